Background: an optimization exercise with open tools, aiming at small area, a short achievable clock period and few clock cycles. Do not read the settings as production practice.
At most, simulation tests tie the RTL to the original design; equivalence was not proved.
The runs stand in the order in which they began. Some may have run side by side, so a run need not build on the results above it, and the first need not be the original design.
Some runs may be left out. An edit can pass the tests and still lose a function that they never use.
Function not checked in runs 2 to 11, 15, 21, 24, 29 and 30: the RTL went through the layout flow alone.
Power and IR drop assume default switching activity.

File: run.sh
#!/bin/bash
# synth_recipe.tcl (not shown) runs the flow's synth.tcl, then flattens the netlist and writes it again
# the make line also repeats each setting of config.mk as NAME=value (left out here)
make -C /OpenROAD-flow-scripts/flow DESIGN_CONFIG=/design/flow/config.mk WORK_HOME=/design/flow/orfs CLKGATE_MAP_FILE= SYNTH_SCRIPT=/design/flow/synth_recipe.tcl finish
File: config.mk
export PLATFORM = sky130hd
export DESIGN_NAME = SAD
export DESIGN_NICKNAME = SAD
export VERILOG_FILES = /design/flow/design.v
export SDC_FILE = /design/flow/constraint.sdc
export NUM_CORES = 4
export LEC_CHECK = 0
export CAP_MARGIN = 20
export CORE_MARGIN = 2
export CORE_UTILIZATION = 40
export SLEW_MARGIN = 20
File: constraint.sdc
create_clock -name core_clock -period 8.0 [get_ports {Clk}]
set_input_delay 1.6000 -clock core_clock [delete_from_list [all_inputs] [get_ports {Clk}]]
set_output_delay 1.6000 -clock core_clock [all_outputs]
set_load 0.01 [all_outputs]
File: design.v
`timescale 1 ns/1 ns
module SAD(Go, A_Addr, A_Data, B_Addr, B_Data, C_Addr, I_RW, I_En, O_RW, O_En, Done, SAD_Out, Clk, Rst);
   input Go;
   input [7:0] A_Data, B_Data;
   output [14:0] A_Addr, B_Addr;
   output reg [6:0] C_Addr;
   output I_RW, I_En, O_RW;
   output reg O_En, Done;
   output [31:0] SAD_Out;
   input Clk, Rst;
   reg [14:0] n;           
   reg [15:0] Sum;
   reg [7:0]  x1;          
   reg        c1;
   reg        f1, f2;      
   reg        l1, l2;      
   reg        e1, e2;      
   wire       run = Go | (|n);
   wire       lastpix = &n[7:0];
   wire [8:0] s = {1'b0, A_Data} + {1'b0, ~B_Data};
   wire       c = s[8];
   assign A_Addr = n;
   assign B_Addr = n;
   assign I_En = 1'b1;
   assign I_RW = 1'b0;
   assign O_RW = 1'b1;
   assign SAD_Out = {16'b0, Sum};
   always @(posedge Clk) begin
      if (Rst) n <= 15'd0;
      else n <= n + {14'd0, run};
      if (lastpix) C_Addr <= n[14:8];
      f1 <= (n[7:0] == 8'd0);
      l1 <= ~Rst & lastpix;
      e1 <= ~Rst & lastpix & (&n[14:8]);
      x1 <= s[7:0] ^ {8{~c}};
      c1 <= c;
      f2 <= f1;
      l2 <= ~Rst & l1;
      e2 <= ~Rst & e1;
      Sum <= (f2 ? 16'd0 : Sum) + {8'd0, x1} + {15'd0, c1};
      O_En <= ~Rst & l2;
      Done <= ~Rst & e2;
   end
endmodule
==> impl_metrics.prom, run 1 <==
# TYPE chip_impl_metric gauge
chip_impl_metric{name="clock_tree.buffer_depth",unit=""} 2
chip_impl_metric{name="grt_first_pass_wirelength",unit="um"} 9777
chip_impl_metric{name="critical_path_required",unit="ns"} 8.18
chip_impl_metric{name="critical_path.n_buffers_inverters",unit=""} 2
chip_impl_metric{name="std_cell_rows",unit=""} 31
chip_impl_metric{name="ioPinCount",unit=""} 93
chip_impl_metric{name="final_standard_cell_utilization_of_the_core",unit="%"} 51.77
chip_impl_info{name="post_synth_most_frequent_cells",value="48 x sky130_fd_sc_hd__dfxtp_1, 34 x sky130_fd_sc_hd__buf_4, 26 x sky130_fd_sc_hd__nor2_1, 24 x sky130_fd_sc_hd__nor2b_1, 18 x sky130_fd_sc_hd__inv_1"} 1
chip_impl_metric{name="powerDensity",unit="nW/um^2"} 246.9
chip_impl_info{name="timing.hold.worst.class",value="flip-flop to flip-flop"} 1
chip_impl_metric{name="drtIter0Drc",unit=""} 50
chip_impl_metric{name="drt-pass1-iter-count",unit=""} 4
chip_impl_metric{name="synth-edff-count",unit=""} 7
chip_impl_metric{name="path_max_fanout",unit=""} 8
chip_impl_metric{name="globalRouteTotalUtil",unit="%"} 14.39
chip_impl_metric{name="worst_slew_pin_slew",unit="ns"} 0.7073
chip_impl_info{name="cts-root-buf",value="sky130_fd_sc_hd__clkbuf_8"} 1
chip_impl_metric{name="multi_input_area",unit="um^2"} 1530
chip_impl_metric{name="worst_skew_pair.late_latency",unit="ns"} 0.31
chip_impl_info{name="grt_setup_unrepaired",value="no"} 1
chip_impl_metric{name="synth_largest_type_area_fraction",unit="%"} 32.27
chip_impl_info{name="postSynth.topFlopCell",value="sky130_fd_sc_hd__dfxtp_1"} 1
chip_impl_info{name="cts_tree",value="built"} 1
chip_impl_metric{name="ys_async_sr_fraction",unit="%"} 0
chip_impl_metric{name="post_cts_buffers",unit=""} 0
chip_impl_info{name="timing.critical_path.from",value="B_Data[0]"} 1
chip_impl_metric{name="cts_num_sinks",unit=""} 55
chip_impl_metric{name="slew_violations",unit=""} 0
chip_impl_metric{name="syn_avg_cell_area",unit="um^2"} 9.364
chip_impl_metric{name="fin_hold_ws",unit="ns"} 0.3394
chip_impl_metric{name="drt-vias-per-instance",unit=""} 4.667
chip_impl_metric{name="cts-buffers-inserted",unit=""} 5
chip_impl_metric{name="mappedNetlistArea",unit="um^2"} 2978
chip_impl_metric{name="grt_start_max_net_pins",unit=""} 24
chip_impl_metric{name="place.port_buffers",unit=""} 73
chip_impl_metric{name="number_of_global_route_vias_before_repair",unit=""} 2167
chip_impl_metric{name="post_drt_wl_per_cell",unit="um"} 11.91
chip_impl_metric{name="antenna_cells_inserted",unit=""} 0
chip_impl_metric{name="ff_latch_area",unit="um^2"} 1171
chip_impl_metric{name="timing.critical_path.slowest_cell_delay",unit="ns"} 0.46
chip_impl_metric{name="overflow",unit=""} 0
chip_impl_info{name="slowest_stage",value="sky130_fd_sc_hd__clkdlybuf4s50_1"} 1
chip_impl_metric{name="cts-hold-fix-buffers",unit=""} 0
chip_impl_metric{name="timing.setup.tns",unit="ns"} 0
chip_impl_info{name="synth_top_area_cell",value="sky130_fd_sc_hd__dfxtp_1"} 1
chip_impl_metric{name="cts_resized",unit=""} 0
chip_impl_metric{name="route.antenna.remaining_nets",unit=""} 0
chip_impl_metric{name="vdd_drop_max",unit="mV"} 0.1144
chip_impl_metric{name="synthCells",unit=""} 318
chip_impl_info{name="startpoint_type",value="primary input"} 1
chip_impl_info{name="critical_path.most_common_cell",value="sky130_fd_sc_hd__nor2_1"} 1
chip_impl_metric{name="final_hold_violating_endpoints",unit=""} 0
chip_impl_metric{name="nFillCells",unit=""} 698
chip_impl_info{name="largest_cells_by_area_after_synthesis",value="sky130_fd_sc_hd__dfxtp_1 32%, sky130_fd_sc_hd__buf_4 8.6%, sky130_fd_sc_hd__ha_1 7.1%, sky130_fd_sc_hd__edfxtp_1 7.1%, sky130_fd_sc_hd__nor2b_1 5.0%"} 1
chip_impl_metric{name="fp.dieW",unit="um"} 90.28
chip_impl_metric{name="slew_headroom",unit="%"} 52.70
chip_impl_metric{name="post-route-period-util",unit="%"} 45.55
chip_impl_metric{name="drt_drc_violations_left",unit=""} 0
chip_impl_metric{name="post_route_cells_drive_above_1_share",unit="%"} 5.585
chip_impl_info{name="crit_chain",value="clkdlybuf4s50_1, inv_1, ha_1, fa_1, a21oi_1, nor2_1, nor2_1, o21ai_4, xnor3_1"} 1
chip_impl_metric{name="place_hpwl",unit="um"} 4338
chip_impl_metric{name="path_clk_slew",unit="ns"} 0.10
chip_impl_metric{name="timing.final.setup_violations",unit=""} 0
chip_impl_info{name="r2r_start",value="f2"} 1
chip_impl_metric{name="postRouteWirelength",unit="um"} 5655
chip_impl_info{name="run_status",value="timing/DRC/antenna clean"} 1
chip_impl_metric{name="flow.area_growth_from_synthesis",unit="%"} 25.42
chip_impl_metric{name="synthesis.yosys.warnings",unit=""} 1
chip_impl_metric{name="design.die.area",unit="um^2"} 8150
chip_impl_metric{name="maxCapViolCount",unit=""} 0
chip_impl_info{name="worst_setup_path_end_kind",value="flip-flop"} 1
chip_impl_metric{name="leakagePower",unit="nW"} 1.447
chip_impl_info{name="critPathKind",value="primary input to flip-flop"} 1
chip_impl_metric{name="start_util",unit="%"} 41.28
chip_impl_metric{name="grt_antenna_before_repair",unit=""} 0
chip_impl_metric{name="ys_seq_elements",unit=""} 55
chip_impl_metric{name="fin_worst_skew",unit="ns"} 0.01357
chip_impl_metric{name="place_congestion",unit=""} 0.7917
chip_impl_metric{name="ys_seq_area_share",unit="%"} 39.33
chip_impl_info{name="yosys.cell_count.top_type",value="sky130_fd_sc_hd__dfxtp_1"} 1
chip_impl_metric{name="number_of_unique_standard_cell_types_used_by_synthesis",unit=""} 49
chip_impl_metric{name="timing.critical_path.arrival",unit="ns"} 3.82
chip_impl_metric{name="max_freq",unit="MHz"} 274.5
chip_impl_metric{name="period_needed",unit="ns"} 3.644
chip_impl_metric{name="detailroute.via_count",unit=""} 2217
chip_impl_info{name="hp-start",value="f1"} 1
chip_impl_metric{name="die_h",unit="um"} 90.28
chip_impl_info{name="critical-path-top-delay-family",value="adder cells"} 1
chip_impl_metric{name="core-area",unit="um^2"} 7214
chip_impl_metric{name="htree_levels",unit=""} 2
chip_impl_metric{name="nNetsFinal",unit=""} 414
[flip-flops by register name, indices dropped and copies added (netlist names), 7 cells and up]
register	cells
C_Addr	7
Sum	16
n	15
x1	8
[layout make-up]
class | instances | area share (%)
clock buffer | 6 | 2.513
clock inverter | 2 | 0.4690
inverter | 18 | 1.809
multi-input combinational | 222 | 40.97
sequential | 55 | 31.36
tap | 99 | 3.317
timing repair buffer | 73 | 19.56
[report_power, final]
| part | switching [mW] | internal (mW) | total (mW) |
|---|---|---|---|
| sequential | 0.0450 | 0.330 | 0.375 |
| clock | 0.0926 | 0.0824 | 0.175 |
| combinational | 0.178 | 0.194 | 0.372 |
| total | 0.315 | 0.607 | 0.922 |
[metrics by stage]
step                      cells  instance area (um^2)  worst slack, ns  total power, mW
after floorplan             335                  3042            4.670           0.6383
after global placement      467                  3618            4.109           0.7506
after detailed placement    467                  3618            4.024           0.7558
after CTS                   475                  3730            4.339           0.9346
after global routing        475                  3735            4.233           0.9905
final                       475                  3735            4.356           0.9223
[logic make-up (layout without fill, tap and decap cells)]
kind of cell	after synthesis	in the layout	share of synthesized area [%]
xor gates and xnor gates	27	27	8.403
adders and majority gates	20	20	9.160
and+or+nand+nor	106	106	19.33
buffers and inverters	58	99	11.60
DFF	55	55	39.33
other	2	19	0.2522
muxes	7	7	2.563
AOI/OAI and AO/OA	43	43	9.370
[path summary, 6_finish.rpt]
kind | to | slack, ns | cells after the start
worst max-delay path | x1[3] | 4.36 | 9
worst min-delay path | f2 | 0.34 | 0
worst max register to register | Sum[14] | 5.07 | 9
worst min register to register | f2 | 0.34 | 0
[layout by cell type (no fill, tap or decap), types with 3 or more instances in the layout]
cell and n:
sky130_fd_sc_hd__a21oi_1 16, sky130_fd_sc_hd__and3_1 3, sky130_fd_sc_hd__clkbuf_8 5, sky130_fd_sc_hd__clkdlybuf4s50_1 73
sky130_fd_sc_hd__conb_1 19, sky130_fd_sc_hd__dfxtp_1 48, sky130_fd_sc_hd__edfxtp_1 7, sky130_fd_sc_hd__fa_1 3
sky130_fd_sc_hd__ha_1 17, sky130_fd_sc_hd__inv_1 18, sky130_fd_sc_hd__mux2_2 5, sky130_fd_sc_hd__nand2_1 9
sky130_fd_sc_hd__nand2b_1 4, sky130_fd_sc_hd__nand3_1 13, sky130_fd_sc_hd__nand4_1 3, sky130_fd_sc_hd__nor2_1 26
sky130_fd_sc_hd__nor2b_1 24, sky130_fd_sc_hd__nor3_1 5, sky130_fd_sc_hd__nor4_1 3, sky130_fd_sc_hd__o21ai_0 9
sky130_fd_sc_hd__o21bai_1 3, sky130_fd_sc_hd__or3_1 3, sky130_fd_sc_hd__or4_1 3, sky130_fd_sc_hd__xnor2_1 16
sky130_fd_sc_hd__xor2_1 10
[metal layers]
metal / GRT usage [%] / share of wire (%) / up-vias
met5: 0 / 0 / -
met4: 5.000 / 1.3 / 0
met2: 23.50 / 46 / 52
li1: - / - / 1143
met1: 18.84 / 49 / 1016
met3: 3.172 / 3.6 / 6
Testbench counts, summed over its fixed seeds: cycles 393,246.
==> run 2: changes to the inputs <==
==> design.v (replaced) <==
`timescale 1 ns/1 ns
module SAD(Go, A_Addr, A_Data, B_Addr, B_Data, C_Addr, I_RW, I_En, O_RW, O_En, Done, SAD_Out, Clk, Rst);
   input Go;
   input [7:0] A_Data, B_Data;
   output [14:0] A_Addr, B_Addr;
   output reg [6:0] C_Addr;
   output I_RW, I_En, O_RW;
   output reg O_En, Done;
   output [31:0] SAD_Out;
   input Clk, Rst;
   reg [14:0] n;           
   reg [15:0] Sum;
   reg [7:0]  x1;
   reg        c1;
   reg        f2;          
   reg        l1, l2;      
   wire       busy = |n;
   wire       run = Go | busy;
   wire       lastpix = &n[7:0];
   wire [14:0] t;
   genvar gi;
   generate
      for (gi = 0; gi < 15; gi = gi + 1) begin : inc
         if (gi == 0) assign t[gi] = run;
         else assign t[gi] = run & (&n[gi-1:0]);
      end
   endgenerate
   wire [7:0] g0 = A_Data & ~B_Data;
   wire [7:0] p0 = ~(A_Data ^ B_Data);
   wire [7:0] g1, p1, g2, p2, g3, p3;
   generate
      for (gi = 0; gi < 8; gi = gi + 1) begin : ks
         if (gi >= 1) begin
            assign g1[gi] = g0[gi] | (p0[gi] & g0[gi-1]);
            assign p1[gi] = p0[gi] & p0[gi-1];
         end else begin
            assign g1[gi] = g0[gi];
            assign p1[gi] = p0[gi];
         end
         if (gi >= 2) begin
            assign g2[gi] = g1[gi] | (p1[gi] & g1[gi-2]);
            assign p2[gi] = p1[gi] & p1[gi-2];
         end else begin
            assign g2[gi] = g1[gi];
            assign p2[gi] = p1[gi];
         end
         if (gi >= 4) begin
            assign g3[gi] = g2[gi] | (p2[gi] & g2[gi-4]);
            assign p3[gi] = p2[gi] & p2[gi-4];
         end else begin
            assign g3[gi] = g2[gi];
            assign p3[gi] = p2[gi];
         end
      end
   endgenerate
   wire [7:0] s = p0 ^ {g3[6:0], 1'b0};
   wire       c = g3[7];
   wire [15:0] base = f2 ? 16'd0 : Sum;
   wire [15:0] acc = base + {8'd0, x1} + {15'd0, c1};
   assign A_Addr = n;
   assign B_Addr = n;
   assign I_En = 1'b1;
   assign I_RW = 1'b0;
   assign O_RW = 1'b1;
   assign SAD_Out = {16'b0, Sum};
   always @(posedge Clk) begin
      n <= Rst ? 15'd0 : (n ^ t);
      if (lastpix) C_Addr <= n[14:8];
      l1 <= ~Rst & lastpix;
      x1 <= s ^ {8{~c}};
      c1 <= c;
      l2 <= ~Rst & l1;
      f2 <= (n[7:0] == 8'd1);
      Sum <= acc;
      O_En <= ~Rst & l2;
      Done <= ~Rst & l2 & ~busy;
   end
endmodule
==> impl_metrics.prom, run 2 <==
# TYPE chip_impl_metric gauge
chip_impl_info{name="rr_endpoint",value="Sum[14]"} 1
chip_impl_metric{name="drt-pass1-iter-count",unit=""} 4
chip_impl_info{name="post_synth_most_frequent_cells",value="45 x sky130_fd_sc_hd__dfxtp_1, 36 x sky130_fd_sc_hd__nor2_1, 34 x sky130_fd_sc_hd__buf_4, 17 x sky130_fd_sc_hd__inv_1, 16 x sky130_fd_sc_hd__ha_1"} 1
chip_impl_metric{name="globalRouteTotalUtil",unit="%"} 13.36
chip_impl_metric{name="flow.area_growth_from_synthesis",unit="%"} 25.05
chip_impl_metric{name="cts_num_sinks",unit=""} 52
chip_impl_metric{name="reg2regPathDepth",unit=""} 8
chip_impl_metric{name="number_of_global_route_vias_before_repair",unit=""} 1924
chip_impl_metric{name="numPlacedInstances",unit=""} 464
chip_impl_metric{name="period_needed",unit="ns"} 3.804
chip_impl_info{name="postSynth.topFlopCell",value="sky130_fd_sc_hd__dfxtp_1"} 1
chip_impl_info{name="timing.hold.worst.class",value="flip-flop to flip-flop"} 1
chip_impl_metric{name="worst_skew_pair.late_latency",unit="ns"} 0.30
chip_impl_metric{name="grt_start_max_net_pins",unit=""} 21
chip_impl_metric{name="ys_async_sr_fraction",unit="%"} 0
chip_impl_metric{name="maxCapViolCount",unit=""} 0
chip_impl_info{name="regMostFlops",value="Sum"} 1
chip_impl_metric{name="drtIter0Drc",unit=""} 54
chip_impl_metric{name="slew_violations",unit=""} 0
chip_impl_metric{name="grt_first_pass_wirelength",unit="um"} 8431
chip_impl_metric{name="core-area",unit="um^2"} 7137
chip_impl_metric{name="place.port_buffers",unit=""} 73
chip_impl_metric{name="die_h",unit="um"} 89.39
chip_impl_metric{name="post_route_cells_drive_above_1_share",unit="%"} 4.826
chip_impl_info{name="critPathKind",value="primary input to flip-flop"} 1
chip_impl_metric{name="path_clk_slew",unit="ns"} 0.09
chip_impl_metric{name="ioPinCount",unit=""} 93
chip_impl_metric{name="syn_avg_cell_area",unit="um^2"} 9.288
chip_impl_metric{name="path_max_fanout",unit=""} 7
chip_impl_metric{name="post_drt_wl_per_cell",unit="um"} 11.06
chip_impl_metric{name="fp.dieW",unit="um"} 89.39
chip_impl_metric{name="number_of_unique_standard_cell_types_used_by_synthesis",unit=""} 46
chip_impl_metric{name="worst_slew_pin_slew",unit="ns"} 0.6762
chip_impl_metric{name="timing.setup.tns",unit="ns"} 0
chip_impl_metric{name="power_frac_clock",unit="%"} 15.7
chip_impl_info{name="worst_setup_path_end_kind",value="flip-flop"} 1
chip_impl_metric{name="number_of_flip_flops_under_the_largest_register_name",unit=""} 16
chip_impl_metric{name="place_congestion",unit=""} 0.8489
chip_impl_metric{name="cts-buffers-inserted",unit=""} 5
chip_impl_info{name="grt_setup_unrepaired",value="no"} 1
chip_impl_metric{name="combinationalPowerShare",unit="%"} 46.0
chip_impl_metric{name="timing.critical_path.arrival",unit="ns"} 3.98
chip_impl_metric{name="postRouteWirelength",unit="um"} 5221
chip_impl_metric{name="route.antenna.remaining_nets",unit=""} 0
chip_impl_info{name="r2r_start",value="f2"} 1
chip_impl_metric{name="detailroute.via_count",unit=""} 2143
chip_impl_metric{name="cell_internal_power",unit="mW"} 0.6156
chip_impl_metric{name="cts-hold-fix-buffers",unit=""} 0
chip_impl_info{name="startpoint_type",value="primary input"} 1
chip_impl_metric{name="nFillCells",unit=""} 703
chip_impl_metric{name="start_util",unit="%"} 40.87
chip_impl_metric{name="nNetsFinal",unit=""} 410
chip_impl_metric{name="fin_area",unit="um^2"} 3647
chip_impl_metric{name="design.die.area",unit="um^2"} 7991
chip_impl_metric{name="post-route-period-util",unit="%"} 47.55
chip_impl_info{name="layout.cells.most_common_list",value="73 x sky130_fd_sc_hd__clkdlybuf4s50_1, 45 x sky130_fd_sc_hd__dfxtp_1, 36 x sky130_fd_sc_hd__nor2_1"} 1
chip_impl_info{name="hold-path-endpoint",value="l2"} 1
chip_impl_metric{name="layoutNonFillerInstCount",unit=""} 472
chip_impl_info{name="cts-root-buf",value="sky130_fd_sc_hd__clkbuf_8"} 1
chip_impl_metric{name="preCtsSetupSlack",unit="ns"} 3.870
chip_impl_metric{name="slew_headroom",unit="%"} 54.86
chip_impl_metric{name="timing.final.setup_violations",unit=""} 0
chip_impl_metric{name="ff_latch_area",unit="um^2"} 1111
chip_impl_info{name="layout.cells.most_common",value="sky130_fd_sc_hd__clkdlybuf4s50_1"} 1
chip_impl_metric{name="synth-edff-count",unit=""} 7
chip_impl_metric{name="powerDensity",unit="nW/um^2"} 265.8
chip_impl_metric{name="cts_resized",unit=""} 0
chip_impl_metric{name="pwr-share-seq",unit="%"} 38.3
chip_impl_metric{name="max_freq",unit="MHz"} 262.9
chip_impl_metric{name="place_hpwl",unit="um"} 4055
chip_impl_metric{name="ys_seq_area_share",unit="%"} 38.10
chip_impl_metric{name="final_standard_cell_utilization_of_the_core",unit="%"} 51.10
chip_impl_metric{name="report.power.total",unit="mW"} 0.9693
chip_impl_info{name="yosys.cell_count.top_type",value="sky130_fd_sc_hd__dfxtp_1"} 1
chip_impl_metric{name="clock_tree.buffer_depth",unit=""} 2
chip_impl_metric{name="synth_largest_type_area_fraction",unit="%"} 30.89
chip_impl_metric{name="ys_seq_elements",unit=""} 52
chip_impl_info{name="synth_top_area_cell",value="sky130_fd_sc_hd__dfxtp_1"} 1
chip_impl_metric{name="hold-path-cell-count",unit=""} 1
chip_impl_metric{name="grt_antenna_before_repair",unit=""} 0
chip_impl_info{name="layout_top_registers",value="Sum x16, n x15, x1 x8"} 1
chip_impl_metric{name="synthCells",unit=""} 314
chip_impl_info{name="largest_cells_by_area_after_synthesis",value="sky130_fd_sc_hd__dfxtp_1 31%, sky130_fd_sc_hd__buf_4 8.8%, sky130_fd_sc_hd__edfxtp_1 7.2%, sky130_fd_sc_hd__ha_1 6.9%, sky130_fd_sc_hd__nor2_1 4.6%"} 1
chip_impl_info{name="hp-start",value="l1"} 1
chip_impl_metric{name="synthesis.yosys.warnings",unit=""} 1
chip_impl_metric{name="dpl_cell_area",unit="um^2"} 3553
chip_impl_metric{name="regToRegSetupSlack",unit="ns"} 5.14
chip_impl_info{name="run_status",value="timing/DRC/antenna clean"} 1
chip_impl_metric{name="antenna_cells_inserted",unit=""} 0
chip_impl_metric{name="drt_drc_violations_left",unit=""} 0
chip_impl_metric{name="fin_hold_ws",unit="ns"} 0.4447
chip_impl_metric{name="overflow",unit=""} 0
chip_impl_metric{name="fin_worst_skew",unit="ns"} 0.008786
chip_impl_metric{name="htree_levels",unit=""} 2
chip_impl_metric{name="critical_path_required",unit="ns"} 8.17
chip_impl_metric{name="power_switching",unit="mW"} 0.3537
chip_impl_metric{name="mappedNetlistArea",unit="um^2"} 2917
chip_impl_metric{name="post_cts_buffers",unit=""} 0
chip_impl_info{name="cts_tree",value="built"} 1
chip_impl_metric{name="post-route-worst-setup-slack",unit="ns"} 4.196
chip_impl_metric{name="final_hold_violating_endpoints",unit=""} 0
chip_impl_metric{name="drt-vias-per-instance",unit=""} 4.540
chip_impl_metric{name="swShare",unit="%"} 36.49
chip_impl_metric{name="vdd_drop_max",unit="mV"} 0.1197
chip_impl_metric{name="std_cell_rows",unit=""} 31
chip_impl_metric{name="leakagePower",unit="nW"} 1.491
chip_impl_metric{name="multi_input_area",unit="um^2"} 1524
run 2: power groups by stage:
stage | clock network [mW] | logic [mW] | registers, mW
4_1_cts | 0.159 | 0.453 | 0.372
2_1_floorplan | 0 | 0.322 | 0.368
5_1_grt | 0.171 | 0.498 | 0.379
6_report | 0.152 | 0.446 | 0.371
3_5_place_dp | 0 | 0.448 | 0.378
3_3_place_gp | 0 | 0.443 | 0.377
run 2: cells by family (layout without fill, tap and decap cells):
logic type      Yosys count  in the layout  synth area share [%]
compound gates           41             41                 9.696
xor+xnor                 30             30                 10.55
fa+ha+maj                19             19                 8.923
buf+inv                  56             98                 11.84
flops                    52             52                 38.10
mux                       4              4                 1.544
other cells               2             19                0.2575
simple gates            110            110                 19.09
run 2: area by class of cell:
class,instances,share of cell area [%]
multi-input combinational,223,41.78
tap,99,3.396
inverter,17,1.750
sequential,52,30.46
clock inverter,1,0.2058
clock buffer,7,2.367
timing repair buffer,73,20.03
run 2: critical path, cell delays in order:
cell and delay (ns):
sky130_fd_sc_hd__clkdlybuf4s50_1 0.45, sky130_fd_sc_hd__inv_1 0.04, sky130_fd_sc_hd__ha_1 0.20, sky130_fd_sc_hd__fa_1 0.40, sky130_fd_sc_hd__a21o_1 0.22, sky130_fd_sc_hd__a221oi_2 0.38, sky130_fd_sc_hd__o21bai_1 0.10, sky130_fd_sc_hd__a21o_1 0.37
sky130_fd_sc_hd__xnor2_2 0.21
run 2: worst max-delay path by stage:
stage               startpoint    end  slack (ns)  cells past startpoint
floorplan            B_Data[0]  x1[4]        4.58                      9
global placement     B_Data[0]  x1[2]        3.90                      9
detailed placement   B_Data[0]  x1[5]        3.87                      9
CTS                  B_Data[0]  x1[5]        4.19                      9
global route         B_Data[0]  x1[2]        4.08                      9
finish               B_Data[0]  x1[5]        4.20                      9
run 2: routing by layer:
| metal | routed length, um | share of wire, % | global-route usage (%) | vias to the layer above |
|---|---|---|---|---|
| met3 | 213 | 4.1 | 2.770 | 2 |
| met4 | 40 | 0.77 | 4.071 | 0 |
| met1 | 2562 | 49 | 17.67 | 957 |
| li1 | - | - | - | 1131 |
| met2 | 2405 | 46 | 21.95 | 53 |
| met5 | 0 | 0 | 0 | - |
==> run 3: changes to the inputs <==
==> flow/run.sh (new file) <==
#!/bin/bash
# Standard layout, with the port buffers made of buf_1 cells instead of the
# delay buffers buffer_ports picks by default.
set -euo pipefail
bash standard.sh "BUFFER_PORTS_ARGS=-buffer_cell sky130_fd_sc_hd__buf_1" finish > make_finish.log 2>&1
==> standard.sh (new file) <==
#!/bin/bash
# synth_recipe.tcl (not shown) runs the flow's synth.tcl, then flattens the netlist and writes it again
# the make line also repeats each setting of config.mk as NAME=value (left out here)
make -C /OpenROAD-flow-scripts/flow DESIGN_CONFIG=/design/flow/config.mk WORK_HOME=/design/flow/orfs CLKGATE_MAP_FILE= SYNTH_SCRIPT=/design/flow/synth_recipe.tcl "${@:-finish}"
removed: run.sh
==> impl_metrics.prom, run 3 <==
# TYPE chip_impl_metric gauge
chip_impl_metric{name="synth_compound_gate_area_share",unit="%"} 9.695
chip_impl_metric{name="post_synth_fa_ha_maj_area_fraction",unit="%"} 8.923
chip_impl_metric{name="design.die.area",unit="um^2"} 7991
chip_impl_metric{name="vdd_drop_max",unit="mV"} 0.08776
chip_impl_metric{name="synthCells",unit=""} 314
chip_impl_metric{name="leakagePower",unit="nW"} 1.308
chip_impl_metric{name="route.antenna.remaining_nets",unit=""} 0
chip_impl_metric{name="cts_resized",unit=""} 0
chip_impl_metric{name="ys_seq_elements",unit=""} 52
chip_impl_metric{name="drtIter0Drc",unit=""} 59
chip_impl_metric{name="cts-buffers-inserted",unit=""} 5
chip_impl_info{name="yosys.cell_count.top_type",value="sky130_fd_sc_hd__dfxtp_1"} 1
chip_impl_info{name="synth_top_area_cell",value="sky130_fd_sc_hd__dfxtp_1"} 1
chip_impl_metric{name="fp.dieW",unit="um"} 89.39
chip_impl_metric{name="grt_first_pass_wirelength",unit="um"} 7893
chip_impl_info{name="synth_top_family_by_area",value="simple AND/OR/NAND/NOR gates"} 1
chip_impl_info{name="timing.hold.worst.class",value="flip-flop to flip-flop"} 1
chip_impl_metric{name="path_max_fanout",unit=""} 7
chip_impl_metric{name="postRouteWirelength",unit="um"} 5035
chip_impl_metric{name="numPlacedInstances",unit=""} 464
chip_impl_metric{name="drt_drc_violations_left",unit=""} 0
chip_impl_metric{name="reg2regPathDepth",unit=""} 8
chip_impl_metric{name="slew_violations",unit=""} 0
chip_impl_info{name="critPathKind",value="primary input to flip-flop"} 1
chip_impl_info{name="cts-root-buf",value="sky130_fd_sc_hd__clkbuf_8"} 1
chip_impl_info{name="grt_setup_unrepaired",value="no"} 1
chip_impl_metric{name="flow.area_growth_from_synthesis",unit="%"} 9.224
chip_impl_metric{name="start_util",unit="%"} 40.87
chip_impl_metric{name="yosys.area_share.simple",unit="%"} 19.09
chip_impl_metric{name="drt-vias-per-instance",unit=""} 4.544
chip_impl_metric{name="grt_antenna_before_repair",unit=""} 0
chip_impl_metric{name="number_of_flip_flops_under_the_largest_register_name",unit=""} 16
chip_impl_info{name="regMostFlops",value="Sum"} 1
chip_impl_metric{name="core-area",unit="um^2"} 7137
chip_impl_metric{name="hold-path-cell-count",unit=""} 1
chip_impl_info{name="layout.cells.most_common",value="sky130_fd_sc_hd__buf_1"} 1
chip_impl_info{name="post_synth_most_frequent_cells",value="45 x sky130_fd_sc_hd__dfxtp_1, 36 x sky130_fd_sc_hd__nor2_1, 34 x sky130_fd_sc_hd__buf_4, 17 x sky130_fd_sc_hd__inv_1, 16 x sky130_fd_sc_hd__ha_1"} 1
chip_impl_metric{name="post-route-period-util",unit="%"} 42.76
chip_impl_metric{name="layoutNonFillerInstCount",unit=""} 472
chip_impl_metric{name="number_of_global_route_vias_before_repair",unit=""} 1796
chip_impl_metric{name="final_standard_cell_utilization_of_the_core",unit="%"} 44.64
chip_impl_metric{name="post_cts_buffers",unit=""} 0
chip_impl_info{name="largest_cells_by_area_after_synthesis",value="sky130_fd_sc_hd__dfxtp_1 31%, sky130_fd_sc_hd__buf_4 8.8%, sky130_fd_sc_hd__edfxtp_1 7.2%, sky130_fd_sc_hd__ha_1 6.9%, sky130_fd_sc_hd__nor2_1 4.6%"} 1
chip_impl_metric{name="syn_avg_cell_area",unit="um^2"} 9.288
chip_impl_metric{name="synth-edff-count",unit=""} 7
chip_impl_info{name="worst_setup_path_end_kind",value="flip-flop"} 1
chip_impl_metric{name="synthesis.yosys.warnings",unit=""} 1
chip_impl_metric{name="cts-hold-fix-buffers",unit=""} 0
chip_impl_metric{name="ioPinCount",unit=""} 93
chip_impl_metric{name="dpl_cell_area",unit="um^2"} 3097
chip_impl_metric{name="path_clk_slew",unit="ns"} 0.09
chip_impl_metric{name="report.power.total",unit="mW"} 0.9129
chip_impl_metric{name="fin_area",unit="um^2"} 3186
chip_impl_metric{name="nNetsFinal",unit=""} 410
chip_impl_metric{name="timing.final.setup_violations",unit=""} 0
chip_impl_metric{name="clock_tree.buffer_depth",unit=""} 2
chip_impl_metric{name="globalRouteTotalUtil",unit="%"} 12.50
chip_impl_info{name="startpoint_type",value="primary input"} 1
chip_impl_metric{name="critical_path_required",unit="ns"} 8.17
chip_impl_metric{name="powerDensity",unit="nW/um^2"} 286.6
chip_impl_metric{name="std_cell_rows",unit=""} 31
chip_impl_info{name="layout.cells.most_common_list",value="73 x sky130_fd_sc_hd__buf_1, 45 x sky130_fd_sc_hd__dfxtp_1, 36 x sky130_fd_sc_hd__nor2_1"} 1
chip_impl_metric{name="ys_seq_area_share",unit="%"} 38.10
chip_impl_metric{name="mappedNetlistArea",unit="um^2"} 2917
chip_impl_metric{name="overflow",unit=""} 0
chip_impl_metric{name="period_needed",unit="ns"} 3.421
chip_impl_metric{name="place.port_buffers",unit=""} 73
chip_impl_metric{name="die_h",unit="um"} 89.39
chip_impl_info{name="run_status",value="timing/DRC/antenna clean"} 1
chip_impl_metric{name="grt_start_max_net_pins",unit=""} 21
chip_impl_metric{name="synth_xor_area_share",unit="%"} 10.55
chip_impl_metric{name="synth_mux_area_share",unit="%"} 1.544
chip_impl_metric{name="synth_largest_type_area_fraction",unit="%"} 30.89
chip_impl_metric{name="fin_worst_skew",unit="ns"} 0.005773
chip_impl_metric{name="place_hpwl",unit="um"} 3880
chip_impl_metric{name="ys_async_sr_fraction",unit="%"} 0
chip_impl_info{name="cts_tree",value="built"} 1
chip_impl_metric{name="slew_headroom",unit="%"} 48.12
chip_impl_metric{name="detailroute.via_count",unit=""} 2145
chip_impl_metric{name="drt-pass1-iter-count",unit=""} 4
chip_impl_metric{name="htree_levels",unit=""} 2
chip_impl_info{name="postSynth.topFlopCell",value="sky130_fd_sc_hd__dfxtp_1"} 1
chip_impl_info{name="layout_top_registers",value="Sum x16, n x15, x1 x8"} 1
chip_impl_metric{name="cts_num_sinks",unit=""} 52
chip_impl_metric{name="maxCapViolCount",unit=""} 0
chip_impl_metric{name="worst_slew_pin_slew",unit="ns"} 0.7782
chip_impl_metric{name="number_of_unique_standard_cell_types_used_by_synthesis",unit=""} 46
chip_impl_metric{name="final_hold_violating_endpoints",unit=""} 0
chip_impl_metric{name="place_congestion",unit=""} 0.8583
chip_impl_metric{name="timing.critical_path.arrival",unit="ns"} 3.59
chip_impl_metric{name="antenna_cells_inserted",unit=""} 0
chip_impl_metric{name="timing.setup.tns",unit="ns"} 0
chip_impl_metric{name="post_route_cells_drive_above_1_share",unit="%"} 4.826
chip_impl_metric{name="worst_skew_pair.late_latency",unit="ns"} 0.30
chip_impl_metric{name="max_freq",unit="MHz"} 292.3
chip_impl_metric{name="post_drt_wl_per_cell",unit="um"} 10.67
run 3: layout make-up:
class | count | area (um^2)
Clock inverter | 2 | 16.27
Sequential cell | 52 | 1111
Clock buffer | 6 | 72.57
Tap cell | 99 | 123.9
Timing Repair Buffer | 73 | 274.0
Multi-Input combinational cell | 223 | 1524
Inverter | 17 | 63.81
Fill cell | 712 | 3951
run 3: routing by layer:
metal	GRT usage, %	vias up	wire length, um
li1	-	1129	-
met5	0	-	0
met4	4.613	0	47
met1	17.32	953	2518
met3	2.678	2	214
met2	19.12	61	2255
run 3: logic make-up (layout without fill, tap and decap cells):
logic type,count (synthesis),count (layout)
mux,4,4
buf+inv,56,98
other cells,2,19
simple gates,110,110
flops,52,52
compound gates,41,41
xor+xnor,30,30
fa+ha+maj,19,19
run 3: worst paths after layout:
kind         slack (ns)       to      start
max                4.58    x1[2]  B_Data[0]
min reg2reg        0.44       l2         l1
max reg2reg        5.14  Sum[14]         f2
min                0.44       l2         l1
run 3: critical path: stages:
cell and delay (ns):
sky130_fd_sc_hd__buf_1 0.07, sky130_fd_sc_hd__inv_1 0.04, sky130_fd_sc_hd__ha_1 0.20, sky130_fd_sc_hd__fa_1 0.40, sky130_fd_sc_hd__a21o_1 0.21, sky130_fd_sc_hd__a221oi_2 0.39, sky130_fd_sc_hd__o21bai_1 0.11, sky130_fd_sc_hd__a21o_1 0.37
sky130_fd_sc_hd__xnor2_2 0.21
run 3: where the power goes:
part | switching [mW] | internal [mW]
clock | 0.0845 | 0.0630
sequential | 0.0519 | 0.318
combinational | 0.221 | 0.174
total | 0.358 | 0.555
run 3: metrics by stage:
step	setup WS [ns]	hold WS (ns)
floorplan	4.575	0.4138
global placement	4.294	0.4216
detailed placement	4.267	0.4292
CTS	4.579	0.4473
global route	4.507	0.4820
finish	4.579	0.4428
==> run 4: changes to the inputs <==
==> design.v (replaced) <==
`timescale 1 ns/1 ns
module SAD(Go, A_Addr, A_Data, B_Addr, B_Data, C_Addr, I_RW, I_En, O_RW, O_En, Done, SAD_Out, Clk, Rst);
   input Go;
   input [7:0] A_Data, B_Data;
   output [14:0] A_Addr, B_Addr;
   output [6:0] C_Addr;
   output I_RW, I_En, O_RW;
   output reg O_En, Done;
   output [31:0] SAD_Out;
   input Clk, Rst;
   reg [7:0]  L;           
   reg [6:0]  H;           
   reg        H7;
   reg [7:0]  Ar, Br;
   reg [15:0] Sum;
   reg        f2;          
   reg        l1, l2;      
   wire       busy = (|L) | (|H);
   wire       run = Go | busy;
   wire       lastpix = &L;
   wire       adv = run & lastpix;
   wire       fb = H[6] ^ H[5] ^ (H[5:0] == 6'd0);
   wire [7:0] d = Ar - Br;
   wire [7:0] ad = (Ar > Br) ? d : -d;
   wire [15:0] base = f2 ? 16'd0 : Sum;
   assign A_Addr = {H, L};
   assign B_Addr = {H, L};
   assign C_Addr = {H7, H[6:1]};
   assign I_En = 1'b1;
   assign I_RW = 1'b0;
   assign O_RW = 1'b1;
   assign SAD_Out = {16'b0, Sum};
   always @(posedge Clk) begin
      if (Rst) begin
         L <= 8'd0;
         H <= 7'd0;
      end else begin
         L <= L + {7'd0, run};
         if (adv) H <= {H[5:0], fb};
      end
      if (adv) H7 <= H[6];
      l1 <= ~Rst & lastpix;
      Ar <= A_Data;
      Br <= B_Data;
      l2 <= ~Rst & l1;
      f2 <= (L == 8'd1);
      Sum <= base + {8'd0, ad};
      O_En <= ~Rst & l2;
      Done <= ~Rst & l2 & ~busy;
   end
endmodule
==> impl_metrics.prom, run 4 <==
# TYPE chip_impl_metric gauge
chip_impl_metric{name="post-route-period-util",unit="%"} 45.50
chip_impl_info{name="grt_setup_unrepaired",value="no"} 1
chip_impl_metric{name="number_of_unique_standard_cell_types_used_by_synthesis",unit=""} 46
chip_impl_metric{name="cts-hold-fix-buffers",unit=""} 0
chip_impl_metric{name="powerDensity",unit="nW/um^2"} 303.8
chip_impl_metric{name="postRouteWirelength",unit="um"} 4945
chip_impl_metric{name="timing.final.setup_violations",unit=""} 0
chip_impl_info{name="critPathKind",value="flip-flop to flip-flop"} 1
chip_impl_metric{name="cts-buffers-inserted",unit=""} 5
chip_impl_info{name="critical_path.most_common_cell",value="sky130_fd_sc_hd__fa_1"} 1
chip_impl_metric{name="grt_antenna_before_repair",unit=""} 0
chip_impl_metric{name="nNetsFinal",unit=""} 397
chip_impl_metric{name="path_max_fanout",unit=""} 7
chip_impl_metric{name="swShare",unit="%"} 37.32
chip_impl_metric{name="leakagePower",unit="nW"} 1.255
chip_impl_info{name="yosys.cell_count.top_type",value="sky130_fd_sc_hd__dfxtp_1"} 1
chip_impl_metric{name="timing.critical_path.slowest_cell_delay",unit="ns"} 0.48
chip_impl_metric{name="route.antenna.remaining_nets",unit=""} 0
chip_impl_metric{name="nFillCells",unit=""} 712
chip_impl_metric{name="place.port_buffers",unit=""} 73
chip_impl_metric{name="drt-pass1-iter-count",unit=""} 4
chip_impl_metric{name="ioPinCount",unit=""} 93
chip_impl_metric{name="grt_start_max_net_pins",unit=""} 19
chip_impl_info{name="postSynth.topFlopCell",value="sky130_fd_sc_hd__dfxtp_1"} 1
chip_impl_metric{name="pwr-share-seq",unit="%"} 36.9
chip_impl_info{name="largest_cells_by_area_after_synthesis",value="sky130_fd_sc_hd__dfxtp_1 37%, sky130_fd_sc_hd__buf_4 11%, sky130_fd_sc_hd__ha_1 8.4%, sky130_fd_sc_hd__xnor2_1 5.3%, sky130_fd_sc_hd__nor2_1 3.8%"} 1
chip_impl_metric{name="number_of_flip_flops_under_the_largest_register_name",unit=""} 16
chip_impl_metric{name="overflow",unit=""} 0
chip_impl_info{name="cts_tree",value="built"} 1
chip_impl_metric{name="ys_async_sr_fraction",unit="%"} 0
chip_impl_metric{name="clock_tree.buffer_depth",unit=""} 2
chip_impl_metric{name="cell_internal_power",unit="mW"} 0.5890
chip_impl_metric{name="path_clk_slew",unit="ns"} 0.09
chip_impl_metric{name="max_freq",unit="MHz"} 274.7
chip_impl_metric{name="vdd_drop_max",unit="mV"} 0.1171
chip_impl_metric{name="routed-wl-met2",unit="um"} 2262
chip_impl_metric{name="preCtsSetupSlack",unit="ns"} 4.364
chip_impl_info{name="synth_top_area_cell",value="sky130_fd_sc_hd__dfxtp_1"} 1
chip_impl_metric{name="globalRouteTotalUtil",unit="%"} 13.21
chip_impl_metric{name="flow.area_growth_from_synthesis",unit="%"} 9.139
chip_impl_metric{name="final_hold_violating_endpoints",unit=""} 0
chip_impl_metric{name="fp.dieW",unit="um"} 88.17
chip_impl_metric{name="slew_headroom",unit="%"} 48.74
chip_impl_metric{name="power_frac_clock",unit="%"} 19.8
chip_impl_metric{name="fin_area",unit="um^2"} 3093
chip_impl_metric{name="post_synth_fa_ha_maj_area_fraction",unit="%"} 9.801
chip_impl_metric{name="met1_length",unit="um"} 2322
chip_impl_metric{name="drtIter0Drc",unit=""} 43
chip_impl_metric{name="post-route-worst-setup-slack",unit="ns"} 4.360
chip_impl_metric{name="synth-edff-count",unit=""} 1
chip_impl_metric{name="combinationalPowerShare",unit="%"} 43.2
chip_impl_metric{name="timing.setup.tns",unit="ns"} 0
chip_impl_metric{name="synth_mux_area_share",unit="%"} 2.826
chip_impl_metric{name="post_route_cells_drive_above_1_share",unit="%"} 5.866
chip_impl_metric{name="cts_num_sinks",unit=""} 53
chip_impl_metric{name="ys_seq_area_share",unit="%"} 37.79
chip_impl_metric{name="cts_resized",unit=""} 0
chip_impl_metric{name="design.die.area",unit="um^2"} 7774
chip_impl_info{name="layout.cells.most_common",value="sky130_fd_sc_hd__buf_1"} 1
chip_impl_info{name="synth_top_family_by_area",value="simple AND/OR/NAND/NOR gates"} 1
chip_impl_info{name="post_synth_most_frequent_cells",value="52 x sky130_fd_sc_hd__dfxtp_1, 41 x sky130_fd_sc_hd__buf_4, 29 x sky130_fd_sc_hd__nor2_1, 19 x sky130_fd_sc_hd__ha_1, 17 x sky130_fd_sc_hd__xnor2_1"} 1
chip_impl_info{name="startpoint_type",value="flip-flop"} 1
chip_impl_metric{name="std_cell_rows",unit=""} 30
chip_impl_metric{name="maxCapViolCount",unit=""} 0
chip_impl_metric{name="slew_violations",unit=""} 0
chip_impl_metric{name="ys_seq_elements",unit=""} 53
chip_impl_metric{name="final_standard_cell_utilization_of_the_core",unit="%"} 45.27
chip_impl_metric{name="critical_path_required",unit="ns"} 8.18
chip_impl_metric{name="syn_avg_cell_area",unit="um^2"} 9.322
chip_impl_metric{name="die_h",unit="um"} 88.17
chip_impl_metric{name="synthCells",unit=""} 304
chip_impl_metric{name="dpl_cell_area",unit="um^2"} 2973
chip_impl_metric{name="drt-vias-per-instance",unit=""} 4.581
chip_impl_metric{name="antenna_cells_inserted",unit=""} 0
chip_impl_metric{name="critical_path.n_buffers_inverters",unit=""} 1
chip_impl_info{name="crit_chain",value="inv_1, ha_1, fa_1, nand2b_1, a21oi_2, a221oi_2, nor2_2, mux2i_1, fa_1, a21oi_1, o21ai_1, a2111oi_4, nor3_1, xnor2_1, nor2_1"} 1
chip_impl_metric{name="core-area",unit="um^2"} 6832
chip_impl_info{name="top_layer",value="met4"} 1
chip_impl_metric{name="fin_worst_skew",unit="ns"} 0.005386
chip_impl_metric{name="route.met3.wl",unit="um"} 310
chip_impl_metric{name="synth_largest_type_area_fraction",unit="%"} 36.73
chip_impl_metric{name="report.power.total",unit="mW"} 0.9397
chip_impl_metric{name="htree_levels",unit=""} 2
chip_impl_info{name="cts-root-buf",value="sky130_fd_sc_hd__clkbuf_8"} 1
chip_impl_info{name="timing.hold.worst.class",value="flip-flop to flip-flop"} 1
chip_impl_info{name="run_status",value="timing/DRC/antenna clean"} 1
chip_impl_metric{name="post_cts_buffers",unit=""} 0
chip_impl_metric{name="synth_xor_area_share",unit="%"} 7.417
chip_impl_info{name="layout.cells.most_common_list",value="73 x sky130_fd_sc_hd__buf_1, 52 x sky130_fd_sc_hd__dfxtp_1, 29 x sky130_fd_sc_hd__nor2_1"} 1
chip_impl_metric{name="ff_latch_area",unit="um^2"} 1071
chip_impl_info{name="worst_setup_path_end_kind",value="flip-flop"} 1
chip_impl_metric{name="post_drt_wl_per_cell",unit="um"} 10.89
chip_impl_metric{name="grt_first_pass_wirelength",unit="um"} 8252
chip_impl_metric{name="synth_compound_gate_area_share",unit="%"} 11.21
chip_impl_metric{name="mappedNetlistArea",unit="um^2"} 2834
chip_impl_metric{name="place_congestion",unit=""} 0.7988
chip_impl_metric{name="timing.critical_path.arrival",unit="ns"} 3.82
chip_impl_metric{name="detailroute.via_count",unit=""} 2080
chip_impl_metric{name="place_hpwl",unit="um"} 3883
chip_impl_metric{name="number_of_global_route_vias_before_repair",unit=""} 1866
chip_impl_info{name="regMostFlops",value="Sum"} 1
chip_impl_info{name="critical-path-top-delay-family",value="compound AO/OA/AOI/OAI gates"} 1
chip_impl_metric{name="worst_skew_pair.late_latency",unit="ns"} 0.30
chip_impl_metric{name="power_switching",unit="mW"} 0.3507
chip_impl_metric{name="period_needed",unit="ns"} 3.640
chip_impl_metric{name="synthesis.yosys.warnings",unit=""} 1
chip_impl_metric{name="start_util",unit="%"} 41.48
chip_impl_metric{name="drt_drc_violations_left",unit=""} 0
chip_impl_metric{name="worst_slew_pin_slew",unit="ns"} 0.7690
chip_impl_info{name="slowest_stage",value="sky130_fd_sc_hd__fa_1"} 1
chip_impl_metric{name="yosys.area_share.simple",unit="%"} 17.31
chip_impl_metric{name="multi_input_area",unit="um^2"} 1448
[run 4: changes by cell type in the layout (fill, tap and decap cells not counted), moves of 4 or more]
cell	before	now
sky130_fd_sc_hd__nand3_1	10	5
sky130_fd_sc_hd__nor2_1	36	29
sky130_fd_sc_hd__edfxtp_1	7	1
sky130_fd_sc_hd__mux2i_1	0	8
sky130_fd_sc_hd__xor2_1	12	7
sky130_fd_sc_hd__xnor2_2	6	0
sky130_fd_sc_hd__nand2_1	13	8
sky130_fd_sc_hd__dfxtp_1	45	52
sky130_fd_sc_hd__xnor2_1	12	17
sky130_fd_sc_hd__or3_1	2	7
sky130_fd_sc_hd__mux2_1	4	0
[run 4: path summary, 6_finish.rpt]
kind / depth (start not counted) / to / slack, ns / start
max: 15 / Sum[10] / 4.36 / Ar[0]
min: 1 / l2 / 0.44 / l1
max reg2reg: 15 / Sum[10] / 4.36 / Ar[0]
min reg2reg: 1 / l2 / 0.44 / l1
[run 4: area by class of cell]
cell class	instances	share of cell area, %
Multi-Input combinational cell	208	46.80
Timing Repair Buffer	73	8.859
Clock buffer	6	2.670
Tap cell	96	3.883
Clock inverter	2	1.214
Inverter	16	1.942
Sequential cell	53	34.63
[run 4: cell families after synthesis]
family,after synthesis
and+or+nand+nor,93
buffers and inverters,60
DFF,53
AOI/OAI and AO/OA,43
xor gates and xnor gates,24
adders and majority gates,21
muxes,8
other,2
[run 4: layer usage]
| metal | vias up | GRT usage, % |
|---|---|---|
| met5 | - | 0 |
| li1 | 1075 | - |
| met1 | 946 | 17.69 |
| met2 | 54 | 20.71 |
| met4 | 0 | 4.545 |
| met3 | 5 | 3.393 |
[run 4: per-stage QoR]
step / std cells / hold slack [ns]
after floorplan: 321 / 0.4138
after global placement: 446 / 0.4179
after detailed placement: 446 / 0.4242
after CTS: 454 / 0.4480
after global routing: 454 / 0.4580
final: 454 / 0.4440
[run 4: power by group through the flow]
stage          Combinational [mW]  Clock, mW  Sequential, mW
3_3_place_gp                0.405          0           0.353
5_1_grt                     0.458      0.207           0.355
2_1_floorplan               0.327          0           0.356
3_5_place_dp                0.407          0           0.355
6_report                    0.406      0.186           0.347
4_1_cts                     0.412      0.196           0.349
==> run 5: changes to the inputs <==
==> flow/run.sh (replaced) <==
#!/bin/bash
# Standard layout, with the port buffers made of buf_1 cells instead of the
# delay buffers buffer_ports picks by default, and adders left to ABC.
set -euo pipefail
bash standard.sh "BUFFER_PORTS_ARGS=-buffer_cell sky130_fd_sc_hd__buf_1" ADDER_MAP_FILE= ABC_CLOCK_PERIOD_IN_PS=2500 finish > make_finish.log 2>&1
==> impl_metrics.prom, run 5 <==
# TYPE chip_impl_metric gauge
chip_impl_metric{name="flow.area_growth_from_synthesis",unit="%"} 8.333
chip_impl_info{name="synth_top_area_cell",value="sky130_fd_sc_hd__dfxtp_1"} 1
chip_impl_metric{name="path_max_fanout",unit=""} 11
chip_impl_info{name="cts-root-buf",value="sky130_fd_sc_hd__clkbuf_8"} 1
chip_impl_metric{name="drtIter0Drc",unit=""} 103
chip_impl_metric{name="overflow",unit=""} 0
chip_impl_metric{name="ys_seq_elements",unit=""} 53
chip_impl_metric{name="cts_resized",unit=""} 0
chip_impl_metric{name="multi_input_area",unit="um^2"} 1723
chip_impl_metric{name="leakagePower",unit="nW"} 1.256
chip_impl_metric{name="htree_levels",unit=""} 2
chip_impl_metric{name="worst_slew_pin_slew",unit="ns"} 0.8250
chip_impl_metric{name="ys_async_sr_fraction",unit="%"} 0
chip_impl_metric{name="grt_antenna_before_repair",unit=""} 0
chip_impl_info{name="post_synth_most_frequent_cells",value="52 x sky130_fd_sc_hd__dfxtp_1, 43 x sky130_fd_sc_hd__nor2_1, 41 x sky130_fd_sc_hd__buf_4, 27 x sky130_fd_sc_hd__nand2_1, 22 x sky130_fd_sc_hd__xnor2_1"} 1
chip_impl_metric{name="syn_avg_cell_area",unit="um^2"} 8.355
chip_impl_metric{name="std_cell_rows",unit=""} 32
chip_impl_metric{name="number_of_unique_standard_cell_types_used_by_synthesis",unit=""} 53
chip_impl_info{name="grt_setup_unrepaired",value="no"} 1
chip_impl_metric{name="timing.setup.tns",unit="ns"} 0
chip_impl_metric{name="postRouteWirelength",unit="um"} 5854
chip_impl_metric{name="post-route-period-util",unit="%"} 50.72
chip_impl_metric{name="place.port_buffers",unit=""} 73
chip_impl_info{name="worst_setup_path_end_kind",value="flip-flop"} 1
chip_impl_metric{name="slew_violations",unit=""} 0
chip_impl_metric{name="drt_drc_violations_left",unit=""} 0
chip_impl_info{name="layout.cells.most_common_list",value="73 x sky130_fd_sc_hd__buf_1, 52 x sky130_fd_sc_hd__dfxtp_1, 43 x sky130_fd_sc_hd__nor2_1"} 1
chip_impl_metric{name="synth_largest_type_area_fraction",unit="%"} 33.49
chip_impl_metric{name="core-area",unit="um^2"} 7607
chip_impl_metric{name="max_freq",unit="MHz"} 246.4
chip_impl_metric{name="drt-pass1-iter-count",unit=""} 4
chip_impl_metric{name="fin_hold_ws",unit="ns"} 0.4495
chip_impl_metric{name="fin_worst_skew",unit="ns"} 0.009989
chip_impl_metric{name="synthesis.yosys.warnings",unit=""} 1
chip_impl_metric{name="cts-hold-fix-buffers",unit=""} 0
chip_impl_metric{name="clock_tree.buffer_depth",unit=""} 2
chip_impl_metric{name="post_cts_buffers",unit=""} 0
chip_impl_metric{name="worst_skew_pair.late_latency",unit="ns"} 0.30
chip_impl_metric{name="drt-vias-per-instance",unit=""} 4.816
chip_impl_metric{name="ioPinCount",unit=""} 93
chip_impl_metric{name="nNetsFinal",unit=""} 442
chip_impl_metric{name="cts_num_sinks",unit=""} 53
chip_impl_info{name="critPathKind",value="flip-flop to flip-flop"} 1
chip_impl_info{name="cts_tree",value="built"} 1
chip_impl_metric{name="number_of_global_route_vias_before_repair",unit=""} 2183
chip_impl_metric{name="vdd_drop_max",unit="mV"} 0.08660
chip_impl_metric{name="grt_start_max_net_pins",unit=""} 23
chip_impl_metric{name="powerDensity",unit="nW/um^2"} 276.2
chip_impl_metric{name="number_of_flip_flops_under_the_largest_register_name",unit=""} 16
chip_impl_metric{name="timing.final.setup_violations",unit=""} 0
chip_impl_info{name="startpoint_type",value="flip-flop"} 1
chip_impl_metric{name="fp.dieW",unit="um"} 92.15
chip_impl_info{name="layout.cells.most_common",value="sky130_fd_sc_hd__buf_1"} 1
chip_impl_metric{name="design.die.area",unit="um^2"} 8491
chip_impl_metric{name="synthCells",unit=""} 372
chip_impl_info{name="largest_cells_by_area_after_synthesis",value="sky130_fd_sc_hd__dfxtp_1 33%, sky130_fd_sc_hd__buf_4 9.9%, sky130_fd_sc_hd__xnor2_1 6.2%, sky130_fd_sc_hd__nor2_1 5.2%, sky130_fd_sc_hd__xor2_1 4.2%"} 1
chip_impl_info{name="postSynth.topFlopCell",value="sky130_fd_sc_hd__dfxtp_1"} 1
chip_impl_metric{name="maxCapViolCount",unit=""} 0
chip_impl_metric{name="post_route_cells_drive_above_1_share",unit="%"} 5.425
chip_impl_metric{name="detailroute.via_count",unit=""} 2533
chip_impl_metric{name="nFillCells",unit=""} 817
chip_impl_metric{name="period_needed",unit="ns"} 4.058
chip_impl_info{name="yosys.cell_count.top_type",value="sky130_fd_sc_hd__dfxtp_1"} 1
chip_impl_metric{name="place_hpwl",unit="um"} 4475
chip_impl_metric{name="route.antenna.remaining_nets",unit=""} 0
chip_impl_metric{name="ys_seq_area_share",unit="%"} 34.46
chip_impl_metric{name="synth-edff-count",unit=""} 1
chip_impl_metric{name="globalRouteTotalUtil",unit="%"} 14.32
chip_impl_metric{name="mappedNetlistArea",unit="um^2"} 3108
chip_impl_metric{name="fin_area",unit="um^2"} 3367
chip_impl_metric{name="antenna_cells_inserted",unit=""} 0
chip_impl_info{name="regMostFlops",value="Sum"} 1
chip_impl_metric{name="post_drt_wl_per_cell",unit="um"} 11.13
chip_impl_metric{name="critical_path_required",unit="ns"} 8.24
chip_impl_metric{name="ff_latch_area",unit="um^2"} 1071
chip_impl_metric{name="dpl_cell_area",unit="um^2"} 3249
chip_impl_metric{name="post-route-worst-setup-slack",unit="ns"} 3.942
chip_impl_metric{name="grt_first_pass_wirelength",unit="um"} 10010
chip_impl_info{name="run_status",value="timing/DRC/antenna clean"} 1
chip_impl_metric{name="final_hold_violating_endpoints",unit=""} 0
chip_impl_metric{name="start_util",unit="%"} 40.86
chip_impl_metric{name="preCtsSetupSlack",unit="ns"} 3.778
chip_impl_metric{name="cts-buffers-inserted",unit=""} 5
chip_impl_metric{name="die_h",unit="um"} 92.15
chip_impl_metric{name="place_congestion",unit=""} 0.8356
chip_impl_metric{name="path_clk_slew",unit="ns"} 0.10
chip_impl_metric{name="timing.critical_path.arrival",unit="ns"} 4.30
chip_impl_info{name="timing.hold.worst.class",value="flip-flop to flip-flop"} 1
chip_impl_metric{name="slew_headroom",unit="%"} 44.80
[run 5: changes by cell type after synthesis, sizes merged, moves of 5 or more]
cell and change:
o21ai -5, nand2 +19, nand3 +5, xnor2 +5, maj3 +6, ha -19
o31ai +6, xor2 +8, o211ai +6, nor2 +12
[run 5: power by group]
part | switching [mW] | internal (mW)
Clock | 0.0887 | 0.0941
Combinational | 0.228 | 0.164
Sequential | 0.0489 | 0.306
[run 5: area by class of cell]
class / count / share of cell area (%)
Multi-Input combinational cell: 275 / 51.17
Sequential cell: 53 / 31.81
Timing Repair Buffer: 74 / 8.361
Tap cell: 102 / 3.790
Clock buffer: 6 / 2.155
Inverter: 14 / 1.561
Clock inverter: 2 / 1.152
[run 5: layer usage]
layer,GRT usage [%],wire length [um]
met1,19.55,2787
met2,22.30,2691
met3,3.287,300
met4,4.726,76
met5,0,0
[run 5: cells by family after synthesis]
logic type	count (synthesis)	share of synthesized area, %
compound gates	61	14.01
xor+xnor	37	10.43
fa+ha+maj	6	2.093
buf+inv	61	12.36
flops	53	34.46
mux	11	3.784
other cells	2	0.2416
simple gates	141	22.62
[run 5: path summary, 6_finish.rpt]
check	start	end	slack, ns	cells after the start
min reg2reg	l1	l2	0.45	1
max	Br[4]	Sum[13]	3.94	12
min	l1	l2	0.45	1
max reg2reg	Br[4]	Sum[13]	3.94	12
[run 5: stage by stage]
step	cells	power, mW	util [%]
5_1_grt	526	1.013	44.26
4_1_cts	526	0.9366	44.18
6_report	526	0.9301	44.26
3_5_place_dp	518	0.7494	42.71
2_1_floorplan	389	0.6705	-
3_3_place_gp	518	0.7440	42.71
[run 5: critical path, stage by stage, from the launching register on]
cell	delay [ns]
sky130_fd_sc_hd__dfxtp_1	0.36
sky130_fd_sc_hd__nand2b_2	0.21
sky130_fd_sc_hd__maj3_2	0.31
sky130_fd_sc_hd__maj3_2	0.31
sky130_fd_sc_hd__maj3_2	0.36
sky130_fd_sc_hd__a21o_4	0.26
sky130_fd_sc_hd__mux2_4	0.32
sky130_fd_sc_hd__maj3_2	0.38
sky130_fd_sc_hd__a221o_1	0.38
sky130_fd_sc_hd__o211ai_2	0.19
sky130_fd_sc_hd__a311oi_2	0.23
sky130_fd_sc_hd__or4_1	0.55
sky130_fd_sc_hd__a21oi_1	0.15
==> run 6: changes to the inputs <==
--- a/design.v
+++ b/design.v
@@ -12,17 +12,47 @@
    reg [6:0]  H;           
    reg        H7;
    reg [7:0]  Ar, Br;
+   reg [7:0]  x1;
+   reg        c1;
    reg [15:0] Sum;
-   reg        f2;          
-   reg        l1, l2;      
+   reg        f3;          
+   reg        l1, l2, l3;  
    wire       busy = (|L) | (|H);
    wire       run = Go | busy;
    wire       lastpix = &L;
    wire       adv = run & lastpix;
    wire       fb = H[6] ^ H[5] ^ (H[5:0] == 6'd0);
-   wire [7:0] d = Ar - Br;
-   wire [7:0] ad = (Ar > Br) ? d : -d;
-   wire [15:0] base = f2 ? 16'd0 : Sum;
+   function [7:0] ks8;
+      input [7:0] a, b;
+      input cin;
+      reg [7:0] g, p, g1, p1, g2, p2, g3;
+      integer i;
+      begin
+         g = a & b;
+         p = a | b;
+         g[0] = g[0] | (p[0] & cin);
+         for (i = 0; i < 8; i = i + 1) begin
+            g1[i] = (i >= 1) ? g[i] | (p[i] & g[i-1]) : g[i];
+            p1[i] = (i >= 1) ? p[i] & p[i-1] : p[i];
+         end
+         for (i = 0; i < 8; i = i + 1) begin
+            g2[i] = (i >= 2) ? g1[i] | (p1[i] & g1[i-2]) : g1[i];
+            p2[i] = (i >= 2) ? p1[i] & p1[i-2] : p1[i];
+         end
+         for (i = 0; i < 8; i = i + 1)
+            g3[i] = (i >= 4) ? g2[i] | (p2[i] & g2[i-4]) : g2[i];
+         ks8 = g3;
+      end
+   endfunction
+   wire [7:0] nb = ~Br;
+   wire [7:0] dc = ks8(Ar, nb, 1'b0);
+   wire [7:0] s = Ar ^ nb ^ {dc[6:0], 1'b0};
+   wire       c = dc[7];
+   wire [15:0] base = f3 ? 16'd0 : Sum;
+   wire [7:0]  lc = ks8(base[7:0], x1, c1);
+   wire [7:0]  lo = base[7:0] ^ x1 ^ {lc[6:0], c1};
+   wire [7:0]  hi1 = base[15:8] + 8'd1;
+   wire [7:0]  hi = lc[7] ? hi1 : base[15:8];
    assign A_Addr = {H, L};
    assign B_Addr = {H, L};
    assign C_Addr = {H7, H[6:1]};
@@ -43,9 +73,12 @@
       Ar <= A_Data;
       Br <= B_Data;
       l2 <= ~Rst & l1;
-      f2 <= (L == 8'd1);
-      Sum <= base + {8'd0, ad};
-      O_En <= ~Rst & l2;
-      Done <= ~Rst & l2 & ~busy;
+      x1 <= s ^ {8{~c}};
+      c1 <= c;
+      l3 <= ~Rst & l2;
+      f3 <= (L == 8'd2);
+      Sum <= {hi, lo};
+      O_En <= ~Rst & l3;
+      Done <= ~Rst & l3 & ~busy;
    end
 endmodule
==> flow/run.sh (replaced) <==
#!/bin/bash
# Standard layout, with the port buffers made of buf_1 cells instead of the
# delay buffers buffer_ports picks by default, and adders left to ABC.
set -euo pipefail
bash standard.sh "BUFFER_PORTS_ARGS=-buffer_cell sky130_fd_sc_hd__buf_1" ADDER_MAP_FILE= finish > make_finish.log 2>&1
==> impl_metrics.prom, run 6 <==
# TYPE chip_impl_metric gauge
chip_impl_info{name="run_status",value="timing/DRC/antenna clean"} 1
chip_impl_metric{name="core-area",unit="um^2"} 8258
chip_impl_metric{name="critical_path_required",unit="ns"} 6.40
chip_impl_metric{name="timing.critical_path.arrival",unit="ns"} 1.06
chip_impl_metric{name="ioPinCount",unit=""} 93
chip_impl_metric{name="number_of_flip_flops_under_the_largest_register_name",unit=""} 16
chip_impl_metric{name="post_route_cells_drive_above_1_share",unit="%"} 8.241
chip_impl_metric{name="place.port_buffers",unit=""} 73
chip_impl_metric{name="vdd_drop_max",unit="mV"} 0.1131
chip_impl_metric{name="drtIter0Drc",unit=""} 71
chip_impl_metric{name="start_util",unit="%"} 41.59
chip_impl_metric{name="slew_violations",unit=""} 0
chip_impl_info{name="regMostFlops",value="Sum"} 1
chip_impl_metric{name="hold-path-cell-count",unit=""} 1
chip_impl_metric{name="cts-buffers-inserted",unit=""} 9
chip_impl_metric{name="cts-hold-fix-buffers",unit=""} 0
chip_impl_metric{name="post_cts_buffers",unit=""} 0
chip_impl_metric{name="mappedNetlistArea",unit="um^2"} 3435
chip_impl_metric{name="worst_slew_pin_slew",unit="ns"} 0.7881
chip_impl_metric{name="synth-edff-count",unit=""} 1
chip_impl_metric{name="drt-pass1-iter-count",unit=""} 4
chip_impl_metric{name="final_standard_cell_utilization_of_the_core",unit="%"} 45.18
chip_impl_metric{name="leakagePower",unit="nW"} 1.420
chip_impl_metric{name="syn_avg_cell_area",unit="um^2"} 8.565
chip_impl_metric{name="ys_seq_area_share",unit="%"} 37.01
chip_impl_metric{name="fp.dieW",unit="um"} 96.66
chip_impl_metric{name="design.die.area",unit="um^2"} 9343
chip_impl_metric{name="final_hold_violating_endpoints",unit=""} 0
chip_impl_metric{name="path_clk_slew",unit="ns"} 0.08
chip_impl_metric{name="number_of_global_route_vias_before_repair",unit=""} 2304
chip_impl_metric{name="place_hpwl",unit="um"} 4391
chip_impl_info{name="timing.hold.worst.class",value="flip-flop to flip-flop"} 1
chip_impl_metric{name="number_of_unique_standard_cell_types_used_by_synthesis",unit=""} 59
chip_impl_metric{name="nNetsFinal",unit=""} 463
chip_impl_metric{name="cts_num_sinks",unit=""} 63
chip_impl_metric{name="clock_tree.buffer_depth",unit=""} 2
chip_impl_metric{name="path_max_fanout",unit=""} 11
chip_impl_metric{name="timing.setup.tns",unit="ns"} 0
chip_impl_metric{name="flow.area_growth_from_synthesis",unit="%"} 8.634
chip_impl_metric{name="fin_worst_skew",unit="ns"} 0.01054
chip_impl_metric{name="detailroute.via_count",unit=""} 2664
chip_impl_info{name="hp-start",value="l2"} 1
chip_impl_info{name="worst_setup_path_end_kind",value="output pin"} 1
chip_impl_info{name="layout.cells.most_common",value="sky130_fd_sc_hd__buf_1"} 1
chip_impl_info{name="cts_tree",value="built"} 1
chip_impl_info{name="largest_cells_by_area_after_synthesis",value="sky130_fd_sc_hd__dfxtp_1 36%, sky130_fd_sc_hd__buf_4 9.0%, sky130_fd_sc_hd__xnor2_1 6.4%, sky130_fd_sc_hd__nor2_1 4.0%, sky130_fd_sc_hd__nand2_1 3.7%"} 1
chip_impl_info{name="post_synth_most_frequent_cells",value="62 x sky130_fd_sc_hd__dfxtp_1, 41 x sky130_fd_sc_hd__buf_4, 37 x sky130_fd_sc_hd__nor2_1, 34 x sky130_fd_sc_hd__nand2_1"} 1
chip_impl_metric{name="reg2regPathDepth",unit=""} 7
chip_impl_info{name="layout.cells.most_common_list",value="73 x sky130_fd_sc_hd__buf_1, 62 x sky130_fd_sc_hd__dfxtp_1, 37 x sky130_fd_sc_hd__nor2_1"} 1
chip_impl_metric{name="synthCells",unit=""} 401
chip_impl_info{name="crit_chain",value="buf_1"} 1
chip_impl_metric{name="htree_levels",unit=""} 3
chip_impl_info{name="r2r_start",value="f3"} 1
chip_impl_metric{name="drt-vias-per-instance",unit=""} 4.809
chip_impl_metric{name="timing.critical_path.slowest_cell_delay",unit="ns"} 0.53
chip_impl_metric{name="max_freq",unit="MHz"} 376.3
chip_impl_info{name="synth_top_area_cell",value="sky130_fd_sc_hd__dfxtp_1"} 1
chip_impl_metric{name="critical_path.n_buffers_inverters",unit=""} 1
chip_impl_metric{name="worst_skew_pair.late_latency",unit="ns"} 0.34
chip_impl_info{name="yosys.cell_count.top_type",value="sky130_fd_sc_hd__dfxtp_1"} 1
chip_impl_info{name="grt_setup_unrepaired",value="no"} 1
chip_impl_info{name="critPathKind",value="flip-flop to output pin"} 1
chip_impl_metric{name="cts_resized",unit=""} 0
chip_impl_info{name="slowest_stage",value="sky130_fd_sc_hd__dfxtp_1"} 1
chip_impl_info{name="cts-root-buf",value="sky130_fd_sc_hd__clkbuf_8"} 1
chip_impl_metric{name="die_h",unit="um"} 96.66
chip_impl_metric{name="globalRouteTotalUtil",unit="%"} 12.99
chip_impl_info{name="hold-path-endpoint",value="l3"} 1
chip_impl_metric{name="synth_largest_type_area_fraction",unit="%"} 36.14
chip_impl_info{name="rr_endpoint",value="Sum[7]"} 1
chip_impl_metric{name="postRouteWirelength",unit="um"} 6071
chip_impl_metric{name="post_drt_wl_per_cell",unit="um"} 10.96
chip_impl_metric{name="antenna_cells_inserted",unit=""} 0
chip_impl_info{name="startpoint_type",value="flip-flop"} 1
chip_impl_metric{name="synthesis.yosys.warnings",unit=""} 1
chip_impl_metric{name="std_cell_rows",unit=""} 33
chip_impl_metric{name="maxCapViolCount",unit=""} 0
chip_impl_metric{name="post-route-period-util",unit="%"} 33.22
chip_impl_metric{name="route.antenna.remaining_nets",unit=""} 0
chip_impl_metric{name="grt_first_pass_wirelength",unit="um"} 10280
chip_impl_metric{name="grt_antenna_before_repair",unit=""} 0
chip_impl_metric{name="drt_drc_violations_left",unit=""} 0
chip_impl_metric{name="ys_async_sr_fraction",unit="%"} 0
chip_impl_metric{name="regToRegSetupSlack",unit="ns"} 5.83
chip_impl_metric{name="ys_seq_elements",unit=""} 63
chip_impl_metric{name="period_needed",unit="ns"} 2.657
chip_impl_metric{name="place_congestion",unit=""} 0.7610
chip_impl_metric{name="timing.final.setup_violations",unit=""} 0
chip_impl_info{name="critical-path-top-delay-family",value="flip-flops"} 1
chip_impl_metric{name="powerDensity",unit="nW/um^2"} 318.8
chip_impl_metric{name="slew_headroom",unit="%"} 47.46
chip_impl_metric{name="overflow",unit=""} 0
chip_impl_metric{name="grt_start_max_net_pins",unit=""} 45
chip_impl_info{name="postSynth.topFlopCell",value="sky130_fd_sc_hd__dfxtp_1"} 1
[run 6: layout make-up]
type	instances	area [um^2]
repair buffers	74	281.5
inverters	14	52.55
clock inverters	6	91.34
clock buffers	10	127.6
multi-input cells	282	1775
flip-flops and latches	63	1271
fillers	830	4527
well taps	105	131.4
[run 6: kinds of logic after synthesis]
| family | after synthesis | share of synthesized area, % |
|---|---|---|
| AOI/OAI and AO/OA | 77 | 15.99 |
| adders and majority gates | 3 | 1.020 |
| xor gates and xnor gates | 35 | 8.925 |
| muxes | 10 | 3.170 |
| other | 2 | 0.2187 |
| buffers and inverters | 73 | 13.15 |
| and+or+nand+nor | 138 | 20.51 |
| DFF | 63 | 37.01 |
[run 6: how the worst max path moves through the flow]
stage | start | end | cells past startpoint
6_report | Sum[3] | SAD_Out[3] | 1
5_1_grt | Sum[3] | SAD_Out[3] | 1
4_1_cts | Sum[3] | SAD_Out[3] | 1
3_5_place_dp | Rst | L[0] | 2
3_3_place_gp | Rst | L[2] | 2
2_1_floorplan | L[0] | B_Addr[0] | 1
[run 6: worst reg2reg max path, cell delays in order (launching register included)]
cell	delay, ns
sky130_fd_sc_hd__dfxtp_1	0.31
sky130_fd_sc_hd__buf_4	0.37
sky130_fd_sc_hd__nand2b_1	0.21
sky130_fd_sc_hd__o31ai_1	0.09
sky130_fd_sc_hd__o21ai_0	0.43
sky130_fd_sc_hd__a21oi_4	0.13
sky130_fd_sc_hd__o41ai_1	0.41
sky130_fd_sc_hd__nor4_2	0.10
[run 6: stage by stage]
step	instances	total power, mW	setup slack (ns)	hold WS [ns]	area [um^2]
2_1_floorplan	418	0.8184	5.771	0.4138	3498
3_3_place_gp	538	0.8838	5.531	0.4178	3512
3_5_place_dp	538	0.8913	5.535	0.4305	3512
4_1_cts	554	1.205	5.303	0.4540	3731
5_1_grt	554	1.284	5.249	0.4604	3731
6_report	554	1.189	5.343	0.4480	3731
[run 6: layer usage]
| metal | up-vias | wire length [um] | track usage [%] |
|---|---|---|---|
| met5 | - | 0 | 0 |
| met4 | 0 | 108 | 5.850 |
| met3 | 12 | 351 | 3.107 |
| met2 | 79 | 2786 | 20.89 |
| met1 | 1189 | 2824 | 16.53 |
| li1 | 1384 | - | - |
[run 6: power by group]
part           leakage, nW  total, mW  switching (mW)  internal (mW)
Clock                0.108      0.306           0.129          0.178
Combinational        0.789      0.422           0.222          0.199
Sequential           0.523      0.461          0.0908          0.370
Total                 1.42       1.19           0.442          0.747
==> run 7: changes to the inputs <==
--- a/config.mk
+++ b/config.mk
@@ -7,5 +7,7 @@
 export LEC_CHECK = 0
 export CAP_MARGIN = 20
 export CORE_MARGIN = 2
-export CORE_UTILIZATION = 40
+export CORE_UTILIZATION = 70
+export CTS_CLUSTER_DIAMETER = 100
+export CTS_CLUSTER_SIZE = 40
 export SLEW_MARGIN = 20
==> impl_metrics.prom, run 7 <==
# TYPE chip_impl_metric gauge
chip_impl_metric{name="ff_latch_area",unit="um^2"} 1271
chip_impl_info{name="post_synth_most_frequent_cells",value="62 x sky130_fd_sc_hd__dfxtp_1, 41 x sky130_fd_sc_hd__buf_4, 37 x sky130_fd_sc_hd__nor2_1, 34 x sky130_fd_sc_hd__nand2_1"} 1
chip_impl_metric{name="place_hpwl",unit="um"} 4190
chip_impl_metric{name="post_drt_wl_per_cell",unit="um"} 11.19
chip_impl_metric{name="drt-vias-per-instance",unit=""} 5.200
chip_impl_metric{name="place.port_buffers",unit=""} 73
chip_impl_metric{name="die_h",unit="um"} 74.05
chip_impl_info{name="postSynth.topFlopCell",value="sky130_fd_sc_hd__dfxtp_1"} 1
chip_impl_metric{name="leakagePower",unit="nW"} 1.425
chip_impl_info{name="top_layer",value="met4"} 1
chip_impl_metric{name="ys_async_sr_fraction",unit="%"} 0
chip_impl_info{name="timing.hold.worst.class",value="flip-flop to flip-flop"} 1
chip_impl_metric{name="worst_skew_pair.late_latency",unit="ns"} 0.33
chip_impl_metric{name="met1_length",unit="um"} 2684
chip_impl_info{name="slowest_stage",value="sky130_fd_sc_hd__dfxtp_1"} 1
chip_impl_info{name="crit_chain",value="buf_1"} 1
chip_impl_metric{name="ys_seq_elements",unit=""} 63
chip_impl_metric{name="std_cell_rows",unit=""} 25
chip_impl_metric{name="post_route_cells_drive_above_1_share",unit="%"} 8.018
chip_impl_info{name="yosys.cell_count.top_type",value="sky130_fd_sc_hd__dfxtp_1"} 1
chip_impl_metric{name="drtIter0Drc",unit=""} 119
chip_impl_metric{name="timing.final.setup_violations",unit=""} 0
chip_impl_metric{name="multi_input_area",unit="um^2"} 1775
chip_impl_metric{name="cts_num_sinks",unit=""} 63
chip_impl_metric{name="design.die.area",unit="um^2"} 5483
chip_impl_metric{name="drt-pass1-iter-count",unit=""} 5
chip_impl_metric{name="drt_drc_violations_left",unit=""} 0
chip_impl_info{name="largest_cells_by_area_after_synthesis",value="sky130_fd_sc_hd__dfxtp_1 36%, sky130_fd_sc_hd__buf_4 9.0%, sky130_fd_sc_hd__xnor2_1 6.4%, sky130_fd_sc_hd__nor2_1 4.0%, sky130_fd_sc_hd__nand2_1 3.7%"} 1
chip_impl_metric{name="postRouteWirelength",unit="um"} 5774
chip_impl_metric{name="slew_violations",unit=""} 0
chip_impl_metric{name="cts-buffers-inserted",unit=""} 9
chip_impl_info{name="cts-root-buf",value="sky130_fd_sc_hd__clkbuf_8"} 1
chip_impl_info{name="critPathKind",value="flip-flop to output pin"} 1
chip_impl_metric{name="flow.area_growth_from_synthesis",unit="%"} 7.395
chip_impl_metric{name="ioPinCount",unit=""} 93
chip_impl_metric{name="report.power.total",unit="mW"} 1.187
chip_impl_metric{name="timing.setup.tns",unit="ns"} 0
chip_impl_metric{name="vdd_drop_max",unit="mV"} 0.1867
chip_impl_metric{name="number_of_global_route_vias_before_repair",unit=""} 2170
chip_impl_metric{name="maxCapViolCount",unit=""} 0
chip_impl_info{name="grt_setup_unrepaired",value="no"} 1
chip_impl_metric{name="globalRouteTotalUtil",unit="%"} 21.90
chip_impl_info{name="synth_top_area_cell",value="sky130_fd_sc_hd__dfxtp_1"} 1
chip_impl_metric{name="timing.critical_path.slowest_cell_delay",unit="ns"} 0.51
chip_impl_metric{name="synth-edff-count",unit=""} 1
chip_impl_metric{name="grt_antenna_before_repair",unit=""} 0
chip_impl_info{name="critical-path-top-delay-family",value="flip-flops"} 1
chip_impl_metric{name="period_needed",unit="ns"} 2.621
chip_impl_metric{name="critical_path.n_buffers_inverters",unit=""} 1
chip_impl_metric{name="place_congestion",unit=""} 0.8662
chip_impl_metric{name="grt_start_max_net_pins",unit=""} 45
chip_impl_metric{name="overflow",unit=""} 0
chip_impl_metric{name="ys_seq_area_share",unit="%"} 37.01
chip_impl_metric{name="synthCells",unit=""} 401
chip_impl_info{name="layout.cells.most_common",value="sky130_fd_sc_hd__buf_1"} 1
chip_impl_info{name="regMostFlops",value="Sum"} 1
chip_impl_metric{name="grt_first_pass_wirelength",unit="um"} 9418
chip_impl_metric{name="syn_avg_cell_area",unit="um^2"} 8.565
chip_impl_metric{name="cts_resized",unit=""} 0
chip_impl_metric{name="number_of_unique_standard_cell_types_used_by_synthesis",unit=""} 59
chip_impl_metric{name="slew_headroom",unit="%"} 44.29
chip_impl_metric{name="core-area",unit="um^2"} 4723
chip_impl_metric{name="clock_tree.buffer_depth",unit=""} 2
chip_impl_info{name="layout.cells.most_common_list",value="73 x sky130_fd_sc_hd__buf_1, 62 x sky130_fd_sc_hd__dfxtp_1, 37 x sky130_fd_sc_hd__nor2_1"} 1
chip_impl_info{name="startpoint_type",value="flip-flop"} 1
chip_impl_metric{name="path_max_fanout",unit=""} 11
chip_impl_metric{name="route.met3.wl",unit="um"} 318
chip_impl_metric{name="path_clk_slew",unit="ns"} 0.07
chip_impl_metric{name="synthesis.yosys.warnings",unit=""} 1
chip_impl_metric{name="detailroute.via_count",unit=""} 2683
chip_impl_metric{name="fin_worst_skew",unit="ns"} 0.009575
chip_impl_metric{name="post-route-period-util",unit="%"} 32.76
chip_impl_metric{name="nFillCells",unit=""} 344
chip_impl_metric{name="cts-hold-fix-buffers",unit=""} 0
chip_impl_info{name="worst_setup_path_end_kind",value="output pin"} 1
chip_impl_info{name="run_status",value="timing/DRC/antenna clean"} 1
chip_impl_metric{name="route.antenna.remaining_nets",unit=""} 0
chip_impl_metric{name="max_freq",unit="MHz"} 381.5
chip_impl_metric{name="final_hold_violating_endpoints",unit=""} 0
chip_impl_metric{name="fp.dieW",unit="um"} 74.05
chip_impl_metric{name="critical_path_required",unit="ns"} 6.40
chip_impl_metric{name="worst_slew_pin_slew",unit="ns"} 0.8357
chip_impl_metric{name="nNetsFinal",unit=""} 463
chip_impl_metric{name="number_of_flip_flops_under_the_largest_register_name",unit=""} 16
chip_impl_metric{name="post_cts_buffers",unit=""} 0
chip_impl_metric{name="start_util",unit="%"} 72.72
chip_impl_metric{name="routed-wl-met2",unit="um"} 2709
chip_impl_metric{name="powerDensity",unit="nW/um^2"} 321.8
chip_impl_metric{name="synth_largest_type_area_fraction",unit="%"} 36.14
chip_impl_metric{name="antenna_cells_inserted",unit=""} 0
chip_impl_metric{name="htree_levels",unit=""} 3
chip_impl_metric{name="mappedNetlistArea",unit="um^2"} 3435
chip_impl_metric{name="timing.critical_path.arrival",unit="ns"} 1.02
chip_impl_info{name="cts_tree",value="built"} 1
run 7: through the flow:
step	utilization, %	hold WS (ns)	instances	worst slack [ns]	instance area [um^2]
after floorplan	-	0.4138	418	5.771	3498
after detailed placement	73.35	0.4317	500	5.517	3465
after global routing	78.09	0.4591	516	5.291	3689
final	78.09	0.4385	516	5.379	3689
after global placement	73.35	0.4184	500	5.553	3465
after CTS	78.09	0.4455	516	5.354	3689
run 7: logic make-up after synthesis:
group	count (synthesis)	synth area share, %
and+or+nand+nor	138	20.51
AOI/OAI and AO/OA	77	15.99
buffers and inverters	73	13.15
DFF	63	37.01
xor gates and xnor gates	35	8.925
muxes	10	3.170
adders and majority gates	3	1.020
other	2	0.2187
run 7: worst paths after layout:
kind,startpoint,endpoint,slack (ns),cells after the start
setup reg to reg,Sum[3],Sum[12],5.82,6
setup / recovery,Sum[3],SAD_Out[3],5.38,1
hold / removal,l2,l3,0.44,1
hold reg to reg,l2,l3,0.44,1
run 7: per-layer routing:
layer,vias to the layer above,GRT usage [%]
li1,1383,-
met1,1210,29.69
met2,84,34.13
met3,6,4.472
met4,0,9.293
met5,-,0
run 7: final cells by class:
| cell class | count | share of cell area, % |
|---|---|---|
| Multi-Input combinational cell | 282 | 48.13 |
| Inverter | 14 | 1.425 |
| Clock buffer | 13 | 4.308 |
| Timing Repair Buffer | 74 | 7.632 |
| Tap cell | 67 | 2.273 |
| Sequential cell | 63 | 34.46 |
| Clock inverter | 3 | 1.764 |
run 7: power breakdown:
part	internal (mW)	switching, mW
Clock	0.192	0.113
Combinational	0.199	0.222
Sequential	0.371	0.0899
Total	0.762	0.425
==> run 8: changes to the inputs <==
--- a/design.v
+++ b/design.v
@@ -11,12 +11,11 @@
    reg [7:0]  L;           
    reg [6:0]  H;           
    reg        H7;
-   reg [7:0]  Ar, Br;
    reg [7:0]  x1;
    reg        c1;
    reg [15:0] Sum;
-   reg        f3;          
-   reg        l1, l2, l3;  
+   reg        f2;          
+   reg        l1, l2;      
    wire       busy = (|L) | (|H);
    wire       run = Go | busy;
    wire       lastpix = &L;
@@ -44,11 +43,11 @@
          ks8 = g3;
       end
    endfunction
-   wire [7:0] nb = ~Br;
-   wire [7:0] dc = ks8(Ar, nb, 1'b0);
-   wire [7:0] s = Ar ^ nb ^ {dc[6:0], 1'b0};
+   wire [7:0] nb = ~B_Data;
+   wire [7:0] dc = ks8(A_Data, nb, 1'b0);
+   wire [7:0] s = A_Data ^ nb ^ {dc[6:0], 1'b0};
    wire       c = dc[7];
-   wire [15:0] base = f3 ? 16'd0 : Sum;
+   wire [15:0] base = f2 ? 16'd0 : Sum;
    wire [7:0]  lc = ks8(base[7:0], x1, c1);
    wire [7:0]  lo = base[7:0] ^ x1 ^ {lc[6:0], c1};
    wire [7:0]  hi1 = base[15:8] + 8'd1;
@@ -70,15 +69,12 @@
       end
       if (adv) H7 <= H[6];
       l1 <= ~Rst & lastpix;
-      Ar <= A_Data;
-      Br <= B_Data;
-      l2 <= ~Rst & l1;
       x1 <= s ^ {8{~c}};
       c1 <= c;
-      l3 <= ~Rst & l2;
-      f3 <= (L == 8'd2);
+      l2 <= ~Rst & l1;
+      f2 <= (L == 8'd1);
       Sum <= {hi, lo};
-      O_En <= ~Rst & l3;
-      Done <= ~Rst & l3 & ~busy;
+      O_En <= ~Rst & l2;
+      Done <= ~Rst & l2 & ~busy;
    end
 endmodule
--- a/config.mk
+++ b/config.mk
@@ -7,7 +7,5 @@
 export LEC_CHECK = 0
 export CAP_MARGIN = 20
 export CORE_MARGIN = 2
-export CORE_UTILIZATION = 70
-export CTS_CLUSTER_DIAMETER = 100
-export CTS_CLUSTER_SIZE = 40
+export CORE_UTILIZATION = 40
 export SLEW_MARGIN = 20
==> impl_metrics.prom, run 8 <==
# TYPE chip_impl_metric gauge
chip_impl_metric{name="number_of_flip_flops_under_the_largest_register_name",unit=""} 16
chip_impl_metric{name="critical_path_required",unit="ns"} 8.17
chip_impl_metric{name="grt_start_max_net_pins",unit=""} 29
chip_impl_metric{name="synthesis.yosys.warnings",unit=""} 1
chip_impl_metric{name="timing.critical_path.arrival",unit="ns"} 3.52
chip_impl_metric{name="ys_async_sr_fraction",unit="%"} 0
chip_impl_metric{name="fp.dieW",unit="um"} 86.98
chip_impl_metric{name="vdd_drop_max",unit="mV"} 0.1014
chip_impl_metric{name="postRouteWirelength",unit="um"} 4996
chip_impl_metric{name="timing.final.setup_violations",unit=""} 0
chip_impl_info{name="worst_setup_path_end_kind",value="flip-flop"} 1
chip_impl_info{name="timing.hold.worst.class",value="flip-flop to flip-flop"} 1
chip_impl_metric{name="detailroute.via_count",unit=""} 2219
chip_impl_info{name="post_synth_most_frequent_cells",value="45 x sky130_fd_sc_hd__dfxtp_1, 43 x sky130_fd_sc_hd__buf_4, 35 x sky130_fd_sc_hd__nor2_1, 32 x sky130_fd_sc_hd__nand2_1, 27 x sky130_fd_sc_hd__xnor2_1"} 1
chip_impl_metric{name="cts_num_sinks",unit=""} 46
chip_impl_info{name="regMostFlops",value="Sum"} 1
chip_impl_metric{name="place_congestion",unit=""} 0.7998
chip_impl_metric{name="preCtsSetupSlack",unit="ns"} 4.332
chip_impl_metric{name="number_of_unique_standard_cell_types_used_by_synthesis",unit=""} 50
chip_impl_metric{name="place_hpwl",unit="um"} 3750
chip_impl_metric{name="nNetsFinal",unit=""} 401
chip_impl_metric{name="core-area",unit="um^2"} 6719
chip_impl_metric{name="ioPinCount",unit=""} 93
chip_impl_metric{name="cts-hold-fix-buffers",unit=""} 0
chip_impl_metric{name="ys_seq_area_share",unit="%"} 33.80
chip_impl_metric{name="synth_largest_type_area_fraction",unit="%"} 32.71
chip_impl_metric{name="post_route_cells_drive_above_1_share",unit="%"} 3.916
chip_impl_metric{name="max_freq",unit="MHz"} 298.5
chip_impl_metric{name="drt_drc_violations_left",unit=""} 0
chip_impl_info{name="layout.cells.most_common_list",value="73 x sky130_fd_sc_hd__buf_1, 45 x sky130_fd_sc_hd__dfxtp_1, 35 x sky130_fd_sc_hd__nor2_1"} 1
chip_impl_metric{name="drtIter0Drc",unit=""} 87
chip_impl_metric{name="post-route-period-util",unit="%"} 41.87
chip_impl_metric{name="leakagePower",unit="nW"} 1.129
chip_impl_metric{name="timing.setup.tns",unit="ns"} 0
chip_impl_metric{name="slew_violations",unit=""} 0
chip_impl_metric{name="maxCapViolCount",unit=""} 0
chip_impl_metric{name="final_standard_cell_utilization_of_the_core",unit="%"} 44.30
chip_impl_metric{name="slew_headroom",unit="%"} 45.30
chip_impl_info{name="cts_tree",value="built"} 1
chip_impl_metric{name="place.port_buffers",unit=""} 73
chip_impl_metric{name="grt_first_pass_wirelength",unit="um"} 8217
chip_impl_metric{name="drt-pass1-iter-count",unit=""} 4
chip_impl_info{name="synth_top_area_cell",value="sky130_fd_sc_hd__dfxtp_1"} 1
chip_impl_metric{name="clock_tree.buffer_depth",unit=""} 2
chip_impl_metric{name="syn_avg_cell_area",unit="um^2"} 8.221
chip_impl_metric{name="post-route-worst-setup-slack",unit="ns"} 4.650
chip_impl_info{name="layout_top_registers",value="Sum x16, L x8, x1 x8"} 1
chip_impl_metric{name="std_cell_rows",unit=""} 30
chip_impl_metric{name="worst_skew_pair.late_latency",unit="ns"} 0.30
chip_impl_metric{name="powerDensity",unit="nW/um^2"} 311.2
chip_impl_metric{name="fin_worst_skew",unit="ns"} 0.004896
chip_impl_metric{name="start_util",unit="%"} 40.99
chip_impl_metric{name="synthCells",unit=""} 335
chip_impl_metric{name="antenna_cells_inserted",unit=""} 0
chip_impl_info{name="run_status",value="timing/DRC/antenna clean"} 1
chip_impl_metric{name="mappedNetlistArea",unit="um^2"} 2754
chip_impl_metric{name="overflow",unit=""} 0
chip_impl_metric{name="grt_antenna_before_repair",unit=""} 0
chip_impl_metric{name="globalRouteTotalUtil",unit="%"} 13.05
chip_impl_metric{name="cts_resized",unit=""} 0
chip_impl_info{name="layout.cells.most_common",value="sky130_fd_sc_hd__buf_1"} 1
chip_impl_metric{name="path_max_fanout",unit=""} 8
chip_impl_info{name="postSynth.topFlopCell",value="sky130_fd_sc_hd__dfxtp_1"} 1
chip_impl_metric{name="numPlacedInstances",unit=""} 455
chip_impl_metric{name="ys_seq_elements",unit=""} 46
chip_impl_metric{name="design.die.area",unit="um^2"} 7565
chip_impl_info{name="yosys.cell_count.top_type",value="sky130_fd_sc_hd__dfxtp_1"} 1
chip_impl_metric{name="htree_levels",unit=""} 2
chip_impl_metric{name="path_clk_slew",unit="ns"} 0.09
chip_impl_info{name="grt_setup_unrepaired",value="no"} 1
chip_impl_metric{name="cts-buffers-inserted",unit=""} 5
chip_impl_metric{name="layoutNonFillerInstCount",unit=""} 463
chip_impl_info{name="startpoint_type",value="primary input"} 1
chip_impl_metric{name="post_cts_buffers",unit=""} 0
chip_impl_info{name="cts-root-buf",value="sky130_fd_sc_hd__clkbuf_8"} 1
chip_impl_metric{name="route.antenna.remaining_nets",unit=""} 0
chip_impl_metric{name="post_drt_wl_per_cell",unit="um"} 10.79
chip_impl_info{name="largest_cells_by_area_after_synthesis",value="sky130_fd_sc_hd__dfxtp_1 33%, sky130_fd_sc_hd__buf_4 12%, sky130_fd_sc_hd__xnor2_1 8.6%, sky130_fd_sc_hd__nor2_1 4.8%, sky130_fd_sc_hd__nand2_1 4.4%"} 1
chip_impl_info{name="critPathKind",value="primary input to flip-flop"} 1
chip_impl_metric{name="die_h",unit="um"} 86.98
chip_impl_metric{name="period_needed",unit="ns"} 3.350
chip_impl_metric{name="synth-edff-count",unit=""} 1
chip_impl_metric{name="final_hold_violating_endpoints",unit=""} 0
chip_impl_metric{name="fin_hold_ws",unit="ns"} 0.4476
chip_impl_metric{name="flow.area_growth_from_synthesis",unit="%"} 8.087
chip_impl_metric{name="drt-vias-per-instance",unit=""} 4.793
chip_impl_metric{name="nFillCells",unit=""} 683
chip_impl_metric{name="number_of_global_route_vias_before_repair",unit=""} 1913
chip_impl_metric{name="worst_slew_pin_slew",unit="ns"} 0.8205
==> run 8: cell types whose count changed in the layout (fill, tap and decap cells not counted), moves of 4 or more <==
| cell | before | now |
|---|---|---|
| sky130_fd_sc_hd__nor2b_1 | 18 | 14 |
| sky130_fd_sc_hd__a21oi_1 | 25 | 19 |
| sky130_fd_sc_hd__nor3b_1 | 6 | 2 |
| sky130_fd_sc_hd__mux2_2 | 7 | 0 |
| sky130_fd_sc_hd__nor3_1 | 7 | 3 |
| sky130_fd_sc_hd__dfxtp_1 | 62 | 45 |
| sky130_fd_sc_hd__and3_1 | 2 | 6 |
| sky130_fd_sc_hd__clkbuf_8 | 11 | 5 |
| sky130_fd_sc_hd__o21ai_0 | 15 | 9 |
==> run 8: power by group <==
group,internal [mW],leakage [nW],switching (mW)
Clock,0.125,0.0683,0.0791
Sequential,0.278,0.380,0.0670
Combinational,0.173,0.681,0.204
==> run 8: stage by stage <==
stage | area (um^2) | power [mW]
2_1_floorplan | 2818 | 0.6630
4_1_cts | 2977 | 0.9358
5_1_grt | 2977 | 0.9989
6_report | 2977 | 0.9263
3_3_place_gp | 2839 | 0.7198
3_5_place_dp | 2839 | 0.7286
==> run 8: area by class of cell <==
cell class / instances / area [um^2] / share of cell area (%)
Sequential cell: 46 / 930.9 / 31.27
Multi-Input combinational cell: 242 / 1478 / 49.64
Tap cell: 80 / 100.1 / 3.363
Timing Repair Buffer: 74 / 281.5 / 9.458
Inverter: 13 / 48.80 / 1.639
Clock buffer: 5 / 68.82 / 2.312
Clock inverter: 3 / 68.82 / 2.312
==> run 8: critical path, cell delays in order <==
cell and delay (ns):
sky130_fd_sc_hd__buf_1 0.09, sky130_fd_sc_hd__nand2b_1 0.18, sky130_fd_sc_hd__maj3_2 0.36, sky130_fd_sc_hd__a311oi_1 0.34
sky130_fd_sc_hd__nor2_1 0.12, sky130_fd_sc_hd__a22oi_1 0.25, sky130_fd_sc_hd__maj3_1 0.46, sky130_fd_sc_hd__xnor2_1 0.13
==> run 8: metal layers <==
| metal | GRT usage [%] | up-vias | part of all wire, % |
|---|---|---|---|
| met4 | 3.835 | 0 | 1.1 |
| met1 | 16.24 | 982 | 49 |
| met2 | 22.76 | 66 | 45 |
| met3 | 2.464 | 4 | 5.3 |
| li1 | - | 1167 | - |
| met5 | 0 | - | 0 |
==> run 8: cell families (layout without fill, tap and decap cells) <==
| family | count (synthesis) | count (layout) | share of synthesized area, % |
|---|---|---|---|
| compound gates | 63 | 63 | 16.22 |
| xor+xnor | 37 | 37 | 11.77 |
| fa+ha+maj | 3 | 3 | 1.136 |
| buf+inv | 64 | 95 | 14.86 |
| flops | 46 | 46 | 33.80 |
| mux | 5 | 5 | 1.954 |
| other cells | 2 | 19 | 0.2727 |
| simple gates | 115 | 115 | 19.99 |
==> run 8: final timing paths <==
check / startpoint / depth (start not counted) / end / slack [ns]
min: l1 / 1 / l2 / 0.45
max reg2reg: f2 / 8 / Sum[15] / 5.40
max: B_Data[0] / 8 / x1[2] / 4.65
min reg2reg: l1 / 1 / l2 / 0.45
==> run 9: changes to the inputs <==
==> flow/run.sh (replaced) <==
#!/bin/bash
# Standard layout with three changes: port buffers made of buf_1 cells
# instead of the delay buffers buffer_ports picks by default, adders left to
# ABC, and no dummy loads added to the clock tree.
set -euo pipefail
bash standard.sh \
  "BUFFER_PORTS_ARGS=-buffer_cell sky130_fd_sc_hd__buf_1" \
  ADDER_MAP_FILE= \
  "CTS_ARGS=-sink_clustering_enable -repair_clock_nets -dont_use_dummy_load" \
  finish > make_finish.log 2>&1
==> impl_metrics.prom, run 9 <==
# TYPE chip_impl_metric gauge
chip_impl_metric{name="synthCells",unit=""} 335
chip_impl_metric{name="number_of_flip_flops_under_the_largest_register_name",unit=""} 16
chip_impl_metric{name="ys_async_sr_fraction",unit="%"} 0
chip_impl_metric{name="dpl_cell_area",unit="um^2"} 2839
chip_impl_metric{name="globalRouteTotalUtil",unit="%"} 13.03
chip_impl_metric{name="overflow",unit=""} 0
chip_impl_info{name="layout.cells.most_common",value="sky130_fd_sc_hd__buf_1"} 1
chip_impl_metric{name="ioPinCount",unit=""} 93
chip_impl_metric{name="post_drt_wl_per_cell",unit="um"} 10.89
chip_impl_metric{name="nFillCells",unit=""} 693
chip_impl_info{name="post_synth_most_frequent_cells",value="45 x sky130_fd_sc_hd__dfxtp_1, 43 x sky130_fd_sc_hd__buf_4, 35 x sky130_fd_sc_hd__nor2_1, 32 x sky130_fd_sc_hd__nand2_1, 27 x sky130_fd_sc_hd__xnor2_1"} 1
chip_impl_metric{name="synth_largest_type_area_fraction",unit="%"} 32.71
chip_impl_metric{name="std_cell_rows",unit=""} 30
chip_impl_metric{name="synthesis.yosys.warnings",unit=""} 1
chip_impl_info{name="postSynth.topFlopCell",value="sky130_fd_sc_hd__dfxtp_1"} 1
chip_impl_info{name="run_status",value="timing/DRC/antenna clean"} 1
chip_impl_metric{name="drt-pass1-iter-count",unit=""} 4
chip_impl_metric{name="reg2regPathDepth",unit=""} 8
chip_impl_metric{name="drt-vias-per-instance",unit=""} 4.828
chip_impl_metric{name="ys_seq_elements",unit=""} 46
chip_impl_metric{name="cts_num_sinks",unit=""} 46
chip_impl_metric{name="cts-hold-fix-buffers",unit=""} 0
chip_impl_metric{name="timing.setup.tns",unit="ns"} 0
chip_impl_metric{name="core-area",unit="um^2"} 6719
chip_impl_info{name="worst_setup_path_end_kind",value="flip-flop"} 1
chip_impl_metric{name="cts_resized",unit=""} 0
chip_impl_metric{name="cp_num_cells",unit=""} 8
chip_impl_metric{name="slew_headroom",unit="%"} 45.29
chip_impl_info{name="slowest_stage",value="sky130_fd_sc_hd__maj3_1"} 1
chip_impl_metric{name="critical_path_required",unit="ns"} 8.16
chip_impl_metric{name="leakagePower",unit="nW"} 1.097
chip_impl_info{name="critical-path-top-delay-family",value="adder cells"} 1
chip_impl_info{name="cts_tree",value="built"} 1
chip_impl_info{name="regMostFlops",value="Sum"} 1
chip_impl_metric{name="synth-edff-count",unit=""} 1
chip_impl_info{name="crit_chain",value="buf_1, nand2b_1, maj3_2, a311oi_1, nor2_1, a22oi_1, maj3_1, xnor2_1"} 1
chip_impl_metric{name="mappedNetlistArea",unit="um^2"} 2754
chip_impl_info{name="layout.cells.most_common_list",value="73 x sky130_fd_sc_hd__buf_1, 45 x sky130_fd_sc_hd__dfxtp_1, 35 x sky130_fd_sc_hd__nor2_1"} 1
chip_impl_metric{name="drt_drc_violations_left",unit=""} 0
chip_impl_metric{name="path_clk_slew",unit="ns"} 0.09
chip_impl_metric{name="grt_start_max_net_pins",unit=""} 29
chip_impl_metric{name="postRouteWirelength",unit="um"} 5011
chip_impl_metric{name="clock_tree.buffer_depth",unit=""} 2
chip_impl_metric{name="path_max_fanout",unit=""} 8
chip_impl_metric{name="powerDensity",unit="nW/um^2"} 291.4
chip_impl_metric{name="detailroute.via_count",unit=""} 2221
chip_impl_metric{name="grt_first_pass_wirelength",unit="um"} 8211
chip_impl_info{name="synth_top_area_cell",value="sky130_fd_sc_hd__dfxtp_1"} 1
chip_impl_metric{name="slew_violations",unit=""} 0
chip_impl_metric{name="design.die.area",unit="um^2"} 7565
chip_impl_metric{name="nNetsFinal",unit=""} 401
chip_impl_metric{name="post_cts_buffers",unit=""} 0
chip_impl_metric{name="fin_hold_ws",unit="ns"} 0.4476
chip_impl_metric{name="post-route-worst-setup-slack",unit="ns"} 4.638
chip_impl_metric{name="timing.final.setup_violations",unit=""} 0
chip_impl_metric{name="preCtsSetupSlack",unit="ns"} 4.332
chip_impl_metric{name="flow.area_growth_from_synthesis",unit="%"} 5.588
chip_impl_metric{name="die_h",unit="um"} 86.98
chip_impl_info{name="largest_cells_by_area_after_synthesis",value="sky130_fd_sc_hd__dfxtp_1 33%, sky130_fd_sc_hd__buf_4 12%, sky130_fd_sc_hd__xnor2_1 8.6%, sky130_fd_sc_hd__nor2_1 4.8%, sky130_fd_sc_hd__nand2_1 4.4%"} 1
chip_impl_metric{name="place_congestion",unit=""} 0.7998
chip_impl_metric{name="antenna_cells_inserted",unit=""} 0
chip_impl_metric{name="vdd_drop_max",unit="mV"} 0.09178
chip_impl_metric{name="critical_path.n_buffers_inverters",unit=""} 1
chip_impl_info{name="critPathKind",value="primary input to flip-flop"} 1
chip_impl_metric{name="report.power.total",unit="mW"} 0.8473
chip_impl_metric{name="worst_slew_pin_slew",unit="ns"} 0.8207
chip_impl_metric{name="htree_levels",unit=""} 2
chip_impl_metric{name="max_freq",unit="MHz"} 297.5
chip_impl_metric{name="number_of_global_route_vias_before_repair",unit=""} 1911
chip_impl_info{name="timing.hold.worst.class",value="flip-flop to flip-flop"} 1
chip_impl_metric{name="number_of_unique_standard_cell_types_used_by_synthesis",unit=""} 50
chip_impl_metric{name="post_route_cells_drive_above_1_share",unit="%"} 3.158
chip_impl_metric{name="route.antenna.remaining_nets",unit=""} 0
chip_impl_metric{name="fp.dieW",unit="um"} 86.98
chip_impl_metric{name="place_hpwl",unit="um"} 3750
chip_impl_metric{name="fin_area",unit="um^2"} 2908
chip_impl_info{name="startpoint_type",value="primary input"} 1
chip_impl_metric{name="fin_worst_skew",unit="ns"} 0.01890
chip_impl_metric{name="grt_antenna_before_repair",unit=""} 0
chip_impl_info{name="grt_setup_unrepaired",value="no"} 1
chip_impl_metric{name="place.port_buffers",unit=""} 73
chip_impl_metric{name="start_util",unit="%"} 40.99
chip_impl_metric{name="maxCapViolCount",unit=""} 0
chip_impl_metric{name="hold-path-cell-count",unit=""} 1
chip_impl_info{name="layout_top_registers",value="Sum x16, L x8, x1 x8"} 1
chip_impl_metric{name="timing.critical_path.slowest_cell_delay",unit="ns"} 0.46
chip_impl_metric{name="period_needed",unit="ns"} 3.362
chip_impl_metric{name="final_standard_cell_utilization_of_the_core",unit="%"} 43.28
chip_impl_info{name="yosys.cell_count.top_type",value="sky130_fd_sc_hd__dfxtp_1"} 1
chip_impl_info{name="cts-root-buf",value="sky130_fd_sc_hd__clkbuf_8"} 1
chip_impl_metric{name="drtIter0Drc",unit=""} 66
chip_impl_metric{name="cts-buffers-inserted",unit=""} 5
chip_impl_metric{name="final_hold_violating_endpoints",unit=""} 0
chip_impl_metric{name="layoutNonFillerInstCount",unit=""} 460
chip_impl_metric{name="worst_skew_pair.late_latency",unit="ns"} 0.30
chip_impl_metric{name="post-route-period-util",unit="%"} 42.02
chip_impl_metric{name="ys_seq_area_share",unit="%"} 33.80
chip_impl_metric{name="syn_avg_cell_area",unit="um^2"} 8.221
chip_impl_metric{name="numPlacedInstances",unit=""} 455
chip_impl_metric{name="timing.critical_path.arrival",unit="ns"} 3.52
## run 9: cell counts after synthesis
Identical to the previous run, type by type.
## run 9: final cells by class
| class | instances | area, um^2 | share of cell area [%] |
|---|---|---|---|
| well taps | 80 | 100.1 | 3.442 |
| repair buffers | 74 | 281.5 | 9.682 |
| multi-input cells | 242 | 1478 | 50.82 |
| clock buffers | 5 | 68.82 | 2.367 |
| inverters | 13 | 48.80 | 1.678 |
| flip-flops and latches | 46 | 930.9 | 32.01 |
## run 9: logic make-up after synthesis
kind of cell / Yosys count / synth area share [%]
AOI/OAI and AO/OA: 63 / 16.22
buffers and inverters: 64 / 14.86
and+or+nand+nor: 115 / 19.99
muxes: 5 / 1.954
other: 2 / 0.2727
DFF: 46 / 33.80
adders and majority gates: 3 / 1.136
xor gates and xnor gates: 37 / 11.77
## run 9: final timing paths
path | startpoint | endpoint | slack [ns]
max | B_Data[0] | x1[2] | 4.64
min | l1 | l2 | 0.45
max reg2reg | f2 | Sum[15] | 5.41
min reg2reg | l1 | l2 | 0.45
## run 9: worst reg2reg max path, delay by kind of cell, from the launching register on
| kind | cells | cell delay [ns] |
|---|---|---|
| and+or+nand+nor | 3 | 0.89 |
| AOI/OAI and AO/OA | 3 | 0.68 |
| DFF | 1 | 0.31 |
| muxes | 1 | 0.30 |
| buffers and inverters | 1 | 0.29 |
## run 9: report_power, final
group / internal (mW) / switching [mW] / total (mW)
Clock: 0.0564 / 0.0685 / 0.125
Combinational: 0.173 / 0.204 / 0.377
Sequential: 0.278 / 0.0674 / 0.346
## run 9: per-layer routing
metal	vias to the layer above	track usage, %	routed length (um)
li1	1165	-	-
met1	980	16.18	2464
met2	72	22.76	2214
met3	4	2.464	275
met4	0	3.835	57
met5	-	0	0
==> run 10: changes to the inputs <==
--- a/design.v
+++ b/design.v
@@ -48,8 +48,9 @@
    wire [7:0] s = A_Data ^ nb ^ {dc[6:0], 1'b0};
    wire       c = dc[7];
    wire [15:0] base = f2 ? 16'd0 : Sum;
-   wire [7:0]  lc = ks8(base[7:0], x1, c1);
-   wire [7:0]  lo = base[7:0] ^ x1 ^ {lc[6:0], c1};
+   wire [7:0]  x = x1 ^ {8{~c1}};
+   wire [7:0]  lc = ks8(base[7:0], x, c1);
+   wire [7:0]  lo = base[7:0] ^ x ^ {lc[6:0], c1};
    wire [7:0]  hi1 = base[15:8] + 8'd1;
    wire [7:0]  hi = lc[7] ? hi1 : base[15:8];
    assign A_Addr = {H, L};
@@ -69,7 +70,7 @@
       end
       if (adv) H7 <= H[6];
       l1 <= ~Rst & lastpix;
-      x1 <= s ^ {8{~c}};
+      x1 <= s;
       c1 <= c;
       l2 <= ~Rst & l1;
       f2 <= (L == 8'd1);
==> impl_metrics.prom, run 10 <==
# TYPE chip_impl_metric gauge
chip_impl_info{name="run_status",value="timing/DRC/antenna clean"} 1
chip_impl_metric{name="reg2regPathDepth",unit=""} 8
chip_impl_metric{name="vdd_drop_max",unit="mV"} 0.1126
chip_impl_metric{name="path_clk_slew",unit="ns"} 0.08
chip_impl_metric{name="multi_input_area",unit="um^2"} 1632
chip_impl_metric{name="post_cts_buffers",unit=""} 0
chip_impl_info{name="critPathKind",value="primary input to flip-flop"} 1
chip_impl_info{name="cts-root-buf",value="sky130_fd_sc_hd__clkbuf_8"} 1
chip_impl_metric{name="synthCells",unit=""} 360
chip_impl_metric{name="leakagePower",unit="nW"} 1.127
chip_impl_metric{name="period_needed",unit="ns"} 3.325
chip_impl_info{name="cts_tree",value="built"} 1
chip_impl_metric{name="ys_async_sr_fraction",unit="%"} 0
chip_impl_metric{name="drt-vias-per-instance",unit=""} 4.869
chip_impl_metric{name="number_of_flip_flops_under_the_largest_register_name",unit=""} 16
chip_impl_metric{name="grt_antenna_before_repair",unit=""} 0
chip_impl_metric{name="number_of_unique_standard_cell_types_used_by_synthesis",unit=""} 50
chip_impl_metric{name="ys_seq_elements",unit=""} 46
chip_impl_metric{name="synthesis.yosys.warnings",unit=""} 1
chip_impl_metric{name="ioPinCount",unit=""} 93
chip_impl_metric{name="worst_skew_pair.late_latency",unit="ns"} 0.30
chip_impl_metric{name="timing.critical_path.slowest_cell_delay",unit="ns"} 0.36
chip_impl_info{name="timing.critical_path.from",value="A_Data[0]"} 1
chip_impl_metric{name="grt_start_max_net_pins",unit=""} 34
chip_impl_metric{name="nNetsFinal",unit=""} 419
chip_impl_metric{name="core-area",unit="um^2"} 7176
chip_impl_info{name="slowest_stage",value="sky130_fd_sc_hd__maj3_2"} 1
chip_impl_info{name="yosys.cell_count.top_type",value="sky130_fd_sc_hd__dfxtp_1"} 1
chip_impl_info{name="synth_top_area_cell",value="sky130_fd_sc_hd__dfxtp_1"} 1
chip_impl_metric{name="clock_tree.buffer_depth",unit=""} 2
chip_impl_metric{name="htree_levels",unit=""} 2
chip_impl_metric{name="fp.dieW",unit="um"} 89.74
chip_impl_metric{name="regToRegSetupSlack",unit="ns"} 5.21
chip_impl_metric{name="start_util",unit="%"} 40.98
chip_impl_metric{name="grt_first_pass_wirelength",unit="um"} 9418
chip_impl_metric{name="worst_slew_pin_slew",unit="ns"} 0.9957
chip_impl_metric{name="detailroute.via_count",unit=""} 2420
chip_impl_metric{name="number_of_global_route_vias_before_repair",unit=""} 2098
chip_impl_metric{name="postRouteWirelength",unit="um"} 5669
chip_impl_metric{name="post_route_cells_drive_above_1_share",unit="%"} 3.769
chip_impl_metric{name="antenna_cells_inserted",unit=""} 0
chip_impl_metric{name="path_max_fanout",unit=""} 5
chip_impl_info{name="setup.worst_path.end",value="c1"} 1
chip_impl_metric{name="place_hpwl",unit="um"} 4107
chip_impl_metric{name="place_congestion",unit=""} 0.7628
chip_impl_info{name="timing.hold.worst.class",value="flip-flop to flip-flop"} 1
chip_impl_metric{name="fin_worst_skew",unit="ns"} 0.01884
chip_impl_info{name="worst_setup_path_end_kind",value="flip-flop"} 1
chip_impl_info{name="critical-path-top-delay-family",value="adder cells"} 1
chip_impl_metric{name="post_drt_wl_per_cell",unit="um"} 11.41
chip_impl_metric{name="globalRouteTotalUtil",unit="%"} 13.75
chip_impl_metric{name="syn_avg_cell_area",unit="um^2"} 8.168
chip_impl_info{name="regMostFlops",value="Sum"} 1
chip_impl_info{name="largest_cells_by_area_after_synthesis",value="sky130_fd_sc_hd__dfxtp_1 31%, sky130_fd_sc_hd__buf_4 10%, sky130_fd_sc_hd__xnor2_1 8.3%, sky130_fd_sc_hd__nor2_1 3.8%, sky130_fd_sc_hd__nor2b_1 3.2%"} 1
chip_impl_metric{name="drtIter0Drc",unit=""} 88
chip_impl_metric{name="drt-pass1-iter-count",unit=""} 4
chip_impl_metric{name="maxCapViolCount",unit=""} 0
chip_impl_metric{name="synth-edff-count",unit=""} 1
chip_impl_metric{name="cts-hold-fix-buffers",unit=""} 0
chip_impl_info{name="rr_endpoint",value="Sum[13]"} 1
chip_impl_metric{name="critical_path_required",unit="ns"} 8.17
chip_impl_metric{name="slew_headroom",unit="%"} 33.33
chip_impl_info{name="layout.cells.most_common_list",value="73 x sky130_fd_sc_hd__buf_1, 45 x sky130_fd_sc_hd__dfxtp_1, 30 x sky130_fd_sc_hd__nor2_1"} 1
chip_impl_info{name="r2r_start",value="c1"} 1
chip_impl_metric{name="cts_resized",unit=""} 0
chip_impl_metric{name="die_h",unit="um"} 89.74
chip_impl_metric{name="drt_drc_violations_left",unit=""} 0
chip_impl_metric{name="route.antenna.remaining_nets",unit=""} 0
chip_impl_info{name="layout_top_registers",value="Sum x16, L x8, x1 x8"} 1
chip_impl_info{name="grt_setup_unrepaired",value="no"} 1
chip_impl_metric{name="design.die.area",unit="um^2"} 8052
chip_impl_metric{name="cp_num_cells",unit=""} 8
chip_impl_metric{name="powerDensity",unit="nW/um^2"} 279.7
chip_impl_info{name="layout.cells.most_common",value="sky130_fd_sc_hd__buf_1"} 1
chip_impl_metric{name="timing.setup.tns",unit="ns"} 0
chip_impl_info{name="critical_path.most_common_cell",value="sky130_fd_sc_hd__maj3_2"} 1
chip_impl_metric{name="flow.area_growth_from_synthesis",unit="%"} 5.575
chip_impl_metric{name="std_cell_rows",unit=""} 31
chip_impl_metric{name="ys_seq_area_share",unit="%"} 31.66
chip_impl_info{name="post_synth_most_frequent_cells",value="45 x sky130_fd_sc_hd__dfxtp_1, 41 x sky130_fd_sc_hd__buf_4, 30 x sky130_fd_sc_hd__nor2_1, 28 x sky130_fd_sc_hd__xnor2_1, 18 x sky130_fd_sc_hd__o21ai_0"} 1
chip_impl_metric{name="timing.critical_path.arrival",unit="ns"} 3.49
chip_impl_metric{name="fin_hold_ws",unit="ns"} 0.4588
chip_impl_metric{name="report.power.total",unit="mW"} 0.8683
chip_impl_info{name="crit_chain",value="buf_1, nor2b_1, maj3_2, maj3_2, maj3_2, a211oi_2, maj3_1, o21ai_0"} 1
chip_impl_metric{name="cts-buffers-inserted",unit=""} 5
chip_impl_metric{name="synth_largest_type_area_fraction",unit="%"} 30.64
chip_impl_metric{name="max_freq",unit="MHz"} 300.7
chip_impl_metric{name="timing.final.setup_violations",unit=""} 0
chip_impl_info{name="startpoint_type",value="primary input"} 1
chip_impl_metric{name="nFillCells",unit=""} 768
chip_impl_metric{name="post-route-period-util",unit="%"} 41.57
chip_impl_metric{name="mappedNetlistArea",unit="um^2"} 2940
chip_impl_metric{name="ff_latch_area",unit="um^2"} 930.9
chip_impl_info{name="postSynth.topFlopCell",value="sky130_fd_sc_hd__dfxtp_1"} 1
chip_impl_metric{name="critical_path.n_buffers_inverters",unit=""} 1
chip_impl_metric{name="slew_violations",unit=""} 0
chip_impl_metric{name="place.port_buffers",unit=""} 73
chip_impl_metric{name="final_hold_violating_endpoints",unit=""} 0
chip_impl_metric{name="cts_num_sinks",unit=""} 46
chip_impl_metric{name="overflow",unit=""} 0
-- run 10: cell count changes after synthesis, moves of 5 or more --
cell,previous run,this run
sky130_fd_sc_hd__a22oi_1,2,7
sky130_fd_sc_hd__or3_1,3,9
sky130_fd_sc_hd__nand2_1,32,14
sky130_fd_sc_hd__mux2i_1,2,9
sky130_fd_sc_hd__o21ai_0,9,18
sky130_fd_sc_hd__nor2_1,35,30
sky130_fd_sc_hd__a211oi_1,1,6
-- run 10: cell families after synthesis --
logic type,count (synthesis),synth area share [%]
AOI/OAI and AO/OA,77,17.23
xor gates and xnor gates,39,12.13
adders and majority gates,6,2.170
buffers and inverters,75,15.02
DFF,46,31.66
muxes,9,3.064
other,2,0.2554
and+or+nand+nor,106,18.47
-- run 10: where the power goes --
| group | internal (mW) | switching, mW |
|---|---|---|
| Combinational | 0.181 | 0.210 |
| Sequential | 0.274 | 0.0757 |
| Clock | 0.0564 | 0.0713 |
| Total | 0.511 | 0.357 |
-- run 10: metal layers --
| layer | track usage [%] | share of wire [%] | vias up |
|---|---|---|---|
| li1 | - | - | 1253 |
| met1 | 16.74 | 47 | 1104 |
| met2 | 23.42 | 46 | 56 |
| met3 | 3.940 | 5.5 | 7 |
| met4 | 4.487 | 1.4 | 0 |
| met5 | 0 | 0 | - |
-- run 10: layout make-up --
| cell class | instances | area share [%] |
|---|---|---|
| clock buffer | 5 | 2.217 |
| inverter | 16 | 1.935 |
| multi-input combinational | 256 | 52.56 |
| sequential | 46 | 29.99 |
| tap | 99 | 3.990 |
| timing repair buffer | 75 | 9.311 |
-- run 10: through the flow --
| stage | instance area [um^2] | setup WS, ns | util, % | instances |
|---|---|---|---|---|
| after floorplan | 3004 | 4.561 | - | 377 |
| after global placement | 3035 | 4.376 | 42.30 | 492 |
| after detailed placement | 3035 | 4.347 | 42.30 | 492 |
| after CTS | 3104 | 4.653 | 43.26 | 497 |
| after global routing | 3104 | 4.576 | 43.26 | 497 |
| final | 3104 | 4.675 | 43.26 | 497 |
-- run 10: how the worst min path moves through the flow --
stage / from / to / slack [ns] / depth (start not counted)
floorplan: l1 / l2 / 0.41 / 1
global placement: l1 / l2 / 0.43 / 1
detailed placement: l1 / l2 / 0.43 / 1
CTS: l1 / l2 / 0.46 / 1
global route: l1 / l2 / 0.47 / 1
finish: l1 / l2 / 0.46 / 1
==> run 11: changes to the inputs <==
==> flow/run.sh (replaced) <==
#!/bin/bash
# Standard layout with three changes: port buffers made of buf_1 cells
# instead of the delay buffers buffer_ports picks by default, adders left to
# ABC, no dummy loads added to the clock tree, and timing repair aimed 5.4 ns below the period.
set -euo pipefail
bash standard.sh \
  "BUFFER_PORTS_ARGS=-buffer_cell sky130_fd_sc_hd__buf_1" \
  ADDER_MAP_FILE= \
  "CTS_ARGS=-sink_clustering_enable -repair_clock_nets -dont_use_dummy_load" \
  SETUP_SLACK_MARGIN=5.4 \
  finish > make_finish.log 2>&1
==> impl_metrics.prom, run 11 <==
# TYPE chip_impl_metric gauge
chip_impl_metric{name="grt_start_max_net_pins",unit=""} 34
chip_impl_metric{name="ys_seq_elements",unit=""} 46
chip_impl_info{name="yosys.cell_count.top_type",value="sky130_fd_sc_hd__dfxtp_1"} 1
chip_impl_metric{name="core-area",unit="um^2"} 7176
chip_impl_metric{name="ys_async_sr_fraction",unit="%"} 0
chip_impl_metric{name="maxCapViolCount",unit=""} 0
chip_impl_metric{name="globalRouteTotalUtil",unit="%"} 13.53
chip_impl_metric{name="cts-buffers-inserted",unit=""} 5
chip_impl_metric{name="place_hpwl",unit="um"} 4028
chip_impl_info{name="critPathKind",value="primary input to flip-flop"} 1
chip_impl_metric{name="post_synth_fa_ha_maj_area_fraction",unit="%"} 2.170
chip_impl_metric{name="synth_xor_area_share",unit="%"} 12.13
chip_impl_metric{name="worst_slew_pin_slew",unit="ns"} 0.7740
chip_impl_metric{name="dpl_cell_area",unit="um^2"} 3044
chip_impl_metric{name="number_of_global_route_vias_before_repair",unit=""} 2119
chip_impl_info{name="grt_setup_unrepaired",value="yes"} 1
chip_impl_metric{name="grt_first_pass_wirelength",unit="um"} 9459
chip_impl_metric{name="fp.dieW",unit="um"} 89.74
chip_impl_info{name="slowest_stage",value="sky130_fd_sc_hd__maj3_2"} 1
chip_impl_info{name="critical_path.most_common_cell",value="sky130_fd_sc_hd__maj3_2"} 1
chip_impl_metric{name="period_needed",unit="ns"} 3.140
chip_impl_metric{name="start_util",unit="%"} 40.98
chip_impl_metric{name="path_clk_slew",unit="ns"} 0.10
chip_impl_metric{name="ioPinCount",unit=""} 93
chip_impl_info{name="crit_chain",value="buf_6, nor2b_4, maj3_2, maj3_2, maj3_2, a211oi_4, maj3_2, o21ai_1"} 1
chip_impl_metric{name="synth_mux_area_share",unit="%"} 3.064
chip_impl_metric{name="fin_area",unit="um^2"} 3253
chip_impl_metric{name="leakagePower",unit="nW"} 1.219
chip_impl_metric{name="synth_compound_gate_area_share",unit="%"} 17.23
chip_impl_info{name="critical-path-top-delay-family",value="adder cells"} 1
chip_impl_info{name="postSynth.topFlopCell",value="sky130_fd_sc_hd__dfxtp_1"} 1
chip_impl_metric{name="path_max_fanout",unit=""} 2
chip_impl_info{name="post_synth_most_frequent_cells",value="45 x sky130_fd_sc_hd__dfxtp_1, 41 x sky130_fd_sc_hd__buf_4, 30 x sky130_fd_sc_hd__nor2_1, 28 x sky130_fd_sc_hd__xnor2_1, 18 x sky130_fd_sc_hd__o21ai_0"} 1
chip_impl_metric{name="flow.area_growth_from_synthesis",unit="%"} 10.64
chip_impl_metric{name="number_of_flip_flops_under_the_largest_register_name",unit=""} 16
chip_impl_metric{name="hold-path-cell-count",unit=""} 1
chip_impl_metric{name="design.die.area",unit="um^2"} 8052
chip_impl_metric{name="syn_avg_cell_area",unit="um^2"} 8.168
chip_impl_metric{name="place_congestion",unit=""} 0.7560
chip_impl_metric{name="cts-hold-fix-buffers",unit=""} 0
chip_impl_metric{name="post_route_cells_drive_above_1_share",unit="%"} 10.27
chip_impl_metric{name="regToRegSetupSlack",unit="ns"} 5.63
chip_impl_info{name="r2r_start",value="x1[0]"} 1
chip_impl_metric{name="slew_violations",unit=""} 0
chip_impl_metric{name="yosys.area_share.simple",unit="%"} 18.47
chip_impl_metric{name="final_hold_violating_endpoints",unit=""} 0
chip_impl_metric{name="timing.setup.tns",unit="ns"} 0
chip_impl_metric{name="slew_headroom",unit="%"} 48.40
chip_impl_info{name="synth_top_family_by_area",value="simple AND/OR/NAND/NOR gates"} 1
chip_impl_metric{name="post_drt_wl_per_cell",unit="um"} 11.02
chip_impl_metric{name="cts_num_sinks",unit=""} 46
chip_impl_info{name="largest_cells_by_area_after_synthesis",value="sky130_fd_sc_hd__dfxtp_1 31%, sky130_fd_sc_hd__buf_4 10%, sky130_fd_sc_hd__xnor2_1 8.3%, sky130_fd_sc_hd__nor2_1 3.8%, sky130_fd_sc_hd__nor2b_1 3.2%"} 1
chip_impl_metric{name="powerDensity",unit="nW/um^2"} 276.0
chip_impl_metric{name="max_freq",unit="MHz"} 318.5
chip_impl_metric{name="vdd_drop_max",unit="mV"} 0.08241
chip_impl_metric{name="grt_antenna_before_repair",unit=""} 0
chip_impl_metric{name="critical_path_required",unit="ns"} 8.17
chip_impl_metric{name="overflow",unit=""} 0
chip_impl_info{name="timing.hold.worst.class",value="flip-flop to flip-flop"} 1
chip_impl_metric{name="synthesis.yosys.warnings",unit=""} 1
chip_impl_metric{name="die_h",unit="um"} 89.74
chip_impl_info{name="layout_top_registers",value="Sum x16, L x8, x1 x8"} 1
chip_impl_info{name="cts_tree",value="built"} 1
chip_impl_info{name="layout.cells.most_common_list",value="70 x sky130_fd_sc_hd__buf_1, 38 x sky130_fd_sc_hd__dfxtp_1, 30 x sky130_fd_sc_hd__nor2_1"} 1
chip_impl_metric{name="number_of_unique_standard_cell_types_used_by_synthesis",unit=""} 50
chip_impl_metric{name="fin_worst_skew",unit="ns"} 0.02897
chip_impl_metric{name="ys_seq_area_share",unit="%"} 31.66
chip_impl_metric{name="route.antenna.remaining_nets",unit=""} 0
chip_impl_metric{name="worst_skew_pair.late_latency",unit="ns"} 0.31
chip_impl_metric{name="timing.critical_path.slowest_cell_delay",unit="ns"} 0.34
chip_impl_metric{name="timing.critical_path.arrival",unit="ns"} 3.31
chip_impl_metric{name="htree_levels",unit=""} 2
chip_impl_metric{name="synth-edff-count",unit=""} 1
chip_impl_metric{name="post-route-period-util",unit="%"} 39.25
chip_impl_metric{name="mappedNetlistArea",unit="um^2"} 2940
chip_impl_metric{name="report.power.total",unit="mW"} 0.8980
chip_impl_info{name="cts-root-buf",value="sky130_fd_sc_hd__clkbuf_8"} 1
chip_impl_metric{name="clock_tree.buffer_depth",unit=""} 2
chip_impl_metric{name="antenna_cells_inserted",unit=""} 0
chip_impl_info{name="worst_setup_path_end_kind",value="flip-flop"} 1
chip_impl_info{name="run_status",value="timing/DRC/antenna clean"} 1
chip_impl_metric{name="std_cell_rows",unit=""} 31
chip_impl_metric{name="drt_drc_violations_left",unit=""} 0
chip_impl_metric{name="reg2regPathDepth",unit=""} 8
chip_impl_metric{name="place.port_buffers",unit=""} 73
chip_impl_metric{name="timing.final.setup_violations",unit=""} 0
chip_impl_info{name="regMostFlops",value="Sum"} 1
chip_impl_info{name="rr_endpoint",value="Sum[14]"} 1
chip_impl_info{name="hp-start",value="l1"} 1
chip_impl_info{name="startpoint_type",value="primary input"} 1
chip_impl_metric{name="drt-vias-per-instance",unit=""} 4.827
chip_impl_metric{name="synthCells",unit=""} 360
chip_impl_metric{name="synth_largest_type_area_fraction",unit="%"} 30.64
chip_impl_info{name="synth_top_area_cell",value="sky130_fd_sc_hd__dfxtp_1"} 1
chip_impl_metric{name="detailroute.via_count",unit=""} 2452
chip_impl_metric{name="drtIter0Drc",unit=""} 160
chip_impl_metric{name="postRouteWirelength",unit="um"} 5597
chip_impl_info{name="layout.cells.most_common",value="sky130_fd_sc_hd__buf_1"} 1
chip_impl_metric{name="drt-pass1-iter-count",unit=""} 4
chip_impl_info{name="hold-path-endpoint",value="l2"} 1
chip_impl_metric{name="nNetsFinal",unit=""} 430
chip_impl_metric{name="critical_path.n_buffers_inverters",unit=""} 1
run 11: worst max path at each step:
stage / start / end / slack, ns / depth (start not counted)
global placement: A_Data[0] / x1[7] / 4.48 / 8
global route: A_Data[0] / x1[7] / 4.81 / 8
floorplan: A_Data[0] / x1[7] / 4.67 / 7
CTS: A_Data[0] / x1[7] / 4.78 / 8
finish: A_Data[0] / c1 / 4.86 / 8
detailed placement: B_Data[0] / x1[7] / 4.42 / 8
run 11: kinds of logic (layout without fill, tap and decap cells):
family	after synthesis	after routing
AO/OA/AOI/OAI	77	77
XOR/XNOR	39	39
adder cells (fa/ha/maj)	6	6
buffers and inverters	75	107
flip-flops	46	46
multiplexers	9	9
other	2	19
AND/OR/NAND/NOR	106	106
run 11: where the power goes:
part / total [mW] / internal (mW) / switching, mW
logic: 0.416 / 0.201 / 0.215
registers: 0.354 / 0.278 / 0.0764
clock network: 0.127 / 0.0564 / 0.0709
run 11: through the flow:
step           worst slack (ns)  std cells  util [%]  hold WS, ns
2_1_floorplan             4.673        377         -       0.4138
3_3_place_gp              4.480        492     42.42       0.4189
3_5_place_dp              4.423        492     42.42       0.4347
4_1_cts                   4.781        505     44.57       0.4595
5_1_grt                   4.809        508     45.34       0.4709
6_report                  4.860        508     45.34       0.4507
run 11: layout make-up:
type	count	area (um^2)
inverter	16	60.06
sequential	46	939.7
timing repair buffer	86	385.4
tap	99	123.9
multi-input combinational	256	1675
clock buffer	5	68.82
fill	745	3923
run 11: worst reg2reg max path, cell delays in order (launching register included):
cell,delay [ns]
sky130_fd_sc_hd__dfxtp_1,0.51
sky130_fd_sc_hd__o21ai_0,0.17
sky130_fd_sc_hd__a21boi_1,0.25
sky130_fd_sc_hd__o21ai_0,0.17
sky130_fd_sc_hd__a21oi_1,0.24
sky130_fd_sc_hd__o211ai_1,0.10
sky130_fd_sc_hd__buf_4,0.18
sky130_fd_sc_hd__or4_1,0.51
sky130_fd_sc_hd__a21oi_1,0.14
run 11: routing by layer:
layer | share of wire, % | vias up | track usage (%)
li1 | - | 1276 | -
met1 | 49 | 1108 | 18.71
met2 | 45 | 63 | 21.72
met3 | 4.7 | 5 | 2.682
met4 | 1.0 | 0 | 3.462
met5 | 0 | - | 0
run 11: timing repair:
item | 4_1_cts | 5_1_grt
setup buffers | 8 | 3
hold endpoints to repair | 0 | 0
endpoints found under the setup margin | 12 | 15
resized for setup | 6 | 13
pin swaps | 8 | 6
==> run 12: changes to the inputs <==
==> design.v (replaced) <==
`timescale 1 ns/1 ns
module SAD(Go, A_Addr, A_Data, B_Addr, B_Data, C_Addr, I_RW, I_En, O_RW, O_En, Done, SAD_Out, Clk, Rst);
   input Go;
   input [7:0] A_Data, B_Data;
   output [14:0] A_Addr, B_Addr;
   output [6:0] C_Addr;
   output I_RW, I_En, O_RW;
   output reg O_En, Done;
   output [31:0] SAD_Out;
   input Clk, Rst;
   reg [7:0]  L;           
   reg [6:0]  H;           
   reg        H7;
   reg [7:0]  x1;
   reg        c1;
   reg [15:0] Sum;
   reg        f2;          
   reg        l1, l2;      
   wire       busy = (|L) | (|H);
   wire       run = Go | busy;
   wire       lastpix = &L;
   wire       adv = run & lastpix;
   wire       fb = H[6] ^ H[5] ^ (H[5:0] == 6'd0);
   wire [7:0] ag = A_Data & ~B_Data;
   wire [7:0] ap = A_Data | ~B_Data;
   wire [7:0] ah = ~(A_Data ^ B_Data);
   wire [7:0] ac;          
   sad_pfx8 u_pa(.g(ag), .p(ap), .c(ac));
   wire [7:0] s = ah ^ {ac[6:0], 1'b0};
   wire [7:0]  x = ~(x1 ^ {8{c1}});
   wire [15:0] base = f2 ? 16'd0 : Sum;
   wire [7:0]  bg = base[7:0] & x;
   wire [7:0]  bp = base[7:0] | x;
   wire [7:0]  bh = base[7:0] ^ x;
   wire        bg0;
   sad_g u_b0(.gh(bg[0]), .ph(bp[0]), .gl(c1), .g(bg0));
   wire [7:0]  bc;         
   sad_pfx8 u_pb(.g({bg[7:1], bg0}), .p(bp), .c(bc));
   wire [7:0]  lo = bh ^ {bc[6:0], c1};
   wire [7:0]  hi1 = base[15:8] + 8'd1;
   wire [7:0]  hi = bc[7] ? hi1 : base[15:8];
   assign A_Addr = {H, L};
   assign B_Addr = {H, L};
   assign C_Addr = {H7, H[6:1]};
   assign I_En = 1'b1;
   assign I_RW = 1'b0;
   assign O_RW = 1'b1;
   assign SAD_Out = {16'b0, Sum};
   always @(posedge Clk) begin
      if (Rst) begin
         L <= 8'd0;
         H <= 7'd0;
      end else begin
         L <= L + {7'd0, run};
         if (adv) H <= {H[5:0], fb};
      end
      if (adv) H7 <= H[6];
      l1 <= ~Rst & lastpix;
      x1 <= s;
      c1 <= ac[7];
      l2 <= ~Rst & l1;
      f2 <= (L == 8'd1);
      Sum <= {hi, lo};
      O_En <= ~Rst & l2;
      Done <= ~Rst & l2 & ~busy;
   end
endmodule
module sad_g(gh, ph, gl, g);
   input gh, ph, gl;
   output g;
   assign g = gh | (ph & gl);
endmodule
module sad_gp(gh, ph, gl, pl, g, p);
   input gh, ph, gl, pl;
   output g, p;
   assign g = gh | (ph & gl);
   assign p = ph & pl;
endmodule
module sad_pfx8(g, p, c);
   input [7:0] g, p;
   output [7:0] c;
   wire g10, g32, p32, g54, p54, g76, p76;
   wire g20, g30, g64, p64, g74, p74;
   sad_g  l1a(.gh(g[1]), .ph(p[1]), .gl(g[0]), .g(g10));
   sad_gp l1b(.gh(g[3]), .ph(p[3]), .gl(g[2]), .pl(p[2]), .g(g32), .p(p32));
   sad_gp l1c(.gh(g[5]), .ph(p[5]), .gl(g[4]), .pl(p[4]), .g(g54), .p(p54));
   sad_gp l1d(.gh(g[7]), .ph(p[7]), .gl(g[6]), .pl(p[6]), .g(g76), .p(p76));
   sad_g  l2a(.gh(g[2]), .ph(p[2]), .gl(g10), .g(g20));
   sad_g  l2b(.gh(g32), .ph(p32), .gl(g10), .g(g30));
   sad_gp l2c(.gh(g[6]), .ph(p[6]), .gl(g54), .pl(p54), .g(g64), .p(p64));
   sad_gp l2d(.gh(g76), .ph(p76), .gl(g54), .pl(p54), .g(g74), .p(p74));
   sad_g  l3a(.gh(g[4]), .ph(p[4]), .gl(g30), .g(c[4]));
   sad_g  l3b(.gh(g54), .ph(p54), .gl(g30), .g(c[5]));
   sad_g  l3c(.gh(g64), .ph(p64), .gl(g30), .g(c[6]));
   sad_g  l3d(.gh(g74), .ph(p74), .gl(g30), .g(c[7]));
   assign c[0] = g[0];
   assign c[1] = g10;
   assign c[2] = g20;
   assign c[3] = g30;
endmodule
==> flow/run.sh (replaced) <==
#!/bin/bash
# Standard layout with three changes: port buffers made of buf_1 cells
# instead of the delay buffers buffer_ports picks by default, adders left to
# ABC, and no dummy loads added to the clock tree.
set -euo pipefail
bash standard.sh \
  "BUFFER_PORTS_ARGS=-buffer_cell sky130_fd_sc_hd__buf_1" \
  ADDER_MAP_FILE= \
  "CTS_ARGS=-sink_clustering_enable -repair_clock_nets -dont_use_dummy_load" \
  finish > make_finish.log 2>&1
--- a/config.mk
+++ b/config.mk
@@ -7,5 +7,7 @@
 export LEC_CHECK = 0
 export CAP_MARGIN = 20
 export CORE_MARGIN = 2
-export CORE_UTILIZATION = 40
+export CORE_UTILIZATION = 45
 export SLEW_MARGIN = 20
+export SYNTH_HIERARCHICAL = 1
+export SYNTH_MINIMUM_KEEP_SIZE = 0
==> impl_metrics.prom, run 12 <==
# TYPE chip_impl_metric gauge
chip_impl_metric{name="mappedNetlistArea",unit="um^2"} 2673
chip_impl_info{name="timing.hold.worst.class",value="flip-flop to flip-flop"} 1
chip_impl_metric{name="design.die.area",unit="um^2"} 6572
chip_impl_metric{name="leakagePower",unit="nW"} 1.217
chip_impl_metric{name="powerDensity",unit="nW/um^2"} 274.5
chip_impl_metric{name="worst_skew_pair.late_latency",unit="ns"} 0.29
chip_impl_metric{name="place_hpwl",unit="um"} 3265
chip_impl_metric{name="drt-vias-per-instance",unit=""} 4.547
chip_impl_metric{name="ioPinCount",unit=""} 93
chip_impl_info{name="layout.cells.most_common_list",value="73 x sky130_fd_sc_hd__buf_1, 45 x sky130_fd_sc_hd__dfxtp_1, 27 x sky130_fd_sc_hd__xnor2_1"} 1
chip_impl_info{name="layout.cells.most_common",value="sky130_fd_sc_hd__buf_1"} 1
chip_impl_metric{name="slew_headroom",unit="%"} 40.64
chip_impl_metric{name="detailroute.via_count",unit=""} 1896
chip_impl_metric{name="cts-hold-fix-buffers",unit=""} 0
chip_impl_metric{name="drt-pass1-iter-count",unit=""} 4
chip_impl_metric{name="post_drt_wl_per_cell",unit="um"} 10.39
chip_impl_metric{name="cp_num_cells",unit=""} 1
chip_impl_info{name="crit_chain",value="buf_1"} 1
chip_impl_metric{name="cts_num_sinks",unit=""} 46
chip_impl_metric{name="slew_violations",unit=""} 0
chip_impl_info{name="cts-root-buf",value="sky130_fd_sc_hd__clkbuf_8"} 1
chip_impl_metric{name="antenna_cells_inserted",unit=""} 0
chip_impl_metric{name="grt_start_max_net_pins",unit=""} 21
chip_impl_metric{name="clock_tree.buffer_depth",unit=""} 2
chip_impl_info{name="critPathKind",value="flip-flop to output pin"} 1
chip_impl_info{name="worst_setup_path_end_kind",value="output pin"} 1
chip_impl_metric{name="flow.area_growth_from_synthesis",unit="%"} 3.745
chip_impl_metric{name="fin_hold_ws",unit="ns"} 0.4428
chip_impl_info{name="cts_tree",value="built"} 1
chip_impl_metric{name="syn_avg_cell_area",unit="um^2"} 8.850
chip_impl_info{name="startpoint_type",value="flip-flop"} 1
chip_impl_metric{name="layoutNonFillerInstCount",unit=""} 417
chip_impl_metric{name="regToRegSetupSlack",unit="ns"} 5.47
chip_impl_metric{name="drtIter0Drc",unit=""} 67
chip_impl_info{name="critical-path-top-delay-family",value="flip-flops"} 1
chip_impl_metric{name="post-route-period-util",unit="%"} 33.30
chip_impl_metric{name="grt_first_pass_wirelength",unit="um"} 6920
chip_impl_metric{name="post_route_cells_drive_above_1_share",unit="%"} 2.924
chip_impl_metric{name="number_of_global_route_vias_before_repair",unit=""} 1548
chip_impl_metric{name="fin_worst_skew",unit="ns"} 0.01558
chip_impl_metric{name="start_util",unit="%"} 45.96
chip_impl_metric{name="globalRouteTotalUtil",unit="%"} 13.34
chip_impl_metric{name="hold-path-cell-count",unit=""} 1
chip_impl_metric{name="numPlacedInstances",unit=""} 412
chip_impl_metric{name="postRouteWirelength",unit="um"} 4331
chip_impl_metric{name="max_freq",unit="MHz"} 375.3
chip_impl_metric{name="fp.dieW",unit="um"} 81.07
chip_impl_info{name="layout_top_registers",value="Sum x16, L x8, x1 x8"} 1
chip_impl_metric{name="place.port_buffers",unit=""} 73
chip_impl_metric{name="overflow",unit=""} 0
chip_impl_metric{name="cts_resized",unit=""} 0
chip_impl_metric{name="period_needed",unit="ns"} 2.664
chip_impl_metric{name="synthesis.yosys.warnings",unit=""} 7
chip_impl_metric{name="timing.setup.tns",unit="ns"} 0
chip_impl_metric{name="path_clk_slew",unit="ns"} 0.09
chip_impl_info{name="grt_setup_unrepaired",value="no"} 1
chip_impl_metric{name="nFillCells",unit=""} 608
chip_impl_metric{name="maxCapViolCount",unit=""} 0
chip_impl_metric{name="worst_slew_pin_slew",unit="ns"} 0.8904
chip_impl_metric{name="nNetsFinal",unit=""} 363
chip_impl_metric{name="final_hold_violating_endpoints",unit=""} 0
chip_impl_metric{name="path_max_fanout",unit=""} 10
chip_impl_info{name="run_status",value="timing/DRC/antenna clean"} 1
chip_impl_metric{name="core-area",unit="um^2"} 5816
chip_impl_metric{name="route.antenna.remaining_nets",unit=""} 0
chip_impl_info{name="slowest_stage",value="sky130_fd_sc_hd__dfxtp_1"} 1
chip_impl_metric{name="reg2regPathDepth",unit=""} 10
chip_impl_metric{name="number_of_flip_flops_under_the_largest_register_name",unit=""} 16
chip_impl_metric{name="timing.final.setup_violations",unit=""} 0
chip_impl_metric{name="vdd_drop_max",unit="mV"} 0.1161
chip_impl_metric{name="htree_levels",unit=""} 2
chip_impl_metric{name="critical_path.n_buffers_inverters",unit=""} 1
chip_impl_metric{name="cts-buffers-inserted",unit=""} 5
chip_impl_metric{name="timing.critical_path.slowest_cell_delay",unit="ns"} 0.57
chip_impl_metric{name="place_congestion",unit=""} 0.7236
chip_impl_metric{name="timing.critical_path.arrival",unit="ns"} 1.06
chip_impl_metric{name="drt_drc_violations_left",unit=""} 0
chip_impl_metric{name="die_h",unit="um"} 81.07
chip_impl_info{name="regMostFlops",value="Sum"} 1
chip_impl_metric{name="report.power.total",unit="mW"} 0.7612
chip_impl_metric{name="grt_antenna_before_repair",unit=""} 0
chip_impl_metric{name="std_cell_rows",unit=""} 28
chip_impl_metric{name="post_cts_buffers",unit=""} 0
chip_impl_metric{name="critical_path_required",unit="ns"} 6.40
chip_impl_metric{name="synthCells",unit=""} 302
==> run 12: path summary, 6_finish.rpt <==
path / from / endpoint
worst min register to register: l1 / l2
worst max register to register: f2 / Sum[15]
worst max-delay path: L[0] / B_Addr[0]
worst min-delay path: l1 / l2
==> run 12: metal layers <==
metal  global-route usage, %  up-vias  share of wire, %
met2                   21.82       52                46
met1                   17.14      852                48
met3                   3.333        4               5.2
met5                       0        -                 0
li1                        -      988                 -
met4                   4.576        0               1.2
==> run 12: area by class of cell <==
cell class / instances / area, um^2 / area share (%)
inverter: 1 / 3.754 / 0.1354
clock buffer: 5 / 68.82 / 2.482
tap: 75 / 93.84 / 3.384
sequential: 46 / 930.9 / 33.57
timing repair buffer: 73 / 274.0 / 9.883
multi-input combinational: 217 / 1401 / 50.54
==> run 12: power breakdown <==
group | internal, mW | switching [mW]
registers | 0.278 | 0.0352
logic | 0.156 | 0.167
clock network | 0.0564 | 0.0694
==> run 12: stage by stage <==
| step | cell area, um^2 | util (%) | setup slack, ns |
|---|---|---|---|
| after floorplan | 2736 | - | 5.366 |
| after global placement | 2704 | 46.49 | 5.166 |
| after detailed placement | 2704 | 46.49 | 5.134 |
| after CTS | 2773 | 47.68 | 5.309 |
| after global routing | 2773 | 47.68 | 5.262 |
| final | 2773 | 47.68 | 5.336 |
Testbench counts for the RTL of run 12, summed over its fixed seeds: cycles 393,246.
==> run 13: changes to the inputs <==
==> flow/run.sh (replaced) <==
#!/bin/bash
# Standard layout with three changes: port buffers made of buf_1 cells
# instead of the delay buffers buffer_ports picks by default, adders left to
# ABC, no dummy loads added to the clock tree, and timing repair aimed 5.4 ns below the period.
set -euo pipefail
bash standard.sh \
  "BUFFER_PORTS_ARGS=-buffer_cell sky130_fd_sc_hd__buf_1" \
  ADDER_MAP_FILE= \
  "CTS_ARGS=-sink_clustering_enable -repair_clock_nets -dont_use_dummy_load" \
  SETUP_SLACK_MARGIN=5.4 \
  finish > make_finish.log 2>&1
==> impl_metrics.prom, run 13 <==
# TYPE chip_impl_metric gauge
chip_impl_metric{name="overflow",unit=""} 0
chip_impl_metric{name="timing.critical_path.arrival",unit="ns"} 2.74
chip_impl_metric{name="drt-vias-per-instance",unit=""} 4.453
chip_impl_metric{name="clock_tree.buffer_depth",unit=""} 2
chip_impl_metric{name="mappedNetlistArea",unit="um^2"} 2673
chip_impl_metric{name="slew_violations",unit=""} 0
chip_impl_metric{name="ioPinCount",unit=""} 93
chip_impl_metric{name="globalRouteTotalUtil",unit="%"} 13.27
chip_impl_metric{name="number_of_global_route_vias_before_repair",unit=""} 1574
chip_impl_metric{name="grt_start_max_net_pins",unit=""} 21
chip_impl_metric{name="regToRegSetupSlack",unit="ns"} 5.69
chip_impl_metric{name="core-area",unit="um^2"} 5816
chip_impl_metric{name="number_of_flip_flops_under_the_largest_register_name",unit=""} 16
chip_impl_metric{name="worst_skew_pair.late_latency",unit="ns"} 0.29
chip_impl_metric{name="htree_levels",unit=""} 2
chip_impl_info{name="critPathKind",value="primary input to flip-flop"} 1
chip_impl_metric{name="post_route_cells_drive_above_1_share",unit="%"} 9.593
chip_impl_metric{name="route.met3.wl",unit="um"} 192
chip_impl_metric{name="critical_path_required",unit="ns"} 8.18
chip_impl_metric{name="cts-buffers-inserted",unit=""} 5
chip_impl_metric{name="cts_num_sinks",unit=""} 46
chip_impl_metric{name="timing.final.setup_violations",unit=""} 0
chip_impl_metric{name="drt-pass1-iter-count",unit=""} 4
chip_impl_metric{name="synthCells",unit=""} 302
chip_impl_metric{name="powerDensity",unit="nW/um^2"} 269.1
chip_impl_info{name="run_status",value="timing/DRC/antenna clean"} 1
chip_impl_metric{name="path_clk_slew",unit="ns"} 0.07
chip_impl_metric{name="cts-hold-fix-buffers",unit=""} 0
chip_impl_metric{name="post-route-period-util",unit="%"} 31.99
chip_impl_metric{name="met1_length",unit="um"} 2050
chip_impl_metric{name="timing.setup.tns",unit="ns"} 0
chip_impl_metric{name="detailroute.via_count",unit=""} 1866
chip_impl_metric{name="final_hold_violating_endpoints",unit=""} 0
chip_impl_metric{name="fin_worst_skew",unit="ns"} 0.009290
chip_impl_metric{name="grt_first_pass_wirelength",unit="um"} 6858
chip_impl_metric{name="place.port_buffers",unit=""} 73
chip_impl_metric{name="drt_drc_violations_left",unit=""} 0
chip_impl_info{name="timing.hold.worst.class",value="flip-flop to flip-flop"} 1
chip_impl_metric{name="antenna_cells_inserted",unit=""} 0
chip_impl_metric{name="die_h",unit="um"} 81.07
chip_impl_metric{name="period_needed",unit="ns"} 2.560
chip_impl_metric{name="hold-path-cell-count",unit=""} 1
chip_impl_info{name="layout_top_registers",value="Sum x16, L x8, x1 x8"} 1
chip_impl_metric{name="syn_avg_cell_area",unit="um^2"} 8.850
chip_impl_metric{name="reg2regPathDepth",unit=""} 10
chip_impl_info{name="setup.worst_path.end",value="x1[7]"} 1
chip_impl_info{name="layout.cells.most_common_list",value="66 x sky130_fd_sc_hd__buf_1, 35 x sky130_fd_sc_hd__dfxtp_1, 27 x sky130_fd_sc_hd__xnor2_1"} 1
chip_impl_info{name="rr_endpoint",value="Sum[15]"} 1
chip_impl_metric{name="fin_hold_ws",unit="ns"} 0.4369
chip_impl_metric{name="flow.area_growth_from_synthesis",unit="%"} 6.507
chip_impl_metric{name="synthesis.yosys.warnings",unit=""} 7
chip_impl_metric{name="start_util",unit="%"} 45.96
chip_impl_info{name="grt_setup_unrepaired",value="no"} 1
chip_impl_metric{name="drtIter0Drc",unit=""} 64
chip_impl_metric{name="routed-wl-met2",unit="um"} 1913
chip_impl_info{name="cts-root-buf",value="sky130_fd_sc_hd__clkbuf_8"} 1
chip_impl_metric{name="std_cell_rows",unit=""} 28
chip_impl_info{name="worst_setup_path_end_kind",value="flip-flop"} 1
chip_impl_info{name="timing.critical_path.from",value="A_Data[0]"} 1
chip_impl_info{name="r2r_start",value="f2"} 1
chip_impl_metric{name="path_max_fanout",unit=""} 5
chip_impl_metric{name="max_freq",unit="MHz"} 390.7
chip_impl_metric{name="vdd_drop_max",unit="mV"} 0.1126
chip_impl_info{name="cts_tree",value="built"} 1
chip_impl_info{name="layout.cells.most_common",value="sky130_fd_sc_hd__buf_1"} 1
chip_impl_metric{name="post_drt_wl_per_cell",unit="um"} 10.09
chip_impl_metric{name="maxCapViolCount",unit=""} 0
chip_impl_info{name="top_layer",value="met4"} 1
chip_impl_metric{name="postRouteWirelength",unit="um"} 4227
chip_impl_metric{name="leakagePower",unit="nW"} 1.273
chip_impl_info{name="regMostFlops",value="Sum"} 1
chip_impl_metric{name="grt_antenna_before_repair",unit=""} 0
chip_impl_metric{name="place_congestion",unit=""} 0.7298
chip_impl_metric{name="place_hpwl",unit="um"} 3230
chip_impl_metric{name="fp.dieW",unit="um"} 81.07
chip_impl_metric{name="design.die.area",unit="um^2"} 6572
chip_impl_metric{name="route.antenna.remaining_nets",unit=""} 0
chip_impl_metric{name="nNetsFinal",unit=""} 365
chip_impl_info{name="startpoint_type",value="primary input"} 1
==> run 13: cell count changes in the layout (fill, tap and decap cells not counted), sizes merged <==
cell,change
buf,-3
clkbuf,+5
==> run 13: area by class of cell <==
class / count / area (um^2)
Clock buffer: 5 / 68.82
Fill cell: 590 / 2969
Inverter: 1 / 3.754
Multi-Input combinational cell: 217 / 1426
Sequential cell: 46 / 943.4
Tap cell: 75 / 93.84
Timing Repair Buffer: 75 / 310.3
==> run 13: what timing repair did <==
action / 4_1_cts / 5_1_grt
endpoints found under the setup margin: 4 / 21
resized for setup: 2 / 23
pin swaps: 0 / 5
hold endpoints to repair: 0 / 0
setup buffers: 0 / 2
==> run 13: worst max-delay path, cell delays in order <==
cell and delay, ns:
sky130_fd_sc_hd__buf_6 0.09, sky130_fd_sc_hd__nor2b_4 0.12, sky130_fd_sc_hd__a21o_1 0.20, sky130_fd_sc_hd__a21o_1 0.24
sky130_fd_sc_hd__a21o_1 0.20, sky130_fd_sc_hd__xor2_1 0.15, sky130_fd_sc_hd__xnor2_1 0.13
==> run 13: how the worst min path moves through the flow <==
stage / start / endpoint
final: l1 / l2
after global routing: l1 / l2
after CTS: l1 / l2
after detailed placement: l1 / l2
after global placement: l1 / l2
after floorplan: l1 / l2
==> run 13: power by group <==
part	switching, mW	total, mW	internal, mW
combinational	0.169	0.328	0.159
clock	0.0677	0.124	0.0563
sequential	0.0358	0.314	0.279
==> run 13: per-layer routing <==
layer  global-route usage, %  up-vias
met5                       0        -
met4                   5.085        0
met3                   3.333        6
met2                   22.23       49
met1                   16.36      813
li1                        -      998
==> run 13: through the flow <==
step                      util (%)  cell area (um^2)  total power [mW]  worst slack (ns)  cells
after floorplan                  -              2744            0.6071             5.374    319
after CTS                    47.85              2783            0.7759             5.404    417
final                        48.95              2846            0.7660             5.440    419
after detailed placement     46.62              2711            0.6462             5.109    412
after global routing         48.95              2846            0.8302             5.401    419
after global placement       46.62              2711            0.6375             5.161    412
==> run 14: changes to the inputs <==
--- a/flow/run.sh
+++ b/flow/run.sh
@@ -6,6 +6,6 @@
 bash standard.sh \
   "BUFFER_PORTS_ARGS=-buffer_cell sky130_fd_sc_hd__buf_1" \
   ADDER_MAP_FILE= \
-  "CTS_ARGS=-sink_clustering_enable -repair_clock_nets -dont_use_dummy_load" \
+  "CTS_ARGS=-sink_clustering_enable -sink_clustering_size 50 -sink_clustering_max_diameter 500 -repair_clock_nets -dont_use_dummy_load" \
   SETUP_SLACK_MARGIN=5.4 \
   finish > make_finish.log 2>&1
==> impl_metrics.prom, run 14 <==
# TYPE chip_impl_metric gauge
chip_impl_info{name="run_status",value="timing/DRC/antenna clean"} 1
chip_impl_metric{name="htree_levels",unit=""} 2
chip_impl_metric{name="place.port_buffers",unit=""} 73
chip_impl_metric{name="design.die.area",unit="um^2"} 6572
chip_impl_metric{name="vdd_drop_max",unit="mV"} 0.1126
chip_impl_info{name="layout.cells.most_common_list",value="66 x sky130_fd_sc_hd__buf_1, 35 x sky130_fd_sc_hd__dfxtp_1, 27 x sky130_fd_sc_hd__xnor2_1"} 1
chip_impl_metric{name="start_util",unit="%"} 45.96
chip_impl_metric{name="maxCapViolCount",unit=""} 0
chip_impl_metric{name="hold-path-cell-count",unit=""} 1
chip_impl_metric{name="post_route_cells_drive_above_1_share",unit="%"} 9.593
chip_impl_metric{name="route.antenna.remaining_nets",unit=""} 0
chip_impl_metric{name="cts_num_sinks",unit=""} 46
chip_impl_metric{name="nNetsFinal",unit=""} 365
chip_impl_metric{name="leakagePower",unit="nW"} 1.273
chip_impl_info{name="cts-root-buf",value="sky130_fd_sc_hd__clkbuf_8"} 1
chip_impl_metric{name="syn_avg_cell_area",unit="um^2"} 8.850
chip_impl_metric{name="mappedNetlistArea",unit="um^2"} 2673
chip_impl_metric{name="core-area",unit="um^2"} 5816
chip_impl_metric{name="final_hold_violating_endpoints",unit=""} 0
chip_impl_metric{name="critical_path_required",unit="ns"} 8.18
chip_impl_metric{name="overflow",unit=""} 0
chip_impl_metric{name="fp.dieW",unit="um"} 81.07
chip_impl_metric{name="globalRouteTotalUtil",unit="%"} 13.27
chip_impl_info{name="startpoint_type",value="primary input"} 1
chip_impl_metric{name="number_of_flip_flops_under_the_largest_register_name",unit=""} 16
chip_impl_metric{name="drtIter0Drc",unit=""} 64
chip_impl_metric{name="reg2regPathDepth",unit=""} 10
chip_impl_metric{name="powerDensity",unit="nW/um^2"} 269.1
chip_impl_metric{name="flow.area_growth_from_synthesis",unit="%"} 6.507
chip_impl_metric{name="place_hpwl",unit="um"} 3230
chip_impl_info{name="worst_setup_path_end_kind",value="flip-flop"} 1
chip_impl_info{name="regMostFlops",value="Sum"} 1
chip_impl_metric{name="cts-buffers-inserted",unit=""} 5
chip_impl_metric{name="slew_violations",unit=""} 0
chip_impl_info{name="grt_setup_unrepaired",value="no"} 1
chip_impl_metric{name="synthesis.yosys.warnings",unit=""} 7
chip_impl_metric{name="drt_drc_violations_left",unit=""} 0
chip_impl_metric{name="max_freq",unit="MHz"} 390.7
chip_impl_metric{name="cts-hold-fix-buffers",unit=""} 0
chip_impl_metric{name="worst_skew_pair.late_latency",unit="ns"} 0.29
chip_impl_metric{name="synthCells",unit=""} 302
chip_impl_metric{name="cp_num_cells",unit=""} 7
chip_impl_metric{name="timing.critical_path.arrival",unit="ns"} 2.74
chip_impl_info{name="timing.hold.worst.class",value="flip-flop to flip-flop"} 1
chip_impl_metric{name="path_clk_slew",unit="ns"} 0.07
chip_impl_metric{name="regToRegSetupSlack",unit="ns"} 5.69
chip_impl_metric{name="preCtsSetupSlack",unit="ns"} 5.109
chip_impl_info{name="hold-path-endpoint",value="l2"} 1
chip_impl_metric{name="period_needed",unit="ns"} 2.560
chip_impl_metric{name="timing.setup.tns",unit="ns"} 0
chip_impl_metric{name="critical_path.n_buffers_inverters",unit=""} 1
chip_impl_info{name="layout_top_registers",value="Sum x16, L x8, x1 x8"} 1
chip_impl_info{name="hp-start",value="l1"} 1
chip_impl_metric{name="number_of_global_route_vias_before_repair",unit=""} 1574
chip_impl_metric{name="fin_area",unit="um^2"} 2846
chip_impl_metric{name="post-route-period-util",unit="%"} 31.99
chip_impl_info{name="layout.cells.most_common",value="sky130_fd_sc_hd__buf_1"} 1
chip_impl_metric{name="dpl_cell_area",unit="um^2"} 2711
chip_impl_metric{name="drt-pass1-iter-count",unit=""} 4
chip_impl_metric{name="fin_worst_skew",unit="ns"} 0.009290
chip_impl_metric{name="timing.critical_path.slowest_cell_delay",unit="ns"} 0.24
chip_impl_metric{name="post-route-worst-setup-slack",unit="ns"} 5.440
chip_impl_info{name="critical-path-top-delay-family",value="compound AO/OA/AOI/OAI gates"} 1
chip_impl_info{name="r2r_start",value="f2"} 1
chip_impl_metric{name="ioPinCount",unit=""} 93
chip_impl_info{name="rr_endpoint",value="Sum[15]"} 1
chip_impl_metric{name="grt_first_pass_wirelength",unit="um"} 6858
chip_impl_metric{name="clock_tree.buffer_depth",unit=""} 2
chip_impl_metric{name="die_h",unit="um"} 81.07
chip_impl_metric{name="postRouteWirelength",unit="um"} 4227
chip_impl_metric{name="timing.final.setup_violations",unit=""} 0
chip_impl_metric{name="detailroute.via_count",unit=""} 1866
chip_impl_metric{name="path_max_fanout",unit=""} 5
chip_impl_metric{name="antenna_cells_inserted",unit=""} 0
chip_impl_info{name="critPathKind",value="primary input to flip-flop"} 1
chip_impl_metric{name="grt_start_max_net_pins",unit=""} 21
chip_impl_info{name="critical_path.most_common_cell",value="sky130_fd_sc_hd__a21o_1"} 1
chip_impl_metric{name="grt_antenna_before_repair",unit=""} 0
chip_impl_metric{name="place_congestion",unit=""} 0.7298
chip_impl_info{name="slowest_stage",value="sky130_fd_sc_hd__a21o_1"} 1
chip_impl_info{name="cts_tree",value="built"} 1
chip_impl_metric{name="drt-vias-per-instance",unit=""} 4.453
chip_impl_metric{name="std_cell_rows",unit=""} 28
chip_impl_info{name="crit_chain",value="buf_6, nor2b_4, a21o_1, a21o_1, a21o_1, xor2_1, xnor2_1"} 1
chip_impl_metric{name="post_drt_wl_per_cell",unit="um"} 10.09
==> run 14: final cells by class <==
type | count | area (um^2)
Inverter | 1 | 3.754
Tap cell | 75 | 93.84
Sequential cell | 46 | 943.4
Fill cell | 590 | 2969
Timing Repair Buffer | 75 | 310.3
Multi-Input combinational cell | 217 | 1426
Clock buffer | 5 | 68.82
==> run 14: through the flow <==
stage | utilization, % | power, mW | hold slack, ns | std cells
after floorplan | - | 0.6071 | 0.4138 | 319
after global placement | 46.62 | 0.6375 | 0.4204 | 412
after detailed placement | 46.62 | 0.6462 | 0.4220 | 412
after CTS | 47.85 | 0.7759 | 0.4416 | 417
after global routing | 48.95 | 0.8302 | 0.4602 | 419
final | 48.95 | 0.7660 | 0.4369 | 419
==> run 14: metal layers <==
layer,GRT usage (%),vias to the layer above,wire length (um)
li1,-,998,-
met1,16.36,813,2050
met2,22.23,49,1913
met3,3.333,6,192
met4,5.085,0,70
met5,0,-,0
==> run 14: how the worst max path moves through the flow <==
stage                   start        end  slack [ns]
finish              A_Data[0]      x1[7]        5.44
global route        A_Data[0]      x1[7]        5.40
detailed placement  A_Data[0]      x1[7]        5.11
floorplan           A_Data[1]      x1[7]        5.37
CTS                      L[1]  A_Addr[1]        5.40
global placement    B_Data[1]      x1[5]        5.16
==> run 14: repair_timing <==
item / 4_1_cts / 5_1_grt
setup buffers: 0 / 2
setup endpoints to repair: 4 / 21
resized for setup: 2 / 23
endpoints found under the hold margin: 0 / 0
pin swaps: 0 / 5
==> run 14: power breakdown <==
| part | leakage, nW | switching (mW) | internal [mW] |
|---|---|---|---|
| clock | 0.0359 | 0.0677 | 0.0563 |
| sequential | 0.384 | 0.0358 | 0.279 |
| combinational | 0.853 | 0.169 | 0.159 |
==> run 15: changes to the inputs <==
--- a/design.v
+++ b/design.v
@@ -12,7 +12,7 @@
    reg [6:0]  H;           
    reg        H7;
    reg [7:0]  x1;
-   reg        c1;
+   reg        c1n;
    reg [15:0] Sum;
    reg        f2;          
    reg        l1, l2;      
@@ -24,10 +24,32 @@
    wire [7:0] ag = A_Data & ~B_Data;
    wire [7:0] ap = A_Data | ~B_Data;
    wire [7:0] ah = ~(A_Data ^ B_Data);
-   wire [7:0] ac;          
-   sad_pfx8 u_pa(.g(ag), .p(ap), .c(ac));
-   wire [7:0] s = ah ^ {ac[6:0], 1'b0};
-   wire [7:0]  x = ~(x1 ^ {8{c1}});
+   wire n10, n32, q32, n54, q54, n76, q76;      
+   wire g20, g30, g64, p64, g74, p74;           
+   wire n40, n50, n60, n70;                     
+   sad_g  #(4'b0001)   l1a(.gh(ag[1]), .ph(ap[1]), .gl(ag[0]), .g(n10));
+   sad_gp #(6'b000011) l1b(.gh(ag[3]), .ph(ap[3]), .gl(ag[2]), .pl(ap[2]), .g(n32), .p(q32));
+   sad_gp #(6'b000011) l1c(.gh(ag[5]), .ph(ap[5]), .gl(ag[4]), .pl(ap[4]), .g(n54), .p(q54));
+   sad_gp #(6'b000011) l1d(.gh(ag[7]), .ph(ap[7]), .gl(ag[6]), .pl(ap[6]), .g(n76), .p(q76));
+   sad_g  #(4'b0010)   l2a(.gh(ag[2]), .ph(ap[2]), .gl(n10), .g(g20));
+   sad_g  #(4'b1110)   l2b(.gh(n32), .ph(q32), .gl(n10), .g(g30));
+   sad_gp #(6'b001100) l2c(.gh(ag[6]), .ph(ap[6]), .gl(n54), .pl(q54), .g(g64), .p(p64));
+   sad_gp #(6'b111100) l2d(.gh(n76), .ph(q76), .gl(n54), .pl(q54), .g(g74), .p(p74));
+   sad_g  #(4'b0001)   l3a(.gh(ag[4]), .ph(ap[4]), .gl(g30), .g(n40));
+   sad_g  #(4'b1101)   l3b(.gh(n54), .ph(q54), .gl(g30), .g(n50));
+   sad_g  #(4'b0001)   l3c(.gh(g64), .ph(p64), .gl(g30), .g(n60));
+   sad_g  #(4'b0001)   l3d(.gh(g74), .ph(p74), .gl(g30), .g(n70));
+   wire [7:0] s;
+   assign s[0] = ah[0];
+   sad_x  u_s1(.a(ah[1]), .b(ag[0]), .y(s[1]));
+   sad_xn u_s2(.a(ah[2]), .b(n10), .y(s[2]));
+   sad_x  u_s3(.a(ah[3]), .b(g20), .y(s[3]));
+   sad_x  u_s4(.a(ah[4]), .b(g30), .y(s[4]));
+   sad_xn u_s5(.a(ah[5]), .b(n40), .y(s[5]));
+   sad_xn u_s6(.a(ah[6]), .b(n50), .y(s[6]));
+   sad_xn u_s7(.a(ah[7]), .b(n60), .y(s[7]));
+   wire        c1 = ~c1n;
+   wire [7:0]  x = x1 ^ {8{c1n}};
    wire [15:0] base = f2 ? 16'd0 : Sum;
    wire [7:0]  bg = base[7:0] & x;
    wire [7:0]  bp = base[7:0] | x;
@@ -57,7 +79,7 @@
       if (adv) H7 <= H[6];
       l1 <= ~Rst & lastpix;
       x1 <= s;
-      c1 <= ac[7];
+      c1n <= n70;
       l2 <= ~Rst & l1;
       f2 <= (L == 8'd1);
       Sum <= {hi, lo};
@@ -66,15 +88,34 @@
    end
 endmodule
 module sad_g(gh, ph, gl, g);
+   parameter INV = 4'b0000;
    input gh, ph, gl;
    output g;
-   assign g = gh | (ph & gl);
+   wire igh = gh ^ INV[3];
+   wire iph = ph ^ INV[2];
+   wire igl = gl ^ INV[1];
+   assign g = (igh | (iph & igl)) ^ INV[0];
 endmodule
 module sad_gp(gh, ph, gl, pl, g, p);
+   parameter INV = 6'b000000;
    input gh, ph, gl, pl;
    output g, p;
-   assign g = gh | (ph & gl);
-   assign p = ph & pl;
+   wire igh = gh ^ INV[5];
+   wire iph = ph ^ INV[4];
+   wire igl = gl ^ INV[3];
+   wire ipl = pl ^ INV[2];
+   assign g = (igh | (iph & igl)) ^ INV[1];
+   assign p = (iph & ipl) ^ INV[0];
+endmodule
+module sad_x(a, b, y);
+   input a, b;
+   output y;
+   assign y = a ^ b;
+endmodule
+module sad_xn(a, b, y);
+   input a, b;
+   output y;
+   assign y = ~(a ^ b);
 endmodule
 module sad_pfx8(g, p, c);
    input [7:0] g, p;
--- a/flow/run.sh
+++ b/flow/run.sh
@@ -6,6 +6,6 @@
 bash standard.sh \
   "BUFFER_PORTS_ARGS=-buffer_cell sky130_fd_sc_hd__buf_1" \
   ADDER_MAP_FILE= \
-  "CTS_ARGS=-sink_clustering_enable -sink_clustering_size 50 -sink_clustering_max_diameter 500 -repair_clock_nets -dont_use_dummy_load" \
+  "CTS_ARGS=-sink_clustering_enable -repair_clock_nets -dont_use_dummy_load" \
   SETUP_SLACK_MARGIN=5.4 \
   finish > make_finish.log 2>&1
==> impl_metrics.prom, run 15 <==
# TYPE chip_impl_metric gauge
chip_impl_info{name="largest_cells_by_area_after_synthesis",value="sky130_fd_sc_hd__dfxtp_1 34%, sky130_fd_sc_hd__buf_4 13%, sky130_fd_sc_hd__xnor2_1 10%, sky130_fd_sc_hd__nand2b_1 5.5%, sky130_fd_sc_hd__xor2_1 4.7%"} 1
chip_impl_info{name="postSynth.topFlopCell",value="sky130_fd_sc_hd__dfxtp_1"} 1
chip_impl_metric{name="route.antenna.remaining_nets",unit=""} 0
chip_impl_metric{name="cts_num_sinks",unit=""} 46
chip_impl_info{name="critical-path-top-delay-family",value="flip-flops"} 1
chip_impl_metric{name="report.power.total",unit="mW"} 0.7373
chip_impl_metric{name="die_h",unit="um"} 80.43
chip_impl_metric{name="path_max_fanout",unit=""} 6
chip_impl_metric{name="path_clk_slew",unit="ns"} 0.08
chip_impl_metric{name="numPlacedInstances",unit=""} 413
chip_impl_metric{name="design.die.area",unit="um^2"} 6469
chip_impl_info{name="worst_setup_path_end_kind",value="output pin"} 1
chip_impl_metric{name="mappedNetlistArea",unit="um^2"} 2629
chip_impl_metric{name="drt-pass1-iter-count",unit=""} 4
chip_impl_metric{name="worst_skew_pair.late_latency",unit="ns"} 0.29
chip_impl_metric{name="ys_async_sr_fraction",unit="%"} 0
chip_impl_metric{name="fin_worst_skew",unit="ns"} 0.01097
chip_impl_metric{name="start_util",unit="%"} 47.16
chip_impl_metric{name="period_needed",unit="ns"} 2.540
chip_impl_metric{name="place_congestion",unit=""} 0.7779
chip_impl_metric{name="htree_levels",unit=""} 2
chip_impl_metric{name="fp.dieW",unit="um"} 80.43
chip_impl_metric{name="reg2regPathDepth",unit=""} 10
chip_impl_metric{name="syn_avg_cell_area",unit="um^2"} 8.705
chip_impl_metric{name="critical_path.n_buffers_inverters",unit=""} 1
chip_impl_metric{name="powerDensity",unit="nW/um^2"} 265.3
chip_impl_info{name="critPathKind",value="flip-flop to output pin"} 1
chip_impl_metric{name="detailroute.via_count",unit=""} 1869
chip_impl_metric{name="slew_headroom",unit="%"} 52.03
chip_impl_metric{name="post_drt_wl_per_cell",unit="um"} 10.12
chip_impl_metric{name="vdd_drop_max",unit="mV"} 0.1170
chip_impl_metric{name="cts-buffers-inserted",unit=""} 5
chip_impl_metric{name="drt-vias-per-instance",unit=""} 4.471
chip_impl_metric{name="layoutNonFillerInstCount",unit=""} 418
chip_impl_info{name="cts-root-buf",value="sky130_fd_sc_hd__clkbuf_8"} 1
chip_impl_metric{name="drt_drc_violations_left",unit=""} 0
chip_impl_info{name="crit_chain",value="buf_1"} 1
chip_impl_metric{name="std_cell_rows",unit=""} 27
chip_impl_metric{name="nFillCells",unit=""} 552
chip_impl_info{name="post_synth_most_frequent_cells",value="46 x sky130_fd_sc_hd__buf_4, 45 x sky130_fd_sc_hd__dfxtp_1, 31 x sky130_fd_sc_hd__xnor2_1, 25 x sky130_fd_sc_hd__nor2_1, 24 x sky130_fd_sc_hd__nand2_1"} 1
chip_impl_metric{name="post_route_cells_drive_above_1_share",unit="%"} 7.803
chip_impl_metric{name="cp_num_cells",unit=""} 1
chip_impl_metric{name="ys_seq_elements",unit=""} 46
chip_impl_metric{name="synth_largest_type_area_fraction",unit="%"} 34.27
chip_impl_metric{name="critical_path_required",unit="ns"} 6.40
chip_impl_info{name="cts_tree",value="built"} 1
chip_impl_metric{name="grt_first_pass_wirelength",unit="um"} 6837
chip_impl_metric{name="place.port_buffers",unit=""} 73
chip_impl_metric{name="cts-hold-fix-buffers",unit=""} 0
chip_impl_metric{name="timing.critical_path.slowest_cell_delay",unit="ns"} 0.47
chip_impl_metric{name="grt_start_max_net_pins",unit=""} 21
chip_impl_metric{name="flow.area_growth_from_synthesis",unit="%"} 5.712
chip_impl_metric{name="hold-path-cell-count",unit=""} 1
chip_impl_metric{name="post_cts_buffers",unit=""} 0
chip_impl_info{name="startpoint_type",value="flip-flop"} 1
chip_impl_metric{name="ys_seq_area_share",unit="%"} 35.41
chip_impl_metric{name="number_of_unique_standard_cell_types_used_by_synthesis",unit=""} 32
chip_impl_info{name="yosys.cell_count.top_type",value="sky130_fd_sc_hd__buf_4"} 1
chip_impl_metric{name="maxCapViolCount",unit=""} 0
chip_impl_info{name="layout.cells.most_common",value="sky130_fd_sc_hd__buf_1"} 1
chip_impl_metric{name="slew_violations",unit=""} 0
chip_impl_metric{name="post-route-period-util",unit="%"} 31.75
chip_impl_metric{name="clock_tree.buffer_depth",unit=""} 2
chip_impl_metric{name="number_of_global_route_vias_before_repair",unit=""} 1534
chip_impl_metric{name="place_hpwl",unit="um"} 3235
chip_impl_metric{name="synth-edff-count",unit=""} 1
chip_impl_metric{name="timing.critical_path.arrival",unit="ns"} 0.94
chip_impl_info{name="regMostFlops",value="Sum"} 1
chip_impl_metric{name="grt_antenna_before_repair",unit=""} 0
chip_impl_info{name="synth_top_area_cell",value="sky130_fd_sc_hd__dfxtp_1"} 1
chip_impl_metric{name="postRouteWirelength",unit="um"} 4231
chip_impl_metric{name="core-area",unit="um^2"} 5574
chip_impl_metric{name="synthesis.yosys.warnings",unit=""} 7
chip_impl_metric{name="leakagePower",unit="nW"} 1.190
chip_impl_metric{name="final_hold_violating_endpoints",unit=""} 0
chip_impl_info{name="run_status",value="timing/DRC/antenna clean"} 1
chip_impl_info{name="layout_top_registers",value="Sum x16, L x8, x1 x8"} 1
chip_impl_metric{name="ioPinCount",unit=""} 93
chip_impl_info{name="layout.cells.most_common_list",value="72 x sky130_fd_sc_hd__buf_1, 36 x sky130_fd_sc_hd__dfxtp_1, 31 x sky130_fd_sc_hd__xnor2_1"} 1
chip_impl_info{name="timing.hold.worst.class",value="flip-flop to flip-flop"} 1
chip_impl_metric{name="synthCells",unit=""} 302
chip_impl_metric{name="number_of_flip_flops_under_the_largest_register_name",unit=""} 16
chip_impl_metric{name="timing.setup.tns",unit="ns"} 0
chip_impl_metric{name="max_freq",unit="MHz"} 393.6
chip_impl_metric{name="timing.final.setup_violations",unit=""} 0
chip_impl_info{name="grt_setup_unrepaired",value="no"} 1
chip_impl_metric{name="overflow",unit=""} 0
chip_impl_metric{name="nNetsFinal",unit=""} 367
chip_impl_info{name="slowest_stage",value="sky130_fd_sc_hd__dfxtp_1"} 1
chip_impl_metric{name="worst_slew_pin_slew",unit="ns"} 0.7196
chip_impl_metric{name="globalRouteTotalUtil",unit="%"} 13.49
chip_impl_metric{name="drtIter0Drc",unit=""} 76
chip_impl_metric{name="antenna_cells_inserted",unit=""} 0
-- run 15: cell types whose count changed in the layout (fill, tap and decap cells not counted), sizes merged, moves of 3 or more --
cell / delta
and2: -5
xor2: -12
xnor2: +4
nand2b: +7
a21o: -10
a21oi: +7
clkbuf: -5
nand2: +3
inv: +4
-- run 15: power by group --
group / leakage (nW) / switching [mW] / internal [mW] / total (mW)
sequential: 0.384 / 0.0372 / 0.278 / 0.315
combinational: 0.770 / 0.156 / 0.144 / 0.300
clock: 0.0359 / 0.0659 / 0.0563 / 0.122
-- run 15: Yosys stat by module (local to each module, per instance), excerpt --
module / flops+latches / cells inside / area, um^2 / copies in the design
sad_pfx8: 0 / 4 / 30.03 / 1
sad_x: 0 / 1 / 8.758 / 3
sad_xn: 0 / 1 / 8.758 / 4
sad_g: 0 / 1 / 7.507 / 8
SAD: 46 / 253 / 2282 / 1
sad_gp: 0 / 2 / 13.76 / 5
-- run 15: path summary, 6_finish.rpt --
check                   end  slack [ns]  startpoint
setup reg to reg    Sum[15]        5.56         c1n
setup / recovery  A_Addr[3]        5.46        L[3]
hold / removal           l2        0.42          l1
hold reg to reg          l2        0.42          l1
-- run 15: cells by family after synthesis --
logic type / after synthesis / share of synthesized area, %
and+or+nand+nor: 114 / 24.47
buffers and inverters: 56 / 14.71
DFF: 46 / 35.41
xor gates and xnor gates: 45 / 14.99
AOI/OAI and AO/OA: 39 / 10.14
other: 2 / 0.2857
-- run 15: worst register-to-register path: cells and delay by family (launching register included) --
family	cells	cell delay (ns)
AO/OA/AOI/OAI	4	0.85
flip-flops	1	0.60
XOR/XNOR	2	0.35
AND/OR/NAND/NOR	4	0.53
-- run 15: cell type report --
type                            count  area, um^2  area share, %
Inverter                            5       18.77         0.6754
Tap cell                           72       90.09          3.242
Clock buffer                        5       68.82          2.476
Timing Repair Buffer               73       280.3          10.09
Sequential cell                    46       942.2          33.90
Multi-Input combinational cell    217        1379          49.62
-- run 15: layer usage --
layer  up-vias  global-route usage (%)  wire (um)
li1       1003                       -          -
met3         5                   3.820        247
met1       798                   18.21       2092
met4         0                   5.593         70
met5         -                       0          0
met2        63                   20.08       1820
-- run 15: repair_timing --
action,4_1_cts,5_1_grt
gates cloned,0,0
resized for setup,3,7
endpoints found under the setup margin,6,15
-- run 15: per-stage QoR --
stage,worst slack (ns),hold WS (ns),utilization (%),cell area [um^2]
after global routing,5.402,0.4605,49.85,2779
after global placement,5.181,0.4197,48.31,2693
after floorplan,5.474,0.4138,-,2696
after detailed placement,5.148,0.4251,48.31,2693
final,5.460,0.4249,49.85,2779
after CTS,5.409,0.4286,49.61,2765
==> run 16: changes to the inputs <==
--- a/design.v
+++ b/design.v
@@ -59,8 +59,15 @@
    wire [7:0]  bc;         
    sad_pfx8 u_pb(.g({bg[7:1], bg0}), .p(bp), .c(bc));
    wire [7:0]  lo = bh ^ {bc[6:0], c1};
-   wire [7:0]  hi1 = base[15:8] + 8'd1;
-   wire [7:0]  hi = bc[7] ? hi1 : base[15:8];
+   wire [7:0]  hp;         
+   assign hp[0] = 1'b1;
+   genvar hi_i;
+   generate
+      for (hi_i = 1; hi_i < 8; hi_i = hi_i + 1) begin : hpg
+         assign hp[hi_i] = &base[hi_i+7:8];
+      end
+   endgenerate
+   wire [7:0]  hi = base[15:8] ^ (hp & {8{bc[7]}});
    assign A_Addr = {H, L};
    assign B_Addr = {H, L};
    assign C_Addr = {H7, H[6:1]};
==> impl_metrics.prom, run 16 <==
# TYPE chip_impl_metric gauge
chip_impl_info{name="run_status",value="timing/DRC/antenna clean"} 1
chip_impl_metric{name="postRouteWirelength",unit="um"} 4164
chip_impl_metric{name="final_hold_violating_endpoints",unit=""} 0
chip_impl_metric{name="timing.critical_path.slowest_cell_delay",unit="ns"} 0.46
chip_impl_metric{name="timing.setup.tns",unit="ns"} 0
chip_impl_metric{name="path_clk_slew",unit="ns"} 0.09
chip_impl_info{name="grt_busiest_layer",value="met2"} 1
chip_impl_metric{name="overflow",unit=""} 0
chip_impl_info{name="postSynth.topFlopCell",value="sky130_fd_sc_hd__dfxtp_1"} 1
chip_impl_metric{name="number_of_flip_flops_under_the_largest_register_name",unit=""} 16
chip_impl_metric{name="place.port_buffers",unit=""} 73
chip_impl_metric{name="route.antenna.remaining_nets",unit=""} 0
chip_impl_info{name="layout.cells.most_common_list",value="73 x sky130_fd_sc_hd__buf_1, 35 x sky130_fd_sc_hd__dfxtp_1, 31 x sky130_fd_sc_hd__xnor2_1"} 1
chip_impl_metric{name="nFillCells",unit=""} 564
chip_impl_metric{name="path_max_fanout",unit=""} 10
chip_impl_info{name="hp-start",value="l1"} 1
chip_impl_metric{name="post_route_cells_drive_above_1_share",unit="%"} 8.671
chip_impl_metric{name="grt_first_pass_wirelength",unit="um"} 6948
chip_impl_metric{name="cts-hold-fix-buffers",unit=""} 0
chip_impl_info{name="timing.hold.worst.class",value="flip-flop to flip-flop"} 1
chip_impl_info{name="critical-path-top-delay-family",value="flip-flops"} 1
chip_impl_metric{name="ioPinCount",unit=""} 93
chip_impl_metric{name="slew_headroom",unit="%"} 43.98
chip_impl_metric{name="grt_antenna_before_repair",unit=""} 0
chip_impl_info{name="critPathKind",value="flip-flop to output pin"} 1
chip_impl_info{name="grt_setup_unrepaired",value="yes"} 1
chip_impl_metric{name="numPlacedInstances",unit=""} 411
chip_impl_metric{name="fin_worst_skew",unit="ns"} 0.02566
chip_impl_metric{name="drt_drc_violations_left",unit=""} 0
chip_impl_metric{name="post-route-worst-setup-slack",unit="ns"} 5.469
chip_impl_info{name="worst_setup_path_end_kind",value="output pin"} 1
chip_impl_metric{name="drt-pass1-iter-count",unit=""} 4
chip_impl_metric{name="detailroute.via_count",unit=""} 1890
chip_impl_info{name="startpoint_type",value="flip-flop"} 1
chip_impl_metric{name="layoutNonFillerInstCount",unit=""} 418
chip_impl_metric{name="std_cell_rows",unit=""} 27
chip_impl_metric{name="ys_seq_area_share",unit="%"} 35.79
chip_impl_metric{name="clock_tree.buffer_depth",unit=""} 2
chip_impl_info{name="cts-root-buf",value="sky130_fd_sc_hd__clkbuf_8"} 1
chip_impl_metric{name="grt.met3_usage",unit="%"} 4.072
chip_impl_metric{name="globalRouteMet2Util",unit="%"} 21.33
chip_impl_metric{name="syn_avg_cell_area",unit="um^2"} 8.700
chip_impl_metric{name="fin_hold_ws",unit="ns"} 0.4260
chip_impl_metric{name="final_standard_cell_utilization_of_the_core",unit="%"} 50.05
chip_impl_metric{name="worst_skew_pair.late_latency",unit="ns"} 0.29
chip_impl_metric{name="ys_seq_elements",unit=""} 46
chip_impl_metric{name="max_freq",unit="MHz"} 395.1
chip_impl_info{name="largest_cells_by_area_after_synthesis",value="sky130_fd_sc_hd__dfxtp_1 35%, sky130_fd_sc_hd__buf_4 13%, sky130_fd_sc_hd__xnor2_1 10%, sky130_fd_sc_hd__nand2b_1 5.5%, sky130_fd_sc_hd__xor2_1 4.4%"} 1
chip_impl_metric{name="period_needed",unit="ns"} 2.531
chip_impl_info{name="timing.critical_path.from",value="L[0]"} 1
chip_impl_metric{name="timing.final.setup_violations",unit=""} 0
chip_impl_metric{name="slew_violations",unit=""} 0
chip_impl_info{name="post_synth_most_frequent_cells",value="45 x sky130_fd_sc_hd__buf_4, 45 x sky130_fd_sc_hd__dfxtp_1, 31 x sky130_fd_sc_hd__xnor2_1"} 1
chip_impl_info{name="layout.cells.most_common",value="sky130_fd_sc_hd__buf_1"} 1
chip_impl_metric{name="place_congestion",unit=""} 0.7350
chip_impl_info{name="cts_tree",value="built"} 1
chip_impl_info{name="slowest_stage",value="sky130_fd_sc_hd__dfxtp_2"} 1
chip_impl_metric{name="fp.dieW",unit="um"} 80.03
chip_impl_metric{name="critical_path.n_buffers_inverters",unit=""} 1
chip_impl_info{name="synth_top_area_cell",value="sky130_fd_sc_hd__dfxtp_1"} 1
chip_impl_metric{name="die_h",unit="um"} 80.03
chip_impl_metric{name="globalRouteTotalUtil",unit="%"} 13.60
chip_impl_metric{name="preCtsSetupSlack",unit="ns"} 5.199
chip_impl_info{name="r2r_start",value="f2"} 1
chip_impl_metric{name="vdd_drop_max",unit="mV"} 0.1001
chip_impl_metric{name="htree_levels",unit=""} 2
chip_impl_metric{name="start_util",unit="%"} 46.95
chip_impl_metric{name="nNetsFinal",unit=""} 367
chip_impl_metric{name="place_hpwl",unit="um"} 3129
chip_impl_info{name="layout_top_registers",value="Sum x16, L x8, x1 x8"} 1
chip_impl_metric{name="leakagePower",unit="nW"} 1.147
chip_impl_metric{name="design.die.area",unit="um^2"} 6405
chip_impl_metric{name="flow.area_growth_from_synthesis",unit="%"} 6.590
chip_impl_metric{name="number_of_unique_standard_cell_types_used_by_synthesis",unit=""} 36
chip_impl_metric{name="core-area",unit="um^2"} 5540
chip_impl_metric{name="synthesis.yosys.warnings",unit=""} 7
chip_impl_info{name="regMostFlops",value="Sum"} 1
chip_impl_metric{name="grt.met1_usage",unit="%"} 17.73
chip_impl_metric{name="post-route-period-util",unit="%"} 31.64
chip_impl_metric{name="drt-vias-per-instance",unit=""} 4.522
chip_impl_metric{name="drtIter0Drc",unit=""} 52
chip_impl_metric{name="grt_start_max_net_pins",unit=""} 21
chip_impl_metric{name="synthCells",unit=""} 299
chip_impl_metric{name="antenna_cells_inserted",unit=""} 0
chip_impl_metric{name="powerDensity",unit="nW/um^2"} 271.5
chip_impl_metric{name="critical_path_required",unit="ns"} 6.40
chip_impl_metric{name="post_drt_wl_per_cell",unit="um"} 9.962
chip_impl_metric{name="number_of_global_route_vias_before_repair",unit=""} 1608
chip_impl_metric{name="ys_async_sr_fraction",unit="%"} 0
chip_impl_metric{name="synth_largest_type_area_fraction",unit="%"} 34.63
chip_impl_metric{name="cts_num_sinks",unit=""} 46
chip_impl_metric{name="worst_slew_pin_slew",unit="ns"} 0.8403
chip_impl_metric{name="timing.critical_path.arrival",unit="ns"} 0.93
chip_impl_metric{name="maxCapViolCount",unit=""} 0
chip_impl_metric{name="mappedNetlistArea",unit="um^2"} 2601
chip_impl_metric{name="synth-edff-count",unit=""} 1
chip_impl_info{name="crit_chain",value="buf_1"} 1
chip_impl_metric{name="cts-buffers-inserted",unit=""} 5
## run 16: layer usage
layer,up-vias,share of wire (%)
met5,-,0
met4,0,1.2
met3,4,6.5
met2,66,44
met1,821,49
li1,999,-
## run 16: kinds of logic (layout without fill, tap and decap cells)
| family | after synthesis | in the layout | share of synthesized area (%) |
|---|---|---|---|
| AND/OR/NAND/NOR | 111 | 111 | 23.95 |
| buffers and inverters | 55 | 85 | 14.53 |
| flip-flops | 46 | 46 | 35.79 |
| XOR/XNOR | 44 | 44 | 14.81 |
| AO/OA/AOI/OAI | 41 | 41 | 10.63 |
| other | 2 | 19 | 0.2887 |
## run 16: area by class of cell
cell class	count	area, um^2	area share (%)
multi-input combinational	215	1360	49.05
sequential	46	945.9	34.12
timing repair buffer	75	289.0	10.42
tap	72	90.09	3.249
clock buffer	5	68.82	2.482
inverter	5	18.77	0.6769
## run 16: final timing paths
check | slack, ns | cells past startpoint | to
min | 0.43 | 1 | l2
max reg2reg | 5.60 | 10 | Sum[15]
max | 5.47 | 1 | A_Addr[0]
min reg2reg | 0.43 | 1 | l2
## run 16: worst reg2reg max path: stages (launching register included)
cell	delay, ns
sky130_fd_sc_hd__dfxtp_4	0.40
sky130_fd_sc_hd__nand2b_1	0.20
sky130_fd_sc_hd__nor2_1	0.12
sky130_fd_sc_hd__a21o_1	0.12
sky130_fd_sc_hd__a21o_1	0.19
sky130_fd_sc_hd__a21o_1	0.20
sky130_fd_sc_hd__a21o_1	0.20
sky130_fd_sc_hd__and4_4	0.28
sky130_fd_sc_hd__nand4_4	0.12
sky130_fd_sc_hd__or3b_1	0.38
sky130_fd_sc_hd__a21oi_1	0.14
## run 16: what timing repair did
action	CTS	global route
setup endpoints to repair	5	13
resized for setup	4	7
buffers inserted	0	2
pin swaps	0	1
cloned	0	0
## run 16: power by group
| group | leakage (nW) | internal (mW) | total [mW] | switching [mW] |
|---|---|---|---|---|
| combinational | 0.726 | 0.155 | 0.313 | 0.158 |
| sequential | 0.384 | 0.279 | 0.317 | 0.0382 |
| clock | 0.0359 | 0.0563 | 0.122 | 0.0661 |
| total | 1.15 | 0.490 | 0.753 | 0.263 |
## run 16: per-stage QoR
stage / cell area [um^2] / power (mW)
floorplan: 2669 / 0.5854
global placement: 2674 / 0.6190
detailed placement: 2674 / 0.6235
CTS: 2748 / 0.7517
global route: 2773 / 0.8196
finish: 2773 / 0.7527
## run 16: Yosys stat by module, one instance, submodules excluded, excerpt
module	cells	area [um^2]
sad_g	1	7.507
sad_x	1	8.758
sad_gp	2	13.76
sad_pfx8	4	30.03
SAD	250	2255
sad_xn	1	8.758
Testbench counts for the RTL of run 16, summed over its fixed seeds: cycles 393,246.
==> run 17: changes to the inputs <==
==> flow/run.sh (replaced) <==
#!/bin/bash
# Standard layout with three changes: port buffers made of buf_1 cells
# instead of the delay buffers buffer_ports picks by default, adders left to
# ABC, no dummy loads added to the clock tree, and timing repair aimed 5.7 ns below the period.
set -euo pipefail
bash standard.sh \
  "BUFFER_PORTS_ARGS=-buffer_cell sky130_fd_sc_hd__buf_1" \
  ADDER_MAP_FILE= \
  "CTS_ARGS=-sink_clustering_enable -repair_clock_nets -dont_use_dummy_load" \
  SETUP_SLACK_MARGIN=5.7 \
  finish > make_finish.log 2>&1
==> impl_metrics.prom, run 17 <==
# TYPE chip_impl_metric gauge
chip_impl_info{name="run_status",value="timing/DRC/antenna clean"} 1
chip_impl_metric{name="drt_drc_violations_left",unit=""} 0
chip_impl_metric{name="critical_path.n_buffers_inverters",unit=""} 1
chip_impl_info{name="cts_tree",value="built"} 1
chip_impl_metric{name="slew_violations",unit=""} 0
chip_impl_metric{name="overflow",unit=""} 0
chip_impl_info{name="timing.hold.worst.class",value="flip-flop to flip-flop"} 1
chip_impl_info{name="largest_cells_by_area_after_synthesis",value="sky130_fd_sc_hd__dfxtp_1 35%, sky130_fd_sc_hd__buf_4 13%, sky130_fd_sc_hd__xnor2_1 10%, sky130_fd_sc_hd__nand2b_1 5.5%, sky130_fd_sc_hd__xor2_1 4.4%"} 1
chip_impl_metric{name="critical_path_required",unit="ns"} 6.40
chip_impl_metric{name="multi_input_area",unit="um^2"} 1409
chip_impl_metric{name="leakagePower",unit="nW"} 1.650
chip_impl_metric{name="final_standard_cell_utilization_of_the_core",unit="%"} 64.25
chip_impl_metric{name="cp_num_cells",unit=""} 1
chip_impl_metric{name="max_freq",unit="MHz"} 419.9
chip_impl_metric{name="nFillCells",unit=""} 454
chip_impl_info{name="synth_top_area_cell",value="sky130_fd_sc_hd__dfxtp_1"} 1
chip_impl_metric{name="place.port_buffers",unit=""} 73
chip_impl_info{name="rr_endpoint",value="Sum[15]"} 1
chip_impl_metric{name="post_drt_wl_per_cell",unit="um"} 10.75
chip_impl_metric{name="detailroute.via_count",unit=""} 2039
chip_impl_metric{name="number_of_global_route_vias_before_repair",unit=""} 1830
chip_impl_metric{name="number_of_flip_flops_under_the_largest_register_name",unit=""} 16
chip_impl_metric{name="timing.final.setup_violations",unit=""} 0
chip_impl_metric{name="number_of_unique_standard_cell_types_used_by_synthesis",unit=""} 36
chip_impl_metric{name="route.antenna.remaining_nets",unit=""} 0
chip_impl_info{name="critPathKind",value="flip-flop to output pin"} 1
chip_impl_info{name="regMostFlops",value="Sum"} 1
chip_impl_metric{name="std_cell_rows",unit=""} 27
chip_impl_metric{name="cts_num_sinks",unit=""} 46
chip_impl_metric{name="flow.area_growth_from_synthesis",unit="%"} 36.84
chip_impl_metric{name="design.die.area",unit="um^2"} 6405
chip_impl_metric{name="synth_largest_type_area_fraction",unit="%"} 34.63
chip_impl_metric{name="place_congestion",unit=""} 0.7874
chip_impl_metric{name="die_h",unit="um"} 80.03
chip_impl_metric{name="drt-vias-per-instance",unit=""} 4.511
chip_impl_metric{name="synth_compound_gate_area_share",unit="%"} 10.63
chip_impl_metric{name="ys_seq_elements",unit=""} 46
chip_impl_metric{name="ff_latch_area",unit="um^2"} 1021
chip_impl_metric{name="drt-pass1-iter-count",unit=""} 4
chip_impl_info{name="startpoint_type",value="flip-flop"} 1
chip_impl_metric{name="grt_start_max_net_pins",unit=""} 21
chip_impl_metric{name="timing.critical_path.slowest_cell_delay",unit="ns"} 0.39
chip_impl_info{name="post_synth_most_frequent_cells",value="45 x sky130_fd_sc_hd__buf_4, 45 x sky130_fd_sc_hd__dfxtp_1, 31 x sky130_fd_sc_hd__xnor2_1"} 1
chip_impl_info{name="cts-root-buf",value="sky130_fd_sc_hd__clkbuf_8"} 1
chip_impl_metric{name="clock_tree.buffer_depth",unit=""} 2
chip_impl_info{name="setup.worst_path.end",value="B_Addr[14]"} 1
chip_impl_info{name="critical-path-top-delay-family",value="flip-flops"} 1
chip_impl_metric{name="syn_avg_cell_area",unit="um^2"} 8.700
chip_impl_metric{name="post_route_cells_drive_above_1_share",unit="%"} 40.53
chip_impl_metric{name="ys_async_sr_fraction",unit="%"} 0
chip_impl_metric{name="core-area",unit="um^2"} 5540
chip_impl_info{name="crit_chain",value="buf_6"} 1
chip_impl_metric{name="grt_first_pass_wirelength",unit="um"} 7893
chip_impl_metric{name="synthesis.yosys.warnings",unit=""} 7
chip_impl_info{name="timing.critical_path.from",value="H[6]"} 1
chip_impl_metric{name="period_needed",unit="ns"} 2.382
chip_impl_info{name="synth_top_family_by_area",value="simple AND/OR/NAND/NOR gates"} 1
chip_impl_metric{name="final_hold_violating_endpoints",unit=""} 0
chip_impl_metric{name="fin_worst_skew",unit="ns"} 0.01017
chip_impl_metric{name="place_hpwl",unit="um"} 3028
chip_impl_info{name="layout_top_registers",value="Sum x16, L x8, x1 x8"} 1
chip_impl_metric{name="synth_xor_area_share",unit="%"} 14.81
chip_impl_info{name="grt_setup_unrepaired",value="yes"} 1
chip_impl_metric{name="yosys.area_share.simple",unit="%"} 23.95
chip_impl_metric{name="maxCapViolCount",unit=""} 0
chip_impl_metric{name="synth_mux_area_share",unit="%"} 0
chip_impl_info{name="postSynth.topFlopCell",value="sky130_fd_sc_hd__dfxtp_1"} 1
chip_impl_info{name="layout.cells.most_common_list",value="53 x sky130_fd_sc_hd__buf_6, 36 x sky130_fd_sc_hd__buf_4, 31 x sky130_fd_sc_hd__xnor2_1"} 1
chip_impl_metric{name="synth-edff-count",unit=""} 1
chip_impl_info{name="slowest_stage",value="sky130_fd_sc_hd__dfxtp_4"} 1
chip_impl_metric{name="path_clk_slew",unit="ns"} 0.08
chip_impl_metric{name="start_util",unit="%"} 46.95
chip_impl_metric{name="timing.critical_path.arrival",unit="ns"} 0.78
chip_impl_metric{name="post-route-period-util",unit="%"} 29.77
chip_impl_metric{name="worst_skew_pair.late_latency",unit="ns"} 0.29
chip_impl_metric{name="synthCells",unit=""} 299
chip_impl_metric{name="ioPinCount",unit=""} 93
chip_impl_info{name="r2r_start",value="c1n"} 1
chip_impl_metric{name="postRouteWirelength",unit="um"} 4858
chip_impl_metric{name="globalRouteTotalUtil",unit="%"} 15.57
chip_impl_metric{name="fp.dieW",unit="um"} 80.03
chip_impl_metric{name="timing.setup.tns",unit="ns"} 0
chip_impl_metric{name="regToRegSetupSlack",unit="ns"} 5.76
chip_impl_metric{name="mappedNetlistArea",unit="um^2"} 2601
chip_impl_metric{name="ys_seq_area_share",unit="%"} 35.79
chip_impl_metric{name="post_synth_fa_ha_maj_area_fraction",unit="%"} 0
chip_impl_metric{name="grt_antenna_before_repair",unit=""} 0
chip_impl_info{name="worst_setup_path_end_kind",value="output pin"} 1
chip_impl_metric{name="drtIter0Drc",unit=""} 45
chip_impl_metric{name="path_max_fanout",unit=""} 5
chip_impl_metric{name="antenna_cells_inserted",unit=""} 0
chip_impl_metric{name="htree_levels",unit=""} 2
chip_impl_info{name="layout.cells.most_common",value="sky130_fd_sc_hd__buf_6"} 1
chip_impl_metric{name="vdd_drop_max",unit="mV"} 0.1582
chip_impl_metric{name="nNetsFinal",unit=""} 401
chip_impl_metric{name="cts-buffers-inserted",unit=""} 5
chip_impl_metric{name="reg2regPathDepth",unit=""} 10
chip_impl_metric{name="powerDensity",unit="nW/um^2"} 239.9
run 17: cell counts after synthesis:
Identical to the previous run, type by type.
run 17: cells by family (layout without fill, tap and decap cells):
group                     Yosys count  after routing
DFF                                46             46
buffers and inverters              55            119
AOI/OAI and AO/OA                  41             41
and+or+nand+nor                   111            111
xor gates and xnor gates           44             44
other                               2             19
run 17: worst reg2reg max path, stage by stage, from the launching register on:
cell and delay [ns]:
sky130_fd_sc_hd__dfxtp_4 0.40, sky130_fd_sc_hd__xnor2_1 0.15, sky130_fd_sc_hd__nand2_1 0.07, sky130_fd_sc_hd__a21o_1 0.14, sky130_fd_sc_hd__a21o_1 0.17, sky130_fd_sc_hd__a21o_1 0.17, sky130_fd_sc_hd__a21o_1 0.16, sky130_fd_sc_hd__and4_4 0.27
sky130_fd_sc_hd__nand4_4 0.12, sky130_fd_sc_hd__or3b_1 0.38, sky130_fd_sc_hd__a21oi_1 0.15
run 17: metrics by stage:
stage,setup slack (ns),cell area (um^2),instances,power (mW),hold slack [ns]
2_1_floorplan,5.584,2694,316,0.5866,0.4138
3_3_place_gp,5.214,2696,411,0.6203,0.4273
3_5_place_dp,5.184,2696,411,0.6214,0.4295
4_1_cts,5.582,3475,445,0.8451,0.4472
5_1_grt,5.561,3560,452,0.9253,0.4493
6_report,5.618,3560,452,0.8539,0.4359
run 17: worst min-delay path by stage:
stage	from	cells after the start	endpoint	slack, ns
after floorplan	l1	1	l2	0.41
after global placement	l1	1	l2	0.43
after detailed placement	l1	1	l2	0.43
after CTS	l1	1	l2	0.45
after global routing	l1	1	l2	0.45
final	l1	1	l2	0.44
run 17: modules after synthesis (local to each module, per instance), a selection:
module / cells / copies in the design / cell area (um^2) / flip-flops and latches
SAD: 250 / 1 / 2255 / 46
sad_g: 1 / 8 / 7.507 / 0
sad_gp: 2 / 5 / 13.76 / 0
sad_pfx8: 4 / 1 / 30.03 / 0
sad_x: 1 / 3 / 8.758 / 0
sad_xn: 1 / 4 / 8.758 / 0
run 17: where the power goes:
group / switching (mW) / leakage [nW] / internal [mW] / total, mW
clock network: 0.0670 / 0.0359 / 0.0563 / 0.123
logic: 0.182 / 1.22 / 0.237 / 0.419
registers: 0.0304 / 0.397 / 0.281 / 0.312
total: 0.279 / 1.65 / 0.574 / 0.854
run 17: timing repair:
action | CTS | global route
hold buffers | 0 | 0
pin swaps | 2 | 6
gates resized for setup | 160 | 13
gates cloned | 0 | 0
endpoints found under the setup margin | 65 | 59
setup buffers | 29 | 7
run 17: routing by layer:
| metal | up-vias | GRT usage (%) | routed length [um] |
|---|---|---|---|
| li1 | 1069 | - | - |
| met3 | 6 | 3.846 | 260 |
| met5 | - | 0 | 0 |
| met2 | 62 | 26.25 | 2403 |
| met1 | 902 | 18.59 | 2125 |
| met4 | 0 | 6.949 | 68 |
run 17: cell type report:
class	count	area share, %
Timing Repair Buffer	109	26.75
Sequential cell	46	28.68
Clock buffer	5	1.933
Inverter	5	0.5272
Tap cell	72	2.531
Multi-Input combinational cell	215	39.58
==> run 18: changes to the inputs <==
==> flow/run.sh (replaced) <==
#!/bin/bash
# Standard layout with three changes: port buffers made of buf_1 cells
# instead of the delay buffers buffer_ports picks by default, adders left to
# ABC, no dummy loads added to the clock tree, and timing repair aimed 5.2 ns below the period.
set -euo pipefail
bash standard.sh \
  "BUFFER_PORTS_ARGS=-buffer_cell sky130_fd_sc_hd__buf_1" \
  ADDER_MAP_FILE= \
  "CTS_ARGS=-sink_clustering_enable -repair_clock_nets -dont_use_dummy_load" \
  SETUP_SLACK_MARGIN=5.2 \
  finish > make_finish.log 2>&1
==> impl_metrics.prom, run 18 <==
# TYPE chip_impl_metric gauge
chip_impl_info{name="run_status",value="timing/DRC/antenna clean"} 1
chip_impl_info{name="largest_cells_by_area_after_synthesis",value="sky130_fd_sc_hd__dfxtp_1 35%, sky130_fd_sc_hd__buf_4 13%, sky130_fd_sc_hd__xnor2_1 10%, sky130_fd_sc_hd__nand2b_1 5.5%, sky130_fd_sc_hd__xor2_1 4.4%"} 1
chip_impl_metric{name="cell_internal_power",unit="mW"} 0.4781
chip_impl_metric{name="place_congestion",unit=""} 0.7692
chip_impl_info{name="timing.hold.worst.class",value="flip-flop to flip-flop"} 1
chip_impl_metric{name="drtIter0Drc",unit=""} 63
chip_impl_metric{name="combinationalPowerShare",unit="%"} 40.5
chip_impl_metric{name="number_of_global_route_vias_before_repair",unit=""} 1561
chip_impl_metric{name="std_cell_rows",unit=""} 27
chip_impl_metric{name="route.antenna.remaining_nets",unit=""} 0
chip_impl_info{name="critical-path-top-delay-family",value="flip-flops"} 1
chip_impl_metric{name="place.port_buffers",unit=""} 73
chip_impl_metric{name="nNetsFinal",unit=""} 365
chip_impl_metric{name="pwr-share-seq",unit="%"} 42.7
chip_impl_metric{name="ioPinCount",unit=""} 93
chip_impl_metric{name="path_max_fanout",unit=""} 10
chip_impl_info{name="synth_top_family_by_area",value="simple AND/OR/NAND/NOR gates"} 1
chip_impl_metric{name="place_hpwl",unit="um"} 3075
chip_impl_info{name="r2r_start",value="c1n"} 1
chip_impl_metric{name="fin_worst_skew",unit="ns"} 0.01443
chip_impl_metric{name="drt-pass1-iter-count",unit=""} 4
chip_impl_metric{name="vdd_drop_max",unit="mV"} 0.1045
chip_impl_info{name="hp-start",value="l1"} 1
chip_impl_info{name="cts_tree",value="built"} 1
chip_impl_metric{name="post_route_cells_drive_above_1_share",unit="%"} 5.233
chip_impl_info{name="cts-root-buf",value="sky130_fd_sc_hd__clkbuf_8"} 1
chip_impl_metric{name="flow.area_growth_from_synthesis",unit="%"} 5.339
chip_impl_info{name="timing.critical_path.from",value="L[0]"} 1
chip_impl_metric{name="design.die.area",unit="um^2"} 6405
chip_impl_metric{name="power_switching",unit="mW"} 0.2594
chip_impl_metric{name="clock_tree.buffer_depth",unit=""} 2
chip_impl_metric{name="start_util",unit="%"} 46.95
chip_impl_info{name="postSynth.topFlopCell",value="sky130_fd_sc_hd__dfxtp_1"} 1
chip_impl_metric{name="synthesis.yosys.warnings",unit=""} 7
chip_impl_metric{name="number_of_unique_standard_cell_types_used_by_synthesis",unit=""} 36
chip_impl_metric{name="grt_antenna_before_repair",unit=""} 0
chip_impl_metric{name="timing.critical_path.arrival",unit="ns"} 1.05
chip_impl_metric{name="timing.setup.tns",unit="ns"} 0
chip_impl_metric{name="postRouteWirelength",unit="um"} 4143
chip_impl_metric{name="reg2regPathDepth",unit=""} 10
chip_impl_metric{name="worst_skew_pair.late_latency",unit="ns"} 0.29
chip_impl_metric{name="leakagePower",unit="nW"} 1.132
chip_impl_metric{name="mappedNetlistArea",unit="um^2"} 2601
chip_impl_metric{name="swShare",unit="%"} 35.17
chip_impl_metric{name="fin_hold_ws",unit="ns"} 0.4477
chip_impl_info{name="slowest_stage",value="sky130_fd_sc_hd__dfxtp_1"} 1
chip_impl_metric{name="post_synth_fa_ha_maj_area_fraction",unit="%"} 0
chip_impl_info{name="worst_setup_path_end_kind",value="output pin"} 1
chip_impl_info{name="post_synth_most_frequent_cells",value="45 x sky130_fd_sc_hd__buf_4, 45 x sky130_fd_sc_hd__dfxtp_1, 31 x sky130_fd_sc_hd__xnor2_1"} 1
chip_impl_metric{name="cts-buffers-inserted",unit=""} 5
chip_impl_metric{name="die_h",unit="um"} 80.03
chip_impl_metric{name="grt_first_pass_wirelength",unit="um"} 6851
chip_impl_metric{name="cts_num_sinks",unit=""} 46
chip_impl_metric{name="max_freq",unit="MHz"} 378.1
chip_impl_metric{name="regToRegSetupSlack",unit="ns"} 5.41
chip_impl_metric{name="ys_async_sr_fraction",unit="%"} 0
chip_impl_metric{name="path_clk_slew",unit="ns"} 0.09
chip_impl_metric{name="slew_headroom",unit="%"} 44.47
chip_impl_metric{name="ys_seq_elements",unit=""} 46
chip_impl_metric{name="maxCapViolCount",unit=""} 0
chip_impl_metric{name="worst_slew_pin_slew",unit="ns"} 0.8329
chip_impl_metric{name="antenna_cells_inserted",unit=""} 0
chip_impl_metric{name="globalRouteTotalUtil",unit="%"} 13.33
chip_impl_metric{name="fp.dieW",unit="um"} 80.03
chip_impl_info{name="synth_top_area_cell",value="sky130_fd_sc_hd__dfxtp_1"} 1
chip_impl_info{name="critPathKind",value="flip-flop to output pin"} 1
chip_impl_metric{name="period_needed",unit="ns"} 2.645
chip_impl_metric{name="post_drt_wl_per_cell",unit="um"} 9.959
chip_impl_metric{name="nFillCells",unit=""} 586
chip_impl_metric{name="synth_mux_area_share",unit="%"} 0
chip_impl_metric{name="synthCells",unit=""} 299
chip_impl_metric{name="synth_compound_gate_area_share",unit="%"} 10.63
chip_impl_metric{name="syn_avg_cell_area",unit="um^2"} 8.700
chip_impl_metric{name="yosys.area_share.simple",unit="%"} 23.95
chip_impl_metric{name="slew_violations",unit=""} 0
chip_impl_metric{name="hold-path-cell-count",unit=""} 1
chip_impl_metric{name="htree_levels",unit=""} 2
chip_impl_info{name="regMostFlops",value="Sum"} 1
chip_impl_info{name="layout.cells.most_common",value="sky130_fd_sc_hd__buf_1"} 1
chip_impl_metric{name="synth-edff-count",unit=""} 1
chip_impl_info{name="grt_setup_unrepaired",value="no"} 1
chip_impl_info{name="crit_chain",value="buf_1"} 1
chip_impl_metric{name="cts-hold-fix-buffers",unit=""} 0
chip_impl_metric{name="synth_xor_area_share",unit="%"} 14.81
chip_impl_metric{name="overflow",unit=""} 0
chip_impl_info{name="layout.cells.most_common_list",value="73 x sky130_fd_sc_hd__buf_1, 44 x sky130_fd_sc_hd__dfxtp_1, 31 x sky130_fd_sc_hd__xnor2_1"} 1
chip_impl_metric{name="critical_path_required",unit="ns"} 6.40
chip_impl_metric{name="power_frac_clock",unit="%"} 16.8
chip_impl_metric{name="powerDensity",unit="nW/um^2"} 269.1
chip_impl_metric{name="final_hold_violating_endpoints",unit=""} 0
chip_impl_metric{name="timing.critical_path.slowest_cell_delay",unit="ns"} 0.56
chip_impl_metric{name="number_of_flip_flops_under_the_largest_register_name",unit=""} 16
chip_impl_info{name="rr_endpoint",value="Sum[15]"} 1
chip_impl_metric{name="core-area",unit="um^2"} 5540
chip_impl_info{name="startpoint_type",value="flip-flop"} 1
chip_impl_metric{name="ys_seq_area_share",unit="%"} 35.79
chip_impl_metric{name="detailroute.via_count",unit=""} 1866
chip_impl_info{name="hold-path-endpoint",value="l2"} 1
chip_impl_info{name="layout_top_registers",value="Sum x16, L x8, x1 x8"} 1
chip_impl_metric{name="post-route-period-util",unit="%"} 33.06
chip_impl_metric{name="synth_largest_type_area_fraction",unit="%"} 34.63
chip_impl_metric{name="critical_path.n_buffers_inverters",unit=""} 1
chip_impl_metric{name="drt-vias-per-instance",unit=""} 4.486
chip_impl_metric{name="timing.final.setup_violations",unit=""} 0
chip_impl_metric{name="grt_start_max_net_pins",unit=""} 21
chip_impl_metric{name="drt_drc_violations_left",unit=""} 0
[run 18: cell counts after synthesis]
No cell type changed its count.
[run 18: through the flow]
step | cell area [um^2] | setup WS (ns) | cells | utilization, % | power (mW)
floorplan | 2665 | 5.358 | 316 | - | 0.5850
global placement | 2670 | 5.147 | 411 | 48.19 | 0.6188
detailed placement | 2670 | 5.099 | 411 | 48.19 | 0.6214
CTS | 2739 | 5.336 | 416 | 49.44 | 0.7505
global route | 2740 | 5.204 | 416 | 49.46 | 0.8054
finish | 2740 | 5.355 | 416 | 49.46 | 0.7375
[run 18: kinds of logic after synthesis]
kind of cell,Yosys count
flops,46
buf+inv,55
other cells,2
xor+xnor,44
simple gates,111
compound gates,41
[run 18: worst max path at each step]
stage / slack, ns / cells after the start / endpoint
2_1_floorplan: 5.36 / 5 / x1[6]
3_3_place_gp: 5.15 / 6 / x1[6]
3_5_place_dp: 5.10 / 6 / x1[6]
4_1_cts: 5.34 / 1 / B_Addr[0]
5_1_grt: 5.20 / 10 / Sum[15]
6_report: 5.35 / 1 / B_Addr[0]
[run 18: per-module statistics from Yosys (local to each module, per instance), excerpt]
module | times used | flip-flops and latches
SAD | 1 | 46
sad_pfx8 | 1 | 0
sad_g | 8 | 0
sad_x | 3 | 0
sad_gp | 5 | 0
sad_xn | 4 | 0
[run 18: metal layers]
layer,up-vias,share of wire [%],GRT usage (%)
met2,62,43,20.42
met3,2,6.1,3.733
met1,800,50,17.74
met4,0,0.94,5.085
met5,-,0,0
li1,1002,-,-
[run 18: power by group through the flow]
stage               Clock (mW)  Combinational, mW  Sequential (mW)
floorplan                    0              0.260            0.325
global placement             0              0.300            0.319
detailed placement           0              0.301            0.321
CTS                      0.131              0.304            0.316
global route             0.143              0.340            0.323
finish                   0.124              0.299            0.315
[run 18: cell type report]
class	count	area [um^2]	share of cell area, %
multi-input cells	215	1356	49.50
well taps	72	90.09	3.288
clock buffers	5	68.82	2.511
flip-flops and latches	46	932.1	34.02
repair buffers	73	274.0	10.00
inverters	5	18.77	0.6849
[run 18: what timing repair did]
item / in CTS / in global routing
setup endpoints to repair: 0 / 1
resized for setup: 0 / 1
buffers inserted: 0 / 0
==> run 19: changes to the inputs <==
==> flow/run.sh (replaced) <==
#!/bin/bash
# Standard layout with three changes: port buffers made of buf_1 cells
# instead of the delay buffers buffer_ports picks by default, adders left to
# ABC, no dummy loads added to the clock tree, and timing repair aimed 5.6 ns below the period.
set -euo pipefail
bash standard.sh \
  "BUFFER_PORTS_ARGS=-buffer_cell sky130_fd_sc_hd__buf_1" \
  ADDER_MAP_FILE= \
  "CTS_ARGS=-sink_clustering_enable -repair_clock_nets -dont_use_dummy_load" \
  SETUP_SLACK_MARGIN=5.6 \
  finish > make_finish.log 2>&1
==> impl_metrics.prom, run 19 <==
# TYPE chip_impl_metric gauge
chip_impl_info{name="run_status",value="timing/DRC/antenna clean"} 1
chip_impl_metric{name="detailroute.via_count",unit=""} 1992
chip_impl_info{name="regMostFlops",value="Sum"} 1
chip_impl_metric{name="critical_path.n_buffers_inverters",unit=""} 1
chip_impl_metric{name="place_congestion",unit=""} 0.8001
chip_impl_metric{name="ff_latch_area",unit="um^2"} 1012
chip_impl_metric{name="overflow",unit=""} 0
chip_impl_metric{name="post_route_cells_drive_above_1_share",unit="%"} 34.97
chip_impl_info{name="layout.cells.most_common",value="sky130_fd_sc_hd__xnor2_1"} 1
chip_impl_metric{name="cts-buffers-inserted",unit=""} 5
chip_impl_info{name="worst_setup_path_end_kind",value="output pin"} 1
chip_impl_metric{name="place.port_buffers",unit=""} 73
chip_impl_info{name="cts_tree",value="built"} 1
chip_impl_info{name="layout.cells.most_common_list",value="31 x sky130_fd_sc_hd__xnor2_1, 29 x sky130_fd_sc_hd__buf_6, 23 x sky130_fd_sc_hd__nor2_1, 23 x sky130_fd_sc_hd__nand2_1, 23 x sky130_fd_sc_hd__buf_4"} 1
chip_impl_metric{name="std_cell_rows",unit=""} 27
chip_impl_metric{name="ys_seq_area_share",unit="%"} 35.79
chip_impl_metric{name="syn_avg_cell_area",unit="um^2"} 8.700
chip_impl_metric{name="drt-vias-per-instance",unit=""} 4.548
chip_impl_metric{name="period_needed",unit="ns"} 2.409
chip_impl_metric{name="worst_skew_pair.late_latency",unit="ns"} 0.30
chip_impl_metric{name="multi_input_area",unit="um^2"} 1385
chip_impl_metric{name="max_freq",unit="MHz"} 415.2
chip_impl_metric{name="place_hpwl",unit="um"} 3114
chip_impl_metric{name="critical_path_required",unit="ns"} 6.40
chip_impl_metric{name="synth_largest_type_area_fraction",unit="%"} 34.63
chip_impl_metric{name="drtIter0Drc",unit=""} 49
chip_impl_info{name="grt_setup_unrepaired",value="yes"} 1
chip_impl_info{name="slowest_stage",value="sky130_fd_sc_hd__dfxtp_4"} 1
chip_impl_metric{name="fin_worst_skew",unit="ns"} 0.01734
chip_impl_metric{name="nNetsFinal",unit=""} 387
chip_impl_metric{name="post-route-period-util",unit="%"} 30.11
chip_impl_metric{name="path_max_fanout",unit=""} 7
chip_impl_metric{name="number_of_global_route_vias_before_repair",unit=""} 1779
chip_impl_metric{name="number_of_flip_flops_under_the_largest_register_name",unit=""} 16
chip_impl_metric{name="clock_tree.buffer_depth",unit=""} 2
chip_impl_metric{name="flow.area_growth_from_synthesis",unit="%"} 25.64
chip_impl_info{name="critPathKind",value="flip-flop to output pin"} 1
chip_impl_metric{name="drt_drc_violations_left",unit=""} 0
chip_impl_metric{name="postRouteWirelength",unit="um"} 4728
chip_impl_metric{name="timing.critical_path.arrival",unit="ns"} 0.81
chip_impl_metric{name="post_drt_wl_per_cell",unit="um"} 10.79
chip_impl_info{name="postSynth.topFlopCell",value="sky130_fd_sc_hd__dfxtp_1"} 1
chip_impl_metric{name="grt_start_max_net_pins",unit=""} 21
chip_impl_metric{name="maxCapViolCount",unit=""} 0
chip_impl_metric{name="cts-hold-fix-buffers",unit=""} 0
chip_impl_metric{name="mappedNetlistArea",unit="um^2"} 2601
chip_impl_metric{name="path_clk_slew",unit="ns"} 0.09
chip_impl_metric{name="report.power.total",unit="mW"} 0.7905
chip_impl_metric{name="synthesis.yosys.warnings",unit=""} 7
chip_impl_info{name="timing.hold.worst.class",value="flip-flop to flip-flop"} 1
chip_impl_metric{name="cts_num_sinks",unit=""} 46
chip_impl_info{name="synth_top_area_cell",value="sky130_fd_sc_hd__dfxtp_1"} 1
chip_impl_metric{name="fp.dieW",unit="um"} 80.03
chip_impl_metric{name="design.die.area",unit="um^2"} 6405
chip_impl_metric{name="final_hold_violating_endpoints",unit=""} 0
chip_impl_info{name="largest_cells_by_area_after_synthesis",value="sky130_fd_sc_hd__dfxtp_1 35%, sky130_fd_sc_hd__buf_4 13%, sky130_fd_sc_hd__xnor2_1 10%, sky130_fd_sc_hd__nand2b_1 5.5%, sky130_fd_sc_hd__xor2_1 4.4%"} 1
chip_impl_metric{name="nFillCells",unit=""} 520
chip_impl_metric{name="ys_seq_elements",unit=""} 46
chip_impl_metric{name="fin_hold_ws",unit="ns"} 0.4258
chip_impl_metric{name="ioPinCount",unit=""} 93
chip_impl_info{name="startpoint_type",value="flip-flop"} 1
chip_impl_metric{name="core-area",unit="um^2"} 5540
chip_impl_info{name="layout_top_registers",value="Sum x16, L x8, x1 x8"} 1
chip_impl_metric{name="synthCells",unit=""} 299
chip_impl_metric{name="leakagePower",unit="nW"} 1.520
chip_impl_info{name="post_synth_most_frequent_cells",value="45 x sky130_fd_sc_hd__buf_4, 45 x sky130_fd_sc_hd__dfxtp_1, 31 x sky130_fd_sc_hd__xnor2_1"} 1
chip_impl_metric{name="timing.critical_path.slowest_cell_delay",unit="ns"} 0.40
chip_impl_metric{name="powerDensity",unit="nW/um^2"} 241.9
chip_impl_metric{name="number_of_unique_standard_cell_types_used_by_synthesis",unit=""} 36
chip_impl_metric{name="die_h",unit="um"} 80.03
chip_impl_info{name="crit_chain",value="buf_6"} 1
chip_impl_metric{name="antenna_cells_inserted",unit=""} 0
chip_impl_metric{name="grt_antenna_before_repair",unit=""} 0
chip_impl_metric{name="ys_async_sr_fraction",unit="%"} 0
chip_impl_metric{name="timing.final.setup_violations",unit=""} 0
chip_impl_metric{name="timing.setup.tns",unit="ns"} 0
chip_impl_metric{name="route.antenna.remaining_nets",unit=""} 0
chip_impl_info{name="critical-path-top-delay-family",value="flip-flops"} 1
chip_impl_metric{name="grt_first_pass_wirelength",unit="um"} 7555
chip_impl_metric{name="vdd_drop_max",unit="mV"} 0.1199
chip_impl_metric{name="htree_levels",unit=""} 2
chip_impl_info{name="cts-root-buf",value="sky130_fd_sc_hd__clkbuf_8"} 1
chip_impl_metric{name="start_util",unit="%"} 46.95
chip_impl_metric{name="synth-edff-count",unit=""} 1
chip_impl_metric{name="globalRouteTotalUtil",unit="%"} 14.82
chip_impl_metric{name="slew_violations",unit=""} 0
chip_impl_metric{name="drt-pass1-iter-count",unit=""} 2
run 19: cell counts after synthesis:
Identical to the previous run, type by type.
run 19: final timing paths:
kind	start	endpoint	slack, ns	depth (start not counted)
worst max-delay path	H[5]	B_Addr[13]	5.59	1
worst min-delay path	l1	l2	0.43	1
worst max register to register	f2	Sum[15]	5.69	10
worst min register to register	l1	l2	0.43	1
run 19: kinds of logic (layout without fill, tap and decap cells):
logic type / count (synthesis) / after routing / share of synthesized area [%]
buffers and inverters: 55 / 105 / 14.53
AOI/OAI and AO/OA: 41 / 41 / 10.63
DFF: 46 / 46 / 35.79
and+or+nand+nor: 111 / 111 / 23.95
other: 2 / 19 / 0.2887
xor gates and xnor gates: 44 / 44 / 14.81
run 19: area by class of cell:
class / count / share of cell area, %
repair buffers: 95 / 21.21
inverters: 5 / 0.5743
well taps: 72 / 2.757
clock buffers: 5 / 2.106
flip-flops and latches: 46 / 30.97
multi-input cells: 215 / 42.38
run 19: what timing repair did:
item                       in CTS  in global routing
pin swaps                       1                  2
setup endpoints to repair      55                 48
resized for setup              87                 49
buffers inserted               19                  3
run 19: through the flow:
step	instance area, um^2	setup WS, ns	util (%)	cells
4_1_cts	3043	5.562	54.92	435
2_1_floorplan	2679	5.584	-	316
5_1_grt	3268	5.545	58.99	438
3_3_place_gp	2684	5.219	48.44	411
3_5_place_dp	2684	5.197	48.44	411
6_report	3268	5.591	58.99	438
run 19: metal layers:
layer  up-vias  wire length, um  global-route usage, %
li1       1045                -                      -
met1       882             2146                  17.92
met2        60             2216                  24.92
met3         5              297                  4.412
met4         0               68                  5.085
met5         -                0                      0
run 19: modules after synthesis, one instance, submodules excluded, a selection:
| module | cells | area, um^2 | flops+latches | copies in the design |
|---|---|---|---|---|
| sad_gp | 2 | 13.76 | 0 | 5 |
| sad_xn | 1 | 8.758 | 0 | 4 |
| sad_pfx8 | 4 | 30.03 | 0 | 1 |
| SAD | 250 | 2255 | 46 | 1 |
| sad_x | 1 | 8.758 | 0 | 3 |
| sad_g | 1 | 7.507 | 0 | 8 |
run 19: power by group:
part | total [mW] | internal, mW | switching (mW)
Clock | 0.125 | 0.0564 | 0.0691
Combinational | 0.352 | 0.183 | 0.169
Sequential | 0.313 | 0.281 | 0.0326
==> run 20: changes to the inputs <==
==> flow/run.sh (replaced) <==
#!/bin/bash
# Standard layout with three changes: port buffers made of buf_1 cells
# instead of the delay buffers buffer_ports picks by default, adders left to
# ABC, no dummy loads added to the clock tree, and timing repair aimed 5.5 ns below the period.
set -euo pipefail
bash standard.sh \
  "BUFFER_PORTS_ARGS=-buffer_cell sky130_fd_sc_hd__buf_1" \
  ADDER_MAP_FILE= \
  "CTS_ARGS=-repair_clock_nets -dont_use_dummy_load -root_buf sky130_fd_sc_hd__clkbuf_16 -buf_list sky130_fd_sc_hd__clkbuf_16" \
  SETUP_SLACK_MARGIN=5.5 \
  finish > make_finish.log 2>&1
==> impl_metrics.prom, run 20 <==
# TYPE chip_impl_metric gauge
chip_impl_metric{name="syn_avg_cell_area",unit="um^2"} 8.700
chip_impl_info{name="regMostFlops",value="Sum"} 1
chip_impl_info{name="run_status",value="timing/DRC/antenna clean"} 1
chip_impl_metric{name="critical_path.n_buffers_inverters",unit=""} 1
chip_impl_metric{name="detailroute.via_count",unit=""} 1884
chip_impl_metric{name="core-area",unit="um^2"} 5540
chip_impl_metric{name="mappedNetlistArea",unit="um^2"} 2601
chip_impl_info{name="post_synth_most_frequent_cells",value="45 x sky130_fd_sc_hd__buf_4, 45 x sky130_fd_sc_hd__dfxtp_1, 31 x sky130_fd_sc_hd__xnor2_1"} 1
chip_impl_metric{name="overflow",unit=""} 0
chip_impl_metric{name="drt-pass1-iter-count",unit=""} 4
chip_impl_metric{name="place_congestion",unit=""} 0.7103
chip_impl_info{name="critical-path-top-delay-family",value="flip-flops"} 1
chip_impl_metric{name="synthCells",unit=""} 299
chip_impl_metric{name="design.die.area",unit="um^2"} 6405
chip_impl_metric{name="htree_levels",unit=""} 2
chip_impl_metric{name="timing.setup.tns",unit="ns"} 0
chip_impl_metric{name="timing.critical_path.arrival",unit="ns"} 0.86
chip_impl_metric{name="std_cell_rows",unit=""} 27
chip_impl_metric{name="final_standard_cell_utilization_of_the_core",unit="%"} 51.40
chip_impl_info{name="layout_top_registers",value="Sum x16, L x8, x1 x8"} 1
chip_impl_metric{name="number_of_global_route_vias_before_repair",unit=""} 1519
chip_impl_metric{name="vdd_drop_max",unit="mV"} 0.09951
chip_impl_metric{name="ys_seq_elements",unit=""} 46
chip_impl_metric{name="timing.critical_path.slowest_cell_delay",unit="ns"} 0.41
chip_impl_metric{name="leakagePower",unit="nW"} 1.191
chip_impl_metric{name="fin_worst_skew",unit="ns"} 0.007852
chip_impl_metric{name="ff_latch_area",unit="um^2"} 957.2
chip_impl_info{name="layout.cells.most_common_list",value="69 x sky130_fd_sc_hd__buf_1, 31 x sky130_fd_sc_hd__xnor2_1, 28 x sky130_fd_sc_hd__dfxtp_1"} 1
chip_impl_metric{name="cts_num_sinks",unit=""} 46
chip_impl_metric{name="drt_drc_violations_left",unit=""} 0
chip_impl_metric{name="postRouteWirelength",unit="um"} 4199
chip_impl_metric{name="synth_largest_type_area_fraction",unit="%"} 34.63
chip_impl_info{name="synth_top_area_cell",value="sky130_fd_sc_hd__dfxtp_1"} 1
chip_impl_metric{name="route.antenna.remaining_nets",unit=""} 0
chip_impl_metric{name="final_hold_violating_endpoints",unit=""} 0
chip_impl_info{name="slowest_stage",value="sky130_fd_sc_hd__dfxtp_1"} 1
chip_impl_metric{name="drt-vias-per-instance",unit=""} 4.507
chip_impl_metric{name="maxCapViolCount",unit=""} 0
chip_impl_info{name="worst_setup_path_end_kind",value="output pin"} 1
chip_impl_metric{name="synth-edff-count",unit=""} 1
chip_impl_metric{name="multi_input_area",unit="um^2"} 1363
chip_impl_metric{name="ys_seq_area_share",unit="%"} 35.79
chip_impl_metric{name="fp.dieW",unit="um"} 80.03
chip_impl_metric{name="powerDensity",unit="nW/um^2"} 286.3
chip_impl_metric{name="worst_skew_pair.late_latency",unit="ns"} 0.28
chip_impl_info{name="timing.hold.worst.class",value="flip-flop to flip-flop"} 1
chip_impl_info{name="cts-root-buf",value="sky130_fd_sc_hd__clkbuf_16"} 1
chip_impl_metric{name="number_of_flip_flops_under_the_largest_register_name",unit=""} 16
chip_impl_metric{name="synthesis.yosys.warnings",unit=""} 7
chip_impl_metric{name="cts-buffers-inserted",unit=""} 5
chip_impl_metric{name="grt_start_max_net_pins",unit=""} 21
chip_impl_info{name="postSynth.topFlopCell",value="sky130_fd_sc_hd__dfxtp_1"} 1
chip_impl_info{name="grt_setup_unrepaired",value="yes"} 1
chip_impl_metric{name="period_needed",unit="ns"} 2.458
chip_impl_info{name="startpoint_type",value="flip-flop"} 1
chip_impl_metric{name="drtIter0Drc",unit=""} 59
chip_impl_metric{name="post_route_cells_drive_above_1_share",unit="%"} 12.14
chip_impl_metric{name="grt_antenna_before_repair",unit=""} 0
chip_impl_metric{name="nFillCells",unit=""} 544
chip_impl_info{name="critPathKind",value="flip-flop to output pin"} 1
chip_impl_metric{name="die_h",unit="um"} 80.03
chip_impl_metric{name="timing.final.setup_violations",unit=""} 0
chip_impl_metric{name="start_util",unit="%"} 46.95
chip_impl_metric{name="antenna_cells_inserted",unit=""} 0
chip_impl_metric{name="globalRouteTotalUtil",unit="%"} 13.21
chip_impl_metric{name="ys_async_sr_fraction",unit="%"} 0
chip_impl_metric{name="post_drt_wl_per_cell",unit="um"} 10.05
chip_impl_metric{name="number_of_unique_standard_cell_types_used_by_synthesis",unit=""} 36
chip_impl_metric{name="post-route-period-util",unit="%"} 30.72
chip_impl_metric{name="path_clk_slew",unit="ns"} 0.06
chip_impl_metric{name="clock_tree.buffer_depth",unit=""} 2
chip_impl_metric{name="place_hpwl",unit="um"} 3168
chip_impl_info{name="crit_chain",value="buf_1"} 1
chip_impl_metric{name="place.port_buffers",unit=""} 73
chip_impl_metric{name="critical_path_required",unit="ns"} 6.40
chip_impl_info{name="cts_tree",value="built"} 1
chip_impl_metric{name="grt_first_pass_wirelength",unit="um"} 6713
chip_impl_metric{name="nNetsFinal",unit=""} 367
chip_impl_metric{name="flow.area_growth_from_synthesis",unit="%"} 9.476
chip_impl_metric{name="max_freq",unit="MHz"} 406.9
chip_impl_info{name="largest_cells_by_area_after_synthesis",value="sky130_fd_sc_hd__dfxtp_1 35%, sky130_fd_sc_hd__buf_4 13%, sky130_fd_sc_hd__xnor2_1 10%, sky130_fd_sc_hd__nand2b_1 5.5%, sky130_fd_sc_hd__xor2_1 4.4%"} 1
chip_impl_info{name="layout.cells.most_common",value="sky130_fd_sc_hd__buf_1"} 1
chip_impl_metric{name="ioPinCount",unit=""} 93
chip_impl_metric{name="slew_violations",unit=""} 0
chip_impl_metric{name="path_max_fanout",unit=""} 5
## run 20: repair_timing
| action | CTS | global route |
|---|---|---|
| endpoints found under the setup margin | 22 | 17 |
| hold endpoints to repair | 0 | 0 |
| setup buffers | 0 | 2 |
| pin swaps | 0 | 1 |
| resized for setup | 13 | 11 |
| hold buffers | 0 | 0 |
## run 20: metal layers
layer / vias to the layer above / routed length [um] / GRT usage (%)
li1: 996 / - / -
met1: 823 / 2019 / 17.28
met2: 60 / 1846 / 20.42
met3: 5 / 275 / 3.846
met4: 0 / 57 / 5.085
met5: - / 0 / 0
## run 20: per-module statistics from Yosys, one instance, submodules excluded, a selection
module | flip-flops and latches | copies in the design
sad_x | 0 | 3
sad_pfx8 | 0 | 1
SAD | 46 | 1
sad_xn | 0 | 4
sad_g | 0 | 8
sad_gp | 0 | 5
## run 20: through the flow
step,hold WS [ns],setup WS (ns),instances,cell area (um^2),total power [mW]
floorplan,0.4138,5.553,316,2671,0.5854
global placement,0.4282,5.220,411,2676,0.6186
detailed placement,0.4278,5.199,411,2676,0.6238
CTS,0.4493,5.500,416,2819,0.8156
global route,0.4554,5.439,418,2848,0.8778
finish,0.4435,5.542,418,2848,0.8152
## run 20: worst paths after layout
check                           startpoint         to  slack, ns  depth (start not counted)
worst min register to register          l1         l2       0.44                          1
worst min-delay path                    l1         l2       0.44                          1
worst max register to register          f2    Sum[15]       5.57                         10
worst max-delay path                  L[7]  A_Addr[7]       5.54                          1
## run 20: logic make-up (layout without fill, tap and decap cells)
group,after synthesis,count (layout),share of synthesized area [%]
compound gates,41,41,10.63
simple gates,111,111,23.95
xor+xnor,44,44,14.81
flops,46,46,35.79
other cells,2,19,0.2887
buf+inv,55,85,14.53
## run 20: power breakdown
group          leakage (nW)  switching (mW)  internal (mW)  total [mW]
registers             0.388          0.0372          0.279       0.316
logic                 0.741           0.159          0.155       0.315
clock network        0.0616          0.0742          0.110       0.185
total                  1.19           0.271          0.544       0.815
## run 20: cell type report
cell class                      instances  share of cell area (%)
Clock buffer                            5                   4.394
Inverter                                5                  0.6591
Multi-Input combinational cell        215                   47.85
Sequential cell                        46                   33.61
Tap cell                               72                   3.163
Timing Repair Buffer                   75                   10.33
==> run 21: changes to the inputs <==
--- a/design.v
+++ b/design.v
@@ -58,16 +58,23 @@
    sad_g u_b0(.gh(bg[0]), .ph(bp[0]), .gl(c1), .g(bg0));
    wire [7:0]  bc;         
    sad_pfx8 u_pb(.g({bg[7:1], bg0}), .p(bp), .c(bc));
-   wire [7:0]  lo = bh ^ {bc[6:0], c1};
-   wire [7:0]  hp;         
-   assign hp[0] = 1'b1;
-   genvar hi_i;
+   wire [7:0]  lo;
+   sad_x u_lo0(.a(bh[0]), .b(c1), .y(lo[0]));
+   genvar lo_i;
    generate
-      for (hi_i = 1; hi_i < 8; hi_i = hi_i + 1) begin : hpg
-         assign hp[hi_i] = &base[hi_i+7:8];
+      for (lo_i = 1; lo_i < 8; lo_i = lo_i + 1) begin : lox
+         sad_x u_lo(.a(bh[lo_i]), .b(bc[lo_i-1]), .y(lo[lo_i]));
       end
    endgenerate
-   wire [7:0]  hi = base[15:8] ^ (hp & {8{bc[7]}});
+   wire [7:0]  hi0 = base[15:8];
+   wire [7:0]  hi1 = base[15:8] + 8'd1;
+   wire [7:0]  hi;
+   genvar hm_i;
+   generate
+      for (hm_i = 0; hm_i < 8; hm_i = hm_i + 1) begin : him
+         sad_mux u_hm(.s(bc[7]), .a(hi1[hm_i]), .b(hi0[hm_i]), .y(hi[hm_i]));
+      end
+   endgenerate
    assign A_Addr = {H, L};
    assign B_Addr = {H, L};
    assign C_Addr = {H7, H[6:1]};
@@ -114,6 +121,11 @@
    assign g = (igh | (iph & igl)) ^ INV[1];
    assign p = (iph & ipl) ^ INV[0];
 endmodule
+module sad_mux(s, a, b, y);
+   input s, a, b;
+   output y;
+   assign y = s ? a : b;
+endmodule
 module sad_x(a, b, y);
    input a, b;
    output y;
--- a/flow/run.sh
+++ b/flow/run.sh
@@ -6,6 +6,6 @@
 bash standard.sh \
   "BUFFER_PORTS_ARGS=-buffer_cell sky130_fd_sc_hd__buf_1" \
   ADDER_MAP_FILE= \
-  "CTS_ARGS=-repair_clock_nets -dont_use_dummy_load -root_buf sky130_fd_sc_hd__clkbuf_16 -buf_list sky130_fd_sc_hd__clkbuf_16" \
+  "CTS_ARGS=-sink_clustering_enable -repair_clock_nets -dont_use_dummy_load" \
   SETUP_SLACK_MARGIN=5.5 \
   finish > make_finish.log 2>&1
==> impl_metrics.prom, run 21 <==
# TYPE chip_impl_metric gauge
chip_impl_metric{name="number_of_unique_standard_cell_types_used_by_synthesis",unit=""} 34
chip_impl_metric{name="fp.dieW",unit="um"} 82.48
chip_impl_metric{name="synth_largest_type_area_fraction",unit="%"} 32.51
chip_impl_metric{name="regToRegSetupSlack",unit="ns"} 5.70
chip_impl_metric{name="grt_antenna_before_repair",unit=""} 0
chip_impl_metric{name="nNetsFinal",unit=""} 376
chip_impl_metric{name="synthCells",unit=""} 312
chip_impl_info{name="largest_cells_by_area_after_synthesis",value="sky130_fd_sc_hd__dfxtp_1 33%, sky130_fd_sc_hd__buf_4 12%, sky130_fd_sc_hd__xnor2_1 7.9%, sky130_fd_sc_hd__nor2b_1 6.3%, sky130_fd_sc_hd__xor2_1 6.0%"} 1
chip_impl_metric{name="postRouteWirelength",unit="um"} 4537
chip_impl_info{name="timing.hold.worst.class",value="flip-flop to flip-flop"} 1
chip_impl_metric{name="ys_seq_area_share",unit="%"} 33.59
chip_impl_metric{name="grt_start_max_net_pins",unit=""} 29
chip_impl_metric{name="cts-hold-fix-buffers",unit=""} 0
chip_impl_metric{name="leakagePower",unit="nW"} 1.293
chip_impl_info{name="hp-start",value="l1"} 1
chip_impl_metric{name="htree_levels",unit=""} 2
chip_impl_info{name="regMostFlops",value="Sum"} 1
chip_impl_metric{name="std_cell_rows",unit=""} 28
chip_impl_metric{name="drt_drc_violations_left",unit=""} 0
chip_impl_metric{name="cts-buffers-inserted",unit=""} 5
chip_impl_metric{name="drt-pass1-iter-count",unit=""} 4
chip_impl_metric{name="slew_violations",unit=""} 0
chip_impl_metric{name="synth-edff-count",unit=""} 1
chip_impl_metric{name="hold-path-cell-count",unit=""} 1
chip_impl_info{name="hold-path-endpoint",value="l2"} 1
chip_impl_metric{name="antenna_cells_inserted",unit=""} 0
chip_impl_metric{name="design.die.area",unit="um^2"} 6802
chip_impl_info{name="layout.cells.most_common",value="sky130_fd_sc_hd__buf_1"} 1
chip_impl_info{name="crit_chain",value="buf_1"} 1
chip_impl_info{name="post_synth_most_frequent_cells",value="46 x sky130_fd_sc_hd__buf_4, 45 x sky130_fd_sc_hd__dfxtp_1, 28 x sky130_fd_sc_hd__nor2b_1, 25 x sky130_fd_sc_hd__xnor2_1, 19 x sky130_fd_sc_hd__xor2_1"} 1
chip_impl_info{name="postSynth.topFlopCell",value="sky130_fd_sc_hd__dfxtp_1"} 1
chip_impl_metric{name="post_drt_wl_per_cell",unit="um"} 10.55
chip_impl_metric{name="overflow",unit=""} 0
chip_impl_metric{name="timing.final.setup_violations",unit=""} 0
chip_impl_metric{name="report.power.total",unit="mW"} 0.7837
chip_impl_metric{name="flow.area_growth_from_synthesis",unit="%"} 7.223
chip_impl_info{name="critPathKind",value="flip-flop to output pin"} 1
chip_impl_metric{name="cts_num_sinks",unit=""} 46
chip_impl_metric{name="max_freq",unit="MHz"} 407.5
chip_impl_info{name="synth_top_area_cell",value="sky130_fd_sc_hd__dfxtp_1"} 1
chip_impl_info{name="run_status",value="timing/DRC/antenna clean"} 1
chip_impl_metric{name="number_of_global_route_vias_before_repair",unit=""} 1637
chip_impl_info{name="startpoint_type",value="flip-flop"} 1
chip_impl_metric{name="detailroute.via_count",unit=""} 1971
chip_impl_metric{name="powerDensity",unit="nW/um^2"} 263.7
chip_impl_metric{name="post_route_cells_drive_above_1_share",unit="%"} 16.62
chip_impl_metric{name="mappedNetlistArea",unit="um^2"} 2771
chip_impl_info{name="r2r_start",value="c1n"} 1
chip_impl_metric{name="drt-vias-per-instance",unit=""} 4.584
chip_impl_metric{name="route.antenna.remaining_nets",unit=""} 0
chip_impl_metric{name="period_needed",unit="ns"} 2.454
chip_impl_metric{name="ys_seq_elements",unit=""} 46
chip_impl_metric{name="path_max_fanout",unit=""} 8
chip_impl_metric{name="grt_first_pass_wirelength",unit="um"} 7141
chip_impl_metric{name="maxCapViolCount",unit=""} 0
chip_impl_metric{name="timing.setup.tns",unit="ns"} 0
chip_impl_metric{name="clock_tree.buffer_depth",unit=""} 2
chip_impl_metric{name="final_hold_violating_endpoints",unit=""} 0
chip_impl_info{name="layout_top_registers",value="Sum x16, L x8, x1 x8"} 1
chip_impl_metric{name="critical_path_required",unit="ns"} 6.40
chip_impl_metric{name="place.port_buffers",unit=""} 73
chip_impl_metric{name="synthesis.yosys.warnings",unit=""} 7
chip_impl_metric{name="reg2regPathDepth",unit=""} 7
chip_impl_info{name="cts-root-buf",value="sky130_fd_sc_hd__clkbuf_8"} 1
chip_impl_metric{name="drtIter0Drc",unit=""} 60
chip_impl_metric{name="nFillCells",unit=""} 607
chip_impl_metric{name="start_util",unit="%"} 46.81
chip_impl_metric{name="ff_latch_area",unit="um^2"} 974.7
chip_impl_metric{name="timing.critical_path.slowest_cell_delay",unit="ns"} 0.41
chip_impl_metric{name="vdd_drop_max",unit="mV"} 0.1208
chip_impl_metric{name="critical_path.n_buffers_inverters",unit=""} 1
chip_impl_metric{name="timing.critical_path.arrival",unit="ns"} 0.85
chip_impl_metric{name="post-route-period-util",unit="%"} 30.68
chip_impl_metric{name="syn_avg_cell_area",unit="um^2"} 8.883
chip_impl_metric{name="place_congestion",unit=""} 0.7371
chip_impl_metric{name="number_of_flip_flops_under_the_largest_register_name",unit=""} 16
chip_impl_info{name="worst_setup_path_end_kind",value="output pin"} 1
chip_impl_info{name="layout.cells.most_common_list",value="62 x sky130_fd_sc_hd__buf_1, 27 x sky130_fd_sc_hd__nor2b_1, 26 x sky130_fd_sc_hd__dfxtp_1"} 1
chip_impl_metric{name="multi_input_area",unit="um^2"} 1491
chip_impl_info{name="cts_tree",value="built"} 1
chip_impl_metric{name="globalRouteTotalUtil",unit="%"} 13.58
chip_impl_metric{name="place_hpwl",unit="um"} 3376
chip_impl_info{name="critical-path-top-delay-family",value="flip-flops"} 1
chip_impl_metric{name="worst_skew_pair.late_latency",unit="ns"} 0.29
chip_impl_metric{name="fin_worst_skew",unit="ns"} 0.004644
chip_impl_metric{name="ioPinCount",unit=""} 93
chip_impl_metric{name="die_h",unit="um"} 82.48
chip_impl_metric{name="path_clk_slew",unit="ns"} 0.07
chip_impl_info{name="yosys.cell_count.top_type",value="sky130_fd_sc_hd__buf_4"} 1
chip_impl_info{name="slowest_stage",value="sky130_fd_sc_hd__dfxtp_4"} 1
chip_impl_metric{name="post_cts_buffers",unit=""} 0
chip_impl_info{name="grt_setup_unrepaired",value="no"} 1
chip_impl_metric{name="core-area",unit="um^2"} 5921
chip_impl_metric{name="ys_async_sr_fraction",unit="%"} 0
chip_impl_info{name="rr_endpoint",value="Sum[9]"} 1
[run 21: cell types whose count changed after synthesis, moves of 6 or more]
| cell | delta |
|---|---|
| sky130_fd_sc_hd__nand2b_1 | -15 |
| sky130_fd_sc_hd__nor2b_1 | +15 |
| sky130_fd_sc_hd__nor2_1 | -10 |
| sky130_fd_sc_hd__nand2_1 | -9 |
| sky130_fd_sc_hd__inv_1 | +8 |
| sky130_fd_sc_hd__mux2_4 | +8 |
| sky130_fd_sc_hd__nor3_1 | +8 |
| sky130_fd_sc_hd__o21ai_0 | +7 |
| sky130_fd_sc_hd__xnor2_1 | -6 |
| sky130_fd_sc_hd__xor2_1 | +6 |
[run 21: cell families (layout without fill, tap and decap cells)]
| logic type | Yosys count | after routing | synth area share [%] |
|---|---|---|---|
| compound gates | 47 | 47 | 11.06 |
| xor+xnor | 44 | 44 | 13.91 |
| buf+inv | 65 | 91 | 15.17 |
| flops | 46 | 46 | 33.59 |
| mux | 8 | 8 | 4.334 |
| other cells | 2 | 19 | 0.2710 |
| simple gates | 100 | 100 | 21.67 |
[run 21: worst max-delay path by stage]
stage,start,to,slack (ns),depth (start not counted)
5_1_grt,L[4],A_Addr[4],5.50,1
6_report,L[1],A_Addr[1],5.55,1
4_1_cts,L[4],A_Addr[4],5.50,1
2_1_floorplan,A_Data[0],x1[6],5.55,5
3_5_place_dp,Rst,H[0],5.16,3
3_3_place_gp,Rst,H[0],5.19,3
[run 21: metal layers]
metal  share of wire, %  GRT usage, %
met5                  0             0
met4                1.5         5.500
met3                6.5         3.478
met2                 46         22.18
met1                 46         17.01
[run 21: cell type report]
cell class / count / share of cell area, %
clock buffer: 5 / 2.316
multi-input combinational: 218 / 50.19
sequential: 46 / 32.80
inverter: 13 / 1.642
tap: 75 / 3.158
timing repair buffer: 73 / 9.895
[run 21: per-module statistics from Yosys (local to each module, per instance), excerpt]
module,area [um^2],flip-flops and latches,cells inside
SAD,2235,46,247
sad_pfx8,30.03,0,4
sad_g,7.507,0,1
sad_xn,8.758,0,1
sad_gp,13.76,0,2
sad_x,8.758,0,1
sad_mux,15.01,0,1
[run 21: repair_timing]
action | CTS | global route
hold endpoints to repair | 0 | 0
gates resized for setup | 17 | 23
setup endpoints to repair | 33 | 40
[run 21: through the flow]
stage	instance area, um^2	cells	setup slack [ns]	hold slack (ns)	util [%]
after CTS	2935	430	5.501	0.4460	49.58
after detailed placement	2838	425	5.159	0.4278	47.93
after floorplan	2841	329	5.553	0.4138	-
after global placement	2838	425	5.191	0.4210	47.93
after global routing	2972	430	5.498	0.4763	50.19
final	2972	430	5.546	0.4529	50.19
[run 21: power breakdown]
part / leakage (nW) / switching [mW] / total (mW) / internal, mW
Combinational: 0.866 / 0.176 / 0.343 / 0.167
Sequential: 0.390 / 0.0394 / 0.317 / 0.277
Clock: 0.0359 / 0.0676 / 0.124 / 0.0564
==> run 22: changes to the inputs <==
--- a/design.v
+++ b/design.v
@@ -58,23 +58,16 @@
    sad_g u_b0(.gh(bg[0]), .ph(bp[0]), .gl(c1), .g(bg0));
    wire [7:0]  bc;         
    sad_pfx8 u_pb(.g({bg[7:1], bg0}), .p(bp), .c(bc));
-   wire [7:0]  lo;
-   sad_x u_lo0(.a(bh[0]), .b(c1), .y(lo[0]));
-   genvar lo_i;
+   wire [7:0]  lo = bh ^ {bc[6:0], c1};
+   wire [7:0]  hp;         
+   assign hp[0] = 1'b1;
+   genvar hi_i;
    generate
-      for (lo_i = 1; lo_i < 8; lo_i = lo_i + 1) begin : lox
-         sad_x u_lo(.a(bh[lo_i]), .b(bc[lo_i-1]), .y(lo[lo_i]));
+      for (hi_i = 1; hi_i < 8; hi_i = hi_i + 1) begin : hpg
+         assign hp[hi_i] = &base[hi_i+7:8];
       end
    endgenerate
-   wire [7:0]  hi0 = base[15:8];
-   wire [7:0]  hi1 = base[15:8] + 8'd1;
-   wire [7:0]  hi;
-   genvar hm_i;
-   generate
-      for (hm_i = 0; hm_i < 8; hm_i = hm_i + 1) begin : him
-         sad_mux u_hm(.s(bc[7]), .a(hi1[hm_i]), .b(hi0[hm_i]), .y(hi[hm_i]));
-      end
-   endgenerate
+   wire [7:0]  hi = base[15:8] ^ (hp & {8{bc[7]}});
    assign A_Addr = {H, L};
    assign B_Addr = {H, L};
    assign C_Addr = {H7, H[6:1]};
@@ -121,11 +114,6 @@
    assign g = (igh | (iph & igl)) ^ INV[1];
    assign p = (iph & ipl) ^ INV[0];
 endmodule
-module sad_mux(s, a, b, y);
-   input s, a, b;
-   output y;
-   assign y = s ? a : b;
-endmodule
 module sad_x(a, b, y);
    input a, b;
    output y;
==> impl_metrics.prom, run 22 <==
# TYPE chip_impl_metric gauge
chip_impl_info{name="regMostFlops",value="Sum"} 1
chip_impl_info{name="synth_top_area_cell",value="sky130_fd_sc_hd__dfxtp_1"} 1
chip_impl_metric{name="timing.critical_path.slowest_cell_delay",unit="ns"} 0.41
chip_impl_metric{name="core-area",unit="um^2"} 5540
chip_impl_metric{name="globalRouteTotalUtil",unit="%"} 13.27
chip_impl_metric{name="slew_violations",unit=""} 0
chip_impl_info{name="post_synth_most_frequent_cells",value="45 x sky130_fd_sc_hd__buf_4, 45 x sky130_fd_sc_hd__dfxtp_1, 31 x sky130_fd_sc_hd__xnor2_1"} 1
chip_impl_metric{name="syn_avg_cell_area",unit="um^2"} 8.700
chip_impl_metric{name="drt-pass1-iter-count",unit=""} 4
chip_impl_metric{name="final_hold_violating_endpoints",unit=""} 0
chip_impl_metric{name="synth_compound_gate_area_share",unit="%"} 10.63
chip_impl_metric{name="ys_seq_elements",unit=""} 46
chip_impl_info{name="largest_cells_by_area_after_synthesis",value="sky130_fd_sc_hd__dfxtp_1 35%, sky130_fd_sc_hd__buf_4 13%, sky130_fd_sc_hd__xnor2_1 10%, sky130_fd_sc_hd__nand2b_1 5.5%, sky130_fd_sc_hd__xor2_1 4.4%"} 1
chip_impl_metric{name="postRouteWirelength",unit="um"} 4250
chip_impl_metric{name="critical_path.n_buffers_inverters",unit=""} 1
chip_impl_info{name="layout.cells.most_common_list",value="67 x sky130_fd_sc_hd__buf_1, 31 x sky130_fd_sc_hd__xnor2_1"} 1
chip_impl_metric{name="ys_async_sr_fraction",unit="%"} 0
chip_impl_metric{name="critical_path_required",unit="ns"} 6.40
chip_impl_metric{name="maxCapViolCount",unit=""} 0
chip_impl_metric{name="ioPinCount",unit=""} 93
chip_impl_metric{name="design.die.area",unit="um^2"} 6405
chip_impl_metric{name="detailroute.via_count",unit=""} 1871
chip_impl_info{name="critical-path-top-delay-family",value="flip-flops"} 1
chip_impl_metric{name="post_synth_fa_ha_maj_area_fraction",unit="%"} 0
chip_impl_metric{name="place_congestion",unit=""} 0.7103
chip_impl_metric{name="cts_num_sinks",unit=""} 46
chip_impl_metric{name="synth_xor_area_share",unit="%"} 14.81
chip_impl_metric{name="std_cell_rows",unit=""} 27
chip_impl_info{name="layout.cells.most_common",value="sky130_fd_sc_hd__buf_1"} 1
chip_impl_metric{name="antenna_cells_inserted",unit=""} 0
chip_impl_metric{name="die_h",unit="um"} 80.03
chip_impl_metric{name="flow.area_growth_from_synthesis",unit="%"} 8.610
chip_impl_info{name="top_layer",value="met4"} 1
chip_impl_metric{name="grt_first_pass_wirelength",unit="um"} 6755
chip_impl_metric{name="leakagePower",unit="nW"} 1.184
chip_impl_metric{name="timing.critical_path.arrival",unit="ns"} 0.86
chip_impl_metric{name="synth-edff-count",unit=""} 1
chip_impl_metric{name="path_clk_slew",unit="ns"} 0.08
chip_impl_info{name="critPathKind",value="flip-flop to output pin"} 1
chip_impl_metric{name="vdd_drop_max",unit="mV"} 0.09317
chip_impl_metric{name="period_needed",unit="ns"} 2.458
chip_impl_info{name="grt_setup_unrepaired",value="yes"} 1
chip_impl_metric{name="place.port_buffers",unit=""} 73
chip_impl_metric{name="grt_antenna_before_repair",unit=""} 0
chip_impl_metric{name="layoutNonFillerInstCount",unit=""} 420
chip_impl_metric{name="numPlacedInstances",unit=""} 411
chip_impl_metric{name="number_of_flip_flops_under_the_largest_register_name",unit=""} 16
chip_impl_info{name="postSynth.topFlopCell",value="sky130_fd_sc_hd__dfxtp_1"} 1
chip_impl_metric{name="overflow",unit=""} 0
chip_impl_metric{name="report.power.total",unit="mW"} 0.7592
chip_impl_metric{name="mappedNetlistArea",unit="um^2"} 2601
chip_impl_metric{name="fp.dieW",unit="um"} 80.03
chip_impl_metric{name="start_util",unit="%"} 46.95
chip_impl_metric{name="post-route-period-util",unit="%"} 30.73
chip_impl_info{name="cts-root-buf",value="sky130_fd_sc_hd__clkbuf_8"} 1
chip_impl_metric{name="routed-wl-met2",unit="um"} 1830
chip_impl_metric{name="yosys.area_share.simple",unit="%"} 23.95
chip_impl_info{name="run_status",value="timing/DRC/antenna clean"} 1
chip_impl_metric{name="max_freq",unit="MHz"} 406.8
chip_impl_metric{name="synthesis.yosys.warnings",unit=""} 7
chip_impl_info{name="synth_top_family_by_area",value="simple AND/OR/NAND/NOR gates"} 1
chip_impl_metric{name="synth_mux_area_share",unit="%"} 0
chip_impl_metric{name="met1_length",unit="um"} 2092
chip_impl_metric{name="fin_worst_skew",unit="ns"} 0.01308
chip_impl_metric{name="post_route_cells_drive_above_1_share",unit="%"} 14.66
chip_impl_metric{name="timing.setup.tns",unit="ns"} 0
chip_impl_metric{name="route.antenna.remaining_nets",unit=""} 0
chip_impl_metric{name="final_standard_cell_utilization_of_the_core",unit="%"} 50.99
chip_impl_metric{name="number_of_global_route_vias_before_repair",unit=""} 1520
chip_impl_info{name="slowest_stage",value="sky130_fd_sc_hd__dfxtp_2"} 1
chip_impl_metric{name="synth_largest_type_area_fraction",unit="%"} 34.63
chip_impl_info{name="crit_chain",value="buf_1"} 1
chip_impl_info{name="layout_top_registers",value="Sum x16, L x8, x1 x8"} 1
chip_impl_metric{name="synthCells",unit=""} 299
chip_impl_metric{name="nNetsFinal",unit=""} 369
chip_impl_metric{name="number_of_unique_standard_cell_types_used_by_synthesis",unit=""} 36
chip_impl_metric{name="timing.final.setup_violations",unit=""} 0
chip_impl_metric{name="drt_drc_violations_left",unit=""} 0
chip_impl_metric{name="path_max_fanout",unit=""} 7
chip_impl_metric{name="drt-vias-per-instance",unit=""} 4.455
chip_impl_info{name="cts_tree",value="built"} 1
chip_impl_metric{name="nFillCells",unit=""} 540
chip_impl_metric{name="place_hpwl",unit="um"} 3168
chip_impl_info{name="worst_setup_path_end_kind",value="output pin"} 1
chip_impl_info{name="timing.hold.worst.class",value="flip-flop to flip-flop"} 1
chip_impl_metric{name="ys_seq_area_share",unit="%"} 35.79
chip_impl_metric{name="cts-buffers-inserted",unit=""} 5
chip_impl_metric{name="htree_levels",unit=""} 2
chip_impl_metric{name="drtIter0Drc",unit=""} 61
chip_impl_metric{name="clock_tree.buffer_depth",unit=""} 2
chip_impl_metric{name="post_drt_wl_per_cell",unit="um"} 10.12
chip_impl_info{name="startpoint_type",value="flip-flop"} 1
chip_impl_metric{name="route.met3.wl",unit="um"} 269
chip_impl_metric{name="grt_start_max_net_pins",unit=""} 21
chip_impl_metric{name="powerDensity",unit="nW/um^2"} 268.7
chip_impl_metric{name="cts-hold-fix-buffers",unit=""} 0
chip_impl_metric{name="worst_skew_pair.late_latency",unit="ns"} 0.29
-- run 22: changes by cell type after synthesis, moves of 9 or more --
cell                       change
sky130_fd_sc_hd__nand2_1       +9
sky130_fd_sc_hd__nor2b_1      -15
sky130_fd_sc_hd__nor2_1       +10
sky130_fd_sc_hd__nand2b_1     +15
-- run 22: final timing paths --
path	start	to	slack [ns]	depth (start not counted)
setup / recovery	L[5]	B_Addr[5]	5.54	1
hold / removal	l1	l2	0.45	1
setup reg to reg	f2	Sum[15]	5.57	10
hold reg to reg	l1	l2	0.45	1
-- run 22: metrics by stage --
stage	cell area, um^2	hold WS (ns)	setup WS, ns
6_report	2825	0.4487	5.542
5_1_grt	2825	0.4599	5.443
4_1_cts	2766	0.4551	5.496
3_5_place_dp	2676	0.4278	5.199
3_3_place_gp	2676	0.4282	5.220
2_1_floorplan	2671	0.4138	5.553
-- run 22: logic make-up (layout without fill, tap and decap cells) --
logic type | after synthesis | in the layout
simple gates | 111 | 111
buf+inv | 55 | 87
flops | 46 | 46
xor+xnor | 44 | 44
compound gates | 41 | 41
other cells | 2 | 19
-- run 22: worst register-to-register path, cell delays in order, from the launching register on --
cell	delay [ns]
sky130_fd_sc_hd__dfxtp_2	0.41
sky130_fd_sc_hd__nand2b_1	0.22
sky130_fd_sc_hd__nor2_1	0.12
sky130_fd_sc_hd__a21o_1	0.12
sky130_fd_sc_hd__a21o_1	0.17
sky130_fd_sc_hd__a21o_1	0.20
sky130_fd_sc_hd__a21o_1	0.20
sky130_fd_sc_hd__and4_4	0.28
sky130_fd_sc_hd__nand4_4	0.12
sky130_fd_sc_hd__or3b_1	0.38
sky130_fd_sc_hd__a21oi_1	0.15
-- run 22: routing by layer --
layer  vias up  GRT usage, %
li1        999             -
met1       805         17.20
met2        62         20.50
met3         5         3.846
met4         0         5.593
met5         -             0
-- run 22: power breakdown --
part	switching [mW]	internal, mW
clock	0.0695	0.0564
combinational	0.161	0.158
sequential	0.0360	0.279
total	0.267	0.493
-- run 22: repair_timing --
action / CTS / global route
gates resized for setup: 15 / 20
pin swaps: 0 / 1
hold endpoints to repair: 0 / 0
endpoints found under the setup margin: 23 / 36
setup buffers: 0 / 4
cloned: 0 / 0
-- run 22: layout make-up --
class                   instances  area, um^2  area share [%]
clock buffers                   5       68.82           2.436
inverters                       5       18.77          0.6643
multi-input cells             215        1363           48.23
flip-flops and latches         46       973.4           34.46
well taps                      72       90.09           3.189
repair buffers                 77       311.5           11.03
-- run 22: modules after synthesis (local to each module, per instance), a selection --
module	times used	cells inside	flops+latches	cell area [um^2]
sad_pfx8	1	4	0	30.03
sad_x	3	1	0	8.758
SAD	1	250	46	2255
sad_gp	5	2	0	13.76
sad_g	8	1	0	7.507
sad_xn	4	1	0	8.758
Testbench counts for the RTL of run 22, summed over its fixed seeds: cycles 393,246.
==> run 23: changes to the inputs <==
--- a/config.mk
+++ b/config.mk
@@ -7,7 +7,7 @@
 export LEC_CHECK = 0
 export CAP_MARGIN = 20
 export CORE_MARGIN = 2
-export CORE_UTILIZATION = 45
+export CORE_UTILIZATION = 60
 export SLEW_MARGIN = 20
 export SYNTH_HIERARCHICAL = 1
 export SYNTH_MINIMUM_KEEP_SIZE = 0
==> impl_metrics.prom, run 23 <==
# TYPE chip_impl_metric gauge
chip_impl_metric{name="core-area",unit="um^2"} 4086
chip_impl_metric{name="synth_mux_area_share",unit="%"} 0
chip_impl_metric{name="nFillCells",unit=""} 369
chip_impl_info{name="synth_top_family_by_area",value="simple AND/OR/NAND/NOR gates"} 1
chip_impl_metric{name="timing.final.setup_violations",unit=""} 0
chip_impl_metric{name="dpl_cell_area",unit="um^2"} 2649
chip_impl_metric{name="cts-hold-fix-buffers",unit=""} 0
chip_impl_info{name="critPathKind",value="flip-flop to output pin"} 1
chip_impl_info{name="postSynth.topFlopCell",value="sky130_fd_sc_hd__dfxtp_1"} 1
chip_impl_info{name="layout.cells.most_common_list",value="71 x sky130_fd_sc_hd__buf_1, 31 x sky130_fd_sc_hd__xnor2_1, 25 x sky130_fd_sc_hd__dfxtp_1"} 1
chip_impl_metric{name="post_drt_wl_per_cell",unit="um"} 10.41
chip_impl_metric{name="timing.setup.tns",unit="ns"} 0
chip_impl_metric{name="ys_async_sr_fraction",unit="%"} 0
chip_impl_metric{name="ys_seq_elements",unit=""} 46
chip_impl_metric{name="worst_skew_pair.late_latency",unit="ns"} 0.29
chip_impl_info{name="crit_chain",value="buf_1"} 1
chip_impl_metric{name="maxCapViolCount",unit=""} 0
chip_impl_metric{name="synth-edff-count",unit=""} 1
chip_impl_metric{name="synth_largest_type_area_fraction",unit="%"} 34.63
chip_impl_metric{name="final_hold_violating_endpoints",unit=""} 0
chip_impl_metric{name="synth_compound_gate_area_share",unit="%"} 10.63
chip_impl_info{name="post_synth_most_frequent_cells",value="45 x sky130_fd_sc_hd__buf_4, 45 x sky130_fd_sc_hd__dfxtp_1, 31 x sky130_fd_sc_hd__xnor2_1"} 1
chip_impl_metric{name="place_congestion",unit=""} 0.7553
chip_impl_info{name="worst_setup_path_end_kind",value="output pin"} 1
chip_impl_metric{name="number_of_flip_flops_under_the_largest_register_name",unit=""} 16
chip_impl_metric{name="postRouteWirelength",unit="um"} 4142
chip_impl_metric{name="post-route-worst-setup-slack",unit="ns"} 5.540
chip_impl_metric{name="critical_path_required",unit="ns"} 6.40
chip_impl_metric{name="drt-vias-per-instance",unit=""} 4.791
chip_impl_metric{name="ioPinCount",unit=""} 93
chip_impl_metric{name="place.port_buffers",unit=""} 73
chip_impl_metric{name="number_of_global_route_vias_before_repair",unit=""} 1558
chip_impl_info{name="run_status",value="timing/DRC/antenna clean"} 1
chip_impl_metric{name="drt-pass1-iter-count",unit=""} 4
chip_impl_metric{name="clock_tree.buffer_depth",unit=""} 2
chip_impl_info{name="cts-root-buf",value="sky130_fd_sc_hd__clkbuf_8"} 1
chip_impl_metric{name="globalRouteTotalUtil",unit="%"} 16.98
chip_impl_metric{name="std_cell_rows",unit=""} 23
chip_impl_metric{name="cts-buffers-inserted",unit=""} 5
chip_impl_metric{name="grt_start_max_net_pins",unit=""} 21
chip_impl_info{name="startpoint_type",value="flip-flop"} 1
chip_impl_metric{name="design.die.area",unit="um^2"} 4878
chip_impl_metric{name="die_h",unit="um"} 69.85
chip_impl_metric{name="overflow",unit=""} 0
chip_impl_metric{name="preCtsSetupSlack",unit="ns"} 5.191
chip_impl_info{name="largest_cells_by_area_after_synthesis",value="sky130_fd_sc_hd__dfxtp_1 35%, sky130_fd_sc_hd__buf_4 13%, sky130_fd_sc_hd__xnor2_1 10%, sky130_fd_sc_hd__nand2b_1 5.5%, sky130_fd_sc_hd__xor2_1 4.4%"} 1
chip_impl_metric{name="mappedNetlistArea",unit="um^2"} 2601
chip_impl_metric{name="fin_worst_skew",unit="ns"} 0.007541
chip_impl_metric{name="leakagePower",unit="nW"} 1.174
chip_impl_metric{name="cts_num_sinks",unit=""} 46
chip_impl_info{name="grt_setup_unrepaired",value="yes"} 1
chip_impl_metric{name="detailroute.via_count",unit=""} 1907
chip_impl_metric{name="ys_seq_area_share",unit="%"} 35.79
chip_impl_metric{name="period_needed",unit="ns"} 2.460
chip_impl_metric{name="fin_area",unit="um^2"} 2803
chip_impl_info{name="critical-path-top-delay-family",value="flip-flops"} 1
chip_impl_metric{name="place_hpwl",unit="um"} 3061
chip_impl_metric{name="max_freq",unit="MHz"} 406.5
chip_impl_info{name="timing.hold.worst.class",value="flip-flop to flip-flop"} 1
chip_impl_metric{name="grt_first_pass_wirelength",unit="um"} 6803
chip_impl_metric{name="post-route-period-util",unit="%"} 30.75
chip_impl_info{name="regMostFlops",value="Sum"} 1
chip_impl_info{name="synth_top_area_cell",value="sky130_fd_sc_hd__dfxtp_1"} 1
chip_impl_info{name="layout_top_registers",value="Sum x16, L x8, x1 x8"} 1
chip_impl_metric{name="critical_path.n_buffers_inverters",unit=""} 1
chip_impl_metric{name="start_util",unit="%"} 63.66
chip_impl_metric{name="drtIter0Drc",unit=""} 109
chip_impl_metric{name="grt_antenna_before_repair",unit=""} 0
chip_impl_metric{name="fp.dieW",unit="um"} 69.85
chip_impl_metric{name="drt_drc_violations_left",unit=""} 0
chip_impl_metric{name="powerDensity",unit="nW/um^2"} 272.8
chip_impl_metric{name="yosys.area_share.simple",unit="%"} 23.95
chip_impl_metric{name="timing.critical_path.arrival",unit="ns"} 0.86
chip_impl_metric{name="route.antenna.remaining_nets",unit=""} 0
chip_impl_metric{name="htree_levels",unit=""} 2
chip_impl_metric{name="post_route_cells_drive_above_1_share",unit="%"} 13.22
chip_impl_metric{name="path_clk_slew",unit="ns"} 0.08
chip_impl_metric{name="synth_xor_area_share",unit="%"} 14.81
chip_impl_metric{name="post_synth_fa_ha_maj_area_fraction",unit="%"} 0
chip_impl_metric{name="synthCells",unit=""} 299
chip_impl_metric{name="nNetsFinal",unit=""} 369
chip_impl_metric{name="number_of_unique_standard_cell_types_used_by_synthesis",unit=""} 36
chip_impl_metric{name="synthesis.yosys.warnings",unit=""} 7
chip_impl_metric{name="syn_avg_cell_area",unit="um^2"} 8.700
chip_impl_metric{name="path_max_fanout",unit=""} 8
chip_impl_info{name="slowest_stage",value="sky130_fd_sc_hd__dfxtp_4"} 1
chip_impl_metric{name="antenna_cells_inserted",unit=""} 0
chip_impl_info{name="cts_tree",value="built"} 1
chip_impl_metric{name="flow.area_growth_from_synthesis",unit="%"} 7.744
chip_impl_metric{name="timing.critical_path.slowest_cell_delay",unit="ns"} 0.41
chip_impl_metric{name="slew_violations",unit=""} 0
chip_impl_metric{name="vdd_drop_max",unit="mV"} 0.1218
chip_impl_info{name="layout.cells.most_common",value="sky130_fd_sc_hd__buf_1"} 1
==> run 23: cell types whose count changed in the layout (fill, tap and decap cells not counted) <==
cell	delta
sky130_fd_sc_hd__nand2b_4	+1
sky130_fd_sc_hd__clkbuf_2	-5
sky130_fd_sc_hd__dfxtp_4	+2
sky130_fd_sc_hd__nand2b_1	-1
sky130_fd_sc_hd__buf_2	+1
sky130_fd_sc_hd__dfxtp_1	+2
sky130_fd_sc_hd__dfxtp_2	-4
sky130_fd_sc_hd__buf_1	+4
==> run 23: cell families (layout without fill, tap and decap cells) <==
kind of cell | Yosys count | count (layout)
compound gates | 41 | 41
flops | 46 | 46
simple gates | 111 | 111
other cells | 2 | 19
buf+inv | 55 | 87
xor+xnor | 44 | 44
==> run 23: per-layer routing <==
| metal | track usage [%] | share of wire, % | wire (um) | up-vias |
|---|---|---|---|---|
| met4 | 6.410 | 1.5 | 64 | 0 |
| met3 | 4.215 | 6.6 | 275 | 6 |
| met1 | 22.67 | 46 | 1917 | 830 |
| li1 | - | - | - | 1007 |
| met2 | 26.46 | 45 | 1883 | 64 |
| met5 | 0 | 0 | 0 | - |
==> run 23: final timing paths <==
kind,start,endpoint,slack (ns),cells past startpoint
worst max register to register,f2,Sum[15],5.68,10
worst max-delay path,L[1],A_Addr[1],5.54,1
worst min-delay path,L[0],L[0],0.44,1
worst min register to register,L[0],L[0],0.44,1
==> run 23: Yosys stat by module (local to each module, per instance), a selection <==
module,flip-flops and latches,cells,area [um^2],times used
SAD,46,250,2255,1
sad_pfx8,0,4,30.03,1
sad_gp,0,2,13.76,5
sad_x,0,1,8.758,3
sad_xn,0,1,8.758,4
sad_g,0,1,7.507,8
==> run 23: final cells by class <==
type	instances	area, um^2	share of cell area (%)
Multi-Input combinational cell	215	1370	48.88
Inverter	5	18.77	0.6696
Sequential cell	46	975.9	34.82
Clock buffer	5	68.82	2.455
Timing Repair Buffer	77	306.5	10.94
Tap cell	50	62.56	2.232
==> run 23: power breakdown <==
group / switching, mW / internal, mW / total, mW
logic: 0.160 / 0.164 / 0.324
clock network: 0.0682 / 0.0564 / 0.125
registers: 0.0377 / 0.278 / 0.316
==> run 23: what timing repair did <==
| action | CTS | global route |
|---|---|---|
| setup buffers | 0 | 4 |
| resized for setup | 17 | 14 |
| pin swaps | 0 | 2 |
| setup endpoints to repair | 26 | 25 |
==> run 23: per-stage QoR <==
step / hold WS [ns] / utilization (%) / power (mW) / instances
global placement: 0.4268 / 64.82 / 0.6163 / 389
finish: 0.4434 / 68.59 / 0.7646 / 398
detailed placement: 0.4387 / 64.82 / 0.6220 / 389
CTS: 0.4598 / 67.09 / 0.7513 / 394
global route: 0.4546 / 68.59 / 0.8237 / 398
floorplan: 0.4138 / - / 0.5854 / 316
==> run 24: changes to the inputs <==
--- a/design.v
+++ b/design.v
@@ -22,8 +22,8 @@
    wire       adv = run & lastpix;
    wire       fb = H[6] ^ H[5] ^ (H[5:0] == 6'd0);
    wire [7:0] ag = A_Data & ~B_Data;
-   wire [7:0] ap = A_Data | ~B_Data;
    wire [7:0] ah = ~(A_Data ^ B_Data);
+   wire [7:0] ap = ah;      
    wire n10, n32, q32, n54, q54, n76, q76;      
    wire g20, g30, g64, p64, g74, p74;           
    wire n40, n50, n60, n70;                     
@@ -52,8 +52,8 @@
    wire [7:0]  x = x1 ^ {8{c1n}};
    wire [15:0] base = f2 ? 16'd0 : Sum;
    wire [7:0]  bg = base[7:0] & x;
-   wire [7:0]  bp = base[7:0] | x;
    wire [7:0]  bh = base[7:0] ^ x;
+   wire [7:0]  bp = bh;     
    wire        bg0;
    sad_g u_b0(.gh(bg[0]), .ph(bp[0]), .gl(c1), .g(bg0));
    wire [7:0]  bc;         
--- a/config.mk
+++ b/config.mk
@@ -7,7 +7,7 @@
 export LEC_CHECK = 0
 export CAP_MARGIN = 20
 export CORE_MARGIN = 2
-export CORE_UTILIZATION = 60
+export CORE_UTILIZATION = 45
 export SLEW_MARGIN = 20
 export SYNTH_HIERARCHICAL = 1
 export SYNTH_MINIMUM_KEEP_SIZE = 0
==> impl_metrics.prom, run 24 <==
# TYPE chip_impl_metric gauge
chip_impl_info{name="run_status",value="timing/DRC/antenna clean"} 1
chip_impl_metric{name="max_freq",unit="MHz"} 406.0
chip_impl_info{name="postSynth.topFlopCell",value="sky130_fd_sc_hd__dfxtp_1"} 1
chip_impl_metric{name="post_route_cells_drive_above_1_share",unit="%"} 16.17
chip_impl_metric{name="post-route-period-util",unit="%"} 30.79
chip_impl_metric{name="number_of_unique_standard_cell_types_used_by_synthesis",unit=""} 35
chip_impl_metric{name="antenna_cells_inserted",unit=""} 0
chip_impl_metric{name="fin_worst_skew",unit="ns"} 0.01221
chip_impl_metric{name="htree_levels",unit=""} 2
chip_impl_metric{name="timing.setup.tns",unit="ns"} 0
chip_impl_info{name="cts_tree",value="built"} 1
chip_impl_metric{name="cell_internal_power",unit="mW"} 0.5040
chip_impl_info{name="worst_setup_path_end_kind",value="output pin"} 1
chip_impl_info{name="post_synth_most_frequent_cells",value="45 x sky130_fd_sc_hd__buf_4, 45 x sky130_fd_sc_hd__dfxtp_1, 34 x sky130_fd_sc_hd__xnor2_1, 28 x sky130_fd_sc_hd__nor2b_1, 19 x sky130_fd_sc_hd__xor2_1"} 1
chip_impl_metric{name="grt_start_max_net_pins",unit=""} 21
chip_impl_metric{name="maxCapViolCount",unit=""} 0
chip_impl_metric{name="cts-buffers-inserted",unit=""} 5
chip_impl_metric{name="timing.critical_path.arrival",unit="ns"} 0.86
chip_impl_metric{name="place.port_buffers",unit=""} 73
chip_impl_metric{name="synthesis.yosys.warnings",unit=""} 7
chip_impl_metric{name="synth_xor_area_share",unit="%"} 18.01
chip_impl_metric{name="critical_path_required",unit="ns"} 6.40
chip_impl_info{name="critical-path-top-delay-family",value="flip-flops"} 1
chip_impl_metric{name="overflow",unit=""} 0
chip_impl_metric{name="path_max_fanout",unit=""} 6
chip_impl_metric{name="grt_first_pass_wirelength",unit="um"} 6796
chip_impl_info{name="grt_setup_unrepaired",value="yes"} 1
chip_impl_metric{name="postRouteWirelength",unit="um"} 4165
chip_impl_metric{name="path_clk_slew",unit="ns"} 0.08
chip_impl_metric{name="grt_antenna_before_repair",unit=""} 0
chip_impl_metric{name="clock_tree.buffer_depth",unit=""} 2
chip_impl_metric{name="detailroute.via_count",unit=""} 1877
chip_impl_metric{name="place_congestion",unit=""} 0.7581
chip_impl_metric{name="pwr-share-seq",unit="%"} 39.9
chip_impl_metric{name="power_frac_clock",unit="%"} 16.3
chip_impl_metric{name="synth_largest_type_area_fraction",unit="%"} 34.95
chip_impl_metric{name="period_needed",unit="ns"} 2.463
chip_impl_metric{name="ys_seq_area_share",unit="%"} 36.12
chip_impl_metric{name="core-area",unit="um^2"} 5507
chip_impl_info{name="synth_top_family_by_area",value="simple AND/OR/NAND/NOR gates"} 1
chip_impl_info{name="startpoint_type",value="flip-flop"} 1
chip_impl_metric{name="post-route-worst-setup-slack",unit="ns"} 5.537
chip_impl_metric{name="post_drt_wl_per_cell",unit="um"} 10.26
chip_impl_metric{name="syn_avg_cell_area",unit="um^2"} 9.044
chip_impl_metric{name="drt-vias-per-instance",unit=""} 4.623
chip_impl_metric{name="cts-hold-fix-buffers",unit=""} 0
chip_impl_metric{name="slew_violations",unit=""} 0
chip_impl_metric{name="cts_num_sinks",unit=""} 46
chip_impl_metric{name="leakagePower",unit="nW"} 1.190
chip_impl_metric{name="die_h",unit="um"} 79.68
chip_impl_info{name="crit_chain",value="buf_1"} 1
chip_impl_metric{name="number_of_flip_flops_under_the_largest_register_name",unit=""} 16
chip_impl_info{name="layout_top_registers",value="Sum x16, L x8, x1 x8"} 1
chip_impl_info{name="cts-root-buf",value="sky130_fd_sc_hd__clkbuf_8"} 1
chip_impl_metric{name="regToRegSetupSlack",unit="ns"} 5.61
chip_impl_metric{name="combinationalPowerShare",unit="%"} 43.8
chip_impl_metric{name="yosys.area_share.simple",unit="%"} 20.15
chip_impl_metric{name="mappedNetlistArea",unit="um^2"} 2577
chip_impl_metric{name="flow.area_growth_from_synthesis",unit="%"} 10.24
chip_impl_metric{name="timing.critical_path.slowest_cell_delay",unit="ns"} 0.40
chip_impl_metric{name="ioPinCount",unit=""} 93
chip_impl_metric{name="globalRouteTotalUtil",unit="%"} 13.61
chip_impl_metric{name="drt-pass1-iter-count",unit=""} 4
chip_impl_metric{name="nFillCells",unit=""} 550
chip_impl_metric{name="critical_path.n_buffers_inverters",unit=""} 1
chip_impl_info{name="timing.hold.worst.class",value="flip-flop to flip-flop"} 1
chip_impl_metric{name="fp.dieW",unit="um"} 79.68
chip_impl_info{name="critPathKind",value="flip-flop to output pin"} 1
chip_impl_metric{name="ys_async_sr_fraction",unit="%"} 0
chip_impl_info{name="slowest_stage",value="sky130_fd_sc_hd__dfxtp_2"} 1
chip_impl_metric{name="post_synth_fa_ha_maj_area_fraction",unit="%"} 0
chip_impl_metric{name="drt_drc_violations_left",unit=""} 0
chip_impl_metric{name="synthCells",unit=""} 285
chip_impl_info{name="regMostFlops",value="Sum"} 1
chip_impl_metric{name="start_util",unit="%"} 46.81
chip_impl_metric{name="synth_mux_area_share",unit="%"} 0
chip_impl_metric{name="nNetsFinal",unit=""} 355
chip_impl_metric{name="preCtsSetupSlack",unit="ns"} 5.185
chip_impl_metric{name="synth-edff-count",unit=""} 1
chip_impl_metric{name="design.die.area",unit="um^2"} 6349
chip_impl_metric{name="std_cell_rows",unit=""} 27
chip_impl_info{name="largest_cells_by_area_after_synthesis",value="sky130_fd_sc_hd__dfxtp_1 35%, sky130_fd_sc_hd__buf_4 13%, sky130_fd_sc_hd__xnor2_1 12%, sky130_fd_sc_hd__nor2b_1 6.8%, sky130_fd_sc_hd__xor2_1 6.5%"} 1
chip_impl_metric{name="timing.final.setup_violations",unit=""} 0
chip_impl_info{name="layout.cells.most_common",value="sky130_fd_sc_hd__buf_1"} 1
chip_impl_metric{name="fin_area",unit="um^2"} 2841
chip_impl_metric{name="final_hold_violating_endpoints",unit=""} 0
chip_impl_metric{name="power_switching",unit="mW"} 0.2733
chip_impl_metric{name="swShare",unit="%"} 35.16
chip_impl_metric{name="route.antenna.remaining_nets",unit=""} 0
chip_impl_metric{name="ys_seq_elements",unit=""} 46
chip_impl_metric{name="powerDensity",unit="nW/um^2"} 273.6
chip_impl_metric{name="number_of_global_route_vias_before_repair",unit=""} 1560
chip_impl_metric{name="drtIter0Drc",unit=""} 35
chip_impl_info{name="synth_top_area_cell",value="sky130_fd_sc_hd__dfxtp_1"} 1
chip_impl_metric{name="dpl_cell_area",unit="um^2"} 2679
chip_impl_metric{name="place_hpwl",unit="um"} 3095
chip_impl_info{name="layout.cells.most_common_list",value="68 x sky130_fd_sc_hd__buf_1, 30 x sky130_fd_sc_hd__xnor2_1, 27 x sky130_fd_sc_hd__nor2b_1"} 1
chip_impl_metric{name="worst_skew_pair.late_latency",unit="ns"} 0.30
chip_impl_metric{name="synth_compound_gate_area_share",unit="%"} 10.73
chip_impl_metric{name="vdd_drop_max",unit="mV"} 0.08974
## run 24: cell count changes after synthesis, sizes merged
| cell | delta |
|---|---|
| nand2b | -22 |
| xnor2 | +3 |
| nor2 | -8 |
| xor2 | +6 |
| nand2 | -8 |
| nor2b | +15 |
## run 24: cell type report
class	count	area (um^2)	area share, %
multi-input cells	201	1375	48.39
clock buffers	5	68.82	2.422
well taps	72	90.09	3.170
repair buffers	77	310.3	10.92
inverters	5	18.77	0.6605
flip-flops and latches	46	978.4	34.43
## run 24: path summary, 6_finish.rpt
check             start   endpoint  depth (start not counted)
hold reg to reg      l1         l2                          1
setup reg to reg     f2    Sum[15]                         10
hold / removal       l1         l2                          1
setup / recovery   L[3]  B_Addr[3]                          1
## run 24: logic make-up after synthesis
kind of cell | Yosys count
buffers and inverters | 55
AND/OR/NAND/NOR | 88
other | 2
XOR/XNOR | 53
AO/OA/AOI/OAI | 41
flip-flops | 46
## run 24: per-module statistics from Yosys (local to each module, per instance), a selection
module	cells	copies in the design	flip-flops and latches	cell area [um^2]
sad_x	1	3	0	8.758
sad_xn	1	4	0	8.758
sad_gp	2	5	0	13.76
sad_pfx8	4	1	0	30.03
SAD	236	1	46	2231
sad_g	1	8	0	7.507
## run 24: power groups by stage
stage / registers (mW) / logic, mW / clock network (mW)
final: 0.310 / 0.340 / 0.127
after CTS: 0.313 / 0.320 / 0.133
after global routing: 0.316 / 0.382 / 0.139
after global placement: 0.317 / 0.313 / 0
after floorplan: 0.320 / 0.277 / 0
after detailed placement: 0.317 / 0.316 / 0
## run 24: metal layers
metal,track usage [%],vias up,routed length [um]
met5,0,-,0
met4,7.241,0,78
met3,3.507,6,296
met2,20.67,68,1849
met1,17.63,838,1940
li1,-,965,-
## run 24: metrics by stage
step / hold slack, ns / std cells / total power, mW / utilization (%)
floorplan: 0.4138 / 302 / 0.5968 / -
global placement: 0.4224 / 397 / 0.6300 / 48.65
detailed placement: 0.4234 / 397 / 0.6328 / 48.65
CTS: 0.4305 / 402 / 0.7650 / 50.49
global route: 0.4497 / 406 / 0.8378 / 51.60
finish: 0.4288 / 406 / 0.7773 / 51.60
## run 24: what timing repair did
item                                    4_1_cts  5_1_grt
endpoints found under the setup margin       28       32
gates resized for setup                      21       17
pin swaps                                     0        2
setup buffers                                 0        4
endpoints found under the hold margin         0        0
==> run 25: changes to the inputs <==
--- a/design.v
+++ b/design.v
@@ -22,8 +22,8 @@
    wire       adv = run & lastpix;
    wire       fb = H[6] ^ H[5] ^ (H[5:0] == 6'd0);
    wire [7:0] ag = A_Data & ~B_Data;
+   wire [7:0] ap = A_Data | ~B_Data;
    wire [7:0] ah = ~(A_Data ^ B_Data);
-   wire [7:0] ap = ah;      
    wire n10, n32, q32, n54, q54, n76, q76;      
    wire g20, g30, g64, p64, g74, p74;           
    wire n40, n50, n60, n70;                     
@@ -52,8 +52,8 @@
    wire [7:0]  x = x1 ^ {8{c1n}};
    wire [15:0] base = f2 ? 16'd0 : Sum;
    wire [7:0]  bg = base[7:0] & x;
+   wire [7:0]  bp = base[7:0] | x;
    wire [7:0]  bh = base[7:0] ^ x;
-   wire [7:0]  bp = bh;     
    wire        bg0;
    sad_g u_b0(.gh(bg[0]), .ph(bp[0]), .gl(c1), .g(bg0));
    wire [7:0]  bc;         
--- a/config.mk
+++ b/config.mk
@@ -8,6 +8,7 @@
 export CAP_MARGIN = 20
 export CORE_MARGIN = 2
 export CORE_UTILIZATION = 45
+export GPL_TIMING_DRIVEN = 0
 export SLEW_MARGIN = 20
 export SYNTH_HIERARCHICAL = 1
 export SYNTH_MINIMUM_KEEP_SIZE = 0
==> impl_metrics.prom, run 25 <==
# TYPE chip_impl_metric gauge
chip_impl_info{name="run_status",value="timing/DRC/antenna clean"} 1
chip_impl_metric{name="fin_area",unit="um^2"} 3536
chip_impl_metric{name="grt_antenna_before_repair",unit=""} 0
chip_impl_info{name="layout.cells.most_common_list",value="48 x sky130_fd_sc_hd__buf_1, 43 x sky130_fd_sc_hd__buf_4, 39 x sky130_fd_sc_hd__buf_6"} 1
chip_impl_info{name="largest_cells_by_area_after_synthesis",value="sky130_fd_sc_hd__dfxtp_1 35%, sky130_fd_sc_hd__buf_4 13%, sky130_fd_sc_hd__xnor2_1 10%, sky130_fd_sc_hd__nand2b_1 5.5%, sky130_fd_sc_hd__xor2_1 4.4%"} 1
chip_impl_metric{name="htree_levels",unit=""} 2
chip_impl_metric{name="critical_path_required",unit="ns"} 6.40
chip_impl_metric{name="route.antenna.remaining_nets",unit=""} 0
chip_impl_info{name="critPathKind",value="flip-flop to output pin"} 1
chip_impl_metric{name="dpl_cell_area",unit="um^2"} 3035
chip_impl_metric{name="grt_first_pass_wirelength",unit="um"} 7707
chip_impl_metric{name="ys_seq_area_share",unit="%"} 35.79
chip_impl_info{name="worst_setup_path_end_kind",value="output pin"} 1
chip_impl_metric{name="postRouteWirelength",unit="um"} 4940
chip_impl_metric{name="post_route_cells_drive_above_1_share",unit="%"} 31.46
chip_impl_metric{name="number_of_unique_standard_cell_types_used_by_synthesis",unit=""} 36
chip_impl_metric{name="timing.final.setup_violations",unit=""} 0
chip_impl_metric{name="start_util",unit="%"} 46.95
chip_impl_metric{name="syn_avg_cell_area",unit="um^2"} 8.700
chip_impl_metric{name="vdd_drop_max",unit="mV"} 0.1309
chip_impl_metric{name="clock_tree.buffer_depth",unit=""} 2
chip_impl_info{name="layout.cells.most_common",value="sky130_fd_sc_hd__buf_1"} 1
chip_impl_metric{name="place_congestion",unit=""} 0.7642
chip_impl_metric{name="design.die.area",unit="um^2"} 6405
chip_impl_metric{name="place.port_buffers",unit=""} 73
chip_impl_metric{name="cts_num_sinks",unit=""} 46
chip_impl_metric{name="place_hpwl",unit="um"} 3393
chip_impl_metric{name="synth_largest_type_area_fraction",unit="%"} 34.63
chip_impl_metric{name="globalRouteTotalUtil",unit="%"} 15.33
chip_impl_metric{name="timing.critical_path.slowest_cell_delay",unit="ns"} 0.39
chip_impl_metric{name="cts-hold-fix-buffers",unit=""} 0
chip_impl_info{name="timing.hold.worst.class",value="flip-flop to flip-flop"} 1
chip_impl_metric{name="die_h",unit="um"} 80.03
chip_impl_info{name="grt_setup_unrepaired",value="yes"} 1
chip_impl_metric{name="timing.setup.tns",unit="ns"} 0
chip_impl_metric{name="fin_worst_skew",unit="ns"} 0.01964
chip_impl_metric{name="cts-buffers-inserted",unit=""} 5
chip_impl_metric{name="timing.critical_path.arrival",unit="ns"} 0.93
chip_impl_metric{name="maxCapViolCount",unit=""} 0
chip_impl_info{name="post_synth_most_frequent_cells",value="45 x sky130_fd_sc_hd__buf_4, 45 x sky130_fd_sc_hd__dfxtp_1, 31 x sky130_fd_sc_hd__xnor2_1"} 1
chip_impl_metric{name="ys_async_sr_fraction",unit="%"} 0
chip_impl_metric{name="path_clk_slew",unit="ns"} 0.09
chip_impl_info{name="slowest_stage",value="sky130_fd_sc_hd__edfxtp_1"} 1
chip_impl_info{name="startpoint_type",value="flip-flop"} 1
chip_impl_metric{name="antenna_cells_inserted",unit=""} 0
chip_impl_metric{name="powerDensity",unit="nW/um^2"} 224.7
chip_impl_metric{name="synthesis.yosys.warnings",unit=""} 7
chip_impl_metric{name="drt-vias-per-instance",unit=""} 4.396
chip_impl_metric{name="fin_hold_ws",unit="ns"} 0.4511
chip_impl_metric{name="worst_skew_pair.late_latency",unit="ns"} 0.30
chip_impl_metric{name="slew_violations",unit=""} 0
chip_impl_metric{name="ioPinCount",unit=""} 93
chip_impl_info{name="cts-root-buf",value="sky130_fd_sc_hd__clkbuf_8"} 1
chip_impl_metric{name="leakagePower",unit="nW"} 1.627
chip_impl_metric{name="fp.dieW",unit="um"} 80.03
chip_impl_metric{name="nNetsFinal",unit=""} 431
chip_impl_metric{name="mappedNetlistArea",unit="um^2"} 2601
chip_impl_metric{name="number_of_flip_flops_under_the_largest_register_name",unit=""} 16
chip_impl_metric{name="detailroute.via_count",unit=""} 2119
chip_impl_metric{name="synthCells",unit=""} 299
chip_impl_info{name="regMostFlops",value="Sum"} 1
chip_impl_metric{name="drtIter0Drc",unit=""} 56
chip_impl_metric{name="final_hold_violating_endpoints",unit=""} 0
chip_impl_metric{name="post-route-period-util",unit="%"} 31.57
chip_impl_info{name="cts_tree",value="built"} 1
chip_impl_metric{name="std_cell_rows",unit=""} 27
chip_impl_metric{name="ys_seq_elements",unit=""} 46
chip_impl_metric{name="drt-pass1-iter-count",unit=""} 4
chip_impl_metric{name="flow.area_growth_from_synthesis",unit="%"} 35.93
chip_impl_info{name="critical_path.most_common_cell",value="sky130_fd_sc_hd__buf_6"} 1
chip_impl_metric{name="overflow",unit=""} 0
chip_impl_metric{name="post_drt_wl_per_cell",unit="um"} 10.25
chip_impl_info{name="synth_top_area_cell",value="sky130_fd_sc_hd__dfxtp_1"} 1
chip_impl_metric{name="max_freq",unit="MHz"} 396.0
chip_impl_metric{name="synth-edff-count",unit=""} 1
chip_impl_metric{name="core-area",unit="um^2"} 5540
chip_impl_info{name="postSynth.topFlopCell",value="sky130_fd_sc_hd__dfxtp_1"} 1
chip_impl_metric{name="grt_start_max_net_pins",unit=""} 15
chip_impl_metric{name="critical_path.n_buffers_inverters",unit=""} 2
chip_impl_metric{name="period_needed",unit="ns"} 2.526
chip_impl_info{name="layout_top_registers",value="Sum x16, L x8, x1 x8"} 1
chip_impl_info{name="critical-path-top-delay-family",value="flip-flops"} 1
chip_impl_metric{name="path_max_fanout",unit=""} 1
chip_impl_metric{name="number_of_global_route_vias_before_repair",unit=""} 1822
chip_impl_info{name="crit_chain",value="buf_6, buf_6"} 1
chip_impl_metric{name="drt_drc_violations_left",unit=""} 0
[run 25: Yosys stat by module (local to each module, per instance), excerpt]
module / cells inside / copies in the design
sad_gp: 2 / 5
SAD: 250 / 1
sad_g: 1 / 8
sad_pfx8: 4 / 1
sad_x: 1 / 3
sad_xn: 1 / 4
[run 25: through the flow]
stage | worst slack, ns | util, % | total power [mW] | cells
floorplan | 5.553 | - | 0.5854 | 316
global placement | 5.287 | 54.79 | 0.6497 | 461
detailed placement | 5.278 | 54.79 | 0.6531 | 461
CTS | 5.465 | 61.38 | 0.7895 | 480
global route | 5.437 | 63.82 | 0.8601 | 482
finish | 5.474 | 63.82 | 0.7946 | 482
[run 25: worst reg2reg max path, delay by kind of cell, from the launching register on]
family | cells | cell delay, ns
simple gates | 5 | 1.09
compound gates | 5 | 0.73
flops | 1 | 0.36
buf+inv | 1 | 0.17
[run 25: kinds of logic (layout without fill, tap and decap cells)]
logic type / Yosys count / in the layout / share of synthesized area, %
AND/OR/NAND/NOR: 111 / 111 / 23.95
buffers and inverters: 55 / 149 / 14.53
flip-flops: 46 / 46 / 35.79
XOR/XNOR: 44 / 44 / 14.81
AO/OA/AOI/OAI: 41 / 41 / 10.63
other: 2 / 19 / 0.2887
[run 25: repair_timing]
item / in CTS / in global routing
setup buffers: 14 / 2
setup endpoints to repair: 40 / 34
resized for setup: 72 / 36
pin swaps: 1 / 1
[run 25: worst paths after layout]
kind / startpoint / end / slack, ns / depth (start not counted)
max reg2reg: f2 / Sum[15] / 5.63 / 11
min reg2reg: l1 / l2 / 0.45 / 1
min: l1 / l2 / 0.45 / 1
max: H7 / C_Addr[6] / 5.47 / 2
[run 25: area by class of cell]
cell class	instances	area, um^2
multi-input combinational	215	1370
tap	72	90.09
inverter	5	18.77
timing repair buffer	89	556.8
fill	461	2004
clock buffer	5	68.82
buffer	50	437.9
sequential	46	993.5
[run 25: where the power goes]
group | switching (mW) | leakage [nW] | internal, mW | total [mW]
combinational | 0.176 | 1.20 | 0.190 | 0.366
sequential | 0.0298 | 0.393 | 0.276 | 0.305
clock | 0.0671 | 0.0359 | 0.0563 | 0.123
[run 25: routing by layer]
| metal | GRT usage [%] | vias to the layer above | share of wire, % |
|---|---|---|---|
| li1 | - | 1134 | - |
| met1 | 18.18 | 917 | 45 |
| met2 | 25.42 | 62 | 48 |
| met3 | 4.751 | 6 | 5.3 |
| met4 | 6.610 | 0 | 1.7 |
| met5 | 0 | - | 0 |
Testbench counts for the RTL of run 25, summed over its fixed seeds: cycles 393,246.
==> run 26: changes to the inputs <==
==> config.mk (replaced) <==
export PLATFORM = sky130hd
export DESIGN_NAME = SAD
export DESIGN_NICKNAME = SAD
export VERILOG_FILES = /design/flow/design.v
export SDC_FILE = /design/flow/constraint.sdc
export NUM_CORES = 4
export LEC_CHECK = 0
export CAP_MARGIN = 0
export CORE_MARGIN = 2
export CORE_UTILIZATION = 45
export SLEW_MARGIN = 0
export SYNTH_HIERARCHICAL = 1
export SYNTH_MINIMUM_KEEP_SIZE = 0
==> impl_metrics.prom, run 26 <==
# TYPE chip_impl_metric gauge
chip_impl_info{name="run_status",value="timing/DRC/antenna clean"} 1
chip_impl_metric{name="htree_levels",unit=""} 2
chip_impl_info{name="r2r_start",value="f2"} 1
chip_impl_metric{name="hold-path-cell-count",unit=""} 1
chip_impl_info{name="critPathKind",value="flip-flop to output pin"} 1
chip_impl_info{name="crit_chain",value="buf_1"} 1
chip_impl_metric{name="layoutNonFillerInstCount",unit=""} 420
chip_impl_metric{name="grt_first_pass_wirelength",unit="um"} 6755
chip_impl_metric{name="place.port_buffers",unit=""} 73
chip_impl_info{name="postSynth.topFlopCell",value="sky130_fd_sc_hd__dfxtp_1"} 1
chip_impl_metric{name="synth_largest_type_area_fraction",unit="%"} 34.63
chip_impl_metric{name="number_of_unique_standard_cell_types_used_by_synthesis",unit=""} 36
chip_impl_metric{name="met1_length",unit="um"} 2092
chip_impl_info{name="grt_setup_unrepaired",value="yes"} 1
chip_impl_metric{name="final_standard_cell_utilization_of_the_core",unit="%"} 50.99
chip_impl_metric{name="post_route_cells_drive_above_1_share",unit="%"} 14.66
chip_impl_metric{name="postRouteWirelength",unit="um"} 4250
chip_impl_metric{name="route.met3.wl",unit="um"} 269
chip_impl_metric{name="max_freq",unit="MHz"} 406.8
chip_impl_metric{name="antenna_cells_inserted",unit=""} 0
chip_impl_info{name="slowest_stage",value="sky130_fd_sc_hd__dfxtp_2"} 1
chip_impl_metric{name="cts-hold-fix-buffers",unit=""} 0
chip_impl_metric{name="ys_seq_elements",unit=""} 46
chip_impl_metric{name="mappedNetlistArea",unit="um^2"} 2601
chip_impl_metric{name="reg2regPathDepth",unit=""} 10
chip_impl_info{name="synth_top_area_cell",value="sky130_fd_sc_hd__dfxtp_1"} 1
chip_impl_metric{name="slew_violations",unit=""} 0
chip_impl_metric{name="timing.critical_path.slowest_cell_delay",unit="ns"} 0.41
chip_impl_metric{name="drtIter0Drc",unit=""} 61
chip_impl_metric{name="core-area",unit="um^2"} 5540
chip_impl_metric{name="synth-edff-count",unit=""} 1
chip_impl_info{name="timing.hold.worst.class",value="flip-flop to flip-flop"} 1
chip_impl_metric{name="fp.dieW",unit="um"} 80.03
chip_impl_metric{name="post-route-worst-setup-slack",unit="ns"} 5.542
chip_impl_metric{name="ioPinCount",unit=""} 93
chip_impl_info{name="layout.cells.most_common_list",value="67 x sky130_fd_sc_hd__buf_1, 31 x sky130_fd_sc_hd__xnor2_1"} 1
chip_impl_metric{name="place_congestion",unit=""} 0.7103
chip_impl_info{name="regMostFlops",value="Sum"} 1
chip_impl_metric{name="std_cell_rows",unit=""} 27
chip_impl_metric{name="post-route-period-util",unit="%"} 30.73
chip_impl_metric{name="globalRouteTotalUtil",unit="%"} 13.27
chip_impl_info{name="cts_tree",value="built"} 1
chip_impl_metric{name="final_hold_violating_endpoints",unit=""} 0
chip_impl_metric{name="route.antenna.remaining_nets",unit=""} 0
chip_impl_metric{name="post_drt_wl_per_cell",unit="um"} 10.12
chip_impl_metric{name="ys_async_sr_fraction",unit="%"} 0
chip_impl_metric{name="design.die.area",unit="um^2"} 6405
chip_impl_metric{name="grt_antenna_before_repair",unit=""} 0
chip_impl_metric{name="critical_path_required",unit="ns"} 6.40
chip_impl_metric{name="nNetsFinal",unit=""} 369
chip_impl_metric{name="drt-vias-per-instance",unit=""} 4.455
chip_impl_info{name="largest_cells_by_area_after_synthesis",value="sky130_fd_sc_hd__dfxtp_1 35%, sky130_fd_sc_hd__buf_4 13%, sky130_fd_sc_hd__xnor2_1 10%, sky130_fd_sc_hd__nand2b_1 5.5%, sky130_fd_sc_hd__xor2_1 4.4%"} 1
chip_impl_metric{name="place_hpwl",unit="um"} 3168
chip_impl_metric{name="cts_num_sinks",unit=""} 46
chip_impl_metric{name="cts-buffers-inserted",unit=""} 5
chip_impl_metric{name="leakagePower",unit="nW"} 1.184
chip_impl_info{name="layout.cells.most_common",value="sky130_fd_sc_hd__buf_1"} 1
chip_impl_metric{name="dpl_cell_area",unit="um^2"} 2676
chip_impl_metric{name="period_needed",unit="ns"} 2.458
chip_impl_metric{name="synthesis.yosys.warnings",unit=""} 7
chip_impl_metric{name="clock_tree.buffer_depth",unit=""} 2
chip_impl_metric{name="overflow",unit=""} 0
chip_impl_metric{name="number_of_flip_flops_under_the_largest_register_name",unit=""} 16
chip_impl_info{name="startpoint_type",value="flip-flop"} 1
chip_impl_metric{name="cp_num_cells",unit=""} 1
chip_impl_metric{name="drt_drc_violations_left",unit=""} 0
chip_impl_metric{name="grt_start_max_net_pins",unit=""} 21
chip_impl_metric{name="synth_mux_area_share",unit="%"} 0
chip_impl_metric{name="detailroute.via_count",unit=""} 1871
chip_impl_info{name="critical-path-top-delay-family",value="flip-flops"} 1
chip_impl_metric{name="powerDensity",unit="nW/um^2"} 268.7
chip_impl_metric{name="yosys.area_share.simple",unit="%"} 23.95
chip_impl_metric{name="maxCapViolCount",unit=""} 0
chip_impl_metric{name="numPlacedInstances",unit=""} 411
chip_impl_info{name="worst_setup_path_end_kind",value="output pin"} 1
chip_impl_metric{name="fin_worst_skew",unit="ns"} 0.01308
chip_impl_metric{name="timing.setup.tns",unit="ns"} 0
chip_impl_metric{name="timing.critical_path.arrival",unit="ns"} 0.86
chip_impl_metric{name="flow.area_growth_from_synthesis",unit="%"} 8.610
chip_impl_metric{name="fin_hold_ws",unit="ns"} 0.4487
chip_impl_metric{name="timing.final.setup_violations",unit=""} 0
chip_impl_metric{name="worst_skew_pair.late_latency",unit="ns"} 0.29
chip_impl_metric{name="routed-wl-met2",unit="um"} 1830
chip_impl_info{name="post_synth_most_frequent_cells",value="45 x sky130_fd_sc_hd__buf_4, 45 x sky130_fd_sc_hd__dfxtp_1, 31 x sky130_fd_sc_hd__xnor2_1"} 1
chip_impl_metric{name="post_synth_fa_ha_maj_area_fraction",unit="%"} 0
chip_impl_metric{name="start_util",unit="%"} 46.95
chip_impl_info{name="top_layer",value="met4"} 1
chip_impl_metric{name="path_clk_slew",unit="ns"} 0.08
chip_impl_metric{name="synthCells",unit=""} 299
chip_impl_metric{name="synth_compound_gate_area_share",unit="%"} 10.63
chip_impl_metric{name="critical_path.n_buffers_inverters",unit=""} 1
chip_impl_metric{name="drt-pass1-iter-count",unit=""} 4
chip_impl_info{name="cts-root-buf",value="sky130_fd_sc_hd__clkbuf_8"} 1
chip_impl_metric{name="syn_avg_cell_area",unit="um^2"} 8.700
chip_impl_metric{name="die_h",unit="um"} 80.03
chip_impl_metric{name="synth_xor_area_share",unit="%"} 14.81
chip_impl_metric{name="vdd_drop_max",unit="mV"} 0.09317
chip_impl_metric{name="preCtsSetupSlack",unit="ns"} 5.199
chip_impl_metric{name="report.power.total",unit="mW"} 0.7592
chip_impl_metric{name="number_of_global_route_vias_before_repair",unit=""} 1520
chip_impl_metric{name="fin_area",unit="um^2"} 2825
chip_impl_info{name="synth_top_family_by_area",value="simple AND/OR/NAND/NOR gates"} 1
chip_impl_info{name="hp-start",value="l1"} 1
chip_impl_metric{name="nFillCells",unit=""} 540
chip_impl_metric{name="ys_seq_area_share",unit="%"} 35.79
chip_impl_metric{name="path_max_fanout",unit=""} 7
chip_impl_info{name="timing.critical_path.from",value="L[5]"} 1
chip_impl_info{name="layout_top_registers",value="Sum x16, L x8, x1 x8"} 1
-- run 26: changes by cell type in the layout (fill, tap and decap cells not counted), moves of 3 or more --
cell                      delta
sky130_fd_sc_hd__buf_1      +19
sky130_fd_sc_hd__buf_2       -3
sky130_fd_sc_hd__buf_4      -39
sky130_fd_sc_hd__buf_6      -39
sky130_fd_sc_hd__dfxtp_2    +11
sky130_fd_sc_hd__dfxtp_4     -9
-- run 26: per-module statistics from Yosys (local to each module, per instance), excerpt --
module    flops+latches  area, um^2  times used  cells
sad_x                 0       8.758           3      1
sad_xn                0       8.758           4      1
sad_pfx8              0       30.03           1      4
SAD                  46        2255           1    250
sad_gp                0       13.76           5      2
sad_g                 0       7.507           8      1
-- run 26: worst paths after layout --
path | to | slack, ns
setup / recovery | B_Addr[5] | 5.54
hold / removal | l2 | 0.45
setup reg to reg | Sum[15] | 5.57
hold reg to reg | l2 | 0.45
-- run 26: repair_timing --
item / CTS / global route
gates resized for setup: 15 / 20
setup endpoints to repair: 23 / 36
pin swaps: 0 / 1
buffers inserted: 0 / 4
-- run 26: layer usage --
metal | vias up | GRT usage [%]
li1 | 999 | -
met1 | 805 | 17.20
met2 | 62 | 20.50
met3 | 5 | 3.846
met4 | 0 | 5.593
met5 | - | 0
-- run 26: layout make-up --
type	instances	area (um^2)	share of cell area, %
timing repair buffer	77	311.5	11.03
clock buffer	5	68.82	2.436
sequential	46	973.4	34.46
tap	72	90.09	3.189
inverter	5	18.77	0.6643
multi-input combinational	215	1363	48.23
-- run 26: cell families after synthesis --
family                    Yosys count
AOI/OAI and AO/OA                  41
other                               2
buffers and inverters              55
DFF                                46
xor gates and xnor gates           44
and+or+nand+nor                   111
-- run 26: where the power goes --
group	switching [mW]	internal, mW
sequential	0.0360	0.279
combinational	0.161	0.158
clock	0.0695	0.0564
total	0.267	0.493
==> run 27: changes to the inputs <==
--- a/config.mk
+++ b/config.mk
@@ -5,9 +5,10 @@
 export SDC_FILE = /design/flow/constraint.sdc
 export NUM_CORES = 4
 export LEC_CHECK = 0
-export CAP_MARGIN = 0
+export CAP_MARGIN = 20
 export CORE_MARGIN = 2
 export CORE_UTILIZATION = 45
-export SLEW_MARGIN = 0
+export SLEW_MARGIN = 20
 export SYNTH_HIERARCHICAL = 1
 export SYNTH_MINIMUM_KEEP_SIZE = 0
+export TNS_END_PERCENT = 0
==> impl_metrics.prom, run 27 <==
# TYPE chip_impl_metric gauge
chip_impl_metric{name="place_congestion",unit=""} 0.7103
chip_impl_metric{name="post-route-period-util",unit="%"} 31.60
chip_impl_info{name="largest_cells_by_area_after_synthesis",value="sky130_fd_sc_hd__dfxtp_1 35%, sky130_fd_sc_hd__buf_4 13%, sky130_fd_sc_hd__xnor2_1 10%, sky130_fd_sc_hd__nand2b_1 5.5%, sky130_fd_sc_hd__xor2_1 4.4%"} 1
chip_impl_info{name="post_synth_most_frequent_cells",value="45 x sky130_fd_sc_hd__buf_4, 45 x sky130_fd_sc_hd__dfxtp_1, 31 x sky130_fd_sc_hd__xnor2_1"} 1
chip_impl_metric{name="globalRouteTotalUtil",unit="%"} 13.27
chip_impl_metric{name="hold-path-cell-count",unit=""} 1
chip_impl_metric{name="report.power.total",unit="mW"} 0.7558
chip_impl_info{name="layout.cells.most_common",value="sky130_fd_sc_hd__buf_1"} 1
chip_impl_info{name="layout_top_registers",value="Sum x16, L x8, x1 x8"} 1
chip_impl_metric{name="timing.critical_path.slowest_cell_delay",unit="ns"} 0.45
chip_impl_metric{name="period_needed",unit="ns"} 2.528
chip_impl_metric{name="clock_tree.buffer_depth",unit=""} 2
chip_impl_metric{name="cts_num_sinks",unit=""} 46
chip_impl_metric{name="slew_violations",unit=""} 0
chip_impl_metric{name="nFillCells",unit=""} 552
chip_impl_metric{name="ys_seq_elements",unit=""} 46
chip_impl_metric{name="worst_slew_pin_slew",unit="ns"} 0.8266
chip_impl_info{name="layout.cells.most_common_list",value="73 x sky130_fd_sc_hd__buf_1, 35 x sky130_fd_sc_hd__dfxtp_1, 31 x sky130_fd_sc_hd__xnor2_1"} 1
chip_impl_metric{name="synthesis.yosys.warnings",unit=""} 7
chip_impl_metric{name="number_of_flip_flops_under_the_largest_register_name",unit=""} 16
chip_impl_metric{name="path_clk_slew",unit="ns"} 0.08
chip_impl_metric{name="maxCapViolCount",unit=""} 0
chip_impl_metric{name="cts-buffers-inserted",unit=""} 5
chip_impl_info{name="timing.hold.worst.class",value="flip-flop to flip-flop"} 1
chip_impl_metric{name="antenna_cells_inserted",unit=""} 0
chip_impl_metric{name="timing.critical_path.arrival",unit="ns"} 0.93
chip_impl_info{name="worst_setup_path_end_kind",value="output pin"} 1
chip_impl_metric{name="overflow",unit=""} 0
chip_impl_info{name="run_status",value="timing/DRC/antenna clean"} 1
chip_impl_metric{name="final_standard_cell_utilization_of_the_core",unit="%"} 50.05
chip_impl_metric{name="start_util",unit="%"} 46.95
chip_impl_metric{name="drtIter0Drc",unit=""} 58
chip_impl_metric{name="leakagePower",unit="nW"} 1.147
chip_impl_metric{name="place.port_buffers",unit=""} 73
chip_impl_info{name="cts_tree",value="built"} 1
chip_impl_metric{name="vdd_drop_max",unit="mV"} 0.09306
chip_impl_metric{name="post_route_cells_drive_above_1_share",unit="%"} 8.960
chip_impl_info{name="slowest_stage",value="sky130_fd_sc_hd__dfxtp_2"} 1
chip_impl_info{name="crit_chain",value="buf_1"} 1
chip_impl_metric{name="max_freq",unit="MHz"} 395.6
chip_impl_metric{name="swShare",unit="%"} 35.19
chip_impl_metric{name="timing.final.setup_violations",unit=""} 0
chip_impl_metric{name="final_hold_violating_endpoints",unit=""} 0
chip_impl_metric{name="design.die.area",unit="um^2"} 6405
chip_impl_metric{name="critical_path.n_buffers_inverters",unit=""} 1
chip_impl_metric{name="power_frac_clock",unit="%"} 16.6
chip_impl_metric{name="grt_start_max_net_pins",unit=""} 21
chip_impl_metric{name="worst_skew_pair.late_latency",unit="ns"} 0.29
chip_impl_metric{name="fp.dieW",unit="um"} 80.03
chip_impl_metric{name="grt_antenna_before_repair",unit=""} 0
chip_impl_metric{name="ys_seq_area_share",unit="%"} 35.79
chip_impl_metric{name="drt-pass1-iter-count",unit=""} 4
chip_impl_metric{name="powerDensity",unit="nW/um^2"} 272.6
chip_impl_metric{name="mappedNetlistArea",unit="um^2"} 2601
chip_impl_metric{name="post_drt_wl_per_cell",unit="um"} 10.07
chip_impl_metric{name="slew_headroom",unit="%"} 44.89
chip_impl_metric{name="number_of_unique_standard_cell_types_used_by_synthesis",unit=""} 36
chip_impl_metric{name="critical_path_required",unit="ns"} 6.40
chip_impl_metric{name="place_hpwl",unit="um"} 3168
chip_impl_info{name="startpoint_type",value="flip-flop"} 1
chip_impl_metric{name="detailroute.via_count",unit=""} 1874
chip_impl_metric{name="core-area",unit="um^2"} 5540
chip_impl_metric{name="route.antenna.remaining_nets",unit=""} 0
chip_impl_metric{name="regToRegSetupSlack",unit="ns"} 5.58
chip_impl_metric{name="synth-edff-count",unit=""} 1
chip_impl_metric{name="std_cell_rows",unit=""} 27
chip_impl_metric{name="flow.area_growth_from_synthesis",unit="%"} 6.590
chip_impl_metric{name="fin_worst_skew",unit="ns"} 0.01288
chip_impl_metric{name="drt-vias-per-instance",unit=""} 4.483
chip_impl_metric{name="postRouteWirelength",unit="um"} 4211
chip_impl_metric{name="cts-hold-fix-buffers",unit=""} 0
chip_impl_metric{name="combinationalPowerShare",unit="%"} 41.6
chip_impl_metric{name="dpl_cell_area",unit="um^2"} 2676
chip_impl_metric{name="cell_internal_power",unit="mW"} 0.4899
chip_impl_info{name="critPathKind",value="flip-flop to output pin"} 1
chip_impl_metric{name="layoutNonFillerInstCount",unit=""} 418
chip_impl_metric{name="path_max_fanout",unit=""} 10
chip_impl_metric{name="syn_avg_cell_area",unit="um^2"} 8.700
chip_impl_metric{name="nNetsFinal",unit=""} 367
chip_impl_metric{name="drt_drc_violations_left",unit=""} 0
chip_impl_metric{name="number_of_global_route_vias_before_repair",unit=""} 1520
chip_impl_info{name="critical-path-top-delay-family",value="flip-flops"} 1
chip_impl_info{name="hold-path-endpoint",value="l2"} 1
chip_impl_metric{name="pwr-share-seq",unit="%"} 41.7
chip_impl_metric{name="numPlacedInstances",unit=""} 411
chip_impl_metric{name="ys_async_sr_fraction",unit="%"} 0
chip_impl_info{name="cts-root-buf",value="sky130_fd_sc_hd__clkbuf_8"} 1
chip_impl_info{name="hp-start",value="l1"} 1
chip_impl_metric{name="ioPinCount",unit=""} 93
chip_impl_info{name="r2r_start",value="f2"} 1
chip_impl_info{name="rr_endpoint",value="Sum[15]"} 1
chip_impl_info{name="regMostFlops",value="Sum"} 1
chip_impl_metric{name="grt_first_pass_wirelength",unit="um"} 6755
chip_impl_metric{name="cp_num_cells",unit=""} 1
chip_impl_metric{name="htree_levels",unit=""} 2
chip_impl_metric{name="die_h",unit="um"} 80.03
chip_impl_metric{name="synth_largest_type_area_fraction",unit="%"} 34.63
chip_impl_metric{name="power_switching",unit="mW"} 0.2660
chip_impl_info{name="synth_top_area_cell",value="sky130_fd_sc_hd__dfxtp_1"} 1
chip_impl_info{name="grt_setup_unrepaired",value="yes"} 1
chip_impl_metric{name="reg2regPathDepth",unit=""} 10
chip_impl_metric{name="timing.setup.tns",unit="ns"} 0
chip_impl_metric{name="fin_area",unit="um^2"} 2773
chip_impl_info{name="postSynth.topFlopCell",value="sky130_fd_sc_hd__dfxtp_1"} 1
chip_impl_metric{name="synthCells",unit=""} 299
-- run 27: cell counts after synthesis --
No cell type changed its count.
-- run 27: cell families (layout without fill, tap and decap cells) --
kind of cell	count (synthesis)	count (layout)	share of synthesized area (%)
and+or+nand+nor	111	111	23.95
buffers and inverters	55	85	14.53
DFF	46	46	35.79
xor gates and xnor gates	44	44	14.81
AOI/OAI and AO/OA	41	41	10.63
other	2	19	0.2887
-- run 27: per-layer routing --
layer	part of all wire [%]	GRT usage, %
met4	1.4	5.593
met5	0	0
met1	49	17.20
met2	44	20.50
met3	6.4	3.846
-- run 27: modules after synthesis, one instance, submodules excluded, excerpt --
module | cells | area [um^2] | times used | flops+latches
SAD | 250 | 2255 | 1 | 46
sad_g | 1 | 7.507 | 8 | 0
sad_gp | 2 | 13.76 | 5 | 0
sad_pfx8 | 4 | 30.03 | 1 | 0
sad_x | 1 | 8.758 | 3 | 0
sad_xn | 1 | 8.758 | 4 | 0
-- run 27: worst max-delay path by stage --
stage	start	endpoint	slack, ns
detailed placement	Rst	H[0]	5.20
finish	L[0]	A_Addr[0]	5.47
CTS	L[2]	B_Addr[2]	5.43
global placement	Rst	H[0]	5.22
global route	H[5]	C_Addr[4]	5.42
floorplan	A_Data[0]	x1[6]	5.55
-- run 27: per-stage QoR --
stage                     hold slack (ns)  worst slack (ns)
final                              0.4485             5.472
after global routing               0.4599             5.416
after CTS                          0.4552             5.425
after detailed placement           0.4278             5.199
after global placement             0.4282             5.220
after floorplan                    0.4138             5.553
-- run 27: final cells by class --
cell class | instances | area (um^2) | share of cell area [%]
Timing Repair Buffer | 75 | 289.0 | 10.42
Clock buffer | 5 | 68.82 | 2.482
Tap cell | 72 | 90.09 | 3.249
Multi-Input combinational cell | 215 | 1363 | 49.14
Sequential cell | 46 | 943.4 | 34.03
Inverter | 5 | 18.77 | 0.6769
-- run 27: repair_timing --
action	CTS	global route
setup buffers	0	2
resized for setup	4	6
setup endpoints to repair	23	43
pin swaps	0	1
endpoints found under the hold margin	0	0
-- run 27: power groups by stage --
| stage | Sequential, mW | Clock (mW) | Combinational [mW] |
|---|---|---|---|
| floorplan | 0.325 | 0 | 0.260 |
| global placement | 0.320 | 0 | 0.299 |
| detailed placement | 0.321 | 0 | 0.303 |
| CTS | 0.316 | 0.132 | 0.306 |
| global route | 0.323 | 0.140 | 0.354 |
| finish | 0.315 | 0.126 | 0.315 |
==> run 28: changes to the inputs <==
--- a/config.mk
+++ b/config.mk
@@ -11,4 +11,4 @@
 export SLEW_MARGIN = 20
 export SYNTH_HIERARCHICAL = 1
 export SYNTH_MINIMUM_KEEP_SIZE = 0
-export TNS_END_PERCENT = 0
+export TNS_END_PERCENT = 100
==> impl_metrics.prom, run 28 <==
# TYPE chip_impl_metric gauge
chip_impl_metric{name="ys_seq_elements",unit=""} 46
chip_impl_metric{name="path_max_fanout",unit=""} 7
chip_impl_metric{name="leakagePower",unit="nW"} 1.184
chip_impl_metric{name="synth_largest_type_area_fraction",unit="%"} 34.63
chip_impl_metric{name="globalRouteTotalUtil",unit="%"} 13.27
chip_impl_metric{name="timing.final.setup_violations",unit=""} 0
chip_impl_metric{name="start_util",unit="%"} 46.95
chip_impl_metric{name="fin_worst_skew",unit="ns"} 0.01308
chip_impl_metric{name="fp.dieW",unit="um"} 80.03
chip_impl_metric{name="ys_async_sr_fraction",unit="%"} 0
chip_impl_metric{name="design.die.area",unit="um^2"} 6405
chip_impl_info{name="timing.hold.worst.class",value="flip-flop to flip-flop"} 1
chip_impl_metric{name="htree_levels",unit=""} 2
chip_impl_metric{name="path_clk_slew",unit="ns"} 0.08
chip_impl_metric{name="mappedNetlistArea",unit="um^2"} 2601
chip_impl_metric{name="critical_path_required",unit="ns"} 6.40
chip_impl_info{name="critical-path-top-delay-family",value="flip-flops"} 1
chip_impl_metric{name="place.port_buffers",unit=""} 73
chip_impl_metric{name="period_needed",unit="ns"} 2.458
chip_impl_metric{name="core-area",unit="um^2"} 5540
chip_impl_metric{name="cts-buffers-inserted",unit=""} 5
chip_impl_info{name="synth_top_area_cell",value="sky130_fd_sc_hd__dfxtp_1"} 1
chip_impl_metric{name="post_route_cells_drive_above_1_share",unit="%"} 14.66
chip_impl_metric{name="final_hold_violating_endpoints",unit=""} 0
chip_impl_metric{name="timing.setup.tns",unit="ns"} 0
chip_impl_metric{name="detailroute.via_count",unit=""} 1871
chip_impl_metric{name="number_of_flip_flops_under_the_largest_register_name",unit=""} 16
chip_impl_info{name="grt_setup_unrepaired",value="yes"} 1
chip_impl_metric{name="post-route-period-util",unit="%"} 30.73
chip_impl_metric{name="drtIter0Drc",unit=""} 61
chip_impl_metric{name="grt_start_max_net_pins",unit=""} 21
chip_impl_metric{name="route.antenna.remaining_nets",unit=""} 0
chip_impl_metric{name="grt_first_pass_wirelength",unit="um"} 6755
chip_impl_metric{name="slew_violations",unit=""} 0
chip_impl_metric{name="synth-edff-count",unit=""} 1
chip_impl_metric{name="drt-pass1-iter-count",unit=""} 4
chip_impl_info{name="startpoint_type",value="flip-flop"} 1
chip_impl_metric{name="synthCells",unit=""} 299
chip_impl_info{name="slowest_stage",value="sky130_fd_sc_hd__dfxtp_2"} 1
chip_impl_info{name="regMostFlops",value="Sum"} 1
chip_impl_metric{name="drt_drc_violations_left",unit=""} 0
chip_impl_metric{name="die_h",unit="um"} 80.03
chip_impl_info{name="critPathKind",value="flip-flop to output pin"} 1
chip_impl_metric{name="vdd_drop_max",unit="mV"} 0.09317
chip_impl_metric{name="nNetsFinal",unit=""} 369
chip_impl_metric{name="number_of_unique_standard_cell_types_used_by_synthesis",unit=""} 36
chip_impl_metric{name="ys_seq_area_share",unit="%"} 35.79
chip_impl_metric{name="powerDensity",unit="nW/um^2"} 268.7
chip_impl_info{name="postSynth.topFlopCell",value="sky130_fd_sc_hd__dfxtp_1"} 1
chip_impl_metric{name="postRouteWirelength",unit="um"} 4250
chip_impl_metric{name="timing.critical_path.arrival",unit="ns"} 0.86
chip_impl_metric{name="syn_avg_cell_area",unit="um^2"} 8.700
chip_impl_info{name="post_synth_most_frequent_cells",value="45 x sky130_fd_sc_hd__buf_4, 45 x sky130_fd_sc_hd__dfxtp_1, 31 x sky130_fd_sc_hd__xnor2_1"} 1
chip_impl_info{name="layout_top_registers",value="Sum x16, L x8, x1 x8"} 1
chip_impl_metric{name="synthesis.yosys.warnings",unit=""} 7
chip_impl_info{name="layout.cells.most_common_list",value="67 x sky130_fd_sc_hd__buf_1, 31 x sky130_fd_sc_hd__xnor2_1"} 1
chip_impl_metric{name="maxCapViolCount",unit=""} 0
chip_impl_metric{name="number_of_global_route_vias_before_repair",unit=""} 1520
chip_impl_info{name="largest_cells_by_area_after_synthesis",value="sky130_fd_sc_hd__dfxtp_1 35%, sky130_fd_sc_hd__buf_4 13%, sky130_fd_sc_hd__xnor2_1 10%, sky130_fd_sc_hd__nand2b_1 5.5%, sky130_fd_sc_hd__xor2_1 4.4%"} 1
chip_impl_info{name="cts-root-buf",value="sky130_fd_sc_hd__clkbuf_8"} 1
chip_impl_metric{name="post-route-worst-setup-slack",unit="ns"} 5.542
chip_impl_metric{name="overflow",unit=""} 0
chip_impl_metric{name="cts_num_sinks",unit=""} 46
chip_impl_metric{name="max_freq",unit="MHz"} 406.8
chip_impl_metric{name="place_congestion",unit=""} 0.7103
chip_impl_metric{name="post_drt_wl_per_cell",unit="um"} 10.12
chip_impl_metric{name="ioPinCount",unit=""} 93
chip_impl_info{name="layout.cells.most_common",value="sky130_fd_sc_hd__buf_1"} 1
chip_impl_metric{name="antenna_cells_inserted",unit=""} 0
chip_impl_metric{name="std_cell_rows",unit=""} 27
chip_impl_metric{name="timing.critical_path.slowest_cell_delay",unit="ns"} 0.41
chip_impl_metric{name="worst_skew_pair.late_latency",unit="ns"} 0.29
chip_impl_info{name="cts_tree",value="built"} 1
chip_impl_info{name="worst_setup_path_end_kind",value="output pin"} 1
chip_impl_metric{name="place_hpwl",unit="um"} 3168
chip_impl_info{name="crit_chain",value="buf_1"} 1
chip_impl_metric{name="drt-vias-per-instance",unit=""} 4.455
chip_impl_info{name="run_status",value="timing/DRC/antenna clean"} 1
chip_impl_metric{name="critical_path.n_buffers_inverters",unit=""} 1
chip_impl_metric{name="preCtsSetupSlack",unit="ns"} 5.199
chip_impl_metric{name="cts-hold-fix-buffers",unit=""} 0
chip_impl_metric{name="grt_antenna_before_repair",unit=""} 0
chip_impl_metric{name="flow.area_growth_from_synthesis",unit="%"} 8.610
chip_impl_metric{name="clock_tree.buffer_depth",unit=""} 2
[run 28: path summary, 6_finish.rpt]
| check | cells after the start | slack [ns] | end | from |
|---|---|---|---|---|
| setup / recovery | 1 | 5.54 | B_Addr[5] | L[5] |
| hold / removal | 1 | 0.45 | l2 | l1 |
| setup reg to reg | 10 | 5.57 | Sum[15] | f2 |
| hold reg to reg | 1 | 0.45 | l2 | l1 |
[run 28: final cells by class]
cell class	instances	area, um^2
inverter	5	18.77
fill	540	2715
clock buffer	5	68.82
sequential	46	973.4
timing repair buffer	77	311.5
tap	72	90.09
multi-input combinational	215	1363
[run 28: cell families (layout without fill, tap and decap cells)]
logic type / count (synthesis) / count (layout) / synth area share (%)
AO/OA/AOI/OAI: 41 / 41 / 10.63
XOR/XNOR: 44 / 44 / 14.81
buffers and inverters: 55 / 87 / 14.53
flip-flops: 46 / 46 / 35.79
other: 2 / 19 / 0.2887
AND/OR/NAND/NOR: 111 / 111 / 23.95
[run 28: modules after synthesis (local to each module, per instance), excerpt]
| module | flops+latches | cell area, um^2 | cells | copies in the design |
|---|---|---|---|---|
| sad_x | 0 | 8.758 | 1 | 3 |
| SAD | 46 | 2255 | 250 | 1 |
| sad_pfx8 | 0 | 30.03 | 4 | 1 |
| sad_g | 0 | 7.507 | 1 | 8 |
| sad_gp | 0 | 13.76 | 2 | 5 |
| sad_xn | 0 | 8.758 | 1 | 4 |
[run 28: metal layers]
metal / up-vias / routed length, um / part of all wire, % / GRT usage (%)
li1: 999 / - / - / -
met1: 805 / 2092 / 49 / 17.20
met2: 62 / 1830 / 43 / 20.50
met3: 5 / 269 / 6.3 / 3.846
met4: 0 / 58 / 1.4 / 5.593
met5: - / 0 / 0 / 0
[run 28: repair_timing]
action,CTS,global route
pin swaps,0,1
gates resized for setup,15,20
endpoints found under the setup margin,23,36
buffers inserted,0,4
[run 28: stage by stage]
stage	util, %	area [um^2]	cells	total power, mW	hold slack, ns
3_3_place_gp	48.31	2676	411	0.6186	0.4282
4_1_cts	49.93	2766	416	0.7551	0.4551
6_report	50.99	2825	420	0.7592	0.4487
5_1_grt	50.99	2825	420	0.8209	0.4599
3_5_place_dp	48.31	2676	411	0.6238	0.4278
2_1_floorplan	-	2671	316	0.5854	0.4138
[run 28: where the power goes]
group / total, mW / internal, mW / switching, mW / leakage [nW]
sequential: 0.315 / 0.279 / 0.0360 / 0.391
combinational: 0.319 / 0.158 / 0.161 / 0.757
clock: 0.126 / 0.0564 / 0.0695 / 0.0359
==> run 29: changes to the inputs <==
--- a/design.v
+++ b/design.v
@@ -59,15 +59,14 @@
    wire [7:0]  bc;         
    sad_pfx8 u_pb(.g({bg[7:1], bg0}), .p(bp), .c(bc));
    wire [7:0]  lo = bh ^ {bc[6:0], c1};
-   wire [7:0]  hp;         
-   assign hp[0] = 1'b1;
-   genvar hi_i;
+   wire [7:0]  hi1 = base[15:8] + 8'd1;
+   wire [7:0]  hi;
+   genvar hm_i;
    generate
-      for (hi_i = 1; hi_i < 8; hi_i = hi_i + 1) begin : hpg
-         assign hp[hi_i] = &base[hi_i+7:8];
+      for (hm_i = 0; hm_i < 8; hm_i = hm_i + 1) begin : him
+         sad_mux u_hm(.s(bc[7]), .a(hi1[hm_i]), .b(base[hm_i+8]), .y(hi[hm_i]));
       end
    endgenerate
-   wire [7:0]  hi = base[15:8] ^ (hp & {8{bc[7]}});
    assign A_Addr = {H, L};
    assign B_Addr = {H, L};
    assign C_Addr = {H7, H[6:1]};
@@ -114,6 +113,11 @@
    assign g = (igh | (iph & igl)) ^ INV[1];
    assign p = (iph & ipl) ^ INV[0];
 endmodule
+module sad_mux(s, a, b, y);
+   input s, a, b;
+   output y;
+   assign y = s ? a : b;
+endmodule
 module sad_x(a, b, y);
    input a, b;
    output y;
--- a/config.mk
+++ b/config.mk
@@ -11,4 +11,3 @@
 export SLEW_MARGIN = 20
 export SYNTH_HIERARCHICAL = 1
 export SYNTH_MINIMUM_KEEP_SIZE = 0
-export TNS_END_PERCENT = 100
==> impl_metrics.prom, run 29 <==
# TYPE chip_impl_metric gauge
chip_impl_metric{name="die_h",unit="um"} 82.34
chip_impl_metric{name="grt_antenna_before_repair",unit=""} 0
chip_impl_info{name="layout.cells.most_common_list",value="59 x sky130_fd_sc_hd__buf_1, 32 x sky130_fd_sc_hd__xnor2_1, 27 x sky130_fd_sc_hd__dfxtp_1"} 1
chip_impl_metric{name="number_of_flip_flops_under_the_largest_register_name",unit=""} 16
chip_impl_metric{name="period_needed",unit="ns"} 2.457
chip_impl_metric{name="place.port_buffers",unit=""} 73
chip_impl_info{name="postSynth.topFlopCell",value="sky130_fd_sc_hd__dfxtp_1"} 1
chip_impl_metric{name="critical_path_required",unit="ns"} 6.40
chip_impl_info{name="run_status",value="timing/DRC/antenna clean"} 1
chip_impl_metric{name="post_route_cells_drive_above_1_share",unit="%"} 18.38
chip_impl_info{name="cts-root-buf",value="sky130_fd_sc_hd__clkbuf_8"} 1
chip_impl_metric{name="synthesis.yosys.warnings",unit=""} 7
chip_impl_info{name="layout.cells.most_common",value="sky130_fd_sc_hd__buf_1"} 1
chip_impl_metric{name="grt_start_max_net_pins",unit=""} 21
chip_impl_metric{name="slew_violations",unit=""} 0
chip_impl_info{name="worst_setup_path_end_kind",value="output pin"} 1
chip_impl_metric{name="drt-pass1-iter-count",unit=""} 4
chip_impl_metric{name="drt_drc_violations_left",unit=""} 0
chip_impl_metric{name="max_freq",unit="MHz"} 407.0
chip_impl_metric{name="number_of_unique_standard_cell_types_used_by_synthesis",unit=""} 35
chip_impl_metric{name="critical_path.n_buffers_inverters",unit=""} 1
chip_impl_metric{name="drt-vias-per-instance",unit=""} 4.509
chip_impl_metric{name="timing.critical_path.arrival",unit="ns"} 0.86
chip_impl_metric{name="place_congestion",unit=""} 0.7350
chip_impl_metric{name="core-area",unit="um^2"} 5921
chip_impl_info{name="synth_top_area_cell",value="sky130_fd_sc_hd__dfxtp_1"} 1
chip_impl_metric{name="multi_input_area",unit="um^2"} 1515
chip_impl_metric{name="nFillCells",unit=""} 581
chip_impl_metric{name="place_hpwl",unit="um"} 3305
chip_impl_info{name="largest_cells_by_area_after_synthesis",value="sky130_fd_sc_hd__dfxtp_1 33%, sky130_fd_sc_hd__buf_4 13%, sky130_fd_sc_hd__xnor2_1 10%, sky130_fd_sc_hd__nand2b_1 5.2%, sky130_fd_sc_hd__nor2b_1 4.5%"} 1
chip_impl_info{name="slowest_stage",value="sky130_fd_sc_hd__dfxtp_4"} 1
chip_impl_metric{name="clock_tree.buffer_depth",unit=""} 2
chip_impl_info{name="critical-path-top-delay-family",value="flip-flops"} 1
chip_impl_metric{name="start_util",unit="%"} 46.64
chip_impl_metric{name="globalRouteTotalUtil",unit="%"} 13.06
chip_impl_metric{name="fin_area",unit="um^2"} 3008
chip_impl_metric{name="route.antenna.remaining_nets",unit=""} 0
chip_impl_metric{name="final_standard_cell_utilization_of_the_core",unit="%"} 50.80
chip_impl_metric{name="post_drt_wl_per_cell",unit="um"} 10.47
chip_impl_metric{name="nNetsFinal",unit=""} 380
chip_impl_metric{name="path_clk_slew",unit="ns"} 0.09
chip_impl_metric{name="postRouteWirelength",unit="um"} 4545
chip_impl_metric{name="number_of_global_route_vias_before_repair",unit=""} 1630
chip_impl_metric{name="synth-edff-count",unit=""} 1
chip_impl_metric{name="grt_first_pass_wirelength",unit="um"} 6900
chip_impl_info{name="post_synth_most_frequent_cells",value="46 x sky130_fd_sc_hd__buf_4, 45 x sky130_fd_sc_hd__dfxtp_1, 32 x sky130_fd_sc_hd__xnor2_1, 23 x sky130_fd_sc_hd__nand2b_1, 22 x sky130_fd_sc_hd__nand2_1"} 1
chip_impl_metric{name="timing.critical_path.slowest_cell_delay",unit="ns"} 0.41
chip_impl_metric{name="post-route-period-util",unit="%"} 30.71
chip_impl_metric{name="vdd_drop_max",unit="mV"} 0.1197
chip_impl_metric{name="antenna_cells_inserted",unit=""} 0
chip_impl_metric{name="synth_largest_type_area_fraction",unit="%"} 32.62
chip_impl_metric{name="std_cell_rows",unit=""} 28
chip_impl_info{name="timing.hold.worst.class",value="flip-flop to flip-flop"} 1
chip_impl_metric{name="design.die.area",unit="um^2"} 6779
chip_impl_metric{name="fin_worst_skew",unit="ns"} 0.01875
chip_impl_info{name="startpoint_type",value="flip-flop"} 1
chip_impl_metric{name="path_max_fanout",unit=""} 8
chip_impl_metric{name="ys_async_sr_fraction",unit="%"} 0
chip_impl_info{name="regMostFlops",value="Sum"} 1
chip_impl_metric{name="final_hold_violating_endpoints",unit=""} 0
chip_impl_info{name="yosys.cell_count.top_type",value="sky130_fd_sc_hd__buf_4"} 1
chip_impl_metric{name="syn_avg_cell_area",unit="um^2"} 8.908
chip_impl_metric{name="dpl_cell_area",unit="um^2"} 2831
chip_impl_metric{name="overflow",unit=""} 0
chip_impl_metric{name="ys_seq_elements",unit=""} 46
chip_impl_metric{name="synthCells",unit=""} 310
chip_impl_metric{name="timing.final.setup_violations",unit=""} 0
chip_impl_metric{name="mappedNetlistArea",unit="um^2"} 2761
chip_impl_metric{name="htree_levels",unit=""} 2
chip_impl_metric{name="ys_seq_area_share",unit="%"} 33.71
chip_impl_info{name="layout_top_registers",value="Sum x16, L x8, x1 x8"} 1
chip_impl_metric{name="cts-buffers-inserted",unit=""} 5
chip_impl_metric{name="fp.dieW",unit="um"} 82.34
chip_impl_metric{name="powerDensity",unit="nW/um^2"} 266.2
chip_impl_metric{name="drtIter0Drc",unit=""} 52
chip_impl_info{name="crit_chain",value="clkbuf_2"} 1
chip_impl_metric{name="maxCapViolCount",unit=""} 0
chip_impl_info{name="critPathKind",value="flip-flop to output pin"} 1
chip_impl_metric{name="detailroute.via_count",unit=""} 1957
chip_impl_metric{name="ff_latch_area",unit="um^2"} 975.9
chip_impl_metric{name="flow.area_growth_from_synthesis",unit="%"} 8.926
chip_impl_metric{name="ioPinCount",unit=""} 93
chip_impl_metric{name="leakagePower",unit="nW"} 1.325
chip_impl_info{name="cts_tree",value="built"} 1
chip_impl_metric{name="cts_num_sinks",unit=""} 46
chip_impl_info{name="grt_setup_unrepaired",value="no"} 1
chip_impl_metric{name="worst_skew_pair.late_latency",unit="ns"} 0.30
chip_impl_metric{name="timing.setup.tns",unit="ns"} 0
[run 29: final cells by class]
type	instances	share of cell area, %
Multi-Input combinational cell	225	50.37
Inverter	5	0.6240
Sequential cell	46	32.45
Tap cell	75	3.120
Timing Repair Buffer	78	11.15
Clock buffer	5	2.288
[run 29: final timing paths]
check,from,end,slack (ns),cells past startpoint
setup / recovery,L[1],A_Addr[1],5.54,1
hold / removal,l1,l2,0.45,1
setup reg to reg,c1n,Sum[8],5.76,7
hold reg to reg,l1,l2,0.45,1
[run 29: routing by layer]
metal | vias up | part of all wire, % | GRT usage [%]
met5 | - | 0 | 0
met4 | 0 | 1.7 | 6.000
met3 | 5 | 6.1 | 3.370
met2 | 59 | 46 | 21.29
met1 | 852 | 46 | 16.06
li1 | 1041 | - | -
[run 29: logic make-up (layout without fill, tap and decap cells)]
group	Yosys count	after routing	share of synthesized area, %
DFF	46	46	33.71
xor gates and xnor gates	44	44	13.96
other	2	19	0.2720
muxes	8	8	4.350
and+or+nand+nor	115	115	24.06
buffers and inverters	56	88	14.00
AOI/OAI and AO/OA	39	39	9.651
[run 29: repair_timing]
item	4_1_cts	5_1_grt
gates resized for setup	19	24
setup endpoints to repair	31	38
cloned	0	0
hold buffers	0	0
buffers inserted	0	5
[run 29: where the power goes]
part           switching, mW  internal [mW]
Clock                 0.0707         0.0564
Combinational          0.175          0.184
Sequential            0.0374          0.277
Total                  0.283          0.517
[run 29: modules after synthesis, one instance, submodules excluded, a selection]
module	cells inside	flip-flops and latches	times used
SAD	253	46	1
sad_g	1	0	8
sad_gp	2	0	5
sad_mux	1	0	8
sad_pfx8	4	0	1
sad_x	1	0	3
sad_xn	1	0	4
[run 29: per-stage QoR]
stage	hold WS, ns	total power, mW	worst slack, ns	std cells
2_1_floorplan	0.4138	0.6349	5.553	327
3_3_place_gp	0.4220	0.6707	5.160	424
3_5_place_dp	0.4397	0.6783	5.121	424
4_1_cts	0.4556	0.8092	5.500	429
5_1_grt	0.4653	0.8688	5.500	434
6_report	0.4505	0.8007	5.543	434
==> run 30: changes to the inputs <==
--- a/design.v
+++ b/design.v
@@ -59,12 +59,18 @@
    wire [7:0]  bc;         
    sad_pfx8 u_pb(.g({bg[7:1], bg0}), .p(bp), .c(bc));
    wire [7:0]  lo = bh ^ {bc[6:0], c1};
-   wire [7:0]  hi1 = base[15:8] + 8'd1;
+   wire [7:0]  hp;         
+   assign hp[0] = 1'b1;
+   genvar hi_i;
+   generate
+      for (hi_i = 1; hi_i < 8; hi_i = hi_i + 1) begin : hpg
+         assign hp[hi_i] = &base[hi_i+7:8];
+      end
+   endgenerate
    wire [7:0]  hi;
-   genvar hm_i;
    generate
-      for (hm_i = 0; hm_i < 8; hm_i = hm_i + 1) begin : him
-         sad_mux u_hm(.s(bc[7]), .a(hi1[hm_i]), .b(base[hm_i+8]), .y(hi[hm_i]));
+      for (hi_i = 0; hi_i < 8; hi_i = hi_i + 1) begin : hix
+         sad_ax u_hx(.a(base[hi_i+8]), .b(hp[hi_i]), .c(bc[7]), .y(hi[hi_i]));
       end
    endgenerate
    assign A_Addr = {H, L};
@@ -113,10 +119,10 @@
    assign g = (igh | (iph & igl)) ^ INV[1];
    assign p = (iph & ipl) ^ INV[0];
 endmodule
-module sad_mux(s, a, b, y);
-   input s, a, b;
+module sad_ax(a, b, c, y);
+   input a, b, c;
    output y;
-   assign y = s ? a : b;
+   assign y = a ^ (b & c);
 endmodule
 module sad_x(a, b, y);
    input a, b;
==> impl_metrics.prom, run 30 <==
# TYPE chip_impl_metric gauge
chip_impl_metric{name="htree_levels",unit=""} 2
chip_impl_metric{name="drt-pass1-iter-count",unit=""} 4
chip_impl_metric{name="ys_seq_area_share",unit="%"} 34.96
chip_impl_metric{name="maxCapViolCount",unit=""} 0
chip_impl_metric{name="dpl_cell_area",unit="um^2"} 2741
chip_impl_metric{name="cp_num_cells",unit=""} 1
chip_impl_metric{name="path_max_fanout",unit=""} 6
chip_impl_info{name="cts_tree",value="built"} 1
chip_impl_metric{name="final_hold_violating_endpoints",unit=""} 0
chip_impl_metric{name="overflow",unit=""} 0
chip_impl_metric{name="ys_seq_elements",unit=""} 46
chip_impl_metric{name="hold-path-cell-count",unit=""} 1
chip_impl_metric{name="start_util",unit="%"} 45.78
chip_impl_metric{name="clock_tree.buffer_depth",unit=""} 2
chip_impl_metric{name="design.die.area",unit="um^2"} 6548
chip_impl_metric{name="route.antenna.remaining_nets",unit=""} 0
chip_impl_metric{name="grt_antenna_before_repair",unit=""} 0
chip_impl_info{name="startpoint_type",value="flip-flop"} 1
chip_impl_info{name="regMostFlops",value="Sum"} 1
chip_impl_metric{name="max_freq",unit="MHz"} 408.3
chip_impl_metric{name="post_drt_wl_per_cell",unit="um"} 9.914
chip_impl_metric{name="cts-buffers-inserted",unit=""} 5
chip_impl_metric{name="syn_avg_cell_area",unit="um^2"} 8.730
chip_impl_metric{name="critical_path_required",unit="ns"} 6.40
chip_impl_metric{name="post_route_cells_drive_above_1_share",unit="%"} 11.90
chip_impl_info{name="hp-start",value="l1"} 1
chip_impl_metric{name="ys_async_sr_fraction",unit="%"} 0
chip_impl_metric{name="fin_worst_skew",unit="ns"} 0.01223
chip_impl_metric{name="globalRouteTotalUtil",unit="%"} 13.49
chip_impl_metric{name="vdd_drop_max",unit="mV"} 0.1045
chip_impl_info{name="largest_cells_by_area_after_synthesis",value="sky130_fd_sc_hd__dfxtp_1 34%, sky130_fd_sc_hd__buf_4 13%, sky130_fd_sc_hd__xnor2_1 12%, sky130_fd_sc_hd__nand2b_1 5.2%, sky130_fd_sc_hd__nor2b_1 4.9%"} 1
chip_impl_metric{name="powerDensity",unit="nW/um^2"} 258.0
chip_impl_metric{name="synth_largest_type_area_fraction",unit="%"} 33.83
chip_impl_info{name="timing.hold.worst.class",value="flip-flop to flip-flop"} 1
chip_impl_metric{name="flow.area_growth_from_synthesis",unit="%"} 8.083
chip_impl_metric{name="drt_drc_violations_left",unit=""} 0
chip_impl_info{name="yosys.cell_count.top_type",value="sky130_fd_sc_hd__buf_4"} 1
chip_impl_metric{name="place.port_buffers",unit=""} 73
chip_impl_metric{name="slew_headroom",unit="%"} 63.71
chip_impl_metric{name="nFillCells",unit=""} 603
chip_impl_metric{name="place_hpwl",unit="um"} 3147
chip_impl_metric{name="leakagePower",unit="nW"} 1.226
chip_impl_metric{name="cts_num_sinks",unit=""} 46
chip_impl_info{name="synth_top_area_cell",value="sky130_fd_sc_hd__dfxtp_1"} 1
chip_impl_metric{name="timing.final.setup_violations",unit=""} 0
chip_impl_info{name="layout.cells.most_common",value="sky130_fd_sc_hd__buf_1"} 1
chip_impl_info{name="critical-path-top-delay-family",value="flip-flops"} 1
chip_impl_metric{name="nNetsFinal",unit=""} 374
chip_impl_metric{name="core-area",unit="um^2"} 5816
chip_impl_metric{name="postRouteWirelength",unit="um"} 4243
chip_impl_metric{name="path_clk_slew",unit="ns"} 0.07
chip_impl_metric{name="timing.critical_path.slowest_cell_delay",unit="ns"} 0.40
chip_impl_info{name="cts-root-buf",value="sky130_fd_sc_hd__clkbuf_8"} 1
chip_impl_metric{name="pwr-share-seq",unit="%"} 41.4
chip_impl_info{name="layout.cells.most_common_list",value="68 x sky130_fd_sc_hd__buf_1, 36 x sky130_fd_sc_hd__xnor2_1, 30 x sky130_fd_sc_hd__dfxtp_1"} 1
chip_impl_metric{name="cts-hold-fix-buffers",unit=""} 0
chip_impl_metric{name="timing.setup.tns",unit="ns"} 0
chip_impl_metric{name="swShare",unit="%"} 35.23
chip_impl_metric{name="power_frac_clock",unit="%"} 16.6
chip_impl_metric{name="ioPinCount",unit=""} 93
chip_impl_metric{name="synthesis.yosys.warnings",unit=""} 7
chip_impl_info{name="critPathKind",value="flip-flop to output pin"} 1
chip_impl_metric{name="drt-vias-per-instance",unit=""} 4.544
chip_impl_metric{name="reg2regPathDepth",unit=""} 8
chip_impl_metric{name="fp.dieW",unit="um"} 80.92
chip_impl_metric{name="grt_first_pass_wirelength",unit="um"} 6913
chip_impl_metric{name="post-route-period-util",unit="%"} 30.61
chip_impl_info{name="crit_chain",value="buf_1"} 1
chip_impl_info{name="postSynth.topFlopCell",value="sky130_fd_sc_hd__dfxtp_1"} 1
chip_impl_metric{name="number_of_flip_flops_under_the_largest_register_name",unit=""} 16
chip_impl_metric{name="critical_path.n_buffers_inverters",unit=""} 1
chip_impl_info{name="post_synth_most_frequent_cells",value="46 x sky130_fd_sc_hd__buf_4, 45 x sky130_fd_sc_hd__dfxtp_1, 36 x sky130_fd_sc_hd__xnor2_1, 29 x sky130_fd_sc_hd__nand2_1, 22 x sky130_fd_sc_hd__nand2b_1"} 1
chip_impl_metric{name="number_of_unique_standard_cell_types_used_by_synthesis",unit=""} 33
chip_impl_info{name="r2r_start",value="f2"} 1
chip_impl_metric{name="antenna_cells_inserted",unit=""} 0
chip_impl_info{name="worst_setup_path_end_kind",value="output pin"} 1
chip_impl_info{name="run_status",value="timing/DRC/antenna clean"} 1
chip_impl_info{name="rr_endpoint",value="Sum[15]"} 1
chip_impl_info{name="hold-path-endpoint",value="l2"} 1
chip_impl_metric{name="timing.critical_path.arrival",unit="ns"} 0.85
chip_impl_metric{name="worst_slew_pin_slew",unit="ns"} 0.5436
chip_impl_metric{name="std_cell_rows",unit=""} 28
chip_impl_metric{name="grt_start_max_net_pins",unit=""} 21
chip_impl_info{name="layout_top_registers",value="Sum x16, L x8, x1 x8"} 1
chip_impl_metric{name="place_congestion",unit=""} 0.7450
chip_impl_metric{name="worst_skew_pair.late_latency",unit="ns"} 0.29
chip_impl_info{name="grt_setup_unrepaired",value="yes"} 1
chip_impl_metric{name="mappedNetlistArea",unit="um^2"} 2663
chip_impl_metric{name="synthCells",unit=""} 305
chip_impl_info{name="slowest_stage",value="sky130_fd_sc_hd__dfxtp_2"} 1
chip_impl_metric{name="slew_violations",unit=""} 0
chip_impl_metric{name="power_switching",unit="mW"} 0.2615
chip_impl_metric{name="fin_area",unit="um^2"} 2878
chip_impl_metric{name="combinationalPowerShare",unit="%"} 41.9
chip_impl_metric{name="period_needed",unit="ns"} 2.449
chip_impl_metric{name="regToRegSetupSlack",unit="ns"} 5.87
chip_impl_metric{name="die_h",unit="um"} 80.92
chip_impl_metric{name="detailroute.via_count",unit=""} 1945
chip_impl_metric{name="cell_internal_power",unit="mW"} 0.4809
chip_impl_metric{name="number_of_global_route_vias_before_repair",unit=""} 1576
chip_impl_metric{name="synth-edff-count",unit=""} 1
chip_impl_metric{name="drtIter0Drc",unit=""} 71
## run 30: cell count changes after synthesis, sizes merged, moves of 2 or more
cell / change
nor2: -4
and3: +3
buf: -2
mux2: -8
nand2: +7
nand3: -3
xnor2: +4
xor2: -3
## run 30: worst max path at each step
stage,end,startpoint,slack [ns]
finish,A_Addr[3],L[3],5.55
global route,B_Addr[14],H[6],5.50
CTS,H[0],Rst,5.50
detailed placement,H[0],Rst,5.17
global placement,H[0],Rst,5.18
floorplan,x1[6],A_Data[0],5.55
## run 30: kinds of logic after synthesis
family / count (synthesis) / share of synthesized area [%]
other: 2 / 0.2821
AO/OA/AOI/OAI: 39 / 10.01
AND/OR/NAND/NOR: 119 / 25.75
flip-flops: 46 / 34.96
XOR/XNOR: 45 / 14.80
buffers and inverters: 54 / 14.19
## run 30: final cells by class
| class | count | area [um^2] | share of cell area [%] |
|---|---|---|---|
| Sequential cell | 46 | 969.7 | 33.70 |
| Multi-Input combinational cell | 223 | 1435 | 49.87 |
| Inverter | 4 | 15.01 | 0.5217 |
| Timing Repair Buffer | 75 | 295.3 | 10.26 |
| Clock buffer | 5 | 68.82 | 2.391 |
| Tap cell | 75 | 93.84 | 3.261 |
## run 30: per-layer routing
layer  up-vias  share of wire, %  track usage [%]  routed length, um
li1       1024                 -                -                  -
met1       846                48            17.76               2030
met2        70                44            20.74               1850
met3         5               7.2            3.778                307
met4         0               1.3            5.593                 55
met5         -                 0                0                  0
## run 30: Yosys stat by module, one instance, submodules excluded, excerpt
module    copies in the design  cell area, um^2  cells  flops+latches
SAD                          1             2216    240             46
sad_gp                       5            13.76      2              0
sad_g                        8            7.507      1              0
sad_pfx8                     1            30.03      4              0
sad_ax                       8            12.51      2              0
sad_xn                       4            8.758      1              0
sad_x                        3            8.758      1              0
## run 30: repair_timing
item,CTS,global route
endpoints found under the setup margin,23,33
setup buffers,0,2
resized for setup,13,17
pin swaps,0,0
## run 30: stage by stage
step	setup slack, ns	power [mW]	cells	hold slack, ns	util, %
2_1_floorplan	5.553	0.5857	323	0.4138	-
3_5_place_dp	5.166	0.6265	421	0.4247	47.14
6_report	5.551	0.7424	428	0.4375	49.48
3_3_place_gp	5.181	0.6228	421	0.4210	47.14
4_1_cts	5.500	0.7550	426	0.4422	48.73
5_1_grt	5.499	0.8124	428	0.4554	49.48
## run 30: power groups by stage
stage / registers (mW) / logic, mW / clock network (mW)
6_report: 0.308 / 0.311 / 0.124
5_1_grt: 0.315 / 0.357 / 0.140
4_1_cts: 0.312 / 0.311 / 0.132
3_5_place_dp: 0.316 / 0.311 / 0
3_3_place_gp: 0.316 / 0.307 / 0
2_1_floorplan: 0.320 / 0.266 / 0
==> run 31: changes to the inputs <==
--- a/design.v
+++ b/design.v
@@ -67,12 +67,7 @@
          assign hp[hi_i] = &base[hi_i+7:8];
       end
    endgenerate
-   wire [7:0]  hi;
-   generate
-      for (hi_i = 0; hi_i < 8; hi_i = hi_i + 1) begin : hix
-         sad_ax u_hx(.a(base[hi_i+8]), .b(hp[hi_i]), .c(bc[7]), .y(hi[hi_i]));
-      end
-   endgenerate
+   wire [7:0]  hi = base[15:8] ^ (hp & {8{bc[7]}});
    assign A_Addr = {H, L};
    assign B_Addr = {H, L};
    assign C_Addr = {H7, H[6:1]};
@@ -119,11 +114,6 @@
    assign g = (igh | (iph & igl)) ^ INV[1];
    assign p = (iph & ipl) ^ INV[0];
 endmodule
-module sad_ax(a, b, c, y);
-   input a, b, c;
-   output y;
-   assign y = a ^ (b & c);
-endmodule
 module sad_x(a, b, y);
    input a, b;
    output y;
==> run.sh (new file) <==
#!/bin/bash
# synth_recipe.tcl (not shown) runs the flow's synth.tcl, then flattens the netlist and writes it again
# the make line also repeats each setting of config.mk as NAME=value (left out here)
make -C /OpenROAD-flow-scripts/flow DESIGN_CONFIG=/design/flow/config.mk WORK_HOME=/design/flow/orfs CLKGATE_MAP_FILE= SYNTH_SCRIPT=/design/flow/synth_recipe.tcl finish
--- a/config.mk
+++ b/config.mk
@@ -8,6 +8,7 @@
 export CAP_MARGIN = 20
 export CORE_MARGIN = 2
 export CORE_UTILIZATION = 45
+export SETUP_SLACK_MARGIN = 5
 export SLEW_MARGIN = 20
 export SYNTH_HIERARCHICAL = 1
 export SYNTH_MINIMUM_KEEP_SIZE = 0
removed: flow/run.sh
removed: standard.sh
==> impl_metrics.prom, run 31 <==
# TYPE chip_impl_metric gauge
chip_impl_metric{name="power_switching",unit="mW"} 0.3186
chip_impl_metric{name="grt_first_pass_wirelength",unit="um"} 8128
chip_impl_metric{name="fp.dieW",unit="um"} 83.92
chip_impl_metric{name="drtIter0Drc",unit=""} 50
chip_impl_metric{name="path_max_fanout",unit=""} 6
chip_impl_metric{name="synth_xor_area_share",unit="%"} 10.36
chip_impl_metric{name="report.power.total",unit="mW"} 0.8905
chip_impl_metric{name="post_drt_wl_per_cell",unit="um"} 10.12
chip_impl_metric{name="worst_skew_pair.late_latency",unit="ns"} 0.30
chip_impl_metric{name="synthCells",unit=""} 330
chip_impl_metric{name="ys_seq_elements",unit=""} 46
chip_impl_metric{name="syn_avg_cell_area",unit="um^2"} 8.709
chip_impl_metric{name="start_util",unit="%"} 45.78
chip_impl_metric{name="period_needed",unit="ns"} 2.919
chip_impl_metric{name="grt_start_max_net_pins",unit=""} 21
chip_impl_metric{name="synth_mux_area_share",unit="%"} 0
chip_impl_metric{name="vdd_drop_max",unit="mV"} 0.1206
chip_impl_metric{name="critical_path.n_buffers_inverters",unit=""} 1
chip_impl_metric{name="number_of_unique_standard_cell_types_used_by_synthesis",unit=""} 34
chip_impl_info{name="critical-path-top-delay-family",value="buffers and inverters"} 1
chip_impl_metric{name="number_of_flip_flops_under_the_largest_register_name",unit=""} 16
chip_impl_metric{name="combinationalPowerShare",unit="%"} 48.1
chip_impl_metric{name="cts-hold-fix-buffers",unit=""} 0
chip_impl_info{name="worst_setup_path_end_kind",value="output pin"} 1
chip_impl_metric{name="drt-pass1-iter-count",unit=""} 4
chip_impl_info{name="run_status",value="timing/DRC/antenna clean"} 1
chip_impl_metric{name="std_cell_rows",unit=""} 29
chip_impl_metric{name="core-area",unit="um^2"} 6277
chip_impl_metric{name="detailroute.via_count",unit=""} 2048
chip_impl_metric{name="place_congestion",unit=""} 0.7791
chip_impl_metric{name="nNetsFinal",unit=""} 430
chip_impl_info{name="regMostFlops",value="Sum"} 1
chip_impl_metric{name="swShare",unit="%"} 35.77
chip_impl_metric{name="die_h",unit="um"} 83.92
chip_impl_metric{name="route.antenna.remaining_nets",unit=""} 0
chip_impl_metric{name="clock_tree.buffer_depth",unit=""} 2
chip_impl_metric{name="cell_internal_power",unit="mW"} 0.5720
chip_impl_metric{name="slew_headroom",unit="%"} 51.24
chip_impl_metric{name="place_hpwl",unit="um"} 3577
chip_impl_metric{name="globalRouteTotalUtil",unit="%"} 13.93
chip_impl_metric{name="fin_worst_skew",unit="ns"} 0.01058
chip_impl_info{name="crit_chain",value="clkdlybuf4s50_1"} 1
chip_impl_metric{name="slew_violations",unit=""} 0
chip_impl_metric{name="nFillCells",unit=""} 581
chip_impl_metric{name="synthesis.yosys.warnings",unit=""} 7
chip_impl_info{name="slowest_stage",value="sky130_fd_sc_hd__clkdlybuf4s50_1"} 1
chip_impl_metric{name="timing.final.setup_violations",unit=""} 0
chip_impl_info{name="largest_cells_by_area_after_synthesis",value="sky130_fd_sc_hd__dfxtp_1 31%, sky130_fd_sc_hd__ha_1 15%, sky130_fd_sc_hd__buf_4 12%, sky130_fd_sc_hd__xor2_1 7.9%, sky130_fd_sc_hd__inv_1 6.7%"} 1
chip_impl_info{name="synth_top_area_cell",value="sky130_fd_sc_hd__dfxtp_1"} 1
chip_impl_metric{name="overflow",unit=""} 0
chip_impl_info{name="grt_setup_unrepaired",value="no"} 1
chip_impl_metric{name="post_route_cells_drive_above_1_share",unit="%"} 6.085
chip_impl_metric{name="postRouteWirelength",unit="um"} 4606
chip_impl_metric{name="yosys.area_share.simple",unit="%"} 13.15
chip_impl_metric{name="critical_path_required",unit="ns"} 6.40
chip_impl_metric{name="number_of_global_route_vias_before_repair",unit=""} 1813
chip_impl_metric{name="ys_async_sr_fraction",unit="%"} 0
chip_impl_metric{name="place.port_buffers",unit=""} 73
chip_impl_metric{name="mappedNetlistArea",unit="um^2"} 2874
chip_impl_metric{name="timing.setup.tns",unit="ns"} 0
chip_impl_metric{name="drt-vias-per-instance",unit=""} 4.501
chip_impl_info{name="layout.cells.most_common",value="sky130_fd_sc_hd__clkdlybuf4s50_1"} 1
chip_impl_metric{name="worst_slew_pin_slew",unit="ns"} 0.7291
chip_impl_metric{name="design.die.area",unit="um^2"} 7042
chip_impl_metric{name="flow.area_growth_from_synthesis",unit="%"} 21.81
chip_impl_metric{name="htree_levels",unit=""} 2
chip_impl_metric{name="synth_compound_gate_area_share",unit="%"} 9.926
chip_impl_metric{name="pwr-share-seq",unit="%"} 36.6
chip_impl_metric{name="final_hold_violating_endpoints",unit=""} 0
chip_impl_metric{name="power_frac_clock",unit="%"} 15.3
chip_impl_metric{name="synth_largest_type_area_fraction",unit="%"} 31.35
chip_impl_info{name="synth_top_family_by_area",value="buffers and inverters"} 1
chip_impl_metric{name="antenna_cells_inserted",unit=""} 0
chip_impl_metric{name="max_freq",unit="MHz"} 342.5
chip_impl_metric{name="cts-buffers-inserted",unit=""} 5
chip_impl_info{name="layout.cells.most_common_list",value="73 x sky130_fd_sc_hd__clkdlybuf4s50_1, 51 x sky130_fd_sc_hd__inv_1, 39 x sky130_fd_sc_hd__dfxtp_1"} 1
chip_impl_metric{name="grt_antenna_before_repair",unit=""} 0
chip_impl_info{name="critPathKind",value="flip-flop to output pin"} 1
chip_impl_metric{name="ys_seq_area_share",unit="%"} 32.39
chip_impl_metric{name="post_synth_fa_ha_maj_area_fraction",unit="%"} 14.80
chip_impl_metric{name="path_clk_slew",unit="ns"} 0.09
chip_impl_info{name="cts_tree",value="built"} 1
chip_impl_metric{name="ioPinCount",unit=""} 93
chip_impl_metric{name="post-route-period-util",unit="%"} 36.49
chip_impl_metric{name="drt_drc_violations_left",unit=""} 0
chip_impl_metric{name="timing.critical_path.slowest_cell_delay",unit="ns"} 0.58
chip_impl_info{name="post_synth_most_frequent_cells",value="51 x sky130_fd_sc_hd__inv_1, 45 x sky130_fd_sc_hd__buf_4, 45 x sky130_fd_sc_hd__dfxtp_1, 34 x sky130_fd_sc_hd__ha_1, 26 x sky130_fd_sc_hd__xor2_1"} 1
chip_impl_metric{name="powerDensity",unit="nW/um^2"} 254.4
chip_impl_metric{name="leakagePower",unit="nW"} 1.684
chip_impl_info{name="timing.hold.worst.class",value="flip-flop to flip-flop"} 1
chip_impl_info{name="yosys.cell_count.top_type",value="sky130_fd_sc_hd__inv_1"} 1
chip_impl_metric{name="maxCapViolCount",unit=""} 0
chip_impl_metric{name="synth-edff-count",unit=""} 1
chip_impl_info{name="layout_top_registers",value="Sum x16, L x8, x1 x8"} 1
chip_impl_info{name="postSynth.topFlopCell",value="sky130_fd_sc_hd__dfxtp_1"} 1
chip_impl_metric{name="timing.critical_path.arrival",unit="ns"} 1.32
chip_impl_metric{name="regToRegSetupSlack",unit="ns"} 5.33
chip_impl_info{name="cts-root-buf",value="sky130_fd_sc_hd__clkbuf_8"} 1
chip_impl_metric{name="post_cts_buffers",unit=""} 0
chip_impl_metric{name="cts_num_sinks",unit=""} 46
chip_impl_info{name="startpoint_type",value="flip-flop"} 1
run 31: cell types whose count changed in the layout (fill, tap and decap cells not counted), moves of 8 or more:
cell                              before  now
sky130_fd_sc_hd__buf_1                68    0
sky130_fd_sc_hd__xor2_1                9   26
sky130_fd_sc_hd__nand2b_1             22   10
sky130_fd_sc_hd__xnor2_1              36    8
sky130_fd_sc_hd__nor2b_1              20    7
sky130_fd_sc_hd__clkdlybuf4s50_1       0   73
sky130_fd_sc_hd__dfxtp_4               8    0
sky130_fd_sc_hd__inv_1                 4   51
sky130_fd_sc_hd__ha_1                  0   34
sky130_fd_sc_hd__dfxtp_1              30   39
sky130_fd_sc_hd__nand2_1              29   13
run 31: final cells by class:
class / count / area, um^2 / share of cell area (%)
clock buffer: 6 / 72.57 / 2.073
tap: 77 / 96.34 / 2.752
multi-input combinational: 200 / 1461 / 41.74
timing repair buffer: 73 / 730.7 / 20.87
sequential: 46 / 938.4 / 26.80
inverter: 51 / 191.4 / 5.468
clock inverter: 2 / 10.01 / 0.2859
run 31: metal layers:
metal  part of all wire [%]  up-vias  GRT usage (%)
met1                     48      918          18.43
met2                     44       60          21.82
met5                      0        -              0
met3                    5.5        4          3.165
met4                    1.7        0          5.865
li1                       -     1066              -
run 31: timing repair:
item,in CTS,in global routing
cloned,0,0
endpoints found under the setup margin,1,11
pin swaps,0,0
endpoints found under the hold margin,0,0
gates resized for setup,1,6
run 31: modules after synthesis, one instance, submodules excluded, excerpt:
module	cells	flops+latches
sad_g	1	0
sad_pfx8	4	0
sad_x	1	0
sad_gp	2	0
sad_xn	1	0
SAD	281	46
run 31: power groups by stage:
stage / combinational [mW] / sequential, mW / clock, mW
after global placement: 0.422 / 0.331 / 0
after global routing: 0.489 / 0.335 / 0.152
after floorplan: 0.314 / 0.334 / 0
after detailed placement: 0.432 / 0.332 / 0
final: 0.428 / 0.326 / 0.136
after CTS: 0.437 / 0.328 / 0.142
run 31: cells by family after synthesis:
| family | Yosys count |
|---|---|
| buf+inv | 101 |
| simple gates | 70 |
| flops | 46 |
| compound gates | 43 |
| xor+xnor | 34 |
| fa+ha+maj | 34 |
| other cells | 2 |
run 31: worst paths after layout:
kind	startpoint	to	cells past startpoint
worst min register to register	l1	l2	1
worst min-delay path	l1	l2	1
worst max register to register	c1n	Sum[13]	12
worst max-delay path	L[0]	B_Addr[0]	1
run 31: metrics by stage:
stage                     utilization [%]  instances  hold slack (ns)  instance area [um^2]  setup slack, ns
after floorplan                         -        347           0.4138                  2938            5.331
after global placement              54.28        447           0.4346                  3407            4.724
after detailed placement            54.28        447           0.4278                  3407            4.675
after CTS                           55.65        455           0.4528                  3493            5.001
after global routing                55.77        455           0.4786                  3501            5.019
final                               55.77        455           0.4507                  3501            5.081
Testbench counts for the RTL of run 31, summed over its fixed seeds: cycles 393,246.
==> run 32: changes to the inputs <==
==> flow/run.sh (new file) <==
#!/bin/bash
# Standard layout with three changes: port buffers made of buf_1 cells
# instead of the delay buffers buffer_ports picks by default, adders left to
# ABC, no dummy loads added to the clock tree, and timing repair aimed 5.5 ns below the period.
set -euo pipefail
bash standard.sh \
  "BUFFER_PORTS_ARGS=-buffer_cell sky130_fd_sc_hd__buf_1" \
  ADDER_MAP_FILE= \
  "CTS_ARGS=-sink_clustering_enable -repair_clock_nets -dont_use_dummy_load" \
  SETUP_SLACK_MARGIN=5.5 \
  finish > make_finish.log 2>&1
==> standard.sh (new file) <==
#!/bin/bash
# synth_recipe.tcl (not shown) runs the flow's synth.tcl, then flattens the netlist and writes it again
# the make line also repeats each setting of config.mk as NAME=value (left out here)
make -C /OpenROAD-flow-scripts/flow DESIGN_CONFIG=/design/flow/config.mk WORK_HOME=/design/flow/orfs CLKGATE_MAP_FILE= SYNTH_SCRIPT=/design/flow/synth_recipe.tcl "${@:-finish}"
--- a/config.mk
+++ b/config.mk
@@ -8,7 +8,7 @@
 export CAP_MARGIN = 20
 export CORE_MARGIN = 2
 export CORE_UTILIZATION = 45
-export SETUP_SLACK_MARGIN = 5
+export GPL_ROUTABILITY_DRIVEN = 0
 export SLEW_MARGIN = 20
 export SYNTH_HIERARCHICAL = 1
 export SYNTH_MINIMUM_KEEP_SIZE = 0
removed: run.sh
==> impl_metrics.prom, run 32 <==
# TYPE chip_impl_metric gauge
chip_impl_metric{name="post-route-period-util",unit="%"} 30.73
chip_impl_metric{name="synth_compound_gate_area_share",unit="%"} 10.63
chip_impl_metric{name="timing.critical_path.arrival",unit="ns"} 0.86
chip_impl_metric{name="place.port_buffers",unit=""} 73
chip_impl_metric{name="grt_start_max_net_pins",unit=""} 21
chip_impl_metric{name="drt-vias-per-instance",unit=""} 4.455
chip_impl_metric{name="period_needed",unit="ns"} 2.458
chip_impl_metric{name="cts_num_sinks",unit=""} 46
chip_impl_metric{name="globalRouteTotalUtil",unit="%"} 13.27
chip_impl_metric{name="slew_violations",unit=""} 0
chip_impl_info{name="layout.cells.most_common_list",value="67 x sky130_fd_sc_hd__buf_1, 31 x sky130_fd_sc_hd__xnor2_1"} 1
chip_impl_info{name="critical-path-top-delay-family",value="flip-flops"} 1
chip_impl_metric{name="preCtsSetupSlack",unit="ns"} 5.199
chip_impl_info{name="postSynth.topFlopCell",value="sky130_fd_sc_hd__dfxtp_1"} 1
chip_impl_metric{name="syn_avg_cell_area",unit="um^2"} 8.700
chip_impl_metric{name="worst_skew_pair.late_latency",unit="ns"} 0.29
chip_impl_info{name="post_synth_most_frequent_cells",value="45 x sky130_fd_sc_hd__buf_4, 45 x sky130_fd_sc_hd__dfxtp_1, 31 x sky130_fd_sc_hd__xnor2_1"} 1
chip_impl_info{name="layout.cells.most_common",value="sky130_fd_sc_hd__buf_1"} 1
chip_impl_metric{name="final_hold_violating_endpoints",unit=""} 0
chip_impl_metric{name="pwr-share-seq",unit="%"} 41.4
chip_impl_metric{name="synth_xor_area_share",unit="%"} 14.81
chip_impl_metric{name="flow.area_growth_from_synthesis",unit="%"} 8.610
chip_impl_metric{name="drtIter0Drc",unit=""} 61
chip_impl_metric{name="start_util",unit="%"} 46.95
chip_impl_metric{name="place_hpwl",unit="um"} 3168
chip_impl_metric{name="nFillCells",unit=""} 540
chip_impl_info{name="cts_tree",value="built"} 1
chip_impl_metric{name="yosys.area_share.simple",unit="%"} 23.95
chip_impl_metric{name="detailroute.via_count",unit=""} 1871
chip_impl_info{name="run_status",value="timing/DRC/antenna clean"} 1
chip_impl_metric{name="drt-pass1-iter-count",unit=""} 4
chip_impl_info{name="synth_top_family_by_area",value="simple AND/OR/NAND/NOR gates"} 1
chip_impl_metric{name="design.die.area",unit="um^2"} 6405
chip_impl_metric{name="hold-path-cell-count",unit=""} 1
chip_impl_metric{name="max_freq",unit="MHz"} 406.8
chip_impl_metric{name="grt_antenna_before_repair",unit=""} 0
chip_impl_metric{name="fin_worst_skew",unit="ns"} 0.01308
chip_impl_metric{name="power_switching",unit="mW"} 0.2666
chip_impl_metric{name="overflow",unit=""} 0
chip_impl_info{name="critPathKind",value="flip-flop to output pin"} 1
chip_impl_metric{name="timing.final.setup_violations",unit=""} 0
chip_impl_metric{name="std_cell_rows",unit=""} 27
chip_impl_info{name="cts-root-buf",value="sky130_fd_sc_hd__clkbuf_8"} 1
chip_impl_metric{name="drt_drc_violations_left",unit=""} 0
chip_impl_info{name="startpoint_type",value="flip-flop"} 1
chip_impl_info{name="crit_chain",value="buf_1"} 1
chip_impl_metric{name="antenna_cells_inserted",unit=""} 0
chip_impl_metric{name="fin_area",unit="um^2"} 2825
chip_impl_info{name="timing.hold.worst.class",value="flip-flop to flip-flop"} 1
chip_impl_info{name="slowest_stage",value="sky130_fd_sc_hd__dfxtp_2"} 1
chip_impl_metric{name="synthCells",unit=""} 299
chip_impl_info{name="rr_endpoint",value="Sum[15]"} 1
chip_impl_info{name="largest_cells_by_area_after_synthesis",value="sky130_fd_sc_hd__dfxtp_1 35%, sky130_fd_sc_hd__buf_4 13%, sky130_fd_sc_hd__xnor2_1 10%, sky130_fd_sc_hd__nand2b_1 5.5%, sky130_fd_sc_hd__xor2_1 4.4%"} 1
chip_impl_metric{name="nNetsFinal",unit=""} 369
chip_impl_metric{name="synth_largest_type_area_fraction",unit="%"} 34.63
chip_impl_metric{name="critical_path.n_buffers_inverters",unit=""} 1
chip_impl_metric{name="timing.critical_path.slowest_cell_delay",unit="ns"} 0.41
chip_impl_metric{name="power_frac_clock",unit="%"} 16.6
chip_impl_info{name="timing.critical_path.from",value="L[5]"} 1
chip_impl_metric{name="ys_seq_area_share",unit="%"} 35.79
chip_impl_metric{name="ioPinCount",unit=""} 93
chip_impl_metric{name="combinationalPowerShare",unit="%"} 42.0
chip_impl_metric{name="cts-hold-fix-buffers",unit=""} 0
chip_impl_metric{name="synth_mux_area_share",unit="%"} 0
chip_impl_metric{name="number_of_global_route_vias_before_repair",unit=""} 1520
chip_impl_metric{name="post_route_cells_drive_above_1_share",unit="%"} 14.66
chip_impl_info{name="r2r_start",value="f2"} 1
chip_impl_metric{name="post_drt_wl_per_cell",unit="um"} 10.12
chip_impl_info{name="layout_top_registers",value="Sum x16, L x8, x1 x8"} 1
chip_impl_info{name="grt_setup_unrepaired",value="yes"} 1
chip_impl_metric{name="critical_path_required",unit="ns"} 6.40
chip_impl_metric{name="core-area",unit="um^2"} 5540
chip_impl_info{name="synth_top_area_cell",value="sky130_fd_sc_hd__dfxtp_1"} 1
chip_impl_metric{name="cell_internal_power",unit="mW"} 0.4926
chip_impl_metric{name="synth-edff-count",unit=""} 1
chip_impl_metric{name="post-route-worst-setup-slack",unit="ns"} 5.542
chip_impl_metric{name="number_of_unique_standard_cell_types_used_by_synthesis",unit=""} 36
chip_impl_metric{name="timing.setup.tns",unit="ns"} 0
chip_impl_metric{name="htree_levels",unit=""} 2
chip_impl_metric{name="leakagePower",unit="nW"} 1.184
chip_impl_metric{name="maxCapViolCount",unit=""} 0
chip_impl_metric{name="mappedNetlistArea",unit="um^2"} 2601
chip_impl_metric{name="vdd_drop_max",unit="mV"} 0.09317
chip_impl_metric{name="path_clk_slew",unit="ns"} 0.08
chip_impl_metric{name="die_h",unit="um"} 80.03
chip_impl_info{name="regMostFlops",value="Sum"} 1
chip_impl_metric{name="reg2regPathDepth",unit=""} 10
chip_impl_metric{name="clock_tree.buffer_depth",unit=""} 2
chip_impl_metric{name="number_of_flip_flops_under_the_largest_register_name",unit=""} 16
chip_impl_metric{name="swShare",unit="%"} 35.11
chip_impl_metric{name="path_max_fanout",unit=""} 7
chip_impl_metric{name="grt_first_pass_wirelength",unit="um"} 6755
chip_impl_metric{name="ys_async_sr_fraction",unit="%"} 0
chip_impl_metric{name="fp.dieW",unit="um"} 80.03
chip_impl_info{name="setup.worst_path.end",value="B_Addr[5]"} 1
chip_impl_metric{name="postRouteWirelength",unit="um"} 4250
chip_impl_metric{name="cts-buffers-inserted",unit=""} 5
chip_impl_metric{name="route.antenna.remaining_nets",unit=""} 0
chip_impl_metric{name="powerDensity",unit="nW/um^2"} 268.7
chip_impl_info{name="worst_setup_path_end_kind",value="output pin"} 1
chip_impl_metric{name="post_synth_fa_ha_maj_area_fraction",unit="%"} 0
chip_impl_metric{name="dpl_cell_area",unit="um^2"} 2676
chip_impl_metric{name="synthesis.yosys.warnings",unit=""} 7
chip_impl_metric{name="ys_seq_elements",unit=""} 46
chip_impl_metric{name="cp_num_cells",unit=""} 1
chip_impl_metric{name="regToRegSetupSlack",unit="ns"} 5.57
[run 32: what timing repair did]
item,in CTS,in global routing
pin swaps,0,1
gates resized for setup,15,20
endpoints found under the setup margin,23,36
buffers inserted,0,4
[run 32: worst min path at each step]
| stage | startpoint | end |
|---|---|---|
| after detailed placement | l1 | l2 |
| after global routing | l1 | l2 |
| after CTS | l1 | l2 |
| after floorplan | l1 | l2 |
| final | l1 | l2 |
| after global placement | l1 | l2 |
[run 32: area by class of cell]
| type | count | area, um^2 | area share [%] |
|---|---|---|---|
| clock buffer | 5 | 68.82 | 2.436 |
| inverter | 5 | 18.77 | 0.6643 |
| multi-input combinational | 215 | 1363 | 48.23 |
| sequential | 46 | 973.4 | 34.46 |
| tap | 72 | 90.09 | 3.189 |
| timing repair buffer | 77 | 311.5 | 11.03 |
[run 32: through the flow]
step           cells  total power, mW  utilization [%]  hold slack (ns)
6_report         420           0.7592            50.99           0.4487
5_1_grt          420           0.8209            50.99           0.4599
4_1_cts          416           0.7551            49.93           0.4551
3_5_place_dp     411           0.6238            48.31           0.4278
3_3_place_gp     411           0.6186            48.31           0.4282
2_1_floorplan    316           0.5854                -           0.4138
[run 32: metal layers]
metal / track usage [%] / routed length, um / share of wire, %
met5: 0 / 0 / 0
met3: 3.846 / 269 / 6.3
met2: 20.50 / 1830 / 43
met4: 5.593 / 58 / 1.4
met1: 17.20 / 2092 / 49
[run 32: logic make-up (layout without fill, tap and decap cells)]
group | count (synthesis) | in the layout
AOI/OAI and AO/OA | 41 | 41
xor gates and xnor gates | 44 | 44
buffers and inverters | 55 | 87
DFF | 46 | 46
other | 2 | 19
and+or+nand+nor | 111 | 111
[run 32: modules after synthesis (local to each module, per instance), a selection]
| module | cells | copies in the design | area, um^2 |
|---|---|---|---|
| sad_xn | 1 | 4 | 8.758 |
| sad_g | 1 | 8 | 7.507 |
| sad_pfx8 | 4 | 1 | 30.03 |
| sad_x | 1 | 3 | 8.758 |
| SAD | 250 | 1 | 2255 |
| sad_gp | 2 | 5 | 13.76 |
[run 32: worst reg2reg max path: stages, from the launching register on]
cell                       delay, ns
sky130_fd_sc_hd__dfxtp_2        0.41
sky130_fd_sc_hd__nand2b_1       0.22
sky130_fd_sc_hd__nor2_1         0.12
sky130_fd_sc_hd__a21o_1         0.12
sky130_fd_sc_hd__a21o_1         0.17
sky130_fd_sc_hd__a21o_1         0.20
sky130_fd_sc_hd__a21o_1         0.20
sky130_fd_sc_hd__and4_4         0.28
sky130_fd_sc_hd__nand4_4        0.12
sky130_fd_sc_hd__or3b_1         0.38
sky130_fd_sc_hd__a21oi_1        0.15
[run 32: power by group through the flow]
stage	sequential (mW)	clock, mW	combinational (mW)
after floorplan	0.325	0	0.260
after global placement	0.320	0	0.299
after detailed placement	0.321	0	0.303
after CTS	0.317	0.132	0.306
after global routing	0.322	0.140	0.359
final	0.315	0.126	0.319
==> run 33: changes to the inputs <==
--- a/config.mk
+++ b/config.mk
@@ -8,7 +8,7 @@
 export CAP_MARGIN = 20
 export CORE_MARGIN = 2
 export CORE_UTILIZATION = 45
-export GPL_ROUTABILITY_DRIVEN = 0
+export PLACE_DENSITY = 0.8
 export SLEW_MARGIN = 20
 export SYNTH_HIERARCHICAL = 1
 export SYNTH_MINIMUM_KEEP_SIZE = 0
==> impl_metrics.prom, run 33 <==
# TYPE chip_impl_metric gauge
chip_impl_metric{name="timing.setup.tns",unit="ns"} 0
chip_impl_metric{name="std_cell_rows",unit=""} 27
chip_impl_metric{name="postRouteWirelength",unit="um"} 4333
chip_impl_metric{name="period_needed",unit="ns"} 2.463
chip_impl_metric{name="number_of_unique_standard_cell_types_used_by_synthesis",unit=""} 36
chip_impl_metric{name="critical_path.n_buffers_inverters",unit=""} 1
chip_impl_metric{name="dpl_cell_area",unit="um^2"} 2676
chip_impl_metric{name="powerDensity",unit="nW/um^2"} 269.7
chip_impl_metric{name="design.die.area",unit="um^2"} 6405
chip_impl_info{name="layout.cells.most_common_list",value="67 x sky130_fd_sc_hd__buf_1, 31 x sky130_fd_sc_hd__xnor2_1, 23 x sky130_fd_sc_hd__dfxtp_1, 23 x sky130_fd_sc_hd__nor2_1, 23 x sky130_fd_sc_hd__nand2_1"} 1
chip_impl_metric{name="core-area",unit="um^2"} 5540
chip_impl_metric{name="vdd_drop_max",unit="mV"} 0.09700
chip_impl_metric{name="start_util",unit="%"} 46.95
chip_impl_info{name="crit_chain",value="buf_1"} 1
chip_impl_info{name="post_synth_most_frequent_cells",value="45 x sky130_fd_sc_hd__buf_4, 45 x sky130_fd_sc_hd__dfxtp_1, 31 x sky130_fd_sc_hd__xnor2_1"} 1
chip_impl_info{name="critical-path-top-delay-family",value="flip-flops"} 1
chip_impl_metric{name="grt_antenna_before_repair",unit=""} 0
chip_impl_metric{name="overflow",unit=""} 0
chip_impl_metric{name="drtIter0Drc",unit=""} 42
chip_impl_info{name="layout_top_registers",value="Sum x16, L x8, x1 x8"} 1
chip_impl_info{name="critPathKind",value="flip-flop to output pin"} 1
chip_impl_metric{name="mappedNetlistArea",unit="um^2"} 2601
chip_impl_metric{name="syn_avg_cell_area",unit="um^2"} 8.700
chip_impl_metric{name="path_max_fanout",unit=""} 7
chip_impl_metric{name="fin_hold_ws",unit="ns"} 0.4394
chip_impl_info{name="cts-root-buf",value="sky130_fd_sc_hd__clkbuf_8"} 1
chip_impl_metric{name="cts-buffers-inserted",unit=""} 5
chip_impl_metric{name="detailroute.via_count",unit=""} 1938
chip_impl_metric{name="route.antenna.remaining_nets",unit=""} 0
chip_impl_metric{name="post-route-period-util",unit="%"} 30.79
chip_impl_metric{name="globalRouteTotalUtil",unit="%"} 13.73
chip_impl_info{name="cts_tree",value="built"} 1
chip_impl_metric{name="ys_seq_elements",unit=""} 46
chip_impl_info{name="grt_setup_unrepaired",value="yes"} 1
chip_impl_metric{name="htree_levels",unit=""} 2
chip_impl_metric{name="slew_violations",unit=""} 0
chip_impl_metric{name="leakagePower",unit="nW"} 1.194
chip_impl_info{name="run_status",value="timing/DRC/antenna clean"} 1
chip_impl_info{name="slowest_stage",value="sky130_fd_sc_hd__dfxtp_2"} 1
chip_impl_metric{name="maxCapViolCount",unit=""} 0
chip_impl_metric{name="ioPinCount",unit=""} 93
chip_impl_metric{name="regToRegSetupSlack",unit="ns"} 5.68
chip_impl_info{name="regMostFlops",value="Sum"} 1
chip_impl_metric{name="grt_first_pass_wirelength",unit="um"} 7003
chip_impl_metric{name="synth_largest_type_area_fraction",unit="%"} 34.63
chip_impl_metric{name="fin_worst_skew",unit="ns"} 0.01921
chip_impl_info{name="largest_cells_by_area_after_synthesis",value="sky130_fd_sc_hd__dfxtp_1 35%, sky130_fd_sc_hd__buf_4 13%, sky130_fd_sc_hd__xnor2_1 10%, sky130_fd_sc_hd__nand2b_1 5.5%, sky130_fd_sc_hd__xor2_1 4.4%"} 1
chip_impl_info{name="rr_endpoint",value="Sum[15]"} 1
chip_impl_metric{name="fin_area",unit="um^2"} 2845
chip_impl_metric{name="final_hold_violating_endpoints",unit=""} 0
chip_impl_metric{name="synthCells",unit=""} 299
chip_impl_metric{name="hold-path-cell-count",unit=""} 1
chip_impl_info{name="timing.hold.worst.class",value="flip-flop to flip-flop"} 1
chip_impl_metric{name="drt-vias-per-instance",unit=""} 4.603
chip_impl_metric{name="drt_drc_violations_left",unit=""} 0
chip_impl_metric{name="synthesis.yosys.warnings",unit=""} 7
chip_impl_info{name="postSynth.topFlopCell",value="sky130_fd_sc_hd__dfxtp_1"} 1
chip_impl_metric{name="final_standard_cell_utilization_of_the_core",unit="%"} 51.36
chip_impl_metric{name="timing.critical_path.slowest_cell_delay",unit="ns"} 0.41
chip_impl_metric{name="antenna_cells_inserted",unit=""} 0
chip_impl_metric{name="timing.critical_path.arrival",unit="ns"} 0.86
chip_impl_metric{name="flow.area_growth_from_synthesis",unit="%"} 9.380
chip_impl_metric{name="number_of_flip_flops_under_the_largest_register_name",unit=""} 16
chip_impl_metric{name="fp.dieW",unit="um"} 80.03
chip_impl_metric{name="post_route_cells_drive_above_1_share",unit="%"} 15.19
chip_impl_info{name="hold-path-endpoint",value="l2"} 1
chip_impl_metric{name="clock_tree.buffer_depth",unit=""} 2
chip_impl_metric{name="reg2regPathDepth",unit=""} 10
chip_impl_metric{name="ys_seq_area_share",unit="%"} 35.79
chip_impl_metric{name="number_of_global_route_vias_before_repair",unit=""} 1627
chip_impl_metric{name="critical_path_required",unit="ns"} 6.40
chip_impl_metric{name="drt-pass1-iter-count",unit=""} 4
chip_impl_metric{name="synth-edff-count",unit=""} 1
chip_impl_metric{name="post_drt_wl_per_cell",unit="um"} 10.29
chip_impl_info{name="startpoint_type",value="flip-flop"} 1
chip_impl_metric{name="place_hpwl",unit="um"} 3273
chip_impl_info{name="synth_top_area_cell",value="sky130_fd_sc_hd__dfxtp_1"} 1
chip_impl_metric{name="place.port_buffers",unit=""} 73
chip_impl_metric{name="path_clk_slew",unit="ns"} 0.08
chip_impl_metric{name="nFillCells",unit=""} 530
chip_impl_metric{name="timing.final.setup_violations",unit=""} 0
chip_impl_info{name="worst_setup_path_end_kind",value="output pin"} 1
chip_impl_metric{name="ys_async_sr_fraction",unit="%"} 0
chip_impl_info{name="layout.cells.most_common",value="sky130_fd_sc_hd__buf_1"} 1
chip_impl_info{name="r2r_start",value="f2"} 1
chip_impl_metric{name="place_congestion",unit=""} 0.7924
chip_impl_metric{name="nNetsFinal",unit=""} 370
chip_impl_metric{name="cts_num_sinks",unit=""} 46
chip_impl_metric{name="grt_start_max_net_pins",unit=""} 21
chip_impl_metric{name="max_freq",unit="MHz"} 406.0
chip_impl_metric{name="worst_skew_pair.late_latency",unit="ns"} 0.29
chip_impl_info{name="hp-start",value="l1"} 1
chip_impl_metric{name="die_h",unit="um"} 80.03
chip_impl_metric{name="cp_num_cells",unit=""} 1
run 33: layout make-up:
cell class | count | area [um^2] | share of cell area, %
tap | 72 | 90.09 | 3.166
sequential | 46 | 978.4 | 34.39
timing repair buffer | 78 | 319.1 | 11.21
inverter | 5 | 18.77 | 0.6596
clock buffer | 5 | 68.82 | 2.419
multi-input combinational | 215 | 1370 | 48.15
run 33: metal layers:
layer	GRT usage (%)	vias to the layer above	part of all wire [%]
met5	0	-	0
met3	3.507	2	5.7
li1	-	1011	-
met2	22.83	59	49
met1	17.04	866	44
met4	5.085	0	0.83
run 33: power by group:
part	internal, mW	switching (mW)	total (mW)
clock network	0.0564	0.0672	0.124
logic	0.164	0.163	0.327
registers	0.279	0.0378	0.317
total	0.499	0.268	0.767
run 33: cells by family (layout without fill, tap and decap cells):
group	count (synthesis)	in the layout	synth area share (%)
compound gates	41	41	10.63
xor+xnor	44	44	14.81
buf+inv	55	88	14.53
flops	46	46	35.79
other cells	2	19	0.2887
simple gates	111	111	23.95
run 33: how the worst max path moves through the flow:
stage	slack, ns	from	endpoint
6_report	5.54	L[5]	B_Addr[5]
3_3_place_gp	5.24	Rst	H[0]
3_5_place_dp	5.22	Rst	H[0]
2_1_floorplan	5.55	A_Data[0]	x1[6]
5_1_grt	5.47	Sum[0]	SAD_Out[0]
4_1_cts	5.50	Sum[13]	SAD_Out[13]
run 33: timing repair:
action | 4_1_cts | 5_1_grt
pin swaps | 0 | 4
gates resized for setup | 15 | 23
setup buffers | 0 | 5
setup endpoints to repair | 23 | 33
hold buffers | 0 | 0
run 33: per-module statistics from Yosys, one instance, submodules excluded, a selection:
module / cell area, um^2 / flip-flops and latches
sad_g: 7.507 / 0
sad_pfx8: 30.03 / 0
sad_xn: 8.758 / 0
sad_x: 8.758 / 0
sad_gp: 13.76 / 0
SAD: 2255 / 46
run 33: through the flow:
step	setup slack [ns]	instances	power, mW
floorplan	5.553	316	0.5854
global placement	5.238	411	0.6147
detailed placement	5.218	411	0.6253
CTS	5.501	416	0.7527
global route	5.473	421	0.8338
finish	5.537	421	0.7674

[separate check: timing with driven ports]
The flow's constraints put no driver on any port. The routed layouts listed below were extracted and timed again, unchanged, in two steps.
Step 1 sets driving cells, clkbuf_16 on the clock port and buf_2 on the other inputs (assumed; they add their load-dependent delay and slew).
Step 2 also shifts input and output timing later by t, the mid clock arrival at the registers, as if the neighbouring blocks saw the same clock.
Three values: ideal ports, drivers, drivers and shift; two values: the first two.
run | t, ns | slack for setup (ns) | worst setup path after step 2
run 1 | 0.332 | 4.356 / 4.362 / 4.030 | input to register
run 2 | 0.322 | 4.196 / 4.198 / 3.876 | input to register
run 3 | 0.321 | 4.579 / 4.585 / 4.264 | input to register
run 4 | 0.329 | 4.360 / 4.360 / 4.360 | register to register
run 5 | 0.329 | 3.942 / 3.942 / 3.942 | register to register
run 6 | 0.366 | 5.343 / 5.312 / 5.537 | input to register
run 7 | 0.349 | 5.379 / 5.352 / 5.503 | input to register
run 8 | 0.321 | 4.650 / 4.654 / 4.333 | input to register
run 9 | 0.313 | 4.638 / 4.642 / 4.329 | input to register
run 10 | 0.317 | 4.675 / 4.680 / 4.363 | input to register
run 11 | 0.319 | 4.860 / 4.855 / 4.536 | input to register
run 12 | 0.312 | 5.336 / 5.310 / 5.149 | input to register
run 13 | 0.314 | 5.440 / 5.436 / 5.123 | input to register
run 14 | 0.314 | 5.440 / 5.436 / 5.123 | input to register
run 15 | 0.313 | 5.460 / 5.432 / 5.165 | input to register
run 16 | 0.310 | 5.469 / 5.442 / 5.206 | input to register
run 17 | 0.311 | 5.618 / 5.591 / 5.439 | input to register
run 18 | 0.308 | 5.355 / 5.327 / 5.097 | input to register
run 19 | 0.317 | 5.591 / 5.564 / 5.376 | input to register
run 20 | 0.306 | 5.542 / 5.510 / 5.341 | input to register
run 21 | 0.313 | 5.546 / 5.518 / 5.339 | input to register
run 22 | 0.315 | 5.542 / 5.514 / 5.344 | input to register
run 23 | 0.314 | 5.540 / 5.513 / 5.338 | input to register
run 24 | 0.321 | 5.537 / 5.510 / 5.292 | input to register
run 25 | 0.317 | 5.474 / 5.447 / 5.352 | input to register
run 26 | 0.315 | 5.542 / 5.514 / 5.344 | input to register
run 27 | 0.314 | 5.472 / 5.445 / 5.199 | input to register
run 28 | 0.315 | 5.542 / 5.514 / 5.344 | input to register
run 29 | 0.322 | 5.543 / 5.513 / 5.325 | input to register
run 30 | 0.313 | 5.551 / 5.522 / 5.347 | input to register
run 31 | 0.322 | 5.081 / 5.051 / 4.834 | input to register
run 32 | 0.315 | 5.542 / 5.514 / 5.344 | input to register
run 33 | 0.309 | 5.537 / 5.509 / 5.335 | input to register
After both steps every run listed still meets setup and hold. The setup slack of run 1, which loses most, moves by +0.006 ns with the drivers and by -0.326 ns with both steps.
